What follows belongs to an exercise in optimizing a design on an open flow for small area and a short achievable clock period; a production flow would make more cautious choices. At most, simulation tests tie the RTL to the original design; equivalence was not proved. Runs are listed by start time; runs that overlapped did not see each other's results, and the first one shown may already differ from the original design. Some runs may be left out. An edit can pass the tests and still lose a function that they never use. Function not checked in runs 2 to 6, 11 to 15 and 18 to 28: the RTL went through the layout flow alone.

File: design/flow/config.mk
export PLATFORM = sky130hd
export DESIGN_NAME = circuit
export DESIGN_NICKNAME = circuit
export VERILOG_FILES = /design/flow/design.v
export SDC_FILE = /design/flow/constraint.sdc
export NUM_CORES = 4
export LEC_CHECK = 0
export CAP_MARGIN = 20
export CORE_MARGIN = 2
export CORE_UTILIZATION = 40
export SLEW_MARGIN = 20
File: design/flow/constraint.sdc
create_clock -name core_clock -period 7.0 [get_ports {clk}]
set_input_delay 1.4000 -clock core_clock [delete_from_list [all_inputs] [get_ports {clk}]]
set_output_delay 1.4000 -clock core_clock [all_outputs]
set_load 0.01 [all_outputs]
File: design/flow/design.v
 module d_flipflop #(parameter N = 18 )
                    ( output reg [N-1:0] q,
                      input [N-1:0] d,
                      input clk,rstn);
  always @(posedge clk) begin
      if (!rstn)
         q <= 0;
      else 
         q <= d;   
  end    
 endmodule
 module add_sub #( parameter TYPE = "ADD", parameter M =19)
                 ( output reg [M-1:0] result,
                   input [M-1:0] a,b);
      always @(*) begin
         if (TYPE == "ADD")
            result = a+b;
         else if (TYPE == "SUB")
            result = a-b;
      end             
 endmodule
 module multi ( output [47:0] out,
                input [18:0] x,
                input [17:0] y);
   assign out = x*y;  
 endmodule 
 module circuit ( output [47:0] p,
                  input [17:0] a,b,d,
                  input [47:0] c,
                  input clk,rstn);
wire [17:0] d_f,b_f,a_f1,a_f2;
wire [47:0] c_f1,c_f2,c_f3;
wire [18:0] w1,w1_f;
wire [47:0] w2,w2_f,w3;
d_flipflop #(18) d1 (d_f,d,clk,rstn);
d_flipflop #(18) d2 (b_f,b,clk,rstn);
add_sub #(.M(19)) a1 (w1,{1'b0,d_f},{1'b0,b_f});
d_flipflop #(19) d6 (w1_f,w1,clk,rstn);
d_flipflop #(18) d3 (a_f1,a,clk,rstn);
d_flipflop #(18) d4 (a_f2,a_f1,clk,rstn);
multi b1 (w2,w1_f,a_f2);
d_flipflop #(48) d7 (w2_f,w2,clk,rstn);
d_flipflop #(48) d5 (c_f1,c,clk,rstn);
d_flipflop #(48) d9 (c_f2,c_f1,clk,rstn);
d_flipflop #(48) d10 (c_f3,c_f2,clk,rstn);
add_sub #(.M(48)) a2 (w3,w2_f,c_f3);
d_flipflop #(48) d8 (p,w3,clk,rstn);
 endmodule
File: design/flow/run.sh
#!/bin/bash
# synth_recipe.tcl (not shown) runs the flow's synth.tcl, then flattens the netlist and writes it again
# the make line also repeats each setting of config.mk as NAME=value (left out here)
make -C /OpenROAD-flow-scripts/flow DESIGN_CONFIG=/design/flow/config.mk WORK_HOME=/design/flow/orfs CLKGATE_MAP_FILE= SYNTH_SCRIPT=/design/flow/synth_recipe.tcl finish
==> results.ini, run 1 <==
[layout]
antenna-diode-count = 0
fillers = 5382
layout-drive-gt1-share = 0.0419
area_delta_synth_final_pct = 15.8
layout_commonest_cell = and2_1
final_cell_mix = and2_1, inv_1, dfxtp_1, fa_1, nand2_1
final_area_um2 = 26000
nets = 3050

[yosys]
ys_types = 67
synth_seq_area_share = 0.286
yosys_warnings = 5
synth_async_sr_flop_share = 0
yosysTopAreaCell = dfxtp_1
synth-edff-count = 0
synth_top_cell_area_share = 0.286
synthCells = 2392
synthFlopType = dfxtp_1
synth_area_um2 = 22400
synth-seq-cells = 320
synth.area.top_cells = dfxtp_1, fa_1, and2_1
syn_avg_cell_area_um2 = 9.38

[critical_path]
required_ps = 7430
critPathCaptureType = flip-flop
r2r_cells = 20
critical_path_arrival_ps = 7030
critPathKind = flip-flop to flip-flop
startpoint_type = flip-flop
critPathMaxFanout = 19

[global_route]
grtUsageTotal = 0.178
grt_pass1_wl_um = 81700
first_global_vias = 16400
grt_antenna_before_repair = 1
overflow = 0
grt_max_degree = 132

[place]
portBuffers = 151
gp_congestion = 0.875
place_area_um2 = 24700
dp.final_hpwl_um = 39800
pre_cts_ws_ps = 474

[detailed_routing]
wl_per_cell_um = 15.2
dr.first_iter.drc_count = 893
drc_errors = 0
routed_wl_um = 49800
num_vias = 15800
dr.pass1.iters = 5
via_per_inst = 4.81
ant_nets = 0

[sta]
rsz0062_at_grt = no
finalSetupViolCount = 0
worst_pin_slew_ps = 833
tns_ps = 0
slew_viol_final = 0
relSlewSlack = 0.444
post-route-period-util = 0.943
fin_crit_ps = 6600
worst_clock_skew_ps = 30.2
max_freq_mhz = 152
timing_hold_violations_final = 0
finalWorstSetupSlack_ps = 402

[floorplan]
die-height_um = 241
initial_utilization = 0.406
fp.dieW_um = 241
fp.dieArea_um2 = 58000
fp-row-count = 86
coreArea_um2 = 55300
ios = 152

[clock_tree]
numClockSinks = 320
h-tree-depth = 2
clk_path_buf_depth = 3
clock-root-buffer = clkbuf_16
ctsResizeCount = 0
clock_latency_ps = 570
clk_pin_slew_ps = 50
holdBufCountCts = 0
cts_tree = done
cts_made_buffers = 37
cts_setup_buffers = 0

[run_status]
outcome = finished clean

[run]
maxCapViolCount = 0

[worst_hold_path]
min_path_type = flip-flop to flip-flop
hold_depth = 1

## state kept, by name (all words and copies together), names as in the netlist
| register | count |
|---|---|
| d8.q | 48 |
| d7.q | 37 |
| d5.q | 48 |
| d4.q | 18 |
| d9.q | 48 |
| d10.q | 48 |
| d2.q | 18 |
| d6.q | 19 |
| d1.q | 18 |
| d3.q | 18 |
## logic make-up (layout without fill, tap and decap cells)
kind of cell             after synthesis  in the layout  synth area share
AND/OR/NAND/NOR                      868            868             0.202
buffers and inverters                445            584            0.0746
adder cells (fa/ha/maj)              440            440             0.337
flip-flops                           320            320             0.286
AO/OA/AOI/OAI                        239            239            0.0694
XOR/XNOR                              72             72            0.0281
multiplexers                           8              8           0.00357
## through the flow
stage	hold slack, ps	utilization	instances
2_1_floorplan	406	-	2392
6_report	422	0.470	3279
3_5_place_dp	417	0.447	3215
3_3_place_gp	412	0.447	3215
4_1_cts	418	0.470	3279
5_1_grt	441	0.470	3279
## path summary, 6_finish.rpt
kind | to | startpoint | slack, ps
min reg2reg | d4.q[12]$_SDFF_PN0_ | d3.q[12]$_SDFF_PN0_ | 420
min | d4.q[12]$_SDFF_PN0_ | d3.q[12]$_SDFF_PN0_ | 420
max reg2reg | d7.q[36]$_SDFF_PN0_ | d4.q[3]$_SDFF_PN0_ | 400
max | d7.q[36]$_SDFF_PN0_ | d4.q[3]$_SDFF_PN0_ | 400
## critical path: stages, from the launching register on
cell	delay, ps
dfxtp_1	800
nand2_1	190
fa_1	540
fa_1	520
fa_1	510
inv_1	50
fa_1	560
fa_1	520
inv_1	50
fa_1	470
inv_1	40
ha_1	380
a21o_1	200
a21o_1	170
a21oi_1	270
and3_1	210
a21oi_1	110
a211o_1	350
a221oi_2	290
xnor2_1	80
and2_1	150
## cell type report
cell class / count / area, um2 / share of cell area
inverters: 341 / 1280 / 0.0493
flip-flops and latches: 320 / 6410 / 0.247
repair buffers: 179 / 1720 / 0.0663
multi-input cells: 1627 / 14400 / 0.553
clock buffers: 51 / 1060 / 0.0408
clock inverters: 13 / 213 / 0.00819
well taps: 748 / 936 / 0.0360
## cell usage after synthesis, types with 3 or more instances
cell / n
ha_1: 166
o21a_1: 14
a31oi_1: 12
a221o_1: 3
o211ai_1: 8
a21oi_1: 83
o21bai_1: 5
a211oi_1: 3
dfxtp_1: 320
a21boi_0: 3
o31a_1: 3
nand2_1: 264
nor3_1: 23
o21ai_0: 38
nor3b_1: 3
a211o_1: 3
a21o_1: 30
and2_1: 387
and3_1: 15
nor2b_1: 20
inv_1: 341
mux2i_1: 8
a211oi_2: 4
nand4_1: 15
o21ai_1: 6
clkbuf_1: 100
fa_1: 274
xor2_1: 32
or3_1: 8
xnor2_1: 40
nor2_1: 91
nand3_1: 15
nand2b_1: 13
## routing by layer
layer	wire (um)	GRT usage	up-vias
met1	21300	0.229	7715
li1	-	-	7627
met3	2410	0.0260	84
met5	0	0	-
met2	24600	0.305	335
met4	1520	0.0602	0
Power of run 1 is not shown: the default activity estimate is doubtful for this run.
==> run 2, diff against run 1 <==
==> design/flow/design.v (replaced) <==
module circuit (
  output [47:0] p,
  input  [17:0] a, b, d,
  input  [47:0] c,
  input  clk, rstn);
  reg [18:0] s_r;
  reg [17:0] a_r;
  reg [47:0] c_r;
  reg v0, v1, v2;
  reg [47:0] r_r;
  reg [47:0] p_r;
  reg t_r_0_0;
  reg t_r_0_1;
  reg t_r_1_0;
  reg t_r_1_1;
  reg t_r_1_2;
  reg t_r_2_0;
  reg t_r_2_1;
  reg t_r_2_2;
  reg t_r_3_0;
  reg t_r_3_1;
  reg t_r_3_2;
  reg t_r_4_0;
  reg t_r_4_1;
  reg t_r_4_2;
  reg t_r_5_0;
  reg t_r_5_1;
  reg t_r_5_2;
  reg t_r_6_0;
  reg t_r_6_1;
  reg t_r_6_2;
  reg t_r_7_0;
  reg t_r_7_1;
  reg t_r_7_2;
  reg t_r_8_0;
  reg t_r_8_1;
  reg t_r_8_2;
  reg t_r_9_0;
  reg t_r_9_1;
  reg t_r_9_2;
  reg t_r_10_0;
  reg t_r_10_1;
  reg t_r_10_2;
  reg t_r_11_0;
  reg t_r_11_1;
  reg t_r_11_2;
  reg t_r_12_0;
  reg t_r_12_1;
  reg t_r_12_2;
  reg t_r_13_0;
  reg t_r_13_1;
  reg t_r_13_2;
  reg t_r_14_0;
  reg t_r_14_1;
  reg t_r_14_2;
  reg t_r_15_0;
  reg t_r_15_1;
  reg t_r_15_2;
  reg t_r_16_0;
  reg t_r_16_1;
  reg t_r_16_2;
  reg t_r_17_0;
  reg t_r_17_1;
  reg t_r_17_2;
  reg t_r_18_0;
  reg t_r_18_1;
  reg t_r_18_2;
  reg t_r_19_0;
  reg t_r_19_1;
  reg t_r_19_2;
  reg t_r_20_0;
  reg t_r_20_1;
  reg t_r_20_2;
  reg t_r_21_0;
  reg t_r_21_1;
  reg t_r_21_2;
  reg t_r_22_0;
  reg t_r_22_1;
  reg t_r_22_2;
  reg t_r_23_0;
  reg t_r_23_1;
  reg t_r_23_2;
  reg t_r_24_0;
  reg t_r_24_1;
  reg t_r_24_2;
  reg t_r_25_0;
  reg t_r_25_1;
  reg t_r_25_2;
  reg t_r_26_0;
  reg t_r_26_1;
  reg t_r_26_2;
  reg t_r_27_0;
  reg t_r_27_1;
  reg t_r_27_2;
  reg t_r_28_0;
  reg t_r_28_1;
  reg t_r_28_2;
  reg t_r_29_0;
  reg t_r_29_1;
  reg t_r_29_2;
  reg t_r_30_0;
  reg t_r_30_1;
  reg t_r_30_2;
  reg t_r_31_0;
  reg t_r_31_1;
  reg t_r_31_2;
  reg t_r_32_0;
  reg t_r_32_1;
  reg t_r_32_2;
  reg t_r_33_0;
  reg t_r_33_1;
  reg t_r_33_2;
  reg t_r_34_0;
  reg t_r_34_1;
  reg t_r_34_2;
  reg t_r_35_0;
  reg t_r_35_1;
  reg t_r_35_2;
  reg t_r_36_0;
  reg t_r_37_0;
  reg t_r_38_0;
  reg t_r_39_0;
  reg t_r_40_0;
  reg t_r_41_0;
  reg t_r_42_0;
  reg t_r_43_0;
  reg t_r_44_0;
  reg t_r_45_0;
  reg t_r_46_0;
  reg t_r_47_0;
  wire hs1;
  wire hc2;
  wire fs3;
  wire fc4;
  wire hs5;
  wire hc6;
  wire fs7;
  wire fc8;
  wire fs9;
  wire fc10;
  wire hs11;
  wire hc12;
  wire fs13;
  wire fc14;
  wire fs15;
  wire fc16;
  wire fs17;
  wire fc18;
  wire hs19;
  wire hc20;
  wire fs21;
  wire fc22;
  wire fs23;
  wire fc24;
  wire fs25;
  wire fc26;
  wire fs27;
  wire fc28;
  wire hs29;
  wire hc30;
  wire fs31;
  wire fc32;
  wire fs33;
  wire fc34;
  wire fs35;
  wire fc36;
  wire fs37;
  wire fc38;
  wire fs39;
  wire fc40;
  wire hs41;
  wire hc42;
  wire fs43;
  wire fc44;
  wire fs45;
  wire fc46;
  wire fs47;
  wire fc48;
  wire fs49;
  wire fc50;
  wire fs51;
  wire fc52;
  wire fs53;
  wire fc54;
  wire hs55;
  wire hc56;
  wire fs57;
  wire fc58;
  wire fs59;
  wire fc60;
  wire fs61;
  wire fc62;
  wire fs63;
  wire fc64;
  wire fs65;
  wire fc66;
  wire fs67;
  wire fc68;
  wire fs69;
  wire fc70;
  wire hs71;
  wire hc72;
  wire fs73;
  wire fc74;
  wire fs75;
  wire fc76;
  wire fs77;
  wire fc78;
  wire fs79;
  wire fc80;
  wire fs81;
  wire fc82;
  wire fs83;
  wire fc84;
  wire fs85;
  wire fc86;
  wire fs87;
  wire fc88;
  wire hs89;
  wire hc90;
  wire fs91;
  wire fc92;
  wire fs93;
  wire fc94;
  wire fs95;
  wire fc96;
  wire fs97;
  wire fc98;
  wire fs99;
  wire fc100;
  wire fs101;
  wire fc102;
  wire fs103;
  wire fc104;
  wire fs105;
  wire fc106;
  wire fs107;
  wire fc108;
  wire hs109;
  wire hc110;
  wire fs111;
  wire fc112;
  wire fs113;
  wire fc114;
  wire fs115;
  wire fc116;
  wire fs117;
  wire fc118;
  wire fs119;
  wire fc120;
  wire fs121;
  wire fc122;
  wire fs123;
  wire fc124;
  wire fs125;
  wire fc126;
  wire fs127;
  wire fc128;
  wire fs129;
  wire fc130;
  wire hs131;
  wire hc132;
  wire fs133;
  wire fc134;
  wire fs135;
  wire fc136;
  wire fs137;
  wire fc138;
  wire fs139;
  wire fc140;
  wire fs141;
  wire fc142;
  wire fs143;
  wire fc144;
  wire fs145;
  wire fc146;
  wire fs147;
  wire fc148;
  wire fs149;
  wire fc150;
  wire fs151;
  wire fc152;
  wire fs153;
  wire fc154;
  wire hs155;
  wire hc156;
  wire fs157;
  wire fc158;
  wire fs159;
  wire fc160;
  wire fs161;
  wire fc162;
  wire fs163;
  wire fc164;
  wire fs165;
  wire fc166;
  wire fs167;
  wire fc168;
  wire fs169;
  wire fc170;
  wire fs171;
  wire fc172;
  wire fs173;
  wire fc174;
  wire fs175;
  wire fc176;
  wire fs177;
  wire fc178;
  wire fs179;
  wire fc180;
  wire hs181;
  wire hc182;
  wire fs183;
  wire fc184;
  wire fs185;
  wire fc186;
  wire fs187;
  wire fc188;
  wire fs189;
  wire fc190;
  wire fs191;
  wire fc192;
  wire fs193;
  wire fc194;
  wire fs195;
  wire fc196;
  wire fs197;
  wire fc198;
  wire fs199;
  wire fc200;
  wire fs201;
  wire fc202;
  wire fs203;
  wire fc204;
  wire fs205;
  wire fc206;
  wire fs207;
  wire fc208;
  wire hs209;
  wire hc210;
  wire fs211;
  wire fc212;
  wire fs213;
  wire fc214;
  wire fs215;
  wire fc216;
  wire fs217;
  wire fc218;
  wire fs219;
  wire fc220;
  wire fs221;
  wire fc222;
  wire fs223;
  wire fc224;
  wire fs225;
  wire fc226;
  wire fs227;
  wire fc228;
  wire fs229;
  wire fc230;
  wire fs231;
  wire fc232;
  wire fs233;
  wire fc234;
  wire fs235;
  wire fc236;
  wire fs237;
  wire fc238;
  wire hs239;
  wire hc240;
  wire fs241;
  wire fc242;
  wire fs243;
  wire fc244;
  wire fs245;
  wire fc246;
  wire fs247;
  wire fc248;
  wire fs249;
  wire fc250;
  wire fs251;
  wire fc252;
  wire fs253;
  wire fc254;
  wire fs255;
  wire fc256;
  wire fs257;
  wire fc258;
  wire fs259;
  wire fc260;
  wire fs261;
  wire fc262;
  wire fs263;
  wire fc264;
  wire fs265;
  wire fc266;
  wire fs267;
  wire fc268;
  wire fs269;
  wire fc270;
  wire hs271;
  wire hc272;
  wire fs273;
  wire fc274;
  wire fs275;
  wire fc276;
  wire fs277;
  wire fc278;
  wire fs279;
  wire fc280;
  wire fs281;
  wire fc282;
  wire fs283;
  wire fc284;
  wire fs285;
  wire fc286;
  wire fs287;
  wire fc288;
  wire fs289;
  wire fc290;
  wire fs291;
  wire fc292;
  wire fs293;
  wire fc294;
  wire fs295;
  wire fc296;
  wire fs297;
  wire fc298;
  wire fs299;
  wire fc300;
  wire fs301;
  wire fc302;
  wire fs303;
  wire fc304;
  wire fs305;
  wire fc306;
  wire fs307;
  wire fc308;
  wire fs309;
  wire fc310;
  wire fs311;
  wire fc312;
  wire fs313;
  wire fc314;
  wire fs315;
  wire fc316;
  wire fs317;
  wire fc318;
  wire fs319;
  wire fc320;
  wire fs321;
  wire fc322;
  wire fs323;
  wire fc324;
  wire fs325;
  wire fc326;
  wire fs327;
  wire fc328;
  wire fs329;
  wire fc330;
  wire fs331;
  wire fc332;
  wire fs333;
  wire fc334;
  wire hs335;
  wire hc336;
  wire fs337;
  wire fc338;
  wire fs339;
  wire fc340;
  wire fs341;
  wire fc342;
  wire fs343;
  wire fc344;
  wire fs345;
  wire fc346;
  wire fs347;
  wire fc348;
  wire fs349;
  wire fc350;
  wire fs351;
  wire fc352;
  wire fs353;
  wire fc354;
  wire fs355;
  wire fc356;
  wire fs357;
  wire fc358;
  wire fs359;
  wire fc360;
  wire fs361;
  wire fc362;
  wire fs363;
  wire fc364;
  wire fs365;
  wire fc366;
  wire fs367;
  wire fc368;
  wire fs369;
  wire fc370;
  wire fs371;
  wire fc372;
  wire fs373;
  wire fc374;
  wire fs375;
  wire fc376;
  wire fs377;
  wire fc378;
  wire fs379;
  wire fc380;
  wire fs381;
  wire fc382;
  wire fs383;
  wire fc384;
  wire fs385;
  wire fc386;
  wire fs387;
  wire fc388;
  wire fs389;
  wire fc390;
  wire fs391;
  wire fc392;
  wire fs393;
  wire fc394;
  wire fs395;
  wire fc396;
  wire fs397;
  wire fc398;
  wire fs399;
  wire fc400;
  wire fs401;
  wire fc402;
  wire fs403;
  wire fc404;
  wire fs405;
  wire fc406;
  wire fs407;
  wire fc408;
  wire fs409;
  wire fc410;
  wire fs411;
  wire fc412;
  wire fs413;
  wire fc414;
  wire fs415;
  wire fc416;
  wire fs417;
  wire fc418;
  wire fs419;
  wire fc420;
  wire fs421;
  wire fc422;
  wire fs423;
  wire fc424;
  wire fs425;
  wire fc426;
  wire fs427;
  wire fc428;
  wire fs429;
  wire fc430;
  wire fs431;
  wire fc432;
  wire fs433;
  wire fc434;
  wire fs435;
  wire fc436;
  wire fs437;
  wire fc438;
  wire fs439;
  wire fc440;
  wire fs441;
  wire fc442;
  wire fs443;
  wire fc444;
  wire fs445;
  wire fc446;
  wire fs447;
  wire fc448;
  wire fs449;
  wire fc450;
  wire fs451;
  wire fc452;
  wire fs453;
  wire fc454;
  wire fs455;
  wire fc456;
  wire fs457;
  wire fc458;
  wire fs459;
  wire fc460;
  wire fs461;
  wire fc462;
  wire fs463;
  wire fc464;
  wire fs465;
  wire fc466;
  wire fs467;
  wire fc468;
  wire fs469;
  wire fc470;
  wire fs471;
  wire fc472;
  wire fs473;
  wire fc474;
  wire fs475;
  wire fc476;
  wire fs477;
  wire fc478;
  wire fs479;
  wire fc480;
  wire fs481;
  wire fc482;
  wire fs483;
  wire fc484;
  wire fs485;
  wire fc486;
  wire fs487;
  wire fc488;
  wire fs489;
  wire fc490;
  wire fs491;
  wire fc492;
  wire fs493;
  wire fc494;
  wire fs495;
  wire fc496;
  wire fs497;
  wire fc498;
  wire fs499;
  wire fc500;
  wire fs501;
  wire fc502;
  wire fs503;
  wire fc504;
  wire fs505;
  wire fc506;
  wire fs507;
  wire fc508;
  wire fs509;
  wire fc510;
  wire fs511;
  wire fc512;
  wire fs513;
  wire fc514;
  wire fs515;
  wire fc516;
  wire fs517;
  wire fc518;
  wire fs519;
  wire fc520;
  wire fs521;
  wire fc522;
  wire fs523;
  wire fc524;
  wire fs525;
  wire fc526;
  wire fs527;
  wire fc528;
  wire fs529;
  wire fc530;
  wire fs531;
  wire fc532;
  wire fs533;
  wire fc534;
  wire fs535;
  wire fc536;
  wire fs537;
  wire fc538;
  wire fs539;
  wire fc540;
  wire fs541;
  wire fc542;
  wire fs543;
  wire fc544;
  wire fs545;
  wire fc546;
  wire fs547;
  wire fc548;
  wire fs549;
  wire fc550;
  wire fs551;
  wire fc552;
  wire fs553;
  wire fc554;
  wire fs555;
  wire fc556;
  wire fs557;
  wire fc558;
  wire fs559;
  wire fc560;
  wire fs561;
  wire fc562;
  wire fs563;
  wire fc564;
  wire fs565;
  wire fc566;
  wire fs567;
  wire fc568;
  wire fs569;
  wire fc570;
  wire fs571;
  wire fc572;
  wire fs573;
  wire fc574;
  wire fs575;
  wire fc576;
  wire hs577;
  wire hc578;
  wire fs579;
  wire fc580;
  wire fs581;
  wire fc582;
  wire fs583;
  wire fc584;
  wire fs585;
  wire fc586;
  wire fs587;
  wire fc588;
  wire fs589;
  wire fc590;
  wire fs591;
  wire fc592;
  wire fs593;
  wire fc594;
  wire fs595;
  wire fc596;
  wire fs597;
  wire fc598;
  wire fs599;
  wire fc600;
  wire fs601;
  wire fc602;
  wire fs603;
  wire fc604;
  wire fs605;
  wire fc606;
  wire fs607;
  wire fc608;
  wire fs609;
  wire fc610;
  wire fs611;
  wire fc612;
  wire fs613;
  wire fc614;
  wire fs615;
  wire fc616;
  wire fs617;
  wire fc618;
  wire fs619;
  wire fc620;
  wire fs621;
  wire fc622;
  wire fs623;
  wire fc624;
  wire fs625;
  wire fc626;
  wire fs627;
  wire fc628;
  wire fs629;
  wire fc630;
  wire fs631;
  wire fc632;
  wire fs633;
  wire fc634;
  wire fs635;
  wire fc636;
  wire fs637;
  wire fc638;
  wire fs639;
  wire fc640;
  wire fs641;
  wire fc642;
  wire fs643;
  wire fc644;
  wire fs645;
  wire fc646;
  wire [47:0] rowA, rowB;
  always @(posedge clk) begin
    s_r <= {1'b0, d} + {1'b0, b};
    a_r <= a;
    c_r <= c;
    v0 <= rstn;
    v1 <= v0 & rstn;
    v2 <= v1 & rstn;
  end
  assign hs1 = c_r[2] ^ (s_r[0] & a_r[2]);
  assign hc2 = c_r[2] & (s_r[0] & a_r[2]);
  assign fs3 = c_r[3] ^ (s_r[0] & a_r[3]) ^ (s_r[1] & a_r[2]);
  assign fc4 = (c_r[3] & (s_r[0] & a_r[3])) | ((s_r[1] & a_r[2]) & (c_r[3] ^ (s_r[0] & a_r[3])));
  assign hs5 = (s_r[2] & a_r[1]) ^ (s_r[3] & a_r[0]);
  assign hc6 = (s_r[2] & a_r[1]) & (s_r[3] & a_r[0]);
  assign fs7 = c_r[4] ^ (s_r[0] & a_r[4]) ^ (s_r[1] & a_r[3]);
  assign fc8 = (c_r[4] & (s_r[0] & a_r[4])) | ((s_r[1] & a_r[3]) & (c_r[4] ^ (s_r[0] & a_r[4])));
  assign fs9 = (s_r[2] & a_r[2]) ^ (s_r[3] & a_r[1]) ^ (s_r[4] & a_r[0]);
  assign fc10 = ((s_r[2] & a_r[2]) & (s_r[3] & a_r[1])) | ((s_r[4] & a_r[0]) & ((s_r[2] & a_r[2]) ^ (s_r[3] & a_r[1])));
  assign hs11 = hc6 ^ fc4;
  assign hc12 = hc6 & fc4;
  assign fs13 = c_r[5] ^ (s_r[0] & a_r[5]) ^ (s_r[1] & a_r[4]);
  assign fc14 = (c_r[5] & (s_r[0] & a_r[5])) | ((s_r[1] & a_r[4]) & (c_r[5] ^ (s_r[0] & a_r[5])));
  assign fs15 = (s_r[2] & a_r[3]) ^ (s_r[3] & a_r[2]) ^ (s_r[4] & a_r[1]);
  assign fc16 = ((s_r[2] & a_r[3]) & (s_r[3] & a_r[2])) | ((s_r[4] & a_r[1]) & ((s_r[2] & a_r[3]) ^ (s_r[3] & a_r[2])));
  assign fs17 = (s_r[5] & a_r[0]) ^ fc10 ^ fc8;
  assign fc18 = ((s_r[5] & a_r[0]) & fc10) | (fc8 & ((s_r[5] & a_r[0]) ^ fc10));
  assign hs19 = fs13 ^ fs15;
  assign hc20 = fs13 & fs15;
  assign fs21 = c_r[6] ^ (s_r[0] & a_r[6]) ^ (s_r[1] & a_r[5]);
  assign fc22 = (c_r[6] & (s_r[0] & a_r[6])) | ((s_r[1] & a_r[5]) & (c_r[6] ^ (s_r[0] & a_r[6])));
  assign fs23 = (s_r[2] & a_r[4]) ^ (s_r[3] & a_r[3]) ^ (s_r[4] & a_r[2]);
  assign fc24 = ((s_r[2] & a_r[4]) & (s_r[3] & a_r[3])) | ((s_r[4] & a_r[2]) & ((s_r[2] & a_r[4]) ^ (s_r[3] & a_r[3])));
  assign fs25 = (s_r[5] & a_r[1]) ^ (s_r[6] & a_r[0]) ^ fc14;
  assign fc26 = ((s_r[5] & a_r[1]) & (s_r[6] & a_r[0])) | (fc14 & ((s_r[5] & a_r[1]) ^ (s_r[6] & a_r[0])));
  assign fs27 = fc16 ^ fs21 ^ fs23;
  assign fc28 = (fc16 & fs21) | (fs23 & (fc16 ^ fs21));
  assign hs29 = hc20 ^ fc18;
  assign hc30 = hc20 & fc18;
  assign fs31 = c_r[7] ^ (s_r[0] & a_r[7]) ^ (s_r[1] & a_r[6]);
  assign fc32 = (c_r[7] & (s_r[0] & a_r[7])) | ((s_r[1] & a_r[6]) & (c_r[7] ^ (s_r[0] & a_r[7])));
  assign fs33 = (s_r[2] & a_r[5]) ^ (s_r[3] & a_r[4]) ^ (s_r[4] & a_r[3]);
  assign fc34 = ((s_r[2] & a_r[5]) & (s_r[3] & a_r[4])) | ((s_r[4] & a_r[3]) & ((s_r[2] & a_r[5]) ^ (s_r[3] & a_r[4])));
  assign fs35 = (s_r[5] & a_r[2]) ^ (s_r[6] & a_r[1]) ^ (s_r[7] & a_r[0]);
  assign fc36 = ((s_r[5] & a_r[2]) & (s_r[6] & a_r[1])) | ((s_r[7] & a_r[0]) & ((s_r[5] & a_r[2]) ^ (s_r[6] & a_r[1])));
  assign fs37 = fc22 ^ fc24 ^ fs31;
  assign fc38 = (fc22 & fc24) | (fs31 & (fc22 ^ fc24));
  assign fs39 = fs33 ^ fs35 ^ fc26;
  assign fc40 = (fs33 & fs35) | (fc26 & (fs33 ^ fs35));
  assign hs41 = fc28 ^ fs37;
  assign hc42 = fc28 & fs37;
  assign fs43 = c_r[8] ^ (s_r[0] & a_r[8]) ^ (s_r[1] & a_r[7]);
  assign fc44 = (c_r[8] & (s_r[0] & a_r[8])) | ((s_r[1] & a_r[7]) & (c_r[8] ^ (s_r[0] & a_r[8])));
  assign fs45 = (s_r[2] & a_r[6]) ^ (s_r[3] & a_r[5]) ^ (s_r[4] & a_r[4]);
  assign fc46 = ((s_r[2] & a_r[6]) & (s_r[3] & a_r[5])) | ((s_r[4] & a_r[4]) & ((s_r[2] & a_r[6]) ^ (s_r[3] & a_r[5])));
  assign fs47 = (s_r[5] & a_r[3]) ^ (s_r[6] & a_r[2]) ^ (s_r[7] & a_r[1]);
  assign fc48 = ((s_r[5] & a_r[3]) & (s_r[6] & a_r[2])) | ((s_r[7] & a_r[1]) & ((s_r[5] & a_r[3]) ^ (s_r[6] & a_r[2])));
  assign fs49 = (s_r[8] & a_r[0]) ^ fc32 ^ fc34;
  assign fc50 = ((s_r[8] & a_r[0]) & fc32) | (fc34 & ((s_r[8] & a_r[0]) ^ fc32));
  assign fs51 = fc36 ^ fs43 ^ fs45;
  assign fc52 = (fc36 & fs43) | (fs45 & (fc36 ^ fs43));
  assign fs53 = fs47 ^ fc38 ^ fs49;
  assign fc54 = (fs47 & fc38) | (fs49 & (fs47 ^ fc38));
  assign hs55 = fs51 ^ hc42;
  assign hc56 = fs51 & hc42;
  assign fs57 = c_r[9] ^ (s_r[0] & a_r[9]) ^ (s_r[1] & a_r[8]);
  assign fc58 = (c_r[9] & (s_r[0] & a_r[9])) | ((s_r[1] & a_r[8]) & (c_r[9] ^ (s_r[0] & a_r[9])));
  assign fs59 = (s_r[2] & a_r[7]) ^ (s_r[3] & a_r[6]) ^ (s_r[4] & a_r[5]);
  assign fc60 = ((s_r[2] & a_r[7]) & (s_r[3] & a_r[6])) | ((s_r[4] & a_r[5]) & ((s_r[2] & a_r[7]) ^ (s_r[3] & a_r[6])));
  assign fs61 = (s_r[5] & a_r[4]) ^ (s_r[6] & a_r[3]) ^ (s_r[7] & a_r[2]);
  assign fc62 = ((s_r[5] & a_r[4]) & (s_r[6] & a_r[3])) | ((s_r[7] & a_r[2]) & ((s_r[5] & a_r[4]) ^ (s_r[6] & a_r[3])));
  assign fs63 = (s_r[8] & a_r[1]) ^ (s_r[9] & a_r[0]) ^ fc44;
  assign fc64 = ((s_r[8] & a_r[1]) & (s_r[9] & a_r[0])) | (fc44 & ((s_r[8] & a_r[1]) ^ (s_r[9] & a_r[0])));
  assign fs65 = fc46 ^ fc48 ^ fs57;
  assign fc66 = (fc46 & fc48) | (fs57 & (fc46 ^ fc48));
  assign fs67 = fs59 ^ fs61 ^ fc50;
  assign fc68 = (fs59 & fs61) | (fc50 & (fs59 ^ fs61));
  assign fs69 = fc52 ^ fs63 ^ fs65;
  assign fc70 = (fc52 & fs63) | (fs65 & (fc52 ^ fs63));
  assign hs71 = fc54 ^ fs67;
  assign hc72 = fc54 & fs67;
  assign fs73 = c_r[10] ^ (s_r[0] & a_r[10]) ^ (s_r[10] & a_r[0]);
  assign fc74 = (c_r[10] & (s_r[0] & a_r[10])) | ((s_r[10] & a_r[0]) & (c_r[10] ^ (s_r[0] & a_r[10])));
  assign fs75 = (s_r[1] & a_r[9]) ^ (s_r[2] & a_r[8]) ^ (s_r[3] & a_r[7]);
  assign fc76 = ((s_r[1] & a_r[9]) & (s_r[2] & a_r[8])) | ((s_r[3] & a_r[7]) & ((s_r[1] & a_r[9]) ^ (s_r[2] & a_r[8])));
  assign fs77 = (s_r[4] & a_r[6]) ^ (s_r[5] & a_r[5]) ^ (s_r[6] & a_r[4]);
  assign fc78 = ((s_r[4] & a_r[6]) & (s_r[5] & a_r[5])) | ((s_r[6] & a_r[4]) & ((s_r[4] & a_r[6]) ^ (s_r[5] & a_r[5])));
  assign fs79 = (s_r[7] & a_r[3]) ^ (s_r[8] & a_r[2]) ^ (s_r[9] & a_r[1]);
  assign fc80 = ((s_r[7] & a_r[3]) & (s_r[8] & a_r[2])) | ((s_r[9] & a_r[1]) & ((s_r[7] & a_r[3]) ^ (s_r[8] & a_r[2])));
  assign fs81 = fc58 ^ fc60 ^ fc62;
  assign fc82 = (fc58 & fc60) | (fc62 & (fc58 ^ fc60));
  assign fs83 = fs73 ^ fs75 ^ fs77;
  assign fc84 = (fs73 & fs75) | (fs77 & (fs73 ^ fs75));
  assign fs85 = fs79 ^ fc64 ^ fc66;
  assign fc86 = (fs79 & fc64) | (fc66 & (fs79 ^ fc64));
  assign fs87 = fs81 ^ fs83 ^ fc68;
  assign fc88 = (fs81 & fs83) | (fc68 & (fs81 ^ fs83));
  assign hs89 = fs85 ^ fc70;
  assign hc90 = fs85 & fc70;
  assign fs91 = c_r[11] ^ (s_r[0] & a_r[11]) ^ (s_r[10] & a_r[1]);
  assign fc92 = (c_r[11] & (s_r[0] & a_r[11])) | ((s_r[10] & a_r[1]) & (c_r[11] ^ (s_r[0] & a_r[11])));
  assign fs93 = (s_r[11] & a_r[0]) ^ (s_r[1] & a_r[10]) ^ (s_r[2] & a_r[9]);
  assign fc94 = ((s_r[11] & a_r[0]) & (s_r[1] & a_r[10])) | ((s_r[2] & a_r[9]) & ((s_r[11] & a_r[0]) ^ (s_r[1] & a_r[10])));
  assign fs95 = (s_r[3] & a_r[8]) ^ (s_r[4] & a_r[7]) ^ (s_r[5] & a_r[6]);
  assign fc96 = ((s_r[3] & a_r[8]) & (s_r[4] & a_r[7])) | ((s_r[5] & a_r[6]) & ((s_r[3] & a_r[8]) ^ (s_r[4] & a_r[7])));
  assign fs97 = (s_r[6] & a_r[5]) ^ (s_r[7] & a_r[4]) ^ (s_r[8] & a_r[3]);
  assign fc98 = ((s_r[6] & a_r[5]) & (s_r[7] & a_r[4])) | ((s_r[8] & a_r[3]) & ((s_r[6] & a_r[5]) ^ (s_r[7] & a_r[4])));
  assign fs99 = (s_r[9] & a_r[2]) ^ fc74 ^ fc76;
  assign fc100 = ((s_r[9] & a_r[2]) & fc74) | (fc76 & ((s_r[9] & a_r[2]) ^ fc74));
  assign fs101 = fc78 ^ fc80 ^ fs91;
  assign fc102 = (fc78 & fc80) | (fs91 & (fc78 ^ fc80));
  assign fs103 = fs93 ^ fs95 ^ fs97;
  assign fc104 = (fs93 & fs95) | (fs97 & (fs93 ^ fs95));
  assign fs105 = fc82 ^ fc84 ^ fs99;
  assign fc106 = (fc82 & fc84) | (fs99 & (fc82 ^ fc84));
  assign fs107 = fs101 ^ fs103 ^ fc86;
  assign fc108 = (fs101 & fs103) | (fc86 & (fs101 ^ fs103));
  assign hs109 = fs105 ^ hc90;
  assign hc110 = fs105 & hc90;
  assign fs111 = c_r[12] ^ (s_r[0] & a_r[12]) ^ (s_r[10] & a_r[2]);
  assign fc112 = (c_r[12] & (s_r[0] & a_r[12])) | ((s_r[10] & a_r[2]) & (c_r[12] ^ (s_r[0] & a_r[12])));
  assign fs113 = (s_r[11] & a_r[1]) ^ (s_r[12] & a_r[0]) ^ (s_r[1] & a_r[11]);
  assign fc114 = ((s_r[11] & a_r[1]) & (s_r[12] & a_r[0])) | ((s_r[1] & a_r[11]) & ((s_r[11] & a_r[1]) ^ (s_r[12] & a_r[0])));
  assign fs115 = (s_r[2] & a_r[10]) ^ (s_r[3] & a_r[9]) ^ (s_r[4] & a_r[8]);
  assign fc116 = ((s_r[2] & a_r[10]) & (s_r[3] & a_r[9])) | ((s_r[4] & a_r[8]) & ((s_r[2] & a_r[10]) ^ (s_r[3] & a_r[9])));
  assign fs117 = (s_r[5] & a_r[7]) ^ (s_r[6] & a_r[6]) ^ (s_r[7] & a_r[5]);
  assign fc118 = ((s_r[5] & a_r[7]) & (s_r[6] & a_r[6])) | ((s_r[7] & a_r[5]) & ((s_r[5] & a_r[7]) ^ (s_r[6] & a_r[6])));
  assign fs119 = (s_r[8] & a_r[4]) ^ (s_r[9] & a_r[3]) ^ fc92;
  assign fc120 = ((s_r[8] & a_r[4]) & (s_r[9] & a_r[3])) | (fc92 & ((s_r[8] & a_r[4]) ^ (s_r[9] & a_r[3])));
  assign fs121 = fc94 ^ fc96 ^ fc98;
  assign fc122 = (fc94 & fc96) | (fc98 & (fc94 ^ fc96));
  assign fs123 = fs111 ^ fs113 ^ fs115;
  assign fc124 = (fs111 & fs113) | (fs115 & (fs111 ^ fs113));
  assign fs125 = fs117 ^ fc100 ^ fc102;
  assign fc126 = (fs117 & fc100) | (fc102 & (fs117 ^ fc100));
  assign fs127 = fc104 ^ fs119 ^ fs121;
  assign fc128 = (fc104 & fs119) | (fs121 & (fc104 ^ fs119));
  assign fs129 = fs123 ^ fc106 ^ fs125;
  assign fc130 = (fs123 & fc106) | (fs125 & (fs123 ^ fc106));
  assign hs131 = fs127 ^ fc108;
  assign hc132 = fs127 & fc108;
  assign fs133 = c_r[13] ^ (s_r[0] & a_r[13]) ^ (s_r[10] & a_r[3]);
  assign fc134 = (c_r[13] & (s_r[0] & a_r[13])) | ((s_r[10] & a_r[3]) & (c_r[13] ^ (s_r[0] & a_r[13])));
  assign fs135 = (s_r[11] & a_r[2]) ^ (s_r[12] & a_r[1]) ^ (s_r[13] & a_r[0]);
  assign fc136 = ((s_r[11] & a_r[2]) & (s_r[12] & a_r[1])) | ((s_r[13] & a_r[0]) & ((s_r[11] & a_r[2]) ^ (s_r[12] & a_r[1])));
  assign fs137 = (s_r[1] & a_r[12]) ^ (s_r[2] & a_r[11]) ^ (s_r[3] & a_r[10]);
  assign fc138 = ((s_r[1] & a_r[12]) & (s_r[2] & a_r[11])) | ((s_r[3] & a_r[10]) & ((s_r[1] & a_r[12]) ^ (s_r[2] & a_r[11])));
  assign fs139 = (s_r[4] & a_r[9]) ^ (s_r[5] & a_r[8]) ^ (s_r[6] & a_r[7]);
  assign fc140 = ((s_r[4] & a_r[9]) & (s_r[5] & a_r[8])) | ((s_r[6] & a_r[7]) & ((s_r[4] & a_r[9]) ^ (s_r[5] & a_r[8])));
  assign fs141 = (s_r[7] & a_r[6]) ^ (s_r[8] & a_r[5]) ^ (s_r[9] & a_r[4]);
  assign fc142 = ((s_r[7] & a_r[6]) & (s_r[8] & a_r[5])) | ((s_r[9] & a_r[4]) & ((s_r[7] & a_r[6]) ^ (s_r[8] & a_r[5])));
  assign fs143 = fc112 ^ fc114 ^ fc116;
  assign fc144 = (fc112 & fc114) | (fc116 & (fc112 ^ fc114));
  assign fs145 = fc118 ^ fs133 ^ fs135;
  assign fc146 = (fc118 & fs133) | (fs135 & (fc118 ^ fs133));
  assign fs147 = fs137 ^ fs139 ^ fs141;
  assign fc148 = (fs137 & fs139) | (fs141 & (fs137 ^ fs139));
  assign fs149 = fc120 ^ fc122 ^ fc124;
  assign fc150 = (fc120 & fc122) | (fc124 & (fc120 ^ fc122));
  assign fs151 = fs143 ^ fs145 ^ fs147;
  assign fc152 = (fs143 & fs145) | (fs147 & (fs143 ^ fs145));
  assign fs153 = fc126 ^ fc128 ^ fs149;
  assign fc154 = (fc126 & fc128) | (fs149 & (fc126 ^ fc128));
  assign hs155 = fs151 ^ fc130;
  assign hc156 = fs151 & fc130;
  assign fs157 = c_r[14] ^ (s_r[0] & a_r[14]) ^ (s_r[10] & a_r[4]);
  assign fc158 = (c_r[14] & (s_r[0] & a_r[14])) | ((s_r[10] & a_r[4]) & (c_r[14] ^ (s_r[0] & a_r[14])));
  assign fs159 = (s_r[11] & a_r[3]) ^ (s_r[12] & a_r[2]) ^ (s_r[13] & a_r[1]);
  assign fc160 = ((s_r[11] & a_r[3]) & (s_r[12] & a_r[2])) | ((s_r[13] & a_r[1]) & ((s_r[11] & a_r[3]) ^ (s_r[12] & a_r[2])));
  assign fs161 = (s_r[14] & a_r[0]) ^ (s_r[1] & a_r[13]) ^ (s_r[2] & a_r[12]);
  assign fc162 = ((s_r[14] & a_r[0]) & (s_r[1] & a_r[13])) | ((s_r[2] & a_r[12]) & ((s_r[14] & a_r[0]) ^ (s_r[1] & a_r[13])));
  assign fs163 = (s_r[3] & a_r[11]) ^ (s_r[4] & a_r[10]) ^ (s_r[5] & a_r[9]);
  assign fc164 = ((s_r[3] & a_r[11]) & (s_r[4] & a_r[10])) | ((s_r[5] & a_r[9]) & ((s_r[3] & a_r[11]) ^ (s_r[4] & a_r[10])));
  assign fs165 = (s_r[6] & a_r[8]) ^ (s_r[7] & a_r[7]) ^ (s_r[8] & a_r[6]);
  assign fc166 = ((s_r[6] & a_r[8]) & (s_r[7] & a_r[7])) | ((s_r[8] & a_r[6]) & ((s_r[6] & a_r[8]) ^ (s_r[7] & a_r[7])));
  assign fs167 = (s_r[9] & a_r[5]) ^ fc134 ^ fc136;
  assign fc168 = ((s_r[9] & a_r[5]) & fc134) | (fc136 & ((s_r[9] & a_r[5]) ^ fc134));
  assign fs169 = fc138 ^ fc140 ^ fc142;
  assign fc170 = (fc138 & fc140) | (fc142 & (fc138 ^ fc140));
  assign fs171 = fs157 ^ fs159 ^ fs161;
  assign fc172 = (fs157 & fs159) | (fs161 & (fs157 ^ fs159));
  assign fs173 = fs163 ^ fs165 ^ fc144;
  assign fc174 = (fs163 & fs165) | (fc144 & (fs163 ^ fs165));
  assign fs175 = fc146 ^ fc148 ^ fs167;
  assign fc176 = (fc146 & fc148) | (fs167 & (fc146 ^ fc148));
  assign fs177 = fs169 ^ fs171 ^ fc150;
  assign fc178 = (fs169 & fs171) | (fc150 & (fs169 ^ fs171));
  assign fs179 = fs173 ^ fs175 ^ fc152;
  assign fc180 = (fs173 & fs175) | (fc152 & (fs173 ^ fs175));
  assign hs181 = fc154 ^ fs177;
  assign hc182 = fc154 & fs177;
  assign fs183 = c_r[15] ^ (s_r[0] & a_r[15]) ^ (s_r[10] & a_r[5]);
  assign fc184 = (c_r[15] & (s_r[0] & a_r[15])) | ((s_r[10] & a_r[5]) & (c_r[15] ^ (s_r[0] & a_r[15])));
  assign fs185 = (s_r[11] & a_r[4]) ^ (s_r[12] & a_r[3]) ^ (s_r[13] & a_r[2]);
  assign fc186 = ((s_r[11] & a_r[4]) & (s_r[12] & a_r[3])) | ((s_r[13] & a_r[2]) & ((s_r[11] & a_r[4]) ^ (s_r[12] & a_r[3])));
  assign fs187 = (s_r[14] & a_r[1]) ^ (s_r[15] & a_r[0]) ^ (s_r[1] & a_r[14]);
  assign fc188 = ((s_r[14] & a_r[1]) & (s_r[15] & a_r[0])) | ((s_r[1] & a_r[14]) & ((s_r[14] & a_r[1]) ^ (s_r[15] & a_r[0])));
  assign fs189 = (s_r[2] & a_r[13]) ^ (s_r[3] & a_r[12]) ^ (s_r[4] & a_r[11]);
  assign fc190 = ((s_r[2] & a_r[13]) & (s_r[3] & a_r[12])) | ((s_r[4] & a_r[11]) & ((s_r[2] & a_r[13]) ^ (s_r[3] & a_r[12])));
  assign fs191 = (s_r[5] & a_r[10]) ^ (s_r[6] & a_r[9]) ^ (s_r[7] & a_r[8]);
  assign fc192 = ((s_r[5] & a_r[10]) & (s_r[6] & a_r[9])) | ((s_r[7] & a_r[8]) & ((s_r[5] & a_r[10]) ^ (s_r[6] & a_r[9])));
  assign fs193 = (s_r[8] & a_r[7]) ^ (s_r[9] & a_r[6]) ^ fc158;
  assign fc194 = ((s_r[8] & a_r[7]) & (s_r[9] & a_r[6])) | (fc158 & ((s_r[8] & a_r[7]) ^ (s_r[9] & a_r[6])));
  assign fs195 = fc160 ^ fc162 ^ fc164;
  assign fc196 = (fc160 & fc162) | (fc164 & (fc160 ^ fc162));
  assign fs197 = fc166 ^ fs183 ^ fs185;
  assign fc198 = (fc166 & fs183) | (fs185 & (fc166 ^ fs183));
  assign fs199 = fs187 ^ fs189 ^ fs191;
  assign fc200 = (fs187 & fs189) | (fs191 & (fs187 ^ fs189));
  assign fs201 = fc168 ^ fc170 ^ fc172;
  assign fc202 = (fc168 & fc170) | (fc172 & (fc168 ^ fc170));
  assign fs203 = fs193 ^ fs195 ^ fs197;
  assign fc204 = (fs193 & fs195) | (fs197 & (fs193 ^ fs195));
  assign fs205 = fs199 ^ fc174 ^ fc176;
  assign fc206 = (fs199 & fc174) | (fc176 & (fs199 ^ fc174));
  assign fs207 = fs201 ^ fs203 ^ fc178;
  assign fc208 = (fs201 & fs203) | (fc178 & (fs201 ^ fs203));
  assign hs209 = fc180 ^ fs205;
  assign hc210 = fc180 & fs205;
  assign fs211 = c_r[16] ^ (s_r[0] & a_r[16]) ^ (s_r[10] & a_r[6]);
  assign fc212 = (c_r[16] & (s_r[0] & a_r[16])) | ((s_r[10] & a_r[6]) & (c_r[16] ^ (s_r[0] & a_r[16])));
  assign fs213 = (s_r[11] & a_r[5]) ^ (s_r[12] & a_r[4]) ^ (s_r[13] & a_r[3]);
  assign fc214 = ((s_r[11] & a_r[5]) & (s_r[12] & a_r[4])) | ((s_r[13] & a_r[3]) & ((s_r[11] & a_r[5]) ^ (s_r[12] & a_r[4])));
  assign fs215 = (s_r[14] & a_r[2]) ^ (s_r[15] & a_r[1]) ^ (s_r[16] & a_r[0]);
  assign fc216 = ((s_r[14] & a_r[2]) & (s_r[15] & a_r[1])) | ((s_r[16] & a_r[0]) & ((s_r[14] & a_r[2]) ^ (s_r[15] & a_r[1])));
  assign fs217 = (s_r[1] & a_r[15]) ^ (s_r[2] & a_r[14]) ^ (s_r[3] & a_r[13]);
  assign fc218 = ((s_r[1] & a_r[15]) & (s_r[2] & a_r[14])) | ((s_r[3] & a_r[13]) & ((s_r[1] & a_r[15]) ^ (s_r[2] & a_r[14])));
  assign fs219 = (s_r[4] & a_r[12]) ^ (s_r[5] & a_r[11]) ^ (s_r[6] & a_r[10]);
  assign fc220 = ((s_r[4] & a_r[12]) & (s_r[5] & a_r[11])) | ((s_r[6] & a_r[10]) & ((s_r[4] & a_r[12]) ^ (s_r[5] & a_r[11])));
  assign fs221 = (s_r[7] & a_r[9]) ^ (s_r[8] & a_r[8]) ^ (s_r[9] & a_r[7]);
  assign fc222 = ((s_r[7] & a_r[9]) & (s_r[8] & a_r[8])) | ((s_r[9] & a_r[7]) & ((s_r[7] & a_r[9]) ^ (s_r[8] & a_r[8])));
  assign fs223 = fc184 ^ fc186 ^ fc188;
  assign fc224 = (fc184 & fc186) | (fc188 & (fc184 ^ fc186));
  assign fs225 = fc190 ^ fc192 ^ fs211;
  assign fc226 = (fc190 & fc192) | (fs211 & (fc190 ^ fc192));
  assign fs227 = fs213 ^ fs215 ^ fs217;
  assign fc228 = (fs213 & fs215) | (fs217 & (fs213 ^ fs215));
  assign fs229 = fs219 ^ fs221 ^ fc194;
  assign fc230 = (fs219 & fs221) | (fc194 & (fs219 ^ fs221));
  assign fs231 = fc196 ^ fc198 ^ fc200;
  assign fc232 = (fc196 & fc198) | (fc200 & (fc196 ^ fc198));
  assign fs233 = fs223 ^ fs225 ^ fs227;
  assign fc234 = (fs223 & fs225) | (fs227 & (fs223 ^ fs225));
  assign fs235 = fc202 ^ fs229 ^ fs231;
  assign fc236 = (fc202 & fs229) | (fs231 & (fc202 ^ fs229));
  assign fs237 = fc204 ^ fs233 ^ fc206;
  assign fc238 = (fc204 & fs233) | (fc206 & (fc204 ^ fs233));
  assign hs239 = fs235 ^ hc210;
  assign hc240 = fs235 & hc210;
  assign fs241 = c_r[17] ^ (s_r[0] & a_r[17]) ^ (s_r[10] & a_r[7]);
  assign fc242 = (c_r[17] & (s_r[0] & a_r[17])) | ((s_r[10] & a_r[7]) & (c_r[17] ^ (s_r[0] & a_r[17])));
  assign fs243 = (s_r[11] & a_r[6]) ^ (s_r[12] & a_r[5]) ^ (s_r[13] & a_r[4]);
  assign fc244 = ((s_r[11] & a_r[6]) & (s_r[12] & a_r[5])) | ((s_r[13] & a_r[4]) & ((s_r[11] & a_r[6]) ^ (s_r[12] & a_r[5])));
  assign fs245 = (s_r[14] & a_r[3]) ^ (s_r[15] & a_r[2]) ^ (s_r[16] & a_r[1]);
  assign fc246 = ((s_r[14] & a_r[3]) & (s_r[15] & a_r[2])) | ((s_r[16] & a_r[1]) & ((s_r[14] & a_r[3]) ^ (s_r[15] & a_r[2])));
  assign fs247 = (s_r[17] & a_r[0]) ^ (s_r[1] & a_r[16]) ^ (s_r[2] & a_r[15]);
  assign fc248 = ((s_r[17] & a_r[0]) & (s_r[1] & a_r[16])) | ((s_r[2] & a_r[15]) & ((s_r[17] & a_r[0]) ^ (s_r[1] & a_r[16])));
  assign fs249 = (s_r[3] & a_r[14]) ^ (s_r[4] & a_r[13]) ^ (s_r[5] & a_r[12]);
  assign fc250 = ((s_r[3] & a_r[14]) & (s_r[4] & a_r[13])) | ((s_r[5] & a_r[12]) & ((s_r[3] & a_r[14]) ^ (s_r[4] & a_r[13])));
  assign fs251 = (s_r[6] & a_r[11]) ^ (s_r[7] & a_r[10]) ^ (s_r[8] & a_r[9]);
  assign fc252 = ((s_r[6] & a_r[11]) & (s_r[7] & a_r[10])) | ((s_r[8] & a_r[9]) & ((s_r[6] & a_r[11]) ^ (s_r[7] & a_r[10])));
  assign fs253 = (s_r[9] & a_r[8]) ^ fc212 ^ fc214;
  assign fc254 = ((s_r[9] & a_r[8]) & fc212) | (fc214 & ((s_r[9] & a_r[8]) ^ fc212));
  assign fs255 = fc216 ^ fc218 ^ fc220;
  assign fc256 = (fc216 & fc218) | (fc220 & (fc216 ^ fc218));
  assign fs257 = fc222 ^ fs241 ^ fs243;
  assign fc258 = (fc222 & fs241) | (fs243 & (fc222 ^ fs241));
  assign fs259 = fs245 ^ fs247 ^ fs249;
  assign fc260 = (fs245 & fs247) | (fs249 & (fs245 ^ fs247));
  assign fs261 = fs251 ^ fc224 ^ fc226;
  assign fc262 = (fs251 & fc224) | (fc226 & (fs251 ^ fc224));
  assign fs263 = fc228 ^ fs253 ^ fs255;
  assign fc264 = (fc228 & fs253) | (fs255 & (fc228 ^ fs253));
  assign fs265 = fs257 ^ fs259 ^ fc230;
  assign fc266 = (fs257 & fs259) | (fc230 & (fs257 ^ fs259));
  assign fs267 = fc232 ^ fs261 ^ fs263;
  assign fc268 = (fc232 & fs261) | (fs263 & (fc232 ^ fs261));
  assign fs269 = fc234 ^ fs265 ^ fc236;
  assign fc270 = (fc234 & fs265) | (fc236 & (fc234 ^ fs265));
  assign hs271 = fs267 ^ fc238;
  assign hc272 = fs267 & fc238;
  assign fs273 = c_r[18] ^ (s_r[10] & a_r[8]) ^ (s_r[11] & a_r[7]);
  assign fc274 = (c_r[18] & (s_r[10] & a_r[8])) | ((s_r[11] & a_r[7]) & (c_r[18] ^ (s_r[10] & a_r[8])));
  assign fs275 = (s_r[12] & a_r[6]) ^ (s_r[13] & a_r[5]) ^ (s_r[14] & a_r[4]);
  assign fc276 = ((s_r[12] & a_r[6]) & (s_r[13] & a_r[5])) | ((s_r[14] & a_r[4]) & ((s_r[12] & a_r[6]) ^ (s_r[13] & a_r[5])));
  assign fs277 = (s_r[15] & a_r[3]) ^ (s_r[16] & a_r[2]) ^ (s_r[17] & a_r[1]);
  assign fc278 = ((s_r[15] & a_r[3]) & (s_r[16] & a_r[2])) | ((s_r[17] & a_r[1]) & ((s_r[15] & a_r[3]) ^ (s_r[16] & a_r[2])));
  assign fs279 = (s_r[18] & a_r[0]) ^ (s_r[1] & a_r[17]) ^ (s_r[2] & a_r[16]);
  assign fc280 = ((s_r[18] & a_r[0]) & (s_r[1] & a_r[17])) | ((s_r[2] & a_r[16]) & ((s_r[18] & a_r[0]) ^ (s_r[1] & a_r[17])));
  assign fs281 = (s_r[3] & a_r[15]) ^ (s_r[4] & a_r[14]) ^ (s_r[5] & a_r[13]);
  assign fc282 = ((s_r[3] & a_r[15]) & (s_r[4] & a_r[14])) | ((s_r[5] & a_r[13]) & ((s_r[3] & a_r[15]) ^ (s_r[4] & a_r[14])));
  assign fs283 = (s_r[6] & a_r[12]) ^ (s_r[7] & a_r[11]) ^ (s_r[8] & a_r[10]);
  assign fc284 = ((s_r[6] & a_r[12]) & (s_r[7] & a_r[11])) | ((s_r[8] & a_r[10]) & ((s_r[6] & a_r[12]) ^ (s_r[7] & a_r[11])));
  assign fs285 = (s_r[9] & a_r[9]) ^ fc242 ^ fc244;
  assign fc286 = ((s_r[9] & a_r[9]) & fc242) | (fc244 & ((s_r[9] & a_r[9]) ^ fc242));
  assign fs287 = fc246 ^ fc248 ^ fc250;
  assign fc288 = (fc246 & fc248) | (fc250 & (fc246 ^ fc248));
  assign fs289 = fc252 ^ fs273 ^ fs275;
  assign fc290 = (fc252 & fs273) | (fs275 & (fc252 ^ fs273));
  assign fs291 = fs277 ^ fs279 ^ fs281;
  assign fc292 = (fs277 & fs279) | (fs281 & (fs277 ^ fs279));
  assign fs293 = fs283 ^ fc254 ^ fc256;
  assign fc294 = (fs283 & fc254) | (fc256 & (fs283 ^ fc254));
  assign fs295 = fc258 ^ fc260 ^ fs285;
  assign fc296 = (fc258 & fc260) | (fs285 & (fc258 ^ fc260));
  assign fs297 = fs287 ^ fs289 ^ fs291;
  assign fc298 = (fs287 & fs289) | (fs291 & (fs287 ^ fs289));
  assign fs299 = fc262 ^ fc264 ^ fs293;
  assign fc300 = (fc262 & fc264) | (fs293 & (fc262 ^ fc264));
  assign fs301 = fs295 ^ fs297 ^ fc266;
  assign fc302 = (fs295 & fs297) | (fc266 & (fs295 ^ fs297));
  assign fs303 = fc268 ^ fs299 ^ fs301;
  assign fc304 = (fc268 & fs299) | (fs301 & (fc268 ^ fs299));
  assign fs305 = c_r[19] ^ (s_r[10] & a_r[9]) ^ (s_r[11] & a_r[8]);
  assign fc306 = (c_r[19] & (s_r[10] & a_r[9])) | ((s_r[11] & a_r[8]) & (c_r[19] ^ (s_r[10] & a_r[9])));
  assign fs307 = (s_r[12] & a_r[7]) ^ (s_r[13] & a_r[6]) ^ (s_r[14] & a_r[5]);
  assign fc308 = ((s_r[12] & a_r[7]) & (s_r[13] & a_r[6])) | ((s_r[14] & a_r[5]) & ((s_r[12] & a_r[7]) ^ (s_r[13] & a_r[6])));
  assign fs309 = (s_r[15] & a_r[4]) ^ (s_r[16] & a_r[3]) ^ (s_r[17] & a_r[2]);
  assign fc310 = ((s_r[15] & a_r[4]) & (s_r[16] & a_r[3])) | ((s_r[17] & a_r[2]) & ((s_r[15] & a_r[4]) ^ (s_r[16] & a_r[3])));
  assign fs311 = (s_r[18] & a_r[1]) ^ (s_r[2] & a_r[17]) ^ (s_r[3] & a_r[16]);
  assign fc312 = ((s_r[18] & a_r[1]) & (s_r[2] & a_r[17])) | ((s_r[3] & a_r[16]) & ((s_r[18] & a_r[1]) ^ (s_r[2] & a_r[17])));
  assign fs313 = (s_r[4] & a_r[15]) ^ (s_r[5] & a_r[14]) ^ (s_r[6] & a_r[13]);
  assign fc314 = ((s_r[4] & a_r[15]) & (s_r[5] & a_r[14])) | ((s_r[6] & a_r[13]) & ((s_r[4] & a_r[15]) ^ (s_r[5] & a_r[14])));
  assign fs315 = (s_r[7] & a_r[12]) ^ (s_r[8] & a_r[11]) ^ (s_r[9] & a_r[10]);
  assign fc316 = ((s_r[7] & a_r[12]) & (s_r[8] & a_r[11])) | ((s_r[9] & a_r[10]) & ((s_r[7] & a_r[12]) ^ (s_r[8] & a_r[11])));
  assign fs317 = fc274 ^ fc276 ^ fc278;
  assign fc318 = (fc274 & fc276) | (fc278 & (fc274 ^ fc276));
  assign fs319 = fc280 ^ fc282 ^ fc284;
  assign fc320 = (fc280 & fc282) | (fc284 & (fc280 ^ fc282));
  assign fs321 = fs305 ^ fs307 ^ fs309;
  assign fc322 = (fs305 & fs307) | (fs309 & (fs305 ^ fs307));
  assign fs323 = fs311 ^ fs313 ^ fs315;
  assign fc324 = (fs311 & fs313) | (fs315 & (fs311 ^ fs313));
  assign fs325 = fc286 ^ fc288 ^ fc290;
  assign fc326 = (fc286 & fc288) | (fc290 & (fc286 ^ fc288));
  assign fs327 = fc292 ^ fs317 ^ fs319;
  assign fc328 = (fc292 & fs317) | (fs319 & (fc292 ^ fs317));
  assign fs329 = fs321 ^ fs323 ^ fc294;
  assign fc330 = (fs321 & fs323) | (fc294 & (fs321 ^ fs323));
  assign fs331 = fc296 ^ fs325 ^ fs327;
  assign fc332 = (fc296 & fs325) | (fs327 & (fc296 ^ fs325));
  assign fs333 = fc298 ^ fc300 ^ fs329;
  assign fc334 = (fc298 & fc300) | (fs329 & (fc298 ^ fc300));
  assign hs335 = fs331 ^ fc302;
  assign hc336 = fs331 & fc302;
  assign fs337 = c_r[20] ^ (s_r[10] & a_r[10]) ^ (s_r[11] & a_r[9]);
  assign fc338 = (c_r[20] & (s_r[10] & a_r[10])) | ((s_r[11] & a_r[9]) & (c_r[20] ^ (s_r[10] & a_r[10])));
  assign fs339 = (s_r[12] & a_r[8]) ^ (s_r[13] & a_r[7]) ^ (s_r[14] & a_r[6]);
  assign fc340 = ((s_r[12] & a_r[8]) & (s_r[13] & a_r[7])) | ((s_r[14] & a_r[6]) & ((s_r[12] & a_r[8]) ^ (s_r[13] & a_r[7])));
  assign fs341 = (s_r[15] & a_r[5]) ^ (s_r[16] & a_r[4]) ^ (s_r[17] & a_r[3]);
  assign fc342 = ((s_r[15] & a_r[5]) & (s_r[16] & a_r[4])) | ((s_r[17] & a_r[3]) & ((s_r[15] & a_r[5]) ^ (s_r[16] & a_r[4])));
  assign fs343 = (s_r[18] & a_r[2]) ^ (s_r[3] & a_r[17]) ^ (s_r[4] & a_r[16]);
  assign fc344 = ((s_r[18] & a_r[2]) & (s_r[3] & a_r[17])) | ((s_r[4] & a_r[16]) & ((s_r[18] & a_r[2]) ^ (s_r[3] & a_r[17])));
  assign fs345 = (s_r[5] & a_r[15]) ^ (s_r[6] & a_r[14]) ^ (s_r[7] & a_r[13]);
  assign fc346 = ((s_r[5] & a_r[15]) & (s_r[6] & a_r[14])) | ((s_r[7] & a_r[13]) & ((s_r[5] & a_r[15]) ^ (s_r[6] & a_r[14])));
  assign fs347 = (s_r[8] & a_r[12]) ^ (s_r[9] & a_r[11]) ^ fc306;
  assign fc348 = ((s_r[8] & a_r[12]) & (s_r[9] & a_r[11])) | (fc306 & ((s_r[8] & a_r[12]) ^ (s_r[9] & a_r[11])));
  assign fs349 = fc308 ^ fc310 ^ fc312;
  assign fc350 = (fc308 & fc310) | (fc312 & (fc308 ^ fc310));
  assign fs351 = fc314 ^ fc316 ^ fs337;
  assign fc352 = (fc314 & fc316) | (fs337 & (fc314 ^ fc316));
  assign fs353 = fs339 ^ fs341 ^ fs343;
  assign fc354 = (fs339 & fs341) | (fs343 & (fs339 ^ fs341));
  assign fs355 = fs345 ^ fc318 ^ fc320;
  assign fc356 = (fs345 & fc318) | (fc320 & (fs345 ^ fc318));
  assign fs357 = fc322 ^ fc324 ^ fs347;
  assign fc358 = (fc322 & fc324) | (fs347 & (fc322 ^ fc324));
  assign fs359 = fs349 ^ fs351 ^ fs353;
  assign fc360 = (fs349 & fs351) | (fs353 & (fs349 ^ fs351));
  assign fs361 = fc326 ^ fc328 ^ fs355;
  assign fc362 = (fc326 & fc328) | (fs355 & (fc326 ^ fc328));
  assign fs363 = fs357 ^ fs359 ^ fc330;
  assign fc364 = (fs357 & fs359) | (fc330 & (fs357 ^ fs359));
  assign fs365 = fc332 ^ fs361 ^ fc334;
  assign fc366 = (fc332 & fs361) | (fc334 & (fc332 ^ fs361));
  assign fs367 = c_r[21] ^ (s_r[10] & a_r[11]) ^ (s_r[11] & a_r[10]);
  assign fc368 = (c_r[21] & (s_r[10] & a_r[11])) | ((s_r[11] & a_r[10]) & (c_r[21] ^ (s_r[10] & a_r[11])));
  assign fs369 = (s_r[12] & a_r[9]) ^ (s_r[13] & a_r[8]) ^ (s_r[14] & a_r[7]);
  assign fc370 = ((s_r[12] & a_r[9]) & (s_r[13] & a_r[8])) | ((s_r[14] & a_r[7]) & ((s_r[12] & a_r[9]) ^ (s_r[13] & a_r[8])));
  assign fs371 = (s_r[15] & a_r[6]) ^ (s_r[16] & a_r[5]) ^ (s_r[17] & a_r[4]);
  assign fc372 = ((s_r[15] & a_r[6]) & (s_r[16] & a_r[5])) | ((s_r[17] & a_r[4]) & ((s_r[15] & a_r[6]) ^ (s_r[16] & a_r[5])));
  assign fs373 = (s_r[18] & a_r[3]) ^ (s_r[4] & a_r[17]) ^ (s_r[5] & a_r[16]);
  assign fc374 = ((s_r[18] & a_r[3]) & (s_r[4] & a_r[17])) | ((s_r[5] & a_r[16]) & ((s_r[18] & a_r[3]) ^ (s_r[4] & a_r[17])));
  assign fs375 = (s_r[6] & a_r[15]) ^ (s_r[7] & a_r[14]) ^ (s_r[8] & a_r[13]);
  assign fc376 = ((s_r[6] & a_r[15]) & (s_r[7] & a_r[14])) | ((s_r[8] & a_r[13]) & ((s_r[6] & a_r[15]) ^ (s_r[7] & a_r[14])));
  assign fs377 = (s_r[9] & a_r[12]) ^ fc338 ^ fc340;
  assign fc378 = ((s_r[9] & a_r[12]) & fc338) | (fc340 & ((s_r[9] & a_r[12]) ^ fc338));
  assign fs379 = fc342 ^ fc344 ^ fc346;
  assign fc380 = (fc342 & fc344) | (fc346 & (fc342 ^ fc344));
  assign fs381 = fs367 ^ fs369 ^ fs371;
  assign fc382 = (fs367 & fs369) | (fs371 & (fs367 ^ fs369));
  assign fs383 = fs373 ^ fs375 ^ fc348;
  assign fc384 = (fs373 & fs375) | (fc348 & (fs373 ^ fs375));
  assign fs385 = fc350 ^ fc352 ^ fc354;
  assign fc386 = (fc350 & fc352) | (fc354 & (fc350 ^ fc352));
  assign fs387 = fs377 ^ fs379 ^ fs381;
  assign fc388 = (fs377 & fs379) | (fs381 & (fs377 ^ fs379));
  assign fs389 = fc356 ^ fc358 ^ fs383;
  assign fc390 = (fc356 & fc358) | (fs383 & (fc356 ^ fc358));
  assign fs391 = fs385 ^ fc360 ^ fs387;
  assign fc392 = (fs385 & fc360) | (fs387 & (fs385 ^ fc360));
  assign fs393 = fc362 ^ fs389 ^ fs391;
  assign fc394 = (fc362 & fs389) | (fs391 & (fc362 ^ fs389));
  assign fs395 = c_r[22] ^ (s_r[10] & a_r[12]) ^ (s_r[11] & a_r[11]);
  assign fc396 = (c_r[22] & (s_r[10] & a_r[12])) | ((s_r[11] & a_r[11]) & (c_r[22] ^ (s_r[10] & a_r[12])));
  assign fs397 = (s_r[12] & a_r[10]) ^ (s_r[13] & a_r[9]) ^ (s_r[14] & a_r[8]);
  assign fc398 = ((s_r[12] & a_r[10]) & (s_r[13] & a_r[9])) | ((s_r[14] & a_r[8]) & ((s_r[12] & a_r[10]) ^ (s_r[13] & a_r[9])));
  assign fs399 = (s_r[15] & a_r[7]) ^ (s_r[16] & a_r[6]) ^ (s_r[17] & a_r[5]);
  assign fc400 = ((s_r[15] & a_r[7]) & (s_r[16] & a_r[6])) | ((s_r[17] & a_r[5]) & ((s_r[15] & a_r[7]) ^ (s_r[16] & a_r[6])));
  assign fs401 = (s_r[18] & a_r[4]) ^ (s_r[5] & a_r[17]) ^ (s_r[6] & a_r[16]);
  assign fc402 = ((s_r[18] & a_r[4]) & (s_r[5] & a_r[17])) | ((s_r[6] & a_r[16]) & ((s_r[18] & a_r[4]) ^ (s_r[5] & a_r[17])));
  assign fs403 = (s_r[7] & a_r[15]) ^ (s_r[8] & a_r[14]) ^ (s_r[9] & a_r[13]);
  assign fc404 = ((s_r[7] & a_r[15]) & (s_r[8] & a_r[14])) | ((s_r[9] & a_r[13]) & ((s_r[7] & a_r[15]) ^ (s_r[8] & a_r[14])));
  assign fs405 = fc368 ^ fc370 ^ fc372;
  assign fc406 = (fc368 & fc370) | (fc372 & (fc368 ^ fc370));
  assign fs407 = fc374 ^ fc376 ^ fs395;
  assign fc408 = (fc374 & fc376) | (fs395 & (fc374 ^ fc376));
  assign fs409 = fs397 ^ fs399 ^ fs401;
  assign fc410 = (fs397 & fs399) | (fs401 & (fs397 ^ fs399));
  assign fs411 = fs403 ^ fc378 ^ fc380;
  assign fc412 = (fs403 & fc378) | (fc380 & (fs403 ^ fc378));
  assign fs413 = fc382 ^ fs405 ^ fs407;
  assign fc414 = (fc382 & fs405) | (fs407 & (fc382 ^ fs405));
  assign fs415 = fs409 ^ fc384 ^ fc386;
  assign fc416 = (fs409 & fc384) | (fc386 & (fs409 ^ fc384));
  assign fs417 = fs411 ^ fc388 ^ fs413;
  assign fc418 = (fs411 & fc388) | (fs413 & (fs411 ^ fc388));
  assign fs419 = fc390 ^ fs415 ^ fc392;
  assign fc420 = (fc390 & fs415) | (fc392 & (fc390 ^ fs415));
  assign fs421 = c_r[23] ^ (s_r[10] & a_r[13]) ^ (s_r[11] & a_r[12]);
  assign fc422 = (c_r[23] & (s_r[10] & a_r[13])) | ((s_r[11] & a_r[12]) & (c_r[23] ^ (s_r[10] & a_r[13])));
  assign fs423 = (s_r[12] & a_r[11]) ^ (s_r[13] & a_r[10]) ^ (s_r[14] & a_r[9]);
  assign fc424 = ((s_r[12] & a_r[11]) & (s_r[13] & a_r[10])) | ((s_r[14] & a_r[9]) & ((s_r[12] & a_r[11]) ^ (s_r[13] & a_r[10])));
  assign fs425 = (s_r[15] & a_r[8]) ^ (s_r[16] & a_r[7]) ^ (s_r[17] & a_r[6]);
  assign fc426 = ((s_r[15] & a_r[8]) & (s_r[16] & a_r[7])) | ((s_r[17] & a_r[6]) & ((s_r[15] & a_r[8]) ^ (s_r[16] & a_r[7])));
  assign fs427 = (s_r[18] & a_r[5]) ^ (s_r[6] & a_r[17]) ^ (s_r[7] & a_r[16]);
  assign fc428 = ((s_r[18] & a_r[5]) & (s_r[6] & a_r[17])) | ((s_r[7] & a_r[16]) & ((s_r[18] & a_r[5]) ^ (s_r[6] & a_r[17])));
  assign fs429 = (s_r[8] & a_r[15]) ^ (s_r[9] & a_r[14]) ^ fc396;
  assign fc430 = ((s_r[8] & a_r[15]) & (s_r[9] & a_r[14])) | (fc396 & ((s_r[8] & a_r[15]) ^ (s_r[9] & a_r[14])));
  assign fs431 = fc398 ^ fc400 ^ fc402;
  assign fc432 = (fc398 & fc400) | (fc402 & (fc398 ^ fc400));
  assign fs433 = fc404 ^ fs421 ^ fs423;
  assign fc434 = (fc404 & fs421) | (fs423 & (fc404 ^ fs421));
  assign fs435 = fs425 ^ fs427 ^ fc406;
  assign fc436 = (fs425 & fs427) | (fc406 & (fs425 ^ fs427));
  assign fs437 = fc408 ^ fc410 ^ fs429;
  assign fc438 = (fc408 & fc410) | (fs429 & (fc408 ^ fc410));
  assign fs439 = fs431 ^ fs433 ^ fc412;
  assign fc440 = (fs431 & fs433) | (fc412 & (fs431 ^ fs433));
  assign fs441 = fs435 ^ fs437 ^ fc414;
  assign fc442 = (fs435 & fs437) | (fc414 & (fs435 ^ fs437));
  assign fs443 = fc416 ^ fs439 ^ fc418;
  assign fc444 = (fc416 & fs439) | (fc418 & (fc416 ^ fs439));
  assign fs445 = c_r[24] ^ (s_r[10] & a_r[14]) ^ (s_r[11] & a_r[13]);
  assign fc446 = (c_r[24] & (s_r[10] & a_r[14])) | ((s_r[11] & a_r[13]) & (c_r[24] ^ (s_r[10] & a_r[14])));
  assign fs447 = (s_r[12] & a_r[12]) ^ (s_r[13] & a_r[11]) ^ (s_r[14] & a_r[10]);
  assign fc448 = ((s_r[12] & a_r[12]) & (s_r[13] & a_r[11])) | ((s_r[14] & a_r[10]) & ((s_r[12] & a_r[12]) ^ (s_r[13] & a_r[11])));
  assign fs449 = (s_r[15] & a_r[9]) ^ (s_r[16] & a_r[8]) ^ (s_r[17] & a_r[7]);
  assign fc450 = ((s_r[15] & a_r[9]) & (s_r[16] & a_r[8])) | ((s_r[17] & a_r[7]) & ((s_r[15] & a_r[9]) ^ (s_r[16] & a_r[8])));
  assign fs451 = (s_r[18] & a_r[6]) ^ (s_r[7] & a_r[17]) ^ (s_r[8] & a_r[16]);
  assign fc452 = ((s_r[18] & a_r[6]) & (s_r[7] & a_r[17])) | ((s_r[8] & a_r[16]) & ((s_r[18] & a_r[6]) ^ (s_r[7] & a_r[17])));
  assign fs453 = (s_r[9] & a_r[15]) ^ fc422 ^ fc424;
  assign fc454 = ((s_r[9] & a_r[15]) & fc422) | (fc424 & ((s_r[9] & a_r[15]) ^ fc422));
  assign fs455 = fc426 ^ fc428 ^ fs445;
  assign fc456 = (fc426 & fc428) | (fs445 & (fc426 ^ fc428));
  assign fs457 = fs447 ^ fs449 ^ fs451;
  assign fc458 = (fs447 & fs449) | (fs451 & (fs447 ^ fs449));
  assign fs459 = fc430 ^ fc432 ^ fc434;
  assign fc460 = (fc430 & fc432) | (fc434 & (fc430 ^ fc432));
  assign fs461 = fs453 ^ fs455 ^ fs457;
  assign fc462 = (fs453 & fs455) | (fs457 & (fs453 ^ fs455));
  assign fs463 = fc436 ^ fc438 ^ fs459;
  assign fc464 = (fc436 & fc438) | (fs459 & (fc436 ^ fc438));
  assign fs465 = fs461 ^ fc440 ^ fc442;
  assign fc466 = (fs461 & fc440) | (fc442 & (fs461 ^ fc440));
  assign fs467 = c_r[25] ^ (s_r[10] & a_r[15]) ^ (s_r[11] & a_r[14]);
  assign fc468 = (c_r[25] & (s_r[10] & a_r[15])) | ((s_r[11] & a_r[14]) & (c_r[25] ^ (s_r[10] & a_r[15])));
  assign fs469 = (s_r[12] & a_r[13]) ^ (s_r[13] & a_r[12]) ^ (s_r[14] & a_r[11]);
  assign fc470 = ((s_r[12] & a_r[13]) & (s_r[13] & a_r[12])) | ((s_r[14] & a_r[11]) & ((s_r[12] & a_r[13]) ^ (s_r[13] & a_r[12])));
  assign fs471 = (s_r[15] & a_r[10]) ^ (s_r[16] & a_r[9]) ^ (s_r[17] & a_r[8]);
  assign fc472 = ((s_r[15] & a_r[10]) & (s_r[16] & a_r[9])) | ((s_r[17] & a_r[8]) & ((s_r[15] & a_r[10]) ^ (s_r[16] & a_r[9])));
  assign fs473 = (s_r[18] & a_r[7]) ^ (s_r[8] & a_r[17]) ^ (s_r[9] & a_r[16]);
  assign fc474 = ((s_r[18] & a_r[7]) & (s_r[8] & a_r[17])) | ((s_r[9] & a_r[16]) & ((s_r[18] & a_r[7]) ^ (s_r[8] & a_r[17])));
  assign fs475 = fc446 ^ fc448 ^ fc450;
  assign fc476 = (fc446 & fc448) | (fc450 & (fc446 ^ fc448));
  assign fs477 = fc452 ^ fs467 ^ fs469;
  assign fc478 = (fc452 & fs467) | (fs469 & (fc452 ^ fs467));
  assign fs479 = fs471 ^ fs473 ^ fc454;
  assign fc480 = (fs471 & fs473) | (fc454 & (fs471 ^ fs473));
  assign fs481 = fc456 ^ fc458 ^ fs475;
  assign fc482 = (fc456 & fc458) | (fs475 & (fc456 ^ fc458));
  assign fs483 = fs477 ^ fc460 ^ fs479;
  assign fc484 = (fs477 & fc460) | (fs479 & (fs477 ^ fc460));
  assign fs485 = fs481 ^ fc462 ^ fc464;
  assign fc486 = (fs481 & fc462) | (fc464 & (fs481 ^ fc462));
  assign fs487 = c_r[26] ^ (s_r[10] & a_r[16]) ^ (s_r[11] & a_r[15]);
  assign fc488 = (c_r[26] & (s_r[10] & a_r[16])) | ((s_r[11] & a_r[15]) & (c_r[26] ^ (s_r[10] & a_r[16])));
  assign fs489 = (s_r[12] & a_r[14]) ^ (s_r[13] & a_r[13]) ^ (s_r[14] & a_r[12]);
  assign fc490 = ((s_r[12] & a_r[14]) & (s_r[13] & a_r[13])) | ((s_r[14] & a_r[12]) & ((s_r[12] & a_r[14]) ^ (s_r[13] & a_r[13])));
  assign fs491 = (s_r[15] & a_r[11]) ^ (s_r[16] & a_r[10]) ^ (s_r[17] & a_r[9]);
  assign fc492 = ((s_r[15] & a_r[11]) & (s_r[16] & a_r[10])) | ((s_r[17] & a_r[9]) & ((s_r[15] & a_r[11]) ^ (s_r[16] & a_r[10])));
  assign fs493 = (s_r[18] & a_r[8]) ^ (s_r[9] & a_r[17]) ^ fc468;
  assign fc494 = ((s_r[18] & a_r[8]) & (s_r[9] & a_r[17])) | (fc468 & ((s_r[18] & a_r[8]) ^ (s_r[9] & a_r[17])));
  assign fs495 = fc470 ^ fc472 ^ fc474;
  assign fc496 = (fc470 & fc472) | (fc474 & (fc470 ^ fc472));
  assign fs497 = fs487 ^ fs489 ^ fs491;
  assign fc498 = (fs487 & fs489) | (fs491 & (fs487 ^ fs489));
  assign fs499 = fc476 ^ fc478 ^ fs493;
  assign fc500 = (fc476 & fc478) | (fs493 & (fc476 ^ fc478));
  assign fs501 = fs495 ^ fs497 ^ fc480;
  assign fc502 = (fs495 & fs497) | (fc480 & (fs495 ^ fs497));
  assign fs503 = fc482 ^ fs499 ^ fc484;
  assign fc504 = (fc482 & fs499) | (fc484 & (fc482 ^ fs499));
  assign fs505 = c_r[27] ^ (s_r[10] & a_r[17]) ^ (s_r[11] & a_r[16]);
  assign fc506 = (c_r[27] & (s_r[10] & a_r[17])) | ((s_r[11] & a_r[16]) & (c_r[27] ^ (s_r[10] & a_r[17])));
  assign fs507 = (s_r[12] & a_r[15]) ^ (s_r[13] & a_r[14]) ^ (s_r[14] & a_r[13]);
  assign fc508 = ((s_r[12] & a_r[15]) & (s_r[13] & a_r[14])) | ((s_r[14] & a_r[13]) & ((s_r[12] & a_r[15]) ^ (s_r[13] & a_r[14])));
  assign fs509 = (s_r[15] & a_r[12]) ^ (s_r[16] & a_r[11]) ^ (s_r[17] & a_r[10]);
  assign fc510 = ((s_r[15] & a_r[12]) & (s_r[16] & a_r[11])) | ((s_r[17] & a_r[10]) & ((s_r[15] & a_r[12]) ^ (s_r[16] & a_r[11])));
  assign fs511 = (s_r[18] & a_r[9]) ^ fc488 ^ fc490;
  assign fc512 = ((s_r[18] & a_r[9]) & fc488) | (fc490 & ((s_r[18] & a_r[9]) ^ fc488));
  assign fs513 = fc492 ^ fs505 ^ fs507;
  assign fc514 = (fc492 & fs505) | (fs507 & (fc492 ^ fs505));
  assign fs515 = fs509 ^ fc494 ^ fc496;
  assign fc516 = (fs509 & fc494) | (fc496 & (fs509 ^ fc494));
  assign fs517 = fc498 ^ fs511 ^ fs513;
  assign fc518 = (fc498 & fs511) | (fs513 & (fc498 ^ fs511));
  assign fs519 = fc500 ^ fs515 ^ fs517;
  assign fc520 = (fc500 & fs515) | (fs517 & (fc500 ^ fs515));
  assign fs521 = c_r[28] ^ (s_r[11] & a_r[17]) ^ (s_r[12] & a_r[16]);
  assign fc522 = (c_r[28] & (s_r[11] & a_r[17])) | ((s_r[12] & a_r[16]) & (c_r[28] ^ (s_r[11] & a_r[17])));
  assign fs523 = (s_r[13] & a_r[15]) ^ (s_r[14] & a_r[14]) ^ (s_r[15] & a_r[13]);
  assign fc524 = ((s_r[13] & a_r[15]) & (s_r[14] & a_r[14])) | ((s_r[15] & a_r[13]) & ((s_r[13] & a_r[15]) ^ (s_r[14] & a_r[14])));
  assign fs525 = (s_r[16] & a_r[12]) ^ (s_r[17] & a_r[11]) ^ (s_r[18] & a_r[10]);
  assign fc526 = ((s_r[16] & a_r[12]) & (s_r[17] & a_r[11])) | ((s_r[18] & a_r[10]) & ((s_r[16] & a_r[12]) ^ (s_r[17] & a_r[11])));
  assign fs527 = fc506 ^ fc508 ^ fc510;
  assign fc528 = (fc506 & fc508) | (fc510 & (fc506 ^ fc508));
  assign fs529 = fs521 ^ fs523 ^ fs525;
  assign fc530 = (fs521 & fs523) | (fs525 & (fs521 ^ fs523));
  assign fs531 = fc512 ^ fc514 ^ fs527;
  assign fc532 = (fc512 & fc514) | (fs527 & (fc512 ^ fc514));
  assign fs533 = fs529 ^ fc516 ^ fs531;
  assign fc534 = (fs529 & fc516) | (fs531 & (fs529 ^ fc516));
  assign fs535 = c_r[29] ^ (s_r[12] & a_r[17]) ^ (s_r[13] & a_r[16]);
  assign fc536 = (c_r[29] & (s_r[12] & a_r[17])) | ((s_r[13] & a_r[16]) & (c_r[29] ^ (s_r[12] & a_r[17])));
  assign fs537 = (s_r[14] & a_r[15]) ^ (s_r[15] & a_r[14]) ^ (s_r[16] & a_r[13]);
  assign fc538 = ((s_r[14] & a_r[15]) & (s_r[15] & a_r[14])) | ((s_r[16] & a_r[13]) & ((s_r[14] & a_r[15]) ^ (s_r[15] & a_r[14])));
  assign fs539 = (s_r[17] & a_r[12]) ^ (s_r[18] & a_r[11]) ^ fc522;
  assign fc540 = ((s_r[17] & a_r[12]) & (s_r[18] & a_r[11])) | (fc522 & ((s_r[17] & a_r[12]) ^ (s_r[18] & a_r[11])));
  assign fs541 = fc524 ^ fc526 ^ fs535;
  assign fc542 = (fc524 & fc526) | (fs535 & (fc524 ^ fc526));
  assign fs543 = fs537 ^ fc528 ^ fc530;
  assign fc544 = (fs537 & fc528) | (fc530 & (fs537 ^ fc528));
  assign fs545 = fs539 ^ fs541 ^ fc532;
  assign fc546 = (fs539 & fs541) | (fc532 & (fs539 ^ fs541));
  assign fs547 = c_r[30] ^ (s_r[13] & a_r[17]) ^ (s_r[14] & a_r[16]);
  assign fc548 = (c_r[30] & (s_r[13] & a_r[17])) | ((s_r[14] & a_r[16]) & (c_r[30] ^ (s_r[13] & a_r[17])));
  assign fs549 = (s_r[15] & a_r[15]) ^ (s_r[16] & a_r[14]) ^ (s_r[17] & a_r[13]);
  assign fc550 = ((s_r[15] & a_r[15]) & (s_r[16] & a_r[14])) | ((s_r[17] & a_r[13]) & ((s_r[15] & a_r[15]) ^ (s_r[16] & a_r[14])));
  assign fs551 = (s_r[18] & a_r[12]) ^ fc536 ^ fc538;
  assign fc552 = ((s_r[18] & a_r[12]) & fc536) | (fc538 & ((s_r[18] & a_r[12]) ^ fc536));
  assign fs553 = fs547 ^ fs549 ^ fc540;
  assign fc554 = (fs547 & fs549) | (fc540 & (fs547 ^ fs549));
  assign fs555 = fc542 ^ fs551 ^ fc544;
  assign fc556 = (fc542 & fs551) | (fc544 & (fc542 ^ fs551));
  assign fs557 = c_r[31] ^ (s_r[14] & a_r[17]) ^ (s_r[15] & a_r[16]);
  assign fc558 = (c_r[31] & (s_r[14] & a_r[17])) | ((s_r[15] & a_r[16]) & (c_r[31] ^ (s_r[14] & a_r[17])));
  assign fs559 = (s_r[16] & a_r[15]) ^ (s_r[17] & a_r[14]) ^ (s_r[18] & a_r[13]);
  assign fc560 = ((s_r[16] & a_r[15]) & (s_r[17] & a_r[14])) | ((s_r[18] & a_r[13]) & ((s_r[16] & a_r[15]) ^ (s_r[17] & a_r[14])));
  assign fs561 = fc548 ^ fc550 ^ fs557;
  assign fc562 = (fc548 & fc550) | (fs557 & (fc548 ^ fc550));
  assign fs563 = fs559 ^ fc552 ^ fs561;
  assign fc564 = (fs559 & fc552) | (fs561 & (fs559 ^ fc552));
  assign fs565 = c_r[32] ^ (s_r[15] & a_r[17]) ^ (s_r[16] & a_r[16]);
  assign fc566 = (c_r[32] & (s_r[15] & a_r[17])) | ((s_r[16] & a_r[16]) & (c_r[32] ^ (s_r[15] & a_r[17])));
  assign fs567 = (s_r[17] & a_r[15]) ^ (s_r[18] & a_r[14]) ^ fc558;
  assign fc568 = ((s_r[17] & a_r[15]) & (s_r[18] & a_r[14])) | (fc558 & ((s_r[17] & a_r[15]) ^ (s_r[18] & a_r[14])));
  assign fs569 = fc560 ^ fs565 ^ fc562;
  assign fc570 = (fc560 & fs565) | (fc562 & (fc560 ^ fs565));
  assign fs571 = c_r[33] ^ (s_r[16] & a_r[17]) ^ (s_r[17] & a_r[16]);
  assign fc572 = (c_r[33] & (s_r[16] & a_r[17])) | ((s_r[17] & a_r[16]) & (c_r[33] ^ (s_r[16] & a_r[17])));
  assign fs573 = (s_r[18] & a_r[15]) ^ fc566 ^ fs571;
  assign fc574 = ((s_r[18] & a_r[15]) & fc566) | (fs571 & ((s_r[18] & a_r[15]) ^ fc566));
  assign fs575 = c_r[34] ^ (s_r[17] & a_r[17]) ^ (s_r[18] & a_r[16]);
  assign fc576 = (c_r[34] & (s_r[17] & a_r[17])) | ((s_r[18] & a_r[16]) & (c_r[34] ^ (s_r[17] & a_r[17])));
  assign hs577 = t_r_1_0 ^ t_r_1_1;
  assign hc578 = t_r_1_0 & t_r_1_1;
  assign fs579 = t_r_2_0 ^ t_r_2_1 ^ t_r_2_2;
  assign fc580 = (t_r_2_0 & t_r_2_1) | (t_r_2_2 & (t_r_2_0 ^ t_r_2_1));
  assign fs581 = t_r_3_0 ^ t_r_3_1 ^ t_r_3_2;
  assign fc582 = (t_r_3_0 & t_r_3_1) | (t_r_3_2 & (t_r_3_0 ^ t_r_3_1));
  assign fs583 = t_r_4_0 ^ t_r_4_1 ^ t_r_4_2;
  assign fc584 = (t_r_4_0 & t_r_4_1) | (t_r_4_2 & (t_r_4_0 ^ t_r_4_1));
  assign fs585 = t_r_5_0 ^ t_r_5_1 ^ t_r_5_2;
  assign fc586 = (t_r_5_0 & t_r_5_1) | (t_r_5_2 & (t_r_5_0 ^ t_r_5_1));
  assign fs587 = t_r_6_0 ^ t_r_6_1 ^ t_r_6_2;
  assign fc588 = (t_r_6_0 & t_r_6_1) | (t_r_6_2 & (t_r_6_0 ^ t_r_6_1));
  assign fs589 = t_r_7_0 ^ t_r_7_1 ^ t_r_7_2;
  assign fc590 = (t_r_7_0 & t_r_7_1) | (t_r_7_2 & (t_r_7_0 ^ t_r_7_1));
  assign fs591 = t_r_8_0 ^ t_r_8_1 ^ t_r_8_2;
  assign fc592 = (t_r_8_0 & t_r_8_1) | (t_r_8_2 & (t_r_8_0 ^ t_r_8_1));
  assign fs593 = t_r_9_0 ^ t_r_9_1 ^ t_r_9_2;
  assign fc594 = (t_r_9_0 & t_r_9_1) | (t_r_9_2 & (t_r_9_0 ^ t_r_9_1));
  assign fs595 = t_r_10_0 ^ t_r_10_1 ^ t_r_10_2;
  assign fc596 = (t_r_10_0 & t_r_10_1) | (t_r_10_2 & (t_r_10_0 ^ t_r_10_1));
  assign fs597 = t_r_11_0 ^ t_r_11_1 ^ t_r_11_2;
  assign fc598 = (t_r_11_0 & t_r_11_1) | (t_r_11_2 & (t_r_11_0 ^ t_r_11_1));
  assign fs599 = t_r_12_0 ^ t_r_12_1 ^ t_r_12_2;
  assign fc600 = (t_r_12_0 & t_r_12_1) | (t_r_12_2 & (t_r_12_0 ^ t_r_12_1));
  assign fs601 = t_r_13_0 ^ t_r_13_1 ^ t_r_13_2;
  assign fc602 = (t_r_13_0 & t_r_13_1) | (t_r_13_2 & (t_r_13_0 ^ t_r_13_1));
  assign fs603 = t_r_14_0 ^ t_r_14_1 ^ t_r_14_2;
  assign fc604 = (t_r_14_0 & t_r_14_1) | (t_r_14_2 & (t_r_14_0 ^ t_r_14_1));
  assign fs605 = t_r_15_0 ^ t_r_15_1 ^ t_r_15_2;
  assign fc606 = (t_r_15_0 & t_r_15_1) | (t_r_15_2 & (t_r_15_0 ^ t_r_15_1));
  assign fs607 = t_r_16_0 ^ t_r_16_1 ^ t_r_16_2;
  assign fc608 = (t_r_16_0 & t_r_16_1) | (t_r_16_2 & (t_r_16_0 ^ t_r_16_1));
  assign fs609 = t_r_17_0 ^ t_r_17_1 ^ t_r_17_2;
  assign fc610 = (t_r_17_0 & t_r_17_1) | (t_r_17_2 & (t_r_17_0 ^ t_r_17_1));
  assign fs611 = t_r_18_0 ^ t_r_18_1 ^ t_r_18_2;
  assign fc612 = (t_r_18_0 & t_r_18_1) | (t_r_18_2 & (t_r_18_0 ^ t_r_18_1));
  assign fs613 = t_r_19_0 ^ t_r_19_1 ^ t_r_19_2;
  assign fc614 = (t_r_19_0 & t_r_19_1) | (t_r_19_2 & (t_r_19_0 ^ t_r_19_1));
  assign fs615 = t_r_20_0 ^ t_r_20_1 ^ t_r_20_2;
  assign fc616 = (t_r_20_0 & t_r_20_1) | (t_r_20_2 & (t_r_20_0 ^ t_r_20_1));
  assign fs617 = t_r_21_0 ^ t_r_21_1 ^ t_r_21_2;
  assign fc618 = (t_r_21_0 & t_r_21_1) | (t_r_21_2 & (t_r_21_0 ^ t_r_21_1));
  assign fs619 = t_r_22_0 ^ t_r_22_1 ^ t_r_22_2;
  assign fc620 = (t_r_22_0 & t_r_22_1) | (t_r_22_2 & (t_r_22_0 ^ t_r_22_1));
  assign fs621 = t_r_23_0 ^ t_r_23_1 ^ t_r_23_2;
  assign fc622 = (t_r_23_0 & t_r_23_1) | (t_r_23_2 & (t_r_23_0 ^ t_r_23_1));
  assign fs623 = t_r_24_0 ^ t_r_24_1 ^ t_r_24_2;
  assign fc624 = (t_r_24_0 & t_r_24_1) | (t_r_24_2 & (t_r_24_0 ^ t_r_24_1));
  assign fs625 = t_r_25_0 ^ t_r_25_1 ^ t_r_25_2;
  assign fc626 = (t_r_25_0 & t_r_25_1) | (t_r_25_2 & (t_r_25_0 ^ t_r_25_1));
  assign fs627 = t_r_26_0 ^ t_r_26_1 ^ t_r_26_2;
  assign fc628 = (t_r_26_0 & t_r_26_1) | (t_r_26_2 & (t_r_26_0 ^ t_r_26_1));
  assign fs629 = t_r_27_0 ^ t_r_27_1 ^ t_r_27_2;
  assign fc630 = (t_r_27_0 & t_r_27_1) | (t_r_27_2 & (t_r_27_0 ^ t_r_27_1));
  assign fs631 = t_r_28_0 ^ t_r_28_1 ^ t_r_28_2;
  assign fc632 = (t_r_28_0 & t_r_28_1) | (t_r_28_2 & (t_r_28_0 ^ t_r_28_1));
  assign fs633 = t_r_29_0 ^ t_r_29_1 ^ t_r_29_2;
  assign fc634 = (t_r_29_0 & t_r_29_1) | (t_r_29_2 & (t_r_29_0 ^ t_r_29_1));
  assign fs635 = t_r_30_0 ^ t_r_30_1 ^ t_r_30_2;
  assign fc636 = (t_r_30_0 & t_r_30_1) | (t_r_30_2 & (t_r_30_0 ^ t_r_30_1));
  assign fs637 = t_r_31_0 ^ t_r_31_1 ^ t_r_31_2;
  assign fc638 = (t_r_31_0 & t_r_31_1) | (t_r_31_2 & (t_r_31_0 ^ t_r_31_1));
  assign fs639 = t_r_32_0 ^ t_r_32_1 ^ t_r_32_2;
  assign fc640 = (t_r_32_0 & t_r_32_1) | (t_r_32_2 & (t_r_32_0 ^ t_r_32_1));
  assign fs641 = t_r_33_0 ^ t_r_33_1 ^ t_r_33_2;
  assign fc642 = (t_r_33_0 & t_r_33_1) | (t_r_33_2 & (t_r_33_0 ^ t_r_33_1));
  assign fs643 = t_r_34_0 ^ t_r_34_1 ^ t_r_34_2;
  assign fc644 = (t_r_34_0 & t_r_34_1) | (t_r_34_2 & (t_r_34_0 ^ t_r_34_1));
  assign fs645 = t_r_35_0 ^ t_r_35_1 ^ t_r_35_2;
  assign fc646 = (t_r_35_0 & t_r_35_1) | (t_r_35_2 & (t_r_35_0 ^ t_r_35_1));
  always @(posedge clk) begin
    t_r_0_0 <= (s_r[0] & a_r[0]);
    t_r_0_1 <= c_r[0];
    t_r_1_0 <= (s_r[1] & a_r[0]);
    t_r_1_1 <= (s_r[0] & a_r[1]);
    t_r_1_2 <= c_r[1];
    t_r_2_0 <= (s_r[1] & a_r[1]);
    t_r_2_1 <= (s_r[2] & a_r[0]);
    t_r_2_2 <= hs1;
    t_r_3_0 <= hc2;
    t_r_3_1 <= fs3;
    t_r_3_2 <= hs5;
    t_r_4_0 <= fs7;
    t_r_4_1 <= fs9;
    t_r_4_2 <= hs11;
    t_r_5_0 <= hc12;
    t_r_5_1 <= fs17;
    t_r_5_2 <= hs19;
    t_r_6_0 <= fs25;
    t_r_6_1 <= fs27;
    t_r_6_2 <= hs29;
    t_r_7_0 <= hc30;
    t_r_7_1 <= fs39;
    t_r_7_2 <= hs41;
    t_r_8_0 <= fc40;
    t_r_8_1 <= fs53;
    t_r_8_2 <= hs55;
    t_r_9_0 <= hc56;
    t_r_9_1 <= fs69;
    t_r_9_2 <= hs71;
    t_r_10_0 <= hc72;
    t_r_10_1 <= fs87;
    t_r_10_2 <= hs89;
    t_r_11_0 <= fc88;
    t_r_11_1 <= fs107;
    t_r_11_2 <= hs109;
    t_r_12_0 <= hc110;
    t_r_12_1 <= fs129;
    t_r_12_2 <= hs131;
    t_r_13_0 <= fs153;
    t_r_13_1 <= hc132;
    t_r_13_2 <= hs155;
    t_r_14_0 <= fs179;
    t_r_14_1 <= hc156;
    t_r_14_2 <= hs181;
    t_r_15_0 <= hc182;
    t_r_15_1 <= fs207;
    t_r_15_2 <= hs209;
    t_r_16_0 <= fc208;
    t_r_16_1 <= fs237;
    t_r_16_2 <= hs239;
    t_r_17_0 <= hc240;
    t_r_17_1 <= fs269;
    t_r_17_2 <= hs271;
    t_r_18_0 <= fc270;
    t_r_18_1 <= hc272;
    t_r_18_2 <= fs303;
    t_r_19_0 <= fs333;
    t_r_19_1 <= fc304;
    t_r_19_2 <= hs335;
    t_r_20_0 <= fs363;
    t_r_20_1 <= hc336;
    t_r_20_2 <= fs365;
    t_r_21_0 <= fc364;
    t_r_21_1 <= fc366;
    t_r_21_2 <= fs393;
    t_r_22_0 <= fs417;
    t_r_22_1 <= fc394;
    t_r_22_2 <= fs419;
    t_r_23_0 <= fs441;
    t_r_23_1 <= fc420;
    t_r_23_2 <= fs443;
    t_r_24_0 <= fs463;
    t_r_24_1 <= fc444;
    t_r_24_2 <= fs465;
    t_r_25_0 <= fs483;
    t_r_25_1 <= fc466;
    t_r_25_2 <= fs485;
    t_r_26_0 <= fs501;
    t_r_26_1 <= fc486;
    t_r_26_2 <= fs503;
    t_r_27_0 <= fc502;
    t_r_27_1 <= fc504;
    t_r_27_2 <= fs519;
    t_r_28_0 <= fc518;
    t_r_28_1 <= fc520;
    t_r_28_2 <= fs533;
    t_r_29_0 <= fs543;
    t_r_29_1 <= fc534;
    t_r_29_2 <= fs545;
    t_r_30_0 <= fs553;
    t_r_30_1 <= fc546;
    t_r_30_2 <= fs555;
    t_r_31_0 <= fc554;
    t_r_31_1 <= fc556;
    t_r_31_2 <= fs563;
    t_r_32_0 <= fs567;
    t_r_32_1 <= fc564;
    t_r_32_2 <= fs569;
    t_r_33_0 <= fc568;
    t_r_33_1 <= fc570;
    t_r_33_2 <= fs573;
    t_r_34_0 <= fc572;
    t_r_34_1 <= fc574;
    t_r_34_2 <= fs575;
    t_r_35_0 <= (s_r[18] & a_r[17]);
    t_r_35_1 <= c_r[35];
    t_r_35_2 <= fc576;
    t_r_36_0 <= c_r[36];
    t_r_37_0 <= c_r[37];
    t_r_38_0 <= c_r[38];
    t_r_39_0 <= c_r[39];
    t_r_40_0 <= c_r[40];
    t_r_41_0 <= c_r[41];
    t_r_42_0 <= c_r[42];
    t_r_43_0 <= c_r[43];
    t_r_44_0 <= c_r[44];
    t_r_45_0 <= c_r[45];
    t_r_46_0 <= c_r[46];
    t_r_47_0 <= c_r[47];
  end
  assign rowA = {t_r_47_0, t_r_46_0, t_r_45_0, t_r_44_0, t_r_43_0, t_r_42_0, t_r_41_0, t_r_40_0, t_r_39_0, t_r_38_0, t_r_37_0, t_r_36_0, fc644, fc642, fc640, fc638, fc636, fc634, fc632, fc630, fc628, fc626, fc624, fc622, fc620, fc618, fc616, fc614, fc612, fc610, fc608, fc606, fc604, fc602, fc600, fc598, fc596, fc594, fc592, fc590, fc588, fc586, fc584, fc582, fc580, hc578, t_r_1_2, t_r_0_0};
  assign rowB = {1'b0, 1'b0, 1'b0, 1'b0, 1'b0, 1'b0, 1'b0, 1'b0, 1'b0, 1'b0, 1'b0, fc646, fs645, fs643, fs641, fs639, fs637, fs635, fs633, fs631, fs629, fs627, fs625, fs623, fs621, fs619, fs617, fs615, fs613, fs611, fs609, fs607, fs605, fs603, fs601, fs599, fs597, fs595, fs593, fs591, fs589, fs587, fs585, fs583, fs581, fs579, hs577, t_r_0_1};
  always @(posedge clk) begin
    r_r <= rowA + rowB;
    if (rstn && v2) p_r <= r_r;
    else p_r <= 48'd0;
  end
  assign p = p_r;
endmodule
==> results.ini, run 2 <==
[clock_tree]
clk_path_buf_depth = 3  ; unchanged
clock_latency_ps = 540  ; -30 ps
h-tree-depth = 2  ; unchanged
numClockSinks = 303  ; -5.3%
cts_tree = done
holdBufCountCts = 0  ; unchanged
clock-root-buffer = clkbuf_16
cts_made_buffers = 35  ; -5.4%
ctsResizeCount = 0  ; unchanged
clk_pin_slew_ps = 60  ; about the same
cts_setup_buffers = 0  ; unchanged

[sta]
finalWorstSetupSlack_ps = 3130  ; +2730 ps
finalSetupViolCount = 0  ; unchanged
slew_viol_final = 0  ; unchanged
worst_clock_skew_ps = 21.0  ; -9.14 ps
relSlewSlack = 0.291  ; -0.153
fin_crit_ps = 3870  ; -2730 ps
tns_ps = 0  ; unchanged
max_freq_mhz = 258  ; +70%
worst_pin_slew_ps = 1060  ; +229 ps
timing_hold_violations_final = 0  ; unchanged
rsz0062_at_grt = no
post-route-period-util = 0.553  ; -0.389

[yosys]
yosysMostFrequentCell = fa_1
yosysTopAreaCell = fa_1
synth_simple_gate_area_frac = 0.151  ; -0.0510
synth_top_family_by_area = adder cells
synth_area_um2 = 19200  ; -14%
synth-edff-count = 0  ; unchanged
synthCells = 1826  ; -24%
syn_avg_cell_area_um2 = 10.5  ; +12%
synth_seq_area_share = 0.316  ; +0.0305
synthXorXnorAreaFrac = 0.0228  ; -0.00529
synth_top_cell_area_share = 0.320  ; +0.0347
synth_async_sr_flop_share = 0  ; unchanged
synth_compound_area_frac = 0.0701  ; +0.000709
ys_types = 69  ; +3.0%
synth-seq-cells = 303  ; -5.3%
synthMuxAreaShare = 0  ; -0.00357
synthFlopType = dfxtp_1
synth.area.top_cells = fa_1, dfxtp_1, and2_1
yosys.area_share.adder = 0.368  ; +0.0307
yosys_warnings = 1  ; -4
synth_commonest_cells = fa_1, dfxtp_1, inv_1, and2_1, nand2_1

[detailed_routing]
ant_nets = 0  ; unchanged
num_vias = 12800  ; -19%
dr.first_iter.drc_count = 753  ; -16%
dr.pass1.iters = 5  ; unchanged
via_per_inst = 4.93  ; +2.5%
drc_errors = 0  ; unchanged
wl_per_cell_um = 17.4  ; +15%
routed_wl_um = 45200  ; -9.2%

[global_route]
overflow = 0  ; unchanged
grt_max_degree = 52  ; -61%
first_global_vias = 13700  ; -17%
grt_antenna_before_repair = 0  ; -1
grtUsageTotal = 0.188  ; +0.0106
grt_pass1_wl_um = 73600  ; -10%

[floorplan]
fp.dieArea_um2 = 49800  ; -14%
fp.dieW_um = 223  ; -7.4%
fp-row-count = 80  ; -7.0%
initial_utilization = 0.404  ; -0.00195
die-height_um = 223  ; -7.4%
ios = 152  ; unchanged
coreArea_um2 = 47500  ; -14%

[place]
pre_cts_ws_ps = 2870  ; +2400 ps
dp.final_hpwl_um = 32600  ; -18%
gp_congestion = 0.852  ; -2.6%
portBuffers = 151  ; unchanged
place_area_um2 = 21300  ; -14%

[critical_path]
r2r_cells = 7  ; -65%
r2r_start = s_r[15]$_DFF_P_
critPathKind = flip-flop to flip-flop
crit_top_cell = fa_1
crit_buf_inv = 1  ; -2
critPathMaxFanout = 18  ; -1
crit_family = adder cells
startpoint_type = flip-flop
required_ps = 7420  ; about the same
critPathCaptureType = flip-flop
critical_path_arrival_ps = 4290  ; -2740 ps
rrSetupSlack_ps = 3130  ; +2730 ps
r2r-end = t_r_18_2$_DFF_P_
crit_chain = nand2_1 -> fa_1 -> fa_1 -> inv_1 -> fa_1 -> fa_1 -> fa_1
crit_path_max_incr_delay_ps = 950  ; +150 ps
crit_slowest_cell = dfxtp_1

[worst_hold_path]
hold_depth = 0  ; -1
worstHoldEndpoint = t_r_42_0$_DFF_P_
holdCritStartpoint = c_r[42]$_DFF_P_
min_path_type = flip-flop to flip-flop

[layout]
antenna-diode-count = 0  ; unchanged
final_core_util = 0.474  ; +0.00384
layout-drive-gt1-share = 0.0464  ; +0.00449
reg_top3 = c_r (48), p_r (48), r_r (48)
fillers = 4391  ; -18%
final_cell_mix = fa_1, dfxtp_1, inv_1, and2_1, nand2_1
final_area_um2 = 22500  ; -13%
nets = 2441  ; -20%
area_delta_synth_final_pct = 17.3
layout_commonest_cell = fa_1

[run]
maxCapViolCount = 0  ; unchanged

[run_status]
outcome = finished clean

==> run 2: layer usage <==
metal / up-vias / part of all wire / wire (um) / track usage
met1: 6357 / 0.46 / 20900 / 0.266
li1: 5910 / - / - / -
met2: 444 / 0.44 / 19900 / 0.293
met3: 95 / 0.071 / 3200 / 0.0356
met4: 0 / 0.027 / 1220 / 0.0589
met5: - / 0 / 0 / 0
==> run 2: worst register-to-register path: cells and delay by family (launching register included) <==
kind	cells	cell delay, ps
fa+ha+maj	5	2570
buf+inv	1	50
flops	1	950
simple gates	1	200
==> run 2: layout make-up <==
| cell class | count | area, um2 | area share |
|---|---|---|---|
| timing repair buffer | 160 | 1580 | 0.0701 |
| clock inverter | 17 | 224 | 0.00995 |
| sequential | 303 | 6070 | 0.269 |
| tap | 615 | 769 | 0.0342 |
| clock buffer | 47 | 1010 | 0.0450 |
| inverter | 299 | 1120 | 0.0499 |
| multi-input combinational | 1158 | 11700 | 0.521 |
==> run 2: cell families (layout without fill, tap and decap cells) <==
group                    count (synthesis)  count (layout)
XOR/XNOR                                50              50
adder cells (fa/ha/maj)                380             380
buffers and inverters                  365             523
flip-flops                             303             303
AO/OA/AOI/OAI                          186             186
AND/OR/NAND/NOR                        542             542
==> run 2: metrics by stage <==
stage | hold slack (ps) | cells
after global routing | 333 | 2599
after global placement | 312 | 2535
after floorplan | 310 | 1826
after detailed placement | 313 | 2535
after CTS | 324 | 2599
final | 325 | 2599
==> run 2: worst max-delay path by stage <==
stage	depth (start not counted)	from	slack, ps	end
finish	7	s_r[15]$_DFF_P_	3130	t_r_18_2$_DFF_P_
global route	10	s_r[14]$_DFF_P_	2980	t_r_20_2$_DFF_P_
CTS	7	s_r[15]$_DFF_P_	3130	t_r_18_2$_DFF_P_
detailed placement	12	b[0]	2870	s_r[18]$_DFF_P_
global placement	12	b[0]	2930	s_r[18]$_DFF_P_
floorplan	9	a_r[8]$_DFF_P_	3570	t_r_18_2$_DFF_P_
Power of run 2 is not shown: the default activity estimate is doubtful for this run.
## Run 3: large edit since run 2, in outline
design/flow/design.v: 1561 -> 1493 lines; modules unchanged: 0
  circuit: edited, 1561 -> 1493 lines, not shown
==> results.ini, run 3 <==
[yosys]
synth_area_um2 = 18000  ; -6.2%
synthFlopType = dfxtp_1
yosysTopAreaCell = fa_1
synth_seq_area_share = 0.299  ; -0.0169
synth.area.top_cells = fa_1, dfxtp_1, inv_1
synth_async_sr_flop_share = 0  ; unchanged
synth_top_cell_area_share = 0.341  ; +0.0212
synth-seq-cells = 269  ; -11%
synth-edff-count = 0  ; unchanged
ys_types = 56  ; -19%
synth_commonest_cells = fa_1, inv_1, dfxtp_1, nand2_1, and2_1
yosys_warnings = 1  ; unchanged
yosysMostFrequentCell = fa_1
syn_avg_cell_area_um2 = 10.2  ; -2.6%
synthCells = 1759  ; -3.7%

[floorplan]
fp-row-count = 77  ; -3.8%
die-height_um = 216  ; -3.1%
initial_utilization = 0.406  ; +0.00253
fp.dieArea_um2 = 46700  ; -6.1%
coreArea_um2 = 44300  ; -6.8%
ios = 152  ; unchanged
fp.dieW_um = 216  ; -3.1%

[layout]
layout-drive-gt1-share = 0.0378  ; -0.00860
area_delta_synth_final_pct = 17.1
fillers = 4110  ; -6.4%
antenna-diode-count = 0  ; unchanged
reg_top3 = c_r (48), p_r (48), r_r (48)
layout_commonest_cell = fa_1
nets = 2370  ; -2.9%
final_cell_mix = fa_1, inv_1, dfxtp_1, nand2_1, clkdlybuf4s50_1

[detailed_routing]
dr.first_iter.drc_count = 684  ; -9.2%
num_vias = 11900  ; -6.7%
via_per_inst = 4.78  ; -3.0%
ant_nets = 0  ; unchanged
routed_wl_um = 43600  ; -3.6%
dr.pass1.iters = 5  ; unchanged
wl_per_cell_um = 17.4  ; +0.25%
drc_errors = 0  ; unchanged

[clock_tree]
cts_made_buffers = 29  ; -17%
ctsResizeCount = 0  ; unchanged
holdBufCountCts = 0  ; unchanged
clk_pin_slew_ps = 60  ; about the same
cts_tree = done
clock-root-buffer = clkbuf_16
cts_setup_buffers = 0  ; unchanged
h-tree-depth = 1  ; -1
numClockSinks = 269  ; -11%
clk_path_buf_depth = 3  ; unchanged
clock_latency_ps = 570  ; +30 ps

[sta]
worst_pin_slew_ps = 987  ; -76.2 ps
slew_viol_final = 0  ; unchanged
relSlewSlack = 0.341  ; +0.0509
tns_ps = 0  ; unchanged
finalSetupViolCount = 0  ; unchanged
max_freq_mhz = 220  ; -15%
hold_ws_ps = 324  ; -0.794 ps
worst_clock_skew_ps = 17.6  ; -3.45 ps
fin_crit_ps = 4550  ; +677 ps
rsz0062_at_grt = no
post-route-period-util = 0.650  ; +0.0967
timing_hold_violations_final = 0  ; unchanged

[global_route]
grt_pass1_wl_um = 70200  ; -4.6%
grtUsageTotal = 0.191  ; +0.00307
overflow = 0  ; unchanged
grt_max_degree = 52  ; unchanged
grt_antenna_before_repair = 0  ; unchanged
first_global_vias = 13000  ; -5.6%

[place]
dp.final_hpwl_um = 32600  ; about the same
portBuffers = 151  ; unchanged
gp_congestion = 0.876  ; +2.8%

[critical_path]
startpoint_type = flip-flop
critical_path_arrival_ps = 5000  ; +710 ps
critPathKind = flip-flop to flip-flop
critPathMaxFanout = 19  ; +1
critPathCaptureType = flip-flop
required_ps = 7450  ; +30 ps

[worst_hold_path]
min_path_type = flip-flop to flip-flop

[run_status]
outcome = finished clean

[run]
maxCapViolCount = 0  ; unchanged

==> run 3: worst paths after layout <==
check | start | endpoint | slack, ps | cells past startpoint
max | a_r[2]$_DFF_P_ | t_r_20_1$_DFF_P_ | 2450 | 9
min | c_r[36]$_DFF_P_ | t_r_36_0$_DFF_P_ | 320 | 0
max reg2reg | a_r[2]$_DFF_P_ | t_r_20_1$_DFF_P_ | 2450 | 9
min reg2reg | c_r[36]$_DFF_P_ | t_r_36_0$_DFF_P_ | 320 | 0
==> run 3: stage by stage <==
step	instances	utilization	setup slack (ps)	cell area, um2
2_1_floorplan	1759	-	2810	18000
3_3_place_gp	2447	0.454	2520	20100
3_5_place_dp	2447	0.454	2440	20100
4_1_cts	2498	0.476	2450	21100
5_1_grt	2498	0.476	2270	21100
6_report	2498	0.476	2450	21100
==> run 3: layout make-up <==
class,count,area (um2),share of cell area
multi-input cells,1138,11300,0.536
clock inverters,16,210,0.00997
repair buffers,165,1620,0.0767
inverters,283,1060,0.0504
clock buffers,35,768,0.0364
well taps,592,741,0.0351
flip-flops and latches,269,5390,0.256
==> run 3: per-layer routing <==
layer,routed length (um),part of all wire,GRT usage,vias up
li1,-,-,-,5647
met1,20100,0.46,0.266,5823
met2,19100,0.44,0.302,418
met3,3570,0.082,0.0486,57
met4,801,0.018,0.0425,0
met5,0,0,0,-
==> run 3: critical path, stage by stage (launching register included) <==
cell     delay [ps]
dfxtp_1         910
nand2_1         180
fa_1            540
fa_1            430
fa_1            460
fa_1            500
fa_1            460
fa_1            490
inv_1            50
fa_1            420
==> run 3: cells by family (layout without fill, tap and decap cells) <==
group                      count (synthesis)  after routing  share of synthesized area
and+or+nand+nor                          531            531                      0.145
AOI/OAI and AO/OA                        170            170                     0.0625
buffers and inverters                    352            499                     0.0736
adders and majority gates                380            380                      0.392
xor gates and xnor gates                  57             57                     0.0277
DFF                                      269            269                      0.299
Power of run 3 is not shown: the default activity estimate is doubtful for this run.
## Run 4: large edit since run 3, in outline
design/flow/design.v: 1493 -> 1625 lines; modules unchanged: 0
  circuit: edited, 1493 -> 1625 lines, not shown
==> results.ini, run 4 <==
[yosys]
synthFlopType = dfxtp_1
yosys_warnings = 1  ; unchanged
synth_commonest_cells = inv_1, dfxtp_1, fa_1, and2_1, nand2_1
yosysTopAreaCell = dfxtp_1
synthCells = 1924  ; +9.4%
synth_seq_area_share = 0.337  ; +0.0376
synth-edff-count = 0  ; unchanged
yosysMostFrequentCell = inv_1
synth_async_sr_flop_share = 0  ; unchanged
synth_area_um2 = 19900  ; +11%
synth.area.top_cells = dfxtp_1, fa_1, and2_1
syn_avg_cell_area_um2 = 10.4  ; +1.1%
synth-seq-cells = 335  ; +25%
synth_top_cell_area_share = 0.337  ; -0.00466
ys_types = 48  ; -14%

[clock_tree]
numClockSinks = 335  ; +25%
cts_made_buffers = 40  ; +38%
clock_latency_ps = 570  ; about the same
ctsResizeCount = 0  ; unchanged
holdBufCountCts = 0  ; unchanged
cts_tree = done
cts_setup_buffers = 0  ; unchanged
clk_pin_slew_ps = 60  ; about the same
clk_path_buf_depth = 3  ; unchanged
h-tree-depth = 2  ; +1
clock-root-buffer = clkbuf_16

[sta]
rsz0062_at_grt = no
tns_ps = 0  ; unchanged
post-route-period-util = 0.555  ; -0.0952
timing_hold_violations_final = 0  ; unchanged
fin_crit_ps = 3880  ; -666 ps
relSlewSlack = 0.295  ; -0.0467
hold_ws_ps = 325  ; +1.05 ps
max_freq_mhz = 258  ; +17%
slew_viol_final = 0  ; unchanged
worst_clock_skew_ps = 29.5  ; +11.9 ps
worst_pin_slew_ps = 1060  ; +70.0 ps
finalSetupViolCount = 0  ; unchanged

[layout]
reg_top3 = c_r (48), p_r (48), r_r (48)
fillers = 4588  ; +12%
final_cell_mix = inv_1, dfxtp_1, fa_1, and2_1, clkdlybuf4s50_1
layout-drive-gt1-share = 0.0397  ; +0.00196
final_area_um2 = 23400  ; +11%
antenna-diode-count = 0  ; unchanged
layout_commonest_cell = inv_1
area_delta_synth_final_pct = 17.6
nets = 2546  ; +7.4%

[run]
maxCapViolCount = 0  ; unchanged

[detailed_routing]
ant_nets = 0  ; unchanged
via_per_inst = 4.63  ; -3.2%
dr.first_iter.drc_count = 627  ; -8.3%
routed_wl_um = 46500  ; +6.6%
drc_errors = 0  ; unchanged
dr.pass1.iters = 5  ; unchanged
num_vias = 12700  ; +6.7%
wl_per_cell_um = 16.9  ; -3.3%

[floorplan]
coreArea_um2 = 49100  ; +11%
initial_utilization = 0.406  ; about the same
fp-row-count = 81  ; +5.2%
die-height_um = 227  ; +5.1%
ios = 152  ; unchanged
fp.dieArea_um2 = 51600  ; +10%
fp.dieW_um = 227  ; +5.1%

[global_route]
overflow = 0  ; unchanged
first_global_vias = 14200  ; +9.7%
grt_max_degree = 52  ; unchanged
grtUsageTotal = 0.189  ; -0.00265
grt_pass1_wl_um = 74800  ; +6.6%
grt_antenna_before_repair = 0  ; unchanged

[place]
dp.final_hpwl_um = 33300  ; +2.3%
place_area_um2 = 22100  ; +9.8%
gp_congestion = 0.849  ; -3.1%
portBuffers = 151  ; unchanged

[worst_hold_path]
min_path_type = flip-flop to flip-flop

[critical_path]
critPathMaxFanout = 5  ; -14
startpoint_type = flip-flop
crit_path_max_incr_delay_ps = 510  ; -400 ps
crit_chain = inv_1 -> fa_1 -> fa_1 -> inv_1 -> ha_1 -> a21oi_1 -> o22ai_1 -> a211oi_1 -> o31a_1 -> o211a_1 -> o21ai_1 -> a21oi_1 -> nor2_1 -> xor2_1
critical_path_arrival_ps = 4320  ; -680 ps
required_ps = 7430  ; -20 ps
critPathKind = flip-flop to flip-flop
critPathCaptureType = flip-flop
crit_slowest_cell = fa_1
crit_family = compound AO/OA/AOI/OAI gates
crit_buf_inv = 2  ; +1

[run_status]
outcome = finished clean

[run 4: cell count changes after synthesis, sizes merged, moves of 5 or more]
cell / change
inv: +128
nand2: -114
and2: +106
dfxtp: +66
a21o: +16
clkbuf: -9
o21ai: -8
xor2: +8
nor2: +7
nor3: -7
xnor2: -7
o211ai: -5
o21a: -5
[run 4: per-layer routing]
layer / up-vias / share of wire / track usage
li1: 6002 / - / -
met1: 6215 / 0.46 / 0.257
met2: 425 / 0.44 / 0.298
met3: 102 / 0.071 / 0.0425
met4: 0 / 0.027 / 0.0641
met5: - / 0 / 0
[run 4: worst paths after layout]
| kind | cells past startpoint | start | slack, ps | endpoint |
|---|---|---|---|---|
| setup / recovery | 14 | t_r_6_0$_DFF_P_ | 3120 | r_r[47]$_DFF_P_ |
| hold / removal | 0 | c_r[0]$_DFF_P_ | 330 | t_r_0_1$_DFF_P_ |
| setup reg to reg | 14 | t_r_6_0$_DFF_P_ | 3120 | r_r[47]$_DFF_P_ |
| hold reg to reg | 0 | c_r[0]$_DFF_P_ | 330 | t_r_0_1$_DFF_P_ |
[run 4: cell families (layout without fill, tap and decap cells)]
group                    Yosys count  count (layout)  share of synthesized area
adder cells (fa/ha/maj)          380             380                      0.354
multiplexers                       2               2                    0.00107
buffers and inverters            472             637                     0.0891
XOR/XNOR                          58              58                     0.0255
flip-flops                       335             335                      0.337
AND/OR/NAND/NOR                  526             526                      0.143
AO/OA/AOI/OAI                    151             151                     0.0498
[run 4: through the flow]
stage / std cells / setup slack, ps / utilization
after floorplan: 1924 / 3500 / -
after detailed placement: 2684 / 2830 / 0.450
after global routing: 2753 / 2900 / 0.478
final: 2753 / 3120 / 0.478
after CTS: 2753 / 3070 / 0.478
after global placement: 2684 / 2870 / 0.450
[run 4: layout make-up]
class                      instances  area (um2)  share of cell area
inverter                         411        1540              0.0659
multi-input combinational       1117       11400               0.488
clock inverter                    18         228             0.00972
timing repair buffer             157        1560              0.0664
sequential                       335        6710               0.286
clock buffer                      51        1120              0.0479
tap                              664         831              0.0355
Power of run 4 is not shown: the default activity estimate is doubtful for this run.
==> run 5, diff against run 4 <==
--- a/design/flow/config.mk
+++ b/design/flow/config.mk
@@ -8,4 +8,5 @@
 export CAP_MARGIN = 20
 export CORE_MARGIN = 2
 export CORE_UTILIZATION = 40
+export SETUP_SLACK_MARGIN = 4.4
 export SLEW_MARGIN = 20
==> results.ini, run 5 <==
[clock_tree]
clk_path_buf_depth = 3  ; unchanged
numClockSinks = 335  ; unchanged
clk_pin_slew_ps = 60  ; about the same
cts_made_buffers = 37  ; -7.5%
cts_tree = done
clock-root-buffer = clkbuf_16
clock_latency_ps = 570  ; about the same
h-tree-depth = 2  ; unchanged

[critical_path]
startpoint_type = flip-flop
crit_family = adder cells
critical_path_arrival_ps = 4050  ; -270 ps
critPathKind = flip-flop to flip-flop
crit_slowest_cell = fa_1
required_ps = 7450  ; +20 ps
crit_buf_inv = 2  ; unchanged
crit_chain = inv_2 -> fa_2 -> fa_1 -> inv_2 -> ha_4 -> nand3_4 -> o22ai_4 -> a211oi_2 -> o31a_1 -> o211a_4 -> nor3_4 -> o211ai_1 -> mux2_1 -> and2_1
critPathCaptureType = flip-flop
critPathMaxFanout = 5  ; unchanged
crit_path_max_incr_delay_ps = 570  ; +60 ps
crit_top_cell = inv_2

[sta]
rsz0062_at_grt = yes
timing_hold_violations_final = 0  ; unchanged
finalSetupViolCount = 0  ; unchanged
worst_clock_skew_ps = 36.1  ; +6.59 ps
tns_ps = 0  ; unchanged
fin_crit_ps = 3600  ; -283 ps
post-route-period-util = 0.514  ; -0.0405
worst_pin_slew_ps = 397  ; -660 ps
max_freq_mhz = 278  ; +7.9%
relSlewSlack = 0.736  ; +0.441
slew_viol_final = 0  ; unchanged

[detailed_routing]
routed_wl_um = 53100  ; +14%
via_per_inst = 4.75  ; +2.6%
drc_errors = 0  ; unchanged
dr.first_iter.drc_count = 879  ; +40%
dr.pass1.iters = 5  ; unchanged
num_vias = 14100  ; +10%
wl_per_cell_um = 17.9  ; +6.4%
ant_nets = 0  ; unchanged

[global_route]
first_global_vias = 15300  ; +7.9%
grt.met3_usage = 0.0493  ; +0.00684
met2_usage = 0.346  ; +0.0482
grt_max_degree = 52  ; unchanged
grt_antenna_before_repair = 0  ; unchanged
overflow = 0  ; unchanged
grtUsageTotal = 0.213  ; +0.0241
grtUsageMet1 = 0.279  ; +0.0223
grt.busiest_layer = met2
grt_pass1_wl_um = 83300  ; +11%

[place]
dp.final_hpwl_um = 33300  ; -0.13%
place_inst = 2681  ; -0.11%
gp_congestion = 0.849  ; about the same
portBuffers = 151  ; unchanged
place_area_um2 = 22400  ; +1.3%

[yosys]
ys_types = 48  ; unchanged
synth-edff-count = 0  ; unchanged
synth_top_cell_area_share = 0.337  ; unchanged
yosys.area_share.adder = 0.354  ; unchanged
yosys_warnings = 1  ; unchanged
synthMuxAreaShare = 0.00107  ; unchanged
synth_top_family_by_area = adder cells
synth_seq_area_share = 0.337  ; unchanged
synth_area_um2 = 19900  ; unchanged
synthFlopType = dfxtp_1
synth_compound_area_frac = 0.0498  ; unchanged
synth-seq-cells = 335  ; unchanged
synthXorXnorAreaFrac = 0.0255  ; unchanged
yosysMostFrequentCell = inv_1
synth.area.top_cells = dfxtp_1, fa_1, and2_1
synthCells = 1924  ; unchanged
yosysTopAreaCell = dfxtp_1
synth_async_sr_flop_share = 0  ; unchanged
synth_simple_gate_area_frac = 0.143  ; unchanged
synth_commonest_cells = inv_1, dfxtp_1, fa_1, and2_1, nand2_1
syn_avg_cell_area_um2 = 10.4  ; unchanged

[run_status]
outcome = finished clean

[layout]
area_delta_synth_final_pct = 33.2
final_area_um2 = 26500  ; +13%
layout.cells.non_filler = 2961  ; +7.6%
nets = 2755  ; +8.2%
layout_commonest_cell = inv_1
final_core_util = 0.541  ; +0.0632
reg_top3 = c_r (48), p_r (48), r_r (48)
final_cell_mix = inv_1, dfxtp_1, fa_1, and2_1, buf_4
layout-drive-gt1-share = 0.287  ; +0.248

[floorplan]
fp.dieW_um = 227  ; unchanged
coreArea_um2 = 49100  ; unchanged
ios = 152  ; unchanged
fp.dieArea_um2 = 51600  ; unchanged
initial_utilization = 0.406  ; unchanged
die-height_um = 227  ; unchanged
fp-row-count = 81  ; unchanged

[run]
maxCapViolCount = 0  ; unchanged

[worst_hold_path]
min_path_type = flip-flop to flip-flop

## run 5: cell count changes in the layout (fill, tap and decap cells not counted), sizes merged, moves of 3 or more
cell	before	now
buf	6	221
clkdlybuf4s50	151	85
dlygate4sd2	0	48
clkdlybuf4s15	0	9
clkinv	10	6
inv	413	416
## run 5: kinds of logic after synthesis
family / after synthesis
and+or+nand+nor: 526
buffers and inverters: 472
adders and majority gates: 380
DFF: 335
AOI/OAI and AO/OA: 151
xor gates and xnor gates: 58
muxes: 2
## run 5: layer usage
| metal | up-vias | share of wire |
|---|---|---|
| li1 | 6428 | - |
| met1 | 6979 | 0.43 |
| met2 | 533 | 0.46 |
| met3 | 124 | 0.083 |
| met4 | 0 | 0.035 |
| met5 | - | 0 |
## run 5: timing repair
action                                  in CTS  in global routing
gates resized for setup                    385                152
hold buffers                                 0                  0
pin swaps                                  134                100
endpoints found under the setup margin     164                105
buffers inserted                           184                 31
## run 5: worst paths after layout
kind,cells after the start,startpoint,endpoint,slack [ps]
setup / recovery,14,t_r_6_1$_DFF_P_,r_r[35]$_DFF_P_,3400
hold reg to reg,0,c_r[36]$_DFF_P_,t_r_36_0$_DFF_P_,330
hold / removal,0,c_r[36]$_DFF_P_,t_r_36_0$_DFF_P_,330
setup reg to reg,14,t_r_6_1$_DFF_P_,r_r[35]$_DFF_P_,3400
## run 5: cell type report
class / count / area, um2
Multi-Input combinational cell: 1117 / 12700
Antenna cell: 1 / 2.50
Tap cell: 664 / 831
Clock inverter: 16 / 183
Sequential cell: 335 / 6850
Timing Repair Buffer: 369 / 3430
Clock buffer: 48 / 1020
Fill cell: 4269 / 22500
Inverter: 411 / 1540
## run 5: per-stage QoR
step,worst slack [ps],hold slack [ps]
after floorplan,3740,310
after global placement,3050,310
after detailed placement,3030,312
after CTS,3480,326
after global routing,3320,324
final,3400,326
Power of run 5 is not shown: the default activity estimate is doubtful for this run.
==> run 6: too many edits to list; what changed since run 5 <==
design/flow/design.v: 1625 -> 1300 lines; modules unchanged: 0
  fa: new, 4 lines
  han: new, 4 lines
  circuit: edited, 1625 -> 1292 lines, not shown
==> module fa as of run 6 <==
module fa (input x, y, z, output s, co);
  assign s  = x ^ y ^ z;
  assign co = (x & y) | (x & z) | (y & z);
endmodule
==> module han as of run 6 <==
module han (input x, y, output s, co);
  assign s  = ~(x ^ y);
  assign co = x | y;
endmodule
--- a/design/flow/config.mk
+++ b/design/flow/config.mk
@@ -8,5 +8,5 @@
 export CAP_MARGIN = 20
 export CORE_MARGIN = 2
 export CORE_UTILIZATION = 40
-export SETUP_SLACK_MARGIN = 4.4
 export SLEW_MARGIN = 20
+export SYNTH_HIERARCHICAL = 1
==> results.ini, run 6 <==
[sta]
fin_crit_ps = 4460  ; +865 ps
worst_pin_slew_ps = 1150  ; +750 ps
worst_clock_skew_ps = 19.2  ; -16.9 ps
timing_hold_violations_final = 0  ; unchanged
slew_viol_final = 0  ; unchanged
max_freq_mhz = 224  ; -19%
finalSetupViolCount = 0  ; unchanged
rsz0062_at_grt = no
relSlewSlack = 0.234  ; -0.501
finalWorstSetupSlack_ps = 2540  ; -865 ps
post-route-period-util = 0.638  ; +0.124
tns_ps = 0  ; unchanged

[detailed_routing]
dr.first_iter.drc_count = 703  ; -20%
ant_nets = 0  ; unchanged
routed_wl_um = 43500  ; -18%
wl_per_cell_um = 17.7  ; -1.6%
dr.pass1.iters = 5  ; unchanged
via_per_inst = 4.90  ; +3.2%
num_vias = 12100  ; -14%
drc_errors = 0  ; unchanged

[clock_tree]
cts_setup_buffers = 0  ; -100%
clock-root-buffer = clkbuf_16
clock_latency_ps = 560  ; about the same
clk_pin_slew_ps = 60  ; about the same
clk_path_buf_depth = 3  ; unchanged
ctsResizeCount = 0  ; -100%
holdBufCountCts = 0  ; unchanged
numClockSinks = 335  ; unchanged
cts_tree = done
cts_made_buffers = 39  ; +5.4%
h-tree-depth = 2  ; unchanged

[critical_path]
crit_path_max_incr_delay_ps = 550  ; -20 ps
crit_slowest_cell = fa_1
startpoint_type = flip-flop
critPathKind = flip-flop to flip-flop
required_ps = 7430  ; -20 ps
startpoint = t_r_2_1$_DFF_P_
crit_chain = fa_1 -> fa_1 -> inv_1 -> ha_1 -> o21ai_0 -> nor2_1 -> o211ai_1 -> a2111oi_4 -> nor3_2 -> o21a_1 -> o21ai_0 -> ha_1 -> ha_1 -> and3_1 -> nand3_1 -> xnor2_1
critPathCaptureType = flip-flop
rrSetupSlack_ps = 2540  ; -860 ps
critPathMaxFanout = 5  ; unchanged
r2r_start = t_r_2_1$_DFF_P_
r2r_cells = 16  ; +2
r2r-end = r_r[47]$_DFF_P_
crit_top_cell = ha_1
critical_path_arrival_ps = 4900  ; +850 ps

[worst_hold_path]
worstHoldEndpoint = ch_r1[1]$_DFF_P_
hold_depth = 0  ; unchanged
holdCritStartpoint = ch_r[1]$_DFF_P_
min_path_type = flip-flop to flip-flop

[layout]
antenna-diode-count = 0  ; -1
fillers = 4207  ; -1.5%
layout_commonest_cell = nand2_1
nets = 2323  ; -16%
final_cell_mix = nand2_1, dfxtp_1, fa_1, inv_1, clkdlybuf4s50_1
reg_top3 = p_r (48), r_r (48), cn_r (37)
area_delta_synth_final_pct = 17.8
layout-drive-gt1-share = 0.0429  ; -0.245

[global_route]
met2_usage = 0.309  ; -0.0365
grt_antenna_before_repair = 1  ; +1
overflow = 0  ; unchanged
grtUsageTotal = 0.191  ; -0.0220
grtUsageMet1 = 0.244  ; -0.0355
grt.busiest_layer = met2
grt_max_degree = 52  ; unchanged
grt.met3_usage = 0.0581  ; +0.00877
grt_pass1_wl_um = 71000  ; -15%
first_global_vias = 13700  ; -11%

[floorplan]
fp.dieArea_um2 = 48100  ; -6.9%
coreArea_um2 = 45600  ; -7.1%
ios = 152  ; unchanged
fp.dieW_um = 219  ; -3.5%
die-height_um = 219  ; -3.5%
fp-row-count = 78  ; -3.7%
initial_utilization = 0.407  ; +0.000469

[yosys]
ys_types = 48  ; unchanged
synth_area_um2 = 18500  ; -7.0%
synthFlopType = dfxtp_1
synth.area.top_cells = dfxtp_1, fa_1, nand2_1
synth-edff-count = 0  ; unchanged
synth_commonest_cells = nand2_1, dfxtp_1, fa_1, inv_1, clkbuf_1
synth_seq_area_share = 0.362  ; +0.0253
yosysMostFrequentCell = nand2_1
yosysTopAreaCell = dfxtp_1
synthCells = 1723  ; -10%
yosys_warnings = 7  ; +6
synth_async_sr_flop_share = 0  ; unchanged
synth_top_cell_area_share = 0.362  ; +0.0253
synth-seq-cells = 335  ; unchanged
syn_avg_cell_area_um2 = 10.8  ; +3.9%

[place]
portBuffers = 151  ; unchanged
dp.final_hpwl_um = 32000  ; -3.9%
gp_congestion = 0.868  ; +2.2%
pre_cts_ws_ps = 2530  ; -500 ps

[run_status]
outcome = finished clean

[run]
maxCapViolCount = 0  ; unchanged

==> run 6: Yosys stat by module (local to each module, per instance) <==
module | cells | cell area (um2) | flip-flops and latches | times used
han | 5 | 27.5 | 0 | 18
fa | 1 | 20.0 | 0 | 305
circuit | 1328 | 11900 | 335 | 1
==> run 6: per-stage QoR <==
step	util	area, um2	instances	hold WS, ps
6_report	0.479	21800	2465	325
5_1_grt	0.479	21800	2465	330
4_1_cts	0.479	21800	2465	325
3_5_place_dp	0.451	20500	2396	312
3_3_place_gp	0.451	20500	2396	311
2_1_floorplan	-	18500	1723	310
==> run 6: logic make-up (layout without fill, tap and decap cells) <==
group | count (synthesis) | count (layout) | share of synthesized area
and+or+nand+nor | 502 | 502 | 0.114
adders and majority gates | 382 | 382 | 0.382
DFF | 335 | 335 | 0.362
buffers and inverters | 295 | 437 | 0.0602
AOI/OAI and AO/OA | 150 | 150 | 0.0531
xor gates and xnor gates | 58 | 58 | 0.0274
muxes | 1 | 1 | 0.000540
==> run 6: area by class of cell <==
class	instances	area (um2)	share of cell area
Tap cell	600	751	0.0344
Multi-Input combinational cell	1093	10700	0.490
Inverter	203	762	0.0349
Clock inverter	14	179	0.00820
Timing Repair Buffer	165	1620	0.0741
Clock buffer	55	1110	0.0507
Sequential cell	335	6710	0.307
==> run 6: layer usage <==
metal,vias up,share of wire
li1,5514,-
met1,5925,0.42
met2,545,0.46
met3,99,0.098
met4,2,0.027
met5,-,0.00028
==> run 6: worst max path at each step <==
stage	end	slack, ps	depth (start not counted)
CTS	r_r[47]$_DFF_P_	2490	16
finish	r_r[47]$_DFF_P_	2540	16
global route	r_r[47]$_DFF_P_	2130	16
detailed placement	r_r[47]$_DFF_P_	2530	16
floorplan	r_r[47]$_DFF_P_	3080	17
global placement	r_r[47]$_DFF_P_	2640	16
==> run 6: critical path: cells and delay by family (launching register included) <==
| kind | cells | cell delay, ps |
|---|---|---|
| xor+xnor | 1 | 130 |
| simple gates | 4 | 660 |
| buf+inv | 1 | 40 |
| compound gates | 5 | 1360 |
| fa+ha+maj | 5 | 1850 |
| flops | 1 | 310 |
Power of run 6 is not shown: the default activity estimate is doubtful for this run.
## Run 7: large edit since run 6, in outline
design/flow/design.v: 1300 -> 2328 lines; modules unchanged: 2
  ginv: new, 1 line
  gnand2: new, 1 line
  gnor2: new, 1 line
  gxor2: new, 1 line
  gxnor2: new, 1 line, not shown
  gaoi21: new, 1 line, not shown
  goai21: new, 1 line, not shown
  circuit: edited, 1292 -> 2313 lines, not shown
==> module ginv as of run 7 <==
module ginv   (input a, output y);       assign y = ~a;              endmodule
==> module gnand2 as of run 7 <==
module gnand2 (input a, b, output y);    assign y = ~(a & b);        endmodule
==> module gnor2 as of run 7 <==
module gnor2  (input a, b, output y);    assign y = ~(a | b);        endmodule
==> module gxor2 as of run 7 <==
module gxor2  (input a, b, output y);    assign y = a ^ b;           endmodule
==> results.ini, run 7 <==
[layout]
largest_reg_flops = 48
largest_register = p_r
layout.cells.non_filler = 2563  ; +4.0%
final_cell_mix = nand2_1, dfxtp_1, fa_1, inv_1, clkdlybuf4s50_1
final_area_um2 = 21900  ; +0.18%
layout_commonest_cell = nand2_1
layout-drive-gt1-share = 0.0601  ; +0.0172
area_delta_synth_final_pct = 17.8  ; about the same
nets = 2364  ; +1.8%
reg_top3 = p_r (48), cn_r (37), lr_r (20)

[floorplan]
die-height_um = 219  ; +0.10%
coreArea_um2 = 45600  ; unchanged
ios = 152  ; unchanged
fp.dieArea_um2 = 48200  ; +0.21%
fp-row-count = 78  ; unchanged
fp.dieW_um = 219  ; +0.10%
initial_utilization = 0.407  ; +0.000851

[detailed_routing]
ant_nets = 0  ; unchanged
routed_wl_um = 41300  ; -5.2%
wl_met2_um = 20600  ; +3.7%
met3_length_um = 2290  ; -46%
wl_met1_um = 16900  ; -7.2%
drc_errors = 0  ; unchanged
dr.first_iter.drc_count = 535  ; -24%
via_per_inst = 4.66  ; -5.0%
wl_per_cell_um = 16.1  ; -8.8%
num_vias = 11900  ; -1.2%
dr.pass1.iters = 5  ; unchanged
top_layer_used = met4

[yosys]
synth_seq_area_share = 0.363  ; +0.00140
ys_types = 28  ; -42%
synthCells = 1811  ; +5.1%
yosysTopAreaCell = dfxtp_1
synth-seq-cells = 337  ; +0.60%
synthFlopType = dfxtp_1
synth_area_um2 = 18600  ; +0.21%
synth_commonest_cells = nand2_1, dfxtp_1, fa_1, inv_1, nor2_1
synth_async_sr_flop_share = 0  ; unchanged
yosys_warnings = 7  ; unchanged
synth.area.top_cells = dfxtp_1, fa_1, nand2_1
synth_top_cell_area_share = 0.363  ; +0.00140
yosysMostFrequentCell = nand2_1
synth-edff-count = 0  ; unchanged
syn_avg_cell_area_um2 = 10.3  ; -4.7%

[critical_path]
critPathKind = flip-flop to flip-flop
rrSetupSlack_ps = 3530  ; +990 ps
critPathMaxFanout = 18  ; +13
critPathCaptureType = flip-flop
required_ps = 7410  ; -20 ps
critical_path_arrival_ps = 3880  ; -1020 ps
startpoint_type = flip-flop

[global_route]
grt_antenna_before_repair = 0  ; -1
grt_max_degree = 25  ; -52%
grt_pass1_wl_um = 67600  ; -4.8%
overflow = 0  ; unchanged
first_global_vias = 13100  ; -4.2%
grtUsageTotal = 0.182  ; -0.00893

[place]
place_inst = 2496  ; +4.2%
portBuffers = 151  ; unchanged
dp.final_hpwl_um = 30300  ; -5.3%
place_area_um2 = 20600  ; +0.29%
gp_congestion = 0.811  ; -6.5%
pre_cts_ws_ps = 3200  ; +677 ps

[sta]
finalSetupViolCount = 0  ; unchanged
worst_pin_slew_ps = 1090  ; -55.9 ps
timing_hold_violations_final = 0  ; unchanged
post-route-period-util = 0.496  ; -0.142
relSlewSlack = 0.272  ; +0.0373
finalWorstSetupSlack_ps = 3530  ; +992 ps
rsz0062_at_grt = no
max_freq_mhz = 288  ; +29%
tns_ps = 0  ; unchanged
slew_viol_final = 0  ; unchanged
worst_clock_skew_ps = 24.4  ; +5.27 ps
fin_crit_ps = 3470  ; -992 ps

[clock_tree]
cts_setup_buffers = 0  ; unchanged
numClockSinks = 337  ; +0.60%
cts_tree = done
h-tree-depth = 2  ; unchanged
clk_pin_slew_ps = 60  ; about the same
ctsResizeCount = 0  ; unchanged
clock-root-buffer = clkbuf_16
clk_path_buf_depth = 3  ; unchanged
cts_made_buffers = 38  ; -2.6%
holdBufCountCts = 0  ; unchanged
clock_latency_ps = 550  ; about the same

[run]
maxCapViolCount = 0  ; unchanged

[run_status]
outcome = finished clean

[worst_hold_path]
min_path_type = flip-flop to flip-flop

[run 7: changes by cell type after synthesis, sizes merged, moves of 29 or more]
cell | previous run | this run
inv | 203 | 173
nand2 | 374 | 460
o21ai | 29 | 73
nor2 | 28 | 133
a21o | 29 | 0
ha | 75 | 19
xor2 | 18 | 92
and3 | 58 | 19
[run 7: through the flow]
stage	hold slack, ps	util
final	324	0.480
after global routing	331	0.480
after CTS	324	0.480
after detailed placement	312	0.452
after global placement	311	0.452
after floorplan	310	-
[run 7: modules after synthesis (local to each module, per instance)]
module | flops+latches | cells inside | area [um2] | copies in the design
fa | 0 | 1 | 20.0 | 305
han | 0 | 5 | 27.5 | 18
gxnor2 | 0 | 1 | 8.76 | 26
ginv | 0 | 1 | 3.75 | 62
gxor2 | 0 | 1 | 8.76 | 83
goai21 | 0 | 1 | 5.00 | 71
gaoi21 | 0 | 1 | 8.76 | 36
gnand2 | 0 | 1 | 3.75 | 98
circuit | 337 | 926 | 9310 | 1
gnor2 | 0 | 1 | 3.75 | 114
[run 7: critical path: stages, from the launching register on]
cell and delay [ps]:
dfxtp_1 1040, nand2_1 190, fa_1 550, fa_1 520
fa_1 610, fa_1 440
[run 7: worst paths after layout]
path / from / endpoint / cells after the start
worst min-delay path: cn_r[36]$_DFF_P_ / t_r_36_0$_DFF_P_ / 0
worst min register to register: cn_r[36]$_DFF_P_ / t_r_36_0$_DFF_P_ / 0
worst max-delay path: s_r[12]$_DFF_P_ / t_r_18_3$_DFF_P_ / 5
worst max register to register: s_r[12]$_DFF_P_ / t_r_18_3$_DFF_P_ / 5
[run 7: cells by family (layout without fill, tap and decap cells)]
group,count (synthesis),in the layout,share of synthesized area
buf+inv,258,408,0.0547
other cells,1,3,0.000202
fa+ha+maj,324,324,0.342
flops,337,337,0.363
mux,9,9,0.00485
xor+xnor,126,126,0.0594
simple gates,635,635,0.134
compound gates,121,121,0.0416
[run 7: metal layers]
layer / GRT usage / up-vias
li1: - / 5654
met1: 0.220 / 5883
met2: 0.316 / 309
met3: 0.0377 / 94
met4: 0.0721 / 0
met5: 0 / -
[run 7: final cells by class]
type | instances | area [um2]
Tap cell | 600 | 751
Fill cell | 4162 | 23700
Sequential cell | 337 | 6750
Timing Repair Buffer | 169 | 1650
Multi-Input combinational cell | 1217 | 10800
Clock buffer | 52 | 1110
Antenna cell | 1 | 2.50
Clock inverter | 14 | 150
Inverter | 173 | 649
Power of run 7 is not shown: the default activity estimate is doubtful for this run.
==> run 8, diff against run 7 <==
--- a/design/flow/config.mk
+++ b/design/flow/config.mk
@@ -8,5 +8,6 @@
 export CAP_MARGIN = 20
 export CORE_MARGIN = 2
 export CORE_UTILIZATION = 40
+export SETUP_SLACK_MARGIN = 4.4
 export SLEW_MARGIN = 20
 export SYNTH_HIERARCHICAL = 1
==> results.ini, run 8 <==
[place]
place_inst = 2496  ; unchanged
gp_congestion = 0.825  ; +1.7%
dp.final_hpwl_um = 30600  ; +0.98%
portBuffers = 151  ; unchanged

[critical_path]
critPathKind = flip-flop to flip-flop
setup.worst_path.end = t_r_14_3$_DFF_P_
crit_buf_inv = 3  ; +3
critical_path_arrival_ps = 3250  ; -630 ps
r2r_cells = 8  ; +3
required_ps = 7420  ; about the same
crit_top_cell = fa_2
critPathCaptureType = flip-flop
r2r_start = s_r[8]$_DFF_P_
crit_path_max_incr_delay_ps = 540  ; -500 ps
critPathMaxFanout = 4  ; -14
cp_num_cells = 8  ; +3
rrSetupSlack_ps = 4170  ; +640 ps
startpoint_type = flip-flop
crit_chain = buf_6 -> buf_6 -> buf_12 -> nand2_4 -> fa_1 -> fa_2 -> fa_2 -> fa_2
r2r-end = t_r_14_3$_DFF_P_
crit_slowest_cell = fa_2
crit_family = adder cells
startpoint = s_r[8]$_DFF_P_

[detailed_routing]
ant_nets = 0  ; unchanged
wl_per_cell_um = 16.8  ; +4.5%
num_vias = 12900  ; +8.4%
via_per_inst = 4.76  ; +2.2%
dr.first_iter.drc_count = 849  ; +59%
drc_errors = 0  ; unchanged
dr.pass1.iters = 6  ; +1
routed_wl_um = 45800  ; +11%

[run]
maxCapViolCount = 0  ; unchanged

[layout]
layout-drive-gt1-share = 0.227  ; +0.167
final_core_util = 0.531  ; +0.0514
area_delta_synth_final_pct = 30.4
layout.cells.non_filler = 2719  ; +6.1%
largest_reg_flops = 48  ; unchanged
reg_top3 = p_r (48), cn_r (37), lr_r (20)
layout_commonest_cell = nand2_1
antenna-diode-count = 0  ; -1
nets = 2521  ; +6.6%
largest_register = p_r
final_cell_mix = nand2_1, dfxtp_1, fa_1, inv_1, buf_4

[yosys]
synthFlopType = dfxtp_1
synth_area_um2 = 18600  ; unchanged
ys_types = 28  ; unchanged
yosysTopAreaCell = dfxtp_1
syn_avg_cell_area_um2 = 10.3  ; unchanged
synth.area.top_cells = dfxtp_1, fa_1, nand2_1
synthCells = 1811  ; unchanged
synth_seq_area_share = 0.363  ; unchanged
synth-edff-count = 0  ; unchanged
yosys_warnings = 7  ; unchanged
synth_commonest_cells = nand2_1, dfxtp_1, fa_1, inv_1, nor2_1
yosysMostFrequentCell = nand2_1
synth_top_cell_area_share = 0.363  ; unchanged
synth_async_sr_flop_share = 0  ; unchanged
synth-seq-cells = 337  ; unchanged

[clock_tree]
h-tree-depth = 2  ; unchanged
clock-root-buffer = clkbuf_16
cts_tree = done
cts_made_buffers = 38  ; unchanged
numClockSinks = 337  ; unchanged
clk_pin_slew_ps = 60  ; about the same
clk_path_buf_depth = 3  ; unchanged
clock_latency_ps = 540  ; about the same

[global_route]
grt_antenna_before_repair = 0  ; unchanged
overflow = 0  ; unchanged
grt_max_degree = 25  ; unchanged
grtUsageTotal = 0.197  ; +0.0148
first_global_vias = 14000  ; +7.0%
grt_pass1_wl_um = 72400  ; +7.2%

[sta]
post-route-period-util = 0.404  ; -0.0918
hold_ws_ps = 325  ; +0.446 ps
worst_pin_slew_ps = 717  ; -374 ps
finalSetupViolCount = 0  ; unchanged
slew_viol_final = 0  ; unchanged
relSlewSlack = 0.522  ; +0.250
tns_ps = 0  ; unchanged
rsz0062_at_grt = yes
fin_crit_ps = 2830  ; -642 ps
max_freq_mhz = 353  ; +23%
timing_hold_violations_final = 0  ; unchanged
worst_clock_skew_ps = 12.9  ; -11.5 ps

[floorplan]
initial_utilization = 0.407  ; unchanged
fp.dieArea_um2 = 48200  ; unchanged
fp-row-count = 78  ; unchanged
coreArea_um2 = 45600  ; unchanged
ios = 152  ; unchanged
fp.dieW_um = 219  ; unchanged
die-height_um = 219  ; unchanged

[run_status]
outcome = finished clean

[worst_hold_path]
min_path_type = flip-flop to flip-flop

run 8: changes by cell type in the layout (fill, tap and decap cells not counted), moves of 31 or more:
| cell | previous run | this run |
|---|---|---|
| buf_4 | 18 | 125 |
| clkdlybuf4s50_1 | 151 | 92 |
| dfxtp_1 | 337 | 306 |
| dlygate4sd2_1 | 0 | 48 |
| fa_1 | 305 | 233 |
| fa_2 | 0 | 72 |
| nand2_1 | 460 | 425 |
| nor2_1 | 133 | 96 |
| nor2_2 | 0 | 31 |
run 8: Yosys stat by module, one instance, submodules excluded:
module   times used  area (um2)
circuit           1        9310
gxor2            83        8.76
gnand2           98        3.75
gaoi21           36        8.76
han              18        27.5
ginv             62        3.75
fa              305        20.0
goai21           71        5.00
gnor2           114        3.75
gxnor2           26        8.76
run 8: stage by stage:
stage	instance area [um2]	setup WS (ps)
global route	24200	4170
CTS	23600	4230
global placement	20700	3640
floorplan	19200	4300
detailed placement	20700	3610
finish	24200	4170
run 8: worst min-delay path by stage:
stage                            from                 to  slack [ps]  depth (start not counted)
floorplan             ch_r[0]$_DFF_P_   ch_r1[0]$_DFF_P_         310                          0
global placement     ch_r1[2]$_DFF_P_   ch_r2[2]$_DFF_P_         310                          0
detailed placement  ch_r1[10]$_DFF_P_  ch_r2[10]$_DFF_P_         310                          0
CTS                  ch_r1[0]$_DFF_P_   ch_r2[0]$_DFF_P_         320                          0
global route          cn_r[0]$_DFF_P_    t_r_0_0$_DFF_P_         330                          0
finish               ch_r1[0]$_DFF_P_   ch_r2[0]$_DFF_P_         320                          0
run 8: final cells by class:
cell class	instances	area [um2]
well taps	600	751
inverters	173	649
multi-input cells	1217	11500
flip-flops and latches	337	6840
fillers	3909	21400
clock buffers	52	1100
clock inverters	14	180
repair buffers	326	3230
run 8: layer usage:
| layer | track usage | wire [um] | up-vias |
|---|---|---|---|
| li1 | - | - | 5979 |
| met1 | 0.233 | 17200 | 6335 |
| met2 | 0.344 | 23000 | 489 |
| met3 | 0.0407 | 3520 | 137 |
| met4 | 0.0890 | 2060 | 0 |
| met5 | 0 | 0 | - |
run 8: cell families (layout without fill, tap and decap cells):
kind of cell             Yosys count  in the layout  synth area share
XOR/XNOR                         126            126            0.0594
AO/OA/AOI/OAI                    121            121            0.0416
multiplexers                       9              9           0.00485
other                              1              2          0.000202
AND/OR/NAND/NOR                  635            635             0.134
flip-flops                       337            337             0.363
adder cells (fa/ha/maj)          324            324             0.342
buffers and inverters            258            565            0.0547
run 8: repair_timing:
action,in CTS,in global routing
pin swaps,79,90
endpoints found under the setup margin,183,94
gates resized for setup,227,126
buffers inserted,132,23
gates cloned,1,1
hold buffers,0,0
Power of run 8 is not shown: the default activity estimate is doubtful for this run.
==> run 9, diff against run 8 <==
--- a/design/flow/config.mk
+++ b/design/flow/config.mk
@@ -8,6 +8,6 @@
 export CAP_MARGIN = 20
 export CORE_MARGIN = 2
 export CORE_UTILIZATION = 40
-export SETUP_SLACK_MARGIN = 4.4
+export SETUP_SLACK_MARGIN = 4.0
 export SLEW_MARGIN = 20
 export SYNTH_HIERARCHICAL = 1
==> results.ini, run 9 <==
[run_status]
outcome = finished clean

[critical_path]
crit_chain = nand2_1 -> fa_1 -> fa_1 -> fa_1 -> fa_1
crit_path_max_incr_delay_ps = 600  ; +60 ps
required_ps = 7420  ; about the same
startpoint_type = flip-flop
crit_top_cell = fa_1
crit_slowest_cell = dfxtp_2
crit_buf_inv = 0  ; -3
critPathKind = flip-flop to flip-flop
critical_path_arrival_ps = 3340  ; +90 ps
crit_family = adder cells
critPathCaptureType = flip-flop
critPathMaxFanout = 18  ; +14

[layout]
layout-drive-gt1-share = 0.0731  ; -0.154
layout.cells.non_filler = 2572  ; -5.4%
largest_reg_flops = 48  ; unchanged
largest_register = p_r
nets = 2369  ; -6.0%
layout_commonest_cell = nand2_1
area_delta_synth_final_pct = 19.1
reg_top3 = p_r (48), cn_r (37), lr_r (20)
final_cell_mix = nand2_1, dfxtp_1, fa_1, inv_1, clkdlybuf4s50_1

[detailed_routing]
ant_nets = 0  ; unchanged
drc_errors = 0  ; unchanged
dr.first_iter.drc_count = 586  ; -31%
wl_per_cell_um = 16.1  ; -4.1%
routed_wl_um = 41500  ; -9.3%
via_per_inst = 4.70  ; -1.3%
num_vias = 12100  ; -6.6%
dr.pass1.iters = 7  ; +1

[sta]
finalSetupViolCount = 0  ; unchanged
worst_pin_slew_ps = 737  ; +20.2 ps
post-route-period-util = 0.417  ; +0.0131
timing_hold_violations_final = 0  ; unchanged
relSlewSlack = 0.508  ; -0.0141
fin_crit_ps = 2920  ; +91.4 ps
worst_clock_skew_ps = 13.6  ; +0.687 ps
tns_ps = 0  ; unchanged
max_freq_mhz = 342  ; -3.1%
rsz0062_at_grt = yes
slew_viol_final = 0  ; unchanged

[place]
place_inst = 2499  ; +0.12%
dp.final_hpwl_um = 30000  ; -1.8%
portBuffers = 151  ; unchanged
gp_congestion = 0.794  ; -3.8%

[floorplan]
initial_utilization = 0.407  ; unchanged
coreArea_um2 = 45600  ; unchanged
ios = 152  ; unchanged
fp-row-count = 78  ; unchanged
fp.dieW_um = 219  ; unchanged
die-height_um = 219  ; unchanged
fp.dieArea_um2 = 48200  ; unchanged

[global_route]
grt_max_degree = 25  ; unchanged
overflow = 0  ; unchanged
grt_antenna_before_repair = 1  ; +1
grtUsageTotal = 0.182  ; -0.0143
first_global_vias = 13400  ; -4.7%
grt_pass1_wl_um = 67900  ; -6.3%

[clock_tree]
holdBufCountCts = 0  ; unchanged
clock-root-buffer = clkbuf_16
clk_pin_slew_ps = 60  ; about the same
clk_path_buf_depth = 3  ; unchanged
cts_setup_buffers = 0  ; -100%
clock_latency_ps = 550  ; about the same
numClockSinks = 337  ; unchanged
h-tree-depth = 2  ; unchanged
cts_made_buffers = 40  ; +5.3%
cts_tree = done

[yosys]
synth-edff-count = 0  ; unchanged
synth_seq_area_share = 0.363  ; unchanged
yosys_warnings = 7  ; unchanged
synthFlopType = dfxtp_1
ys_types = 28  ; unchanged
yosysTopAreaCell = dfxtp_1
synth-seq-cells = 337  ; unchanged
synthCells = 1811  ; unchanged
synth_area_um2 = 18600  ; unchanged
synth_top_cell_area_share = 0.363  ; unchanged
synth_commonest_cells = nand2_1, dfxtp_1, fa_1, inv_1, nor2_1
yosysMostFrequentCell = nand2_1
syn_avg_cell_area_um2 = 10.3  ; unchanged
synth.area.top_cells = dfxtp_1, fa_1, nand2_1
synth_async_sr_flop_share = 0  ; unchanged

[run]
maxCapViolCount = 0  ; unchanged

[worst_hold_path]
min_path_type = flip-flop to flip-flop

-- run 9: changes by cell type in the layout (fill, tap and decap cells not counted), sizes merged --
| cell | delta |
|---|---|
| clkinv | -2 |
| clkdlybuf4s50 | +59 |
| bufinv | -2 |
| diode | +1 |
| buf | -152 |
| clkdlybuf4s15 | -1 |
| clkinvlp | -1 |
| clkbuf | +8 |
| dlygate4sd2 | -48 |
| inv | +1 |
| dlymetal6s2s | -10 |
-- run 9: layout make-up --
| class | count | area, um2 |
|---|---|---|
| multi-input combinational | 1217 | 10800 |
| sequential | 337 | 6810 |
| fill | 4167 | 23500 |
| clock inverter | 10 | 123 |
| inverter | 173 | 649 |
| antenna | 1 | 2.50 |
| clock buffer | 62 | 1250 |
| timing repair buffer | 172 | 1700 |
| tap | 600 | 751 |
-- run 9: per-module statistics from Yosys (local to each module, per instance), excerpt --
| module | times used | area (um2) | flip-flops and latches | cells inside |
|---|---|---|---|---|
| circuit | 1 | 9310 | 337 | 926 |
| fa | 305 | 20.0 | 0 | 1 |
| gxnor2 | 26 | 8.76 | 0 | 1 |
| ginv | 62 | 3.75 | 0 | 1 |
| gxor2 | 83 | 8.76 | 0 | 1 |
| gaoi21 | 36 | 8.76 | 0 | 1 |
| goai21 | 71 | 5.00 | 0 | 1 |
-- run 9: per-layer routing --
metal  GRT usage  part of all wire
met1       0.218              0.40
met2       0.314              0.50
met3      0.0446             0.067
met4      0.0755             0.040
met5           0                 0
-- run 9: through the flow --
step / setup slack [ps] / hold WS [ps] / util / instance area, um2
2_1_floorplan: 3990 / 310 / - / 18600
4_1_cts: 3980 / 323 / 0.484 / 22000
6_report: 4080 / 321 / 0.485 / 22100
5_1_grt: 3980 / 325 / 0.485 / 22100
3_3_place_gp: 3280 / 311 / 0.453 / 20600
3_5_place_dp: 3250 / 312 / 0.453 / 20600
-- run 9: cells by family after synthesis --
logic type | after synthesis | synth area share
xor gates and xnor gates | 126 | 0.0594
muxes | 9 | 0.00485
and+or+nand+nor | 635 | 0.134
AOI/OAI and AO/OA | 121 | 0.0416
adders and majority gates | 324 | 0.342
DFF | 337 | 0.363
other | 1 | 0.000202
buffers and inverters | 258 | 0.0547
-- run 9: worst reg2reg max path, stage by stage (launching register included) --
cell and delay, ps:
dfxtp_2 600, nand2_1 150, fa_1 600, fa_1 450
fa_1 490, fa_1 510
-- run 9: timing repair --
action                                  4_1_cts  5_1_grt
endpoints found under the setup margin       58       32
pin swaps                                     0        0
endpoints found under the hold margin         0        0
gates resized for setup                      26       21
-- run 9: worst paths after layout --
path                                        from          endpoint  slack [ps]  cells past startpoint
worst min register to register  ch_r1[9]$_DFF_P_  ch_r2[9]$_DFF_P_         320                      0
worst max register to register   s_r[18]$_DFF_P_  t_r_23_3$_DFF_P_        4080                      5
worst max-delay path             s_r[18]$_DFF_P_  t_r_23_3$_DFF_P_        4080                      5
worst min-delay path            ch_r1[9]$_DFF_P_  ch_r2[9]$_DFF_P_         320                      0
Power of run 9 is not shown: the default activity estimate is doubtful for this run.
==> run 10, diff against run 9 <==
==> design/flow/flow/run.sh (new file) <==
#!/bin/bash
# Standard layout, with the port buffers made of buf_2 cells instead of the default delay buffer.
set -euo pipefail
export BUFFER_PORTS_ARGS="-buffer_cell sky130_fd_sc_hd__buf_2"
bash standard.sh > standard.log 2>&1
==> design/flow/standard.sh (new file) <==
#!/bin/bash
# synth_recipe.tcl (not shown) runs the flow's synth.tcl, then flattens the netlist and writes it again
# the make line also repeats each setting of config.mk as NAME=value (left out here)
make -C /OpenROAD-flow-scripts/flow DESIGN_CONFIG=/design/flow/config.mk WORK_HOME=/design/flow/orfs CLKGATE_MAP_FILE= SYNTH_SCRIPT=/design/flow/synth_recipe.tcl "${@:-finish}"
removed: design/flow/run.sh
==> results.ini, run 10 <==
[sta]
timing_hold_violations_final = 0  ; unchanged
max_freq_mhz = 339  ; -0.87%
worst_pin_slew_ps = 866  ; +130 ps
finalWorstSetupSlack_ps = 4050  ; -25.7 ps
tns_ps = 0  ; unchanged
finalSetupViolCount = 0  ; unchanged
worst_clock_skew_ps = 24.7  ; +11.1 ps
hold_ws_ps = 324  ; +2.92 ps
fin_crit_ps = 2950  ; +25.7 ps
post-route-period-util = 0.421  ; +0.00368
slew_viol_final = 0  ; unchanged
rsz0062_at_grt = no
relSlewSlack = 0.419  ; -0.0896

[detailed_routing]
ant_nets = 0  ; unchanged
dr.first_iter.drc_count = 586  ; unchanged
via_per_inst = 4.68  ; -0.40%
num_vias = 12000  ; -0.86%
drc_errors = 0  ; unchanged
dr.pass1.iters = 6  ; -1
routed_wl_um = 41700  ; +0.52%
wl_per_cell_um = 16.3  ; +0.99%

[critical_path]
r2r_start = s_r[11]$_DFF_P_
crit_top_cell = fa_1
critical_path_arrival_ps = 3380  ; +40 ps
r2r_cells = 5  ; unchanged
crit_slowest_cell = dfxtp_2
startpoint_type = flip-flop
r2r-end = t_r_19_3$_DFF_P_
crit_chain = nand2_1 -> fa_1 -> fa_1 -> fa_1 -> fa_1
crit_path_max_incr_delay_ps = 640  ; +40 ps
critPathMaxFanout = 18  ; unchanged
rrSetupSlack_ps = 4050  ; -30 ps
startpoint = s_r[11]$_DFF_P_
critPathKind = flip-flop to flip-flop
required_ps = 7430  ; about the same
critPathCaptureType = flip-flop

[clock_tree]
holdBufCountCts = 0  ; unchanged
cts_tree = done
numClockSinks = 337  ; unchanged
cts_setup_buffers = 0  ; unchanged
h-tree-depth = 2  ; unchanged
clk_path_buf_depth = 3  ; unchanged
clock_latency_ps = 560  ; about the same
clk_pin_slew_ps = 60  ; about the same
clock-root-buffer = clkbuf_16
cts_made_buffers = 40  ; unchanged

[layout]
layout.cells.non_filler = 2560  ; -0.47%
largest_register = p_r
layout_commonest_cell = nand2_1
area_delta_synth_final_pct = 14.5
nets = 2363  ; -0.25%
antenna-diode-count = 0  ; -1
final_cell_mix = nand2_1, dfxtp_1, fa_1, inv_1, buf_2
largest_reg_flops = 48  ; unchanged
layout-drive-gt1-share = 0.147  ; +0.0744
reg_top3 = p_r (48), cn_r (37), lr_r (20)

[global_route]
overflow = 0  ; unchanged
grtUsageTotal = 0.183  ; +0.000550
grt_pass1_wl_um = 67600  ; -0.49%
first_global_vias = 13100  ; -2.0%
grt_antenna_before_repair = 0  ; -1
grt_max_degree = 25  ; unchanged

[place]
dp.final_hpwl_um = 30400  ; +1.3%
gp_congestion = 0.860  ; +8.3%
portBuffers = 151  ; unchanged
pre_cts_ws_ps = 3650  ; +395 ps
place_inst = 2493  ; -0.24%

[run]
maxCapViolCount = 0  ; unchanged

[yosys]
synthCells = 1811  ; unchanged
synth.area.top_cells = dfxtp_1, fa_1, nand2_1
synth_compound_area_frac = 0.0416  ; unchanged
yosysTopAreaCell = dfxtp_1
yosys_warnings = 7  ; unchanged
synthXorXnorAreaFrac = 0.0594  ; unchanged
synth_top_cell_area_share = 0.363  ; unchanged
synth_commonest_cells = nand2_1, dfxtp_1, fa_1, inv_1, nor2_1
synth_seq_area_share = 0.363  ; unchanged
ys_types = 28  ; unchanged
synth-seq-cells = 337  ; unchanged
synthMuxAreaShare = 0.00485  ; unchanged
synthFlopType = dfxtp_1
synth-edff-count = 0  ; unchanged
synth_top_family_by_area = adder cells
synth_async_sr_flop_share = 0  ; unchanged
yosys.area_share.adder = 0.342  ; unchanged
yosysMostFrequentCell = nand2_1
synth_area_um2 = 18600  ; unchanged
synth_simple_gate_area_frac = 0.134  ; unchanged
syn_avg_cell_area_um2 = 10.3  ; unchanged

[worst_hold_path]
worstHoldEndpoint = ch_r2[2]$_DFF_P_
holdCritStartpoint = ch_r1[2]$_DFF_P_
min_path_type = flip-flop to flip-flop
hold_depth = 0  ; unchanged

[floorplan]
fp-row-count = 78  ; unchanged
fp.dieW_um = 219  ; unchanged
fp.dieArea_um2 = 48200  ; unchanged
coreArea_um2 = 45600  ; unchanged
ios = 152  ; unchanged
die-height_um = 219  ; unchanged
initial_utilization = 0.407  ; unchanged

[run_status]
outcome = finished clean

run 10: cell types whose count changed in the layout (fill, tap and decap cells not counted), sizes merged:
| cell | before | now |
|---|---|---|
| bufinv | 2 | 3 |
| buf | 21 | 166 |
| clkinvlp | 0 | 2 |
| clkdlybuf4s50 | 151 | 0 |
| clkinv | 6 | 7 |
| diode | 1 | 0 |
| clkbuf | 62 | 55 |
| inv | 175 | 173 |
run 10: worst max path at each step:
stage / cells past startpoint / slack [ps] / end
3_3_place_gp: 8 / 3660 / s_r[9]$_DFF_P_
4_1_cts: 5 / 4000 / t_r_15_3$_DFF_P_
2_1_floorplan: 7 / 3990 / t_r_16_3$_DFF_P_
5_1_grt: 5 / 4010 / t_r_22_3$_DFF_P_
3_5_place_dp: 8 / 3650 / s_r[17]$_DFF_P_
6_report: 5 / 4050 / t_r_19_3$_DFF_P_
run 10: modules after synthesis, one instance, submodules excluded:
module   copies in the design  flip-flops and latches
gxor2                      83                       0
gaoi21                     36                       0
fa                        305                       0
gnand2                     98                       0
circuit                     1                     337
gxnor2                     26                       0
han                        18                       0
ginv                       62                       0
gnor2                     114                       0
goai21                     71                       0
run 10: what timing repair did:
item,4_1_cts,5_1_grt
setup endpoints to repair,53,21
resized for setup,24,18
pin swaps,0,1
run 10: per-stage QoR:
stage | area, um2 | util
floorplan | 18600 | -
global placement | 19800 | 0.435
detailed placement | 19800 | 0.435
CTS | 21200 | 0.465
global route | 21300 | 0.466
finish | 21300 | 0.466
run 10: kinds of logic after synthesis:
| logic type | after synthesis |
|---|---|
| AOI/OAI and AO/OA | 121 |
| xor gates and xnor gates | 126 |
| adders and majority gates | 324 |
| buffers and inverters | 258 |
| DFF | 337 |
| muxes | 9 |
| other | 1 |
| and+or+nand+nor | 635 |
run 10: per-layer routing:
metal | wire length (um) | part of all wire | track usage | vias to the layer above
li1 | - | - | - | 5649
met1 | 16500 | 0.40 | 0.219 | 5797
met2 | 20300 | 0.49 | 0.311 | 414
met3 | 2880 | 0.069 | 0.0399 | 121
met4 | 2080 | 0.050 | 0.0921 | 0
met5 | 0 | 0 | 0 | -
run 10: critical path: cells and delay by family, from the launching register on:
kind	cells	cell delay [ps]
flops	1	640
fa+ha+maj	4	2020
simple gates	1	170
run 10: cell type report:
| cell class | count | area [um2] |
|---|---|---|
| tap | 600 | 751 |
| fill | 4175 | 24300 |
| clock buffer | 55 | 1180 |
| timing repair buffer | 166 | 872 |
| clock inverter | 12 | 159 |
| sequential | 337 | 6810 |
| inverter | 173 | 649 |
| multi-input combinational | 1217 | 10800 |
Power of run 10 is not shown: the default activity estimate is doubtful for this run.
==> run 11: too many edits to list; what changed since run 10 <==
design/flow/design.v: 2328 -> 2866 lines; modules unchanged: 9
  gand2: new, 1 line
  gor2: new, 1 line
  circuit: edited, 2313 -> 2849 lines, not shown
==> module gand2 as of run 11 <==
module gand2  (input a, b, output y);    assign y = a & b;           endmodule
==> module gor2 as of run 11 <==
module gor2   (input a, b, output y);    assign y = a | b;           endmodule
--- a/design/flow/config.mk
+++ b/design/flow/config.mk
@@ -8,6 +8,6 @@
 export CAP_MARGIN = 20
 export CORE_MARGIN = 2
 export CORE_UTILIZATION = 40
-export SETUP_SLACK_MARGIN = 4.0
+export SETUP_SLACK_MARGIN = 4.4
 export SLEW_MARGIN = 20
 export SYNTH_HIERARCHICAL = 1
==> results.ini, run 11 <==
[run_status]
outcome = finished clean

[detailed_routing]
ant_nets = 0  ; unchanged
via_per_inst = 4.81  ; +2.9%
drc_errors = 0  ; unchanged
dr.first_iter.drc_count = 629  ; +7.3%
routed_wl_um = 52600  ; +26%
wl_per_cell_um = 18.5  ; +13%
num_vias = 13700  ; +14%
dr.pass1.iters = 5  ; -1

[clock_tree]
h-tree-depth = 2  ; unchanged
numClockSinks = 430  ; +28%
clk_pin_slew_ps = 70  ; about the same
clock_latency_ps = 600  ; +40 ps
cts_tree = done
cts_made_buffers = 46  ; +15%
clock-root-buffer = clkbuf_16
clk_path_buf_depth = 3  ; unchanged
cts_setup_buffers = 0  ; unchanged

[critical_path]
crit_top_cell = a21oi_2
critPathCaptureType = flip-flop
crit_slowest_cell = o21ai_1
required_ps = 7460  ; +30 ps
critPathMaxFanout = 6  ; -12
critPathKind = flip-flop to flip-flop
crit_path_max_incr_delay_ps = 580  ; -60 ps
startpoint_type = flip-flop
critical_path_arrival_ps = 3000  ; -380 ps
crit_chain = a21oi_2 -> o21ai_1 -> a21oi_2 -> o21ai_1 -> a21oi_2 -> xor2_1 -> and3_1

[global_route]
first_global_vias = 15300  ; +17%
met2_usage = 0.332  ; +0.0207
grt.busiest_layer = met2
grt_pass1_wl_um = 83000  ; +23%
grt.met3_usage = 0.0446  ; +0.00468
overflow = 0  ; unchanged
grt_max_degree = 41  ; +64%
grtUsageTotal = 0.199  ; +0.0159
grt_antenna_before_repair = 1  ; +1
grtUsageMet1 = 0.254  ; +0.0351

[floorplan]
coreArea_um2 = 52600  ; +15%
fp.dieW_um = 234  ; +6.8%
die-height_um = 234  ; +6.8%
initial_utilization = 0.404  ; -0.00331
ios = 152  ; unchanged
fp.dieArea_um2 = 54900  ; +14%
fp-row-count = 84  ; +7.7%

[layout]
fillers = 4891  ; +17%
largest_reg_flops = 48  ; unchanged
nets = 2544  ; +7.7%
layout_commonest_cell = nand2_1
area_delta_synth_final_pct = 13.5
largest_register = p_r
reg_top3 = p_r (48), cn_r (37), s_r (19)
final_area_um2 = 24100  ; +13%
layout-drive-gt1-share = 0.176  ; +0.0290
final_cell_mix = nand2_1, dfxtp_1, fa_1, buf_2, inv_1

[sta]
finalWorstSetupSlack_ps = 4470  ; +413 ps
relSlewSlack = 0.318  ; -0.100
post-route-period-util = 0.362  ; -0.0590
finalSetupViolCount = 0  ; unchanged
max_freq_mhz = 395  ; +16%
timing_hold_violations_final = 0  ; unchanged
rsz0062_at_grt = no
slew_viol_final = 0  ; unchanged
worst_pin_slew_ps = 1020  ; +155 ps
worst_clock_skew_ps = 26.5  ; +1.78 ps
tns_ps = 0  ; unchanged
fin_crit_ps = 2530  ; -413 ps

[place]
gp_congestion = 0.876  ; +2.0%
dp.final_hpwl_um = 39800  ; +31%
portBuffers = 151  ; unchanged
place_area_um2 = 22500  ; +13%
pre_cts_ws_ps = 4160  ; +514 ps

[yosys]
synthCells = 1992  ; +10%
syn_avg_cell_area_um2 = 10.7  ; +4.0%
synth_area_um2 = 21200  ; +14%
synthMuxAreaShare = 0  ; -0.00485
synth_simple_gate_area_frac = 0.148  ; +0.0134
synthFlopType = dfxtp_1
synth-edff-count = 0  ; unchanged
synth.area.top_cells = dfxtp_1, fa_1, nand2_1
synth_commonest_cells = nand2_1, dfxtp_1, fa_1, inv_1, a21oi_2
synthXorXnorAreaFrac = 0.0342  ; -0.0252
yosys.area_share.adder = 0.298  ; -0.0435
yosysMostFrequentCell = nand2_1
synth_top_family_by_area = adder cells
synth-seq-cells = 430  ; +28%
synth_compound_area_frac = 0.0719  ; +0.0303
yosys_warnings = 7  ; unchanged
yosysTopAreaCell = dfxtp_1
synth_top_cell_area_share = 0.405  ; +0.0420
synth_async_sr_flop_share = 0  ; unchanged
ys_types = 23  ; -18%
synth_seq_area_share = 0.405  ; +0.0420

[run]
maxCapViolCount = 0  ; unchanged

[worst_hold_path]
min_path_type = flip-flop to flip-flop

-- run 11: cell count changes after synthesis, moves of 17 or more --
cell / previous run / this run
and2_1: 4 / 39
clkbuf_1: 61 / 2
dfxtp_1: 337 / 430
nor2b_1: 7 / 37
buf_2: 20 / 75
and3_1: 19 / 36
a21oi_2: 36 / 116
nor2_1: 133 / 111
or2_1: 0 / 37
xor2_1: 92 / 48
o21ai_1: 72 / 102
inv_1: 173 / 125
-- run 11: kinds of logic (layout without fill, tap and decap cells) --
group | count (synthesis) | in the layout
AO/OA/AOI/OAI | 218 | 218
AND/OR/NAND/NOR | 728 | 728
flip-flops | 430 | 430
other | 1 | 2
adder cells (fa/ha/maj) | 323 | 323
buffers and inverters | 209 | 371
XOR/XNOR | 83 | 83
-- run 11: layout make-up --
cell class / count / area [um2] / share of cell area
Multi-Input combinational cell: 1353 / 11700 / 0.487
Sequential cell: 430 / 8640 / 0.359
Clock buffer: 65 / 1300 / 0.0540
Tap cell: 688 / 861 / 0.0357
Timing Repair Buffer: 161 / 831 / 0.0345
Inverter: 125 / 469 / 0.0195
Clock inverter: 20 / 264 / 0.0110
Antenna cell: 1 / 2.50 / 0.000104
-- run 11: what timing repair did --
item                                    in CTS  in global routing
hold buffers                                 0                  0
endpoints found under the setup margin      39                 15
gates resized for setup                     25                  3
-- run 11: metal layers --
layer / vias to the layer above / part of all wire
li1: 6371 / -
met3: 104 / 0.079
met4: 0 / 0.032
met2: 508 / 0.47
met5: - / 0
met1: 6704 / 0.42
-- run 11: worst paths after layout --
path                     from                 end  slack [ps]  cells past startpoint
max             u_r_0$_DFF_P_  p_r[32]$_SDFF_PN0_        4470                      7
min          cn_r[34]$_DFF_P_    t_r_34_0$_DFF_P_         320                      0
max reg2reg     u_r_0$_DFF_P_  p_r[32]$_SDFF_PN0_        4470                      7
min reg2reg  cn_r[34]$_DFF_P_    t_r_34_0$_DFF_P_         320                      0
-- run 11: stage by stage --
step / hold WS (ps) / instances / utilization
6_report: 325 / 2843 / 0.459
5_1_grt: 332 / 2842 / 0.459
4_1_cts: 326 / 2842 / 0.458
3_5_place_dp: 312 / 2757 / 0.428
3_3_place_gp: 310 / 2757 / 0.428
2_1_floorplan: 310 / 1992 / -
-- run 11: worst max-delay path: cells and delay by family (launching register included) --
family	cells	cell delay, ps
AO/OA/AOI/OAI	5	1530
flip-flops	1	510
AND/OR/NAND/NOR	1	190
XOR/XNOR	1	180
-- run 11: modules after synthesis, one instance, submodules excluded, excerpt --
module,times used,area (um2)
gand2,37,6.26
gxor2,45,8.76
gaoi21,116,8.76
gnand2,115,3.75
gxnor2,27,8.76
gnor2,100,3.75
han,18,27.5
circuit,1,11100
gor2,37,6.26
fa,305,20.0
ginv,16,3.75
Power of run 11 is not shown: the default activity estimate is doubtful for this run.
==> run 12, diff against run 11 <==
--- a/design/flow/config.mk
+++ b/design/flow/config.mk
@@ -8,6 +8,6 @@
 export CAP_MARGIN = 20
 export CORE_MARGIN = 2
 export CORE_UTILIZATION = 40
-export SETUP_SLACK_MARGIN = 4.4
+export SETUP_SLACK_MARGIN = 4.6
 export SLEW_MARGIN = 20
 export SYNTH_HIERARCHICAL = 1
==> results.ini, run 12 <==
[critical_path]
crit_path_max_incr_delay_ps = 320  ; -260 ps
required_ps = 5600  ; -1860 ps
critPathCaptureType = primary output
setup.worst_path.end = p[24]
r2r_cells = 4  ; -3
crit_chain = buf_6
r2r_start = a_r[7]$_DFF_P_
cp_num_cells = 1  ; -6
critical_path_arrival_ps = 1010  ; -1990 ps
crit_family = flip-flops
critPathMaxFanout = 1  ; -5
startpoint = p_r[24]$_SDFF_PN0_
r2r-end = t_r_18_5$_DFF_P_
crit_slowest_cell = dfxtp_2
rrSetupSlack_ps = 4670  ; +200 ps
critPathKind = flip-flop to primary output
startpoint_type = flip-flop
crit_buf_inv = 1  ; +1

[layout]
multiInputGateArea_um2 = 11700  ; +0.12%
fillers = 4875  ; -0.33%
area_delta_synth_final_pct = 14.9
antenna-diode-count = 0  ; -1
layout_commonest_cell = nand2_1
final_core_util = 0.464  ; +0.00559
final_cell_mix = nand2_1, dfxtp_1, fa_1, buf_2, inv_1
largest_register = p_r
layout.cells.non_filler = 2838  ; -0.18%
largest_reg_flops = 48  ; unchanged
nets = 2544  ; unchanged
ff_latch_area_um2 = 8730  ; +0.98%
layout-drive-gt1-share = 0.189  ; +0.0129
reg_top3 = p_r (48), cn_r (37), s_r (19)

[sta]
timing_hold_violations_final = 0  ; unchanged
rsz0062_at_grt = yes
relSlewSlack = 0.323  ; +0.00450
tns_ps = 0  ; unchanged
hold_ws_ps = 322  ; -2.49 ps
worst_clock_skew_ps = 21.8  ; -4.74 ps
finalSetupViolCount = 0  ; unchanged
fin_crit_ps = 2410  ; -123 ps
max_freq_mhz = 415  ; +5.1%
worst_pin_slew_ps = 1010  ; -6.74 ps
post-route-period-util = 0.344  ; -0.0176
slew_viol_final = 0  ; unchanged

[yosys]
synth_top_cell_area_share = 0.405  ; unchanged
synth-edff-count = 0  ; unchanged
syn_avg_cell_area_um2 = 10.7  ; unchanged
synth_area_um2 = 21200  ; unchanged
yosysTopAreaCell = dfxtp_1
synth-seq-cells = 430  ; unchanged
synthFlopType = dfxtp_1
ys_types = 23  ; unchanged
synthCells = 1992  ; unchanged
synth_async_sr_flop_share = 0  ; unchanged
synth.area.top_cells = dfxtp_1, fa_1, nand2_1
yosysMostFrequentCell = nand2_1
synth_seq_area_share = 0.405  ; unchanged
yosys_warnings = 7  ; unchanged
synth_commonest_cells = nand2_1, dfxtp_1, fa_1, inv_1, a21oi_2

[floorplan]
die-height_um = 234  ; unchanged
fp-row-count = 84  ; unchanged
fp.dieW_um = 234  ; unchanged
coreArea_um2 = 52600  ; unchanged
fp.dieArea_um2 = 54900  ; unchanged
ios = 152  ; unchanged
initial_utilization = 0.404  ; unchanged

[detailed_routing]
drc_errors = 0  ; unchanged
num_vias = 13800  ; +0.96%
wl_per_cell_um = 18.3  ; -1.1%
dr.first_iter.drc_count = 811  ; +29%
dr.pass1.iters = 5  ; unchanged
via_per_inst = 4.87  ; +1.1%
routed_wl_um = 51900  ; -1.3%
ant_nets = 0  ; unchanged

[worst_hold_path]
min_path_type = flip-flop to flip-flop

[global_route]
first_global_vias = 15000  ; -2.0%
grt_antenna_before_repair = 0  ; -1
grt_pass1_wl_um = 81700  ; -1.5%
grtUsageTotal = 0.195  ; -0.00386
grt_max_degree = 41  ; unchanged
overflow = 0  ; unchanged

[clock_tree]
cts_made_buffers = 45  ; -2.2%
cts_tree = done
clock-root-buffer = clkbuf_16
clock_latency_ps = 570  ; -30 ps
h-tree-depth = 2  ; unchanged
cts_setup_buffers = 0  ; unchanged
clk_path_buf_depth = 3  ; unchanged
clk_pin_slew_ps = 60  ; about the same
numClockSinks = 430  ; unchanged

[run_status]
outcome = finished clean

[place]
dp.final_hpwl_um = 39400  ; -1.0%
place_inst = 2758  ; +0.036%
portBuffers = 151  ; unchanged
gp_congestion = 0.896  ; +2.2%

[run]
maxCapViolCount = 0  ; unchanged

-- run 12: cell counts after synthesis --
Identical to the previous run, type by type.
-- run 12: cells by family (layout without fill, tap and decap cells) --
group / count (synthesis) / count (layout) / share of synthesized area
AND/OR/NAND/NOR: 728 / 728 / 0.148
flip-flops: 430 / 430 / 0.405
adder cells (fa/ha/maj): 323 / 323 / 0.298
AO/OA/AOI/OAI: 218 / 218 / 0.0719
other: 1 / 1 / 0.000177
XOR/XNOR: 83 / 83 / 0.0342
buffers and inverters: 209 / 367 / 0.0426
-- run 12: worst register-to-register path: stages (launching register included) --
cell and delay [ps]:
dfxtp_4 530, nand2_1 150, fa_1 460, fa_1 580
fa_1 490
-- run 12: through the flow --
| stage | setup WS, ps | instance area, um2 |
|---|---|---|
| floorplan | 4610 | 21200 |
| global placement | 4180 | 22500 |
| detailed placement | 4180 | 22500 |
| CTS | 4550 | 24200 |
| global route | 4540 | 24400 |
| finish | 4590 | 24400 |
-- run 12: cell type report --
type                    instances  share of cell area
flip-flops and latches        430               0.358
multi-input cells            1353               0.481
inverters                     125              0.0192
clock buffers                  60              0.0539
clock inverters                20              0.0116
repair buffers                162              0.0408
well taps                     688              0.0353
-- run 12: per-module statistics from Yosys, one instance, submodules excluded --
module | flops+latches | area, um2 | times used | cells
gnand2 | 0 | 3.75 | 115 | 1
gnor2 | 0 | 3.75 | 100 | 1
ginv | 0 | 3.75 | 16 | 1
gxnor2 | 0 | 8.76 | 27 | 1
gaoi21 | 0 | 8.76 | 116 | 1
gor2 | 0 | 6.26 | 37 | 1
circuit | 430 | 11100 | 1 | 1002
goai21 | 0 | 5.00 | 102 | 1
fa | 0 | 20.0 | 305 | 1
gxor2 | 0 | 8.76 | 45 | 1
gand2 | 0 | 6.26 | 37 | 1
han | 0 | 27.5 | 18 | 5
-- run 12: how the worst min path moves through the flow --
stage | cells after the start | start | end | slack, ps
3_3_place_gp | 0 | ch_r1[4]$_DFF_P_ | ch_r2[4]$_DFF_P_ | 310
2_1_floorplan | 0 | ch_r[0]$_DFF_P_ | ch_r1[0]$_DFF_P_ | 310
5_1_grt | 0 | ch_r[1]$_DFF_P_ | ch_r1[1]$_DFF_P_ | 330
4_1_cts | 0 | ch_r[1]$_DFF_P_ | ch_r1[1]$_DFF_P_ | 330
6_report | 0 | ch_r[1]$_DFF_P_ | ch_r1[1]$_DFF_P_ | 320
3_5_place_dp | 0 | ch_r[10]$_DFF_P_ | ch_r1[10]$_DFF_P_ | 310
-- run 12: timing repair --
item                                    4_1_cts  5_1_grt
hold endpoints to repair                      0        0
gates cloned                                  0        0
endpoints found under the setup margin      106       76
resized for setup                            46       57
hold buffers                                  0        0
-- run 12: routing by layer --
metal / vias up / global-route usage / wire (um)
met5: - / 0 / 0
met3: 136 / 0.0466 / 4290
met4: 0 / 0.0735 / 1840
met2: 541 / 0.319 / 23900
li1: 6354 / - / -
met1: 6788 / 0.251 / 21900
Power of run 12 is not shown: the default activity estimate is doubtful for this run.
==> run 13, diff against run 12 <==
--- a/design/flow/config.mk
+++ b/design/flow/config.mk
@@ -7,7 +7,8 @@
 export LEC_CHECK = 0
 export CAP_MARGIN = 20
 export CORE_MARGIN = 2
-export CORE_UTILIZATION = 40
+export CORE_UTILIZATION = 65
+export CTS_BUF_LIST = sky130_fd_sc_hd__clkbuf_8
 export SETUP_SLACK_MARGIN = 4.6
 export SLEW_MARGIN = 20
 export SYNTH_HIERARCHICAL = 1
==> results.ini, run 13 <==
[critical_path]
critPathMaxFanout = 1  ; unchanged
crit_family = flip-flops
crit_chain = buf_6
rrSetupSlack_ps = 4630  ; -40 ps
critPathKind = flip-flop to primary output
r2r-end = t_r_20_5$_DFF_P_
required_ps = 5600  ; about the same
critPathCaptureType = primary output
r2r_start = a_r[7]$_DFF_P_
cp_num_cells = 1  ; unchanged
crit_path_max_incr_delay_ps = 330  ; about the same
r2r_cells = 4  ; unchanged
crit_slowest_cell = dfxtp_2
startpoint = p_r[33]$_SDFF_PN0_
crit_buf_inv = 1  ; unchanged
startpoint_type = flip-flop
critical_path_arrival_ps = 1040  ; +30 ps
setup.worst_path.end = p[33]

[sta]
finalSetupViolCount = 0  ; unchanged
relSlewSlack = 0.629  ; +0.306
rsz0062_at_grt = yes
worst_pin_slew_ps = 557  ; -458 ps
max_freq_mhz = 410  ; -1.1%
worst_clock_skew_ps = 38.0  ; +16.2 ps
timing_hold_violations_final = 0  ; unchanged
fin_crit_ps = 2440  ; +26.8 ps
post-route-period-util = 0.348  ; +0.00383
slew_viol_final = 0  ; unchanged
tns_ps = 0  ; unchanged

[detailed_routing]
wl_per_cell_um = 19.1  ; +4.3%
dr.first_iter.drc_count = 1009  ; +24%
ant_nets = 0  ; unchanged
routed_wl_um = 50200  ; -3.2%
via_per_inst = 5.38  ; +11%
num_vias = 14200  ; +2.6%
drc_errors = 0  ; unchanged
dr.pass1.iters = 6  ; +1

[layout]
antenna-diode-count = 0  ; unchanged
largest_reg_flops = 48  ; unchanged
fillers = 2323  ; -52%
final_core_util = 0.739  ; +0.274
reg_top3 = p_r (48), cn_r (37), s_r (19)
multiInputGateArea_um2 = 11700  ; about the same
layout_commonest_cell = nand2_1
largest_register = p_r
layout-drive-gt1-share = 0.202  ; +0.0123
final_cell_mix = nand2_1, dfxtp_1, fa_1, inv_1, buf_2
area_delta_synth_final_pct = 12.6
final_area_um2 = 23900  ; -2.0%
nets = 2570  ; +1.0%
ff_latch_area_um2 = 8740  ; +0.13%

[yosys]
ys_types = 23  ; unchanged
syn_avg_cell_area_um2 = 10.7  ; unchanged
synth.area.top_cells = dfxtp_1, fa_1, nand2_1
yosys_warnings = 7  ; unchanged
synth_seq_area_share = 0.405  ; unchanged
synth_top_cell_area_share = 0.405  ; unchanged
yosysTopAreaCell = dfxtp_1
yosysMostFrequentCell = nand2_1
synth_area_um2 = 21200  ; unchanged
synthCells = 1992  ; unchanged
synth-seq-cells = 430  ; unchanged
synth-edff-count = 0  ; unchanged
synthFlopType = dfxtp_1
synth_commonest_cells = nand2_1, dfxtp_1, fa_1, inv_1, a21oi_2
synth_async_sr_flop_share = 0  ; unchanged

[place]
gp_congestion = 0.952  ; +6.2%
dp.final_hpwl_um = 37200  ; -5.5%
place_area_um2 = 22200  ; -1.4%
portBuffers = 151  ; unchanged

[clock_tree]
h-tree-depth = 3  ; +1
holdBufCountCts = 0  ; unchanged
cts_tree = done
clk_path_buf_depth = 3  ; unchanged
clock-root-buffer = clkbuf_8
clk_pin_slew_ps = 60  ; about the same
clock_latency_ps = 630  ; +60 ps
cts_made_buffers = 69  ; +53%
numClockSinks = 430  ; unchanged

[floorplan]
initial_utilization = 0.656  ; +0.252
fp.dieArea_um2 = 34100  ; -38%
die-height_um = 185  ; -21%
fp-row-count = 66  ; -21%
coreArea_um2 = 32400  ; -38%
ios = 152  ; unchanged
fp.dieW_um = 185  ; -21%

[global_route]
grt_pass1_wl_um = 79300  ; -2.9%
grt_max_degree = 41  ; unchanged
grt_antenna_before_repair = 0  ; unchanged
grtUsageTotal = 0.309  ; +0.114
first_global_vias = 15500  ; +3.3%
overflow = 0  ; unchanged

[run_status]
outcome = finished clean

[worst_hold_path]
min_path_type = flip-flop to flip-flop

[run]
maxCapViolCount = 0  ; unchanged

==> run 13: worst register-to-register path, delay by kind of cell, from the launching register on <==
| kind | cells | cell delay, ps |
|---|---|---|
| flops | 1 | 550 |
| fa+ha+maj | 3 | 1550 |
| simple gates | 1 | 150 |
==> run 13: kinds of logic (layout without fill, tap and decap cells) <==
kind of cell    after synthesis  after routing  share of synthesized area
compound gates              218            218                     0.0719
buf+inv                     209            409                     0.0426
fa+ha+maj                   323            323                      0.298
other cells                   1              1                   0.000177
flops                       430            430                      0.405
simple gates                728            728                      0.148
xor+xnor                     83             83                     0.0342
==> run 13: worst min path at each step <==
stage                           from  cells after the start               end
detailed placement  ch_r1[5]$_DFF_P_                      0  ch_r2[5]$_DFF_P_
global route        cn_r[32]$_DFF_P_                      0  t_r_32_1$_DFF_P_
global placement    cn_r[32]$_DFF_P_                      0  t_r_32_1$_DFF_P_
floorplan            ch_r[0]$_DFF_P_                      0  ch_r1[0]$_DFF_P_
CTS                 cn_r[35]$_DFF_P_                      0  t_r_35_0$_DFF_P_
finish              cn_r[35]$_DFF_P_                      0  t_r_35_0$_DFF_P_
==> run 13: layout make-up <==
class / count / area share
flip-flops and latches: 430 / 0.366
multi-input cells: 1353 / 0.491
clock buffers: 93 / 0.0535
well taps: 442 / 0.0231
inverters: 125 / 0.0196
clock inverters: 27 / 0.00534
repair buffers: 164 / 0.0416
==> run 13: per-layer routing <==
metal	share of wire	up-vias	GRT usage
li1	-	6439	-
met1	0.38	6835	0.372
met2	0.48	728	0.517
met3	0.091	178	0.0887
met4	0.044	0	0.139
met5	0	-	0
==> run 13: Yosys stat by module (local to each module, per instance) <==
module	cells	area, um2	copies in the design
circuit	1002	11100	1
gxor2	1	8.76	45
gand2	1	6.26	37
gxnor2	1	8.76	27
ginv	1	3.75	16
gnand2	1	3.75	115
gnor2	1	3.75	100
fa	1	20.0	305
goai21	1	5.00	102
han	5	27.5	18
gor2	1	6.26	37
gaoi21	1	8.76	116
==> run 13: repair_timing <==
action,4_1_cts,5_1_grt
gates resized for setup,49,57
pin swaps,0,1
setup buffers,0,4
endpoints found under the setup margin,104,74
==> run 13: per-stage QoR <==
step	worst slack (ps)	hold WS (ps)	cells
3_3_place_gp	4210	310	2510
2_1_floorplan	4610	310	1992
6_report	4560	322	2634
5_1_grt	4510	326	2634
3_5_place_dp	4100	312	2510
4_1_cts	4520	322	2630
Power of run 13 is not shown: the default activity estimate is doubtful for this run.
==> run 14, diff against run 13 <==
--- a/design/flow/config.mk
+++ b/design/flow/config.mk
@@ -8,7 +8,6 @@
 export CAP_MARGIN = 20
 export CORE_MARGIN = 2
 export CORE_UTILIZATION = 65
-export CTS_BUF_LIST = sky130_fd_sc_hd__clkbuf_8
 export SETUP_SLACK_MARGIN = 4.6
 export SLEW_MARGIN = 20
 export SYNTH_HIERARCHICAL = 1
==> results.ini, run 14 <==
[layout]
final_cell_mix = nand2_1, dfxtp_1, fa_1, buf_2, inv_1
largest_reg_flops = 48  ; unchanged
layout.cells.non_filler = 2594  ; -1.5%
nets = 2545  ; -0.97%
largest_register = p_r
final_area_um2 = 24000  ; +0.42%
layout-drive-gt1-share = 0.192  ; -0.00973
ff_latch_area_um2 = 8740  ; unchanged
multiInputGateArea_um2 = 11700  ; unchanged
area_delta_synth_final_pct = 13.1
fillers = 2283  ; -1.7%
layout_commonest_cell = nand2_1
reg_top3 = p_r (48), cn_r (37), s_r (19)
antenna-diode-count = 0  ; unchanged

[place]
gp_congestion = 0.952  ; unchanged
dp.final_hpwl_um = 37200  ; unchanged
place_area_um2 = 22200  ; unchanged
place_inst = 2510  ; unchanged
portBuffers = 151  ; unchanged

[floorplan]
fp-row-count = 66  ; unchanged
fp.dieArea_um2 = 34100  ; unchanged
die-height_um = 185  ; unchanged
ios = 152  ; unchanged
coreArea_um2 = 32400  ; unchanged
fp.dieW_um = 185  ; unchanged
initial_utilization = 0.656  ; unchanged

[yosys]
yosysTopAreaCell = dfxtp_1
synth-edff-count = 0  ; unchanged
synth-seq-cells = 430  ; unchanged
yosys.area_share.adder = 0.298  ; unchanged
synth_area_um2 = 21200  ; unchanged
synthXorXnorAreaFrac = 0.0342  ; unchanged
synth_compound_area_frac = 0.0719  ; unchanged
synth_async_sr_flop_share = 0  ; unchanged
synth.area.top_cells = dfxtp_1, fa_1, nand2_1
synth_commonest_cells = nand2_1, dfxtp_1, fa_1, inv_1, a21oi_2
synthFlopType = dfxtp_1
syn_avg_cell_area_um2 = 10.7  ; unchanged
synth_simple_gate_area_frac = 0.148  ; unchanged
synthCells = 1992  ; unchanged
synth_top_cell_area_share = 0.405  ; unchanged
ys_types = 23  ; unchanged
synth_seq_area_share = 0.405  ; unchanged
synth_top_family_by_area = adder cells
synthMuxAreaShare = 0  ; unchanged
yosysMostFrequentCell = nand2_1
yosys_warnings = 7  ; unchanged

[global_route]
grtUsageTotal = 0.313  ; +0.00399
overflow = 0  ; unchanged
grt_max_degree = 41  ; unchanged
grt_antenna_before_repair = 0  ; unchanged
grt_pass1_wl_um = 79700  ; +0.51%
first_global_vias = 15300  ; -0.80%

[sta]
worst_clock_skew_ps = 34.3  ; -3.68 ps
post-route-period-util = 0.345  ; -0.00280
worst_pin_slew_ps = 543  ; -13.4 ps
fin_crit_ps = 2420  ; -19.6 ps
relSlewSlack = 0.638  ; +0.00895
rsz0062_at_grt = yes
tns_ps = 0  ; unchanged
slew_viol_final = 0  ; unchanged
finalSetupViolCount = 0  ; unchanged
timing_hold_violations_final = 0  ; unchanged
max_freq_mhz = 414  ; +0.81%

[detailed_routing]
routed_wl_um = 51300  ; +2.1%
drc_errors = 0  ; unchanged
dr.first_iter.drc_count = 1013  ; +0.40%
via_per_inst = 5.43  ; +0.91%
ant_nets = 0  ; unchanged
wl_per_cell_um = 19.8  ; +3.6%
dr.pass1.iters = 5  ; -1
num_vias = 14100  ; -0.62%

[critical_path]
crit_chain = buf_6
r2r_cells = 4  ; unchanged
startpoint_type = flip-flop
rrSetupSlack_ps = 4660  ; +30 ps
crit_family = flip-flops
cp_num_cells = 1  ; unchanged
crit_slowest_cell = dfxtp_2
critPathMaxFanout = 1  ; unchanged
crit_path_max_incr_delay_ps = 350  ; +20 ps
required_ps = 5600  ; about the same
critPathKind = flip-flop to primary output
critPathCaptureType = primary output
crit_buf_inv = 1  ; unchanged
critical_path_arrival_ps = 1020  ; -20 ps

[run_status]
outcome = finished clean

[clock_tree]
numClockSinks = 430  ; unchanged
holdBufCountCts = 0  ; unchanged
clk_pin_slew_ps = 60  ; about the same
h-tree-depth = 2  ; -1
clk_path_buf_depth = 3  ; unchanged
clock_latency_ps = 590  ; -40 ps
clock-root-buffer = clkbuf_16
cts_tree = done
cts_made_buffers = 45  ; -35%

[run]
maxCapViolCount = 0  ; unchanged

[worst_hold_path]
min_path_type = flip-flop to flip-flop
hold_depth = 0  ; unchanged

[run 14: Yosys stat by module, one instance, submodules excluded]
module | times used | flip-flops and latches | area (um2) | cells inside
gand2 | 37 | 0 | 6.26 | 1
han | 18 | 0 | 27.5 | 5
gor2 | 37 | 0 | 6.26 | 1
gxnor2 | 27 | 0 | 8.76 | 1
ginv | 16 | 0 | 3.75 | 1
gxor2 | 45 | 0 | 8.76 | 1
gnor2 | 100 | 0 | 3.75 | 1
fa | 305 | 0 | 20.0 | 1
gaoi21 | 116 | 0 | 8.76 | 1
gnand2 | 115 | 0 | 3.75 | 1
goai21 | 102 | 0 | 5.00 | 1
circuit | 1 | 430 | 11100 | 1002
[run 14: through the flow]
step | hold slack [ps] | utilization | worst slack, ps
2_1_floorplan | 310 | - | 4610
3_3_place_gp | 310 | 0.685 | 4210
3_5_place_dp | 312 | 0.685 | 4100
4_1_cts | 325 | 0.735 | 4560
5_1_grt | 324 | 0.742 | 4540
6_report | 324 | 0.742 | 4580
[run 14: kinds of logic (layout without fill, tap and decap cells)]
logic type	count (synthesis)	after routing
buffers and inverters	209	369
AND/OR/NAND/NOR	728	728
AO/OA/AOI/OAI	218	218
other	1	1
adder cells (fa/ha/maj)	323	323
flip-flops	430	430
XOR/XNOR	83	83
[run 14: final timing paths]
kind / from / endpoint
worst max-delay path: p_r[44]$_SDFF_PN0_ / p[44]
worst min-delay path: cn_r[1]$_DFF_P_ / t_r_1_0$_DFF_P_
worst max register to register: a_r[7]$_DFF_P_ / t_r_20_5$_DFF_P_
worst min register to register: cn_r[1]$_DFF_P_ / t_r_1_0$_DFF_P_
[run 14: per-layer routing]
metal  routed length [um]  GRT usage  vias up  share of wire
met1                19200      0.367     6811           0.37
li1                     -          -     6374              -
met2                24800      0.535      708           0.48
met4                 2300      0.137        2          0.045
met5                   49     0.0119        -        0.00096
met3                 4890     0.0893      197          0.095
[run 14: layout make-up]
class	count	area share
Multi-Input combinational cell	1353	0.489
Inverter	125	0.0195
Clock buffer	57	0.0513
Clock inverter	24	0.0113
Tap cell	442	0.0230
Timing Repair Buffer	163	0.0416
Sequential cell	430	0.364
[run 14: worst reg2reg max path, delay by kind of cell (launching register included)]
kind | cells | cell delay [ps]
fa+ha+maj | 3 | 1530
flops | 1 | 550
simple gates | 1 | 150
[run 14: what timing repair did]
item | in CTS | in global routing
gates cloned | 0 | 0
hold endpoints to repair | 0 | 0
resized for setup | 50 | 59
endpoints found under the setup margin | 107 | 77
buffers inserted | 0 | 3
pin swaps | 0 | 1
Power of run 14 is not shown: the default activity estimate is doubtful for this run.
==> run 15, diff against run 14 <==
--- a/design/flow/design.v
+++ b/design/flow/design.v
@@ -1473,130 +1473,6 @@
   wire n1973;
   wire n1975;
   wire n1977;
-  wire n1979;
-  wire n1981;
-  wire n1983;
-  wire n1985;
-  wire n1987;
-  wire n1989;
-  wire n1991;
-  wire n1993;
-  wire n1995;
-  wire n1997;
-  wire n1999;
-  wire n2001;
-  wire n2003;
-  wire n2005;
-  wire n2007;
-  wire n2009;
-  wire n2011;
-  wire n2013;
-  wire n2015;
-  wire n2017;
-  wire n2019;
-  wire n2021;
-  wire n2023;
-  wire n2025;
-  wire n2027;
-  wire n2029;
-  wire n2031;
-  wire n2033;
-  wire n2035;
-  wire n2037;
-  wire n2039;
-  wire n2041;
-  wire n2043;
-  wire n2045;
-  wire n2047;
-  wire n2049;
-  wire n2051;
-  wire n2053;
-  wire n2055;
-  wire n2057;
-  wire n2059;
-  wire n2061;
-  wire n2063;
-  wire n2065;
-  wire n2067;
-  wire n2069;
-  wire n2071;
-  wire n2073;
-  wire n2075;
-  wire n2077;
-  wire n2079;
-  wire n2081;
-  wire n2083;
-  wire n2085;
-  wire n2087;
-  wire n2089;
-  wire n2091;
-  wire n2093;
-  wire n2095;
-  wire n2097;
-  wire n2099;
-  wire n2101;
-  wire n2103;
-  wire n2105;
-  wire n2107;
-  wire n2109;
-  wire n2111;
-  wire n2113;
-  wire n2115;
-  wire n2117;
-  wire n2119;
-  wire n2121;
-  wire n2123;
-  wire n2125;
-  wire n2127;
-  wire n2129;
-  wire n2131;
-  wire n2133;
-  wire n2135;
-  wire n2137;
-  wire n2139;
-  wire n2141;
-  wire n2143;
-  wire n2145;
-  wire n2147;
-  wire n2149;
-  wire n2151;
-  wire n2153;
-  wire n2155;
-  wire n2157;
-  wire n2159;
-  wire n2161;
-  wire n2163;
-  wire n2165;
-  wire n2167;
-  wire n2169;
-  wire n2171;
-  wire n2173;
-  wire n2175;
-  wire n2177;
-  wire n2179;
-  wire n2181;
-  wire n2183;
-  wire n2185;
-  wire n2187;
-  wire n2189;
-  wire n2191;
-  wire n2193;
-  wire n2195;
-  wire n2197;
-  wire n2199;
-  wire n2201;
-  wire n2203;
-  wire n2205;
-  wire n2207;
-  wire n2209;
-  wire n2211;
-  wire n2213;
-  wire n2215;
-  wire n2217;
-  wire n2219;
-  wire n2221;
-  wire n2223;
-  wire n2225;
   genvar gi, gj;
   generate for (gi = 0; gi < 18; gi = gi + 1) begin : g_pp
     for (gj = 0; gj < 19; gj = gj + 1) begin : g_ppj
@@ -2215,367 +2091,243 @@
   assign e1505 = u_r_35 & ~g_r_35;
   assign e1506 = u_r_36 & ~g_r_36;
   gaoi21 u1508 (.a(u_r_1), .b(u_r_0), .c(g_r_1), .y(n1507));
-  gaoi21 u1510 (.a(u_r_2), .b(g_r_1), .c(g_r_2), .y(n1509));
-  gnand2 u1512 (.a(u_r_2), .b(u_r_1), .y(n1511));
-  gaoi21 u1514 (.a(u_r_3), .b(g_r_2), .c(g_r_3), .y(n1513));
-  gnand2 u1516 (.a(u_r_3), .b(u_r_2), .y(n1515));
-  gaoi21 u1518 (.a(u_r_4), .b(g_r_3), .c(g_r_4), .y(n1517));
-  gnand2 u1520 (.a(u_r_4), .b(u_r_3), .y(n1519));
-  gaoi21 u1522 (.a(u_r_5), .b(g_r_4), .c(g_r_5), .y(n1521));
-  gnand2 u1524 (.a(u_r_5), .b(u_r_4), .y(n1523));
-  gaoi21 u1526 (.a(u_r_6), .b(g_r_5), .c(g_r_6), .y(n1525));
-  gnand2 u1528 (.a(u_r_6), .b(u_r_5), .y(n1527));
-  gaoi21 u1530 (.a(u_r_7), .b(g_r_6), .c(g_r_7), .y(n1529));
-  gnand2 u1532 (.a(u_r_7), .b(u_r_6), .y(n1531));
-  gaoi21 u1534 (.a(u_r_8), .b(g_r_7), .c(g_r_8), .y(n1533));
-  gnand2 u1536 (.a(u_r_8), .b(u_r_7), .y(n1535));
-  gaoi21 u1538 (.a(u_r_9), .b(g_r_8), .c(g_r_9), .y(n1537));
-  gnand2 u1540 (.a(u_r_9), .b(u_r_8), .y(n1539));
-  gaoi21 u1542 (.a(u_r_10), .b(g_r_9), .c(g_r_10), .y(n1541));
-  gnand2 u1544 (.a(u_r_10), .b(u_r_9), .y(n1543));
-  gaoi21 u1546 (.a(u_r_11), .b(g_r_10), .c(g_r_11), .y(n1545));
-  gnand2 u1548 (.a(u_r_11), .b(u_r_10), .y(n1547));
-  gaoi21 u1550 (.a(u_r_12), .b(g_r_11), .c(g_r_12), .y(n1549));
-  gnand2 u1552 (.a(u_r_12), .b(u_r_11), .y(n1551));
-  gaoi21 u1554 (.a(u_r_13), .b(g_r_12), .c(g_r_13), .y(n1553));
-  gnand2 u1556 (.a(u_r_13), .b(u_r_12), .y(n1555));
-  gaoi21 u1558 (.a(u_r_14), .b(g_r_13), .c(g_r_14), .y(n1557));
-  gnand2 u1560 (.a(u_r_14), .b(u_r_13), .y(n1559));
-  gaoi21 u1562 (.a(u_r_15), .b(g_r_14), .c(g_r_15), .y(n1561));
-  gnand2 u1564 (.a(u_r_15), .b(u_r_14), .y(n1563));
-  gaoi21 u1566 (.a(u_r_16), .b(g_r_15), .c(g_r_16), .y(n1565));
-  gnand2 u1568 (.a(u_r_16), .b(u_r_15), .y(n1567));
-  gaoi21 u1570 (.a(u_r_17), .b(g_r_16), .c(g_r_17), .y(n1569));
-  gnand2 u1572 (.a(u_r_17), .b(u_r_16), .y(n1571));
-  gaoi21 u1574 (.a(u_r_18), .b(g_r_17), .c(g_r_18), .y(n1573));
-  gnand2 u1576 (.a(u_r_18), .b(u_r_17), .y(n1575));
-  gaoi21 u1578 (.a(u_r_19), .b(g_r_18), .c(g_r_19), .y(n1577));
-  gnand2 u1580 (.a(u_r_19), .b(u_r_18), .y(n1579));
-  gaoi21 u1582 (.a(u_r_20), .b(g_r_19), .c(g_r_20), .y(n1581));
-  gnand2 u1584 (.a(u_r_20), .b(u_r_19), .y(n1583));
-  gaoi21 u1586 (.a(u_r_21), .b(g_r_20), .c(g_r_21), .y(n1585));
-  gnand2 u1588 (.a(u_r_21), .b(u_r_20), .y(n1587));
-  gaoi21 u1590 (.a(u_r_22), .b(g_r_21), .c(g_r_22), .y(n1589));
-  gnand2 u1592 (.a(u_r_22), .b(u_r_21), .y(n1591));
-  gaoi21 u1594 (.a(u_r_23), .b(g_r_22), .c(g_r_23), .y(n1593));
-  gnand2 u1596 (.a(u_r_23), .b(u_r_22), .y(n1595));
-  gaoi21 u1598 (.a(u_r_24), .b(g_r_23), .c(g_r_24), .y(n1597));
-  gnand2 u1600 (.a(u_r_24), .b(u_r_23), .y(n1599));
-  gaoi21 u1602 (.a(u_r_25), .b(g_r_24), .c(g_r_25), .y(n1601));
-  gnand2 u1604 (.a(u_r_25), .b(u_r_24), .y(n1603));
-  gaoi21 u1606 (.a(u_r_26), .b(g_r_25), .c(g_r_26), .y(n1605));
-  gnand2 u1608 (.a(u_r_26), .b(u_r_25), .y(n1607));
-  gaoi21 u1610 (.a(u_r_27), .b(g_r_26), .c(g_r_27), .y(n1609));
-  gnand2 u1612 (.a(u_r_27), .b(u_r_26), .y(n1611));
-  gaoi21 u1614 (.a(u_r_28), .b(g_r_27), .c(g_r_28), .y(n1613));
-  gnand2 u1616 (.a(u_r_28), .b(u_r_27), .y(n1615));
-  gaoi21 u1618 (.a(u_r_29), .b(g_r_28), .c(g_r_29), .y(n1617));
-  gnand2 u1620 (.a(u_r_29), .b(u_r_28), .y(n1619));
-  gaoi21 u1622 (.a(u_r_30), .b(g_r_29), .c(g_r_30), .y(n1621));
-  gnand2 u1624 (.a(u_r_30), .b(u_r_29), .y(n1623));
-  gaoi21 u1626 (.a(u_r_31), .b(g_r_30), .c(g_r_31), .y(n1625));
-  gnand2 u1628 (.a(u_r_31), .b(u_r_30), .y(n1627));
-  gaoi21 u1630 (.a(u_r_32), .b(g_r_31), .c(g_r_32), .y(n1629));
-  gnand2 u1632 (.a(u_r_32), .b(u_r_31), .y(n1631));
-  gaoi21 u1634 (.a(u_r_33), .b(g_r_32), .c(g_r_33), .y(n1633));
-  gnand2 u1636 (.a(u_r_33), .b(u_r_32), .y(n1635));
-  gaoi21 u1638 (.a(u_r_34), .b(g_r_33), .c(g_r_34), .y(n1637));
-  gnand2 u1640 (.a(u_r_34), .b(u_r_33), .y(n1639));
-  gaoi21 u1642 (.a(u_r_35), .b(g_r_34), .c(g_r_35), .y(n1641));
-  gnand2 u1644 (.a(u_r_35), .b(u_r_34), .y(n1643));
-  gaoi21 u1646 (.a(u_r_36), .b(g_r_35), .c(g_r_36), .y(n1645));
-  gnand2 u1648 (.a(u_r_36), .b(u_r_35), .y(n1647));
-  gaoi21 u1650 (.a(1'b1), .b(g_r_36), .c(1'b1), .y(n1649));
-  gnand2 u1652 (.a(1'b1), .b(u_r_36), .y(n1651));
-  ginv u1654 (.a(u_r_0), .y(n1653));
-  goai21 u1656 (.a(n1511), .b(n1653), .c(n1509), .y(n1655));
-  goai21 u1658 (.a(n1515), .b(n1507), .c(n1513), .y(n1657));
-  goai21 u1660 (.a(n1519), .b(n1509), .c(n1517), .y(n1659));
-  gnor2 u1662 (.a(n1519), .b(n1511), .y(n1661));
-  goai21 u1664 (.a(n1523), .b(n1513), .c(n1521), .y(n1663));
-  gnor2 u1666 (.a(n1523), .b(n1515), .y(n1665));
-  goai21 u1668 (.a(n1527), .b(n1517), .c(n1525), .y(n1667));
-  gnor2 u1670 (.a(n1527), .b(n1519), .y(n1669));
-  goai21 u1672 (.a(n1531), .b(n1521), .c(n1529), .y(n1671));
-  gnor2 u1674 (.a(n1531), .b(n1523), .y(n1673));
-  goai21 u1676 (.a(n1535), .b(n1525), .c(n1533), .y(n1675));
-  gnor2 u1678 (.a(n1535), .b(n1527), .y(n1677));
-  goai21 u1680 (.a(n1539), .b(n1529), .c(n1537), .y(n1679));
-  gnor2 u1682 (.a(n1539), .b(n1531), .y(n1681));
-  goai21 u1684 (.a(n1543), .b(n1533), .c(n1541), .y(n1683));
-  gnor2 u1686 (.a(n1543), .b(n1535), .y(n1685));
-  goai21 u1688 (.a(n1547), .b(n1537), .c(n1545), .y(n1687));
-  gnor2 u1690 (.a(n1547), .b(n1539), .y(n1689));
-  goai21 u1692 (.a(n1551), .b(n1541), .c(n1549), .y(n1691));
-  gnor2 u1694 (.a(n1551), .b(n1543), .y(n1693));
-  goai21 u1696 (.a(n1555), .b(n1545), .c(n1553), .y(n1695));
-  gnor2 u1698 (.a(n1555), .b(n1547), .y(n1697));
-  goai21 u1700 (.a(n1559), .b(n1549), .c(n1557), .y(n1699));
-  gnor2 u1702 (.a(n1559), .b(n1551), .y(n1701));
-  goai21 u1704 (.a(n1563), .b(n1553), .c(n1561), .y(n1703));
-  gnor2 u1706 (.a(n1563), .b(n1555), .y(n1705));
-  goai21 u1708 (.a(n1567), .b(n1557), .c(n1565), .y(n1707));
-  gnor2 u1710 (.a(n1567), .b(n1559), .y(n1709));
-  goai21 u1712 (.a(n1571), .b(n1561), .c(n1569), .y(n1711));
-  gnor2 u1714 (.a(n1571), .b(n1563), .y(n1713));
-  goai21 u1716 (.a(n1575), .b(n1565), .c(n1573), .y(n1715));
-  gnor2 u1718 (.a(n1575), .b(n1567), .y(n1717));
-  goai21 u1720 (.a(n1579), .b(n1569), .c(n1577), .y(n1719));
-  gnor2 u1722 (.a(n1579), .b(n1571), .y(n1721));
-  goai21 u1724 (.a(n1583), .b(n1573), .c(n1581), .y(n1723));
-  gnor2 u1726 (.a(n1583), .b(n1575), .y(n1725));
-  goai21 u1728 (.a(n1587), .b(n1577), .c(n1585), .y(n1727));
-  gnor2 u1730 (.a(n1587), .b(n1579), .y(n1729));
-  goai21 u1732 (.a(n1591), .b(n1581), .c(n1589), .y(n1731));
-  gnor2 u1734 (.a(n1591), .b(n1583), .y(n1733));
-  goai21 u1736 (.a(n1595), .b(n1585), .c(n1593), .y(n1735));
-  gnor2 u1738 (.a(n1595), .b(n1587), .y(n1737));
-  goai21 u1740 (.a(n1599), .b(n1589), .c(n1597), .y(n1739));
-  gnor2 u1742 (.a(n1599), .b(n1591), .y(n1741));
-  goai21 u1744 (.a(n1603), .b(n1593), .c(n1601), .y(n1743));
-  gnor2 u1746 (.a(n1603), .b(n1595), .y(n1745));
-  goai21 u1748 (.a(n1607), .b(n1597), .c(n1605), .y(n1747));
-  gnor2 u1750 (.a(n1607), .b(n1599), .y(n1749));
-  goai21 u1752 (.a(n1611), .b(n1601), .c(n1609), .y(n1751));
-  gnor2 u1754 (.a(n1611), .b(n1603), .y(n1753));
-  goai21 u1756 (.a(n1615), .b(n1605), .c(n1613), .y(n1755));
-  gnor2 u1758 (.a(n1615), .b(n1607), .y(n1757));
-  goai21 u1760 (.a(n1619), .b(n1609), .c(n1617), .y(n1759));
-  gnor2 u1762 (.a(n1619), .b(n1611), .y(n1761));
-  goai21 u1764 (.a(n1623), .b(n1613), .c(n1621), .y(n1763));
-  gnor2 u1766 (.a(n1623), .b(n1615), .y(n1765));
-  goai21 u1768 (.a(n1627), .b(n1617), .c(n1625), .y(n1767));
-  gnor2 u1770 (.a(n1627), .b(n1619), .y(n1769));
-  goai21 u1772 (.a(n1631), .b(n1621), .c(n1629), .y(n1771));
-  gnor2 u1774 (.a(n1631), .b(n1623), .y(n1773));
-  goai21 u1776 (.a(n1635), .b(n1625), .c(n1633), .y(n1775));
-  gnor2 u1778 (.a(n1635), .b(n1627), .y(n1777));
-  goai21 u1780 (.a(n1639), .b(n1629), .c(n1637), .y(n1779));
-  gnor2 u1782 (.a(n1639), .b(n1631), .y(n1781));
-  goai21 u1784 (.a(n1643), .b(n1633), .c(n1641), .y(n1783));
-  gnor2 u1786 (.a(n1643), .b(n1635), .y(n1785));
-  goai21 u1788 (.a(n1647), .b(n1637), .c(n1645), .y(n1787));
-  gnor2 u1790 (.a(n1647), .b(n1639), .y(n1789));
-  goai21 u1792 (.a(n1651), .b(n1641), .c(n1649), .y(n1791));
-  gnor2 u1794 (.a(n1651), .b(n1643), .y(n1793));
-  gaoi21 u1796 (.a(n1661), .b(u_r_0), .c(n1659), .y(n1795));
-  ginv u1798 (.a(n1507), .y(n1797));
-  gaoi21 u1800 (.a(n1665), .b(n1797), .c(n1663), .y(n1799));
-  gaoi21 u1802 (.a(n1669), .b(n1655), .c(n1667), .y(n1801));
-  gaoi21 u1804 (.a(n1673), .b(n1657), .c(n1671), .y(n1803));
-  gaoi21 u1806 (.a(n1677), .b(n1659), .c(n1675), .y(n1805));
-  gnand2 u1808 (.a(n1677), .b(n1661), .y(n1807));
-  gaoi21 u1810 (.a(n1681), .b(n1663), .c(n1679), .y(n1809));
-  gnand2 u1812 (.a(n1681), .b(n1665), .y(n1811));
-  gaoi21 u1814 (.a(n1685), .b(n1667), .c(n1683), .y(n1813));
-  gnand2 u1816 (.a(n1685), .b(n1669), .y(n1815));
-  gaoi21 u1818 (.a(n1689), .b(n1671), .c(n1687), .y(n1817));
-  gnand2 u1820 (.a(n1689), .b(n1673), .y(n1819));
-  gaoi21 u1822 (.a(n1693), .b(n1675), .c(n1691), .y(n1821));
-  gnand2 u1824 (.a(n1693), .b(n1677), .y(n1823));
-  gaoi21 u1826 (.a(n1697), .b(n1679), .c(n1695), .y(n1825));
-  gnand2 u1828 (.a(n1697), .b(n1681), .y(n1827));
-  gaoi21 u1830 (.a(n1701), .b(n1683), .c(n1699), .y(n1829));
-  gnand2 u1832 (.a(n1701), .b(n1685), .y(n1831));
-  gaoi21 u1834 (.a(n1705), .b(n1687), .c(n1703), .y(n1833));
-  gnand2 u1836 (.a(n1705), .b(n1689), .y(n1835));
-  gaoi21 u1838 (.a(n1709), .b(n1691), .c(n1707), .y(n1837));
-  gnand2 u1840 (.a(n1709), .b(n1693), .y(n1839));
-  gaoi21 u1842 (.a(n1713), .b(n1695), .c(n1711), .y(n1841));
-  gnand2 u1844 (.a(n1713), .b(n1697), .y(n1843));
-  gaoi21 u1846 (.a(n1717), .b(n1699), .c(n1715), .y(n1845));
-  gnand2 u1848 (.a(n1717), .b(n1701), .y(n1847));
-  gaoi21 u1850 (.a(n1721), .b(n1703), .c(n1719), .y(n1849));
-  gnand2 u1852 (.a(n1721), .b(n1705), .y(n1851));
-  gaoi21 u1854 (.a(n1725), .b(n1707), .c(n1723), .y(n1853));
-  gnand2 u1856 (.a(n1725), .b(n1709), .y(n1855));
-  gaoi21 u1858 (.a(n1729), .b(n1711), .c(n1727), .y(n1857));
-  gnand2 u1860 (.a(n1729), .b(n1713), .y(n1859));
-  gaoi21 u1862 (.a(n1733), .b(n1715), .c(n1731), .y(n1861));
-  gnand2 u1864 (.a(n1733), .b(n1717), .y(n1863));
-  gaoi21 u1866 (.a(n1737), .b(n1719), .c(n1735), .y(n1865));
-  gnand2 u1868 (.a(n1737), .b(n1721), .y(n1867));
-  gaoi21 u1870 (.a(n1741), .b(n1723), .c(n1739), .y(n1869));
-  gnand2 u1872 (.a(n1741), .b(n1725), .y(n1871));
-  gaoi21 u1874 (.a(n1745), .b(n1727), .c(n1743), .y(n1873));
-  gnand2 u1876 (.a(n1745), .b(n1729), .y(n1875));
-  gaoi21 u1878 (.a(n1749), .b(n1731), .c(n1747), .y(n1877));
-  gnand2 u1880 (.a(n1749), .b(n1733), .y(n1879));
-  gaoi21 u1882 (.a(n1753), .b(n1735), .c(n1751), .y(n1881));
-  gnand2 u1884 (.a(n1753), .b(n1737), .y(n1883));
-  gaoi21 u1886 (.a(n1757), .b(n1739), .c(n1755), .y(n1885));
-  gnand2 u1888 (.a(n1757), .b(n1741), .y(n1887));
-  gaoi21 u1890 (.a(n1761), .b(n1743), .c(n1759), .y(n1889));
-  gnand2 u1892 (.a(n1761), .b(n1745), .y(n1891));
-  gaoi21 u1894 (.a(n1765), .b(n1747), .c(n1763), .y(n1893));
-  gnand2 u1896 (.a(n1765), .b(n1749), .y(n1895));
-  gaoi21 u1898 (.a(n1769), .b(n1751), .c(n1767), .y(n1897));
-  gnand2 u1900 (.a(n1769), .b(n1753), .y(n1899));
-  gaoi21 u1902 (.a(n1773), .b(n1755), .c(n1771), .y(n1901));
-  gnand2 u1904 (.a(n1773), .b(n1757), .y(n1903));
-  gaoi21 u1906 (.a(n1777), .b(n1759), .c(n1775), .y(n1905));
-  gnand2 u1908 (.a(n1777), .b(n1761), .y(n1907));
-  gaoi21 u1910 (.a(n1781), .b(n1763), .c(n1779), .y(n1909));
-  gnand2 u1912 (.a(n1781), .b(n1765), .y(n1911));
-  gaoi21 u1914 (.a(n1785), .b(n1767), .c(n1783), .y(n1913));
-  gnand2 u1916 (.a(n1785), .b(n1769), .y(n1915));
-  gaoi21 u1918 (.a(n1789), .b(n1771), .c(n1787), .y(n1917));
-  gnand2 u1920 (.a(n1789), .b(n1773), .y(n1919));
-  gaoi21 u1922 (.a(n1793), .b(n1775), .c(n1791), .y(n1921));
-  gnand2 u1924 (.a(n1793), .b(n1777), .y(n1923));
-  goai21 u1926 (.a(n1807), .b(n1653), .c(n1805), .y(n1925));
-  goai21 u1928 (.a(n1811), .b(n1507), .c(n1809), .y(n1927));
-  ginv u1930 (.a(n1655), .y(n1929));
-  goai21 u1932 (.a(n1815), .b(n1929), .c(n1813), .y(n1931));
-  ginv u1934 (.a(n1657), .y(n1933));
-  goai21 u1936 (.a(n1819), .b(n1933), .c(n1817), .y(n1935));
-  goai21 u1938 (.a(n1823), .b(n1795), .c(n1821), .y(n1937));
-  goai21 u1940 (.a(n1827), .b(n1799), .c(n1825), .y(n1939));
-  goai21 u1942 (.a(n1831), .b(n1801), .c(n1829), .y(n1941));
-  goai21 u1944 (.a(n1835), .b(n1803), .c(n1833), .y(n1943));
-  goai21 u1946 (.a(n1839), .b(n1805), .c(n1837), .y(n1945));
-  gnor2 u1948 (.a(n1839), .b(n1807), .y(n1947));
-  goai21 u1950 (.a(n1843), .b(n1809), .c(n1841), .y(n1949));
-  gnor2 u1952 (.a(n1843), .b(n1811), .y(n1951));
-  goai21 u1954 (.a(n1847), .b(n1813), .c(n1845), .y(n1953));
-  gnor2 u1956 (.a(n1847), .b(n1815), .y(n1955));
-  goai21 u1958 (.a(n1851), .b(n1817), .c(n1849), .y(n1957));
-  gnor2 u1960 (.a(n1851), .b(n1819), .y(n1959));
-  goai21 u1962 (.a(n1855), .b(n1821), .c(n1853), .y(n1961));
-  gnor2 u1964 (.a(n1855), .b(n1823), .y(n1963));
-  goai21 u1966 (.a(n1859), .b(n1825), .c(n1857), .y(n1965));
-  gnor2 u1968 (.a(n1859), .b(n1827), .y(n1967));
-  goai21 u1970 (.a(n1863), .b(n1829), .c(n1861), .y(n1969));
-  gnor2 u1972 (.a(n1863), .b(n1831), .y(n1971));
-  goai21 u1974 (.a(n1867), .b(n1833), .c(n1865), .y(n1973));
-  gnor2 u1976 (.a(n1867), .b(n1835), .y(n1975));
-  goai21 u1978 (.a(n1871), .b(n1837), .c(n1869), .y(n1977));
-  gnor2 u1980 (.a(n1871), .b(n1839), .y(n1979));
-  goai21 u1982 (.a(n1875), .b(n1841), .c(n1873), .y(n1981));
-  gnor2 u1984 (.a(n1875), .b(n1843), .y(n1983));
-  goai21 u1986 (.a(n1879), .b(n1845), .c(n1877), .y(n1985));
-  gnor2 u1988 (.a(n1879), .b(n1847), .y(n1987));
-  goai21 u1990 (.a(n1883), .b(n1849), .c(n1881), .y(n1989));
-  gnor2 u1992 (.a(n1883), .b(n1851), .y(n1991));
-  goai21 u1994 (.a(n1887), .b(n1853), .c(n1885), .y(n1993));
-  gnor2 u1996 (.a(n1887), .b(n1855), .y(n1995));
-  goai21 u1998 (.a(n1891), .b(n1857), .c(n1889), .y(n1997));
-  gnor2 u2000 (.a(n1891), .b(n1859), .y(n1999));
-  goai21 u2002 (.a(n1895), .b(n1861), .c(n1893), .y(n2001));
-  gnor2 u2004 (.a(n1895), .b(n1863), .y(n2003));
-  goai21 u2006 (.a(n1899), .b(n1865), .c(n1897), .y(n2005));
-  gnor2 u2008 (.a(n1899), .b(n1867), .y(n2007));
-  goai21 u2010 (.a(n1903), .b(n1869), .c(n1901), .y(n2009));
-  gnor2 u2012 (.a(n1903), .b(n1871), .y(n2011));
-  goai21 u2014 (.a(n1907), .b(n1873), .c(n1905), .y(n2013));
-  gnor2 u2016 (.a(n1907), .b(n1875), .y(n2015));
-  goai21 u2018 (.a(n1911), .b(n1877), .c(n1909), .y(n2017));
-  gnor2 u2020 (.a(n1911), .b(n1879), .y(n2019));
-  goai21 u2022 (.a(n1915), .b(n1881), .c(n1913), .y(n2021));
-  gnor2 u2024 (.a(n1915), .b(n1883), .y(n2023));
-  goai21 u2026 (.a(n1919), .b(n1885), .c(n1917), .y(n2025));
-  gnor2 u2028 (.a(n1919), .b(n1887), .y(n2027));
-  goai21 u2030 (.a(n1923), .b(n1889), .c(n1921), .y(n2029));
-  gnor2 u2032 (.a(n1923), .b(n1891), .y(n2031));
-  gaoi21 u2034 (.a(n1947), .b(u_r_0), .c(n1945), .y(n2033));
-  gaoi21 u2036 (.a(n1951), .b(n1797), .c(n1949), .y(n2035));
-  gaoi21 u2038 (.a(n1955), .b(n1655), .c(n1953), .y(n2037));
-  gaoi21 u2040 (.a(n1959), .b(n1657), .c(n1957), .y(n2039));
-  ginv u2042 (.a(n1795), .y(n2041));
-  gaoi21 u2044 (.a(n1963), .b(n2041), .c(n1961), .y(n2043));
-  ginv u2046 (.a(n1799), .y(n2045));
-  gaoi21 u2048 (.a(n1967), .b(n2045), .c(n1965), .y(n2047));
-  ginv u2050 (.a(n1801), .y(n2049));
-  gaoi21 u2052 (.a(n1971), .b(n2049), .c(n1969), .y(n2051));
-  ginv u2054 (.a(n1803), .y(n2053));
-  gaoi21 u2056 (.a(n1975), .b(n2053), .c(n1973), .y(n2055));
-  gaoi21 u2058 (.a(n1979), .b(n1925), .c(n1977), .y(n2057));
-  gaoi21 u2060 (.a(n1983), .b(n1927), .c(n1981), .y(n2059));
-  gaoi21 u2062 (.a(n1987), .b(n1931), .c(n1985), .y(n2061));
-  gaoi21 u2064 (.a(n1991), .b(n1935), .c(n1989), .y(n2063));
-  gaoi21 u2066 (.a(n1995), .b(n1937), .c(n1993), .y(n2065));
-  gaoi21 u2068 (.a(n1999), .b(n1939), .c(n1997), .y(n2067));
-  gaoi21 u2070 (.a(n2003), .b(n1941), .c(n2001), .y(n2069));
-  gaoi21 u2072 (.a(n2007), .b(n1943), .c(n2005), .y(n2071));
-  gaoi21 u2074 (.a(n2011), .b(n1945), .c(n2009), .y(n2073));
-  gnand2 u2076 (.a(n2011), .b(n1947), .y(n2075));
-  gaoi21 u2078 (.a(n2015), .b(n1949), .c(n2013), .y(n2077));
-  gnand2 u2080 (.a(n2015), .b(n1951), .y(n2079));
-  gaoi21 u2082 (.a(n2019), .b(n1953), .c(n2017), .y(n2081));
-  gnand2 u2084 (.a(n2019), .b(n1955), .y(n2083));
-  gaoi21 u2086 (.a(n2023), .b(n1957), .c(n2021), .y(n2085));
-  gnand2 u2088 (.a(n2023), .b(n1959), .y(n2087));
-  gaoi21 u2090 (.a(n2027), .b(n1961), .c(n2025), .y(n2089));
-  gnand2 u2092 (.a(n2027), .b(n1963), .y(n2091));
-  gaoi21 u2094 (.a(n2031), .b(n1965), .c(n2029), .y(n2093));
-  gnand2 u2096 (.a(n2031), .b(n1967), .y(n2095));
-  goai21 u2098 (.a(n2075), .b(n1653), .c(n2073), .y(n2097));
-  goai21 u2100 (.a(n2079), .b(n1507), .c(n2077), .y(n2099));
-  goai21 u2102 (.a(n2083), .b(n1929), .c(n2081), .y(n2101));
-  goai21 u2104 (.a(n2087), .b(n1933), .c(n2085), .y(n2103));
-  goai21 u2106 (.a(n2091), .b(n1795), .c(n2089), .y(n2105));
-  goai21 u2108 (.a(n2095), .b(n1799), .c(n2093), .y(n2107));
-  gxnor2 u2110 (.a(e1471), .b(u_r_0), .y(n2109));
-  gxor2 u2112 (.a(e1472), .b(n1507), .y(n2111));
-  gxnor2 u2114 (.a(e1473), .b(n1655), .y(n2113));
-  gxnor2 u2116 (.a(e1474), .b(n1657), .y(n2115));
-  gxor2 u2118 (.a(e1475), .b(n1795), .y(n2117));
-  gxor2 u2120 (.a(e1476), .b(n1799), .y(n2119));
-  gxor2 u2122 (.a(e1477), .b(n1801), .y(n2121));
-  gxor2 u2124 (.a(e1478), .b(n1803), .y(n2123));
-  gxnor2 u2126 (.a(e1479), .b(n1925), .y(n2125));
-  gxnor2 u2128 (.a(e1480), .b(n1927), .y(n2127));
-  gxnor2 u2130 (.a(e1481), .b(n1931), .y(n2129));
-  gxnor2 u2132 (.a(e1482), .b(n1935), .y(n2131));
-  gxnor2 u2134 (.a(e1483), .b(n1937), .y(n2133));
-  gxnor2 u2136 (.a(e1484), .b(n1939), .y(n2135));
-  gxnor2 u2138 (.a(e1485), .b(n1941), .y(n2137));
-  gxnor2 u2140 (.a(e1486), .b(n1943), .y(n2139));
-  gxor2 u2142 (.a(e1487), .b(n2033), .y(n2141));
-  gxor2 u2144 (.a(e1488), .b(n2035), .y(n2143));
-  gxor2 u2146 (.a(e1489), .b(n2037), .y(n2145));
-  gxor2 u2148 (.a(e1490), .b(n2039), .y(n2147));
-  gxor2 u2150 (.a(e1491), .b(n2043), .y(n2149));
-  gxor2 u2152 (.a(e1492), .b(n2047), .y(n2151));
-  gxor2 u2154 (.a(e1493), .b(n2051), .y(n2153));
-  gxor2 u2156 (.a(e1494), .b(n2055), .y(n2155));
-  gxor2 u2158 (.a(e1495), .b(n2057), .y(n2157));
-  gxor2 u2160 (.a(e1496), .b(n2059), .y(n2159));
-  gxor2 u2162 (.a(e1497), .b(n2061), .y(n2161));
-  gxor2 u2164 (.a(e1498), .b(n2063), .y(n2163));
-  gxor2 u2166 (.a(e1499), .b(n2065), .y(n2165));
-  gxor2 u2168 (.a(e1500), .b(n2067), .y(n2167));
-  gxor2 u2170 (.a(e1501), .b(n2069), .y(n2169));
-  gxor2 u2172 (.a(e1502), .b(n2071), .y(n2171));
-  gxnor2 u2174 (.a(e1503), .b(n2097), .y(n2173));
-  gxnor2 u2176 (.a(e1504), .b(n2099), .y(n2175));
-  gxnor2 u2178 (.a(e1505), .b(n2101), .y(n2177));
-  gxnor2 u2180 (.a(e1506), .b(n2103), .y(n2179));
-  gxnor2 u2182 (.a(1'b0), .b(n2105), .y(n2181));
-  gnand2 u2184 (.a(ch_r2[1]), .b(ch_r2[0]), .y(n2183));
-  gnand2 u2186 (.a(ch_r2[3]), .b(ch_r2[2]), .y(n2185));
-  gnand2 u2188 (.a(ch_r2[5]), .b(ch_r2[4]), .y(n2187));
-  gnand2 u2190 (.a(ch_r2[7]), .b(ch_r2[6]), .y(n2189));
-  gnand2 u2192 (.a(ch_r2[9]), .b(ch_r2[8]), .y(n2191));
-  ginv u2194 (.a(n2183), .y(n2193));
-  gnand2 u2196 (.a(ch_r2[2]), .b(n2193), .y(n2195));
-  gnor2 u2198 (.a(n2185), .b(n2183), .y(n2197));
-  ginv u2200 (.a(n2187), .y(n2199));
-  gnand2 u2202 (.a(ch_r2[6]), .b(n2199), .y(n2201));
-  gnor2 u2204 (.a(n2189), .b(n2187), .y(n2203));
-  ginv u2206 (.a(n2191), .y(n2205));
-  gnand2 u2208 (.a(ch_r2[10]), .b(n2205), .y(n2207));
-  gnand2 u2210 (.a(ch_r2[4]), .b(n2197), .y(n2209));
-  gnand2 u2212 (.a(n2199), .b(n2197), .y(n2211));
-  ginv u2214 (.a(n2201), .y(n2213));
-  gnand2 u2216 (.a(n2213), .b(n2197), .y(n2215));
-  gnand2 u2218 (.a(n2203), .b(n2197), .y(n2217));
-  ginv u2220 (.a(n2217), .y(n2219));
-  gnand2 u2222 (.a(ch_r2[8]), .b(n2219), .y(n2221));
-  gnor2 u2224 (.a(n2191), .b(n2217), .y(n2223));
-  gnor2 u2226 (.a(n2207), .b(n2217), .y(n2225));
-  assign ch_inc = {(ch_r2[10] ^ n2223), (ch_r2[9] ^ ~n2221), (ch_r2[8] ^ ~n2217), (ch_r2[7] ^ ~n2215), (ch_r2[6] ^ ~n2211), (ch_r2[5] ^ ~n2209), (ch_r2[4] ^ n2197), (ch_r2[3] ^ ~n2195), (ch_r2[2] ^ ~n2183), (ch_r2[1] ^ ch_r2[0]), (~ch_r2[0])};
-  assign lo = {n2181, n2179, n2177, n2175, n2173, n2171, n2169, n2167, n2165, n2163, n2161, n2159, n2157, n2155, n2153, n2151, n2149, n2147, n2145, n2143, n2141, n2139, n2137, n2135, n2133, n2131, n2129, n2127, n2125, n2123, n2121, n2119, n2117, n2115, n2113, n2111, n2109, e1470};
+  gaoi21 u1510 (.a(u_r_3), .b(g_r_2), .c(g_r_3), .y(n1509));
+  gnand2 u1512 (.a(u_r_3), .b(u_r_2), .y(n1511));
+  gaoi21 u1514 (.a(u_r_5), .b(g_r_4), .c(g_r_5), .y(n1513));
+  gnand2 u1516 (.a(u_r_5), .b(u_r_4), .y(n1515));
+  gaoi21 u1518 (.a(u_r_7), .b(g_r_6), .c(g_r_7), .y(n1517));
+  gnand2 u1520 (.a(u_r_7), .b(u_r_6), .y(n1519));
+  gaoi21 u1522 (.a(u_r_9), .b(g_r_8), .c(g_r_9), .y(n1521));
+  gnand2 u1524 (.a(u_r_9), .b(u_r_8), .y(n1523));
+  gaoi21 u1526 (.a(u_r_11), .b(g_r_10), .c(g_r_11), .y(n1525));
+  gnand2 u1528 (.a(u_r_11), .b(u_r_10), .y(n1527));
+  gaoi21 u1530 (.a(u_r_13), .b(g_r_12), .c(g_r_13), .y(n1529));
+  gnand2 u1532 (.a(u_r_13), .b(u_r_12), .y(n1531));
+  gaoi21 u1534 (.a(u_r_15), .b(g_r_14), .c(g_r_15), .y(n1533));
+  gnand2 u1536 (.a(u_r_15), .b(u_r_14), .y(n1535));
+  gaoi21 u1538 (.a(u_r_17), .b(g_r_16), .c(g_r_17), .y(n1537));
+  gnand2 u1540 (.a(u_r_17), .b(u_r_16), .y(n1539));
+  gaoi21 u1542 (.a(u_r_19), .b(g_r_18), .c(g_r_19), .y(n1541));
+  gnand2 u1544 (.a(u_r_19), .b(u_r_18), .y(n1543));
+  gaoi21 u1546 (.a(u_r_21), .b(g_r_20), .c(g_r_21), .y(n1545));
+  gnand2 u1548 (.a(u_r_21), .b(u_r_20), .y(n1547));
+  gaoi21 u1550 (.a(u_r_23), .b(g_r_22), .c(g_r_23), .y(n1549));
+  gnand2 u1552 (.a(u_r_23), .b(u_r_22), .y(n1551));
+  gaoi21 u1554 (.a(u_r_25), .b(g_r_24), .c(g_r_25), .y(n1553));
+  gnand2 u1556 (.a(u_r_25), .b(u_r_24), .y(n1555));
+  gaoi21 u1558 (.a(u_r_27), .b(g_r_26), .c(g_r_27), .y(n1557));
+  gnand2 u1560 (.a(u_r_27), .b(u_r_26), .y(n1559));
+  gaoi21 u1562 (.a(u_r_29), .b(g_r_28), .c(g_r_29), .y(n1561));
+  gnand2 u1564 (.a(u_r_29), .b(u_r_28), .y(n1563));
+  gaoi21 u1566 (.a(u_r_31), .b(g_r_30), .c(g_r_31), .y(n1565));
+  gnand2 u1568 (.a(u_r_31), .b(u_r_30), .y(n1567));
+  gaoi21 u1570 (.a(u_r_33), .b(g_r_32), .c(g_r_33), .y(n1569));
+  gnand2 u1572 (.a(u_r_33), .b(u_r_32), .y(n1571));
+  gaoi21 u1574 (.a(u_r_35), .b(g_r_34), .c(g_r_35), .y(n1573));
+  gnand2 u1576 (.a(u_r_35), .b(u_r_34), .y(n1575));
+  gaoi21 u1578 (.a(1'b1), .b(g_r_36), .c(1'b1), .y(n1577));
+  gnand2 u1580 (.a(1'b1), .b(u_r_36), .y(n1579));
+  goai21 u1582 (.a(n1511), .b(n1507), .c(n1509), .y(n1581));
+  goai21 u1584 (.a(n1515), .b(n1509), .c(n1513), .y(n1583));
+  gnor2 u1586 (.a(n1515), .b(n1511), .y(n1585));
+  goai21 u1588 (.a(n1519), .b(n1513), .c(n1517), .y(n1587));
+  gnor2 u1590 (.a(n1519), .b(n1515), .y(n1589));
+  goai21 u1592 (.a(n1523), .b(n1517), .c(n1521), .y(n1591));
+  gnor2 u1594 (.a(n1523), .b(n1519), .y(n1593));
+  goai21 u1596 (.a(n1527), .b(n1521), .c(n1525), .y(n1595));
+  gnor2 u1598 (.a(n1527), .b(n1523), .y(n1597));
+  goai21 u1600 (.a(n1531), .b(n1525), .c(n1529), .y(n1599));
+  gnor2 u1602 (.a(n1531), .b(n1527), .y(n1601));
+  goai21 u1604 (.a(n1535), .b(n1529), .c(n1533), .y(n1603));
+  gnor2 u1606 (.a(n1535), .b(n1531), .y(n1605));
+  goai21 u1608 (.a(n1539), .b(n1533), .c(n1537), .y(n1607));
+  gnor2 u1610 (.a(n1539), .b(n1535), .y(n1609));
+  goai21 u1612 (.a(n1543), .b(n1537), .c(n1541), .y(n1611));
+  gnor2 u1614 (.a(n1543), .b(n1539), .y(n1613));
+  goai21 u1616 (.a(n1547), .b(n1541), .c(n1545), .y(n1615));
+  gnor2 u1618 (.a(n1547), .b(n1543), .y(n1617));
+  goai21 u1620 (.a(n1551), .b(n1545), .c(n1549), .y(n1619));
+  gnor2 u1622 (.a(n1551), .b(n1547), .y(n1621));
+  goai21 u1624 (.a(n1555), .b(n1549), .c(n1553), .y(n1623));
+  gnor2 u1626 (.a(n1555), .b(n1551), .y(n1625));
+  goai21 u1628 (.a(n1559), .b(n1553), .c(n1557), .y(n1627));
+  gnor2 u1630 (.a(n1559), .b(n1555), .y(n1629));
+  goai21 u1632 (.a(n1563), .b(n1557), .c(n1561), .y(n1631));
+  gnor2 u1634 (.a(n1563), .b(n1559), .y(n1633));
+  goai21 u1636 (.a(n1567), .b(n1561), .c(n1565), .y(n1635));
+  gnor2 u1638 (.a(n1567), .b(n1563), .y(n1637));
+  goai21 u1640 (.a(n1571), .b(n1565), .c(n1569), .y(n1639));
+  gnor2 u1642 (.a(n1571), .b(n1567), .y(n1641));
+  goai21 u1644 (.a(n1575), .b(n1569), .c(n1573), .y(n1643));
+  gnor2 u1646 (.a(n1575), .b(n1571), .y(n1645));
+  goai21 u1648 (.a(n1579), .b(n1573), .c(n1577), .y(n1647));
+  gnor2 u1650 (.a(n1579), .b(n1575), .y(n1649));
+  ginv u1652 (.a(n1507), .y(n1651));
+  gaoi21 u1654 (.a(n1585), .b(n1651), .c(n1583), .y(n1653));
+  gaoi21 u1656 (.a(n1589), .b(n1581), .c(n1587), .y(n1655));
+  gaoi21 u1658 (.a(n1593), .b(n1583), .c(n1591), .y(n1657));
+  gnand2 u1660 (.a(n1593), .b(n1585), .y(n1659));
+  gaoi21 u1662 (.a(n1597), .b(n1587), .c(n1595), .y(n1661));
+  gnand2 u1664 (.a(n1597), .b(n1589), .y(n1663));
+  gaoi21 u1666 (.a(n1601), .b(n1591), .c(n1599), .y(n1665));
+  gnand2 u1668 (.a(n1601), .b(n1593), .y(n1667));
+  gaoi21 u1670 (.a(n1605), .b(n1595), .c(n1603), .y(n1669));
+  gnand2 u1672 (.a(n1605), .b(n1597), .y(n1671));
+  gaoi21 u1674 (.a(n1609), .b(n1599), .c(n1607), .y(n1673));
+  gnand2 u1676 (.a(n1609), .b(n1601), .y(n1675));
+  gaoi21 u1678 (.a(n1613), .b(n1603), .c(n1611), .y(n1677));
+  gnand2 u1680 (.a(n1613), .b(n1605), .y(n1679));
+  gaoi21 u1682 (.a(n1617), .b(n1607), .c(n1615), .y(n1681));
+  gnand2 u1684 (.a(n1617), .b(n1609), .y(n1683));
+  gaoi21 u1686 (.a(n1621), .b(n1611), .c(n1619), .y(n1685));
+  gnand2 u1688 (.a(n1621), .b(n1613), .y(n1687));
+  gaoi21 u1690 (.a(n1625), .b(n1615), .c(n1623), .y(n1689));
+  gnand2 u1692 (.a(n1625), .b(n1617), .y(n1691));
+  gaoi21 u1694 (.a(n1629), .b(n1619), .c(n1627), .y(n1693));
+  gnand2 u1696 (.a(n1629), .b(n1621), .y(n1695));
+  gaoi21 u1698 (.a(n1633), .b(n1623), .c(n1631), .y(n1697));
+  gnand2 u1700 (.a(n1633), .b(n1625), .y(n1699));
+  gaoi21 u1702 (.a(n1637), .b(n1627), .c(n1635), .y(n1701));
+  gnand2 u1704 (.a(n1637), .b(n1629), .y(n1703));
+  gaoi21 u1706 (.a(n1641), .b(n1631), .c(n1639), .y(n1705));
+  gnand2 u1708 (.a(n1641), .b(n1633), .y(n1707));
+  gaoi21 u1710 (.a(n1645), .b(n1635), .c(n1643), .y(n1709));
+  gnand2 u1712 (.a(n1645), .b(n1637), .y(n1711));
+  gaoi21 u1714 (.a(n1649), .b(n1639), .c(n1647), .y(n1713));
+  gnand2 u1716 (.a(n1649), .b(n1641), .y(n1715));
+  goai21 u1718 (.a(n1659), .b(n1507), .c(n1657), .y(n1717));
+  ginv u1720 (.a(n1581), .y(n1719));
+  goai21 u1722 (.a(n1663), .b(n1719), .c(n1661), .y(n1721));
+  goai21 u1724 (.a(n1667), .b(n1653), .c(n1665), .y(n1723));
+  goai21 u1726 (.a(n1671), .b(n1655), .c(n1669), .y(n1725));
+  goai21 u1728 (.a(n1675), .b(n1657), .c(n1673), .y(n1727));
+  gnor2 u1730 (.a(n1675), .b(n1659), .y(n1729));
+  goai21 u1732 (.a(n1679), .b(n1661), .c(n1677), .y(n1731));
+  gnor2 u1734 (.a(n1679), .b(n1663), .y(n1733));
+  goai21 u1736 (.a(n1683), .b(n1665), .c(n1681), .y(n1735));
+  gnor2 u1738 (.a(n1683), .b(n1667), .y(n1737));
+  goai21 u1740 (.a(n1687), .b(n1669), .c(n1685), .y(n1739));
+  gnor2 u1742 (.a(n1687), .b(n1671), .y(n1741));
+  goai21 u1744 (.a(n1691), .b(n1673), .c(n1689), .y(n1743));
+  gnor2 u1746 (.a(n1691), .b(n1675), .y(n1745));
+  goai21 u1748 (.a(n1695), .b(n1677), .c(n1693), .y(n1747));
+  gnor2 u1750 (.a(n1695), .b(n1679), .y(n1749));
+  goai21 u1752 (.a(n1699), .b(n1681), .c(n1697), .y(n1751));
+  gnor2 u1754 (.a(n1699), .b(n1683), .y(n1753));
+  goai21 u1756 (.a(n1703), .b(n1685), .c(n1701), .y(n1755));
+  gnor2 u1758 (.a(n1703), .b(n1687), .y(n1757));
+  goai21 u1760 (.a(n1707), .b(n1689), .c(n1705), .y(n1759));
+  gnor2 u1762 (.a(n1707), .b(n1691), .y(n1761));
+  goai21 u1764 (.a(n1711), .b(n1693), .c(n1709), .y(n1763));
+  gnor2 u1766 (.a(n1711), .b(n1695), .y(n1765));
+  goai21 u1768 (.a(n1715), .b(n1697), .c(n1713), .y(n1767));
+  gnor2 u1770 (.a(n1715), .b(n1699), .y(n1769));
+  gaoi21 u1772 (.a(n1729), .b(n1651), .c(n1727), .y(n1771));
+  gaoi21 u1774 (.a(n1733), .b(n1581), .c(n1731), .y(n1773));
+  ginv u1776 (.a(n1653), .y(n1775));
+  gaoi21 u1778 (.a(n1737), .b(n1775), .c(n1735), .y(n1777));
+  ginv u1780 (.a(n1655), .y(n1779));
+  gaoi21 u1782 (.a(n1741), .b(n1779), .c(n1739), .y(n1781));
+  gaoi21 u1784 (.a(n1745), .b(n1717), .c(n1743), .y(n1783));
+  gaoi21 u1786 (.a(n1749), .b(n1721), .c(n1747), .y(n1785));
+  gaoi21 u1788 (.a(n1753), .b(n1723), .c(n1751), .y(n1787));
+  gaoi21 u1790 (.a(n1757), .b(n1725), .c(n1755), .y(n1789));
+  gaoi21 u1792 (.a(n1761), .b(n1727), .c(n1759), .y(n1791));
+  gnand2 u1794 (.a(n1761), .b(n1729), .y(n1793));
+  gaoi21 u1796 (.a(n1765), .b(n1731), .c(n1763), .y(n1795));
+  gnand2 u1798 (.a(n1765), .b(n1733), .y(n1797));
+  gaoi21 u1800 (.a(n1769), .b(n1735), .c(n1767), .y(n1799));
+  gnand2 u1802 (.a(n1769), .b(n1737), .y(n1801));
+  goai21 u1804 (.a(n1793), .b(n1507), .c(n1791), .y(n1803));
+  goai21 u1806 (.a(n1797), .b(n1719), .c(n1795), .y(n1805));
+  goai21 u1808 (.a(n1801), .b(n1653), .c(n1799), .y(n1807));
+  gaoi21 u1810 (.a(u_r_2), .b(n1651), .c(g_r_2), .y(n1809));
+  gaoi21 u1812 (.a(u_r_4), .b(n1581), .c(g_r_4), .y(n1811));
+  gaoi21 u1814 (.a(u_r_6), .b(n1775), .c(g_r_6), .y(n1813));
+  gaoi21 u1816 (.a(u_r_8), .b(n1779), .c(g_r_8), .y(n1815));
+  gaoi21 u1818 (.a(u_r_10), .b(n1717), .c(g_r_10), .y(n1817));
+  gaoi21 u1820 (.a(u_r_12), .b(n1721), .c(g_r_12), .y(n1819));
+  gaoi21 u1822 (.a(u_r_14), .b(n1723), .c(g_r_14), .y(n1821));
+  gaoi21 u1824 (.a(u_r_16), .b(n1725), .c(g_r_16), .y(n1823));
+  ginv u1826 (.a(n1771), .y(n1825));
+  gaoi21 u1828 (.a(u_r_18), .b(n1825), .c(g_r_18), .y(n1827));
+  ginv u1830 (.a(n1773), .y(n1829));
+  gaoi21 u1832 (.a(u_r_20), .b(n1829), .c(g_r_20), .y(n1831));
+  ginv u1834 (.a(n1777), .y(n1833));
+  gaoi21 u1836 (.a(u_r_22), .b(n1833), .c(g_r_22), .y(n1835));
+  ginv u1838 (.a(n1781), .y(n1837));
+  gaoi21 u1840 (.a(u_r_24), .b(n1837), .c(g_r_24), .y(n1839));
+  ginv u1842 (.a(n1783), .y(n1841));
+  gaoi21 u1844 (.a(u_r_26), .b(n1841), .c(g_r_26), .y(n1843));
+  ginv u1846 (.a(n1785), .y(n1845));
+  gaoi21 u1848 (.a(u_r_28), .b(n1845), .c(g_r_28), .y(n1847));
+  ginv u1850 (.a(n1787), .y(n1849));
+  gaoi21 u1852 (.a(u_r_30), .b(n1849), .c(g_r_30), .y(n1851));
+  ginv u1854 (.a(n1789), .y(n1853));
+  gaoi21 u1856 (.a(u_r_32), .b(n1853), .c(g_r_32), .y(n1855));
+  gaoi21 u1858 (.a(u_r_34), .b(n1803), .c(g_r_34), .y(n1857));
+  gaoi21 u1860 (.a(u_r_36), .b(n1805), .c(g_r_36), .y(n1859));
+  gxnor2 u1862 (.a(e1471), .b(u_r_0), .y(n1861));
+  gxor2 u1864 (.a(e1472), .b(n1507), .y(n1863));
+  gxor2 u1866 (.a(e1473), .b(n1809), .y(n1865));
+  gxnor2 u1868 (.a(e1474), .b(n1581), .y(n1867));
+  gxor2 u1870 (.a(e1475), .b(n1811), .y(n1869));
+  gxor2 u1872 (.a(e1476), .b(n1653), .y(n1871));
+  gxor2 u1874 (.a(e1477), .b(n1813), .y(n1873));
+  gxor2 u1876 (.a(e1478), .b(n1655), .y(n1875));
+  gxor2 u1878 (.a(e1479), .b(n1815), .y(n1877));
+  gxnor2 u1880 (.a(e1480), .b(n1717), .y(n1879));
+  gxor2 u1882 (.a(e1481), .b(n1817), .y(n1881));
+  gxnor2 u1884 (.a(e1482), .b(n1721), .y(n1883));
+  gxor2 u1886 (.a(e1483), .b(n1819), .y(n1885));
+  gxnor2 u1888 (.a(e1484), .b(n1723), .y(n1887));
+  gxor2 u1890 (.a(e1485), .b(n1821), .y(n1889));
+  gxnor2 u1892 (.a(e1486), .b(n1725), .y(n1891));
+  gxor2 u1894 (.a(e1487), .b(n1823), .y(n1893));
+  gxor2 u1896 (.a(e1488), .b(n1771), .y(n1895));
+  gxor2 u1898 (.a(e1489), .b(n1827), .y(n1897));
+  gxor2 u1900 (.a(e1490), .b(n1773), .y(n1899));
+  gxor2 u1902 (.a(e1491), .b(n1831), .y(n1901));
+  gxor2 u1904 (.a(e1492), .b(n1777), .y(n1903));
+  gxor2 u1906 (.a(e1493), .b(n1835), .y(n1905));
+  gxor2 u1908 (.a(e1494), .b(n1781), .y(n1907));
+  gxor2 u1910 (.a(e1495), .b(n1839), .y(n1909));
+  gxor2 u1912 (.a(e1496), .b(n1783), .y(n1911));
+  gxor2 u1914 (.a(e1497), .b(n1843), .y(n1913));
+  gxor2 u1916 (.a(e1498), .b(n1785), .y(n1915));
+  gxor2 u1918 (.a(e1499), .b(n1847), .y(n1917));
+  gxor2 u1920 (.a(e1500), .b(n1787), .y(n1919));
+  gxor2 u1922 (.a(e1501), .b(n1851), .y(n1921));
+  gxor2 u1924 (.a(e1502), .b(n1789), .y(n1923));
+  gxor2 u1926 (.a(e1503), .b(n1855), .y(n1925));
+  gxnor2 u1928 (.a(e1504), .b(n1803), .y(n1927));
+  gxor2 u1930 (.a(e1505), .b(n1857), .y(n1929));
+  gxnor2 u1932 (.a(e1506), .b(n1805), .y(n1931));
+  gxor2 u1934 (.a(1'b0), .b(n1859), .y(n1933));
+  gnand2 u1936 (.a(ch_r2[1]), .b(ch_r2[0]), .y(n1935));
+  gnand2 u1938 (.a(ch_r2[3]), .b(ch_r2[2]), .y(n1937));
+  gnand2 u1940 (.a(ch_r2[5]), .b(ch_r2[4]), .y(n1939));
+  gnand2 u1942 (.a(ch_r2[7]), .b(ch_r2[6]), .y(n1941));
+  gnand2 u1944 (.a(ch_r2[9]), .b(ch_r2[8]), .y(n1943));
+  ginv u1946 (.a(n1935), .y(n1945));
+  gnand2 u1948 (.a(ch_r2[2]), .b(n1945), .y(n1947));
+  gnor2 u1950 (.a(n1937), .b(n1935), .y(n1949));
+  ginv u1952 (.a(n1939), .y(n1951));
+  gnand2 u1954 (.a(ch_r2[6]), .b(n1951), .y(n1953));
+  gnor2 u1956 (.a(n1941), .b(n1939), .y(n1955));
+  ginv u1958 (.a(n1943), .y(n1957));
+  gnand2 u1960 (.a(ch_r2[10]), .b(n1957), .y(n1959));
+  gnand2 u1962 (.a(ch_r2[4]), .b(n1949), .y(n1961));
+  gnand2 u1964 (.a(n1951), .b(n1949), .y(n1963));
+  ginv u1966 (.a(n1953), .y(n1965));
+  gnand2 u1968 (.a(n1965), .b(n1949), .y(n1967));
+  gnand2 u1970 (.a(n1955), .b(n1949), .y(n1969));
+  ginv u1972 (.a(n1969), .y(n1971));
+  gnand2 u1974 (.a(ch_r2[8]), .b(n1971), .y(n1973));
+  gnor2 u1976 (.a(n1943), .b(n1969), .y(n1975));
+  gnor2 u1978 (.a(n1959), .b(n1969), .y(n1977));
+  assign ch_inc = {(ch_r2[10] ^ n1975), (ch_r2[9] ^ ~n1973), (ch_r2[8] ^ ~n1969), (ch_r2[7] ^ ~n1967), (ch_r2[6] ^ ~n1963), (ch_r2[5] ^ ~n1961), (ch_r2[4] ^ n1949), (ch_r2[3] ^ ~n1947), (ch_r2[2] ^ ~n1935), (ch_r2[1] ^ ch_r2[0]), (~ch_r2[0])};
+  assign lo = {n1933, n1931, n1929, n1927, n1925, n1923, n1921, n1919, n1917, n1915, n1913, n1911, n1909, n1907, n1905, n1903, n1901, n1899, n1897, n1895, n1893, n1891, n1889, n1887, n1885, n1883, n1881, n1879, n1877, n1875, n1873, n1871, n1869, n1867, n1865, n1863, n1861, e1470};
   assign p_nx = {lo[37] ? ch_inc : ch_r2, lo[36:0]};
   always @(posedge clk) begin
     s_r <= s_in;
--- a/design/flow/config.mk
+++ b/design/flow/config.mk
@@ -8,6 +8,8 @@
 export CAP_MARGIN = 20
 export CORE_MARGIN = 2
 export CORE_UTILIZATION = 65
+export CTS_CLUSTER_DIAMETER = 80
+export CTS_CLUSTER_SIZE = 25
 export SETUP_SLACK_MARGIN = 4.6
 export SLEW_MARGIN = 20
 export SYNTH_HIERARCHICAL = 1
==> results.ini, run 15 <==
[worst_hold_path]
holdCritStartpoint = ch_r[1]$_DFF_P_
min_path_type = flip-flop to flip-flop
worstHoldEndpoint = ch_r1[1]$_DFF_P_
hold_depth = 0  ; unchanged

[floorplan]
coreArea_um2 = 31400  ; -3.0%
fp-row-count = 65  ; -1.5%
fp.dieW_um = 182  ; -1.5%
ios = 152  ; unchanged
initial_utilization = 0.656  ; about the same
fp.dieArea_um2 = 33100  ; -3.0%
die-height_um = 182  ; -1.5%

[yosys]
synth_seq_area_share = 0.418  ; +0.0128
synthMuxAreaShare = 0  ; unchanged
syn_avg_cell_area_um2 = 11.0  ; +3.4%
synth-seq-cells = 430  ; unchanged
synthFlopType = dfxtp_1
synthCells = 1868  ; -6.2%
synth_top_family_by_area = adder cells
synth.area.top_cells = dfxtp_1, fa_1, nand2_1
synth_compound_area_frac = 0.0535  ; -0.0184
synth-edff-count = 0  ; unchanged
synth_simple_gate_area_frac = 0.141  ; -0.00701
synthXorXnorAreaFrac = 0.0353  ; +0.00108
yosysTopAreaCell = dfxtp_1
synth_area_um2 = 20600  ; -3.1%
synth_top_cell_area_share = 0.418  ; +0.0128
synth_async_sr_flop_share = 0  ; unchanged
yosys.area_share.adder = 0.308  ; +0.00942
yosys_warnings = 7  ; unchanged
yosysMostFrequentCell = dfxtp_1
synth_commonest_cells = dfxtp_1, nand2_1, fa_1, inv_1, a21oi_2
ys_types = 23  ; unchanged

[detailed_routing]
wl_per_cell_um = 18.9  ; -4.1%
num_vias = 12900  ; -8.7%
ant_nets = 0  ; unchanged
via_per_inst = 5.35  ; -1.4%
routed_wl_um = 45500  ; -11%
drc_errors = 0  ; unchanged
dr.first_iter.drc_count = 880  ; -13%
dr.pass1.iters = 7  ; +2

[global_route]
grt_antenna_before_repair = 1  ; +1
grt_pass1_wl_um = 72500  ; -9.1%
grtUsageMet1 = 0.385  ; +0.0188
grtUsageTotal = 0.286  ; -0.0261
met2_usage = 0.471  ; -0.0645
first_global_vias = 13700  ; -11%
grt.busiest_layer = met2
grt_max_degree = 41  ; unchanged
overflow = 0  ; unchanged
grt.met3_usage = 0.0700  ; -0.0193

[critical_path]
startpoint = p_r[18]$_SDFF_PN0_
critPathMaxFanout = 1  ; unchanged
crit_chain = buf_6
r2r_cells = 4  ; unchanged
crit_buf_inv = 1  ; unchanged
crit_slowest_cell = dfxtp_2
critPathCaptureType = primary output
critical_path_arrival_ps = 1000  ; -20 ps
required_ps = 5600  ; about the same
crit_path_max_incr_delay_ps = 330  ; -20 ps
startpoint_type = flip-flop
rrSetupSlack_ps = 4670  ; about the same
r2r_start = s_r[11]$_DFF_P_
critPathKind = flip-flop to primary output
r2r-end = t_r_16_5$_DFF_P_
crit_family = flip-flops

[layout]
final_cell_mix = nand2_1, dfxtp_1, fa_1, inv_1, buf_2
layout.cells.non_filler = 2402  ; -7.4%
layout_commonest_cell = nand2_1
nets = 2416  ; -5.1%
fillers = 2247  ; -1.6%
layout-drive-gt1-share = 0.185  ; -0.00682
largest_register = p_r
reg_top3 = p_r (48), cn_r (37), s_r (19)
area_delta_synth_final_pct = 11.0
largest_reg_flops = 48  ; unchanged

[sta]
worst_pin_slew_ps = 609  ; +65.5 ps
max_freq_mhz = 417  ; +0.88%
timing_hold_violations_final = 0  ; unchanged
fin_crit_ps = 2400  ; -21.1 ps
relSlewSlack = 0.594  ; -0.0437
tns_ps = 0  ; unchanged
finalSetupViolCount = 0  ; unchanged
rsz0062_at_grt = yes
post-route-period-util = 0.342  ; -0.00301
slew_viol_final = 0  ; unchanged
worst_clock_skew_ps = 22.8  ; -11.5 ps

[place]
dp.final_hpwl_um = 33000  ; -11%
gp_congestion = 0.908  ; -4.6%
place_inst = 2348  ; -6.5%
portBuffers = 151  ; unchanged

[clock_tree]
numClockSinks = 430  ; unchanged
clock-root-buffer = clkbuf_16
cts_tree = done
clk_path_buf_depth = 3  ; unchanged
holdBufCountCts = 0  ; unchanged
h-tree-depth = 1  ; -1
clk_pin_slew_ps = 90  ; +30 ps
cts_made_buffers = 24  ; -47%
clock_latency_ps = 570  ; -20 ps

[run_status]
outcome = finished clean

[run]
maxCapViolCount = 0  ; unchanged

## run 15: cell types whose count changed in the layout (fill, tap and decap cells not counted), sizes merged, moves of 3 or more
cell,delta
buf,+15
clkinvlp,-3
clkinv,-8
xnor2,-8
a21oi,-28
bufinv,-3
nor2,-28
clkbuf,-31
xor2,+9
inv,+4
o21ai,-36
nand2,-36
## run 15: cells by family (layout without fill, tap and decap cells)
group                      after synthesis  after routing
and+or+nand+nor                        664            664
DFF                                    430            430
AOI/OAI and AO/OA                      154            154
buffers and inverters                  213            343
adders and majority gates              323            323
other                                    1              2
xor gates and xnor gates                83             84
## run 15: layout make-up
cell class	count	area, um2	share of cell area
Timing Repair Buffer	178	1160	0.0508
Clock buffer	26	639	0.0280
Multi-Input combinational cell	1226	11200	0.488
Antenna cell	1	2.50	0.000109
Clock inverter	10	168	0.00734
Sequential cell	430	8740	0.382
Tap cell	402	503	0.0220
Inverter	129	484	0.0212
## run 15: what timing repair did
action	4_1_cts	5_1_grt
endpoints found under the setup margin	100	83
gates resized for setup	61	67
cloned	0	1
buffers inserted	1	15
pin swaps	1	6
## run 15: through the flow
| step | hold slack (ps) | worst slack, ps | area, um2 | util |
|---|---|---|---|---|
| after detailed placement | 312 | 4160 | 21500 | 0.685 |
| after CTS | 334 | 4570 | 22500 | 0.716 |
| final | 329 | 4600 | 22900 | 0.728 |
| after global placement | 310 | 4220 | 21500 | 0.685 |
| after floorplan | 310 | 4610 | 20600 | - |
| after global routing | 340 | 4550 | 22900 | 0.728 |
## run 15: worst max-delay path by stage
stage	to	slack, ps	cells past startpoint
floorplan	s_r[16]$_DFF_P_	4610	6
global placement	t_r_18_5$_DFF_P_	4220	4
detailed placement	t_r_16_5$_DFF_P_	4160	4
CTS	p[33]	4570	1
global route	p[43]	4550	1
finish	p[18]	4600	1
## run 15: per-layer routing
layer | wire length (um) | up-vias
met5 | 0 | -
met2 | 21400 | 609
li1 | - | 5896
met3 | 4930 | 86
met1 | 18200 | 6269
met4 | 1050 | 0
## run 15: Yosys stat by module (local to each module, per instance)
module	flops+latches	copies in the design
circuit	430	1
han	0	18
fa	0	305
gaoi21	0	88
gxnor2	0	19
gxor2	0	53
gand2	0	37
gor2	0	37
goai21	0	66
ginv	0	20
gnand2	0	79
gnor2	0	72
Power of run 15 is not shown: the default activity estimate is doubtful for this run.
## Run 16: large edit since run 15, in outline
design/flow/design.v: 2618 -> 2564 lines; modules unchanged: 11
  circuit: edited, 2601 -> 2547 lines, not shown
--- a/design/flow/config.mk
+++ b/design/flow/config.mk
@@ -7,9 +7,10 @@
 export LEC_CHECK = 0
 export CAP_MARGIN = 20
 export CORE_MARGIN = 2
-export CORE_UTILIZATION = 65
+export CORE_UTILIZATION = 75
 export CTS_CLUSTER_DIAMETER = 80
 export CTS_CLUSTER_SIZE = 25
+export PLACE_DENSITY = 0.8
 export SETUP_SLACK_MARGIN = 4.6
 export SLEW_MARGIN = 20
 export SYNTH_HIERARCHICAL = 1
==> results.ini, run 16 <==
[yosys]
ys_types = 23  ; unchanged
synth-seq-cells = 405  ; -5.8%
synth.area.top_cells = dfxtp_1, fa_1, nand2_1
synth_area_um2 = 20100  ; -2.5%
synthFlopType = dfxtp_1
syn_avg_cell_area_um2 = 10.9  ; -0.93%
synthCells = 1838  ; -1.6%
yosys_warnings = 7  ; unchanged
synth-edff-count = 0  ; unchanged
synth_seq_area_share = 0.404  ; -0.0141
yosysTopAreaCell = dfxtp_1
synth_async_sr_flop_share = 0  ; unchanged
yosysMostFrequentCell = nand2_1
synth_top_cell_area_share = 0.404  ; -0.0141
synth_commonest_cells = nand2_1, dfxtp_1, fa_1, inv_1, a21oi_2

[place]
gp_congestion = 0.896  ; -1.2%
place_area_um2 = 20800  ; -3.1%
portBuffers = 151  ; unchanged
dp.final_hpwl_um = 33600  ; +1.9%

[floorplan]
fp.dieArea_um2 = 28100  ; -15%
fp.dieW_um = 168  ; -7.9%
coreArea_um2 = 26100  ; -17%
ios = 152  ; unchanged
initial_utilization = 0.768  ; +0.112
die-height_um = 168  ; -7.9%
fp-row-count = 59  ; -9.2%

[sta]
fin_crit_ps = 2440  ; +46.5 ps
hold_ws_ps = 329  ; +0.107 ps
timing_hold_violations_final = 0  ; unchanged
relSlewSlack = 0.299  ; -0.295
post-route-period-util = 0.349  ; +0.00665
finalSetupViolCount = 0  ; unchanged
max_freq_mhz = 409  ; -1.9%
tns_ps = 0  ; unchanged
worst_pin_slew_ps = 1050  ; +442 ps
slew_viol_final = 0  ; unchanged
worst_clock_skew_ps = 27.7  ; +4.90 ps
rsz0062_at_grt = yes

[layout]
final_area_um2 = 22000  ; -3.9%
reg_top3 = p_r (48), cn_r (37), s_r (19)
fillers = 1424  ; -37%
layout-drive-gt1-share = 0.184  ; -0.00146
final_cell_mix = nand2_1, dfxtp_1, fa_1, buf_2, inv_1
final_core_util = 0.841  ; +0.113
antenna-diode-count = 0  ; -1
layout_commonest_cell = nand2_1
area_delta_synth_final_pct = 9.51
largest_register = p_r
largest_reg_flops = 48  ; unchanged
nets = 2379  ; -1.5%

[clock_tree]
clock_latency_ps = 560  ; about the same
clk_path_buf_depth = 3  ; unchanged
cts_tree = done
holdBufCountCts = 0  ; unchanged
clk_pin_slew_ps = 90  ; about the same
h-tree-depth = 1  ; unchanged
numClockSinks = 405  ; -5.8%
cts_made_buffers = 20  ; -17%
clock-root-buffer = clkbuf_16

[global_route]
grt_antenna_before_repair = 1  ; unchanged
first_global_vias = 14400  ; +4.7%
grt_max_degree = 41  ; unchanged
overflow = 0  ; unchanged
grt_pass1_wl_um = 73700  ; +1.6%
grtUsageTotal = 0.342  ; +0.0553

[critical_path]
startpoint_type = flip-flop
critPathMaxFanout = 18  ; +17
critPathKind = flip-flop to flip-flop
required_ps = 7420  ; +1820 ps
critPathCaptureType = flip-flop
critical_path_arrival_ps = 2870  ; +1870 ps

[detailed_routing]
num_vias = 13300  ; +3.7%
dr.first_iter.drc_count = 1203  ; +37%
ant_nets = 0  ; unchanged
routed_wl_um = 48100  ; +5.7%
dr.pass1.iters = 6  ; -1
drc_errors = 0  ; unchanged
wl_per_cell_um = 21.0  ; +11%
via_per_inst = 5.83  ; +8.8%

[worst_hold_path]
min_path_type = flip-flop to flip-flop

[run_status]
outcome = finished clean

[run]
maxCapViolCount = 0  ; unchanged

-- run 16: worst max-delay path: stages (launching register included) --
cell and delay (ps):
dfxtp_4 550, nand2_1 180, fa_1 490, fa_1 640, fa_1 450
-- run 16: final cells by class --
type | instances | area [um2] | area share
multi-input cells | 1224 | 11200 | 0.508
flip-flops and latches | 405 | 8260 | 0.376
repair buffers | 175 | 1100 | 0.0502
clock buffers | 22 | 518 | 0.0236
inverters | 126 | 473 | 0.0215
well taps | 335 | 419 | 0.0191
clock inverters | 3 | 36.3 | 0.00165
-- run 16: per-layer routing --
metal,part of all wire,vias to the layer above,track usage
li1,-,5785,-
met1,0.35,6361,0.416
met2,0.48,935,0.584
met3,0.11,260,0.0823
met4,0.055,0,0.155
met5,0,-,0
-- run 16: final timing paths --
check / slack (ps) / from / endpoint / cells past startpoint
worst max-delay path: 4560 / s_r[14]$_DFF_P_ / t_r_22_5$_DFF_P_ / 4
worst min-delay path: 330 / ch_r1[9]$_DFF_P_ / ch_r2[9]$_DFF_P_ / 0
worst min register to register: 330 / ch_r1[9]$_DFF_P_ / ch_r2[9]$_DFF_P_ / 0
worst max register to register: 4560 / s_r[14]$_DFF_P_ / t_r_22_5$_DFF_P_ / 4
-- run 16: what timing repair did --
item	in CTS	in global routing
endpoints found under the setup margin	94	63
buffers inserted	0	20
resized for setup	81	44
gates cloned	0	1
pin swaps	0	9
-- run 16: cell families (layout without fill, tap and decap cells) --
group / Yosys count / after routing / synth area share
other cells: 2 / 2 / 0.000374
compound gates: 154 / 154 / 0.0549
flops: 405 / 405 / 0.404
simple gates: 661 / 661 / 0.143
xor+xnor: 83 / 84 / 0.0362
fa+ha+maj: 323 / 323 / 0.316
buf+inv: 210 / 326 / 0.0453
-- run 16: through the flow --
step | std cells | setup slack [ps]
6_report | 2290 | 4560
5_1_grt | 2290 | 4540
4_1_cts | 2269 | 4600
3_5_place_dp | 2244 | 4050
3_3_place_gp | 2244 | 4050
2_1_floorplan | 1838 | 4610
-- run 16: per-module statistics from Yosys (local to each module, per instance), a selection --
module / area, um2 / flip-flops and latches / copies in the design
circuit: 10600 / 405 / 1
han: 27.5 / 0 / 17
fa: 20.0 / 0 / 306
gxnor2: 8.76 / 0 / 19
gxor2: 8.76 / 0 / 53
gor2: 6.26 / 0 / 36
goai21: 5.00 / 0 / 66
gnor2: 3.75 / 0 / 72
Power of run 16 is not shown: the default activity estimate is doubtful for this run.
==> run 17, diff against run 16 <==
--- a/design/flow/config.mk
+++ b/design/flow/config.mk
@@ -7,10 +7,9 @@
 export LEC_CHECK = 0
 export CAP_MARGIN = 20
 export CORE_MARGIN = 2
-export CORE_UTILIZATION = 75
+export CORE_UTILIZATION = 65
 export CTS_CLUSTER_DIAMETER = 80
 export CTS_CLUSTER_SIZE = 25
-export PLACE_DENSITY = 0.8
 export SETUP_SLACK_MARGIN = 4.6
 export SLEW_MARGIN = 20
 export SYNTH_HIERARCHICAL = 1
==> results.ini, run 17 <==
[run_status]
outcome = finished clean

[yosys]
synth_async_sr_flop_share = 0  ; unchanged
synth_seq_area_share = 0.404  ; unchanged
synth_commonest_cells = nand2_1, dfxtp_1, fa_1, inv_1, a21oi_2
synth.area.top_cells = dfxtp_1, fa_1, nand2_1
yosysTopAreaCell = dfxtp_1
yosysMostFrequentCell = nand2_1
synth-edff-count = 0  ; unchanged
synthCells = 1838  ; unchanged
yosys_warnings = 7  ; unchanged
syn_avg_cell_area_um2 = 10.9  ; unchanged
ys_types = 23  ; unchanged
synthFlopType = dfxtp_1
synth-seq-cells = 405  ; unchanged
synth_top_cell_area_share = 0.404  ; unchanged
synth_area_um2 = 20100  ; unchanged

[critical_path]
crit_family = flip-flops
crit_path_max_incr_delay_ps = 330  ; -310 ps
critPathMaxFanout = 1  ; -17
crit_chain = buf_2
critPathCaptureType = primary output
crit_slowest_cell = dfxtp_1
startpoint_type = flip-flop
critPathKind = flip-flop to primary output
critical_path_arrival_ps = 980  ; -1890 ps
required_ps = 5600  ; -1820 ps
crit_buf_inv = 1  ; +1

[floorplan]
ios = 152  ; unchanged
die-height_um = 180  ; +7.2%
coreArea_um2 = 30500  ; +17%
initial_utilization = 0.658  ; -0.110
fp.dieW_um = 180  ; +7.2%
fp.dieArea_um2 = 32300  ; +15%
fp-row-count = 64  ; +8.5%

[worst_hold_path]
min_path_type = flip-flop to flip-flop

[clock_tree]
clk_path_buf_depth = 3  ; unchanged
clock_latency_ps = 540  ; -20 ps
numClockSinks = 405  ; unchanged
h-tree-depth = 1  ; unchanged
clk_pin_slew_ps = 90  ; about the same
cts_made_buffers = 21  ; +5.0%
cts_tree = done
clock-root-buffer = clkbuf_16

[place]
portBuffers = 151  ; unchanged
dp.final_hpwl_um = 33100  ; -1.6%
pre_cts_ws_ps = 4170  ; +119 ps
gp_congestion = 0.894  ; -0.27%
place_area_um2 = 20900  ; +0.40%

[detailed_routing]
ant_nets = 0  ; unchanged
top_layer_used = met5
via_per_inst = 5.40  ; -7.3%
routed_wl_um = 44600  ; -7.4%
dr.first_iter.drc_count = 930  ; -23%
wl_met1_um = 18300  ; +7.6%
dr.pass1.iters = 5  ; -1
num_vias = 12600  ; -5.4%
drc_errors = 0  ; unchanged
wl_per_cell_um = 19.1  ; -9.3%
met3_length_um = 3740  ; -29%
wl_met2_um = 21400  ; -8.0%

[global_route]
first_global_vias = 13600  ; -5.5%
overflow = 0  ; unchanged
grt_max_degree = 41  ; unchanged
grt_pass1_wl_um = 71800  ; -2.6%
grt_antenna_before_repair = 1  ; unchanged
grtUsageTotal = 0.284  ; -0.0576

[layout]
layout-drive-gt1-share = 0.178  ; -0.00537
largest_register = p_r
final_core_util = 0.719  ; -0.122
final_cell_mix = nand2_1, dfxtp_1, fa_1, buf_2, inv_1
antenna-diode-count = 0  ; unchanged
reg_top3 = p_r (48), cn_r (37), s_r (19)
area_delta_synth_final_pct = 9.35
layout_commonest_cell = nand2_1
final_area_um2 = 21900  ; -0.14%
largest_reg_flops = 48  ; unchanged
fillers = 2208  ; +55%
nets = 2363  ; -0.67%

[sta]
tns_ps = 0  ; unchanged
relSlewSlack = 0.629  ; +0.331
timing_hold_violations_final = 0  ; unchanged
fin_crit_ps = 2380  ; -59.2 ps
finalSetupViolCount = 0  ; unchanged
worst_clock_skew_ps = 26.0  ; -1.74 ps
post-route-period-util = 0.341  ; -0.00845
finalWorstSetupSlack_ps = 4620  ; +59.2 ps
max_freq_mhz = 419  ; +2.5%
worst_pin_slew_ps = 556  ; -495 ps
slew_viol_final = 0  ; unchanged
rsz0062_at_grt = yes

[run]
maxCapViolCount = 0  ; unchanged

[run 17: per-module statistics from Yosys (local to each module, per instance), excerpt]
module,cells inside,area [um2],flip-flops and latches,copies in the design
circuit,977,10600,405,1
fa,1,20.0,0,306
gand2,1,6.26,0,36
ginv,1,3.75,0,21
gnand2,1,3.75,0,79
gnor2,1,3.75,0,72
goai21,1,5.00,0,66
gor2,1,6.26,0,36
gxnor2,1,8.76,0,19
han,5,27.5,0,17
[run 17: what timing repair did]
| item | in CTS | in global routing |
|---|---|---|
| resized for setup | 63 | 63 |
| setup endpoints to repair | 88 | 62 |
| gates cloned | 0 | 1 |
| hold buffers | 0 | 0 |
| pin swaps | 1 | 5 |
| setup buffers | 0 | 2 |
[run 17: layer usage]
layer,vias to the layer above,track usage
met4,2,0.0745
li1,5748,-
met1,6140,0.388
met5,-,0
met3,112,0.0486
met2,613,0.477
[run 17: worst paths after layout]
path                            cells after the start  slack, ps               end          startpoint
worst min-delay path                                0        330     g_r_1$_DFF_P_     t_r_1_0$_DFF_P_
worst max-delay path                                1       4620             p[11]  p_r[11]$_SDFF_PN0_
worst max register to register                      4       4660  t_r_18_5$_DFF_P_     s_r[10]$_DFF_P_
worst min register to register                      0        330     g_r_1$_DFF_P_     t_r_1_0$_DFF_P_
[run 17: stage by stage]
stage,std cells,hold WS (ps)
2_1_floorplan,1838,310
3_3_place_gp,2306,310
3_5_place_dp,2306,313
4_1_cts,2334,334
5_1_grt,2337,343
6_report,2337,330
[run 17: kinds of logic (layout without fill, tap and decap cells)]
group	after synthesis	after routing	share of synthesized area
simple gates	661	661	0.143
flops	405	405	0.404
fa+ha+maj	323	323	0.316
buf+inv	210	312	0.0453
compound gates	154	154	0.0549
xor+xnor	83	84	0.0362
other cells	2	2	0.000374
[run 17: layout make-up]
class	count	area (um2)	share of cell area
Sequential cell	405	8260	0.376
Multi-Input combinational cell	1224	11200	0.509
Timing Repair Buffer	158	938	0.0428
Tap cell	396	495	0.0226
Inverter	126	473	0.0216
Clock inverter	5	75.1	0.00342
Clock buffer	23	543	0.0247
Power of run 17 is not shown: the default activity estimate is doubtful for this run.
--- run 18: outline of the changes from run 17 ---
design/flow/design.v: 2564 -> 2581 lines; modules unchanged: 11
  circuit: edited, 2547 -> 2564 lines, shown in part
==> module circuit, changes in run 18, first 62 of 3194 lines <==
@@ -439,51 +439,47 @@
   wire n349;
   wire n351;
   wire hs353;
-  wire hc354;
-  wire fs356;
-  wire fc357;
-  wire hs359;
-  wire hc360;
-  wire fs362;
-  wire fc363;
-  wire fs365;
-  wire fc366;
-  wire hs368;
-  wire hc369;
-  wire fs371;
-  wire fc372;
+  wire hc355;
+  wire fs357;
+  wire fc358;
+  wire hs360;
+  wire hc362;
+  wire fs364;
+  wire fc365;
+  wire fs367;
+  wire fc368;
+  wire hs370;
+  wire hc372;
   wire fs374;
   wire fc375;
   wire fs377;
   wire fc378;
-  wire hs380;
-  wire hc381;
-  wire fs383;
-  wire fc384;
-  wire fs386;
-  wire fc387;
-  wire fs389;
-  wire fc390;
-  wire fs392;
-  wire fc393;
-  wire hs395;
-  wire hc396;
-  wire fs398;
-  wire fc399;
-  wire fs401;
-  wire fc402;
-  wire fs404;
-  wire fc405;
-  wire fs407;
-  wire fc408;
-  wire fs410;
-  wire fc411;
-  wire hs413;
-  wire hc414;
-  wire fs416;
-  wire fc417;
-  wire fs419;
-  wire fc420;
+  wire fs380;
+  wire fc381;
==> results.ini, run 18 <==
[run_status]
outcome = finished clean

[critical_path]
startpoint_type = flip-flop
critPathMaxFanout = 1  ; unchanged
crit_path_max_incr_delay_ps = 340  ; about the same
crit_buf_inv = 1  ; unchanged
required_ps = 5600  ; about the same
critPathCaptureType = primary output
crit_slowest_cell = dfxtp_2
crit_chain = buf_6
critical_path_arrival_ps = 980  ; about the same
critPathKind = flip-flop to primary output
crit_family = flip-flops

[detailed_routing]
wl_per_cell_um = 19.5  ; +2.3%
via_per_inst = 5.50  ; +1.9%
drc_errors = 0  ; unchanged
num_vias = 12500  ; -0.86%
ant_nets = 0  ; unchanged
routed_wl_um = 44300  ; -0.55%
dr.pass1.iters = 5  ; unchanged
dr.first_iter.drc_count = 853  ; -8.3%

[global_route]
first_global_vias = 13600  ; +0.22%
grt_max_degree = 41  ; unchanged
overflow = 0  ; unchanged
grt_pass1_wl_um = 70100  ; -2.4%
grt_antenna_before_repair = 0  ; -1
grtUsageTotal = 0.289  ; +0.00499

[layout]
largest_reg_flops = 48  ; unchanged
largest_register = p_r
final_core_util = 0.727  ; +0.00823
antenna-diode-count = 0  ; unchanged
layout_commonest_cell = nand2_1
layout-drive-gt1-share = 0.181  ; +0.00230
nets = 2288  ; -3.2%
final_cell_mix = nand2_1, dfxtp_1, fa_1, buf_2, a21oi_2
reg_top3 = p_r (48), cn_r (37), s_r (19)
area_delta_synth_final_pct = 9.58
final_area_um2 = 21700  ; -0.96%

[yosys]
ys_types = 21  ; -8.7%
synth.area.top_cells = dfxtp_1, fa_1, nand2_1
synth_top_cell_area_share = 0.409  ; +0.00477
synth_commonest_cells = nand2_1, dfxtp_1, fa_1, a21oi_2, nor2_1
synth-edff-count = 0  ; unchanged
synth_seq_area_share = 0.409  ; +0.00477
synth-seq-cells = 405  ; unchanged
yosysMostFrequentCell = nand2_1
yosys_warnings = 7  ; unchanged
syn_avg_cell_area_um2 = 11.1  ; +1.8%
synthCells = 1784  ; -2.9%
synthFlopType = dfxtp_1
yosysTopAreaCell = dfxtp_1
synth_async_sr_flop_share = 0  ; unchanged
synth_area_um2 = 19800  ; -1.2%

[clock_tree]
cts_setup_buffers = 0  ; unchanged
clock-root-buffer = clkbuf_16
clk_path_buf_depth = 3  ; unchanged
h-tree-depth = 1  ; unchanged
cts_made_buffers = 20  ; -4.8%
clock_latency_ps = 530  ; about the same
cts_tree = done
clk_pin_slew_ps = 90  ; about the same
numClockSinks = 405  ; unchanged

[sta]
relSlewSlack = 0.620  ; -0.00907
tns_ps = 0  ; unchanged
max_freq_mhz = 419  ; about the same
finalSetupViolCount = 0  ; unchanged
worst_pin_slew_ps = 570  ; +13.6 ps
timing_hold_violations_final = 0  ; unchanged
slew_viol_final = 0  ; unchanged
worst_clock_skew_ps = 19.0  ; -6.98 ps
fin_crit_ps = 2380  ; +0.210 ps
rsz0062_at_grt = yes
post-route-period-util = 0.341  ; about the same
hold_ws_ps = 332  ; +2.00 ps

[floorplan]
initial_utilization = 0.664  ; +0.00613
die-height_um = 179  ; -0.57%
fp-row-count = 63  ; -1.6%
fp.dieArea_um2 = 31900  ; -1.1%
fp.dieW_um = 179  ; -0.57%
ios = 152  ; unchanged
coreArea_um2 = 29900  ; -2.1%

[place]
dp.final_hpwl_um = 33400  ; +0.90%
gp_congestion = 0.874  ; -2.2%
place_area_um2 = 20700  ; -1.2%
portBuffers = 151  ; unchanged

[worst_hold_path]
min_path_type = flip-flop to flip-flop

[run]
maxCapViolCount = 0  ; unchanged

## run 18: changes by cell type in the layout (fill, tap and decap cells not counted), sizes merged, moves of 2 or more
cell and delta:
buf -2, or2 +17, ha -17, xnor2 +17
conb -2, inv -71, bufinv +3, xor2 -2
## run 18: Yosys stat by module, one instance, submodules excluded
module / times used / flops+latches
gand2: 36 / 0
fa: 306 / 0
gor2: 53 / 0
gnand2: 79 / 0
goai21: 66 / 0
ginv: 21 / 0
gxnor2: 36 / 0
circuit: 1 / 405
gnor2: 72 / 0
gaoi21: 87 / 0
gxor2: 52 / 0
## run 18: final cells by class
type,count,area (um2)
inverters,58,218
repair buffers,156,1010
flip-flops and latches,405,8270
fillers,2144,8140
clock buffers,22,529
well taps,390,488
multi-input cells,1237,11100
clock inverters,5,125
## run 18: routing by layer
| metal | share of wire | global-route usage |
|---|---|---|
| met1 | 0.40 | 0.370 |
| met2 | 0.48 | 0.487 |
| met3 | 0.098 | 0.0740 |
| met4 | 0.029 | 0.0898 |
| met5 | 0 | 0 |
## run 18: path summary, 6_finish.rpt
check,depth (start not counted),end,start,slack [ps]
setup reg to reg,4,t_r_18_5$_DFF_P_,a_r[7]$_DFF_P_,4640
hold reg to reg,0,ch_r1[10]$_DFF_P_,ch_r[10]$_DFF_P_,330
setup / recovery,1,p[17],p_r[17]$_SDFF_PN0_,4620
hold / removal,0,ch_r1[10]$_DFF_P_,ch_r[10]$_DFF_P_,330
## run 18: stage by stage
stage / setup slack [ps] / cells
floorplan: 4610 / 1784
global placement: 4190 / 2246
detailed placement: 4160 / 2246
CTS: 4590 / 2273
global route: 4590 / 2273
finish: 4620 / 2273
## run 18: kinds of logic after synthesis
family | count (synthesis) | share of synthesized area
adders and majority gates | 306 | 0.309
xor gates and xnor gates | 99 | 0.0437
buffers and inverters | 142 | 0.0329
and+or+nand+nor | 679 | 0.151
AOI/OAI and AO/OA | 153 | 0.0551
DFF | 405 | 0.409
## run 18: repair_timing
action,CTS,global route
resized for setup,68,70
endpoints found under the setup margin,82,67
hold buffers,0,0
Power of run 18 is not shown: the default activity estimate is doubtful for this run.
==> run 19, diff against run 18 <==
--- a/design/flow/config.mk
+++ b/design/flow/config.mk
@@ -8,8 +8,8 @@
 export CAP_MARGIN = 20
 export CORE_MARGIN = 2
 export CORE_UTILIZATION = 65
-export CTS_CLUSTER_DIAMETER = 80
-export CTS_CLUSTER_SIZE = 25
+export CTS_CLUSTER_DIAMETER = 60
+export CTS_CLUSTER_SIZE = 30
 export SETUP_SLACK_MARGIN = 4.6
 export SLEW_MARGIN = 20
 export SYNTH_HIERARCHICAL = 1
==> results.ini, run 19 <==
[run_status]
outcome = finished clean

[yosys]
synth_area_um2 = 19800  ; unchanged
synthCells = 1784  ; unchanged
yosysTopAreaCell = dfxtp_1
synth-edff-count = 0  ; unchanged
synth_top_cell_area_share = 0.409  ; unchanged
synthFlopType = dfxtp_1
ys_types = 21  ; unchanged
syn_avg_cell_area_um2 = 11.1  ; unchanged
synth-seq-cells = 405  ; unchanged
synth_async_sr_flop_share = 0  ; unchanged
synth_commonest_cells = nand2_1, dfxtp_1, fa_1, a21oi_2, nor2_1
synth.area.top_cells = dfxtp_1, fa_1, nand2_1
yosysMostFrequentCell = nand2_1
synth_seq_area_share = 0.409  ; unchanged
yosys_warnings = 7  ; unchanged

[layout]
layout-drive-gt1-share = 0.192  ; +0.0118
reg_top3 = p_r (48), cn_r (37), s_r (19)
area_delta_synth_final_pct = 11.3
multiInputGateArea_um2 = 11100  ; unchanged
antenna-diode-count = 0  ; unchanged
largest_register = p_r
fillers = 2099  ; -2.1%
largest_reg_flops = 48  ; unchanged
layout_commonest_cell = nand2_1
ff_latch_area_um2 = 8270  ; about the same
nets = 2297  ; +0.39%
final_cell_mix = nand2_1, dfxtp_1, fa_1, buf_2, a21oi_2

[global_route]
grt_pass1_wl_um = 71200  ; +1.5%
met2_usage = 0.492  ; +0.00499
grt_max_degree = 41  ; unchanged
grtUsageMet1 = 0.376  ; +0.00571
overflow = 0  ; unchanged
grt_antenna_before_repair = 0  ; unchanged
grt.met3_usage = 0.0755  ; +0.00148
grtUsageTotal = 0.294  ; +0.00519
first_global_vias = 13800  ; +1.6%
grt.busiest_layer = met2

[floorplan]
initial_utilization = 0.664  ; unchanged
fp.dieArea_um2 = 31900  ; unchanged
ios = 152  ; unchanged
fp.dieW_um = 179  ; unchanged
fp-row-count = 63  ; unchanged
die-height_um = 179  ; unchanged
coreArea_um2 = 29900  ; unchanged

[critical_path]
crit_slowest_cell = dfxtp_2
crit_path_max_incr_delay_ps = 330  ; about the same
required_ps = 5600  ; about the same
crit_buf_inv = 1  ; unchanged
critPathMaxFanout = 1  ; unchanged
critPathKind = flip-flop to primary output
critical_path_arrival_ps = 1020  ; +40 ps
crit_family = flip-flops
startpoint_type = flip-flop
critPathCaptureType = primary output
crit_chain = buf_6

[clock_tree]
clock_latency_ps = 580  ; +50 ps
holdBufCountCts = 0  ; unchanged
cts_tree = done
numClockSinks = 405  ; unchanged
clk_pin_slew_ps = 100  ; about the same
cts_made_buffers = 27  ; +35%
h-tree-depth = 1  ; unchanged
clk_path_buf_depth = 3  ; unchanged
clock-root-buffer = clkbuf_16

[place]
portBuffers = 151  ; unchanged
dp.final_hpwl_um = 33400  ; unchanged
gp_congestion = 0.874  ; unchanged

[sta]
max_freq_mhz = 413  ; -1.6%
slew_viol_final = 0  ; unchanged
post-route-period-util = 0.346  ; +0.00553
worst_clock_skew_ps = 19.2  ; +0.180 ps
rsz0062_at_grt = yes
relSlewSlack = 0.617  ; -0.00371
fin_crit_ps = 2420  ; +38.7 ps
worst_pin_slew_ps = 575  ; +5.56 ps
timing_hold_violations_final = 0  ; unchanged
tns_ps = 0  ; unchanged
finalSetupViolCount = 0  ; unchanged

[worst_hold_path]
min_path_type = flip-flop to flip-flop

[detailed_routing]
dr.pass1.iters = 5  ; unchanged
via_per_inst = 5.50  ; about the same
routed_wl_um = 45000  ; +1.5%
drc_errors = 0  ; unchanged
ant_nets = 0  ; unchanged
num_vias = 12600  ; +1.0%
dr.first_iter.drc_count = 839  ; -1.6%
wl_per_cell_um = 19.6  ; +0.41%

[run]
maxCapViolCount = 0  ; unchanged

## run 19: routing by layer
layer / wire [um] / vias to the layer above / share of wire
li1: - / 5675 / -
met1: 17600 / 6143 / 0.39
met2: 21300 / 678 / 0.47
met3: 4450 / 141 / 0.099
met4: 1600 / 0 / 0.036
met5: 0 / - / 0
## run 19: kinds of logic (layout without fill, tap and decap cells)
family	Yosys count	after routing	share of synthesized area
flip-flops	405	405	0.409
AND/OR/NAND/NOR	679	679	0.151
adder cells (fa/ha/maj)	306	306	0.309
AO/OA/AOI/OAI	153	153	0.0551
buffers and inverters	142	266	0.0329
XOR/XNOR	99	99	0.0437
## run 19: area by class of cell
| cell class | count | share of cell area |
|---|---|---|
| timing repair buffer | 158 | 0.0466 |
| tap | 390 | 0.0221 |
| multi-input combinational | 1237 | 0.503 |
| clock inverter | 22 | 0.0129 |
| inverter | 58 | 0.00986 |
| clock buffer | 28 | 0.0312 |
| sequential | 405 | 0.375 |
## run 19: per-module statistics from Yosys (local to each module, per instance), a selection
module   times used  area [um2]  cells
circuit           1       10600    976
fa              306        20.0      1
gand2            36        6.26      1
gaoi21           87        8.76      1
ginv             21        3.75      1
gxnor2           36        8.76      1
## run 19: path summary, 6_finish.rpt
path | startpoint | endpoint | slack, ps | cells after the start
hold reg to reg | ch_r[0]$_DFF_P_ | ch_r1[0]$_DFF_P_ | 330 | 0
setup / recovery | p_r[27]$_SDFF_PN0_ | p[27] | 4580 | 1
setup reg to reg | a_r[7]$_DFF_P_ | t_r_20_5$_DFF_P_ | 4640 | 4
hold / removal | ch_r[0]$_DFF_P_ | ch_r1[0]$_DFF_P_ | 330 | 0
## run 19: what timing repair did
action                                  CTS  global route
setup buffers                             0             2
endpoints found under the setup margin  123            77
gates resized for setup                  87            51
gates cloned                              0             0
endpoints found under the hold margin     0             0
## run 19: stage by stage
stage          std cells  worst slack (ps)  hold WS [ps]  utilization  instance area [um2]
2_1_floorplan       1784              4610           310            -                19800
3_3_place_gp        2246              4190           310        0.692                20700
3_5_place_dp        2246              4160           312        0.692                20700
4_1_cts             2296              4540           334        0.732                21900
5_1_grt             2298              4520           340        0.739                22100
6_report            2298              4580           334        0.739                22100
Power of run 19 is not shown: the default activity estimate is doubtful for this run.
==> run 20, diff against run 19 <==
--- a/design/flow/config.mk
+++ b/design/flow/config.mk
@@ -8,8 +8,8 @@
 export CAP_MARGIN = 20
 export CORE_MARGIN = 2
 export CORE_UTILIZATION = 65
-export CTS_CLUSTER_DIAMETER = 60
-export CTS_CLUSTER_SIZE = 30
-export SETUP_SLACK_MARGIN = 4.6
+export CTS_CLUSTER_DIAMETER = 80
+export CTS_CLUSTER_SIZE = 25
+export SETUP_SLACK_MARGIN = 4.5
 export SLEW_MARGIN = 20
 export SYNTH_HIERARCHICAL = 1
==> results.ini, run 20 <==
[run_status]
outcome = finished clean

[layout]
reg_top3 = p_r (48), cn_r (37), s_r (19)
largest_register = p_r
antenna-diode-count = 0  ; unchanged
layout_commonest_cell = nand2_1
fillers = 2186  ; +4.1%
layout-drive-gt1-share = 0.161  ; -0.0315
final_cell_mix = nand2_1, dfxtp_1, fa_1, buf_2, a21oi_2
largest_reg_flops = 48  ; unchanged
ff_latch_area_um2 = 8190  ; -0.98%
nets = 2291  ; -0.26%
area_delta_synth_final_pct = 7.79
multiInputGateArea_um2 = 11100  ; about the same

[sta]
worst_pin_slew_ps = 565  ; -10.4 ps
worst_clock_skew_ps = 16.7  ; -2.50 ps
finalSetupViolCount = 0  ; unchanged
timing_hold_violations_final = 0  ; unchanged
relSlewSlack = 0.624  ; +0.00691
max_freq_mhz = 409  ; -0.97%
tns_ps = 0  ; unchanged
rsz0062_at_grt = no
slew_viol_final = 0  ; unchanged
post-route-period-util = 0.350  ; +0.00338
fin_crit_ps = 2450  ; +23.6 ps

[clock_tree]
cts_tree = done
clock-root-buffer = clkbuf_16
numClockSinks = 405  ; unchanged
clk_path_buf_depth = 3  ; unchanged
cts_setup_buffers = 0  ; unchanged
h-tree-depth = 1  ; unchanged
clock_latency_ps = 550  ; -30 ps
clk_pin_slew_ps = 90  ; about the same
cts_made_buffers = 20  ; -26%

[detailed_routing]
wl_per_cell_um = 19.3  ; -1.6%
drc_errors = 0  ; unchanged
dr.first_iter.drc_count = 929  ; +11%
num_vias = 12300  ; -2.3%
routed_wl_um = 43800  ; -2.6%
ant_nets = 0  ; unchanged
dr.pass1.iters = 5  ; unchanged
via_per_inst = 5.43  ; -1.3%

[run]
maxCapViolCount = 0  ; unchanged

[critical_path]
crit_slowest_cell = dfxtp_2
startpoint_type = flip-flop
rrSetupSlack_ps = 4550  ; -90 ps
crit_buf_inv = 0  ; -1
crit_family = adder cells
critical_path_arrival_ps = 2860  ; +1840 ps
r2r_start = a_r[10]$_DFF_P_
r2r-end = t_r_21_5$_DFF_P_
r2r_cells = 4  ; unchanged
crit_top_cell = fa_1
critPathCaptureType = flip-flop
required_ps = 7420  ; +1820 ps
crit_chain = nand2_1 -> fa_1 -> fa_1 -> fa_1
critPathMaxFanout = 19  ; +18
critPathKind = flip-flop to flip-flop
crit_path_max_incr_delay_ps = 640  ; +310 ps

[floorplan]
ios = 152  ; unchanged
initial_utilization = 0.664  ; unchanged
coreArea_um2 = 29900  ; unchanged
fp.dieArea_um2 = 31900  ; unchanged
fp.dieW_um = 179  ; unchanged
die-height_um = 179  ; unchanged
fp-row-count = 63  ; unchanged

[yosys]
yosysTopAreaCell = dfxtp_1
synth_seq_area_share = 0.409  ; unchanged
syn_avg_cell_area_um2 = 11.1  ; unchanged
synthFlopType = dfxtp_1
synth_top_cell_area_share = 0.409  ; unchanged
synthCells = 1784  ; unchanged
yosys_warnings = 7  ; unchanged
ys_types = 21  ; unchanged
synth.area.top_cells = dfxtp_1, fa_1, nand2_1
synth-seq-cells = 405  ; unchanged
synth_async_sr_flop_share = 0  ; unchanged
synth_commonest_cells = nand2_1, dfxtp_1, fa_1, a21oi_2, nor2_1
synth-edff-count = 0  ; unchanged
yosysMostFrequentCell = nand2_1
synth_area_um2 = 19800  ; unchanged

[place]
gp_congestion = 0.964  ; +10%
dp.final_hpwl_um = 32500  ; -2.6%
portBuffers = 151  ; unchanged

[worst_hold_path]
min_path_type = flip-flop to flip-flop
holdCritStartpoint = ch_r1[3]$_DFF_P_
worstHoldEndpoint = ch_r2[3]$_DFF_P_
hold_depth = 0  ; unchanged

[global_route]
grt_max_degree = 41  ; unchanged
grtUsageTotal = 0.291  ; -0.00308
first_global_vias = 13500  ; -2.3%
grt_antenna_before_repair = 0  ; unchanged
grt_pass1_wl_um = 70700  ; -0.74%
overflow = 0  ; unchanged

==> run 20: cell counts after synthesis <==
No cell type changed its count.
==> run 20: final cells by class <==
class | instances | share of cell area
Clock buffer | 22 | 0.0248
Clock inverter | 3 | 0.00234
Tap cell | 390 | 0.0228
Inverter | 58 | 0.0102
Sequential cell | 405 | 0.383
Multi-Input combinational cell | 1237 | 0.519
Timing Repair Buffer | 159 | 0.0382
==> run 20: layer usage <==
metal,global-route usage,vias to the layer above,wire [um]
li1,-,5640,-
met5,0,-,0
met4,0.0823,0,1220
met1,0.386,6000,17900
met3,0.0736,117,4340
met2,0.480,586,20400
==> run 20: worst max path at each step <==
| stage | end | slack [ps] | from | depth (start not counted) |
|---|---|---|---|---|
| CTS | t_r_16_5$_DFF_P_ | 4500 | a_r[5]$_DFF_P_ | 4 |
| global route | t_r_20_5$_DFF_P_ | 4500 | s_r[6]$_DFF_P_ | 4 |
| floorplan | s_r[16]$_DFF_P_ | 4530 | d[0] | 6 |
| global placement | s_r[16]$_DFF_P_ | 4190 | d[0] | 7 |
| detailed placement | t_r_16_5$_DFF_P_ | 4150 | a_r[5]$_DFF_P_ | 4 |
| finish | t_r_21_5$_DFF_P_ | 4550 | a_r[10]$_DFF_P_ | 4 |
==> run 20: per-stage QoR <==
step | hold slack [ps] | cells | setup slack (ps) | util | area (um2)
4_1_cts | 334 | 2274 | 4500 | 0.714 | 21300
5_1_grt | 342 | 2274 | 4500 | 0.716 | 21400
6_report | 333 | 2274 | 4550 | 0.716 | 21400
3_3_place_gp | 309 | 2249 | 4190 | 0.693 | 20700
3_5_place_dp | 312 | 2249 | 4150 | 0.693 | 20700
2_1_floorplan | 310 | 1784 | 4530 | - | 19800
==> run 20: cell families after synthesis <==
group,synth area share
buffers and inverters,0.0329
AOI/OAI and AO/OA,0.0551
and+or+nand+nor,0.151
DFF,0.409
adders and majority gates,0.309
xor gates and xnor gates,0.0437
==> run 20: per-module statistics from Yosys (local to each module, per instance) <==
module / flops+latches / copies in the design
circuit: 405 / 1
fa: 0 / 306
gand2: 0 / 36
gaoi21: 0 / 87
ginv: 0 / 21
gnand2: 0 / 79
gnor2: 0 / 72
goai21: 0 / 66
gor2: 0 / 53
gxnor2: 0 / 36
gxor2: 0 / 52
==> run 20: repair_timing <==
item,in CTS,in global routing
hold buffers,0,0
gates resized for setup,31,20
endpoints found under the setup margin,69,25
Power of run 20 is not shown: the default activity estimate is doubtful for this run.
==> run 21, diff against run 20 <==
--- a/design/flow/config.mk
+++ b/design/flow/config.mk
@@ -10,6 +10,6 @@
 export CORE_UTILIZATION = 65
 export CTS_CLUSTER_DIAMETER = 80
 export CTS_CLUSTER_SIZE = 25
-export SETUP_SLACK_MARGIN = 4.5
+export SETUP_SLACK_MARGIN = 4.7
 export SLEW_MARGIN = 20
 export SYNTH_HIERARCHICAL = 1
==> results.ini, run 21 <==
[critical_path]
critPathKind = flip-flop to primary output
critPathCaptureType = primary output
critPathMaxFanout = 1  ; -18
crit_slowest_cell = dfxtp_2
crit_chain = buf_6
r2r_start = t_r_14_0$_DFF_P_
critical_path_arrival_ps = 980  ; -1880 ps
crit_family = flip-flops
crit_buf_inv = 1  ; +1
required_ps = 5600  ; -1820 ps
crit_path_max_incr_delay_ps = 340  ; -300 ps
startpoint = p_r[15]$_SDFF_PN0_
startpoint_type = flip-flop

[run_status]
outcome = finished clean

[yosys]
yosysTopAreaCell = dfxtp_1
synthCells = 1784  ; unchanged
synthMuxAreaShare = 0  ; unchanged
synth_compound_area_frac = 0.0551  ; unchanged
synth_seq_area_share = 0.409  ; unchanged
synth_top_cell_area_share = 0.409  ; unchanged
synth-seq-cells = 405  ; unchanged
synthXorXnorAreaFrac = 0.0437  ; unchanged
synth_top_family_by_area = adder cells
synth_async_sr_flop_share = 0  ; unchanged
ys_types = 21  ; unchanged
yosys_warnings = 7  ; unchanged
yosys.area_share.adder = 0.309  ; unchanged
synth_simple_gate_area_frac = 0.151  ; unchanged
yosysMostFrequentCell = nand2_1
synth-edff-count = 0  ; unchanged
synth.area.top_cells = dfxtp_1, fa_1, nand2_1
syn_avg_cell_area_um2 = 11.1  ; unchanged
synth_commonest_cells = nand2_1, dfxtp_1, fa_1, a21oi_2, nor2_1
synth_area_um2 = 19800  ; unchanged
synthFlopType = dfxtp_1

[place]
dp.final_hpwl_um = 32200  ; -0.97%
gp_congestion = 0.956  ; -0.86%
portBuffers = 151  ; unchanged

[sta]
timing_hold_violations_final = 0  ; unchanged
relSlewSlack = 0.325  ; -0.299
rsz0062_at_grt = yes
worst_pin_slew_ps = 1010  ; +447 ps
slew_viol_final = 0  ; unchanged
finalSetupViolCount = 0  ; unchanged
fin_crit_ps = 2380  ; -64.8 ps
worst_clock_skew_ps = 30.4  ; +13.8 ps
post-route-period-util = 0.340  ; -0.00926
max_freq_mhz = 420  ; +2.7%
tns_ps = 0  ; unchanged

[floorplan]
die-height_um = 179  ; unchanged
fp.dieArea_um2 = 31900  ; unchanged
initial_utilization = 0.664  ; unchanged
fp-row-count = 63  ; unchanged
fp.dieW_um = 179  ; unchanged
coreArea_um2 = 29900  ; unchanged
ios = 152  ; unchanged

[global_route]
grtUsageTotal = 0.282  ; -0.00910
grt_max_degree = 41  ; unchanged
grt_antenna_before_repair = 0  ; unchanged
grt_pass1_wl_um = 68200  ; -3.5%
overflow = 0  ; unchanged
first_global_vias = 13000  ; -3.4%

[worst_hold_path]
holdCritStartpoint = t_r_1_0$_DFF_P_
min_path_type = flip-flop to flip-flop

[detailed_routing]
routed_wl_um = 43000  ; -1.9%
wl_per_cell_um = 18.6  ; -3.5%
dr.pass1.iters = 5  ; unchanged
drc_errors = 0  ; unchanged
num_vias = 12500  ; +1.4%
ant_nets = 0  ; unchanged
dr.first_iter.drc_count = 833  ; -10%
via_per_inst = 5.41  ; -0.30%

[layout]
nets = 2328  ; +1.6%
antenna-diode-count = 0  ; unchanged
area_delta_synth_final_pct = 10.9
layout_commonest_cell = nand2_1
largest_register = p_r
fillers = 2142  ; -2.0%
multiInputGateArea_um2 = 11100  ; +0.52%
ff_latch_area_um2 = 8260  ; +0.82%
final_cell_mix = nand2_1, dfxtp_1, fa_1, buf_2, a21oi_2
reg_top3 = p_r (48), cn_r (37), s_r (19)
layout-drive-gt1-share = 0.200  ; +0.0394
largest_reg_flops = 48  ; unchanged

[clock_tree]
clock_latency_ps = 550  ; about the same
h-tree-depth = 1  ; unchanged
clock-root-buffer = clkbuf_16
numClockSinks = 405  ; unchanged
cts_tree = done
holdBufCountCts = 0  ; unchanged
clk_path_buf_depth = 3  ; unchanged
clk_pin_slew_ps = 90  ; about the same
cts_made_buffers = 21  ; +5.0%

[run]
maxCapViolCount = 0  ; unchanged

run 21: worst register-to-register path: cells and delay by family, from the launching register on:
| kind | cells | cell delay (ps) |
|---|---|---|
| AND/OR/NAND/NOR | 1 | 270 |
| adder cells (fa/ha/maj) | 3 | 1550 |
| flip-flops | 1 | 330 |
run 21: cell families (layout without fill, tap and decap cells):
logic type / Yosys count / count (layout)
simple gates: 679 / 679
flops: 405 / 405
fa+ha+maj: 306 / 306
compound gates: 153 / 153
buf+inv: 142 / 281
xor+xnor: 99 / 99
run 21: path summary, 6_finish.rpt:
kind,to,slack [ps],cells past startpoint
worst min-delay path,g_r_1$_DFF_P_,330,0
worst max-delay path,p[15],4620,1
worst max register to register,u_r_14$_DFF_P_,4730,4
worst min register to register,g_r_1$_DFF_P_,330,0
run 21: layer usage:
layer / share of wire / global-route usage / up-vias / routed length [um]
met5: 0 / 0 / - / 0
met4: 0.032 / 0.0881 / 0 / 1390
met3: 0.10 / 0.0746 / 105 / 4450
met2: 0.46 / 0.447 / 629 / 19700
met1: 0.41 / 0.385 / 6061 / 17500
li1: - / - / 5722 / -
run 21: cell type report:
class,count,share of cell area
multi-input combinational,1237,0.506
sequential,405,0.375
timing repair buffer,195,0.0591
clock buffer,23,0.0242
tap,390,0.0222
inverter,58,0.00990
clock inverter,5,0.00279
run 21: repair_timing:
item / CTS / global route
resized for setup: 82 / 46
buffers inserted: 15 / 23
setup endpoints to repair: 144 / 81
run 21: through the flow:
| step | instances | setup slack [ps] | instance area, um2 | hold slack [ps] | utilization |
|---|---|---|---|---|---|
| 3_5_place_dp | 2247 | 4120 | 20700 | 313 | 0.694 |
| 6_report | 2313 | 4620 | 22000 | 325 | 0.736 |
| 4_1_cts | 2290 | 4590 | 21600 | 329 | 0.725 |
| 5_1_grt | 2313 | 4570 | 22000 | 337 | 0.736 |
| 2_1_floorplan | 1784 | 4680 | 19900 | 310 | - |
| 3_3_place_gp | 2247 | 4230 | 20700 | 310 | 0.694 |
run 21: Yosys stat by module (local to each module, per instance):
module   flops+latches  copies in the design  area [um2]
circuit            405                     1       10600
fa                   0                   306        20.0
gaoi21               0                    87        8.76
gxnor2               0                    36        8.76
gxor2                0                    52        8.76
gand2                0                    36        6.26
gor2                 0                    53        6.26
goai21               0                    66        5.00
ginv                 0                    21        3.75
gnand2               0                    79        3.75
gnor2                0                    72        3.75
Power of run 21 is not shown: the default activity estimate is doubtful for this run.
==> run 22, diff against run 21 <==
==> design/flow/flow/run.sh (replaced) <==
#!/bin/bash
# Standard layout, with the port buffers made of buf_1 cells instead of the default delay buffer.
set -euo pipefail
export BUFFER_PORTS_ARGS="-buffer_cell sky130_fd_sc_hd__buf_1"
bash standard.sh > standard.log 2>&1
--- a/design/flow/config.mk
+++ b/design/flow/config.mk
@@ -10,6 +10,6 @@
 export CORE_UTILIZATION = 65
 export CTS_CLUSTER_DIAMETER = 80
 export CTS_CLUSTER_SIZE = 25
-export SETUP_SLACK_MARGIN = 4.7
+export SETUP_SLACK_MARGIN = 4.6
 export SLEW_MARGIN = 20
 export SYNTH_HIERARCHICAL = 1
==> results.ini, run 22 <==
[global_route]
grt_antenna_before_repair = 0  ; unchanged
grt_pass1_wl_um = 69300  ; +1.6%
overflow = 0  ; unchanged
first_global_vias = 13200  ; +1.4%
grtUsageTotal = 0.286  ; +0.00388
grt_max_degree = 41  ; unchanged

[yosys]
synth_commonest_cells = nand2_1, dfxtp_1, fa_1, a21oi_2, nor2_1
synth.area.top_cells = dfxtp_1, fa_1, nand2_1
yosysMostFrequentCell = nand2_1
synthXorXnorAreaFrac = 0.0437  ; unchanged
synth-seq-cells = 405  ; unchanged
synthFlopType = dfxtp_1
yosys_warnings = 7  ; unchanged
synth_top_cell_area_share = 0.409  ; unchanged
synth-edff-count = 0  ; unchanged
synthCells = 1784  ; unchanged
syn_avg_cell_area_um2 = 11.1  ; unchanged
ys_types = 21  ; unchanged
synth_area_um2 = 19800  ; unchanged
synth_simple_gate_area_frac = 0.151  ; unchanged
yosysTopAreaCell = dfxtp_1
synthMuxAreaShare = 0  ; unchanged
synth_compound_area_frac = 0.0551  ; unchanged
synth_async_sr_flop_share = 0  ; unchanged
yosys.area_share.adder = 0.309  ; unchanged
synth_seq_area_share = 0.409  ; unchanged
synth_top_family_by_area = adder cells

[layout]
layout_commonest_cell = nand2_1
ff_latch_area_um2 = 8260  ; unchanged
final_cell_mix = nand2_1, dfxtp_1, fa_1, buf_1, a21oi_2
multiInputGateArea_um2 = 11100  ; -0.46%
largest_register = p_r
largest_reg_flops = 48  ; unchanged
reg_top3 = p_r (48), cn_r (37), s_r (19)
antenna-diode-count = 0  ; unchanged
fillers = 2196  ; +2.5%
nets = 2294  ; -1.5%
area_delta_synth_final_pct = 9.05
layout-drive-gt1-share = 0.130  ; -0.0706

[critical_path]
r2r_start = s_r[4]$_DFF_P_
required_ps = 5600  ; about the same
crit_path_max_incr_delay_ps = 340  ; about the same
cp_num_cells = 1  ; unchanged
r2r-end = t_r_17_5$_DFF_P_
critPathMaxFanout = 1  ; unchanged
setup.worst_path.end = p[8]
crit_slowest_cell = dfxtp_2
critPathCaptureType = primary output
critical_path_arrival_ps = 990  ; about the same
crit_family = flip-flops
rrSetupSlack_ps = 4640  ; -90 ps
startpoint = p_r[8]$_SDFF_PN0_
r2r_cells = 4  ; unchanged
crit_chain = buf_6
startpoint_type = flip-flop
crit_buf_inv = 1  ; unchanged
critPathKind = flip-flop to primary output

[detailed_routing]
top_layer_used = met4
dr.pass1.iters = 5  ; unchanged
wl_met2_um = 20800  ; +5.6%
dr.first_iter.drc_count = 852  ; +2.3%
num_vias = 12300  ; -1.4%
met3_length_um = 3980  ; -11%
wl_per_cell_um = 19.1  ; +2.8%
drc_errors = 0  ; unchanged
routed_wl_um = 43600  ; +1.3%
via_per_inst = 5.41  ; about the same
wl_met1_um = 17600  ; +0.56%
ant_nets = 0  ; unchanged

[clock_tree]
clk_pin_slew_ps = 90  ; about the same
numClockSinks = 405  ; unchanged
clock-root-buffer = clkbuf_16
cts_tree = done
clock_latency_ps = 550  ; about the same
cts_made_buffers = 21  ; unchanged
cts_setup_buffers = 0  ; -15
holdBufCountCts = 0  ; unchanged
h-tree-depth = 1  ; unchanged
clk_path_buf_depth = 3  ; unchanged

[sta]
fin_crit_ps = 2390  ; +10.9 ps
worst_pin_slew_ps = 590  ; -422 ps
timing_hold_violations_final = 0  ; unchanged
post-route-period-util = 0.342  ; +0.00155
relSlewSlack = 0.607  ; +0.282
worst_clock_skew_ps = 20.8  ; -9.64 ps
tns_ps = 0  ; unchanged
rsz0062_at_grt = yes
max_freq_mhz = 418  ; -0.45%
finalSetupViolCount = 0  ; unchanged
slew_viol_final = 0  ; unchanged

[floorplan]
coreArea_um2 = 29900  ; unchanged
fp-row-count = 63  ; unchanged
fp.dieArea_um2 = 31900  ; unchanged
die-height_um = 179  ; unchanged
fp.dieW_um = 179  ; unchanged
ios = 152  ; unchanged
initial_utilization = 0.664  ; unchanged

[run_status]
outcome = finished clean

[place]
portBuffers = 151  ; unchanged
gp_congestion = 0.959  ; +0.36%
dp.final_hpwl_um = 32400  ; +0.75%

[run]
maxCapViolCount = 0  ; unchanged

[worst_hold_path]
min_path_type = flip-flop to flip-flop

==> run 22: cell counts after synthesis <==
Identical to the previous run, type by type.
==> run 22: layer usage <==
metal,vias up,global-route usage
li1,5662,-
met1,6030,0.375
met2,557,0.487
met3,97,0.0600
met4,0,0.0752
met5,-,0
==> run 22: cells by family (layout without fill, tap and decap cells) <==
family                     after synthesis  after routing
adders and majority gates              306            306
buffers and inverters                  142            249
and+or+nand+nor                        679            679
DFF                                    405            405
AOI/OAI and AO/OA                      153            153
xor gates and xnor gates                99             99
==> run 22: area by class of cell <==
type	count	area share
Timing Repair Buffer	161	0.0435
Inverter	58	0.0101
Multi-Input combinational cell	1237	0.513
Tap cell	390	0.0226
Clock buffer	25	0.0264
Clock inverter	5	0.00272
Sequential cell	405	0.382
==> run 22: how the worst min path moves through the flow <==
stage / to / cells after the start / startpoint / slack [ps]
floorplan: ch_r1[0]$_DFF_P_ / 0 / ch_r[0]$_DFF_P_ / 310
global placement: ch_r1[9]$_DFF_P_ / 0 / ch_r[9]$_DFF_P_ / 310
detailed placement: ch_r2[3]$_DFF_P_ / 0 / ch_r1[3]$_DFF_P_ / 310
CTS: ch_r2[3]$_DFF_P_ / 0 / ch_r1[3]$_DFF_P_ / 330
global route: ch_r2[10]$_DFF_P_ / 0 / ch_r1[10]$_DFF_P_ / 340
finish: ch_r2[3]$_DFF_P_ / 0 / ch_r1[3]$_DFF_P_ / 330
==> run 22: per-stage QoR <==
step	util	cell area, um2	cells	setup WS, ps	hold WS [ps]
after floorplan	-	19800	1784	4610	310
after global placement	0.687	20500	2251	4190	310
after detailed placement	0.687	20500	2251	4190	312
after CTS	0.716	21400	2281	4570	334
after global routing	0.724	21600	2281	4570	338
final	0.724	21600	2281	4610	333
==> run 22: repair_timing <==
action | 4_1_cts | 5_1_grt
endpoints found under the setup margin | 120 | 91
cloned | 0 | 0
pin swaps | 0 | 0
gates resized for setup | 112 | 72
==> run 22: Yosys stat by module (local to each module, per instance), excerpt <==
module,flops+latches,cell area (um2)
circuit,405,10600
gaoi21,0,8.76
gnand2,0,3.75
gnor2,0,3.75
gor2,0,6.26
gxor2,0,8.76
Power of run 22 is not shown: the default activity estimate is doubtful for this run.
## Run 23: large edit since run 22, in outline
design/flow/design.v: 2581 -> 2429 lines; modules unchanged: 11
  circuit: edited, 2564 -> 2412 lines, shown in part
==> module circuit, changes in run 23, first 51 of 3126 lines <==
@@ -396,68 +396,80 @@
   wire n263;
   wire n265;
   wire n267;
-  wire n269;
-  wire n271;
-  wire n273;
-  wire n275;
-  wire n277;
-  wire n279;
-  wire n281;
-  wire n283;
-  wire n285;
-  wire n287;
-  wire n289;
-  wire n291;
-  wire n293;
-  wire n295;
-  wire n297;
-  wire n299;
-  wire n301;
-  wire n303;
-  wire n305;
-  wire n307;
-  wire n309;
-  wire n311;
-  wire n313;
-  wire n315;
-  wire n317;
-  wire n319;
-  wire n321;
-  wire n323;
-  wire n325;
-  wire n327;
-  wire n329;
-  wire n331;
-  wire n333;
-  wire n335;
-  wire n337;
-  wire n339;
-  wire n341;
-  wire n343;
-  wire n345;
-  wire n347;
-  wire n349;
-  wire n351;
-  wire hs353;
-  wire hc355;
-  wire fs357;
-  wire fc358;
-  wire hs360;
==> design/flow/flow/run.sh (replaced) <==
#!/bin/bash
# Standard layout, with the port buffers made of buf_2 cells instead of the default delay buffer.
set -euo pipefail
export BUFFER_PORTS_ARGS="-buffer_cell sky130_fd_sc_hd__buf_2"
bash standard.sh > standard.log 2>&1
==> results.ini, run 23 <==
[run_status]
outcome = finished clean

[yosys]
yosys_warnings = 7  ; unchanged
synth_seq_area_share = 0.416  ; +0.00743
synthCells = 1709  ; -4.2%
synth_async_sr_flop_share = 0  ; unchanged
syn_avg_cell_area_um2 = 11.4  ; +2.5%
synth-edff-count = 0  ; unchanged
synthFlopType = dfxtp_1
ys_types = 20  ; -4.8%
synth.area.top_cells = dfxtp_1, fa_1, nand2_1
yosysTopAreaCell = dfxtp_1
synth_top_cell_area_share = 0.416  ; +0.00743
synth_area_um2 = 19500  ; -1.8%
yosysMostFrequentCell = nand2_1
synth-seq-cells = 405  ; unchanged
synth_commonest_cells = nand2_1, dfxtp_1, fa_1, xor2_1, a21oi_2

[critical_path]
r2r_cells = 4  ; unchanged
crit_family = flip-flops
critPathCaptureType = primary output
cp_num_cells = 1  ; unchanged
crit_chain = buf_6
crit_path_max_incr_delay_ps = 340  ; about the same
critPathKind = flip-flop to primary output
r2r_start = a_r[0]$_DFF_P_
startpoint = p_r[20]$_SDFF_PN0_
rrSetupSlack_ps = 4680  ; +40 ps
setup.worst_path.end = p[20]
critical_path_arrival_ps = 980  ; about the same
required_ps = 5600  ; about the same
critPathMaxFanout = 1  ; unchanged
crit_slowest_cell = dfxtp_2
r2r-end = t_r_18_5$_DFF_P_
crit_buf_inv = 1  ; unchanged
startpoint_type = flip-flop

[clock_tree]
h-tree-depth = 1  ; unchanged
numClockSinks = 405  ; unchanged
holdBufCountCts = 0  ; unchanged
clk_path_buf_depth = 3  ; unchanged
clock-root-buffer = clkbuf_16
cts_tree = done
clock_latency_ps = 560  ; about the same
clk_pin_slew_ps = 90  ; about the same
cts_setup_buffers = 0  ; unchanged
cts_made_buffers = 21  ; unchanged

[place]
gp_congestion = 0.887  ; -7.5%
dp.final_hpwl_um = 31300  ; -3.4%
pre_cts_ws_ps = 4100  ; -87.7 ps
portBuffers = 151  ; unchanged

[global_route]
grtUsageTotal = 0.281  ; -0.00549
overflow = 0  ; unchanged
grt_antenna_before_repair = 0  ; unchanged
first_global_vias = 12700  ; -3.8%
grt_pass1_wl_um = 66800  ; -3.6%
grt_max_degree = 42  ; +2.4%

[layout]
layout_commonest_cell = nand2_1
layout-drive-gt1-share = 0.178  ; +0.0480
area_delta_synth_final_pct = 9.24
antenna-diode-count = 0  ; unchanged
largest_register = p_r
final_cell_mix = nand2_1, dfxtp_1, fa_1, buf_2, xor2_1
reg_top3 = p_r (48), cn_r (37), s_r (19)
fillers = 2218  ; +1.0%
nets = 2213  ; -3.5%
largest_reg_flops = 48  ; unchanged

[sta]
finalSetupViolCount = 0  ; unchanged
tns_ps = 0  ; unchanged
hold_ws_ps = 331  ; -1.62 ps
worst_pin_slew_ps = 1050  ; +465 ps
relSlewSlack = 0.296  ; -0.311
rsz0062_at_grt = yes
max_freq_mhz = 420  ; +0.43%
timing_hold_violations_final = 0  ; unchanged
post-route-period-util = 0.340  ; -0.00147
slew_viol_final = 0  ; unchanged
fin_crit_ps = 2380  ; -10.3 ps
worst_clock_skew_ps = 28.2  ; +7.38 ps
finalWorstSetupSlack_ps = 4620  ; +10.3 ps

[detailed_routing]
wl_per_cell_um = 19.1  ; +0.15%
dr.pass1.iters = 5  ; unchanged
drc_errors = 0  ; unchanged
routed_wl_um = 42000  ; -3.5%
num_vias = 11900  ; -3.6%
ant_nets = 0  ; unchanged
via_per_inst = 5.41  ; about the same
dr.first_iter.drc_count = 731  ; -14%

[floorplan]
fp.dieArea_um2 = 31400  ; -1.7%
fp.dieW_um = 177  ; -0.88%
die-height_um = 177  ; -0.88%
ios = 152  ; unchanged
initial_utilization = 0.659  ; -0.00490
fp-row-count = 63  ; unchanged
coreArea_um2 = 29600  ; -1.1%

[run]
maxCapViolCount = 0  ; unchanged

[worst_hold_path]
min_path_type = flip-flop to flip-flop

-- run 23: changes by cell type after synthesis, moves of 12 or more --
cell	before	now
a21oi_2	87	74
nor2_1	84	72
nor2b_1	36	1
or2_1	53	17
xor2_1	55	97
-- run 23: modules after synthesis, one instance, submodules excluded, excerpt --
module | copies in the design | flops+latches | area, um2
fa | 306 | 0 | 20.0
gand2 | 36 | 0 | 6.26
ginv | 22 | 0 | 3.75
goai21 | 58 | 0 | 5.00
gxnor2 | 30 | 0 | 8.76
gxor2 | 94 | 0 | 8.76
-- run 23: final cells by class --
cell class              instances  area (um2)  area share
flip-flops and latches        405        8260       0.388
clock buffers                  22         529      0.0249
inverters                      59         221      0.0104
well taps                     390         488      0.0229
repair buffers                155         917      0.0431
clock inverters                 6        87.6     0.00412
multi-input cells            1161       10800       0.506
-- run 23: how the worst min path moves through the flow --
| stage | startpoint | endpoint | slack (ps) | cells past startpoint |
|---|---|---|---|---|
| floorplan | ch_r[0]$_DFF_P_ | ch_r1[0]$_DFF_P_ | 310 | 0 |
| global placement | ch_r1[2]$_DFF_P_ | ch_r2[2]$_DFF_P_ | 310 | 0 |
| detailed placement | ch_r1[5]$_DFF_P_ | ch_r2[5]$_DFF_P_ | 310 | 0 |
| CTS | ch_r1[8]$_DFF_P_ | ch_r2[8]$_DFF_P_ | 330 | 0 |
| global route | ch_r[5]$_DFF_P_ | ch_r1[5]$_DFF_P_ | 340 | 0 |
| finish | ch_r1[2]$_DFF_P_ | ch_r2[2]$_DFF_P_ | 330 | 0 |
-- run 23: cell families (layout without fill, tap and decap cells) --
| kind of cell | count (synthesis) | after routing | share of synthesized area |
|---|---|---|---|
| compound gates | 132 | 132 | 0.0482 |
| xor+xnor | 135 | 135 | 0.0607 |
| fa+ha+maj | 306 | 306 | 0.315 |
| buf+inv | 143 | 242 | 0.0338 |
| flops | 405 | 405 | 0.416 |
| simple gates | 588 | 588 | 0.127 |
-- run 23: metal layers --
metal	track usage	up-vias	routed length, um	share of wire
met5	0	-	0	0
met4	0.0833	0	1220	0.029
met3	0.0614	99	3710	0.088
met2	0.459	515	19800	0.47
li1	-	5384	-	-
met1	0.379	5904	17400	0.41
-- run 23: repair_timing --
action | 4_1_cts | 5_1_grt
resized for setup | 69 | 44
endpoints found under the setup margin | 104 | 80
cloned | 0 | 0
-- run 23: stage by stage --
stage | utilization | instance area, um2 | instances
after global routing | 0.720 | 21300 | 2198
after floorplan | - | 19500 | 1709
after global placement | 0.689 | 20400 | 2170
after CTS | 0.715 | 21100 | 2198
after detailed placement | 0.689 | 20400 | 2170
final | 0.720 | 21300 | 2198
Power of run 23 is not shown: the default activity estimate is doubtful for this run.
## Run 24: large edit since run 23, in outline
design/flow/design.v: 2429 -> 2513 lines; modules unchanged: 11
  circuit: edited, 2412 -> 2496 lines, shown in part
==> module circuit, changes in run 24, first 62 of 3027 lines <==
@@ -396,80 +396,68 @@
   wire n263;
   wire n265;
   wire n267;
-  wire hs269;
-  wire hc271;
-  wire fs273;
-  wire fc274;
-  wire hs276;
-  wire hc278;
-  wire fs280;
-  wire fc281;
-  wire fs283;
-  wire fc284;
-  wire hs286;
-  wire hc288;
-  wire fs290;
-  wire fc291;
-  wire fs293;
-  wire fc294;
-  wire fs296;
-  wire fc297;
-  wire hs299;
-  wire hc301;
-  wire fs303;
-  wire fc304;
-  wire fs306;
-  wire fc307;
-  wire fs309;
-  wire fc310;
-  wire fs312;
-  wire fc313;
-  wire hs315;
-  wire hc317;
-  wire fs319;
-  wire fc320;
-  wire fs322;
-  wire fc323;
-  wire fs325;
-  wire fc326;
-  wire fs328;
-  wire fc329;
-  wire fs331;
-  wire fc332;
-  wire hs334;
-  wire hc336;
-  wire fs338;
-  wire fc339;
-  wire fs341;
-  wire fc342;
-  wire fs344;
-  wire fc345;
-  wire fs347;
-  wire fc348;
-  wire fs350;
-  wire fc351;
-  wire fs353;
-  wire fc354;
-  wire fs356;
-  wire fc357;
-  wire fs359;
-  wire fc360;
==> results.ini, run 24 <==
[run_status]
outcome = finished clean

[yosys]
synth_commonest_cells = nand2_1, dfxtp_1, fa_1, xor2_1, a21oi_2
synth_top_cell_area_share = 0.411  ; -0.00491
yosysMostFrequentCell = nand2_1
synthFlopType = dfxtp_1
synthCells = 1751  ; +2.5%
synth-seq-cells = 405  ; unchanged
synth_seq_area_share = 0.411  ; -0.00491
yosysTopAreaCell = dfxtp_1
ys_types = 20  ; unchanged
synth-edff-count = 0  ; unchanged
synth_async_sr_flop_share = 0  ; unchanged
synth.area.top_cells = dfxtp_1, fa_1, nand2_1
yosys_warnings = 7  ; unchanged
synth_area_um2 = 19700  ; +1.2%
syn_avg_cell_area_um2 = 11.3  ; -1.2%

[place]
portBuffers = 151  ; unchanged
gp_congestion = 0.897  ; +1.1%
dp.final_hpwl_um = 32000  ; +2.1%

[critical_path]
crit_family = flip-flops
critPathMaxFanout = 1  ; unchanged
cp_num_cells = 1  ; unchanged
critPathCaptureType = primary output
startpoint_type = flip-flop
required_ps = 5600  ; about the same
crit_chain = buf_6
crit_slowest_cell = dfxtp_2
critical_path_arrival_ps = 980  ; about the same
r2r_cells = 4  ; unchanged
r2r-end = t_r_19_5$_DFF_P_
rrSetupSlack_ps = 4660  ; -20 ps
crit_path_max_incr_delay_ps = 340  ; about the same
r2r_start = s_r[3]$_DFF_P_
critPathKind = flip-flop to primary output
crit_buf_inv = 1  ; unchanged

[clock_tree]
holdBufCountCts = 0  ; unchanged
clock_latency_ps = 540  ; -20 ps
clk_path_buf_depth = 3  ; unchanged
cts_tree = done
clock-root-buffer = clkbuf_16
clk_pin_slew_ps = 90  ; about the same
numClockSinks = 405  ; unchanged
h-tree-depth = 1  ; unchanged
cts_made_buffers = 21  ; unchanged

[sta]
post-route-period-util = 0.341  ; about the same
timing_hold_violations_final = 0  ; unchanged
relSlewSlack = 0.605  ; +0.309
fin_crit_ps = 2380  ; +1.43 ps
max_freq_mhz = 419  ; about the same
tns_ps = 0  ; unchanged
finalSetupViolCount = 0  ; unchanged
slew_viol_final = 0  ; unchanged
worst_clock_skew_ps = 22.6  ; -5.60 ps
worst_pin_slew_ps = 593  ; -462 ps
rsz0062_at_grt = yes

[global_route]
overflow = 0  ; unchanged
grt_max_degree = 42  ; unchanged
grtUsageTotal = 0.286  ; +0.00525
first_global_vias = 13100  ; +2.8%
grt_pass1_wl_um = 68600  ; +2.6%
grt_antenna_before_repair = 1  ; +1

[floorplan]
die-height_um = 178  ; +0.58%
coreArea_um2 = 29700  ; +0.53%
ios = 152  ; unchanged
fp-row-count = 63  ; unchanged
fp.dieArea_um2 = 31700  ; +1.2%
initial_utilization = 0.663  ; +0.00434
fp.dieW_um = 178  ; +0.58%

[layout]
nets = 2258  ; +2.0%
area_delta_synth_final_pct = 9.15  ; about the same
fillers = 2094  ; -5.6%
layout_commonest_cell = nand2_1
final_cell_mix = nand2_1, dfxtp_1, fa_1, buf_2, xor2_1
largest_reg_flops = 48  ; unchanged
antenna-diode-count = 0  ; unchanged
layout-drive-gt1-share = 0.179  ; +0.00109
reg_top3 = p_r (48), cn_r (37), s_r (19)
largest_register = p_r
ff_latch_area_um2 = 8250  ; -0.11%
multiInputGateArea_um2 = 11000  ; +1.8%

[detailed_routing]
num_vias = 12300  ; +3.0%
via_per_inst = 5.47  ; +0.94%
dr.first_iter.drc_count = 832  ; +14%
drc_errors = 0  ; unchanged
wl_per_cell_um = 19.4  ; +1.5%
ant_nets = 0  ; unchanged
dr.pass1.iters = 5  ; unchanged
routed_wl_um = 43600  ; +3.6%

[worst_hold_path]
hold_depth = 0  ; unchanged
min_path_type = flip-flop to flip-flop
worstHoldEndpoint = ch_r2[4]$_DFF_P_
holdCritStartpoint = ch_r1[4]$_DFF_P_

[run]
maxCapViolCount = 0  ; unchanged

run 24: changes by cell type after synthesis, sizes merged:
| cell | before | now |
|---|---|---|
| nand2 | 417 | 425 |
| o21ai | 58 | 66 |
| xnor2 | 38 | 43 |
| xor2 | 97 | 92 |
| a21oi | 74 | 87 |
| nor2 | 72 | 85 |
run 24: worst max path at each step:
stage	endpoint	slack, ps	start
detailed placement	t_r_22_5$_DFF_P_	4100	s_r[15]$_DFF_P_
CTS	p[36]	4600	p_r[36]$_SDFF_PN0_
floorplan	s_r[16]$_DFF_P_	4610	d[0]
finish	p[17]	4620	p_r[17]$_SDFF_PN0_
global route	p[17]	4580	p_r[17]$_SDFF_PN0_
global placement	t_r_24_2$_DFF_P_	4200	s_r[15]$_DFF_P_
run 24: timing repair:
action | CTS | global route
hold endpoints to repair | 0 | 0
gates resized for setup | 73 | 42
endpoints found under the setup margin | 100 | 76
buffers inserted | 0 | 0
run 24: layout make-up:
| class | instances | area share |
|---|---|---|
| inverters | 59 | 0.0103 |
| well taps | 390 | 0.0227 |
| flip-flops and latches | 405 | 0.383 |
| multi-input cells | 1203 | 0.510 |
| repair buffers | 158 | 0.0452 |
| clock buffers | 21 | 0.0244 |
| clock inverters | 7 | 0.00395 |
run 24: logic make-up (layout without fill, tap and decap cells):
logic type	after synthesis	after routing	share of synthesized area
AO/OA/AOI/OAI	153	153	0.0554
XOR/XNOR	135	135	0.0600
adder cells (fa/ha/maj)	306	306	0.311
buffers and inverters	143	245	0.0334
flip-flops	405	405	0.411
AND/OR/NAND/NOR	609	609	0.129
run 24: through the flow:
step,util,cell area (um2),hold WS (ps),instances,worst slack (ps)
finish,0.724,21500,332,2243,4620
CTS,0.719,21400,334,2243,4600
global placement,0.692,20600,310,2215,4200
detailed placement,0.692,20600,312,2215,4100
floorplan,-,19700,310,1751,4610
global route,0.724,21500,336,2243,4580
run 24: Yosys stat by module (local to each module, per instance):
module | cells inside | flops+latches | area, um2 | copies in the design
gxnor2 | 1 | 0 | 8.76 | 35
fa | 1 | 0 | 20.0 | 306
gnor2 | 1 | 0 | 3.75 | 73
gand2 | 1 | 0 | 6.26 | 36
gxor2 | 1 | 0 | 8.76 | 89
gor2 | 1 | 0 | 6.26 | 17
ginv | 1 | 0 | 3.75 | 22
goai21 | 1 | 0 | 5.00 | 66
gnand2 | 1 | 0 | 3.75 | 79
gaoi21 | 1 | 0 | 8.76 | 87
circuit | 941 | 405 | 10400 | 1
run 24: metal layers:
metal,GRT usage,up-vias,routed length [um]
met2,0.489,585,20900
li1,-,5540,-
met3,0.0648,104,4150
met1,0.369,6029,17300
met5,0,-,13
met4,0.0758,2,1180
Power of run 24 is not shown: the default activity estimate is doubtful for this run.
==> run 25, diff against run 24 <==
==> design/flow/design.v: back to that of run 23 <==
--- a/design/flow/config.mk
+++ b/design/flow/config.mk
@@ -7,7 +7,7 @@
 export LEC_CHECK = 0
 export CAP_MARGIN = 20
 export CORE_MARGIN = 2
-export CORE_UTILIZATION = 65
+export CORE_UTILIZATION = 70
 export CTS_CLUSTER_DIAMETER = 80
 export CTS_CLUSTER_SIZE = 25
 export SETUP_SLACK_MARGIN = 4.6
==> results.ini, run 25 <==
[layout]
final_cell_mix = nand2_1, dfxtp_1, fa_1, buf_2, xor2_1
final_core_util = 0.770  ; +0.0462
reg_top3 = p_r (48), cn_r (37), s_r (19)
nets = 2216  ; -1.9%
area_delta_synth_final_pct = 8.95
antenna-diode-count = 0  ; unchanged
final_area_um2 = 21200  ; -1.4%
layout.cells.non_filler = 2186  ; -2.5%
layout-drive-gt1-share = 0.177  ; -0.00164
fillers = 1812  ; -13%
largest_reg_flops = 48  ; unchanged
largest_register = p_r
layout_commonest_cell = nand2_1

[worst_hold_path]
holdCritStartpoint = ch_r1[9]$_DFF_P_
worstHoldEndpoint = ch_r2[9]$_DFF_P_
min_path_type = flip-flop to flip-flop
hold_depth = 0  ; unchanged

[yosys]
synth_async_sr_flop_share = 0  ; unchanged
yosys.area_share.adder = 0.315  ; +0.00371
ys_types = 20  ; unchanged
synth_area_um2 = 19500  ; -1.2%
synth.area.top_cells = dfxtp_1, fa_1, nand2_1
synth_commonest_cells = nand2_1, dfxtp_1, fa_1, xor2_1, a21oi_2
yosysTopAreaCell = dfxtp_1
synth-seq-cells = 405  ; unchanged
synth_top_cell_area_share = 0.416  ; +0.00491
synth_simple_gate_area_frac = 0.127  ; -0.00251
synth_compound_area_frac = 0.0482  ; -0.00724
synth_top_family_by_area = adder cells
synthMuxAreaShare = 0  ; unchanged
synth_seq_area_share = 0.416  ; +0.00491
synth-edff-count = 0  ; unchanged
syn_avg_cell_area_um2 = 11.4  ; +1.2%
synthXorXnorAreaFrac = 0.0607  ; +0.000717
synthFlopType = dfxtp_1
yosysMostFrequentCell = nand2_1
synthCells = 1709  ; -2.4%
yosys_warnings = 7  ; unchanged

[detailed_routing]
num_vias = 11900  ; -2.6%
ant_nets = 0  ; unchanged
drc_errors = 0  ; unchanged
wl_per_cell_um = 19.5  ; +0.33%
routed_wl_um = 42600  ; -2.2%
via_per_inst = 5.47  ; about the same
dr.first_iter.drc_count = 821  ; -1.3%
dr.pass1.iters = 5  ; unchanged

[global_route]
grt_max_degree = 42  ; unchanged
first_global_vias = 12900  ; -1.3%
grt_antenna_before_repair = 0  ; -1
grt_pass1_wl_um = 67400  ; -1.7%
grtUsageTotal = 0.307  ; +0.0210
overflow = 0  ; unchanged

[clock_tree]
cts_tree = done
clock-root-buffer = clkbuf_16
numClockSinks = 405  ; unchanged
cts_made_buffers = 20  ; -4.8%
clk_path_buf_depth = 3  ; unchanged
clock_latency_ps = 550  ; about the same
clk_pin_slew_ps = 90  ; about the same
holdBufCountCts = 0  ; unchanged
h-tree-depth = 1  ; unchanged

[critical_path]
crit_buf_inv = 1  ; unchanged
rrSetupSlack_ps = 4640  ; -20 ps
critPathKind = flip-flop to primary output
r2r_cells = 4  ; unchanged
critPathMaxFanout = 1  ; unchanged
crit_family = flip-flops
r2r-end = t_r_21_5$_DFF_P_
r2r_start = s_r[10]$_DFF_P_
startpoint_type = flip-flop
crit_path_max_incr_delay_ps = 340  ; about the same
critical_path_arrival_ps = 990  ; about the same
critPathCaptureType = primary output
crit_slowest_cell = dfxtp_2
required_ps = 5600  ; about the same
crit_chain = buf_6

[sta]
fin_crit_ps = 2390  ; +4.42 ps
max_freq_mhz = 419  ; -0.18%
relSlewSlack = 0.318  ; -0.286
post-route-period-util = 0.341  ; +0.000631
rsz0062_at_grt = yes
tns_ps = 0  ; unchanged
finalSetupViolCount = 0  ; unchanged
worst_pin_slew_ps = 1020  ; +428 ps
timing_hold_violations_final = 0  ; unchanged
worst_clock_skew_ps = 26.0  ; +3.40 ps
slew_viol_final = 0  ; unchanged

[place]
place_inst = 2158  ; -2.6%
dp.final_hpwl_um = 31400  ; -1.9%
place_area_um2 = 20300  ; -1.1%
portBuffers = 151  ; unchanged
gp_congestion = 0.905  ; +0.94%

[floorplan]
fp.dieW_um = 171  ; -4.1%
die-height_um = 171  ; -4.1%
coreArea_um2 = 27600  ; -7.3%
initial_utilization = 0.707  ; +0.0437
ios = 152  ; unchanged
fp-row-count = 61  ; -3.2%
fp.dieArea_um2 = 29200  ; -8.1%

[run_status]
outcome = finished clean

[run]
maxCapViolCount = 0  ; unchanged

run 25: changes by cell type after synthesis:
cell,before,now
a21oi_2,87,74
nand2_1,424,416
nor2_1,85,72
o21ai_1,66,58
xnor2_1,43,38
xor2_1,92,97
run 25: cells by family after synthesis:
kind of cell               count (synthesis)
AOI/OAI and AO/OA                        132
DFF                                      405
and+or+nand+nor                          588
buffers and inverters                    143
xor gates and xnor gates                 135
adders and majority gates                306
run 25: stage by stage:
| step | setup WS (ps) | hold WS, ps |
|---|---|---|
| after floorplan | 4610 | 310 |
| after global placement | 4200 | 310 |
| after detailed placement | 4200 | 312 |
| after CTS | 4560 | 333 |
| after global routing | 4570 | 341 |
| final | 4610 | 333 |
run 25: worst max-delay path by stage:
stage	end	cells after the start	from	slack, ps
detailed placement	s_r[7]$_DFF_P_	8	b[1]	4200
global placement	s_r[7]$_DFF_P_	8	b[1]	4200
finish	p[20]	1	p_r[20]$_SDFF_PN0_	4610
global route	p[4]	1	p_r[4]$_SDFF_PN0_	4570
floorplan	s_r[17]$_DFF_P_	7	b[1]	4610
CTS	t_r_21_5$_DFF_P_	4	a_r[11]$_DFF_P_	4560
run 25: timing repair:
item                       in CTS  in global routing
setup endpoints to repair     102                 85
setup buffers                   0                  4
gates resized for setup        77                 33
run 25: layer usage:
metal	track usage	routed length [um]	vias up
li1	-	-	5392
met1	0.396	16700	5842
met2	0.512	20500	596
met3	0.0717	3770	117
met4	0.112	1620	0
met5	0	0	-
run 25: cell type report:
type	instances	area [um2]	share of cell area
Multi-Input combinational cell	1161	10800	0.508
Sequential cell	405	8260	0.389
Timing Repair Buffer	159	938	0.0442
Clock buffer	21	514	0.0242
Tap cell	378	473	0.0223
Inverter	59	221	0.0104
Clock inverter	3	41.3	0.00195
run 25: Yosys stat by module (local to each module, per instance):
| module | times used | cells inside | area [um2] |
|---|---|---|---|
| gnand2 | 71 | 1 | 3.75 |
| ginv | 22 | 1 | 3.75 |
| gnor2 | 60 | 1 | 3.75 |
| circuit | 1 | 941 | 10400 |
| goai21 | 58 | 1 | 5.00 |
| gor2 | 17 | 1 | 6.26 |
| gaoi21 | 74 | 1 | 8.76 |
| fa | 306 | 1 | 20.0 |
| gand2 | 36 | 1 | 6.26 |
| gxor2 | 94 | 1 | 8.76 |
| gxnor2 | 30 | 1 | 8.76 |
Power of run 25 is not shown: the default activity estimate is doubtful for this run.
--- run 26: outline of the changes from run 25 ---
design/flow/design.v: 2429 -> 2397 lines; modules unchanged: 11
  hap: new, 4 lines
  circuit: edited, 2412 -> 2376 lines, shown in part
==> module hap as of run 26 <==
module hap (input a, b, output s, co);
  assign s  = a ^ b;
  assign co = a & b;
endmodule
==> module circuit, changes in run 26, first 34 of 963 lines <==
@@ -1042,82 +1042,100 @@
   wire fc1250;
   wire fs1252;
   wire fc1253;
-  wire n1255;
-  wire n1257;
-  wire n1259;
-  wire n1261;
-  wire n1263;
-  wire n1265;
-  wire n1267;
-  wire n1269;
-  wire n1271;
-  wire n1273;
-  wire n1275;
-  wire n1277;
-  wire n1279;
-  wire n1281;
-  wire n1283;
-  wire n1285;
-  wire n1287;
-  wire n1289;
-  wire n1291;
-  wire n1293;
-  wire n1295;
-  wire n1297;
-  wire n1299;
-  wire n1301;
-  wire n1303;
-  wire n1305;
-  wire n1307;
-  wire n1309;
-  wire n1311;
-  wire n1313;
--- a/design/flow/config.mk
+++ b/design/flow/config.mk
@@ -7,7 +7,7 @@
 export LEC_CHECK = 0
 export CAP_MARGIN = 20
 export CORE_MARGIN = 2
-export CORE_UTILIZATION = 70
+export CORE_UTILIZATION = 65
 export CTS_CLUSTER_DIAMETER = 80
 export CTS_CLUSTER_SIZE = 25
 export SETUP_SLACK_MARGIN = 4.6
==> results.ini, run 26 <==
[critical_path]
critPathMaxFanout = 1  ; unchanged
required_ps = 5600  ; about the same
crit_slowest_cell = dfxtp_2
r2r_cells = 4  ; unchanged
crit_path_max_incr_delay_ps = 360  ; +20 ps
critPathCaptureType = primary output
crit_family = flip-flops
critPathKind = flip-flop to primary output
crit_buf_inv = 1  ; unchanged
r2r_start = a_r[7]$_DFF_P_
critical_path_arrival_ps = 990  ; about the same
startpoint_type = flip-flop
rrSetupSlack_ps = 4660  ; +20 ps
crit_chain = buf_6
r2r-end = t_r_17_5$_DFF_P_

[floorplan]
die-height_um = 177  ; +3.4%
fp-row-count = 63  ; +3.3%
fp.dieArea_um2 = 31200  ; +6.9%
ios = 152  ; unchanged
fp.dieW_um = 177  ; +3.4%
coreArea_um2 = 29500  ; +7.0%
initial_utilization = 0.657  ; -0.0500

[global_route]
grtUsageTotal = 0.286  ; -0.0212
first_global_vias = 12400  ; -4.0%
grt.busiest_layer = met2
grt_antenna_before_repair = 0  ; unchanged
met2_usage = 0.480  ; -0.0317
grt_pass1_wl_um = 66900  ; -0.68%
grt_max_degree = 43  ; +2.4%
grtUsageMet1 = 0.383  ; -0.0129
overflow = 0  ; unchanged
grt.met3_usage = 0.0550  ; -0.0167

[layout]
fillers = 2186  ; +21%
layout-drive-gt1-share = 0.181  ; +0.00390
reg_top3 = p_r (48), cn_r (37), s_r (19)
layout_commonest_cell = nand2_1
layout.cells.non_filler = 2159  ; -1.2%
final_cell_mix = nand2_1, dfxtp_1, fa_1, buf_2, a21oi_2
antenna-diode-count = 0  ; unchanged
area_delta_synth_final_pct = 9.29
final_core_util = 0.718  ; -0.0522
largest_register = p_r
nets = 2213  ; -0.14%
largest_reg_flops = 48  ; unchanged

[clock_tree]
cts_tree = done
clock-root-buffer = clkbuf_16
numClockSinks = 405  ; unchanged
h-tree-depth = 1  ; unchanged
clk_pin_slew_ps = 90  ; about the same
holdBufCountCts = 0  ; unchanged
clk_path_buf_depth = 3  ; unchanged
cts_setup_buffers = 0  ; unchanged
cts_made_buffers = 20  ; unchanged
clock_latency_ps = 540  ; about the same

[sta]
finalWorstSetupSlack_ps = 4610  ; -4.27 ps
max_freq_mhz = 418  ; -0.18%
slew_viol_final = 0  ; unchanged
finalSetupViolCount = 0  ; unchanged
tns_ps = 0  ; unchanged
fin_crit_ps = 2390  ; +4.27 ps
rsz0062_at_grt = yes
worst_pin_slew_ps = 610  ; -411 ps
relSlewSlack = 0.594  ; +0.275
worst_clock_skew_ps = 23.2  ; -2.73 ps
timing_hold_violations_final = 0  ; unchanged
post-route-period-util = 0.342  ; +0.000610

[detailed_routing]
wl_per_cell_um = 19.8  ; +1.5%
via_per_inst = 5.43  ; -0.65%
dr.pass1.iters = 5  ; unchanged
drc_errors = 0  ; unchanged
num_vias = 11700  ; -1.9%
dr.first_iter.drc_count = 897  ; +9.3%
routed_wl_um = 42700  ; +0.27%
ant_nets = 0  ; unchanged

[place]
portBuffers = 151  ; unchanged
pre_cts_ws_ps = 4180  ; -18.5 ps
place_inst = 2134  ; -1.1%
gp_congestion = 0.923  ; +2.0%
dp.final_hpwl_um = 31600  ; +0.76%

[yosys]
ys_types = 19  ; -5.0%
yosys_warnings = 7  ; unchanged
synth_seq_area_share = 0.419  ; +0.00237
yosysMostFrequentCell = nand2_1
synth_async_sr_flop_share = 0  ; unchanged
synthCells = 1670  ; -2.3%
synth-edff-count = 0  ; unchanged
synth_area_um2 = 19400  ; -0.57%
synth_commonest_cells = nand2_1, dfxtp_1, fa_1, a21oi_2, buf_2
syn_avg_cell_area_um2 = 11.6  ; +1.8%
yosysTopAreaCell = dfxtp_1
synthFlopType = dfxtp_1
synth-seq-cells = 405  ; unchanged
synth_top_cell_area_share = 0.419  ; +0.00237
synth.area.top_cells = dfxtp_1, fa_1, nand2_1

[run_status]
outcome = finished clean

[worst_hold_path]
min_path_type = flip-flop to flip-flop
holdCritStartpoint = ch_r1[3]$_DFF_P_
worstHoldEndpoint = ch_r2[3]$_DFF_P_
hold_depth = 0  ; unchanged

[run]
maxCapViolCount = 0  ; unchanged

## run 26: changes by cell type in the layout (fill, tap and decap cells not counted), moves of 3 or more
cell and change:
ha_1 +37, and2_1 -36, dfxtp_4 -3, dfxtp_2 +3, xor2_1 -37
## run 26: timing repair
action                     4_1_cts  5_1_grt
pin swaps                        0        1
gates resized for setup         64       46
setup endpoints to repair      101       87
## run 26: layout make-up
type	instances	area (um2)	share of cell area
flip-flops and latches	405	8250	0.390
multi-input cells	1124	10700	0.506
clock buffers	23	543	0.0257
well taps	390	488	0.0231
clock inverters	2	46.3	0.00219
repair buffers	156	912	0.0431
inverters	59	221	0.0105
## run 26: routing by layer
metal | vias to the layer above | routed length [um] | share of wire
met5 | - | 0 | 0
met4 | 0 | 1100 | 0.026
met2 | 562 | 20700 | 0.48
met1 | 5793 | 17100 | 0.40
met3 | 63 | 3820 | 0.089
li1 | 5305 | - | -
## run 26: per-module statistics from Yosys, one instance, submodules excluded, a selection
module / area, um2 / cells
gnor2: 3.75 / 1
ginv: 3.75 / 1
circuit: 10400 / 938
gxor2: 8.76 / 1
goai21: 5.00 / 1
gaoi21: 8.76 / 1
hap: 12.5 / 1
## run 26: kinds of logic (layout without fill, tap and decap cells)
family | Yosys count | in the layout | share of synthesized area
fa+ha+maj | 343 | 343 | 0.340
compound gates | 132 | 132 | 0.0485
simple gates | 551 | 551 | 0.116
xor+xnor | 98 | 98 | 0.0443
buf+inv | 141 | 240 | 0.0328
flops | 405 | 405 | 0.419
## run 26: worst max-delay path by stage
stage / start / end / slack, ps / cells after the start
floorplan: b[1] / s_r[17]$_DFF_P_ / 4610 / 7
global placement: s_r[14]$_DFF_P_ / t_r_21_5$_DFF_P_ / 4200 / 4
detailed placement: a_r[7]$_DFF_P_ / t_r_20_5$_DFF_P_ / 4180 / 4
CTS: p_r[37]$_SDFF_PN0_ / p[37] / 4570 / 1
global route: u_r_0$_DFF_P_ / p_r[25]$_SDFF_PN0_ / 4530 / 11
finish: p_r[37]$_SDFF_PN0_ / p[37] / 4610 / 1
## run 26: per-stage QoR
step	area [um2]	hold slack, ps
2_1_floorplan	19400	310
3_3_place_gp	20300	310
3_5_place_dp	20300	312
4_1_cts	21000	334
5_1_grt	21200	337
6_report	21200	332
Power of run 26 is not shown: the default activity estimate is doubtful for this run.
==> run 27, diff against run 26 <==
--- a/design/flow/config.mk
+++ b/design/flow/config.mk
@@ -7,7 +7,7 @@
 export LEC_CHECK = 0
 export CAP_MARGIN = 20
 export CORE_MARGIN = 2
-export CORE_UTILIZATION = 65
+export CORE_UTILIZATION = 70
 export CTS_CLUSTER_DIAMETER = 80
 export CTS_CLUSTER_SIZE = 25
 export SETUP_SLACK_MARGIN = 4.6
==> results.ini, run 27 <==
[sta]
worst_clock_skew_ps = 35.2  ; +12.0 ps
post-route-period-util = 0.342  ; about the same
max_freq_mhz = 418  ; about the same
worst_pin_slew_ps = 618  ; +8.43 ps
finalWorstSetupSlack_ps = 4610  ; +0.940 ps
tns_ps = 0  ; unchanged
hold_ws_ps = 330  ; -2.62 ps
relSlewSlack = 0.588  ; -0.00562
fin_crit_ps = 2390  ; -0.940 ps
slew_viol_final = 0  ; unchanged
finalSetupViolCount = 0  ; unchanged
rsz0062_at_grt = yes
timing_hold_violations_final = 0  ; unchanged

[yosys]
synth_area_um2 = 19400  ; unchanged
synth_compound_area_frac = 0.0485  ; unchanged
synthMuxAreaShare = 0  ; unchanged
synthCells = 1670  ; unchanged
ys_types = 19  ; unchanged
synth_top_cell_area_share = 0.419  ; unchanged
synth_top_family_by_area = adder cells
synthXorXnorAreaFrac = 0.0443  ; unchanged
synth_async_sr_flop_share = 0  ; unchanged
synthFlopType = dfxtp_1
yosysMostFrequentCell = nand2_1
synth-seq-cells = 405  ; unchanged
synth_simple_gate_area_frac = 0.116  ; unchanged
yosys_warnings = 7  ; unchanged
synth_commonest_cells = nand2_1, dfxtp_1, fa_1, a21oi_2, buf_2
yosysTopAreaCell = dfxtp_1
synth.area.top_cells = dfxtp_1, fa_1, nand2_1
synth_seq_area_share = 0.419  ; unchanged
yosys.area_share.adder = 0.340  ; unchanged
synth-edff-count = 0  ; unchanged
syn_avg_cell_area_um2 = 11.6  ; unchanged

[place]
place_inst = 2090  ; -2.1%
portBuffers = 151  ; unchanged
pre_cts_ws_ps = 4240  ; +54.4 ps
dp.final_hpwl_um = 31100  ; -1.8%
gp_congestion = 0.974  ; +5.5%

[critical_path]
r2r-end = t_r_20_5$_DFF_P_
required_ps = 5600  ; about the same
startpoint_type = flip-flop
crit_chain = buf_6
r2r_cells = 5  ; +1
r2r_start = s_r[2]$_DFF_P_
crit_family = flip-flops
critPathMaxFanout = 1  ; unchanged
rrSetupSlack_ps = 4690  ; +30 ps
crit_path_max_incr_delay_ps = 340  ; -20 ps
crit_slowest_cell = dfxtp_2
critPathKind = flip-flop to primary output
crit_buf_inv = 1  ; unchanged
critical_path_arrival_ps = 990  ; about the same
critPathCaptureType = primary output

[global_route]
overflow = 0  ; unchanged
grtUsageTotal = 0.303  ; +0.0178
grt_antenna_before_repair = 0  ; unchanged
grt_pass1_wl_um = 66500  ; -0.61%
first_global_vias = 12800  ; +3.1%
grt_max_degree = 43  ; unchanged

[floorplan]
ios = 152  ; unchanged
fp-row-count = 60  ; -4.8%
initial_utilization = 0.717  ; +0.0597
coreArea_um2 = 27000  ; -8.3%
die-height_um = 170  ; -3.6%
fp.dieW_um = 170  ; -3.6%
fp.dieArea_um2 = 29000  ; -7.0%

[clock_tree]
h-tree-depth = 1  ; unchanged
clock-root-buffer = clkbuf_16
clk_path_buf_depth = 3  ; unchanged
holdBufCountCts = 0  ; unchanged
cts_made_buffers = 20  ; unchanged
cts_tree = done
numClockSinks = 405  ; unchanged
clk_pin_slew_ps = 90  ; about the same
clock_latency_ps = 550  ; about the same

[detailed_routing]
dr.first_iter.drc_count = 1087  ; +21%
num_vias = 12100  ; +3.0%
drc_errors = 0  ; unchanged
wl_per_cell_um = 19.9  ; +0.81%
via_per_inst = 5.71  ; +5.2%
routed_wl_um = 42200  ; -1.3%
dr.pass1.iters = 6  ; +1
ant_nets = 0  ; unchanged

[layout]
antenna-diode-count = 0  ; unchanged
nets = 2218  ; +0.23%
layout.cells.non_filler = 2114  ; -2.1%
area_delta_synth_final_pct = 8.75
reg_top3 = p_r (48), cn_r (37), s_r (19)
layout_commonest_cell = nand2_1
largest_register = p_r
layout-drive-gt1-share = 0.177  ; -0.00379
final_cell_mix = nand2_1, dfxtp_1, fa_1, buf_2, a21oi_2
largest_reg_flops = 48  ; unchanged

[worst_hold_path]
hold_depth = 0  ; unchanged
holdCritStartpoint = ch_r1[9]$_DFF_P_
worstHoldEndpoint = ch_r2[9]$_DFF_P_
min_path_type = flip-flop to flip-flop

[run_status]
outcome = finished clean

[run]
maxCapViolCount = 0  ; unchanged

run 27: cell types whose count changed in the layout (fill, tap and decap cells not counted), moves of 2 or more:
| cell | before | now |
|---|---|---|
| dfxtp_2 | 22 | 20 |
| dfxtp_4 | 30 | 27 |
| a21oi_2 | 71 | 73 |
| buf_6 | 19 | 21 |
| o21ai_1 | 50 | 53 |
| a21oi_4 | 3 | 1 |
| dfxtp_1 | 353 | 358 |
| buf_4 | 5 | 8 |
| o21ai_2 | 7 | 4 |
run 27: per-layer routing:
layer	vias up	GRT usage	routed length, um
met5	-	0	0
met4	0	0.0948	1580
met3	140	0.0719	4590
met2	723	0.504	19700
met1	5902	0.401	16300
li1	5314	-	-
run 27: cell type report:
class / instances / area, um2
inverters: 59 / 221
well taps: 341 / 427
flip-flops and latches: 405 / 8230
repair buffers: 161 / 957
clock inverters: 2 / 36.3
multi-input cells: 1124 / 10700
fillers: 1740 / 5960
clock buffers: 22 / 508
run 27: worst max path at each step:
stage | startpoint | slack [ps] | to | depth (start not counted)
5_1_grt | p_r[44]$_SDFF_PN0_ | 4570 | p[44] | 1
2_1_floorplan | b[1] | 4610 | s_r[17]$_DFF_P_ | 7
3_3_place_gp | a_r[10]$_DFF_P_ | 4280 | t_r_21_5$_DFF_P_ | 4
4_1_cts | a_r[13]$_DFF_P_ | 4570 | t_r_31_1$_DFF_P_ | 4
3_5_place_dp | a_r[9]$_DFF_P_ | 4240 | t_r_24_3$_DFF_P_ | 4
6_report | p_r[32]$_SDFF_PN0_ | 4610 | p[32] | 1
run 27: cell families (layout without fill, tap and decap cells):
| logic type | count (synthesis) | after routing |
|---|---|---|
| and+or+nand+nor | 551 | 551 |
| buffers and inverters | 141 | 244 |
| xor gates and xnor gates | 98 | 98 |
| AOI/OAI and AO/OA | 132 | 132 |
| DFF | 405 | 405 |
| adders and majority gates | 343 | 343 |
run 27: modules after synthesis, one instance, submodules excluded:
module | flops+latches | cells inside | times used
circuit | 405 | 938 | 1
fa | 0 | 1 | 306
hap | 0 | 1 | 36
gaoi21 | 0 | 1 | 74
gxnor2 | 0 | 1 | 30
gxor2 | 0 | 1 | 58
gor2 | 0 | 1 | 17
goai21 | 0 | 1 | 58
ginv | 0 | 1 | 22
gnand2 | 0 | 1 | 71
gnor2 | 0 | 1 | 60
run 27: stage by stage:
stage          utilization  instance area [um2]
3_3_place_gp         0.749                20300
2_1_floorplan            -                19400
4_1_cts              0.774                20900
6_report             0.779                21100
3_5_place_dp         0.749                20300
5_1_grt              0.779                21100
run 27: repair_timing:
| item | in CTS | in global routing |
|---|---|---|
| pin swaps | 0 | 0 |
| setup endpoints to repair | 107 | 90 |
| resized for setup | 49 | 48 |
| buffers inserted | 0 | 0 |
Power of run 27 is not shown: the default activity estimate is doubtful for this run.
--- run 28: outline of the changes from run 27 ---
design/flow/design.v: 2397 -> 2319 lines; modules unchanged: 12
  circuit: edited, 2376 -> 2298 lines, not shown
--- a/design/flow/config.mk
+++ b/design/flow/config.mk
@@ -7,7 +7,7 @@
 export LEC_CHECK = 0
 export CAP_MARGIN = 20
 export CORE_MARGIN = 2
-export CORE_UTILIZATION = 70
+export CORE_UTILIZATION = 65
 export CTS_CLUSTER_DIAMETER = 80
 export CTS_CLUSTER_SIZE = 25
 export SETUP_SLACK_MARGIN = 4.6
==> results.ini, run 28 <==
[sta]
tns_ps = 0  ; unchanged
finalSetupViolCount = 0  ; unchanged
relSlewSlack = 0.606  ; +0.0184
max_freq_mhz = 419  ; +0.17%
rsz0062_at_grt = yes
post-route-period-util = 0.341  ; -0.000583
worst_pin_slew_ps = 591  ; -27.6 ps
slew_viol_final = 0  ; unchanged
timing_hold_violations_final = 0  ; unchanged
worst_clock_skew_ps = 13.6  ; -21.7 ps
fin_crit_ps = 2390  ; -4.08 ps

[layout]
final_cell_mix = nand2_1, dfxtp_1, fa_1, buf_2
final_core_util = 0.726  ; -0.0533
area_delta_synth_final_pct = 9.29
layout-drive-gt1-share = 0.184  ; +0.00682
largest_register = p_r
largest_reg_flops = 48  ; unchanged
layout_commonest_cell = nand2_1
antenna-diode-count = 0  ; unchanged
nets = 2171  ; -2.1%
reg_top3 = p_r (48), cn_r (37), s_r (19)

[floorplan]
initial_utilization = 0.664  ; -0.0523
die-height_um = 173  ; +1.7%
ios = 152  ; unchanged
fp.dieW_um = 173  ; +1.7%
fp-row-count = 61  ; +1.7%
coreArea_um2 = 28000  ; +3.6%
fp.dieArea_um2 = 30000  ; +3.4%

[detailed_routing]
via_per_inst = 5.47  ; -4.3%
routed_wl_um = 40400  ; -4.1%
dr.first_iter.drc_count = 893  ; -18%
num_vias = 11500  ; -4.7%
dr.pass1.iters = 6  ; unchanged
ant_nets = 0  ; unchanged
drc_errors = 0  ; unchanged
wl_per_cell_um = 19.2  ; -3.8%

[clock_tree]
cts_tree = done
clk_pin_slew_ps = 90  ; about the same
h-tree-depth = 1  ; unchanged
numClockSinks = 368  ; -9.1%
clock-root-buffer = clkbuf_16
clk_path_buf_depth = 3  ; unchanged
cts_made_buffers = 19  ; -5.0%
clock_latency_ps = 540  ; about the same

[yosys]
synthXorXnorAreaFrac = 0.0452  ; +0.000864
synthMuxAreaShare = 0  ; unchanged
synth_compound_area_frac = 0.0495  ; +0.00103
ys_types = 20  ; +1
yosysMostFrequentCell = nand2_1
synth-seq-cells = 368  ; -9.1%
synth_area_um2 = 18600  ; -3.9%
yosys_warnings = 7  ; unchanged
synth_async_sr_flop_share = 0  ; unchanged
syn_avg_cell_area_um2 = 11.4  ; -1.6%
yosys.area_share.adder = 0.355  ; +0.0147
synth.area.top_cells = dfxtp_1, fa_1, nand2_1
synth_top_cell_area_share = 0.396  ; -0.0227
yosysTopAreaCell = dfxtp_1
synthCells = 1631  ; -2.3%
synth_commonest_cells = nand2_1, dfxtp_1, fa_1, nor2_1
synthFlopType = dfxtp_1
synth_top_family_by_area = adder cells
synth_simple_gate_area_frac = 0.120  ; +0.00424
synth-edff-count = 0  ; unchanged
synth_seq_area_share = 0.396  ; -0.0227

[critical_path]
crit_family = flip-flops
critPathKind = flip-flop to primary output
critPathMaxFanout = 1  ; unchanged
critical_path_arrival_ps = 990  ; about the same
r2r_cells = 4  ; -1
crit_path_max_incr_delay_ps = 320  ; -20 ps
crit_slowest_cell = dfxtp_1
crit_chain = buf_2
cp_num_cells = 1  ; unchanged
critPathCaptureType = primary output
required_ps = 5600  ; about the same
crit_buf_inv = 1  ; unchanged
startpoint_type = flip-flop

[global_route]
grt_max_degree = 43  ; unchanged
grt_pass1_wl_um = 65200  ; -1.9%
grtUsageTotal = 0.279  ; -0.0241
grt_antenna_before_repair = 1  ; +1
first_global_vias = 12400  ; -3.3%
overflow = 0  ; unchanged

[place]
dp.final_hpwl_um = 29400  ; -5.4%
gp_congestion = 0.874  ; -10%
portBuffers = 151  ; unchanged

[worst_hold_path]
min_path_type = flip-flop to flip-flop
hold_depth = 0  ; unchanged

[run]
maxCapViolCount = 0  ; unchanged

[run_status]
outcome = finished clean

[run 28: modules after synthesis, one instance, submodules excluded]
module / cell area [um2] / cells
gnor2: 3.75 / 1
gnand2: 3.75 / 1
hap: 12.5 / 1
gxnor2: 8.76 / 1
gor2: 6.26 / 1
goai21: 5.00 / 1
gxor2: 8.76 / 1
ginv: 3.75 / 1
gaoi21: 8.76 / 1
circuit: 9670 / 904
fa: 20.0 / 1
[run 28: final timing paths]
kind | to | slack, ps | startpoint
worst min-delay path | g_r_3$_DFF_P_ | 330 | t_r_3_0$_DFF_P_
worst min register to register | g_r_3$_DFF_P_ | 330 | t_r_3_0$_DFF_P_
worst max register to register | t_r_18_5$_DFF_P_ | 4680 | s_r[16]$_DFF_P_
worst max-delay path | p[30] | 4610 | p_r[30]$_SDFF_PN0_
[run 28: cell families after synthesis]
| group | after synthesis |
|---|---|
| other | 1 |
| DFF | 368 |
| AOI/OAI and AO/OA | 130 |
| buffers and inverters | 143 |
| and+or+nand+nor | 550 |
| xor gates and xnor gates | 96 |
| adders and majority gates | 343 |
[run 28: cell type report]
type	count	area, um2
clock buffer	21	483
clock inverter	5	50.0
fill	2028	7670
inverter	61	229
multi-input combinational	1121	10700
sequential	368	7530
tap	378	473
timing repair buffer	153	902
[run 28: layer usage]
layer  global-route usage  wire (um)
met1                0.373      16100
met2                0.459      19000
met3               0.0622       3780
met4               0.0925       1550
met5                    0         13
[run 28: repair_timing]
| action | CTS | global route |
|---|---|---|
| gates cloned | 0 | 0 |
| buffers inserted | 0 | 2 |
| resized for setup | 73 | 45 |
| hold buffers | 0 | 0 |
| endpoints found under the setup margin | 134 | 89 |
| hold endpoints to repair | 0 | 0 |
[run 28: per-stage QoR]
step | hold WS (ps) | cells | setup WS [ps] | area (um2)
2_1_floorplan | 310 | 1632 | 4610 | 18700
3_3_place_gp | 310 | 2079 | 4200 | 19500
4_1_cts | 334 | 2105 | 4580 | 20200
6_report | 333 | 2107 | 4610 | 20300
5_1_grt | 339 | 2107 | 4580 | 20300
3_5_place_dp | 312 | 2079 | 4170 | 19500
Power of run 28 is not shown: the default activity estimate is doubtful for this run.
--- run 29: outline of the changes from run 28 ---
design/flow/design.v: 2319 -> 2312 lines; modules unchanged: 12
  circuit: edited, 2298 -> 2291 lines, not shown
==> results.ini, run 29 <==
[run_status]
outcome = finished clean

[yosys]
synth.area.top_cells = dfxtp_1, fa_1, nand2_1
synth-seq-cells = 362  ; -1.6%
synthCells = 1628  ; -0.18%
yosys_warnings = 7  ; unchanged
synth_async_sr_flop_share = 0  ; unchanged
synthFlopType = dfxtp_1
yosysMostFrequentCell = nand2_1
synth_top_cell_area_share = 0.393  ; -0.00305
ys_types = 20  ; unchanged
synth-edff-count = 0  ; unchanged
synth_commonest_cells = nand2_1, dfxtp_1, fa_1, nor2_1, buf_2
syn_avg_cell_area_um2 = 11.3  ; -0.68%
yosysTopAreaCell = dfxtp_1
synth_area_um2 = 18400  ; -0.87%
synth_seq_area_share = 0.393  ; -0.00305

[global_route]
grt_antenna_before_repair = 0  ; -1
overflow = 0  ; unchanged
grtUsageTotal = 0.284  ; +0.00445
first_global_vias = 12400  ; +0.48%
grt_pass1_wl_um = 63700  ; -2.4%
grt_max_degree = 43  ; unchanged

[floorplan]
fp.dieW_um = 172  ; -0.42%
die-height_um = 172  ; -0.42%
fp.dieArea_um2 = 29700  ; -0.85%
coreArea_um2 = 27900  ; -0.54%
ios = 152  ; unchanged
fp-row-count = 61  ; unchanged
initial_utilization = 0.662  ; -0.00215

[detailed_routing]
ant_nets = 0  ; unchanged
via_per_inst = 5.45  ; -0.31%
wl_per_cell_um = 18.8  ; -1.8%
routed_wl_um = 39700  ; -1.8%
dr.first_iter.drc_count = 709  ; -21%
dr.pass1.iters = 5  ; -1
drc_errors = 0  ; unchanged
num_vias = 11500  ; -0.26%

[clock_tree]
clock-root-buffer = clkbuf_16
ctsResizeCount = 62  ; -15%
clk_pin_slew_ps = 90  ; about the same
holdBufCountCts = 0  ; unchanged
h-tree-depth = 1  ; unchanged
numClockSinks = 362  ; -1.6%
cts_setup_buffers = 0  ; unchanged
clock_latency_ps = 530  ; about the same
cts_tree = done
cts_made_buffers = 19  ; unchanged
clk_path_buf_depth = 3  ; unchanged

[place]
dp.final_hpwl_um = 29200  ; -0.77%
gp_congestion = 0.857  ; -2.0%
portBuffers = 151  ; unchanged

[sta]
slew_viol_final = 0  ; unchanged
worst_clock_skew_ps = 20.9  ; +7.33 ps
worst_pin_slew_ps = 567  ; -23.6 ps
max_freq_mhz = 422  ; +0.71%
relSlewSlack = 0.622  ; +0.0157
timing_hold_violations_final = 0  ; unchanged
finalSetupViolCount = 0  ; unchanged
fin_crit_ps = 2370  ; -16.8 ps
rsz0062_at_grt = yes
post-route-period-util = 0.339  ; -0.00240
tns_ps = 0  ; unchanged

[critical_path]
crit_family = flip-flops
startpoint_type = flip-flop
crit_slowest_cell = dfxtp_2
crit_chain = buf_2
critPathKind = flip-flop to primary output
critPathMaxFanout = 1  ; unchanged
crit_path_max_incr_delay_ps = 320  ; about the same
crit_buf_inv = 1  ; unchanged
critPathCaptureType = primary output
critical_path_arrival_ps = 970  ; -20 ps
required_ps = 5600  ; about the same

[worst_hold_path]
min_path_type = flip-flop to flip-flop

[layout]
final_cell_mix = nand2_1, fa_1, dfxtp_1, buf_2, nor2_1
area_delta_synth_final_pct = 9.88
nets = 2166  ; -0.23%
layout_commonest_cell = nand2_1
largest_register = p_r
reg_top3 = p_r (48), cn_r (37), s_r (19)
layout-drive-gt1-share = 0.187  ; +0.00278
antenna-diode-count = 0  ; unchanged
largest_reg_flops = 48  ; unchanged

[run]
maxCapViolCount = 0  ; unchanged

-- run 29: cell count changes in the layout (fill, tap and decap cells not counted), moves of 6 or more --
| cell | before | now |
|---|---|---|
| conb_1 | 2 | 8 |
| a21oi_2 | 70 | 64 |
| dfxtp_2 | 21 | 34 |
| buf_6 | 19 | 28 |
| buf_2 | 132 | 122 |
| dfxtp_1 | 310 | 291 |
| ha_1 | 35 | 28 |
-- run 29: Yosys stat by module, one instance, submodules excluded --
| module | area, um2 | flops+latches |
|---|---|---|
| circuit | 9550 | 362 |
| fa | 20.0 | 0 |
| gaoi21 | 8.76 | 0 |
| ginv | 3.75 | 0 |
| gnand2 | 3.75 | 0 |
| gnor2 | 3.75 | 0 |
| goai21 | 5.00 | 0 |
| gor2 | 6.26 | 0 |
| gxnor2 | 8.76 | 0 |
| gxor2 | 8.76 | 0 |
| hap | 12.5 | 0 |
-- run 29: final timing paths --
kind | startpoint | to | slack [ps] | depth (start not counted)
setup / recovery | p_r[28]$_SDFF_PN0_ | p[28] | 4630 | 1
hold reg to reg | ch_r[10]$_DFF_P_ | ch_r1[10]$_DFF_P_ | 330 | 0
setup reg to reg | s_r[16]$_DFF_P_ | t_r_22_5$_DFF_P_ | 4670 | 4
hold / removal | ch_r[10]$_DFF_P_ | ch_r1[10]$_DFF_P_ | 330 | 0
-- run 29: layout make-up --
class / count / area [um2]
inverter: 61 / 229
multi-input combinational: 1130 / 10600
fill: 1996 / 7590
tap: 378 / 473
sequential: 362 / 7430
timing repair buffer: 152 / 941
clock inverter: 5 / 71.3
clock buffer: 20 / 489
-- run 29: layer usage --
layer / wire length (um) / global-route usage / vias up
met3: 4380 / 0.0874 / 107
met4: 1300 / 0.100 / 2
met5: 51 / 0.0139 / -
met1: 15900 / 0.374 / 5592
li1: - / - / 5173
met2: 18100 / 0.448 / 613
-- run 29: stage by stage --
step	instance area [um2]	cells	setup WS [ps]	utilization	hold slack, ps
3_5_place_dp	19300	2083	4190	0.694	312
6_report	20300	2108	4630	0.728	330
5_1_grt	20300	2108	4600	0.728	336
3_3_place_gp	19300	2083	4230	0.694	310
4_1_cts	20000	2108	4590	0.718	333
2_1_floorplan	18500	1635	4610	-	310
-- run 29: logic make-up after synthesis --
kind of cell | Yosys count | synth area share
other | 1 | 0.000203
and+or+nand+nor | 556 | 0.122
adders and majority gates | 336 | 0.353
AOI/OAI and AO/OA | 127 | 0.0479
buffers and inverters | 143 | 0.0348
DFF | 362 | 0.393
xor gates and xnor gates | 103 | 0.0489
Power of run 29 is not shown: the default activity estimate is doubtful for this run.
==> run 30, diff against run 29 <==
--- a/design/flow/config.mk
+++ b/design/flow/config.mk
@@ -7,7 +7,7 @@
 export LEC_CHECK = 0
 export CAP_MARGIN = 20
 export CORE_MARGIN = 2
-export CORE_UTILIZATION = 65
+export CORE_UTILIZATION = 70
 export CTS_CLUSTER_DIAMETER = 80
 export CTS_CLUSTER_SIZE = 25
 export SETUP_SLACK_MARGIN = 4.6
==> results.ini, run 30 <==
[floorplan]
fp.dieW_um = 166  ; -3.6%
initial_utilization = 0.710  ; +0.0477
fp-row-count = 59  ; -3.3%
fp.dieArea_um2 = 27700  ; -7.0%
coreArea_um2 = 26000  ; -6.7%
die-height_um = 166  ; -3.6%
ios = 152  ; unchanged

[clock_tree]
clock_latency_ps = 540  ; about the same
cts_made_buffers = 18  ; -1
cts_tree = done
h-tree-depth = 1  ; unchanged
clk_path_buf_depth = 3  ; unchanged
clock-root-buffer = clkbuf_16
numClockSinks = 362  ; unchanged
holdBufCountCts = 0  ; unchanged
clk_pin_slew_ps = 90  ; about the same

[critical_path]
crit_slowest_cell = dfxtp_1
critPathCaptureType = primary output
required_ps = 5600  ; about the same
critPathMaxFanout = 1  ; unchanged
startpoint_type = flip-flop
crit_buf_inv = 1  ; unchanged
critical_path_arrival_ps = 970  ; about the same
critPathKind = flip-flop to primary output
crit_family = flip-flops
crit_path_max_incr_delay_ps = 320  ; about the same
crit_chain = buf_2

[layout]
final_cell_mix = nand2_1, fa_1, dfxtp_1, buf_2, nor2_1
reg_top3 = p_r (48), cn_r (37), s_r (19)
area_delta_synth_final_pct = 9.18
layout_commonest_cell = nand2_1
nets = 2173  ; +0.32%
largest_reg_flops = 48  ; unchanged
largest_register = p_r
fillers = 1677  ; -16%
layout-drive-gt1-share = 0.180  ; -0.00677
antenna-diode-count = 0  ; unchanged

[detailed_routing]
num_vias = 11700  ; +1.9%
dr.pass1.iters = 5  ; unchanged
drc_errors = 0  ; unchanged
wl_per_cell_um = 19.5  ; +3.3%
via_per_inst = 5.66  ; +3.8%
ant_nets = 0  ; unchanged
dr.first_iter.drc_count = 1040  ; +47%
routed_wl_um = 40300  ; +1.4%

[sta]
fin_crit_ps = 2370  ; +1.06 ps
worst_clock_skew_ps = 25.4  ; +4.50 ps
tns_ps = 0  ; unchanged
finalSetupViolCount = 0  ; unchanged
relSlewSlack = 0.656  ; +0.0340
timing_hold_violations_final = 0  ; unchanged
worst_pin_slew_ps = 516  ; -51.0 ps
rsz0062_at_grt = yes
hold_ws_ps = 328  ; -2.28 ps
slew_viol_final = 0  ; unchanged
finalWorstSetupSlack_ps = 4630  ; -1.06 ps
post-route-period-util = 0.339  ; about the same
max_freq_mhz = 422  ; about the same

[global_route]
grt_max_degree = 43  ; unchanged
grt_pass1_wl_um = 64900  ; +2.0%
overflow = 0  ; unchanged
first_global_vias = 12700  ; +2.1%
grtUsageTotal = 0.300  ; +0.0159
grt_antenna_before_repair = 1  ; +1

[yosys]
yosysMostFrequentCell = nand2_1
synth_async_sr_flop_share = 0  ; unchanged
ys_types = 20  ; unchanged
yosys_warnings = 7  ; unchanged
syn_avg_cell_area_um2 = 11.3  ; unchanged
synth-seq-cells = 362  ; unchanged
synth_commonest_cells = nand2_1, dfxtp_1, fa_1, nor2_1, buf_2
synth_seq_area_share = 0.393  ; unchanged
synth.area.top_cells = dfxtp_1, fa_1, nand2_1
yosysTopAreaCell = dfxtp_1
synth_area_um2 = 18400  ; unchanged
synthCells = 1628  ; unchanged
synthFlopType = dfxtp_1
synth_top_cell_area_share = 0.393  ; unchanged
synth-edff-count = 0  ; unchanged

[place]
portBuffers = 151  ; unchanged
pre_cts_ws_ps = 4230  ; +42.7 ps
dp.final_hpwl_um = 29600  ; +1.3%
gp_congestion = 0.907  ; +5.8%

[run_status]
outcome = finished clean

[run]
maxCapViolCount = 0  ; unchanged

[worst_hold_path]
min_path_type = flip-flop to flip-flop

-- run 30: area by class of cell --
cell class / instances / area [um2] / area share
inverter: 61 / 229 / 0.0114
clock buffer: 18 / 450 / 0.0224
sequential: 362 / 7410 / 0.368
tap: 335 / 419 / 0.0208
multi-input combinational: 1130 / 10600 / 0.528
timing repair buffer: 160 / 961 / 0.0477
clock inverter: 3 / 32.5 / 0.00162
-- run 30: routing by layer --
| metal | up-vias | GRT usage | wire length, um |
|---|---|---|---|
| met2 | 677 | 0.494 | 18800 |
| li1 | 5168 | - | - |
| met1 | 5735 | 0.402 | 15800 |
| met4 | 0 | 0.0885 | 1320 |
| met5 | - | 0 | 0 |
| met3 | 123 | 0.0724 | 4340 |
-- run 30: modules after synthesis (local to each module, per instance), excerpt --
module  cells inside  area (um2)
gaoi21             1        8.76
gnand2             1        3.75
fa                 1        20.0
ginv               1        3.75
goai21             1        5.00
gor2               1        6.26
hap                1        12.5
gxor2              1        8.76
-- run 30: path summary, 6_finish.rpt --
check / from / end / slack, ps / depth (start not counted)
worst max-delay path: p_r[22]$_SDFF_PN0_ / p[22] / 4630 / 1
worst min-delay path: ch_r[3]$_DFF_P_ / ch_r1[3]$_DFF_P_ / 330 / 0
worst max register to register: a_r[7]$_DFF_P_ / t_r_20_5$_DFF_P_ / 4660 / 4
worst min register to register: ch_r[3]$_DFF_P_ / ch_r1[3]$_DFF_P_ / 330 / 0
-- run 30: repair_timing --
item / in CTS / in global routing
setup endpoints to repair: 112 / 71
setup buffers: 0 / 8
resized for setup: 65 / 50
-- run 30: cells by family (layout without fill, tap and decap cells) --
logic type      Yosys count  in the layout  share of synthesized area
fa+ha+maj               336            336                      0.353
compound gates          127            127                     0.0479
xor+xnor                103            103                     0.0489
buf+inv                 143            242                     0.0348
flops                   362            362                      0.393
other cells               1              8                   0.000203
simple gates            556            556                      0.122
-- run 30: through the flow --
| step | area, um2 | instances | utilization |
|---|---|---|---|
| after floorplan | 18500 | 1635 | - |
| after global placement | 19300 | 2040 | 0.742 |
| after detailed placement | 19300 | 2040 | 0.742 |
| after CTS | 19900 | 2061 | 0.765 |
| after global routing | 20100 | 2069 | 0.775 |
| final | 20100 | 2069 | 0.775 |
Power of run 30 is not shown: the default activity estimate is doubtful for this run.
## Run 31: large edit since run 30, in outline
design/flow/design.v: 2312 -> 2302 lines; modules unchanged: 12
  circuit: edited, 2291 -> 2281 lines, not shown
--- a/design/flow/config.mk
+++ b/design/flow/config.mk
@@ -7,7 +7,7 @@
 export LEC_CHECK = 0
 export CAP_MARGIN = 20
 export CORE_MARGIN = 2
-export CORE_UTILIZATION = 70
+export CORE_UTILIZATION = 65
 export CTS_CLUSTER_DIAMETER = 80
 export CTS_CLUSTER_SIZE = 25
 export SETUP_SLACK_MARGIN = 4.6
==> results.ini, run 31 <==
[clock_tree]
clk_pin_slew_ps = 90  ; about the same
clk_path_buf_depth = 3  ; unchanged
numClockSinks = 360  ; -0.55%
holdBufCountCts = 0  ; unchanged
cts_tree = done
clock-root-buffer = clkbuf_16
cts_made_buffers = 19  ; +1
h-tree-depth = 1  ; unchanged
clock_latency_ps = 520  ; -20 ps

[floorplan]
fp-row-count = 61  ; +3.4%
coreArea_um2 = 27900  ; +7.2%
fp.dieArea_um2 = 29700  ; +7.4%
die-height_um = 172  ; +3.6%
ios = 152  ; unchanged
initial_utilization = 0.661  ; -0.0486
fp.dieW_um = 172  ; +3.6%

[critical_path]
crit_buf_inv = 1  ; unchanged
startpoint_type = flip-flop
critPathMaxFanout = 1  ; unchanged
critPathCaptureType = primary output
critPathKind = flip-flop to primary output
critical_path_arrival_ps = 960  ; about the same
crit_path_max_incr_delay_ps = 330  ; about the same
cp_num_cells = 1  ; unchanged
r2r_cells = 8  ; +4
crit_slowest_cell = dfxtp_2
required_ps = 5600  ; about the same
crit_chain = buf_2
crit_family = flip-flops

[yosys]
ys_types = 19  ; -5.0%
synthFlopType = dfxtp_1
syn_avg_cell_area_um2 = 11.3  ; -0.56%
synth.area.top_cells = dfxtp_1, fa_1, nand2_1
synthCells = 1635  ; +0.43%
yosys_warnings = 7  ; unchanged
yosysMostFrequentCell = nand2_1
synth_area_um2 = 18400  ; -0.14%
synth-seq-cells = 360  ; -0.55%
yosysTopAreaCell = dfxtp_1
synth_top_cell_area_share = 0.391  ; -0.00164
synth-edff-count = 0  ; unchanged
synth_commonest_cells = nand2_1, dfxtp_1, fa_1, nor2_1, buf_2
synth_seq_area_share = 0.391  ; -0.00164
synth_async_sr_flop_share = 0  ; unchanged

[layout]
reg_top3 = p_r (48), cn_r (37), s_r (19)
layout-drive-gt1-share = 0.176  ; -0.00441
nets = 2167  ; -0.28%
final_cell_mix = nand2_1, dfxtp_1, fa_1, buf_2, nor2_1
layout_commonest_cell = nand2_1
largest_register = p_r
area_delta_synth_final_pct = 9.06
largest_reg_flops = 48  ; unchanged

[run]
maxCapViolCount = 0  ; unchanged

[sta]
max_freq_mhz = 423  ; +0.38%
worst_clock_skew_ps = 15.4  ; -10.0 ps
finalSetupViolCount = 0  ; unchanged
tns_ps = 0  ; unchanged
worst_pin_slew_ps = 600  ; +84.0 ps
relSlewSlack = 0.600  ; -0.0560
rsz0062_at_grt = yes
timing_hold_violations_final = 0  ; unchanged
fin_crit_ps = 2360  ; -9.06 ps
slew_viol_final = 0  ; unchanged
post-route-period-util = 0.338  ; -0.00129

[global_route]
grtUsageTotal = 0.283  ; -0.0172
first_global_vias = 12100  ; -4.2%
grt_antenna_before_repair = 0  ; -1
grt_pass1_wl_um = 63300  ; -2.5%
overflow = 0  ; unchanged
grt_max_degree = 43  ; unchanged

[place]
gp_congestion = 0.863  ; -4.8%
portBuffers = 151  ; unchanged
dp.final_hpwl_um = 28900  ; -2.3%

[detailed_routing]
ant_nets = 0  ; unchanged
via_per_inst = 5.43  ; -4.1%
dr.first_iter.drc_count = 842  ; -19%
routed_wl_um = 40100  ; -0.45%
num_vias = 11500  ; -2.1%
wl_per_cell_um = 19.0  ; -2.4%
dr.pass1.iters = 6  ; +1
drc_errors = 0  ; unchanged

[run_status]
outcome = finished clean

[worst_hold_path]
hold_depth = 0  ; unchanged
min_path_type = flip-flop to flip-flop

-- run 31: cell types whose count changed after synthesis --
cell | previous run | this run
inv_1 | 61 | 68
nand2_1 | 417 | 420
nor2_1 | 76 | 79
a21oi_2 | 66 | 64
dfxtp_1 | 362 | 360
ha_1 | 28 | 26
xor2_1 | 62 | 64
conb_1 | 1 | 0
o21ai_1 | 61 | 60
-- run 31: metrics by stage --
stage | utilization | cells | hold WS, ps | setup WS (ps) | cell area, um2
after floorplan | - | 1635 | 310 | 4610 | 18500
after global placement | 0.692 | 2083 | 311 | 4190 | 19300
after detailed placement | 0.692 | 2083 | 312 | 4190 | 19300
after CTS | 0.716 | 2110 | 333 | 4600 | 19900
after global routing | 0.721 | 2110 | 334 | 4580 | 20100
final | 0.721 | 2111 | 329 | 4640 | 20100
-- run 31: what timing repair did --
item,in CTS,in global routing
gates cloned,1,0
resized for setup,55,47
setup buffers,2,0
setup endpoints to repair,116,69
pin swaps,3,1
-- run 31: worst paths after layout --
path	end	slack [ps]	from
setup / recovery	p[24]	4640	p_r[24]$_SDFF_PN0_
setup reg to reg	lo_r_11$_DFF_P_	4660	t_r_10_2$_DFF_P_
hold / removal	t_r_36_0$_DFF_P_	330	cn_r[36]$_DFF_P_
hold reg to reg	t_r_36_0$_DFF_P_	330	cn_r[36]$_DFF_P_
-- run 31: cell type report --
cell class,count,area [um2]
Multi-Input combinational cell,1126,10600
Fill cell,1969,7770
Sequential cell,360,7360
Timing Repair Buffer,154,835
Clock buffer,20,489
Tap cell,378,473
Inverter,68,255
Clock inverter,4,45.0
Antenna cell,1,2.50
-- run 31: modules after synthesis, one instance, submodules excluded --
module,copies in the design,flip-flops and latches,cells,area [um2]
gxnor2,33,0,1,8.76
gxor2,62,0,1,8.76
circuit,1,360,897,9520
hap,25,0,1,12.5
gor2,15,0,1,6.26
gaoi21,64,0,1,8.76
gnand2,73,0,1,3.75
fa,308,0,1,20.0
ginv,31,0,1,3.75
gnor2,67,0,1,3.75
goai21,60,0,1,5.00
-- run 31: per-layer routing --
metal	share of wire	global-route usage	vias up
li1	-	-	5173
met1	0.41	0.384	5559
met2	0.46	0.457	593
met3	0.086	0.0540	128
met4	0.040	0.105	0
met5	0	0	-
-- run 31: kinds of logic (layout without fill, tap and decap cells) --
| logic type | count (synthesis) | in the layout | synth area share |
|---|---|---|---|
| xor gates and xnor gates | 105 | 105 | 0.0499 |
| adders and majority gates | 334 | 334 | 0.352 |
| other | 0 | 1 | 0 |
| AOI/OAI and AO/OA | 124 | 125 | 0.0467 |
| DFF | 360 | 360 | 0.391 |
| buffers and inverters | 150 | 246 | 0.0363 |
| and+or+nand+nor | 562 | 562 | 0.124 |
Power of run 31 is not shown: the default activity estimate is doubtful for this run.
==> run 32, diff against run 31 <==
--- a/design/flow/config.mk
+++ b/design/flow/config.mk
@@ -8,8 +8,8 @@
 export CAP_MARGIN = 20
 export CORE_MARGIN = 2
 export CORE_UTILIZATION = 65
-export CTS_CLUSTER_DIAMETER = 80
-export CTS_CLUSTER_SIZE = 25
+export CTS_CLUSTER_DIAMETER = 50
+export CTS_CLUSTER_SIZE = 20
 export SETUP_SLACK_MARGIN = 4.6
 export SLEW_MARGIN = 20
 export SYNTH_HIERARCHICAL = 1
==> results.ini, run 32 <==
[yosys]
synth_commonest_cells = nand2_1, dfxtp_1, fa_1, nor2_1, buf_2
synth_async_sr_flop_share = 0  ; unchanged
syn_avg_cell_area_um2 = 11.3  ; unchanged
yosysMostFrequentCell = nand2_1
synth_top_cell_area_share = 0.391  ; unchanged
synth-seq-cells = 360  ; unchanged
synth-edff-count = 0  ; unchanged
synth_area_um2 = 18400  ; unchanged
synth.area.top_cells = dfxtp_1, fa_1, nand2_1
synthFlopType = dfxtp_1
ys_types = 19  ; unchanged
yosys_warnings = 7  ; unchanged
synthCells = 1635  ; unchanged
synth_seq_area_share = 0.391  ; unchanged
yosysTopAreaCell = dfxtp_1

[floorplan]
fp.dieW_um = 172  ; unchanged
fp.dieArea_um2 = 29700  ; unchanged
die-height_um = 172  ; unchanged
ios = 152  ; unchanged
initial_utilization = 0.661  ; unchanged
fp-row-count = 61  ; unchanged
coreArea_um2 = 27900  ; unchanged

[place]
dp.final_hpwl_um = 28900  ; unchanged
gp_congestion = 0.863  ; unchanged
portBuffers = 151  ; unchanged

[layout]
reg_top3 = p_r (48), cn_r (37), s_r (19)
final_cell_mix = nand2_1, dfxtp_1, fa_1, buf_2, nor2_1
nets = 2185  ; +0.83%
largest_reg_flops = 48  ; unchanged
layout_commonest_cell = nand2_1
area_delta_synth_final_pct = 13.0
layout-drive-gt1-share = 0.193  ; +0.0172
final_core_util = 0.747  ; +0.0262
antenna-diode-count = 0  ; -1
largest_register = p_r

[critical_path]
crit_slowest_cell = dfxtp_1
critPathCaptureType = primary output
crit_buf_inv = 1  ; unchanged
setup.worst_path.end = p[24]
r2r_start = s_r[8]$_DFF_P_
critPathKind = flip-flop to primary output
startpoint = p_r[24]$_SDFF_PN0_
required_ps = 5600  ; about the same
r2r_cells = 4  ; -4
cp_num_cells = 1  ; unchanged
startpoint_type = flip-flop
rrSetupSlack_ps = 4690  ; +30 ps
crit_chain = buf_2
critPathMaxFanout = 1  ; unchanged
crit_path_max_incr_delay_ps = 330  ; about the same
critical_path_arrival_ps = 970  ; about the same
crit_family = flip-flops
r2r-end = t_r_13_3$_DFF_P_

[run_status]
outcome = finished clean

[sta]
worst_pin_slew_ps = 594  ; -5.85 ps
fin_crit_ps = 2370  ; +12.0 ps
slew_viol_final = 0  ; unchanged
relSlewSlack = 0.604  ; +0.00390
timing_hold_violations_final = 0  ; unchanged
worst_clock_skew_ps = 16.3  ; +0.906 ps
max_freq_mhz = 421  ; -0.51%
tns_ps = 0  ; unchanged
post-route-period-util = 0.339  ; +0.00172
finalSetupViolCount = 0  ; unchanged
rsz0062_at_grt = no

[run]
maxCapViolCount = 0  ; unchanged

[global_route]
grt_pass1_wl_um = 64200  ; +1.5%
overflow = 0  ; unchanged
grt.busiest_layer = met2
met2_usage = 0.463  ; +0.00609
grtUsageTotal = 0.287  ; +0.00457
grtUsageMet1 = 0.388  ; +0.00409
first_global_vias = 12400  ; +2.5%
grt_antenna_before_repair = 0  ; unchanged
grt_max_degree = 43  ; unchanged
grt.met3_usage = 0.0529  ; -0.00114

[clock_tree]
numClockSinks = 360  ; unchanged
holdBufCountCts = 0  ; unchanged
clk_path_buf_depth = 3  ; unchanged
clock_latency_ps = 530  ; about the same
clock-root-buffer = clkbuf_16
cts_tree = done
clk_pin_slew_ps = 70  ; -20 ps
cts_made_buffers = 37  ; +18
h-tree-depth = 2  ; +1

[detailed_routing]
dr.pass1.iters = 5  ; -1
via_per_inst = 5.38  ; -0.86%
ant_nets = 0  ; unchanged
wl_per_cell_um = 18.8  ; -0.91%
routed_wl_um = 40500  ; +1.1%
num_vias = 11600  ; +1.1%
dr.first_iter.drc_count = 826  ; -1.9%
drc_errors = 0  ; unchanged

[worst_hold_path]
min_path_type = flip-flop to flip-flop

==> run 32: cell counts after synthesis <==
Identical to the previous run, type by type.
==> run 32: layout make-up <==
cell class	count	area, um2
multi-input combinational	1126	10600
sequential	360	7350
fill	1866	7040
clock buffer	41	1000
timing repair buffer	154	810
tap	378	473
clock inverter	26	295
inverter	68	255
==> run 32: worst min-delay path by stage <==
stage               slack (ps)                to        startpoint  cells past startpoint
floorplan                  310  ch_r1[0]$_DFF_P_   ch_r[0]$_DFF_P_                      0
global placement           310  ch_r2[7]$_DFF_P_  ch_r1[7]$_DFF_P_                      0
detailed placement         310  t_r_36_0$_DFF_P_  cn_r[36]$_DFF_P_                      0
CTS                        330  ch_r2[1]$_DFF_P_  ch_r1[1]$_DFF_P_                      0
global route               330  ch_r2[1]$_DFF_P_  ch_r1[1]$_DFF_P_                      0
finish                     320  ch_r2[1]$_DFF_P_  ch_r1[1]$_DFF_P_                      0
==> run 32: kinds of logic after synthesis <==
| group | share of synthesized area |
|---|---|
| adder cells (fa/ha/maj) | 0.352 |
| flip-flops | 0.391 |
| AND/OR/NAND/NOR | 0.124 |
| buffers and inverters | 0.0363 |
| XOR/XNOR | 0.0499 |
| AO/OA/AOI/OAI | 0.0467 |
==> run 32: through the flow <==
stage | setup slack, ps | instances | hold WS [ps] | cell area [um2]
after floorplan | 4610 | 1635 | 310 | 18500
after global placement | 4190 | 2083 | 311 | 19300
after detailed placement | 4190 | 2083 | 312 | 19300
after CTS | 4600 | 2152 | 328 | 20700
after global routing | 4590 | 2153 | 331 | 20800
final | 4630 | 2153 | 320 | 20800
==> run 32: routing by layer <==
metal,up-vias,routed length [um]
li1,5242,-
met1,5596,16600
met2,601,18600
met3,141,3610
met4,0,1730
met5,-,0
==> run 32: per-module statistics from Yosys (local to each module, per instance), excerpt <==
module	copies in the design	flops+latches	cell area, um2	cells inside
goai21	60	0	5.00	1
fa	308	0	20.0	1
gaoi21	64	0	8.76	1
gor2	15	0	6.26	1
gnand2	73	0	3.75	1
gxor2	62	0	8.76	1
gxnor2	33	0	8.76	1
==> run 32: timing repair <==
action                     CTS  global route
resized for setup           58            35
pin swaps                    3             4
gates cloned                 1             0
buffers inserted             1             1
setup endpoints to repair  118            60
Power of run 32 is not shown: the default activity estimate is doubtful for this run.
==> run 33, diff against run 32 <==
--- a/design/flow/design.v
+++ b/design/flow/design.v
@@ -1322,6 +1322,7 @@
   wire n1825;
   wire n1827;
   wire n1829;
+  wire n1831;
   genvar gi, gj;
   generate for (gi = 0; gi < 18; gi = gi + 1) begin : g_pp
     for (gj = 0; gj < 19; gj = gj + 1) begin : g_ppj
@@ -2033,55 +2034,56 @@
   gaoi21 u1732 (.a(u_r_34), .b(n1729), .c(g_r_34), .y(n1731));
   ginv u1734 (.a(n1703), .y(n1733));
   gaoi21 u1736 (.a(u_r_36), .b(n1733), .c(g_r_36), .y(n1735));
-  gxnor2 u1738 (.a(u_r_12), .b(ck_r), .y(n1737));
-  gxor2 u1740 (.a(u_r_13), .b(n1529), .y(n1739));
-  gxor2 u1742 (.a(u_r_14), .b(n1533), .y(n1741));
-  gxor2 u1744 (.a(u_r_15), .b(n1705), .y(n1743));
-  gxnor2 u1746 (.a(u_r_16), .b(n1581), .y(n1745));
-  gxor2 u1748 (.a(u_r_17), .b(n1707), .y(n1747));
-  gxor2 u1750 (.a(u_r_18), .b(n1627), .y(n1749));
-  gxor2 u1752 (.a(u_r_19), .b(n1709), .y(n1751));
-  gxor2 u1754 (.a(u_r_20), .b(n1629), .y(n1753));
-  gxor2 u1756 (.a(u_r_21), .b(n1711), .y(n1755));
-  gxnor2 u1758 (.a(u_r_22), .b(n1665), .y(n1757));
-  gxor2 u1760 (.a(u_r_23), .b(n1713), .y(n1759));
-  gxnor2 u1762 (.a(u_r_24), .b(n1669), .y(n1761));
-  gxor2 u1764 (.a(u_r_25), .b(n1715), .y(n1763));
-  gxnor2 u1766 (.a(u_r_26), .b(n1671), .y(n1765));
-  gxor2 u1768 (.a(u_r_27), .b(n1717), .y(n1767));
-  gxnor2 u1770 (.a(u_r_28), .b(n1673), .y(n1769));
-  gxor2 u1772 (.a(u_r_29), .b(n1719), .y(n1771));
-  gxor2 u1774 (.a(u_r_30), .b(n1693), .y(n1773));
-  gxor2 u1776 (.a(u_r_31), .b(n1723), .y(n1775));
-  gxor2 u1778 (.a(u_r_32), .b(n1695), .y(n1777));
-  gxor2 u1780 (.a(u_r_33), .b(n1727), .y(n1779));
-  gxor2 u1782 (.a(u_r_34), .b(n1699), .y(n1781));
-  gxor2 u1784 (.a(u_r_35), .b(n1731), .y(n1783));
-  gxor2 u1786 (.a(u_r_36), .b(n1703), .y(n1785));
-  gnand2 u1788 (.a(ch_r2[1]), .b(ch_r2[0]), .y(n1787));
-  gnand2 u1790 (.a(ch_r2[3]), .b(ch_r2[2]), .y(n1789));
-  gnand2 u1792 (.a(ch_r2[5]), .b(ch_r2[4]), .y(n1791));
-  gnand2 u1794 (.a(ch_r2[7]), .b(ch_r2[6]), .y(n1793));
-  gnand2 u1796 (.a(ch_r2[9]), .b(ch_r2[8]), .y(n1795));
-  ginv u1798 (.a(n1787), .y(n1797));
-  gnand2 u1800 (.a(ch_r2[2]), .b(n1797), .y(n1799));
-  gnor2 u1802 (.a(n1789), .b(n1787), .y(n1801));
-  ginv u1804 (.a(n1791), .y(n1803));
-  gnand2 u1806 (.a(ch_r2[6]), .b(n1803), .y(n1805));
-  gnor2 u1808 (.a(n1793), .b(n1791), .y(n1807));
-  ginv u1810 (.a(n1795), .y(n1809));
-  gnand2 u1812 (.a(ch_r2[10]), .b(n1809), .y(n1811));
-  gnand2 u1814 (.a(ch_r2[4]), .b(n1801), .y(n1813));
-  gnand2 u1816 (.a(n1803), .b(n1801), .y(n1815));
-  ginv u1818 (.a(n1805), .y(n1817));
-  gnand2 u1820 (.a(n1817), .b(n1801), .y(n1819));
-  gnand2 u1822 (.a(n1807), .b(n1801), .y(n1821));
-  ginv u1824 (.a(n1821), .y(n1823));
-  gnand2 u1826 (.a(ch_r2[8]), .b(n1823), .y(n1825));
-  gnor2 u1828 (.a(n1795), .b(n1821), .y(n1827));
-  gnor2 u1830 (.a(n1811), .b(n1821), .y(n1829));
-  assign lo = {n1735, n1785, n1783, n1781, n1779, n1777, n1775, n1773, n1771, n1769, n1767, n1765, n1763, n1761, n1759, n1757, n1755, n1753, n1751, n1749, n1747, n1745, n1743, n1741, n1739, n1737, lo_r_11, lo_r_10, lo_r_9, lo_r_8, lo_r_7, lo_r_6, lo_r_5, lo_r_4, lo_r_3, lo_r_2, lo_r_1, lo_r_0};
-  assign ch_inc = {(ch_r2[10] ^ (lo[37] & n1827)), (ch_r2[9] ^ (lo[37] & ~n1825)), (ch_r2[8] ^ (lo[37] & ~n1821)), (ch_r2[7] ^ (lo[37] & ~n1819)), (ch_r2[6] ^ (lo[37] & ~n1815)), (ch_r2[5] ^ (lo[37] & ~n1813)), (ch_r2[4] ^ (lo[37] & n1801)), (ch_r2[3] ^ (lo[37] & ~n1799)), (ch_r2[2] ^ (lo[37] & ~n1787)), (ch_r2[1] ^ (lo[37] & ch_r2[0])), (ch_r2[0] ^ lo[37])};
+  gxor2 u1738 (.a(u_r_12), .b(ck_r), .y(n1737));
+  gxnor2 u1740 (.a(u_r_13), .b(n1529), .y(n1739));
+  gxnor2 u1742 (.a(u_r_14), .b(n1533), .y(n1741));
+  gxnor2 u1744 (.a(u_r_15), .b(n1705), .y(n1743));
+  gxor2 u1746 (.a(u_r_16), .b(n1581), .y(n1745));
+  gxnor2 u1748 (.a(u_r_17), .b(n1707), .y(n1747));
+  gxnor2 u1750 (.a(u_r_18), .b(n1627), .y(n1749));
+  gxnor2 u1752 (.a(u_r_19), .b(n1709), .y(n1751));
+  gxnor2 u1754 (.a(u_r_20), .b(n1629), .y(n1753));
+  gxnor2 u1756 (.a(u_r_21), .b(n1711), .y(n1755));
+  gxor2 u1758 (.a(u_r_22), .b(n1665), .y(n1757));
+  gxnor2 u1760 (.a(u_r_23), .b(n1713), .y(n1759));
+  gxor2 u1762 (.a(u_r_24), .b(n1669), .y(n1761));
+  gxnor2 u1764 (.a(u_r_25), .b(n1715), .y(n1763));
+  gxor2 u1766 (.a(u_r_26), .b(n1671), .y(n1765));
+  gxnor2 u1768 (.a(u_r_27), .b(n1717), .y(n1767));
+  gxor2 u1770 (.a(u_r_28), .b(n1673), .y(n1769));
+  gxnor2 u1772 (.a(u_r_29), .b(n1719), .y(n1771));
+  gxnor2 u1774 (.a(u_r_30), .b(n1693), .y(n1773));
+  gxnor2 u1776 (.a(u_r_31), .b(n1723), .y(n1775));
+  gxnor2 u1778 (.a(u_r_32), .b(n1695), .y(n1777));
+  gxnor2 u1780 (.a(u_r_33), .b(n1727), .y(n1779));
+  gxnor2 u1782 (.a(u_r_34), .b(n1699), .y(n1781));
+  gxnor2 u1784 (.a(u_r_35), .b(n1731), .y(n1783));
+  gxnor2 u1786 (.a(u_r_36), .b(n1703), .y(n1785));
+  ginv u1788 (.a(n1735), .y(n1787));
+  gnand2 u1790 (.a(ch_r2[1]), .b(ch_r2[0]), .y(n1789));
+  gnand2 u1792 (.a(ch_r2[3]), .b(ch_r2[2]), .y(n1791));
+  gnand2 u1794 (.a(ch_r2[5]), .b(ch_r2[4]), .y(n1793));
+  gnand2 u1796 (.a(ch_r2[7]), .b(ch_r2[6]), .y(n1795));
+  gnand2 u1798 (.a(ch_r2[9]), .b(ch_r2[8]), .y(n1797));
+  ginv u1800 (.a(n1789), .y(n1799));
+  gnand2 u1802 (.a(ch_r2[2]), .b(n1799), .y(n1801));
+  gnor2 u1804 (.a(n1791), .b(n1789), .y(n1803));
+  ginv u1806 (.a(n1793), .y(n1805));
+  gnand2 u1808 (.a(ch_r2[6]), .b(n1805), .y(n1807));
+  gnor2 u1810 (.a(n1795), .b(n1793), .y(n1809));
+  ginv u1812 (.a(n1797), .y(n1811));
+  gnand2 u1814 (.a(ch_r2[10]), .b(n1811), .y(n1813));
+  gnand2 u1816 (.a(ch_r2[4]), .b(n1803), .y(n1815));
+  gnand2 u1818 (.a(n1805), .b(n1803), .y(n1817));
+  ginv u1820 (.a(n1807), .y(n1819));
+  gnand2 u1822 (.a(n1819), .b(n1803), .y(n1821));
+  gnand2 u1824 (.a(n1809), .b(n1803), .y(n1823));
+  ginv u1826 (.a(n1823), .y(n1825));
+  gnand2 u1828 (.a(ch_r2[8]), .b(n1825), .y(n1827));
+  gnor2 u1830 (.a(n1797), .b(n1823), .y(n1829));
+  gnor2 u1832 (.a(n1813), .b(n1823), .y(n1831));
+  assign lo = {~n1787, ~n1785, ~n1783, ~n1781, ~n1779, ~n1777, ~n1775, ~n1773, ~n1771, ~n1769, ~n1767, ~n1765, ~n1763, ~n1761, ~n1759, ~n1757, ~n1755, ~n1753, ~n1751, ~n1749, ~n1747, ~n1745, ~n1743, ~n1741, ~n1739, ~n1737, lo_r_11, lo_r_10, lo_r_9, lo_r_8, lo_r_7, lo_r_6, lo_r_5, lo_r_4, lo_r_3, lo_r_2, lo_r_1, lo_r_0};
+  assign ch_inc = {(ch_r2[10] ^ (lo[37] & n1829)), (ch_r2[9] ^ (lo[37] & ~n1827)), (ch_r2[8] ^ (lo[37] & ~n1823)), (ch_r2[7] ^ (lo[37] & ~n1821)), (ch_r2[6] ^ (lo[37] & ~n1817)), (ch_r2[5] ^ (lo[37] & ~n1815)), (ch_r2[4] ^ (lo[37] & n1803)), (ch_r2[3] ^ (lo[37] & ~n1801)), (ch_r2[2] ^ (lo[37] & ~n1789)), (ch_r2[1] ^ (lo[37] & ch_r2[0])), (ch_r2[0] ^ lo[37])};
   assign p_nx = {ch_inc, lo[36:0]};
   always @(posedge clk) begin
     s_r <= s_in;
--- a/design/flow/config.mk
+++ b/design/flow/config.mk
@@ -8,8 +8,9 @@
 export CAP_MARGIN = 20
 export CORE_MARGIN = 2
 export CORE_UTILIZATION = 65
-export CTS_CLUSTER_DIAMETER = 50
-export CTS_CLUSTER_SIZE = 20
+export CTS_CLUSTER_DIAMETER = 80
+export CTS_CLUSTER_SIZE = 25
+export PLACE_DENSITY = 0.75
 export SETUP_SLACK_MARGIN = 4.6
 export SLEW_MARGIN = 20
 export SYNTH_HIERARCHICAL = 1
==> results.ini, run 33 <==
[clock_tree]
cts_tree = done
holdBufCountCts = 0  ; unchanged
clock_latency_ps = 530  ; about the same
cts_made_buffers = 18  ; -51%
h-tree-depth = 1  ; -1
numClockSinks = 360  ; unchanged
clock-root-buffer = clkbuf_16
clk_path_buf_depth = 3  ; unchanged
clk_pin_slew_ps = 90  ; +20 ps

[floorplan]
initial_utilization = 0.658  ; -0.00282
die-height_um = 172  ; -0.34%
coreArea_um2 = 27800  ; -0.27%
fp-row-count = 61  ; unchanged
fp.dieArea_um2 = 29500  ; -0.68%
fp.dieW_um = 172  ; -0.34%
ios = 152  ; unchanged

[yosys]
ys_types = 22  ; +3
synth_async_sr_flop_share = 0  ; unchanged
synth.area.top_cells = dfxtp_1, fa_1, nand2_1
synth_top_cell_area_share = 0.394  ; +0.00276
synth_area_um2 = 18300  ; -0.70%
synth-seq-cells = 360  ; unchanged
synth_commonest_cells = nand2_1, dfxtp_1, fa_1, nor2_1, inv_1
yosys_warnings = 7  ; unchanged
syn_avg_cell_area_um2 = 11.2  ; -0.70%
yosysTopAreaCell = dfxtp_1
synthCells = 1635  ; unchanged
synthFlopType = dfxtp_1
yosysMostFrequentCell = nand2_1
synth_seq_area_share = 0.394  ; +0.00276
synth-edff-count = 0  ; unchanged

[critical_path]
crit_path_max_incr_delay_ps = 350  ; +20 ps
crit_chain = buf_6
r2r_start = a_r[16]$_DFF_P_
crit_buf_inv = 1  ; unchanged
critPathMaxFanout = 1  ; unchanged
r2r_cells = 4  ; unchanged
critPathCaptureType = primary output
crit_slowest_cell = dfxtp_1
rrSetupSlack_ps = 4660  ; -30 ps
r2r-end = t_r_24_3$_DFF_P_
crit_family = flip-flops
critical_path_arrival_ps = 980  ; about the same
critPathKind = flip-flop to primary output
startpoint_type = flip-flop
required_ps = 5600  ; about the same

[layout]
area_delta_synth_final_pct = 11.1
antenna-diode-count = 0  ; unchanged
largest_reg_flops = 48  ; unchanged
layout-drive-gt1-share = 0.199  ; +0.00629
reg_top3 = p_r (48), cn_r (37), s_r (19)
final_cell_mix = nand2_1, fa_1, dfxtp_1, buf_2, nor2_1
nets = 2184  ; -0.046%
layout_commonest_cell = nand2_1
fillers = 1934  ; +3.6%
largest_register = p_r

[global_route]
grt_pass1_wl_um = 65500  ; +2.0%
grt.busiest_layer = met2
grt.met3_usage = 0.0769  ; +0.0240
grtUsageTotal = 0.293  ; +0.00631
grt_max_degree = 36  ; -16%
grtUsageMet1 = 0.381  ; -0.00701
grt_antenna_before_repair = 1  ; +1
met2_usage = 0.481  ; +0.0179
overflow = 0  ; unchanged
first_global_vias = 12700  ; +1.8%

[run_status]
outcome = finished clean

[sta]
max_freq_mhz = 421  ; -0.11%
slew_viol_final = 0  ; unchanged
post-route-period-util = 0.340  ; +0.000383
finalSetupViolCount = 0  ; unchanged
relSlewSlack = 0.476  ; -0.128
fin_crit_ps = 2380  ; +2.68 ps
worst_clock_skew_ps = 12.7  ; -3.59 ps
worst_pin_slew_ps = 784  ; +190 ps
timing_hold_violations_final = 0  ; unchanged
finalWorstSetupSlack_ps = 4620  ; -2.68 ps
tns_ps = 0  ; unchanged
rsz0062_at_grt = yes

[worst_hold_path]
holdCritStartpoint = ch_r[1]$_DFF_P_
hold_depth = 0  ; unchanged
worstHoldEndpoint = ch_r1[1]$_DFF_P_
min_path_type = flip-flop to flip-flop

[place]
portBuffers = 151  ; unchanged
pre_cts_ws_ps = 4170  ; -14.4 ps
dp.final_hpwl_um = 29300  ; +1.3%
gp_congestion = 0.867  ; +0.43%

[run]
maxCapViolCount = 0  ; unchanged

[detailed_routing]
num_vias = 11800  ; +1.5%
wl_per_cell_um = 19.6  ; +4.3%
ant_nets = 0  ; unchanged
via_per_inst = 5.53  ; +2.7%
dr.pass1.iters = 6  ; +1
dr.first_iter.drc_count = 891  ; +7.9%
drc_errors = 0  ; unchanged
routed_wl_um = 41700  ; +3.0%

## run 33: cell types whose count changed after synthesis, sizes merged
cell / change
nor2: +18
a21oi: +7
xnor2: +8
or3: +7
xor2: -15
and2b: -5
o21ai: +7
and3: -25
nand2: -2
inv: +2
clkbuf: +16
buf: -18
## run 33: per-stage QoR
| stage | std cells | hold WS [ps] | area (um2) | util |
|---|---|---|---|---|
| 2_1_floorplan | 1635 | 310 | 18300 | - |
| 3_3_place_gp | 2084 | 312 | 19200 | 0.691 |
| 3_5_place_dp | 2084 | 315 | 19200 | 0.692 |
| 4_1_cts | 2125 | 337 | 20100 | 0.723 |
| 5_1_grt | 2127 | 341 | 20300 | 0.732 |
| 6_report | 2127 | 333 | 20300 | 0.732 |
## run 33: repair_timing
action | CTS | global route
pin swaps | 10 | 7
cloned | 2 | 0
setup buffers | 16 | 2
setup endpoints to repair | 124 | 87
resized for setup | 84 | 61
## run 33: logic make-up after synthesis
logic type                 after synthesis  share of synthesized area
AOI/OAI and AO/OA                      138                     0.0509
DFF                                    360                      0.394
xor gates and xnor gates                98                     0.0469
adders and majority gates              334                      0.355
buffers and inverters                  150                     0.0337
and+or+nand+nor                        555                      0.120
## run 33: area by class of cell
| type | count | area (um2) | share of cell area |
|---|---|---|---|
| Clock buffer | 19 | 464 | 0.0228 |
| Sequential cell | 360 | 7370 | 0.363 |
| Timing Repair Buffer | 169 | 1030 | 0.0505 |
| Clock inverter | 4 | 83.8 | 0.00412 |
| Tap cell | 378 | 473 | 0.0233 |
| Multi-Input combinational cell | 1125 | 10600 | 0.523 |
| Timing Repair inverter | 2 | 15.0 | 0.000739 |
| Inverter | 70 | 265 | 0.0131 |
## run 33: per-layer routing
layer / vias up / wire, um
li1: 5192 / -
met1: 5713 / 16200
met2: 700 / 19600
met3: 147 / 4390
met4: 0 / 1540
met5: - / 0
## run 33: worst max-delay path by stage
| stage | from | endpoint | slack, ps | cells after the start |
|---|---|---|---|---|
| 2_1_floorplan | a_r[10]$_DFF_P_ | t_r_13_3$_DFF_P_ | 4600 | 6 |
| 4_1_cts | u_r_12$_DFF_P_ | p_r[40]$_SDFF_PN0_ | 4580 | 12 |
| 5_1_grt | u_r_12$_DFF_P_ | p_r[43]$_SDFF_PN0_ | 4520 | 12 |
| 6_report | p_r[43]$_SDFF_PN0_ | p[43] | 4620 | 1 |
| 3_3_place_gp | rstn | p_r[27]$_SDFF_PN0_ | 4180 | 3 |
| 3_5_place_dp | a_r[16]$_DFF_P_ | t_r_24_3$_DFF_P_ | 4170 | 4 |
## run 33: modules after synthesis, one instance, submodules excluded
module / cell area [um2] / copies in the design
gxor2: 8.76 / 49
circuit: 9380 / 1
gnand2: 3.75 / 73
gor2: 6.26 / 15
goai21: 5.00 / 60
gaoi21: 8.76 / 64
gnor2: 3.75 / 67
gxnor2: 8.76 / 46
fa: 20.0 / 308
ginv: 3.75 / 32
hap: 12.5 / 25
Power of run 33 is not shown: the default activity estimate is doubtful for this run.
==> run 34, diff against run 33 <==
--- a/design/flow/config.mk
+++ b/design/flow/config.mk
@@ -10,7 +10,6 @@
 export CORE_UTILIZATION = 65
 export CTS_CLUSTER_DIAMETER = 80
 export CTS_CLUSTER_SIZE = 25
-export PLACE_DENSITY = 0.75
-export SETUP_SLACK_MARGIN = 4.6
+export SETUP_SLACK_MARGIN = 4.55
 export SLEW_MARGIN = 20
 export SYNTH_HIERARCHICAL = 1
==> results.ini, run 34 <==
[run_status]
outcome = finished clean

[yosys]
synth_area_um2 = 18300  ; unchanged
yosysTopAreaCell = dfxtp_1
synth_commonest_cells = nand2_1, dfxtp_1, fa_1, nor2_1, inv_1
synth.area.top_cells = dfxtp_1, fa_1, nand2_1
yosys_warnings = 7  ; unchanged
synth_seq_area_share = 0.394  ; unchanged
synthCells = 1635  ; unchanged
syn_avg_cell_area_um2 = 11.2  ; unchanged
synth-edff-count = 0  ; unchanged
synthFlopType = dfxtp_1
yosysMostFrequentCell = nand2_1
synth_top_cell_area_share = 0.394  ; unchanged
synth_async_sr_flop_share = 0  ; unchanged
ys_types = 22  ; unchanged
synth-seq-cells = 360  ; unchanged

[critical_path]
crit_chain = buf_2
critPathKind = flip-flop to primary output
critPathCaptureType = primary output
required_ps = 5600  ; about the same
crit_buf_inv = 1  ; unchanged
startpoint_type = flip-flop
crit_family = flip-flops
crit_path_max_incr_delay_ps = 350  ; about the same
cp_num_cells = 1  ; unchanged
critPathMaxFanout = 1  ; unchanged
critical_path_arrival_ps = 1020  ; +40 ps
r2r_cells = 4  ; unchanged
crit_slowest_cell = dfxtp_1

[clock_tree]
clk_path_buf_depth = 3  ; unchanged
clk_pin_slew_ps = 100  ; about the same
h-tree-depth = 1  ; unchanged
cts_made_buffers = 18  ; unchanged
clock-root-buffer = clkbuf_16
clock_latency_ps = 540  ; about the same
numClockSinks = 360  ; unchanged
holdBufCountCts = 0  ; unchanged
cts_tree = done

[sta]
finalSetupViolCount = 0  ; unchanged
max_freq_mhz = 413  ; -1.7%
post-route-period-util = 0.346  ; +0.00593
timing_hold_violations_final = 0  ; unchanged
fin_crit_ps = 2420  ; +41.5 ps
rsz0062_at_grt = yes
worst_clock_skew_ps = 35.9  ; +23.2 ps
tns_ps = 0  ; unchanged
slew_viol_final = 0  ; unchanged
relSlewSlack = 0.500  ; +0.0242
worst_pin_slew_ps = 748  ; -36.2 ps

[layout]
layout-drive-gt1-share = 0.172  ; -0.0274
fillers = 2109  ; +9.0%
nets = 2171  ; -0.60%
largest_reg_flops = 48  ; unchanged
area_delta_synth_final_pct = 9.08
layout_commonest_cell = nand2_1
reg_top3 = p_r (48), cn_r (37), s_r (19)
antenna-diode-count = 0  ; unchanged
largest_register = p_r
final_area_um2 = 20000  ; -1.8%
final_cell_mix = nand2_1, dfxtp_1, fa_1, buf_2, nor2_1

[detailed_routing]
ant_nets = 0  ; unchanged
dr.first_iter.drc_count = 944  ; +5.9%
via_per_inst = 5.45  ; -1.4%
drc_errors = 0  ; unchanged
dr.pass1.iters = 6  ; unchanged
num_vias = 11500  ; -1.9%
wl_per_cell_um = 18.6  ; -5.0%
routed_wl_um = 39400  ; -5.5%

[global_route]
grt_pass1_wl_um = 63700  ; -2.8%
grt_max_degree = 36  ; unchanged
first_global_vias = 12200  ; -3.5%
grtUsageTotal = 0.283  ; -0.0105
grt_antenna_before_repair = 0  ; -1
overflow = 0  ; unchanged

[place]
dp.final_hpwl_um = 28500  ; -2.7%
gp_congestion = 0.872  ; +0.59%
portBuffers = 151  ; unchanged
place_area_um2 = 19200  ; -0.16%

[floorplan]
fp.dieW_um = 172  ; unchanged
initial_utilization = 0.658  ; unchanged
die-height_um = 172  ; unchanged
ios = 152  ; unchanged
coreArea_um2 = 27800  ; unchanged
fp.dieArea_um2 = 29500  ; unchanged
fp-row-count = 61  ; unchanged

[worst_hold_path]
hold_depth = 0  ; unchanged
min_path_type = flip-flop to flip-flop

[run]
maxCapViolCount = 0  ; unchanged

==> run 34: cell counts after synthesis <==
Identical to the previous run, type by type.
==> run 34: layer usage <==
metal,part of all wire,track usage,vias up
met2,0.46,0.452,577
met1,0.41,0.396,5652
met4,0.038,0.0972,0
met5,0,0,-
met3,0.090,0.0497,122
li1,-,-,5175
==> run 34: cell type report <==
class | count | area [um2] | share of cell area
multi-input cells | 1125 | 10500 | 0.527
flip-flops and latches | 360 | 7350 | 0.368
repair buffers | 158 | 808 | 0.0405
clock buffers | 22 | 507 | 0.0254
well taps | 378 | 473 | 0.0237
inverters | 70 | 265 | 0.0133
clock inverters | 2 | 38.8 | 0.00194
==> run 34: repair_timing <==
action / 4_1_cts / 5_1_grt
setup buffers: 2 / 5
pin swaps: 2 / 6
endpoints found under the setup margin: 114 / 39
cloned: 0 / 0
gates resized for setup: 53 / 31
==> run 34: path summary, 6_finish.rpt <==
| kind | endpoint | slack (ps) | from |
|---|---|---|---|
| setup / recovery | p[28] | 4580 | p_r[28]$_SDFF_PN0_ |
| setup reg to reg | t_r_20_5$_DFF_P_ | 4630 | a_r[17]$_DFF_P_ |
| hold reg to reg | ch_r2[7]$_DFF_P_ | 330 | ch_r1[7]$_DFF_P_ |
| hold / removal | ch_r2[7]$_DFF_P_ | 330 | ch_r1[7]$_DFF_P_ |
==> run 34: metrics by stage <==
stage | setup WS (ps) | util | hold slack (ps) | instances
finish | 4580 | 0.718 | 333 | 2115
global route | 4500 | 0.718 | 339 | 2115
CTS | 4550 | 0.714 | 333 | 2110
detailed placement | 4180 | 0.690 | 312 | 2084
global placement | 4160 | 0.690 | 310 | 2084
floorplan | 4540 | - | 310 | 1635
==> run 34: cell families (layout without fill, tap and decap cells) <==
| family | count (synthesis) | in the layout | synth area share |
|---|---|---|---|
| buffers and inverters | 150 | 252 | 0.0337 |
| adders and majority gates | 334 | 334 | 0.355 |
| xor gates and xnor gates | 98 | 98 | 0.0469 |
| DFF | 360 | 360 | 0.394 |
| AOI/OAI and AO/OA | 138 | 138 | 0.0509 |
| and+or+nand+nor | 555 | 555 | 0.120 |
==> run 34: modules after synthesis (local to each module, per instance), a selection <==
module	times used	cells	area, um2	flip-flops and latches
gaoi21	64	1	8.76	0
gxnor2	46	1	8.76	0
goai21	60	1	5.00	0
fa	308	1	20.0	0
circuit	1	896	9380	360
gnand2	73	1	3.75	0
Power of run 34 is not shown: the default activity estimate is doubtful for this run.
==> run 35, diff against run 34 <==
--- a/design/flow/config.mk
+++ b/design/flow/config.mk
@@ -7,9 +7,9 @@
 export LEC_CHECK = 0
 export CAP_MARGIN = 20
 export CORE_MARGIN = 2
-export CORE_UTILIZATION = 65
+export CORE_UTILIZATION = 70
 export CTS_CLUSTER_DIAMETER = 80
 export CTS_CLUSTER_SIZE = 25
-export SETUP_SLACK_MARGIN = 4.55
+export SETUP_SLACK_MARGIN = 4.6
 export SLEW_MARGIN = 20
 export SYNTH_HIERARCHICAL = 1
==> results.ini, run 35 <==
[run_status]
outcome = finished clean

[sta]
worst_clock_skew_ps = 35.1  ; -0.770 ps
relSlewSlack = 0.529  ; +0.0287
finalSetupViolCount = 0  ; unchanged
post-route-period-util = 0.342  ; -0.00354
worst_pin_slew_ps = 705  ; -42.9 ps
fin_crit_ps = 2390  ; -24.8 ps
rsz0062_at_grt = yes
tns_ps = 0  ; unchanged
timing_hold_violations_final = 0  ; unchanged
max_freq_mhz = 418  ; +1.0%
slew_viol_final = 0  ; unchanged

[layout]
nets = 2179  ; +0.37%
layout_commonest_cell = nand2_1
final_cell_mix = nand2_1, fa_1, dfxtp_1, buf_2, nor2_1
largest_register = p_r
antenna-diode-count = 0  ; unchanged
largest_reg_flops = 48  ; unchanged
reg_top3 = p_r (48), cn_r (37), s_r (19)
layout-drive-gt1-share = 0.189  ; +0.0171
area_delta_synth_final_pct = 9.97

[global_route]
grtUsageTotal = 0.300  ; +0.0169
overflow = 0  ; unchanged
grtUsageMet1 = 0.404  ; +0.00760
grt_antenna_before_repair = 0  ; unchanged
grt.busiest_layer = met2
grt.met3_usage = 0.0585  ; +0.00884
grt_max_degree = 36  ; unchanged
first_global_vias = 12800  ; +5.0%
grt_pass1_wl_um = 64700  ; +1.6%
met2_usage = 0.491  ; +0.0383

[clock_tree]
clock_latency_ps = 550  ; about the same
h-tree-depth = 1  ; unchanged
cts_made_buffers = 18  ; unchanged
holdBufCountCts = 0  ; unchanged
clk_pin_slew_ps = 90  ; about the same
clock-root-buffer = clkbuf_16
numClockSinks = 360  ; unchanged
cts_tree = done
clk_path_buf_depth = 3  ; unchanged

[critical_path]
crit_slowest_cell = dfxtp_2
r2r_start = a_r[4]$_DFF_P_
crit_buf_inv = 1  ; unchanged
critPathKind = flip-flop to primary output
crit_path_max_incr_delay_ps = 340  ; about the same
critical_path_arrival_ps = 990  ; -30 ps
r2r-end = t_r_6_1$_DFF_P_
rrSetupSlack_ps = 4660  ; +30 ps
startpoint_type = flip-flop
crit_family = flip-flops
r2r_cells = 4  ; unchanged
required_ps = 5600  ; about the same
crit_chain = buf_6
critPathMaxFanout = 1  ; unchanged
critPathCaptureType = primary output

[run]
maxCapViolCount = 0  ; unchanged

[yosys]
synth-edff-count = 0  ; unchanged
synth_top_cell_area_share = 0.394  ; unchanged
synth_commonest_cells = nand2_1, dfxtp_1, fa_1, nor2_1, inv_1
syn_avg_cell_area_um2 = 11.2  ; unchanged
yosysTopAreaCell = dfxtp_1
synth.area.top_cells = dfxtp_1, fa_1, nand2_1
synthCells = 1635  ; unchanged
ys_types = 22  ; unchanged
synthFlopType = dfxtp_1
yosys_warnings = 7  ; unchanged
synth_area_um2 = 18300  ; unchanged
synth_seq_area_share = 0.394  ; unchanged
synth_async_sr_flop_share = 0  ; unchanged
yosysMostFrequentCell = nand2_1
synth-seq-cells = 360  ; unchanged

[detailed_routing]
num_vias = 11700  ; +1.5%
dr.first_iter.drc_count = 1066  ; +13%
drc_errors = 0  ; unchanged
via_per_inst = 5.63  ; +3.3%
routed_wl_um = 39900  ; +1.3%
wl_per_cell_um = 19.2  ; +3.1%
dr.pass1.iters = 5  ; -1
ant_nets = 0  ; unchanged

[place]
dp.final_hpwl_um = 29200  ; +2.4%
gp_congestion = 0.900  ; +3.2%
portBuffers = 151  ; unchanged

[floorplan]
fp-row-count = 59  ; -3.3%
initial_utilization = 0.708  ; +0.0496
fp.dieArea_um2 = 27400  ; -7.0%
fp.dieW_um = 166  ; -3.6%
coreArea_um2 = 25800  ; -7.0%
ios = 152  ; unchanged
die-height_um = 166  ; -3.6%

[worst_hold_path]
holdCritStartpoint = ch_r[4]$_DFF_P_
min_path_type = flip-flop to flip-flop
hold_depth = 0  ; unchanged
worstHoldEndpoint = ch_r1[4]$_DFF_P_

run 35: cell type report:
type | instances | area (um2)
Multi-Input combinational cell | 1125 | 10600
Sequential cell | 360 | 7370
Fill cell | 1682 | 5720
Timing Repair Buffer | 165 | 998
Clock buffer | 20 | 468
Tap cell | 335 | 419
Inverter | 70 | 265
Clock inverter | 3 | 33.8
Timing Repair inverter | 1 | 7.51
run 35: logic make-up (layout without fill, tap and decap cells):
kind of cell,Yosys count,count (layout),share of synthesized area
AOI/OAI and AO/OA,138,138,0.0509
xor gates and xnor gates,98,98,0.0469
adders and majority gates,334,334,0.355
buffers and inverters,150,259,0.0337
DFF,360,360,0.394
and+or+nand+nor,555,555,0.120
run 35: how the worst max path moves through the flow:
stage                        from  depth (start not counted)  slack (ps)                  to
6_report       p_r[24]$_SDFF_PN0_                          1        4610               p[24]
5_1_grt              ck_r$_DFF_P_                         13        4540  p_r[44]$_SDFF_PN0_
4_1_cts        p_r[24]$_SDFF_PN0_                          1        4580               p[24]
3_5_place_dp      a_r[12]$_DFF_P_                          4        4160    t_r_18_5$_DFF_P_
3_3_place_gp       u_r_12$_DFF_P_                         12        4190  p_r[40]$_SDFF_PN0_
2_1_floorplan     a_r[10]$_DFF_P_                          6        4600    t_r_13_3$_DFF_P_
run 35: metal layers:
layer	vias to the layer above	routed length, um
li1	5200	-
met1	5681	15800
met2	659	18800
met3	161	3700
met4	0	1690
met5	-	0
run 35: what timing repair did:
item | CTS | global route
pin swaps | 3 | 7
setup buffers | 3 | 11
cloned | 0 | 1
gates resized for setup | 69 | 54
setup endpoints to repair | 125 | 83
run 35: per-module statistics from Yosys, one instance, submodules excluded:
module | cell area, um2 | cells inside
goai21 | 5.00 | 1
gnor2 | 3.75 | 1
gxnor2 | 8.76 | 1
fa | 20.0 | 1
gnand2 | 3.75 | 1
gor2 | 6.26 | 1
gaoi21 | 8.76 | 1
ginv | 3.75 | 1
hap | 12.5 | 1
gxor2 | 8.76 | 1
circuit | 9380 | 896
run 35: stage by stage:
stage / instances / area (um2) / worst slack (ps) / utilization / hold slack, ps
2_1_floorplan: 1635 / 18300 / 4600 / - / 310
3_3_place_gp: 2041 / 19200 / 4190 / 0.741 / 310
3_5_place_dp: 2041 / 19200 / 4160 / 0.742 / 313
4_1_cts: 2067 / 19800 / 4580 / 0.768 / 335
5_1_grt: 2079 / 20100 / 4540 / 0.779 / 343
6_report: 2079 / 20100 / 4610 / 0.779 / 332
Power of run 35 is not shown: the default activity estimate is doubtful for this run.
==> run 36, diff against run 35 <==
--- a/design/flow/config.mk
+++ b/design/flow/config.mk
@@ -7,9 +7,9 @@
 export LEC_CHECK = 0
 export CAP_MARGIN = 20
 export CORE_MARGIN = 2
-export CORE_UTILIZATION = 70
+export CORE_UTILIZATION = 65
 export CTS_CLUSTER_DIAMETER = 80
 export CTS_CLUSTER_SIZE = 25
-export SETUP_SLACK_MARGIN = 4.6
+export SETUP_SLACK_MARGIN = 4.65
 export SLEW_MARGIN = 20
 export SYNTH_HIERARCHICAL = 1
==> results.ini, run 36 <==
[yosys]
synth_top_cell_area_share = 0.394  ; unchanged
synth-seq-cells = 360  ; unchanged
yosysTopAreaCell = dfxtp_1
ys_types = 22  ; unchanged
yosysMostFrequentCell = nand2_1
synthCells = 1635  ; unchanged
synth_area_um2 = 18300  ; unchanged
yosys_warnings = 7  ; unchanged
synth-edff-count = 0  ; unchanged
synth_async_sr_flop_share = 0  ; unchanged
synth_seq_area_share = 0.394  ; unchanged
syn_avg_cell_area_um2 = 11.2  ; unchanged
synth.area.top_cells = dfxtp_1, fa_1, nand2_1
synth_commonest_cells = nand2_1, dfxtp_1, fa_1, nor2_1, inv_1
synthFlopType = dfxtp_1

[critical_path]
required_ps = 5600  ; about the same
crit_path_max_incr_delay_ps = 340  ; about the same
critPathKind = flip-flop to primary output
crit_family = flip-flops
critPathCaptureType = primary output
critical_path_arrival_ps = 980  ; about the same
crit_slowest_cell = dfxtp_2
crit_chain = buf_6
crit_buf_inv = 1  ; unchanged
critPathMaxFanout = 1  ; unchanged
startpoint_type = flip-flop

[sta]
slew_viol_final = 0  ; unchanged
relSlewSlack = 0.725  ; +0.196
timing_hold_violations_final = 0  ; unchanged
worst_pin_slew_ps = 413  ; -292 ps
finalSetupViolCount = 0  ; unchanged
post-route-period-util = 0.340  ; -0.00186
max_freq_mhz = 420  ; +0.55%
worst_clock_skew_ps = 18.3  ; -16.8 ps
rsz0062_at_grt = yes
tns_ps = 0  ; unchanged
finalWorstSetupSlack_ps = 4620  ; +13.0 ps
fin_crit_ps = 2380  ; -13.0 ps

[global_route]
grt_antenna_before_repair = 1  ; +1
grt_max_degree = 36  ; unchanged
overflow = 0  ; unchanged
grt_pass1_wl_um = 62900  ; -2.7%
grtUsageTotal = 0.281  ; -0.0191
first_global_vias = 12200  ; -5.1%

[clock_tree]
clk_pin_slew_ps = 90  ; about the same
clock-root-buffer = clkbuf_16
cts_made_buffers = 18  ; unchanged
numClockSinks = 360  ; unchanged
h-tree-depth = 1  ; unchanged
clock_latency_ps = 540  ; about the same
holdBufCountCts = 0  ; unchanged
clk_path_buf_depth = 3  ; unchanged
cts_tree = done

[layout]
antenna-diode-count = 0  ; unchanged
nets = 2180  ; +0.046%
final_cell_mix = nand2_1, fa_1, dfxtp_1, buf_2, nor2_1
fillers = 1970  ; +17%
reg_top3 = p_r (48), cn_r (37), s_r (19)
area_delta_synth_final_pct = 11.5
layout_commonest_cell = nand2_1
ff_latch_area_um2 = 7390  ; +0.25%
layout-drive-gt1-share = 0.202  ; +0.0130
largest_reg_flops = 48  ; unchanged
largest_register = p_r
multiInputGateArea_um2 = 10600  ; +0.58%
final_core_util = 0.734  ; -0.0446

[place]
gp_congestion = 0.884  ; -1.9%
pre_cts_ws_ps = 4140  ; -17.2 ps
portBuffers = 151  ; unchanged
dp.final_hpwl_um = 29200  ; +0.15%

[run]
maxCapViolCount = 0  ; unchanged

[detailed_routing]
dr.pass1.iters = 7  ; +2
num_vias = 11600  ; -1.2%
wl_per_cell_um = 19.0  ; -0.88%
drc_errors = 0  ; unchanged
dr.first_iter.drc_count = 791  ; -26%
routed_wl_um = 40400  ; +1.3%
ant_nets = 0  ; unchanged
via_per_inst = 5.44  ; -3.3%

[floorplan]
fp-row-count = 61  ; +3.4%
ios = 152  ; unchanged
fp.dieW_um = 172  ; +3.7%
initial_utilization = 0.658  ; -0.0496
coreArea_um2 = 27800  ; +7.5%
die-height_um = 172  ; +3.7%
fp.dieArea_um2 = 29500  ; +7.5%

[worst_hold_path]
min_path_type = flip-flop to flip-flop

[run_status]
outcome = finished clean

run 36: cell counts after synthesis:
Identical to the previous run, type by type.
run 36: through the flow:
stage          instance area (um2)  hold slack (ps)  instances
3_3_place_gp                 19200              311       2085
2_1_floorplan                18400              310       1635
5_1_grt                      20400              340       2124
3_5_place_dp                 19200              313       2085
4_1_cts                      20100              334       2114
6_report                     20400              332       2124
run 36: kinds of logic (layout without fill, tap and decap cells):
group           count (synthesis)  after routing  share of synthesized area
simple gates                  555            555                      0.120
buf+inv                       150            261                     0.0337
flops                         360            360                      0.394
fa+ha+maj                     334            334                      0.355
xor+xnor                       98             98                     0.0469
compound gates                138            138                     0.0509
run 36: worst register-to-register path, cell delays in order, from the launching register on:
cell and delay, ps:
dfxtp_4 540, nand2_1 170, fa_1 480, fa_1 590, fa_1 430
run 36: final cells by class:
cell class	instances	share of cell area
Clock buffer	20	0.0225
Clock inverter	4	0.00411
Inverter	70	0.0130
Multi-Input combinational cell	1125	0.521
Sequential cell	360	0.362
Tap cell	378	0.0232
Timing Repair Buffer	166	0.0539
Timing Repair inverter	1	0.000368
run 36: modules after synthesis (local to each module, per instance):
module / cell area [um2] / copies in the design / flops+latches
ginv: 3.75 / 32 / 0
circuit: 9380 / 1 / 360
gaoi21: 8.76 / 64 / 0
hap: 12.5 / 25 / 0
fa: 20.0 / 308 / 0
gxnor2: 8.76 / 46 / 0
gor2: 6.26 / 15 / 0
gnor2: 3.75 / 67 / 0
goai21: 5.00 / 60 / 0
gnand2: 3.75 / 73 / 0
gxor2: 8.76 / 49 / 0
run 36: final timing paths:
check                                         from               end  slack, ps  cells after the start
worst min-delay path               ch_r[6]$_DFF_P_  ch_r1[6]$_DFF_P_        330                      0
worst max-delay path            p_r[23]$_SDFF_PN0_             p[23]       4620                      1
worst max register to register      s_r[7]$_DFF_P_  t_r_15_4$_DFF_P_       4670                      4
worst min register to register     ch_r[6]$_DFF_P_  ch_r1[6]$_DFF_P_        330                      0
run 36: layer usage:
metal  track usage  up-vias  share of wire
met1         0.385     5692           0.40
met3        0.0568      122          0.088
met2         0.455      560           0.47
li1              -     5188              -
met5             0        -              0
met4        0.0899        0          0.034
run 36: what timing repair did:
item | 4_1_cts | 5_1_grt
buffers inserted | 5 | 9
setup endpoints to repair | 165 | 87
cloned | 0 | 1
hold endpoints to repair | 0 | 0
gates resized for setup | 106 | 55
pin swaps | 6 | 6
Power of run 36 is not shown: the default activity estimate is doubtful for this run.
==> run 37, diff against run 36 <==
--- a/design/flow/config.mk
+++ b/design/flow/config.mk
@@ -10,6 +10,6 @@
 export CORE_UTILIZATION = 65
 export CTS_CLUSTER_DIAMETER = 80
 export CTS_CLUSTER_SIZE = 25
-export SETUP_SLACK_MARGIN = 4.65
+export SETUP_SLACK_MARGIN = 4.6
 export SLEW_MARGIN = 20
 export SYNTH_HIERARCHICAL = 1
==> results.ini, run 37 <==
[yosys]
yosys_warnings = 7  ; unchanged
yosysMostFrequentCell = nand2_1
ys_types = 22  ; unchanged
synth.area.top_cells = dfxtp_1, fa_1, nand2_1
synth_async_sr_flop_share = 0  ; unchanged
synth_top_cell_area_share = 0.394  ; unchanged
synth_commonest_cells = nand2_1, dfxtp_1, fa_1, nor2_1, inv_1
synthCells = 1635  ; unchanged
synthFlopType = dfxtp_1
synth-edff-count = 0  ; unchanged
synth_seq_area_share = 0.394  ; unchanged
syn_avg_cell_area_um2 = 11.2  ; unchanged
yosysTopAreaCell = dfxtp_1
synth_area_um2 = 18300  ; unchanged
synth-seq-cells = 360  ; unchanged

[global_route]
grt_antenna_before_repair = 0  ; -1
grt_max_degree = 36  ; unchanged
grt_pass1_wl_um = 63500  ; +0.93%
overflow = 0  ; unchanged
first_global_vias = 12200  ; +0.041%
grtUsageTotal = 0.282  ; +0.00171

[clock_tree]
numClockSinks = 360  ; unchanged
clk_pin_slew_ps = 90  ; about the same
holdBufCountCts = 0  ; unchanged
cts_made_buffers = 18  ; unchanged
clock_latency_ps = 530  ; about the same
clock-root-buffer = clkbuf_16
clk_path_buf_depth = 3  ; unchanged
cts_tree = done
h-tree-depth = 1  ; unchanged

[critical_path]
crit_chain = buf_6
critPathMaxFanout = 1  ; unchanged
rrSetupSlack_ps = 4670  ; about the same
required_ps = 5600  ; about the same
crit_family = flip-flops
crit_slowest_cell = dfxtp_2
critPathCaptureType = primary output
critPathKind = flip-flop to primary output
critical_path_arrival_ps = 970  ; about the same
startpoint_type = flip-flop
crit_buf_inv = 1  ; unchanged
crit_path_max_incr_delay_ps = 330  ; about the same

[floorplan]
initial_utilization = 0.658  ; unchanged
ios = 152  ; unchanged
fp.dieW_um = 172  ; unchanged
fp.dieArea_um2 = 29500  ; unchanged
fp-row-count = 61  ; unchanged
coreArea_um2 = 27800  ; unchanged
die-height_um = 172  ; unchanged

[detailed_routing]
num_vias = 11500  ; -0.81%
via_per_inst = 5.42  ; -0.44%
routed_wl_um = 39700  ; -1.9%
wl_per_cell_um = 18.7  ; -1.5%
ant_nets = 0  ; unchanged
dr.first_iter.drc_count = 783  ; -1.0%
drc_errors = 0  ; unchanged
dr.pass1.iters = 6  ; -1

[layout]
layout_commonest_cell = nand2_1
layout-drive-gt1-share = 0.191  ; -0.0106
layout.cells.non_filler = 2116  ; -0.38%
largest_reg_flops = 48  ; unchanged
largest_register = p_r
reg_top3 = p_r (48), cn_r (37), s_r (19)
final_cell_mix = nand2_1, fa_1, dfxtp_1, buf_2, nor2_1
nets = 2174  ; -0.28%
final_area_um2 = 20200  ; -0.90%
antenna-diode-count = 0  ; unchanged
fillers = 2038  ; +3.5%
area_delta_synth_final_pct = 10.5
final_core_util = 0.727  ; -0.00662

[sta]
rsz0062_at_grt = yes
worst_clock_skew_ps = 24.8  ; +6.48 ps
max_freq_mhz = 422  ; +0.60%
slew_viol_final = 0  ; unchanged
finalSetupViolCount = 0  ; unchanged
relSlewSlack = 0.695  ; -0.0302
worst_pin_slew_ps = 455  ; +42.2 ps
tns_ps = 0  ; unchanged
post-route-period-util = 0.338  ; -0.00203
fin_crit_ps = 2370  ; -14.2 ps
timing_hold_violations_final = 0  ; unchanged

[run]
maxCapViolCount = 0  ; unchanged

[place]
place_area_um2 = 19200  ; -0.15%
place_inst = 2085  ; unchanged
portBuffers = 151  ; unchanged
dp.final_hpwl_um = 28600  ; -2.2%
gp_congestion = 0.871  ; -1.4%

[run_status]
outcome = finished clean

[worst_hold_path]
min_path_type = flip-flop to flip-flop

[run 37: cell count changes in the layout (fill, tap and decap cells not counted), sizes merged]
cell | before | now
buf | 166 | 161
clkbuf | 20 | 19
clkinv | 1 | 0
clkinvlp | 2 | 0
inv | 70 | 71
[run 37: repair_timing]
item	4_1_cts	5_1_grt
gates resized for setup	77	66
pin swaps	6	5
setup endpoints to repair	121	87
setup buffers	4	5
[run 37: cells by family after synthesis]
group / count (synthesis) / synth area share
fa+ha+maj: 334 / 0.355
buf+inv: 150 / 0.0337
xor+xnor: 98 / 0.0469
flops: 360 / 0.394
compound gates: 138 / 0.0509
simple gates: 555 / 0.120
[run 37: modules after synthesis (local to each module, per instance), excerpt]
module | flops+latches | cells inside | cell area (um2)
circuit | 360 | 896 | 9380
gaoi21 | 0 | 1 | 8.76
gnand2 | 0 | 1 | 3.75
goai21 | 0 | 1 | 5.00
gor2 | 0 | 1 | 6.26
gxor2 | 0 | 1 | 8.76
hap | 0 | 1 | 12.5
[run 37: worst paths after layout]
kind / cells past startpoint / endpoint / from
worst max-delay path: 1 / p[5] / p_r[5]$_SDFF_PN0_
worst min-delay path: 0 / ch_r2[10]$_DFF_P_ / ch_r1[10]$_DFF_P_
worst max register to register: 4 / t_r_16_4$_DFF_P_ / s_r[6]$_DFF_P_
worst min register to register: 0 / ch_r2[10]$_DFF_P_ / ch_r1[10]$_DFF_P_
[run 37: layout make-up]
| type | instances | area, um2 | area share |
|---|---|---|---|
| clock buffer | 19 | 475 | 0.0235 |
| clock inverter | 3 | 68.8 | 0.00341 |
| inverter | 70 | 265 | 0.0131 |
| multi-input combinational | 1125 | 10500 | 0.521 |
| sequential | 360 | 7380 | 0.365 |
| tap | 378 | 473 | 0.0234 |
| timing repair buffer | 161 | 1010 | 0.0498 |
[run 37: stage by stage]
step / hold WS (ps) / setup slack, ps
6_report: 331 / 4630
5_1_grt: 344 / 4560
4_1_cts: 333 / 4590
3_5_place_dp: 312 / 4130
3_3_place_gp: 310 / 4210
2_1_floorplan: 310 / 4600
[run 37: layer usage]
layer | routed length [um] | up-vias | track usage
met5 | 0 | - | 0
met4 | 1140 | 0 | 0.0789
met3 | 3120 | 96 | 0.0522
met2 | 18700 | 518 | 0.459
met1 | 16700 | 5673 | 0.395
li1 | - | 5181 | -
[run 37: worst register-to-register path, stage by stage, from the launching register on]
cell	delay (ps)
dfxtp_4	550
nand2_1	150
fa_1	520
fa_1	480
fa_1	500
Power of run 37 is not shown: the default activity estimate is doubtful for this run.
==> run 38, diff against run 37 <==
--- a/design/flow/config.mk
+++ b/design/flow/config.mk
@@ -10,6 +10,7 @@
 export CORE_UTILIZATION = 65
 export CTS_CLUSTER_DIAMETER = 80
 export CTS_CLUSTER_SIZE = 25
+export GPL_TIMING_DRIVEN = 0
 export SETUP_SLACK_MARGIN = 4.6
 export SLEW_MARGIN = 20
 export SYNTH_HIERARCHICAL = 1
==> results.ini, run 38 <==
[run_status]
outcome = finished clean

[sta]
relSlewSlack = 0.680  ; -0.0147
slew_viol_final = 0  ; unchanged
fin_crit_ps = 2410  ; +40.3 ps
worst_clock_skew_ps = 19.1  ; -5.73 ps
max_freq_mhz = 415  ; -1.7%
timing_hold_violations_final = 0  ; unchanged
tns_ps = 0  ; unchanged
rsz0062_at_grt = yes
finalSetupViolCount = 0  ; unchanged
hold_ws_ps = 330  ; -1.12 ps
post-route-period-util = 0.344  ; +0.00575
finalWorstSetupSlack_ps = 4590  ; -40.3 ps
worst_pin_slew_ps = 480  ; +25.1 ps

[yosys]
synth.area.top_cells = dfxtp_1, fa_1, nand2_1
synth_top_cell_area_share = 0.394  ; unchanged
yosysMostFrequentCell = nand2_1
synth_simple_gate_area_frac = 0.120  ; unchanged
synthFlopType = dfxtp_1
synthCells = 1635  ; unchanged
synthXorXnorAreaFrac = 0.0469  ; unchanged
ys_types = 22  ; unchanged
syn_avg_cell_area_um2 = 11.2  ; unchanged
synth_top_family_by_area = adder cells
synth_async_sr_flop_share = 0  ; unchanged
synth-edff-count = 0  ; unchanged
synth-seq-cells = 360  ; unchanged
synthMuxAreaShare = 0  ; unchanged
yosys_warnings = 7  ; unchanged
synth_seq_area_share = 0.394  ; unchanged
synth_area_um2 = 18300  ; unchanged
yosys.area_share.adder = 0.355  ; unchanged
yosysTopAreaCell = dfxtp_1
synth_commonest_cells = nand2_1, dfxtp_1, fa_1, nor2_1, inv_1
synth_compound_area_frac = 0.0509  ; unchanged

[critical_path]
critical_path_arrival_ps = 2790  ; +1820 ps
required_ps = 7380  ; +1780 ps
startpoint_type = flip-flop
rrSetupSlack_ps = 4590  ; -80 ps
critPathCaptureType = flip-flop
r2r_start = a_r[14]$_DFF_P_
r2r-end = t_r_20_5$_DFF_P_
critPathMaxFanout = 10  ; +9
critPathKind = flip-flop to flip-flop
r2r_cells = 6  ; +2

[layout]
area_delta_synth_final_pct = 17.6
largest_register = p_r
layout.cells.non_filler = 2243  ; +6.0%
layout-drive-gt1-share = 0.230  ; +0.0390
largest_reg_flops = 48  ; unchanged
final_cell_mix = nand2_1, dfxtp_1, fa_1, buf_2, nor2_1
nets = 2302  ; +5.9%
antenna-diode-count = 0  ; unchanged
layout_commonest_cell = nand2_1
reg_top3 = p_r (48), cn_r (37), s_r (19)

[detailed_routing]
drc_errors = 0  ; unchanged
dr.first_iter.drc_count = 801  ; +2.3%
routed_wl_um = 42600  ; +7.3%
via_per_inst = 5.42  ; about the same
num_vias = 12200  ; +6.0%
dr.pass1.iters = 5  ; -1
ant_nets = 0  ; unchanged
wl_per_cell_um = 19.0  ; +1.3%

[global_route]
grtUsageTotal = 0.293  ; +0.0109
grt_max_degree = 26  ; -28%
grt_pass1_wl_um = 65100  ; +2.5%
overflow = 0  ; unchanged
first_global_vias = 12500  ; +2.3%
grt_antenna_before_repair = 0  ; unchanged

[floorplan]
fp-row-count = 61  ; unchanged
ios = 152  ; unchanged
die-height_um = 172  ; unchanged
fp.dieArea_um2 = 29500  ; unchanged
initial_utilization = 0.658  ; unchanged
fp.dieW_um = 172  ; unchanged
coreArea_um2 = 27800  ; unchanged

[clock_tree]
clock-root-buffer = clkbuf_16
cts_tree = done
clk_path_buf_depth = 3  ; unchanged
clk_pin_slew_ps = 100  ; about the same
cts_made_buffers = 18  ; unchanged
numClockSinks = 360  ; unchanged
clock_latency_ps = 530  ; about the same
h-tree-depth = 1  ; unchanged

[place]
dp.final_hpwl_um = 31000  ; +8.7%
place_inst = 2164  ; +3.8%
gp_congestion = 0.903  ; +3.6%
portBuffers = 151  ; unchanged
pre_cts_ws_ps = 3990  ; -134 ps

[worst_hold_path]
min_path_type = flip-flop to flip-flop
hold_depth = 0  ; unchanged
worstHoldEndpoint = ch_r1[4]$_DFF_P_
holdCritStartpoint = ch_r[4]$_DFF_P_

[run]
maxCapViolCount = 0  ; unchanged

==> run 38: cell families (layout without fill, tap and decap cells) <==
| family | after synthesis | after routing |
|---|---|---|
| AOI/OAI and AO/OA | 138 | 138 |
| xor gates and xnor gates | 98 | 98 |
| adders and majority gates | 334 | 334 |
| buffers and inverters | 150 | 380 |
| DFF | 360 | 360 |
| and+or+nand+nor | 555 | 555 |
==> run 38: per-module statistics from Yosys (local to each module, per instance) <==
module   cells  flops+latches  times used  area [um2]
gaoi21       1              0          64        8.76
gxnor2       1              0          46        8.76
circuit    896            360           1        9380
goai21       1              0          60        5.00
ginv         1              0          32        3.75
gor2         1              0          15        6.26
hap          1              0          25        12.5
gxor2        1              0          49        8.76
gnand2       1              0          73        3.75
fa           1              0         308        20.0
gnor2        1              0          67        3.75
==> run 38: worst max path at each step <==
stage | start | endpoint | slack, ps | cells past startpoint
after CTS | s_r[14]$_DFF_P_ | t_r_21_5$_DFF_P_ | 4600 | 6
after detailed placement | s_r[12]$_DFF_P_ | t_r_20_5$_DFF_P_ | 3990 | 6
final | a_r[14]$_DFF_P_ | t_r_20_5$_DFF_P_ | 4590 | 6
after global placement | s_r[15]$_DFF_P_ | t_r_20_5$_DFF_P_ | 4030 | 6
after floorplan | a_r[10]$_DFF_P_ | t_r_13_3$_DFF_P_ | 4600 | 6
after global routing | u_r_12$_DFF_P_ | p_r[45]$_SDFF_PN0_ | 4570 | 13
==> run 38: per-stage QoR <==
step                cell area, um2   util
CTS                          20800  0.747
detailed placement           19600  0.705
global route                 21500  0.774
floorplan                    18300      -
finish                       21500  0.774
global placement             19600  0.705
==> run 38: layout make-up <==
| class | count | area, um2 |
|---|---|---|
| buffer | 80 | 1070 |
| tap | 378 | 473 |
| timing repair buffer | 209 | 1380 |
| sequential | 360 | 7240 |
| inverter | 70 | 263 |
| clock inverter | 2 | 21.3 |
| clock buffer | 19 | 475 |
| fill | 1897 | 6270 |
| multi-input combinational | 1125 | 10600 |
==> run 38: per-layer routing <==
metal  wire length, um  GRT usage  vias up
met4              1700     0.0972        0
met1             17100      0.398     5948
met2             20000      0.476      653
met5                 0          0        -
met3              3850     0.0630      121
li1                  -          -     5439
==> run 38: worst max-delay path, cell delays in order (launching register included) <==
cell and delay [ps]:
dfxtp_1 350, buf_6 150, buf_8 170, nand2_1 90, fa_1 470, fa_1 580
fa_1 460
==> run 38: timing repair <==
action / CTS / global route
setup buffers: 12 / 44
hold buffers: 0 / 0
endpoints found under the setup margin: 128 / 61
resized for setup: 187 / 103
pin swaps: 6 / 30
cloned: 0 / 2
Power of run 38 is not shown: the default activity estimate is doubtful for this run.

==> afterwards: timing with drivers on the ports <==
How much do the figures lean on ideal ports? The routed layouts below were timed once more, with nothing changed but the port constraints. Step 1, drivers: a clkbuf_16 drives clk and a buf_2 each remaining input, both assumed. Step 2 also shifts input and output timing later by t, the mid clock arrival at the registers, as if the neighbouring blocks saw the same clock. a / b / c = ideal / step 1 / step 2; a / b = the first two.
| run | shift t [ns] | slack for setup (ns) | worst data-port slew with drivers (ns) |
|---|---|---|---|
| run 1 | 0.609 | 0.402 / 0.402 / 0.402 | 0.06 |
| run 2 | 0.585 | 3.128 / 3.128 / 2.873 | 0.05 |
| run 3 | 0.613 | 2.451 / 2.451 / 2.451 | 0.06 |
| run 4 | 0.609 | 3.117 / 3.117 / 2.801 | 0.05 |
| run 5 | 0.607 | 3.401 / 3.401 / 3.401 | 0.06 |
| run 6 | 0.601 | 2.536 / 2.536 / 2.536 | 0.05 |
| run 7 | 0.595 | 3.528 / 3.528 / 3.171 | 0.05 |
| run 8 | 0.594 | 4.170 / 4.170 / 3.907 | 0.05 |
| run 9 | 0.602 | 4.079 / 4.079 / 3.662 | 0.07 |
| run 10 | 0.607 | 4.053 / 4.053 / 3.618 | 0.05 |
| run 11 | 0.646 | 4.466 / 4.466 / 4.187 | 0.05 |
| run 12 | 0.625 | 4.589 / 4.528 / 4.190 | 0.05 |
| run 13 | 0.656 | 4.562 / 4.515 / 4.204 | 0.05 |
| run 14 | 0.625 | 4.582 / 4.526 / 4.194 | 0.05 |
| run 15 | 0.603 | 4.603 / 4.553 / 4.215 | 0.05 |
| run 16 | 0.591 | 4.557 / 4.543 / 4.083 | 0.05 |
| run 17 | 0.578 | 4.616 / 4.563 / 4.284 | 0.05 |
| run 18 | 0.577 | 4.616 / 4.563 / 4.186 | 0.06 |
| run 19 | 0.623 | 4.577 / 4.524 / 4.188 | 0.06 |
| run 20 | 0.587 | 4.553 / 4.543 / 4.170 | 0.05 |
| run 21 | 0.591 | 4.618 / 4.565 / 4.283 | 0.05 |
| run 22 | 0.595 | 4.607 / 4.553 / 4.211 | 0.05 |
| run 23 | 0.593 | 4.617 / 4.567 / 4.168 | 0.05 |
| run 24 | 0.583 | 4.616 / 4.564 / 4.259 | 0.05 |
| run 25 | 0.584 | 4.612 / 4.561 / 4.236 | 0.04 |
| run 26 | 0.580 | 4.607 / 4.557 / 4.183 | 0.04 |
| run 27 | 0.585 | 4.608 / 4.559 / 4.273 | 0.04 |
| run 28 | 0.585 | 4.612 / 4.559 / 4.275 | 0.05 |
| run 29 | 0.572 | 4.629 / 4.575 / 4.258 | 0.04 |
| run 30 | 0.576 | 4.628 / 4.578 / 4.236 | 0.04 |
| run 31 | 0.565 | 4.637 / 4.584 / 4.168 | 0.05 |
| run 32 | 0.569 | 4.625 / 4.574 / 4.227 | 0.05 |
| run 33 | 0.575 | 4.622 / 4.569 / 4.281 | 0.05 |
| run 34 | 0.567 | 4.581 / 4.531 / 4.222 | 0.04 |
| run 35 | 0.581 | 4.606 / 4.556 / 4.263 | 0.04 |
| run 36 | 0.577 | 4.619 / 4.569 / 4.261 | 0.05 |
| run 37 | 0.572 | 4.633 / 4.578 / 4.252 | 0.04 |
| run 38 | 0.569 | 4.593 / 4.580 / 4.264 | 0.04 |
After both steps setup and hold are still met in every run listed. The setup slack of run 16, which loses most, moves by -0.014 ns with the drivers and by -0.474 ns with both steps.
